This is an optimization exercise on Yosys and OpenROAD, whose aim is small area and a short achievable clock period, not a production implementation.
At most, simulation tests tie the RTL to the original design; equivalence was not proved.
The runs stand in the order in which they began. Some may have run side by side, so a run need not build on the results above it, and the first need not be the original design.
Not every run is shown, and edits may drop behaviour that the tests do not exercise.
No functional check of the RTL was part of runs 3 to 6, 9 to 11, 14 and 16.
Power and IR drop assume default switching activity.

$ cat design/flow/constraint.sdc
create_clock -name core_clock -period 13.0 [get_ports {clk}]
set_input_delay 2.6000 -clock core_clock [delete_from_list [all_inputs] [get_ports {clk}]]
set_output_delay 2.6000 -clock core_clock [all_outputs]
set_load 0.01 [all_outputs]
$ cat design/flow/config.mk
export PLATFORM = sky130hd
export DESIGN_NAME = FPU
export DESIGN_NICKNAME = FPU
export VERILOG_FILES = /design/flow/design.v
export SDC_FILE = /design/flow/constraint.sdc
export NUM_CORES = 4
export LEC_CHECK = 0
export CAP_MARGIN = 20
export CORE_MARGIN = 2
export CORE_UTILIZATION = 40
export SLEW_MARGIN = 20
$ cat design/flow/design.v
`timescale 1ns / 1ps
module control(
    input clk,
    input [2:0] OPC,
    output clk1,output clk2,output clk3,output clk4,output clk5  
    );
assign clk1=(OPC==0); 
assign clk2=(OPC==1); 
assign clk3=(OPC==2); 
assign clk4=(OPC==3); 
assign clk5=(OPC==4); 
endmodule
`timescale 1ns / 1ps
module ieeesub(input opc,
    output reg [31:0] out,
    input clk,
    input en,
    input [31:0] A,
    input [31:0] B
    );
reg [7:0]e_sam,e_diff;
reg [23:0]m;
reg [24:0]m_add,m_sub;
reg [4:0]i_baf,i;
reg x;
reg [31:0]X1,X2,X3;
always @(posedge clk)
    if(en)
    begin
    if(opc==0)
    begin
        X1=(A[30:0]>B[30:0])?A:B;
        X2=(A[30:0]<B[30:0])?A:B;
        out[31]=X1[31];
        e_diff=X1[30:23]-X2[30:23];
        e_sam=X1[30:23];
        m={1'b1,X2[22:0]}>>e_diff;
        if(X1[31]==X2[31])
            begin
                m_add={1'b1,X1[22:0]}+m;
                out[22:0]=(m_add[24]==1)?m_add[23:1]:m_add[22:0];
                out[30:23]=(m_add[24]==1)?(e_sam+1):e_sam;      
            end
         else
            begin
                m_add={1'b1,X1[22:0]}-m;
                i_baf=23;i=23; x=0;
                for (i=23;i>0;i=i-1)
                      begin
                           if((m_add[i]==1) && (x==0))
                                  begin
                                     i_baf=i;
                                     x=1;
                                     end
                       end
                 m_sub[23:0]=m_add[23:0]<<(23-i_baf);
                 out[22:0]=m_sub[22:0];
                 out[30:23]=e_sam-(23-i_baf);       
            end
    end 
        else
        begin
        X3={~B[31],B[30:0]};
        X1=(A[30:0]>B[30:0])?A:X3;
        X2=(A[30:0]<B[30:0])?A:X3;
        out[31]=X1[31];
        e_diff=X1[30:23]-X2[30:23];
        e_sam=X1[30:23];
        m={1'b1,X2[22:0]}>>e_diff;
        if(X1[31]==X2[31])
            begin
                m_add={1'b1,X1[22:0]}+m;
                out[22:0]=(m_add[24]==1)?m_add[23:1]:m_add[22:0];
                out[30:23]=(m_add[24]==1)?(e_sam+1):e_sam;      
            end
         else
            begin
                m_add={1'b1,X1[22:0]}-m;
                i_baf=23;i=23; x=0;
                for (i=23;i>0;i=i-1)
                      begin
                           if((m_add[i]==1) && (x==0))
                                  begin
                                     i_baf=i;
                                     x=1;
                                     end
                       end
                 m_sub[23:0]=m_add[23:0]<<(23-i_baf);
                 out[22:0]=m_sub[22:0];
                 out[30:23]=e_sam-(23-i_baf);       
            end
    end      
    end
endmodule
`timescale 1ns / 1ps
module ieeemul(output reg [31:0] ans,
    input clk,
    input en,
    input [31:0] A,
    input [31:0] B
    );
reg [47:0]inter;
always @ (posedge clk)
if(en)
begin
if(A ==0 | B==0)
ans=0;
else
begin
    ans[31]=A[31]^B[31];
    inter[47:0]={1'b1,A[22:0]}*{1'b1,B[22:0]};
    if (inter[47]==1)
        begin
        ans[30:23]=(A[30:23]+B[30:23]-8'd126);
        ans[22:0]=inter[46:24];
        end
    else
    begin
        ans[30:23]=(A[30:23]+B[30:23]-8'd127);
        ans[22:0]=inter[45:23];
        end
    end
end
endmodule
`timescale 1ns / 1ps
module ieeedivision(
    output reg [31:0] out,
    input [31:0] A,
    input [31:0] B,
    input clk,
    input en
    );
reg [26:0]X,Y,Z,W,V;
reg [3:0]Q;
reg [26:0]M;
reg k;
always @ (posedge clk)
if(en)
begin
    out[31]=A[31]^B[31];
    X={1'b1,25'd0}-{3'b001,B[22:0]};
    Y={1'b1,25'd0}-(2*{3'b001,B[22:0]});
    Z={1'b1,25'd0}-(3*{3'b001,B[22:0]});
    W={1'b1,25'd0}-(4*{3'b001,B[22:0]});
    V={1'b1,25'd0}-(5*{3'b001,B[22:0]});
    if(X[26]==1)
        Q=3'd0;
    else if(Y[26]==1)
        Q=3'd1;
    else if(Z[26]==1)
        Q=3'd2;
    else if(W[26]==1)
        Q=3'd3;
    else if(V[26]==1)
        Q=3'd4;
    M={1'b1,A[22:0]}*Q;
          out[30:23]=(M[26]==1) ? (A[30:23]-B[30:23]+8'd126) :(A[30:23]-B[30:23]+8'd127);
          out[22:0]=(M[26]==1)  ? M[25:3] : M[24:2];
end    
endmodule
`timescale 1ns / 1ps
module ieecomp(output reg AEB,output reg AGB,output reg ALB,
    input clk,
    input en,
    input [31:0] A,
    input [31:0] B
    );
reg [31:0]D;
always @ (posedge clk)
if(en)
begin
AEB=0;ALB=0;AGB=0;
    if(A[31]^B[31]==0)
        begin
                D=A[30:0]-B[30:0];
                if(D==0)
                    AEB=1'b1;
                else if(D[31]==1)
                    if(A[31]==1)
                    ALB=1'b1;
                    else
                    AGB=1'b1;
                else
                    if(A[31]==1)
                    AGB=1'b1;
                    else
                    ALB=1'b1;       
        end
    else
        if(A[31]==1)
                ALB=1'b1;
        else
                AGB=1'b1;
end
endmodule
`timescale 1ns / 1ps
module finalmux(
    input [31:0] add1,
    input [31:0] sub1,
    input [31:0] mul1,
    input [31:0] div1,
    input ce,
    input cg,
    input cl,
    input [2:0] opc,
    output reg [31:0] OUT,
    output reg AEB,
    output reg AGB,
    output reg ALB
    );
always @ (opc,add1,sub1,mul1,div1,ce,cg,cl)
begin
    if(opc==0)
        begin
        OUT=add1;
        AEB=0;AGB=0;ALB=0;
        end
    else if(opc==1)
        begin
        OUT=sub1;
        AEB=0;AGB=0;ALB=0;
        end
    else if(opc==2)
        begin
        OUT=mul1;
        AEB=0;AGB=0;ALB=0;
        end
    else if(opc==3)
        begin
        OUT=div1;
        AEB=0;AGB=0;ALB=0;
        end
    else if (opc==4)
        begin
        OUT=0;
        AEB=ce;ALB=cl;AGB=cg;
        end
    else
    begin
    OUT=0;
     AEB=0;ALB=0;AGB=0;
     end
end
endmodule
`timescale 1ns / 1ps
module FPU(
    input clk,
    input [31:0] A,
    input [31:0] B,
    input [2:0] OPC,
    output [31:0] OUT,
    output AEB,
    output ALB,
    output AGB
    );
wire clk1,clk2,clk3,clk4,clk5;
wire [31:0]o1,o2,o3,o4;
wire aeb,alb,agb;
control X1(clk,OPC,clk1,clk2,clk3,clk4,clk5);
ieeesub X2(1'b0,o1,clk,clk1,A,B);
ieeesub X3(1'b1,o2,clk,clk2,A,B);
ieeemul x4(o3,clk,clk3,A,B);
ieeedivision x5(o4,A,B,clk,clk4);
ieecomp x6(aeb,agb,alb,clk,clk5,A,B);
finalmux x7(o1,o2,o3,o4,aeb,agb,alb,OPC,OUT,AEB,AGB,ALB);
endmodule
$ cat design/flow/run.sh
#!/bin/bash
# synth_recipe.tcl (not shown) runs the flow's synth.tcl, then flattens the netlist and writes it again
# the make line also repeats each setting of config.mk as NAME=value (left out here)
make -C /OpenROAD-flow-scripts/flow DESIGN_CONFIG=/design/flow/config.mk WORK_HOME=/design/flow/orfs CLKGATE_MAP_FILE= SYNTH_SCRIPT=/design/flow/synth_recipe.tcl finish
==> flow_metrics.env, run 1 <==
export IMPL_initial_utilization_pct=40.4
export IMPL_synth_avg_cell_area_um2=8.56
export IMPL_worst_setup_path_end_kind="flop"
export IMPL_fp_dieW_um=317
export IMPL_route_final_wire_length_um=134000
export IMPL_io_buffer_count=102
export IMPL_post_synth_top_area_fraction_pct=27.2
export IMPL_rrSetupSlack_ns=6.53
export IMPL_drt_iter0_markers=2809
export IMPL_gp_routability_congestion=0.994
export IMPL_seq_area_frac_synth_pct=10.4
export IMPL_gr_usage_all_layers_pct=27.2
export IMPL_num_fill_cells=9460
export IMPL_r2r_start="x5.Q[2]"
export IMPL_postLayoutCellArea_mm2=0.0439
export IMPL_slew_limit_headroom_pct=27.7
export IMPL_detail_route_antenna_nets=0
export IMPL_wire_length_of_the_first_global_routing_pass_um=208000
export IMPL_critical_path_slowest_cell="clkdlybuf4s50_1"
export IMPL_timing_hold_worst_start="x5.Q[1]"
export IMPL_run_status="timing/DRC/antenna clean"
export IMPL_dominantRegCellSynth="edfxtp_1"
export IMPL_grt_start_max_net_pins=54
export IMPL_remaining_drc_errors=0
export IMPL_drtPass1Iterations=5
export IMPL_timing_startpoint_of_the_critical_path="A[0]"
export IMPL_postSynthCellCount=4573
export IMPL_cp_data_required_time_ns=13.17
export IMPL_syn_cell_area_mm2=0.0392
export IMPL_standard_cell_area_after_detailed_placement_mm2=0.0432
export IMPL_tightestPinTransition_ns=1.08
export IMPL_cts_hold_buf=0
export IMPL_vias_per_cell=5.59
export IMPL_hpwl_um=106000
export IMPL_insertion_delay_ns=0.43
export IMPL_synth_edf_count=135
export IMPL_clkSlewWorstSetupHoldPaths_ns=0.07
export IMPL_report_final_setup_viol=0
export IMPL_cts_sinks=135
export IMPL_cpLargestDelayFamily="compound AO/OA/AOI/OAI gates"
export IMPL_syn_num_nets=5590
export IMPL_cts_made_buffers=17
export IMPL_die_height_um=317
export IMPL_synth_top_cells_by_area="fa_1, ha_1, edfxtp_1"
export IMPL_final_setup_skew_ns=0.0136
export IMPL_critical_path_buf_inv_count=5
export IMPL_grt_pass1_vias=34000
export IMPL_dieArea_mm2=0.100
export IMPL_final_max_slew_violation_count=0
export IMPL_yosys_warnings=5
export IMPL_hold_path_class="reg -> reg"
export IMPL_yosys_cell_types_count=104
export IMPL_vias=33800
export IMPL_final_net_count=5776
export IMPL_post_route_cells_drive_above_1_share_pct=10.3
export IMPL_post_route_period_util_pct=95.6
export IMPL_antenna_violations_before_repair=2
export IMPL_worstPathMaxFanout=9
export IMPL_final_period_minus_worst_setup_slack_ns=12.42
export IMPL_setup_repair_after_global_routing_missed_its_margin="false"
export IMPL_arrival_ns=12.59
export IMPL_setup_worst_path_class="in -> reg"
export IMPL_ys_async_sr_fraction_pct=0
export IMPL_detail_route_wl_per_cell_um=22.1
export IMPL_core_area_mm2=0.0969
export IMPL_boundaryPins=103
export IMPL_worst_setup_path_start_kind="primary input"
export IMPL_htreeDepth=4
export IMPL_max_cap_viol_count=0
export IMPL_critical_path_max_stage_delay_ns=0.56
export IMPL_synth_ff_latch_count=135
export IMPL_cts_root_buffer="clkbuf_16"
export IMPL_synthToLayoutAreaGrowth_pct=12.0
export IMPL_clock_tree_from_tritoncts="yes"
export IMPL_cts_path_max_buffers=2
export IMPL_max_clock_freq_mhz=80.5
export IMPL_gr_total_overflow=0
export IMPL_synth_area_leader_cell="fa_1"
export IMPL_rows=114
export IMPL_hold_viol_final=0
==> kinds of logic after synthesis <==
logic type / Yosys count / synth area share [%]
and+or+nand+nor: 1424 / 17.6
muxes: 195 / 6.22
DFF: 135 / 10.4
xor gates and xnor gates: 149 / 3.33
AOI/OAI and AO/OA: 738 / 12.3
buffers and inverters: 976 / 9.50
adders and majority gates: 956 / 40.7
==> per-layer routing <==
layer	track usage [%]	vias to the layer above	part of all wire, %
met2	44.7	1336	46
met5	0	-	0.0097
met1	36.8	16800	43
met3	3.78	262	7.2
met4	9.01	2	3.8
li1	-	15400	-
==> through the flow <==
step / hold slack, ns / cells / worst slack (ns) / util [%] / setup TNS, ns
2_1_floorplan: 0.875 / 4573 / 0.0287 / - / 0
3_3_place_gp: 0.713 / 6013 / -0.0187 / 44.6 / -0.0564
3_5_place_dp: 0.718 / 6013 / -0.00853 / 44.6 / -0.0141
4_1_cts: 0.745 / 6045 / 0.411 / 45.2 / 0
5_1_grt: 0.780 / 6049 / 0.00948 / 45.3 / 0
6_report: 0.764 / 6050 / 0.576 / 45.3 / 0
==> cell usage in the layout (no fill, tap or decap), types with 19 or more instances in the layout <==
cell	Yosys	layout
a211oi_1	28	27
a21oi_1	191	191
edfxtp_1	135	135
o21ai_0	164	163
xor2_1	44	43
mux2_2	38	38
fa_1	532	530
o21a_1	28	28
nand4_1	24	24
o21bai_1	23	23
mux2i_1	122	122
buf_4	2	303
o22ai_1	27	26
and2_1	221	221
inv_1	730	730
a21o_1	57	57
nand3_1	51	51
nor2b_1	67	67
o31ai_1	19	19
nor2_1	235	234
xnor2_1	105	104
ha_1	417	415
nor3_1	81	78
nand2b_1	35	34
mux4_2	35	35
nand2_1	580	580
clkdlybuf4s50_1	0	99
nor4_1	26	22
a31oi_1	19	19
==> cell type report <==
cell class,count,area [um^2],share of cell area [%]
diodes,2,5.00,0.0114
clock buffers,19,433,0.987
clock inverters,13,170,0.388
inverters,735,2760,6.30
multi-input cells,3462,31500,71.8
flip-flops and latches,135,4050,9.24
well taps,1276,1600,3.64
repair buffers,408,3330,7.59
==> worst paths after layout <==
kind	to	cells after the start
worst max-delay path	X3.out[30]	49
worst min-delay path	x5.Q[1]	2
worst max register to register	x5.out[12]	23
worst min register to register	x5.Q[1]	2
==> worst min-delay path: stages (launching register included) <==
cell      delay [ns]
edfxtp_1        0.35
a21o_1          0.16
buf_4           0.14
==> flip-flops by register name (all words and copies together), names as in the netlist <==
name / cells
X3.out: 32
x6.AGB: 1
x5.out: 32
x5.Q: 4
x6.AEB: 1
x6.ALB: 1
x4.ans: 32
X2.out: 32
==> synth_stat cells, types with 35 or more instances <==
master	number
a21o_1	57
a21oi_1	191
and2_1	221
clkbuf_1	187
edfxtp_1	135
fa_1	532
ha_1	417
inv_1	730
mux2_2	38
mux2i_1	122
mux4_2	35
nand2_1	580
nand2b_1	35
nand3_1	51
nor2_1	235
nor2b_1	67
nor3_1	81
o21ai_0	164
xnor2_1	105
xor2_1	44
==> timing repair <==
item	in CTS	in global routing
gates resized for setup	0	8
setup buffers	0	2
endpoints found under the setup margin	0	25
Power of run 1 is not shown: the default activity estimate is doubtful for this run.
==> run 2, diff against run 1 <==
==> design/flow/design.v (replaced) <==
module control(
    input clk,
    input [31:0] d_out,
    input d_aeb,
    input d_alb,
    input d_agb,
    output reg [31:0] q_out,
    output reg q_aeb,
    output reg q_alb,
    output reg q_agb
    );
always @(posedge clk) begin
    q_out <= d_out;
    q_aeb <= d_aeb;
    q_alb <= d_alb;
    q_agb <= d_agb;
end
endmodule
module ieeesub(
    input sub,
    input [31:0] A,
    input [31:0] B,
    input gt,
    input eq,
    output [31:0] out
    );
wire bs = B[31] ^ sub;
wire [30:0] mx   = gt ? A[30:0] : B[30:0];
wire [30:0] mn = gt ? B[30:0] : A[30:0];
wire sign = gt ? A[31] : bs;
wire effsub = (A[31] ^ bs) & ~eq;
wire [7:0] ediff = mx[30:23] - mn[30:23];
wire [23:0] sm = {1'b1, mn[22:0]} >> ediff;
wire [24:0] mb = {2'b01, mx[22:0]};
wire [24:0] s = effsub ? (mb - {1'b0, sm}) : (mb + {1'b0, sm});
wire [22:0] am = s[24] ? s[23:1] : s[22:0];
wire [7:0]  ae = mx[30:23] + {7'd0, s[24]};
reg [4:0] lz;
integer i;
always @* begin
    lz = 5'd0;
    for (i = 1; i <= 23; i = i + 1)
        if (s[i]) lz = 5'd23 - i[4:0];
end
wire [23:0] sl = s[23:0] << lz;
wire [22:0] smn = sl[22:0];
wire [7:0]  se = mx[30:23] - {3'd0, lz};
assign out = effsub ? {sign, se, smn} : {sign, ae, am};
endmodule
module ieeemul(
    input [31:0] A,
    input [31:0] B,
    output [31:0] ans
    );
wire [47:0] p = {1'b1, A[22:0]} * {1'b1, B[22:0]};
wire zero = (A == 32'd0) | (B == 32'd0);
wire [7:0] e = A[30:23] + B[30:23] + 8'd129 + {7'd0, p[47]};
wire [22:0] m = p[47] ? p[46:24] : p[45:23];
assign ans = zero ? 32'd0 : {A[31] ^ B[31], e, m};
endmodule
module ieeedivision(
    input [31:0] A,
    input [31:0] B,
    output [31:0] out
    );
wire [23:0] a = {1'b1, A[22:0]};
wire [25:0] a3 = {2'b00, a} + {1'b0, a, 1'b0};
wire q2 = B[22:0] > 23'd2796202;    
wire q4 = B[22:0] == 23'd0;
wire [22:0] m = q2 ? a[23:1] : (q4 ? a[22:0] : a3[24:2]);
wire [7:0] e = A[30:23] - B[30:23] + 8'd127;
assign out = {A[31] ^ B[31], e, m};
endmodule
module ieecomp(
    input [31:0] A,
    input [31:0] B,
    output gt,
    output eq,
    output ceq,
    output clt,
    output cgt
    );
assign gt = A[30:0] > B[30:0];
assign eq = A[30:0] == B[30:0];
wire lt = ~gt & ~eq;
wire same = ~(A[31] ^ B[31]);
assign ceq = same & eq;
assign cgt = same ? (~eq & (lt ^ A[31])) : ~A[31];
assign clt = same ? (~eq & ~(lt ^ A[31])) : A[31];
endmodule
module finalmux(
    input [2:0] opc,
    input [31:0] as_r,
    input [31:0] mul_r,
    input [31:0] div_r,
    input ceq,
    input clt,
    input cgt,
    output reg [31:0] out,
    output aeb,
    output alb,
    output agb
    );
always @* begin
    case (opc)
        3'd0, 3'd1: out = as_r;
        3'd2:       out = mul_r;
        3'd3:       out = div_r;
        default:    out = 32'd0;
    endcase
end
wire is_cmp = (opc == 3'd4);
assign aeb = is_cmp & ceq;
assign alb = is_cmp & clt;
assign agb = is_cmp & cgt;
endmodule
module FPU(
    input clk,
    input [31:0] A,
    input [31:0] B,
    input [2:0] OPC,
    output [31:0] OUT,
    output AEB,
    output ALB,
    output AGB
    );
wire gt, eq;
wire [31:0] o_as, o_mul, o_div;
wire ceq, clt, cgt;
wire [31:0] nxt_out;
wire nxt_aeb, nxt_alb, nxt_agb;
ieecomp      x6(A, B, gt, eq, ceq, clt, cgt);
ieeesub      x2(OPC[0], A, B, gt, eq, o_as);
ieeemul      x4(A, B, o_mul);
ieeedivision x5(A, B, o_div);
finalmux     x7(OPC, o_as, o_mul, o_div, ceq, clt, cgt, nxt_out, nxt_aeb, nxt_alb, nxt_agb);
control      x1(clk, nxt_out, nxt_aeb, nxt_alb, nxt_agb, OUT, AEB, ALB, AGB);
endmodule
==> run 2 against run 1 <==
Compared with the run above: still clean; sequential share of layout area shrank 7.2 points; critical path depth down 10; final cell count decreased by 18%; fmax fell by 2.6%; area after synthesis down 25%; routed wire length down 13%; clock-buffer cell count is 12 lower; cell area fell by 21%; utilization up 2.1 points; critical endpoint is now x1.q_out[29]; largest cell class unchanged; highest routed layer unchanged.
==> flow_metrics.env, run 2 <==
export IMPL_run_status="timing/DRC/antenna clean"
export IMPL_synthToLayoutAreaGrowth_pct=17.6
export IMPL_drtPass1Iterations=5
export IMPL_boundaryPins=103
export IMPL_seq_area_frac_synth_pct=2.39
export IMPL_synth_area_leader_cell="fa_1"
export IMPL_max_clock_freq_mhz=78.4
export IMPL_cts_sinks=35
export IMPL_synth_avg_cell_area_um2=7.97
export IMPL_postSynthCellCount=3677
export IMPL_detail_route_antenna_nets=0
export IMPL_gr_total_overflow=0
export IMPL_critPathMostFrequentCell="fa_1"
export IMPL_cp_data_required_time_ns=13.13
export IMPL_setup_worst_path_class="in -> reg"
export IMPL_postLayoutCellArea_mm2=0.0345
export IMPL_dominantRegCellSynth="dfxtp_1"
export IMPL_ys_async_sr_fraction_pct=0
export IMPL_route_final_wire_length_um=117000
export IMPL_standard_cell_area_after_detailed_placement_mm2=0.0341
export IMPL_syn_cell_area_mm2=0.0293
export IMPL_rows=99
export IMPL_utilization_pct=47.4
export IMPL_yosys_cell_count_top_type="inv_1"
export IMPL_drt_iter0_markers=3110
export IMPL_remaining_drc_errors=0
export IMPL_clkSlewWorstSetupHoldPaths_ns=0.06
export IMPL_clock_tree_from_tritoncts="yes"
export IMPL_hpwl_um=95100
export IMPL_cts_path_max_buffers=2
export IMPL_hold_path_class="in -> reg"
export IMPL_netlist_top_cells_count="inv_1, fa_1, nand2_1, nor2_1, ha_1"
export IMPL_io_buffer_count=102
export IMPL_syn_num_nets=4541
export IMPL_detail_route_wl_per_cell_um=23.5
export IMPL_grt_start_max_net_pins=42
export IMPL_gp_routability_congestion=1.01
export IMPL_cts_hold_buf=0
export IMPL_worst_setup_path_end_kind="flop"
export IMPL_critical_path_slowest_cell="fa_1"
export IMPL_yosys_cell_types_count=112
export IMPL_fp_dieW_um=275
export IMPL_initial_utilization_pct=40.3
export IMPL_max_cap_viol_count=0
export IMPL_layout_cells_most_common="inv_1"
export IMPL_synth_ff_latch_count=35
export IMPL_final_max_slew_violation_count=0
export IMPL_cts_root_buffer="clkbuf_16"
export IMPL_core_area_mm2=0.0727
export IMPL_worstPathMaxFanout=21
export IMPL_worst_setup_path_start_kind="primary input"
export IMPL_hold_viol_final=0
export IMPL_dieArea_mm2=0.0754
export IMPL_layout_common_cells="inv_1, fa_1, nand2_1"
export IMPL_die_height_um=275
export IMPL_report_final_setup_viol=0
export IMPL_arrival_ns=12.89
export IMPL_tightestPinTransition_ns=1.11
export IMPL_final_net_count=4880
export IMPL_post_synth_top_area_fraction_pct=33.5
export IMPL_cpLargestDelayFamily="adder cells"
export IMPL_timing_hold_worst_start="OPC[2]"
export IMPL_largest_reg_flops=32
export IMPL_gr_usage_all_layers_pct=31.2
export IMPL_cts_made_buffers=5
export IMPL_critical_path_buf_inv_count=8
export IMPL_post_route_setup_tns_ns=0
export IMPL_critical_path_max_stage_delay_ns=0.55
export IMPL_post_route_period_util_pct=98.1
export IMPL_post_route_cells_drive_above_1_share_pct=14.4
export IMPL_vias=28600
export IMPL_synth_edf_count=0
export IMPL_synth_top_cells_by_area="fa_1, ha_1, inv_1"
export IMPL_largest_register="x1.q_out"
export IMPL_antenna_violations_before_repair=3
export IMPL_slew_limit_headroom_pct=26.3
export IMPL_htreeDepth=2
export IMPL_timing_startpoint_of_the_critical_path="A[4]"
export IMPL_vias_per_cell=5.74
export IMPL_wire_length_of_the_first_global_routing_pass_um=177000
export IMPL_yosys_warnings=3
export IMPL_grt_pass1_vias=28500
export IMPL_final_period_minus_worst_setup_slack_ns=12.76
-- run 2: changes by cell type after synthesis, sizes merged, moves of 77 or more --
cell	delta
nand2	-121
nor2	+95
edfxtp	-135
inv	-85
and2	-186
mux2i	-77
ha	-111
-- run 2: layer usage --
metal  global-route usage (%)  part of all wire (%)
met2                     48.7                    43
met5                        0                  0.10
met4                     13.5                   5.7
met3                     6.11                    10
met1                     42.2                    41
-- run 2: final timing paths --
check / end / slack, ns / depth (start not counted)
worst min-delay path: x1.q_out[28] / 3.05 / 2
worst max-delay path: x1.q_out[29] / 0.24 / 39
-- run 2: final cells by class --
class / instances / area, um^2
Fill cell: 7240 / 38300
Inverter: 648 / 2440
Clock inverter: 1 / 8.76
Multi-Input combinational cell: 2770 / 25400
Clock buffer: 7 / 143
Antenna cell: 1 / 2.50
Timing Repair Buffer: 556 / 4600
Tap cell: 959 / 1200
Sequential cell: 35 / 701
-- run 2: cell families (layout without fill, tap and decap cells) --
| group | after synthesis | in the layout | share of synthesized area, % |
|---|---|---|---|
| other | 0 | 1 | 0 |
| AO/OA/AOI/OAI | 717 | 717 | 16.8 |
| AND/OR/NAND/NOR | 1087 | 1087 | 16.6 |
| XOR/XNOR | 105 | 105 | 3.22 |
| buffers and inverters | 872 | 1212 | 11.5 |
| adder cells (fa/ha/maj) | 796 | 796 | 46.5 |
| flip-flops | 35 | 35 | 2.39 |
| multiplexers | 65 | 65 | 2.88 |
-- run 2: stage by stage --
step                worst slack [ns]  std cells  hold slack [ns]
floorplan                     0.0358       3677             2.67
global placement              -0.298       4960             3.34
detailed placement            -0.333       4960             3.34
CTS                           0.0224       4968             3.06
global route                 -0.0214       4976             3.09
finish                         0.242       4977             3.05
-- run 2: repair_timing --
action                     4_1_cts  5_1_grt
resized for setup                2       49
setup endpoints to repair        1        5
pin swaps                        0       16
setup buffers                    0        8
Power of run 2 is left out: the tool's default activity adds up to more than one toggle a clock period on the data nets, which glitch-free logic cannot reach.
==> run 3, diff against run 2 <==
==> design/flow/design.v (replaced) <==
module control(
    input clk,
    input [59:0] d_st,
    input [1:0] d_tag,
    input [2:0] d_flg,
    output reg [59:0] q_st,
    output reg [1:0] q_tag,
    output reg [2:0] q_flg
    );
always @(posedge clk) begin
    q_st <= d_st;
    q_tag <= d_tag;
    q_flg <= d_flg;
end
endmodule
module ieeesub_pre(
    input sub,
    input [31:0] A,
    input [31:0] B,
    input gt,
    input eq,
    output [34:0] st
    );
wire bs = B[31] ^ sub;
wire [22:0] mxm = gt ? A[22:0] : B[22:0];
wire [22:0] mnm = gt ? B[22:0] : A[22:0];
wire [7:0] mxe = gt ? A[30:23] : B[30:23];
wire sign = gt ? A[31] : bs;
wire effsub = (A[31] ^ bs) & ~eq;
wire [8:0] dab = {1'b0, A[30:23]} - {1'b0, B[30:23]};
wire [7:0] dba = B[30:23] - A[30:23];
wire [7:0] ediff = dab[8] ? dba : dab[7:0];
wire [23:0] sm = {1'b1, mnm} >> ediff;
wire [24:0] mb = {2'b01, mxm};
wire [24:0] s;
wire s_co;
as_add25 ad(mb, {1'b0, sm} ^ {25{effsub}}, effsub, s, s_co);
assign st = {effsub, sign, mxe, s};
endmodule
module ieeesub_post(
    input [34:0] st,
    output [31:0] out
    );
wire [24:0] s = st[24:0];
wire [7:0] e = st[32:25];
wire sign = st[33];
wire effsub = st[34];
wire [22:0] am = s[24] ? s[23:1] : s[22:0];
wire [7:0]  ae = e + {7'd0, s[24]};
reg [4:0] lz;
integer i;
always @* begin
    lz = 5'd0;
    for (i = 1; i <= 23; i = i + 1)
        if (s[i]) lz = 5'd23 - i[4:0];
end
wire [23:0] sl = s[23:0] << lz;
wire [7:0]  se = e - {3'd0, lz};
assign out = effsub ? {sign, se, sl[22:0]} : {sign, ae, am};
endmodule
module as_add25(input [24:0] x, input [24:0] y, input ci, output [24:0] s, output co);
wire a_g0_0 = x[0] & y[0];
wire a_p0_0 = x[0] ^ y[0];
wire a_g1_1 = x[1] & y[1];
wire a_p1_1 = x[1] ^ y[1];
wire a_g2_2 = x[2] & y[2];
wire a_p2_2 = x[2] ^ y[2];
wire a_g3_3 = x[3] & y[3];
wire a_p3_3 = x[3] ^ y[3];
wire a_g4_4 = x[4] & y[4];
wire a_p4_4 = x[4] ^ y[4];
wire a_g5_5 = x[5] & y[5];
wire a_p5_5 = x[5] ^ y[5];
wire a_g6_6 = x[6] & y[6];
wire a_p6_6 = x[6] ^ y[6];
wire a_g7_7 = x[7] & y[7];
wire a_p7_7 = x[7] ^ y[7];
wire a_g8_8 = x[8] & y[8];
wire a_p8_8 = x[8] ^ y[8];
wire a_g9_9 = x[9] & y[9];
wire a_p9_9 = x[9] ^ y[9];
wire a_g10_10 = x[10] & y[10];
wire a_p10_10 = x[10] ^ y[10];
wire a_g11_11 = x[11] & y[11];
wire a_p11_11 = x[11] ^ y[11];
wire a_g12_12 = x[12] & y[12];
wire a_p12_12 = x[12] ^ y[12];
wire a_g13_13 = x[13] & y[13];
wire a_p13_13 = x[13] ^ y[13];
wire a_g14_14 = x[14] & y[14];
wire a_p14_14 = x[14] ^ y[14];
wire a_g15_15 = x[15] & y[15];
wire a_p15_15 = x[15] ^ y[15];
wire a_g16_16 = x[16] & y[16];
wire a_p16_16 = x[16] ^ y[16];
wire a_g17_17 = x[17] & y[17];
wire a_p17_17 = x[17] ^ y[17];
wire a_g18_18 = x[18] & y[18];
wire a_p18_18 = x[18] ^ y[18];
wire a_g19_19 = x[19] & y[19];
wire a_p19_19 = x[19] ^ y[19];
wire a_g20_20 = x[20] & y[20];
wire a_p20_20 = x[20] ^ y[20];
wire a_g21_21 = x[21] & y[21];
wire a_p21_21 = x[21] ^ y[21];
wire a_g22_22 = x[22] & y[22];
wire a_p22_22 = x[22] ^ y[22];
wire a_g23_23 = x[23] & y[23];
wire a_p23_23 = x[23] ^ y[23];
wire a_g24_24 = x[24] & y[24];
wire a_p24_24 = x[24] ^ y[24];
wire a_g0c = a_g0_0 | (a_p0_0 & ci);
wire a_G1 = a_g1_1 | (a_p1_1 & a_g0c);
wire a_P1 = a_p1_1 & a_p0_0;
wire a_G2 = a_g3_3 | (a_p3_3 & a_g2_2);
wire a_P2 = a_p3_3 & a_p2_2;
wire a_G3 = a_g5_5 | (a_p5_5 & a_g4_4);
wire a_P3 = a_p5_5 & a_p4_4;
wire a_G4 = a_g7_7 | (a_p7_7 & a_g6_6);
wire a_P4 = a_p7_7 & a_p6_6;
wire a_G5 = a_g9_9 | (a_p9_9 & a_g8_8);
wire a_P5 = a_p9_9 & a_p8_8;
wire a_G6 = a_g11_11 | (a_p11_11 & a_g10_10);
wire a_P6 = a_p11_11 & a_p10_10;
wire a_G7 = a_g13_13 | (a_p13_13 & a_g12_12);
wire a_P7 = a_p13_13 & a_p12_12;
wire a_G8 = a_g15_15 | (a_p15_15 & a_g14_14);
wire a_P8 = a_p15_15 & a_p14_14;
wire a_G9 = a_g17_17 | (a_p17_17 & a_g16_16);
wire a_P9 = a_p17_17 & a_p16_16;
wire a_G10 = a_g19_19 | (a_p19_19 & a_g18_18);
wire a_P10 = a_p19_19 & a_p18_18;
wire a_G11 = a_g21_21 | (a_p21_21 & a_g20_20);
wire a_P11 = a_p21_21 & a_p20_20;
wire a_G12 = a_g23_23 | (a_p23_23 & a_g22_22);
wire a_P12 = a_p23_23 & a_p22_22;
wire a_G13 = a_g2_2 | (a_p2_2 & a_G1);
wire a_P13 = a_p2_2 & a_P1;
wire a_G14 = a_G2 | (a_P2 & a_G1);
wire a_P14 = a_P2 & a_P1;
wire a_G15 = a_g6_6 | (a_p6_6 & a_G3);
wire a_P15 = a_p6_6 & a_P3;
wire a_G16 = a_G4 | (a_P4 & a_G3);
wire a_P16 = a_P4 & a_P3;
wire a_G17 = a_g10_10 | (a_p10_10 & a_G5);
wire a_P17 = a_p10_10 & a_P5;
wire a_G18 = a_G6 | (a_P6 & a_G5);
wire a_P18 = a_P6 & a_P5;
wire a_G19 = a_g14_14 | (a_p14_14 & a_G7);
wire a_P19 = a_p14_14 & a_P7;
wire a_G20 = a_G8 | (a_P8 & a_G7);
wire a_P20 = a_P8 & a_P7;
wire a_G21 = a_g18_18 | (a_p18_18 & a_G9);
wire a_P21 = a_p18_18 & a_P9;
wire a_G22 = a_G10 | (a_P10 & a_G9);
wire a_P22 = a_P10 & a_P9;
wire a_G23 = a_g22_22 | (a_p22_22 & a_G11);
wire a_P23 = a_p22_22 & a_P11;
wire a_G24 = a_G12 | (a_P12 & a_G11);
wire a_P24 = a_P12 & a_P11;
wire a_G25 = a_g4_4 | (a_p4_4 & a_G14);
wire a_P25 = a_p4_4 & a_P14;
wire a_G26 = a_G3 | (a_P3 & a_G14);
wire a_P26 = a_P3 & a_P14;
wire a_G27 = a_G15 | (a_P15 & a_G14);
wire a_P27 = a_P15 & a_P14;
wire a_G28 = a_G16 | (a_P16 & a_G14);
wire a_P28 = a_P16 & a_P14;
wire a_G29 = a_g12_12 | (a_p12_12 & a_G18);
wire a_P29 = a_p12_12 & a_P18;
wire a_G30 = a_G7 | (a_P7 & a_G18);
wire a_P30 = a_P7 & a_P18;
wire a_G31 = a_G19 | (a_P19 & a_G18);
wire a_P31 = a_P19 & a_P18;
wire a_G32 = a_G20 | (a_P20 & a_G18);
wire a_P32 = a_P20 & a_P18;
wire a_G33 = a_g20_20 | (a_p20_20 & a_G22);
wire a_P33 = a_p20_20 & a_P22;
wire a_G34 = a_G11 | (a_P11 & a_G22);
wire a_P34 = a_P11 & a_P22;
wire a_G35 = a_G23 | (a_P23 & a_G22);
wire a_P35 = a_P23 & a_P22;
wire a_G36 = a_G24 | (a_P24 & a_G22);
wire a_P36 = a_P24 & a_P22;
wire a_G37 = a_g8_8 | (a_p8_8 & a_G28);
wire a_P37 = a_p8_8 & a_P28;
wire a_G38 = a_G5 | (a_P5 & a_G28);
wire a_P38 = a_P5 & a_P28;
wire a_G39 = a_G17 | (a_P17 & a_G28);
wire a_P39 = a_P17 & a_P28;
wire a_G40 = a_G18 | (a_P18 & a_G28);
wire a_P40 = a_P18 & a_P28;
wire a_G41 = a_G29 | (a_P29 & a_G28);
wire a_P41 = a_P29 & a_P28;
wire a_G42 = a_G30 | (a_P30 & a_G28);
wire a_P42 = a_P30 & a_P28;
wire a_G43 = a_G31 | (a_P31 & a_G28);
wire a_P43 = a_P31 & a_P28;
wire a_G44 = a_G32 | (a_P32 & a_G28);
wire a_P44 = a_P32 & a_P28;
wire a_G45 = a_g24_24 | (a_p24_24 & a_G36);
wire a_P45 = a_p24_24 & a_P36;
wire a_G46 = a_g16_16 | (a_p16_16 & a_G44);
wire a_P46 = a_p16_16 & a_P44;
wire a_G47 = a_G9 | (a_P9 & a_G44);
wire a_P47 = a_P9 & a_P44;
wire a_G48 = a_G21 | (a_P21 & a_G44);
wire a_P48 = a_P21 & a_P44;
wire a_G49 = a_G22 | (a_P22 & a_G44);
wire a_P49 = a_P22 & a_P44;
wire a_G50 = a_G33 | (a_P33 & a_G44);
wire a_P50 = a_P33 & a_P44;
wire a_G51 = a_G34 | (a_P34 & a_G44);
wire a_P51 = a_P34 & a_P44;
wire a_G52 = a_G35 | (a_P35 & a_G44);
wire a_P52 = a_P35 & a_P44;
wire a_G53 = a_G36 | (a_P36 & a_G44);
wire a_P53 = a_P36 & a_P44;
wire a_G54 = a_G45 | (a_P45 & a_G44);
wire a_P54 = a_P45 & a_P44;
wire a_s0 = a_p0_0 ^ ci;
wire a_s1 = a_p1_1 ^ a_g0c;
wire a_s2 = a_p2_2 ^ a_G1;
wire a_s3 = a_p3_3 ^ a_G13;
wire a_s4 = a_p4_4 ^ a_G14;
wire a_s5 = a_p5_5 ^ a_G25;
wire a_s6 = a_p6_6 ^ a_G26;
wire a_s7 = a_p7_7 ^ a_G27;
wire a_s8 = a_p8_8 ^ a_G28;
wire a_s9 = a_p9_9 ^ a_G37;
wire a_s10 = a_p10_10 ^ a_G38;
wire a_s11 = a_p11_11 ^ a_G39;
wire a_s12 = a_p12_12 ^ a_G40;
wire a_s13 = a_p13_13 ^ a_G41;
wire a_s14 = a_p14_14 ^ a_G42;
wire a_s15 = a_p15_15 ^ a_G43;
wire a_s16 = a_p16_16 ^ a_G44;
wire a_s17 = a_p17_17 ^ a_G46;
wire a_s18 = a_p18_18 ^ a_G47;
wire a_s19 = a_p19_19 ^ a_G48;
wire a_s20 = a_p20_20 ^ a_G49;
wire a_s21 = a_p21_21 ^ a_G50;
wire a_s22 = a_p22_22 ^ a_G51;
wire a_s23 = a_p23_23 ^ a_G52;
wire a_s24 = a_p24_24 ^ a_G53;
assign s = {a_s24, a_s23, a_s22, a_s21, a_s20, a_s19, a_s18, a_s17, a_s16, a_s15, a_s14, a_s13, a_s12, a_s11, a_s10, a_s9, a_s8, a_s7, a_s6, a_s5, a_s4, a_s3, a_s2, a_s1, a_s0};
assign co = a_G54;
endmodule
module mul_tree(input [23:0] a, input [23:0] b, output [47:0] r0, output [47:0] r1);
wire w1 = (b[1] & ~b[0]);
wire w2 = ((b[0] & a[0]) ^ b[1]);
wire w3 = (((b[0] & a[1]) | (w1 & a[0])) ^ b[1]);
wire w4 = (((b[0] & a[2]) | (w1 & a[1])) ^ b[1]);
wire w5 = (((b[0] & a[3]) | (w1 & a[2])) ^ b[1]);
wire w6 = (((b[0] & a[4]) | (w1 & a[3])) ^ b[1]);
wire w7 = (((b[0] & a[5]) | (w1 & a[4])) ^ b[1]);
wire w8 = (((b[0] & a[6]) | (w1 & a[5])) ^ b[1]);
wire w9 = (((b[0] & a[7]) | (w1 & a[6])) ^ b[1]);
wire w10 = (((b[0] & a[8]) | (w1 & a[7])) ^ b[1]);
wire w11 = (((b[0] & a[9]) | (w1 & a[8])) ^ b[1]);
wire w12 = (((b[0] & a[10]) | (w1 & a[9])) ^ b[1]);
wire w13 = (((b[0] & a[11]) | (w1 & a[10])) ^ b[1]);
wire w14 = (((b[0] & a[12]) | (w1 & a[11])) ^ b[1]);
wire w15 = (((b[0] & a[13]) | (w1 & a[12])) ^ b[1]);
wire w16 = (((b[0] & a[14]) | (w1 & a[13])) ^ b[1]);
wire w17 = (((b[0] & a[15]) | (w1 & a[14])) ^ b[1]);
wire w18 = (((b[0] & a[16]) | (w1 & a[15])) ^ b[1]);
wire w19 = (((b[0] & a[17]) | (w1 & a[16])) ^ b[1]);
wire w20 = (((b[0] & a[18]) | (w1 & a[17])) ^ b[1]);
wire w21 = (((b[0] & a[19]) | (w1 & a[18])) ^ b[1]);
wire w22 = (((b[0] & a[20]) | (w1 & a[19])) ^ b[1]);
wire w23 = (((b[0] & a[21]) | (w1 & a[20])) ^ b[1]);
wire w24 = (((b[0] & a[22]) | (w1 & a[21])) ^ b[1]);
wire w25 = ((b[0] | (w1 & a[22])) ^ b[1]);
wire w26 = (w1 ^ b[1]);
wire w27 = ~b[1];
wire w28 = (b[2] ^ b[1]);
wire w29 = (((b[3] & ~b[2]) & ~b[1]) | ((~b[3] & b[2]) & b[1]));
wire w30 = ((w28 & a[0]) ^ b[3]);
wire w31 = (((w28 & a[1]) | (w29 & a[0])) ^ b[3]);
wire w32 = (((w28 & a[2]) | (w29 & a[1])) ^ b[3]);
wire w33 = (((w28 & a[3]) | (w29 & a[2])) ^ b[3]);
wire w34 = (((w28 & a[4]) | (w29 & a[3])) ^ b[3]);
wire w35 = (((w28 & a[5]) | (w29 & a[4])) ^ b[3]);
wire w36 = (((w28 & a[6]) | (w29 & a[5])) ^ b[3]);
wire w37 = (((w28 & a[7]) | (w29 & a[6])) ^ b[3]);
wire w38 = (((w28 & a[8]) | (w29 & a[7])) ^ b[3]);
wire w39 = (((w28 & a[9]) | (w29 & a[8])) ^ b[3]);
wire w40 = (((w28 & a[10]) | (w29 & a[9])) ^ b[3]);
wire w41 = (((w28 & a[11]) | (w29 & a[10])) ^ b[3]);
wire w42 = (((w28 & a[12]) | (w29 & a[11])) ^ b[3]);
wire w43 = (((w28 & a[13]) | (w29 & a[12])) ^ b[3]);
wire w44 = (((w28 & a[14]) | (w29 & a[13])) ^ b[3]);
wire w45 = (((w28 & a[15]) | (w29 & a[14])) ^ b[3]);
wire w46 = (((w28 & a[16]) | (w29 & a[15])) ^ b[3]);
wire w47 = (((w28 & a[17]) | (w29 & a[16])) ^ b[3]);
wire w48 = (((w28 & a[18]) | (w29 & a[17])) ^ b[3]);
wire w49 = (((w28 & a[19]) | (w29 & a[18])) ^ b[3]);
wire w50 = (((w28 & a[20]) | (w29 & a[19])) ^ b[3]);
wire w51 = (((w28 & a[21]) | (w29 & a[20])) ^ b[3]);
wire w52 = (((w28 & a[22]) | (w29 & a[21])) ^ b[3]);
wire w53 = ((w28 | (w29 & a[22])) ^ b[3]);
wire w54 = (w29 ^ b[3]);
wire w55 = ~b[3];
wire w56 = (b[4] ^ b[3]);
wire w57 = (((b[5] & ~b[4]) & ~b[3]) | ((~b[5] & b[4]) & b[3]));
wire w58 = ((w56 & a[0]) ^ b[5]);
wire w59 = (((w56 & a[1]) | (w57 & a[0])) ^ b[5]);
wire w60 = (((w56 & a[2]) | (w57 & a[1])) ^ b[5]);
wire w61 = (((w56 & a[3]) | (w57 & a[2])) ^ b[5]);
wire w62 = (((w56 & a[4]) | (w57 & a[3])) ^ b[5]);
wire w63 = (((w56 & a[5]) | (w57 & a[4])) ^ b[5]);
wire w64 = (((w56 & a[6]) | (w57 & a[5])) ^ b[5]);
wire w65 = (((w56 & a[7]) | (w57 & a[6])) ^ b[5]);
wire w66 = (((w56 & a[8]) | (w57 & a[7])) ^ b[5]);
wire w67 = (((w56 & a[9]) | (w57 & a[8])) ^ b[5]);
wire w68 = (((w56 & a[10]) | (w57 & a[9])) ^ b[5]);
wire w69 = (((w56 & a[11]) | (w57 & a[10])) ^ b[5]);
wire w70 = (((w56 & a[12]) | (w57 & a[11])) ^ b[5]);
wire w71 = (((w56 & a[13]) | (w57 & a[12])) ^ b[5]);
wire w72 = (((w56 & a[14]) | (w57 & a[13])) ^ b[5]);
wire w73 = (((w56 & a[15]) | (w57 & a[14])) ^ b[5]);
wire w74 = (((w56 & a[16]) | (w57 & a[15])) ^ b[5]);
wire w75 = (((w56 & a[17]) | (w57 & a[16])) ^ b[5]);
wire w76 = (((w56 & a[18]) | (w57 & a[17])) ^ b[5]);
wire w77 = (((w56 & a[19]) | (w57 & a[18])) ^ b[5]);
wire w78 = (((w56 & a[20]) | (w57 & a[19])) ^ b[5]);
wire w79 = (((w56 & a[21]) | (w57 & a[20])) ^ b[5]);
wire w80 = (((w56 & a[22]) | (w57 & a[21])) ^ b[5]);
wire w81 = ((w56 | (w57 & a[22])) ^ b[5]);
wire w82 = (w57 ^ b[5]);
wire w83 = ~b[5];
wire w84 = (b[6] ^ b[5]);
wire w85 = (((b[7] & ~b[6]) & ~b[5]) | ((~b[7] & b[6]) & b[5]));
wire w86 = ((w84 & a[0]) ^ b[7]);
wire w87 = (((w84 & a[1]) | (w85 & a[0])) ^ b[7]);
wire w88 = (((w84 & a[2]) | (w85 & a[1])) ^ b[7]);
wire w89 = (((w84 & a[3]) | (w85 & a[2])) ^ b[7]);
wire w90 = (((w84 & a[4]) | (w85 & a[3])) ^ b[7]);
wire w91 = (((w84 & a[5]) | (w85 & a[4])) ^ b[7]);
wire w92 = (((w84 & a[6]) | (w85 & a[5])) ^ b[7]);
wire w93 = (((w84 & a[7]) | (w85 & a[6])) ^ b[7]);
wire w94 = (((w84 & a[8]) | (w85 & a[7])) ^ b[7]);
wire w95 = (((w84 & a[9]) | (w85 & a[8])) ^ b[7]);
wire w96 = (((w84 & a[10]) | (w85 & a[9])) ^ b[7]);
wire w97 = (((w84 & a[11]) | (w85 & a[10])) ^ b[7]);
wire w98 = (((w84 & a[12]) | (w85 & a[11])) ^ b[7]);
wire w99 = (((w84 & a[13]) | (w85 & a[12])) ^ b[7]);
wire w100 = (((w84 & a[14]) | (w85 & a[13])) ^ b[7]);
wire w101 = (((w84 & a[15]) | (w85 & a[14])) ^ b[7]);
wire w102 = (((w84 & a[16]) | (w85 & a[15])) ^ b[7]);
wire w103 = (((w84 & a[17]) | (w85 & a[16])) ^ b[7]);
wire w104 = (((w84 & a[18]) | (w85 & a[17])) ^ b[7]);
wire w105 = (((w84 & a[19]) | (w85 & a[18])) ^ b[7]);
wire w106 = (((w84 & a[20]) | (w85 & a[19])) ^ b[7]);
wire w107 = (((w84 & a[21]) | (w85 & a[20])) ^ b[7]);
wire w108 = (((w84 & a[22]) | (w85 & a[21])) ^ b[7]);
wire w109 = ((w84 | (w85 & a[22])) ^ b[7]);
wire w110 = (w85 ^ b[7]);
wire w111 = ~b[7];
wire w112 = (b[8] ^ b[7]);
wire w113 = (((b[9] & ~b[8]) & ~b[7]) | ((~b[9] & b[8]) & b[7]));
wire w114 = ((w112 & a[0]) ^ b[9]);
wire w115 = (((w112 & a[1]) | (w113 & a[0])) ^ b[9]);
wire w116 = (((w112 & a[2]) | (w113 & a[1])) ^ b[9]);
wire w117 = (((w112 & a[3]) | (w113 & a[2])) ^ b[9]);
wire w118 = (((w112 & a[4]) | (w113 & a[3])) ^ b[9]);
wire w119 = (((w112 & a[5]) | (w113 & a[4])) ^ b[9]);
wire w120 = (((w112 & a[6]) | (w113 & a[5])) ^ b[9]);
wire w121 = (((w112 & a[7]) | (w113 & a[6])) ^ b[9]);
wire w122 = (((w112 & a[8]) | (w113 & a[7])) ^ b[9]);
wire w123 = (((w112 & a[9]) | (w113 & a[8])) ^ b[9]);
wire w124 = (((w112 & a[10]) | (w113 & a[9])) ^ b[9]);
wire w125 = (((w112 & a[11]) | (w113 & a[10])) ^ b[9]);
wire w126 = (((w112 & a[12]) | (w113 & a[11])) ^ b[9]);
wire w127 = (((w112 & a[13]) | (w113 & a[12])) ^ b[9]);
wire w128 = (((w112 & a[14]) | (w113 & a[13])) ^ b[9]);
wire w129 = (((w112 & a[15]) | (w113 & a[14])) ^ b[9]);
wire w130 = (((w112 & a[16]) | (w113 & a[15])) ^ b[9]);
wire w131 = (((w112 & a[17]) | (w113 & a[16])) ^ b[9]);
wire w132 = (((w112 & a[18]) | (w113 & a[17])) ^ b[9]);
wire w133 = (((w112 & a[19]) | (w113 & a[18])) ^ b[9]);
wire w134 = (((w112 & a[20]) | (w113 & a[19])) ^ b[9]);
wire w135 = (((w112 & a[21]) | (w113 & a[20])) ^ b[9]);
wire w136 = (((w112 & a[22]) | (w113 & a[21])) ^ b[9]);
wire w137 = ((w112 | (w113 & a[22])) ^ b[9]);
wire w138 = (w113 ^ b[9]);
wire w139 = ~b[9];
wire w140 = (b[10] ^ b[9]);
wire w141 = (((b[11] & ~b[10]) & ~b[9]) | ((~b[11] & b[10]) & b[9]));
wire w142 = ((w140 & a[0]) ^ b[11]);
wire w143 = (((w140 & a[1]) | (w141 & a[0])) ^ b[11]);
wire w144 = (((w140 & a[2]) | (w141 & a[1])) ^ b[11]);
wire w145 = (((w140 & a[3]) | (w141 & a[2])) ^ b[11]);
wire w146 = (((w140 & a[4]) | (w141 & a[3])) ^ b[11]);
wire w147 = (((w140 & a[5]) | (w141 & a[4])) ^ b[11]);
wire w148 = (((w140 & a[6]) | (w141 & a[5])) ^ b[11]);
wire w149 = (((w140 & a[7]) | (w141 & a[6])) ^ b[11]);
wire w150 = (((w140 & a[8]) | (w141 & a[7])) ^ b[11]);
wire w151 = (((w140 & a[9]) | (w141 & a[8])) ^ b[11]);
wire w152 = (((w140 & a[10]) | (w141 & a[9])) ^ b[11]);
wire w153 = (((w140 & a[11]) | (w141 & a[10])) ^ b[11]);
wire w154 = (((w140 & a[12]) | (w141 & a[11])) ^ b[11]);
wire w155 = (((w140 & a[13]) | (w141 & a[12])) ^ b[11]);
wire w156 = (((w140 & a[14]) | (w141 & a[13])) ^ b[11]);
wire w157 = (((w140 & a[15]) | (w141 & a[14])) ^ b[11]);
wire w158 = (((w140 & a[16]) | (w141 & a[15])) ^ b[11]);
wire w159 = (((w140 & a[17]) | (w141 & a[16])) ^ b[11]);
wire w160 = (((w140 & a[18]) | (w141 & a[17])) ^ b[11]);
wire w161 = (((w140 & a[19]) | (w141 & a[18])) ^ b[11]);
wire w162 = (((w140 & a[20]) | (w141 & a[19])) ^ b[11]);
wire w163 = (((w140 & a[21]) | (w141 & a[20])) ^ b[11]);
wire w164 = (((w140 & a[22]) | (w141 & a[21])) ^ b[11]);
wire w165 = ((w140 | (w141 & a[22])) ^ b[11]);
wire w166 = (w141 ^ b[11]);
wire w167 = ~b[11];
wire w168 = (b[12] ^ b[11]);
wire w169 = (((b[13] & ~b[12]) & ~b[11]) | ((~b[13] & b[12]) & b[11]));
wire w170 = ((w168 & a[0]) ^ b[13]);
wire w171 = (((w168 & a[1]) | (w169 & a[0])) ^ b[13]);
wire w172 = (((w168 & a[2]) | (w169 & a[1])) ^ b[13]);
wire w173 = (((w168 & a[3]) | (w169 & a[2])) ^ b[13]);
wire w174 = (((w168 & a[4]) | (w169 & a[3])) ^ b[13]);
wire w175 = (((w168 & a[5]) | (w169 & a[4])) ^ b[13]);
wire w176 = (((w168 & a[6]) | (w169 & a[5])) ^ b[13]);
wire w177 = (((w168 & a[7]) | (w169 & a[6])) ^ b[13]);
wire w178 = (((w168 & a[8]) | (w169 & a[7])) ^ b[13]);
wire w179 = (((w168 & a[9]) | (w169 & a[8])) ^ b[13]);
wire w180 = (((w168 & a[10]) | (w169 & a[9])) ^ b[13]);
wire w181 = (((w168 & a[11]) | (w169 & a[10])) ^ b[13]);
wire w182 = (((w168 & a[12]) | (w169 & a[11])) ^ b[13]);
wire w183 = (((w168 & a[13]) | (w169 & a[12])) ^ b[13]);
wire w184 = (((w168 & a[14]) | (w169 & a[13])) ^ b[13]);
wire w185 = (((w168 & a[15]) | (w169 & a[14])) ^ b[13]);
wire w186 = (((w168 & a[16]) | (w169 & a[15])) ^ b[13]);
wire w187 = (((w168 & a[17]) | (w169 & a[16])) ^ b[13]);
wire w188 = (((w168 & a[18]) | (w169 & a[17])) ^ b[13]);
wire w189 = (((w168 & a[19]) | (w169 & a[18])) ^ b[13]);
wire w190 = (((w168 & a[20]) | (w169 & a[19])) ^ b[13]);
wire w191 = (((w168 & a[21]) | (w169 & a[20])) ^ b[13]);
wire w192 = (((w168 & a[22]) | (w169 & a[21])) ^ b[13]);
wire w193 = ((w168 | (w169 & a[22])) ^ b[13]);
wire w194 = (w169 ^ b[13]);
wire w195 = ~b[13];
wire w196 = (b[14] ^ b[13]);
wire w197 = (((b[15] & ~b[14]) & ~b[13]) | ((~b[15] & b[14]) & b[13]));
wire w198 = ((w196 & a[0]) ^ b[15]);
wire w199 = (((w196 & a[1]) | (w197 & a[0])) ^ b[15]);
wire w200 = (((w196 & a[2]) | (w197 & a[1])) ^ b[15]);
wire w201 = (((w196 & a[3]) | (w197 & a[2])) ^ b[15]);
wire w202 = (((w196 & a[4]) | (w197 & a[3])) ^ b[15]);
wire w203 = (((w196 & a[5]) | (w197 & a[4])) ^ b[15]);
wire w204 = (((w196 & a[6]) | (w197 & a[5])) ^ b[15]);
wire w205 = (((w196 & a[7]) | (w197 & a[6])) ^ b[15]);
wire w206 = (((w196 & a[8]) | (w197 & a[7])) ^ b[15]);
wire w207 = (((w196 & a[9]) | (w197 & a[8])) ^ b[15]);
wire w208 = (((w196 & a[10]) | (w197 & a[9])) ^ b[15]);
wire w209 = (((w196 & a[11]) | (w197 & a[10])) ^ b[15]);
wire w210 = (((w196 & a[12]) | (w197 & a[11])) ^ b[15]);
wire w211 = (((w196 & a[13]) | (w197 & a[12])) ^ b[15]);
wire w212 = (((w196 & a[14]) | (w197 & a[13])) ^ b[15]);
wire w213 = (((w196 & a[15]) | (w197 & a[14])) ^ b[15]);
wire w214 = (((w196 & a[16]) | (w197 & a[15])) ^ b[15]);
wire w215 = (((w196 & a[17]) | (w197 & a[16])) ^ b[15]);
wire w216 = (((w196 & a[18]) | (w197 & a[17])) ^ b[15]);
wire w217 = (((w196 & a[19]) | (w197 & a[18])) ^ b[15]);
wire w218 = (((w196 & a[20]) | (w197 & a[19])) ^ b[15]);
wire w219 = (((w196 & a[21]) | (w197 & a[20])) ^ b[15]);
wire w220 = (((w196 & a[22]) | (w197 & a[21])) ^ b[15]);
wire w221 = ((w196 | (w197 & a[22])) ^ b[15]);
wire w222 = (w197 ^ b[15]);
wire w223 = ~b[15];
wire w224 = (b[16] ^ b[15]);
wire w225 = (((b[17] & ~b[16]) & ~b[15]) | ((~b[17] & b[16]) & b[15]));
wire w226 = ((w224 & a[0]) ^ b[17]);
wire w227 = (((w224 & a[1]) | (w225 & a[0])) ^ b[17]);
wire w228 = (((w224 & a[2]) | (w225 & a[1])) ^ b[17]);
wire w229 = (((w224 & a[3]) | (w225 & a[2])) ^ b[17]);
wire w230 = (((w224 & a[4]) | (w225 & a[3])) ^ b[17]);
wire w231 = (((w224 & a[5]) | (w225 & a[4])) ^ b[17]);
wire w232 = (((w224 & a[6]) | (w225 & a[5])) ^ b[17]);
wire w233 = (((w224 & a[7]) | (w225 & a[6])) ^ b[17]);
wire w234 = (((w224 & a[8]) | (w225 & a[7])) ^ b[17]);
wire w235 = (((w224 & a[9]) | (w225 & a[8])) ^ b[17]);
wire w236 = (((w224 & a[10]) | (w225 & a[9])) ^ b[17]);
wire w237 = (((w224 & a[11]) | (w225 & a[10])) ^ b[17]);
wire w238 = (((w224 & a[12]) | (w225 & a[11])) ^ b[17]);
wire w239 = (((w224 & a[13]) | (w225 & a[12])) ^ b[17]);
wire w240 = (((w224 & a[14]) | (w225 & a[13])) ^ b[17]);
wire w241 = (((w224 & a[15]) | (w225 & a[14])) ^ b[17]);
wire w242 = (((w224 & a[16]) | (w225 & a[15])) ^ b[17]);
wire w243 = (((w224 & a[17]) | (w225 & a[16])) ^ b[17]);
wire w244 = (((w224 & a[18]) | (w225 & a[17])) ^ b[17]);
wire w245 = (((w224 & a[19]) | (w225 & a[18])) ^ b[17]);
wire w246 = (((w224 & a[20]) | (w225 & a[19])) ^ b[17]);
wire w247 = (((w224 & a[21]) | (w225 & a[20])) ^ b[17]);
wire w248 = (((w224 & a[22]) | (w225 & a[21])) ^ b[17]);
wire w249 = ((w224 | (w225 & a[22])) ^ b[17]);
wire w250 = (w225 ^ b[17]);
wire w251 = ~b[17];
wire w252 = (b[18] ^ b[17]);
wire w253 = (((b[19] & ~b[18]) & ~b[17]) | ((~b[19] & b[18]) & b[17]));
wire w254 = ((w252 & a[0]) ^ b[19]);
wire w255 = (((w252 & a[1]) | (w253 & a[0])) ^ b[19]);
wire w256 = (((w252 & a[2]) | (w253 & a[1])) ^ b[19]);
wire w257 = (((w252 & a[3]) | (w253 & a[2])) ^ b[19]);
wire w258 = (((w252 & a[4]) | (w253 & a[3])) ^ b[19]);
wire w259 = (((w252 & a[5]) | (w253 & a[4])) ^ b[19]);
wire w260 = (((w252 & a[6]) | (w253 & a[5])) ^ b[19]);
wire w261 = (((w252 & a[7]) | (w253 & a[6])) ^ b[19]);
wire w262 = (((w252 & a[8]) | (w253 & a[7])) ^ b[19]);
wire w263 = (((w252 & a[9]) | (w253 & a[8])) ^ b[19]);
wire w264 = (((w252 & a[10]) | (w253 & a[9])) ^ b[19]);
wire w265 = (((w252 & a[11]) | (w253 & a[10])) ^ b[19]);
wire w266 = (((w252 & a[12]) | (w253 & a[11])) ^ b[19]);
wire w267 = (((w252 & a[13]) | (w253 & a[12])) ^ b[19]);
wire w268 = (((w252 & a[14]) | (w253 & a[13])) ^ b[19]);
wire w269 = (((w252 & a[15]) | (w253 & a[14])) ^ b[19]);
wire w270 = (((w252 & a[16]) | (w253 & a[15])) ^ b[19]);
wire w271 = (((w252 & a[17]) | (w253 & a[16])) ^ b[19]);
wire w272 = (((w252 & a[18]) | (w253 & a[17])) ^ b[19]);
wire w273 = (((w252 & a[19]) | (w253 & a[18])) ^ b[19]);
wire w274 = (((w252 & a[20]) | (w253 & a[19])) ^ b[19]);
wire w275 = (((w252 & a[21]) | (w253 & a[20])) ^ b[19]);
wire w276 = (((w252 & a[22]) | (w253 & a[21])) ^ b[19]);
wire w277 = ((w252 | (w253 & a[22])) ^ b[19]);
wire w278 = (w253 ^ b[19]);
wire w279 = ~b[19];
wire w280 = (b[20] ^ b[19]);
wire w281 = (((b[21] & ~b[20]) & ~b[19]) | ((~b[21] & b[20]) & b[19]));
wire w282 = ((w280 & a[0]) ^ b[21]);
wire w283 = (((w280 & a[1]) | (w281 & a[0])) ^ b[21]);
wire w284 = (((w280 & a[2]) | (w281 & a[1])) ^ b[21]);
wire w285 = (((w280 & a[3]) | (w281 & a[2])) ^ b[21]);
wire w286 = (((w280 & a[4]) | (w281 & a[3])) ^ b[21]);
wire w287 = (((w280 & a[5]) | (w281 & a[4])) ^ b[21]);
wire w288 = (((w280 & a[6]) | (w281 & a[5])) ^ b[21]);
wire w289 = (((w280 & a[7]) | (w281 & a[6])) ^ b[21]);
wire w290 = (((w280 & a[8]) | (w281 & a[7])) ^ b[21]);
wire w291 = (((w280 & a[9]) | (w281 & a[8])) ^ b[21]);
wire w292 = (((w280 & a[10]) | (w281 & a[9])) ^ b[21]);
wire w293 = (((w280 & a[11]) | (w281 & a[10])) ^ b[21]);
wire w294 = (((w280 & a[12]) | (w281 & a[11])) ^ b[21]);
wire w295 = (((w280 & a[13]) | (w281 & a[12])) ^ b[21]);
wire w296 = (((w280 & a[14]) | (w281 & a[13])) ^ b[21]);
wire w297 = (((w280 & a[15]) | (w281 & a[14])) ^ b[21]);
wire w298 = (((w280 & a[16]) | (w281 & a[15])) ^ b[21]);
wire w299 = (((w280 & a[17]) | (w281 & a[16])) ^ b[21]);
wire w300 = (((w280 & a[18]) | (w281 & a[17])) ^ b[21]);
wire w301 = (((w280 & a[19]) | (w281 & a[18])) ^ b[21]);
wire w302 = (((w280 & a[20]) | (w281 & a[19])) ^ b[21]);
wire w303 = (((w280 & a[21]) | (w281 & a[20])) ^ b[21]);
wire w304 = (((w280 & a[22]) | (w281 & a[21])) ^ b[21]);
wire w305 = ((w280 | (w281 & a[22])) ^ b[21]);
wire w306 = (w281 ^ b[21]);
wire w307 = ~b[21];
wire w308 = (b[22] ^ b[21]);
wire w309 = (~b[22] & ~b[21]);
wire w310 = ~(w308 & a[0]);
wire w311 = ~((w308 & a[1]) | (w309 & a[0]));
wire w312 = ~((w308 & a[2]) | (w309 & a[1]));
wire w313 = ~((w308 & a[3]) | (w309 & a[2]));
wire w314 = ~((w308 & a[4]) | (w309 & a[3]));
wire w315 = ~((w308 & a[5]) | (w309 & a[4]));
wire w316 = ~((w308 & a[6]) | (w309 & a[5]));
wire w317 = ~((w308 & a[7]) | (w309 & a[6]));
wire w318 = ~((w308 & a[8]) | (w309 & a[7]));
wire w319 = ~((w308 & a[9]) | (w309 & a[8]));
wire w320 = ~((w308 & a[10]) | (w309 & a[9]));
wire w321 = ~((w308 & a[11]) | (w309 & a[10]));
wire w322 = ~((w308 & a[12]) | (w309 & a[11]));
wire w323 = ~((w308 & a[13]) | (w309 & a[12]));
wire w324 = ~((w308 & a[14]) | (w309 & a[13]));
wire w325 = ~((w308 & a[15]) | (w309 & a[14]));
wire w326 = ~((w308 & a[16]) | (w309 & a[15]));
wire w327 = ~((w308 & a[17]) | (w309 & a[16]));
wire w328 = ~((w308 & a[18]) | (w309 & a[17]));
wire w329 = ~((w308 & a[19]) | (w309 & a[18]));
wire w330 = ~((w308 & a[20]) | (w309 & a[19]));
wire w331 = ~((w308 & a[21]) | (w309 & a[20]));
wire w332 = ~((w308 & a[22]) | (w309 & a[21]));
wire w333 = ~(w308 | (w309 & a[22]));
wire w334 = ~w309;
wire hs0 = w18 ^ w44;
wire hc0 = w18 & w44;
wire hs1 = w19 ^ w45;
wire hc1 = w19 & w45;
wire fs0 = w20 ^ w46 ^ w72;
wire fc0 = (w20 & w46) | (w20 & w72) | (w46 & w72);
wire hs2 = w98 ^ w124;
wire hc2 = w98 & w124;
wire fs1 = w21 ^ w47 ^ w73;
wire fc1 = (w21 & w47) | (w21 & w73) | (w47 & w73);
wire hs3 = w99 ^ w125;
wire hc3 = w99 & w125;
wire fs2 = w22 ^ w48 ^ w74;
wire fc2 = (w22 & w48) | (w22 & w74) | (w48 & w74);
wire fs3 = w100 ^ w126 ^ w152;
wire fc3 = (w100 & w126) | (w100 & w152) | (w126 & w152);
wire hs4 = w178 ^ w204;
wire hc4 = w178 & w204;
wire fs4 = w23 ^ w49 ^ w75;
wire fc4 = (w23 & w49) | (w23 & w75) | (w49 & w75);
wire fs5 = w101 ^ w127 ^ w153;
wire fc5 = (w101 & w127) | (w101 & w153) | (w127 & w153);
wire hs5 = w179 ^ w205;
wire hc5 = w179 & w205;
wire fs6 = w24 ^ w50 ^ w76;
wire fc6 = (w24 & w50) | (w24 & w76) | (w50 & w76);
wire fs7 = w102 ^ w128 ^ w154;
wire fc7 = (w102 & w128) | (w102 & w154) | (w128 & w154);
wire fs8 = w180 ^ w206 ^ w232;
wire fc8 = (w180 & w206) | (w180 & w232) | (w206 & w232);
wire fs9 = w25 ^ w51 ^ w77;
wire fc9 = (w25 & w51) | (w25 & w77) | (w51 & w77);
wire fs10 = w103 ^ w129 ^ w155;
wire fc10 = (w103 & w129) | (w103 & w155) | (w129 & w155);
wire fs11 = w181 ^ w207 ^ w233;
wire fc11 = (w181 & w207) | (w181 & w233) | (w207 & w233);
wire hs6 = w259 ^ w285;
wire hc6 = w259 & w285;
wire fs12 = w26 ^ w52 ^ w78;
wire fc12 = (w26 & w52) | (w26 & w78) | (w52 & w78);
wire fs13 = w104 ^ w130 ^ w156;
wire fc13 = (w104 & w130) | (w104 & w156) | (w130 & w156);
wire fs14 = w182 ^ w208 ^ w234;
wire fc14 = (w182 & w208) | (w182 & w234) | (w208 & w234);
wire fs15 = w260 ^ w286 ^ w312;
wire fc15 = (w260 & w286) | (w260 & w312) | (w286 & w312);
wire fs16 = w53 ^ w79 ^ w105;
wire fc16 = (w53 & w79) | (w53 & w105) | (w79 & w105);
wire fs17 = w131 ^ w157 ^ w183;
wire fc17 = (w131 & w157) | (w131 & w183) | (w157 & w183);
wire fs18 = w209 ^ w235 ^ w261;
wire fc18 = (w209 & w235) | (w209 & w261) | (w235 & w261);
wire fs19 = w287 ^ w313 ^ a[1];
wire fc19 = (w287 & w313) | (w287 & a[1]) | (w313 & a[1]);
wire fs20 = w54 ^ w80 ^ w106;
wire fc20 = (w54 & w80) | (w54 & w106) | (w80 & w106);
wire fs21 = w132 ^ w158 ^ w184;
wire fc21 = (w132 & w158) | (w132 & w184) | (w158 & w184);
wire fs22 = w210 ^ w236 ^ w262;
wire fc22 = (w210 & w236) | (w210 & w262) | (w236 & w262);
wire fs23 = w288 ^ a[2] ^ w27;
wire fc23 = (w288 & a[2]) | (w288 & w27) | (a[2] & w27);
wire fs24 = w55 ^ w81 ^ w107;
wire fc24 = (w55 & w81) | (w55 & w107) | (w81 & w107);
wire fs25 = w133 ^ w159 ^ w185;
wire fc25 = (w133 & w159) | (w133 & w185) | (w159 & w185);
wire fs26 = w211 ^ w237 ^ w263;
wire fc26 = (w211 & w237) | (w211 & w263) | (w237 & w263);
wire fs27 = w289 ^ w315 ^ a[3];
wire fc27 = (w289 & w315) | (w289 & a[3]) | (w315 & a[3]);
wire fs28 = w82 ^ w108 ^ w134;
wire fc28 = (w82 & w108) | (w82 & w134) | (w108 & w134);
wire fs29 = w160 ^ w186 ^ w212;
wire fc29 = (w160 & w186) | (w160 & w212) | (w186 & w212);
wire fs30 = w238 ^ w264 ^ w290;
wire fc30 = (w238 & w264) | (w238 & w290) | (w264 & w290);
wire hs7 = w316 ^ a[4];
wire hc7 = w316 & a[4];
wire fs31 = w83 ^ w109 ^ w135;
wire fc31 = (w83 & w109) | (w83 & w135) | (w109 & w135);
wire fs32 = w161 ^ w187 ^ w213;
wire fc32 = (w161 & w187) | (w161 & w213) | (w187 & w213);
wire fs33 = w239 ^ w265 ^ w291;
wire fc33 = (w239 & w265) | (w239 & w291) | (w265 & w291);
wire fs34 = w110 ^ w136 ^ w162;
wire fc34 = (w110 & w136) | (w110 & w162) | (w136 & w162);
wire fs35 = w188 ^ w214 ^ w240;
wire fc35 = (w188 & w214) | (w188 & w240) | (w214 & w240);
wire hs8 = w266 ^ w292;
wire hc8 = w266 & w292;
wire fs36 = w111 ^ w137 ^ w163;
wire fc36 = (w111 & w137) | (w111 & w163) | (w137 & w163);
wire fs37 = w189 ^ w215 ^ w241;
wire fc37 = (w189 & w215) | (w189 & w241) | (w215 & w241);
wire fs38 = w138 ^ w164 ^ w190;
wire fc38 = (w138 & w164) | (w138 & w190) | (w164 & w190);
wire hs9 = w216 ^ w242;
wire hc9 = w216 & w242;
wire fs39 = w139 ^ w165 ^ w191;
wire fc39 = (w139 & w165) | (w139 & w191) | (w165 & w191);
wire hs10 = w166 ^ w192;
wire hc10 = w166 & w192;
wire hs11 = w12 ^ w38;
wire hc11 = w12 & w38;
wire hs12 = w13 ^ w39;
wire hc12 = w13 & w39;
wire fs40 = w14 ^ w40 ^ w66;
wire fc40 = (w14 & w40) | (w14 & w66) | (w40 & w66);
wire hs13 = w92 ^ w118;
wire hc13 = w92 & w118;
wire fs41 = w15 ^ w41 ^ w67;
wire fc41 = (w15 & w41) | (w15 & w67) | (w41 & w67);
wire hs14 = w93 ^ w119;
wire hc14 = w93 & w119;
wire fs42 = w16 ^ w42 ^ w68;
wire fc42 = (w16 & w42) | (w16 & w68) | (w42 & w68);
wire fs43 = w94 ^ w120 ^ w146;
wire fc43 = (w94 & w120) | (w94 & w146) | (w120 & w146);
wire hs15 = w172 ^ w198;
wire hc15 = w172 & w198;
wire fs44 = w17 ^ w43 ^ w69;
wire fc44 = (w17 & w43) | (w17 & w69) | (w43 & w69);
wire fs45 = w95 ^ w121 ^ w147;
wire fc45 = (w95 & w121) | (w95 & w147) | (w121 & w147);
wire hs16 = w173 ^ w199;
wire hc16 = w173 & w199;
wire fs46 = hs0 ^ w70 ^ w96;
wire fc46 = (hs0 & w70) | (hs0 & w96) | (w70 & w96);
wire fs47 = w122 ^ w148 ^ w174;
wire fc47 = (w122 & w148) | (w122 & w174) | (w148 & w174);
wire fs48 = w200 ^ w226 ^ b[17];
wire fc48 = (w200 & w226) | (w200 & b[17]) | (w226 & b[17]);
wire fs49 = hc0 ^ hs1 ^ w71;
wire fc49 = (hc0 & hs1) | (hc0 & w71) | (hs1 & w71);
wire fs50 = w97 ^ w123 ^ w149;
wire fc50 = (w97 & w123) | (w97 & w149) | (w123 & w149);
wire fs51 = w175 ^ w201 ^ w227;
wire fc51 = (w175 & w201) | (w175 & w227) | (w201 & w227);
wire fs52 = hc1 ^ fs0 ^ hs2;
wire fc52 = (hc1 & fs0) | (hc1 & hs2) | (fs0 & hs2);
wire fs53 = w150 ^ w176 ^ w202;
wire fc53 = (w150 & w176) | (w150 & w202) | (w176 & w202);
wire fs54 = w228 ^ w254 ^ b[19];
wire fc54 = (w228 & w254) | (w228 & b[19]) | (w254 & b[19]);
wire fs55 = fc0 ^ hc2 ^ fs1;
wire fc55 = (fc0 & hc2) | (fc0 & fs1) | (hc2 & fs1);
wire fs56 = hs3 ^ w151 ^ w177;
wire fc56 = (hs3 & w151) | (hs3 & w177) | (w151 & w177);
wire fs57 = w203 ^ w229 ^ w255;
wire fc57 = (w203 & w229) | (w203 & w255) | (w229 & w255);
wire fs58 = fc1 ^ hc3 ^ fs2;
wire fc58 = (fc1 & hc3) | (fc1 & fs2) | (hc3 & fs2);
wire fs59 = fs3 ^ hs4 ^ w230;
wire fc59 = (fs3 & hs4) | (fs3 & w230) | (hs4 & w230);
wire fs60 = w256 ^ w282 ^ b[21];
wire fc60 = (w256 & w282) | (w256 & b[21]) | (w282 & b[21]);
wire fs61 = fc2 ^ fc3 ^ hc4;
wire fc61 = (fc2 & fc3) | (fc2 & hc4) | (fc3 & hc4);
wire fs62 = fs4 ^ fs5 ^ hs5;
wire fc62 = (fs4 & fs5) | (fs4 & hs5) | (fs5 & hs5);
wire fs63 = w231 ^ w257 ^ w283;
wire fc63 = (w231 & w257) | (w231 & w283) | (w257 & w283);
wire fs64 = fc4 ^ fc5 ^ hc5;
wire fc64 = (fc4 & fc5) | (fc4 & hc5) | (fc5 & hc5);
wire fs65 = fs6 ^ fs7 ^ fs8;
wire fc65 = (fs6 & fs7) | (fs6 & fs8) | (fs7 & fs8);
wire fs66 = w258 ^ w284 ^ (w308 & a[0]);
wire fc66 = (w258 & w284) | (w258 & (w308 & a[0])) | (w284 & (w308 & a[0]));
wire fs67 = fc6 ^ fc7 ^ fc8;
wire fc67 = (fc6 & fc7) | (fc6 & fc8) | (fc7 & fc8);
wire fs68 = fs9 ^ fs10 ^ fs11;
wire fc68 = (fs9 & fs10) | (fs9 & fs11) | (fs10 & fs11);
wire fs69 = hs6 ^ w311 ^ w310;
wire fc69 = (hs6 & w311) | (hs6 & w310) | (w311 & w310);
wire fs70 = fc9 ^ fc10 ^ fc11;
wire fc70 = (fc9 & fc10) | (fc9 & fc11) | (fc10 & fc11);
wire fs71 = hc6 ^ fs12 ^ fs13;
wire fc71 = (hc6 & fs12) | (hc6 & fs13) | (fs12 & fs13);
wire fs72 = fs14 ^ fs15 ^ a[0];
wire fc72 = (fs14 & fs15) | (fs14 & a[0]) | (fs15 & a[0]);
wire fs73 = fc12 ^ fc13 ^ fc14;
wire fc73 = (fc12 & fc13) | (fc12 & fc14) | (fc13 & fc14);
wire fs74 = fc15 ^ fs16 ^ fs17;
wire fc74 = (fc15 & fs16) | (fc15 & fs17) | (fs16 & fs17);
wire fs75 = fs18 ^ fs19 ^ b[1];
wire fc75 = (fs18 & fs19) | (fs18 & b[1]) | (fs19 & b[1]);
wire fs76 = fc16 ^ fc17 ^ fc18;
wire fc76 = (fc16 & fc17) | (fc16 & fc18) | (fc17 & fc18);
wire fs77 = fc19 ^ fs20 ^ fs21;
wire fc77 = (fc19 & fs20) | (fc19 & fs21) | (fs20 & fs21);
wire fs78 = fs22 ^ fs23 ^ ((w308 & a[4]) | (w309 & a[3]));
wire fc78 = (fs22 & fs23) | (fs22 & ((w308 & a[4]) | (w309 & a[3]))) | (fs23 & ((w308 & a[4]) | (w309 & a[3])));
wire fs79 = fc20 ^ fc21 ^ fc22;
wire fc79 = (fc20 & fc21) | (fc20 & fc22) | (fc21 & fc22);
wire fs80 = fc23 ^ fs24 ^ fs25;
wire fc80 = (fc23 & fs24) | (fc23 & fs25) | (fs24 & fs25);
wire fs81 = fs26 ^ fs27 ^ w314;
wire fc81 = (fs26 & fs27) | (fs26 & w314) | (fs27 & w314);
wire fs82 = fc24 ^ fc25 ^ fc26;
wire fc82 = (fc24 & fc25) | (fc24 & fc26) | (fc25 & fc26);
wire fs83 = fc27 ^ fs28 ^ fs29;
wire fc83 = (fc27 & fs28) | (fc27 & fs29) | (fs28 & fs29);
wire fs84 = fs30 ^ hs7 ^ 1'b1;
wire fc84 = (fs30 & hs7) | (fs30 & 1'b1) | (hs7 & 1'b1);
wire fs85 = fc28 ^ fc29 ^ fc30;
wire fc85 = (fc28 & fc29) | (fc28 & fc30) | (fc29 & fc30);
wire fs86 = hc7 ^ fs31 ^ fs32;
wire fc86 = (hc7 & fs31) | (hc7 & fs32) | (fs31 & fs32);
wire fs87 = fs33 ^ w317 ^ a[5];
wire fc87 = (fs33 & w317) | (fs33 & a[5]) | (w317 & a[5]);
wire fs88 = fc31 ^ fc32 ^ fc33;
wire fc88 = (fc31 & fc32) | (fc31 & fc33) | (fc32 & fc33);
wire fs89 = fs34 ^ fs35 ^ hs8;
wire fc89 = (fs34 & fs35) | (fs34 & hs8) | (fs35 & hs8);
wire fs90 = w318 ^ a[6] ^ 1'b1;
wire fc90 = (w318 & a[6]) | (w318 & 1'b1) | (a[6] & 1'b1);
wire fs91 = fc34 ^ fc35 ^ hc8;
wire fc91 = (fc34 & fc35) | (fc34 & hc8) | (fc35 & hc8);
wire fs92 = fs36 ^ fs37 ^ w267;
wire fc92 = (fs36 & fs37) | (fs36 & w267) | (fs37 & w267);
wire fs93 = w293 ^ w319 ^ a[7];
wire fc93 = (w293 & w319) | (w293 & a[7]) | (w319 & a[7]);
wire fs94 = fc36 ^ fc37 ^ fs38;
wire fc94 = (fc36 & fc37) | (fc36 & fs38) | (fc37 & fs38);
wire fs95 = hs9 ^ w268 ^ w294;
wire fc95 = (hs9 & w268) | (hs9 & w294) | (w268 & w294);
wire fs96 = w320 ^ a[8] ^ 1'b1;
wire fc96 = (w320 & a[8]) | (w320 & 1'b1) | (a[8] & 1'b1);
wire fs97 = fc38 ^ hc9 ^ fs39;
wire fc97 = (fc38 & hc9) | (fc38 & fs39) | (hc9 & fs39);
wire fs98 = w217 ^ w243 ^ w269;
wire fc98 = (w217 & w243) | (w217 & w269) | (w243 & w269);
wire fs99 = w295 ^ w321 ^ a[9];
wire fc99 = (w295 & w321) | (w295 & a[9]) | (w321 & a[9]);
wire fs100 = fc39 ^ hs10 ^ w218;
wire fc100 = (fc39 & hs10) | (fc39 & w218) | (hs10 & w218);
wire fs101 = w244 ^ w270 ^ w296;
wire fc101 = (w244 & w270) | (w244 & w296) | (w270 & w296);
wire fs102 = w322 ^ a[10] ^ 1'b1;
wire fc102 = (w322 & a[10]) | (w322 & 1'b1) | (a[10] & 1'b1);
wire fs103 = hc10 ^ w167 ^ w193;
wire fc103 = (hc10 & w167) | (hc10 & w193) | (w167 & w193);
wire fs104 = w219 ^ w245 ^ w271;
wire fc104 = (w219 & w245) | (w219 & w271) | (w245 & w271);
wire fs105 = w297 ^ w323 ^ a[11];
wire fc105 = (w297 & w323) | (w297 & a[11]) | (w323 & a[11]);
wire fs106 = w194 ^ w220 ^ w246;
wire fc106 = (w194 & w220) | (w194 & w246) | (w220 & w246);
wire fs107 = w272 ^ w298 ^ w324;
wire fc107 = (w272 & w298) | (w272 & w324) | (w298 & w324);
wire hs17 = a[12] ^ 1'b1;
wire hc17 = a[12] & 1'b1;
wire fs108 = w195 ^ w221 ^ w247;
wire fc108 = (w195 & w221) | (w195 & w247) | (w221 & w247);
wire fs109 = w273 ^ w299 ^ w325;
wire fc109 = (w273 & w299) | (w273 & w325) | (w299 & w325);
wire fs110 = w222 ^ w248 ^ w274;
wire fc110 = (w222 & w248) | (w222 & w274) | (w248 & w274);
wire hs18 = w300 ^ w326;
wire hc18 = w300 & w326;
wire fs111 = w223 ^ w249 ^ w275;
wire fc111 = (w223 & w249) | (w223 & w275) | (w249 & w275);
wire hs19 = w250 ^ w276;
wire hc19 = w250 & w276;
wire hs20 = w8 ^ w34;
wire hc20 = w8 & w34;
wire hs21 = w9 ^ w35;
wire hc21 = w9 & w35;
wire fs112 = w10 ^ w36 ^ w62;
wire fc112 = (w10 & w36) | (w10 & w62) | (w36 & w62);
wire hs22 = w88 ^ w114;
wire hc22 = w88 & w114;
wire fs113 = w11 ^ w37 ^ w63;
wire fc113 = (w11 & w37) | (w11 & w63) | (w37 & w63);
wire hs23 = w89 ^ w115;
wire hc23 = w89 & w115;
wire fs114 = hs11 ^ w64 ^ w90;
wire fc114 = (hs11 & w64) | (hs11 & w90) | (w64 & w90);
wire fs115 = w116 ^ w142 ^ b[11];
wire fc115 = (w116 & w142) | (w116 & b[11]) | (w142 & b[11]);
wire fs116 = hc11 ^ hs12 ^ w65;
wire fc116 = (hc11 & hs12) | (hc11 & w65) | (hs12 & w65);
wire fs117 = w91 ^ w117 ^ w143;
wire fc117 = (w91 & w117) | (w91 & w143) | (w117 & w143);
wire fs118 = hc12 ^ fs40 ^ hs13;
wire fc118 = (hc12 & fs40) | (hc12 & hs13) | (fs40 & hs13);
wire fs119 = w144 ^ w170 ^ b[13];
wire fc119 = (w144 & w170) | (w144 & b[13]) | (w170 & b[13]);
wire fs120 = fc40 ^ hc13 ^ fs41;
wire fc120 = (fc40 & hc13) | (fc40 & fs41) | (hc13 & fs41);
wire fs121 = hs14 ^ w145 ^ w171;
wire fc121 = (hs14 & w145) | (hs14 & w171) | (w145 & w171);
wire fs122 = fc41 ^ hc14 ^ fs42;
wire fc122 = (fc41 & hc14) | (fc41 & fs42) | (hc14 & fs42);
wire fs123 = fs43 ^ hs15 ^ b[15];
wire fc123 = (fs43 & hs15) | (fs43 & b[15]) | (hs15 & b[15]);
wire fs124 = fc42 ^ fc43 ^ hc15;
wire fc124 = (fc42 & fc43) | (fc42 & hc15) | (fc43 & hc15);
wire fs125 = fs44 ^ fs45 ^ hs16;
wire fc125 = (fs44 & fs45) | (fs44 & hs16) | (fs45 & hs16);
wire fs126 = fc44 ^ fc45 ^ hc16;
wire fc126 = (fc44 & fc45) | (fc44 & hc16) | (fc45 & hc16);
wire fs127 = fs46 ^ fs47 ^ fs48;
wire fc127 = (fs46 & fs47) | (fs46 & fs48) | (fs47 & fs48);
wire fs128 = fc46 ^ fc47 ^ fc48;
wire fc128 = (fc46 & fc47) | (fc46 & fc48) | (fc47 & fc48);
wire fs129 = fs49 ^ fs50 ^ fs51;
wire fc129 = (fs49 & fs50) | (fs49 & fs51) | (fs50 & fs51);
wire fs130 = fc49 ^ fc50 ^ fc51;
wire fc130 = (fc49 & fc50) | (fc49 & fc51) | (fc50 & fc51);
wire fs131 = fs52 ^ fs53 ^ fs54;
wire fc131 = (fs52 & fs53) | (fs52 & fs54) | (fs53 & fs54);
wire fs132 = fc52 ^ fc53 ^ fc54;
wire fc132 = (fc52 & fc53) | (fc52 & fc54) | (fc53 & fc54);
wire fs133 = fs55 ^ fs56 ^ fs57;
wire fc133 = (fs55 & fs56) | (fs55 & fs57) | (fs56 & fs57);
wire fs134 = fc55 ^ fc56 ^ fc57;
wire fc134 = (fc55 & fc56) | (fc55 & fc57) | (fc56 & fc57);
wire fs135 = fs58 ^ fs59 ^ fs60;
wire fc135 = (fs58 & fs59) | (fs58 & fs60) | (fs59 & fs60);
wire fs136 = fc58 ^ fc59 ^ fc60;
wire fc136 = (fc58 & fc59) | (fc58 & fc60) | (fc59 & fc60);
wire fs137 = fs61 ^ fs62 ^ fs63;
wire fc137 = (fs61 & fs62) | (fs61 & fs63) | (fs62 & fs63);
wire fs138 = fc61 ^ fc62 ^ fc63;
wire fc138 = (fc61 & fc62) | (fc61 & fc63) | (fc62 & fc63);
wire fs139 = fs64 ^ fs65 ^ fs66;
wire fc139 = (fs64 & fs65) | (fs64 & fs66) | (fs65 & fs66);
wire fs140 = fc64 ^ fc65 ^ fc66;
wire fc140 = (fc64 & fc65) | (fc64 & fc66) | (fc65 & fc66);
wire fs141 = fs67 ^ fs68 ^ fs69;
wire fc141 = (fs67 & fs68) | (fs67 & fs69) | (fs68 & fs69);
wire fs142 = fc67 ^ fc68 ^ fc69;
wire fc142 = (fc67 & fc68) | (fc67 & fc69) | (fc68 & fc69);
wire fs143 = fs70 ^ fs71 ^ fs72;
wire fc143 = (fs70 & fs71) | (fs70 & fs72) | (fs71 & fs72);
wire fs144 = fc70 ^ fc71 ^ fc72;
wire fc144 = (fc70 & fc71) | (fc70 & fc72) | (fc71 & fc72);
wire fs145 = fs73 ^ fs74 ^ fs75;
wire fc145 = (fs73 & fs74) | (fs73 & fs75) | (fs74 & fs75);
wire fs146 = fc73 ^ fc74 ^ fc75;
wire fc146 = (fc73 & fc74) | (fc73 & fc75) | (fc74 & fc75);
wire fs147 = fs76 ^ fs77 ^ fs78;
wire fc147 = (fs76 & fs77) | (fs76 & fs78) | (fs77 & fs78);
wire fs148 = fc76 ^ fc77 ^ fc78;
wire fc148 = (fc76 & fc77) | (fc76 & fc78) | (fc77 & fc78);
wire fs149 = fs79 ^ fs80 ^ fs81;
wire fc149 = (fs79 & fs80) | (fs79 & fs81) | (fs80 & fs81);
wire fs150 = fc79 ^ fc80 ^ fc81;
wire fc150 = (fc79 & fc80) | (fc79 & fc81) | (fc80 & fc81);
wire fs151 = fs82 ^ fs83 ^ fs84;
wire fc151 = (fs82 & fs83) | (fs82 & fs84) | (fs83 & fs84);
wire fs152 = fc82 ^ fc83 ^ fc84;
wire fc152 = (fc82 & fc83) | (fc82 & fc84) | (fc83 & fc84);
wire fs153 = fs85 ^ fs86 ^ fs87;
wire fc153 = (fs85 & fs86) | (fs85 & fs87) | (fs86 & fs87);
wire fs154 = fc85 ^ fc86 ^ fc87;
wire fc154 = (fc85 & fc86) | (fc85 & fc87) | (fc86 & fc87);
wire fs155 = fs88 ^ fs89 ^ fs90;
wire fc155 = (fs88 & fs89) | (fs88 & fs90) | (fs89 & fs90);
wire fs156 = fc88 ^ fc89 ^ fc90;
wire fc156 = (fc88 & fc89) | (fc88 & fc90) | (fc89 & fc90);
wire fs157 = fs91 ^ fs92 ^ fs93;
wire fc157 = (fs91 & fs92) | (fs91 & fs93) | (fs92 & fs93);
wire fs158 = fc91 ^ fc92 ^ fc93;
wire fc158 = (fc91 & fc92) | (fc91 & fc93) | (fc92 & fc93);
wire fs159 = fs94 ^ fs95 ^ fs96;
wire fc159 = (fs94 & fs95) | (fs94 & fs96) | (fs95 & fs96);
wire fs160 = fc94 ^ fc95 ^ fc96;
wire fc160 = (fc94 & fc95) | (fc94 & fc96) | (fc95 & fc96);
wire fs161 = fs97 ^ fs98 ^ fs99;
wire fc161 = (fs97 & fs98) | (fs97 & fs99) | (fs98 & fs99);
wire fs162 = fc97 ^ fc98 ^ fc99;
wire fc162 = (fc97 & fc98) | (fc97 & fc99) | (fc98 & fc99);
wire fs163 = fs100 ^ fs101 ^ fs102;
wire fc163 = (fs100 & fs101) | (fs100 & fs102) | (fs101 & fs102);
wire fs164 = fc100 ^ fc101 ^ fc102;
wire fc164 = (fc100 & fc101) | (fc100 & fc102) | (fc101 & fc102);
wire fs165 = fs103 ^ fs104 ^ fs105;
wire fc165 = (fs103 & fs104) | (fs103 & fs105) | (fs104 & fs105);
wire fs166 = fc103 ^ fc104 ^ fc105;
wire fc166 = (fc103 & fc104) | (fc103 & fc105) | (fc104 & fc105);
wire fs167 = fs106 ^ fs107 ^ hs17;
wire fc167 = (fs106 & fs107) | (fs106 & hs17) | (fs107 & hs17);
wire fs168 = fc106 ^ fc107 ^ hc17;
wire fc168 = (fc106 & fc107) | (fc106 & hc17) | (fc107 & hc17);
wire fs169 = fs108 ^ fs109 ^ a[13];
wire fc169 = (fs108 & fs109) | (fs108 & a[13]) | (fs109 & a[13]);
wire fs170 = fc108 ^ fc109 ^ fs110;
wire fc170 = (fc108 & fc109) | (fc108 & fs110) | (fc109 & fs110);
wire fs171 = hs18 ^ a[14] ^ 1'b1;
wire fc171 = (hs18 & a[14]) | (hs18 & 1'b1) | (a[14] & 1'b1);
wire fs172 = fc110 ^ hc18 ^ fs111;
wire fc172 = (fc110 & hc18) | (fc110 & fs111) | (hc18 & fs111);
wire fs173 = w301 ^ w327 ^ a[15];
wire fc173 = (w301 & w327) | (w301 & a[15]) | (w327 & a[15]);
wire fs174 = fc111 ^ hs19 ^ w302;
wire fc174 = (fc111 & hs19) | (fc111 & w302) | (hs19 & w302);
wire fs175 = w328 ^ a[16] ^ 1'b1;
wire fc175 = (w328 & a[16]) | (w328 & 1'b1) | (a[16] & 1'b1);
wire fs176 = hc19 ^ w251 ^ w277;
wire fc176 = (hc19 & w251) | (hc19 & w277) | (w251 & w277);
wire fs177 = w303 ^ w329 ^ a[17];
wire fc177 = (w303 & w329) | (w303 & a[17]) | (w329 & a[17]);
wire fs178 = w278 ^ w304 ^ w330;
wire fc178 = (w278 & w304) | (w278 & w330) | (w304 & w330);
wire hs24 = a[18] ^ 1'b1;
wire hc24 = a[18] & 1'b1;
wire fs179 = w279 ^ w305 ^ w331;
wire fc179 = (w279 & w305) | (w279 & w331) | (w305 & w331);
wire hs25 = w306 ^ w332;
wire hc25 = w306 & w332;
wire hs26 = w6 ^ w32;
wire hc26 = w6 & w32;
wire hs27 = w7 ^ w33;
wire hc27 = w7 & w33;
wire fs180 = hs20 ^ w60 ^ w86;
wire fc180 = (hs20 & w60) | (hs20 & w86) | (w60 & w86);
wire fs181 = hc20 ^ hs21 ^ w61;
wire fc181 = (hc20 & hs21) | (hc20 & w61) | (hs21 & w61);
wire fs182 = hc21 ^ fs112 ^ hs22;
wire fc182 = (hc21 & fs112) | (hc21 & hs22) | (fs112 & hs22);
wire fs183 = fc112 ^ hc22 ^ fs113;
wire fc183 = (fc112 & hc22) | (fc112 & fs113) | (hc22 & fs113);
wire fs184 = fc113 ^ hc23 ^ fs114;
wire fc184 = (fc113 & hc23) | (fc113 & fs114) | (hc23 & fs114);
wire fs185 = fc114 ^ fc115 ^ fs116;
wire fc185 = (fc114 & fc115) | (fc114 & fs116) | (fc115 & fs116);
wire fs186 = fc116 ^ fc117 ^ fs118;
wire fc186 = (fc116 & fc117) | (fc116 & fs118) | (fc117 & fs118);
wire fs187 = fc118 ^ fc119 ^ fs120;
wire fc187 = (fc118 & fc119) | (fc118 & fs120) | (fc119 & fs120);
wire fs188 = fc120 ^ fc121 ^ fs122;
wire fc188 = (fc120 & fc121) | (fc120 & fs122) | (fc121 & fs122);
wire fs189 = fc122 ^ fc123 ^ fs124;
wire fc189 = (fc122 & fc123) | (fc122 & fs124) | (fc123 & fs124);
wire fs190 = fc124 ^ fc125 ^ fs126;
wire fc190 = (fc124 & fc125) | (fc124 & fs126) | (fc125 & fs126);
wire fs191 = fc126 ^ fc127 ^ fs128;
wire fc191 = (fc126 & fc127) | (fc126 & fs128) | (fc127 & fs128);
wire fs192 = fc128 ^ fc129 ^ fs130;
wire fc192 = (fc128 & fc129) | (fc128 & fs130) | (fc129 & fs130);
wire fs193 = fc130 ^ fc131 ^ fs132;
wire fc193 = (fc130 & fc131) | (fc130 & fs132) | (fc131 & fs132);
wire fs194 = fc132 ^ fc133 ^ fs134;
wire fc194 = (fc132 & fc133) | (fc132 & fs134) | (fc133 & fs134);
wire fs195 = fc134 ^ fc135 ^ fs136;
wire fc195 = (fc134 & fc135) | (fc134 & fs136) | (fc135 & fs136);
wire fs196 = fc136 ^ fc137 ^ fs138;
wire fc196 = (fc136 & fc137) | (fc136 & fs138) | (fc137 & fs138);
wire fs197 = fc138 ^ fc139 ^ fs140;
wire fc197 = (fc138 & fc139) | (fc138 & fs140) | (fc139 & fs140);
wire fs198 = fc140 ^ fc141 ^ fs142;
wire fc198 = (fc140 & fc141) | (fc140 & fs142) | (fc141 & fs142);
wire fs199 = fc142 ^ fc143 ^ fs144;
wire fc199 = (fc142 & fc143) | (fc142 & fs144) | (fc143 & fs144);
wire fs200 = fc144 ^ fc145 ^ fs146;
wire fc200 = (fc144 & fc145) | (fc144 & fs146) | (fc145 & fs146);
wire fs201 = fc146 ^ fc147 ^ fs148;
wire fc201 = (fc146 & fc147) | (fc146 & fs148) | (fc147 & fs148);
wire fs202 = fc148 ^ fc149 ^ fs150;
wire fc202 = (fc148 & fc149) | (fc148 & fs150) | (fc149 & fs150);
wire fs203 = fc150 ^ fc151 ^ fs152;
wire fc203 = (fc150 & fc151) | (fc150 & fs152) | (fc151 & fs152);
wire fs204 = fc152 ^ fc153 ^ fs154;
wire fc204 = (fc152 & fc153) | (fc152 & fs154) | (fc153 & fs154);
wire fs205 = fc154 ^ fc155 ^ fs156;
wire fc205 = (fc154 & fc155) | (fc154 & fs156) | (fc155 & fs156);
wire fs206 = fc156 ^ fc157 ^ fs158;
wire fc206 = (fc156 & fc157) | (fc156 & fs158) | (fc157 & fs158);
wire fs207 = fc158 ^ fc159 ^ fs160;
wire fc207 = (fc158 & fc159) | (fc158 & fs160) | (fc159 & fs160);
wire fs208 = fc160 ^ fc161 ^ fs162;
wire fc208 = (fc160 & fc161) | (fc160 & fs162) | (fc161 & fs162);
wire fs209 = fc162 ^ fc163 ^ fs164;
wire fc209 = (fc162 & fc163) | (fc162 & fs164) | (fc163 & fs164);
wire fs210 = fc164 ^ fc165 ^ fs166;
wire fc210 = (fc164 & fc165) | (fc164 & fs166) | (fc165 & fs166);
wire fs211 = fc166 ^ fc167 ^ fs168;
wire fc211 = (fc166 & fc167) | (fc166 & fs168) | (fc167 & fs168);
wire fs212 = fc168 ^ fc169 ^ fs170;
wire fc212 = (fc168 & fc169) | (fc168 & fs170) | (fc169 & fs170);
wire fs213 = fc170 ^ fc171 ^ fs172;
wire fc213 = (fc170 & fc171) | (fc170 & fs172) | (fc171 & fs172);
wire fs214 = fc172 ^ fc173 ^ fs174;
wire fc214 = (fc172 & fc173) | (fc172 & fs174) | (fc173 & fs174);
wire fs215 = fc174 ^ fc175 ^ fs176;
wire fc215 = (fc174 & fc175) | (fc174 & fs176) | (fc175 & fs176);
wire fs216 = fc176 ^ fc177 ^ fs178;
wire fc216 = (fc176 & fc177) | (fc176 & fs178) | (fc177 & fs178);
wire fs217 = fc178 ^ hc24 ^ fs179;
wire fc217 = (fc178 & hc24) | (fc178 & fs179) | (hc24 & fs179);
wire fs218 = fc179 ^ hs25 ^ a[20];
wire fc218 = (fc179 & hs25) | (fc179 & a[20]) | (hs25 & a[20]);
wire fs219 = hc25 ^ w307 ^ w333;
wire fc219 = (hc25 & w307) | (hc25 & w333) | (w307 & w333);
wire hs28 = w334 ^ a[22];
wire hc28 = w334 & a[22];
wire hs29 = w4 ^ w30;
wire hc29 = w4 & w30;
wire hs30 = w5 ^ w31;
wire hc30 = w5 & w31;
wire fs220 = hs26 ^ w58 ^ b[5];
wire fc220 = (hs26 & w58) | (hs26 & b[5]) | (w58 & b[5]);
wire fs221 = hc26 ^ hs27 ^ w59;
wire fc221 = (hc26 & hs27) | (hc26 & w59) | (hs27 & w59);
wire fs222 = hc27 ^ fs180 ^ b[7];
wire fc222 = (hc27 & fs180) | (hc27 & b[7]) | (fs180 & b[7]);
wire fs223 = fc180 ^ fs181 ^ w87;
wire fc223 = (fc180 & fs181) | (fc180 & w87) | (fs181 & w87);
wire fs224 = fc181 ^ fs182 ^ b[9];
wire fc224 = (fc181 & fs182) | (fc181 & b[9]) | (fs182 & b[9]);
wire fs225 = fc182 ^ fs183 ^ hs23;
wire fc225 = (fc182 & fs183) | (fc182 & hs23) | (fs183 & hs23);
wire fs226 = fc183 ^ fs184 ^ fs115;
wire fc226 = (fc183 & fs184) | (fc183 & fs115) | (fs184 & fs115);
wire fs227 = fc184 ^ fs185 ^ fs117;
wire fc227 = (fc184 & fs185) | (fc184 & fs117) | (fs185 & fs117);
wire fs228 = fc185 ^ fs186 ^ fs119;
wire fc228 = (fc185 & fs186) | (fc185 & fs119) | (fs186 & fs119);
wire fs229 = fc186 ^ fs187 ^ fs121;
wire fc229 = (fc186 & fs187) | (fc186 & fs121) | (fs187 & fs121);
wire fs230 = fc187 ^ fs188 ^ fs123;
wire fc230 = (fc187 & fs188) | (fc187 & fs123) | (fs188 & fs123);
wire fs231 = fc188 ^ fs189 ^ fs125;
wire fc231 = (fc188 & fs189) | (fc188 & fs125) | (fs189 & fs125);
wire fs232 = fc189 ^ fs190 ^ fs127;
wire fc232 = (fc189 & fs190) | (fc189 & fs127) | (fs190 & fs127);
wire fs233 = fc190 ^ fs191 ^ fs129;
wire fc233 = (fc190 & fs191) | (fc190 & fs129) | (fs191 & fs129);
wire fs234 = fc191 ^ fs192 ^ fs131;
wire fc234 = (fc191 & fs192) | (fc191 & fs131) | (fs192 & fs131);
wire fs235 = fc192 ^ fs193 ^ fs133;
wire fc235 = (fc192 & fs193) | (fc192 & fs133) | (fs193 & fs133);
wire fs236 = fc193 ^ fs194 ^ fs135;
wire fc236 = (fc193 & fs194) | (fc193 & fs135) | (fs194 & fs135);
wire fs237 = fc194 ^ fs195 ^ fs137;
wire fc237 = (fc194 & fs195) | (fc194 & fs137) | (fs195 & fs137);
wire fs238 = fc195 ^ fs196 ^ fs139;
wire fc238 = (fc195 & fs196) | (fc195 & fs139) | (fs196 & fs139);
wire fs239 = fc196 ^ fs197 ^ fs141;
wire fc239 = (fc196 & fs197) | (fc196 & fs141) | (fs197 & fs141);
wire fs240 = fc197 ^ fs198 ^ fs143;
wire fc240 = (fc197 & fs198) | (fc197 & fs143) | (fs198 & fs143);
wire fs241 = fc198 ^ fs199 ^ fs145;
wire fc241 = (fc198 & fs199) | (fc198 & fs145) | (fs199 & fs145);
wire fs242 = fc199 ^ fs200 ^ fs147;
wire fc242 = (fc199 & fs200) | (fc199 & fs147) | (fs200 & fs147);
wire fs243 = fc200 ^ fs201 ^ fs149;
wire fc243 = (fc200 & fs201) | (fc200 & fs149) | (fs201 & fs149);
wire fs244 = fc201 ^ fs202 ^ fs151;
wire fc244 = (fc201 & fs202) | (fc201 & fs151) | (fs202 & fs151);
wire fs245 = fc202 ^ fs203 ^ fs153;
wire fc245 = (fc202 & fs203) | (fc202 & fs153) | (fs203 & fs153);
wire fs246 = fc203 ^ fs204 ^ fs155;
wire fc246 = (fc203 & fs204) | (fc203 & fs155) | (fs204 & fs155);
wire fs247 = fc204 ^ fs205 ^ fs157;
wire fc247 = (fc204 & fs205) | (fc204 & fs157) | (fs205 & fs157);
wire fs248 = fc205 ^ fs206 ^ fs159;
wire fc248 = (fc205 & fs206) | (fc205 & fs159) | (fs206 & fs159);
wire fs249 = fc206 ^ fs207 ^ fs161;
wire fc249 = (fc206 & fs207) | (fc206 & fs161) | (fs207 & fs161);
wire fs250 = fc207 ^ fs208 ^ fs163;
wire fc250 = (fc207 & fs208) | (fc207 & fs163) | (fs208 & fs163);
wire fs251 = fc208 ^ fs209 ^ fs165;
wire fc251 = (fc208 & fs209) | (fc208 & fs165) | (fs209 & fs165);
wire fs252 = fc209 ^ fs210 ^ fs167;
wire fc252 = (fc209 & fs210) | (fc209 & fs167) | (fs210 & fs167);
wire fs253 = fc210 ^ fs211 ^ fs169;
wire fc253 = (fc210 & fs211) | (fc210 & fs169) | (fs211 & fs169);
wire fs254 = fc211 ^ fs212 ^ fs171;
wire fc254 = (fc211 & fs212) | (fc211 & fs171) | (fs212 & fs171);
wire fs255 = fc212 ^ fs213 ^ fs173;
wire fc255 = (fc212 & fs213) | (fc212 & fs173) | (fs213 & fs173);
wire fs256 = fc213 ^ fs214 ^ fs175;
wire fc256 = (fc213 & fs214) | (fc213 & fs175) | (fs214 & fs175);
wire fs257 = fc214 ^ fs215 ^ fs177;
wire fc257 = (fc214 & fs215) | (fc214 & fs177) | (fs215 & fs177);
wire fs258 = fc215 ^ fs216 ^ hs24;
wire fc258 = (fc215 & fs216) | (fc215 & hs24) | (fs216 & hs24);
wire fs259 = fc216 ^ fs217 ^ a[19];
wire fc259 = (fc216 & fs217) | (fc216 & a[19]) | (fs217 & a[19]);
wire fs260 = fc217 ^ fs218 ^ 1'b1;
wire fc260 = (fc217 & fs218) | (fc217 & 1'b1) | (fs218 & 1'b1);
wire fs261 = fc218 ^ fs219 ^ a[21];
wire fc261 = (fc218 & fs219) | (fc218 & a[21]) | (fs219 & a[21]);
wire fs262 = fc219 ^ hs28 ^ 1'b1;
wire fc262 = (fc219 & hs28) | (fc219 & 1'b1) | (hs28 & 1'b1);
wire hs31 = hc28 ^ 1'b1;
wire hc31 = hc28 & 1'b1;
assign r0 = {fc262, fc261, fc260, fc259, fc258, fc257, fc256, fc255, fc254, fc253, fc252, fc251, fc250, fc249, fc248, fc247, fc246, fc245, fc244, fc243, fc242, fc241, fc240, fc239, fc238, fc237, fc236, fc235, fc234, fc233, fc232, fc231, fc230, fc229, fc228, fc227, fc226, fc225, fc224, fc223, fc222, fc221, fc220, hc30, hc29, hs29, w3, w2};
assign r1 = {hs31, fs262, fs261, fs260, fs259, fs258, fs257, fs256, fs255, fs254, fs253, fs252, fs251, fs250, fs249, fs248, fs247, fs246, fs245, fs244, fs243, fs242, fs241, fs240, fs239, fs238, fs237, fs236, fs235, fs234, fs233, fs232, fs231, fs230, fs229, fs228, fs227, fs226, fs225, fs224, fs223, fs222, fs221, fs220, hs30, b[3], 1'b0, b[1]};
endmodule
module ieeemul_pre(
    input [31:0] A,
    input [31:0] B,
    output [59:0] st,
    output zero
    );
wire [47:0] r0, r1;
mul_tree t({1'b1, A[22:0]}, {1'b1, B[22:0]}, r0, r1);
wire [23:0] lo = {1'b0, r0[22:0]} + {1'b0, r1[22:0]};
wire cin = lo[23];
wire [7:0] eb = A[30:23] + B[30:23] + 8'd129;
assign zero = (A == 32'd0) | (B == 32'd0);
assign st = {A[31] ^ B[31], eb, cin, r1[47:23], r0[47:23]};
endmodule
module ieeemul_post(
    input [59:0] st,
    output [31:0] ans
    );
wire [24:0] p = st[24:0] + st[49:25] + {24'd0, st[50]};   
wire [7:0] eb = st[58:51];
wire [7:0] e = eb + {7'd0, p[24]};
wire [22:0] m = p[24] ? p[23:1] : p[22:0];
assign ans = {st[59], e, m};
endmodule
module ieeedivision(
    input [31:0] A,
    input [31:0] B,
    output [31:0] out
    );
wire [23:0] a = {1'b1, A[22:0]};
wire [25:0] a3 = {2'b00, a} + {1'b0, a, 1'b0};
wire q2 = B[22:0] > 23'd2796202;    
wire q4 = B[22:0] == 23'd0;
wire [22:0] m = q2 ? a[23:1] : (q4 ? a[22:0] : a3[24:2]);
wire [7:0] e = A[30:23] - B[30:23] + 8'd127;
assign out = {A[31] ^ B[31], e, m};
endmodule
module ieecomp(
    input [31:0] A,
    input [31:0] B,
    output gt,
    output eq,
    output ceq,
    output clt,
    output cgt
    );
assign gt = A[30:0] > B[30:0];
assign eq = A[30:0] == B[30:0];
wire lt = ~gt & ~eq;
wire same = ~(A[31] ^ B[31]);
assign ceq = same & eq;
assign cgt = same ? (~eq & (lt ^ A[31])) : ~A[31];
assign clt = same ? (~eq & ~(lt ^ A[31])) : A[31];
endmodule
module finalmux_pre(
    input [2:0] opc,
    input [34:0] st_as,
    input [59:0] st_mul,
    input mul_zero,
    input [31:0] div_r,
    input ceq,
    input clt,
    input cgt,
    output reg [59:0] st,
    output reg [1:0] tag,
    output [2:0] flg
    );
always @* begin
    st = 60'd0;
    tag = 2'd0;
    case (opc)
        3'd0, 3'd1: begin st = {25'd0, st_as}; tag = 2'd2; end
        3'd2: if (!mul_zero) begin st = st_mul; tag = 2'd1; end
        3'd3: st = {28'd0, div_r};
        default: ;
    endcase
end
wire is_cmp = (opc == 3'd4);
assign flg = {is_cmp & ceq, is_cmp & clt, is_cmp & cgt};
endmodule
module finalmux_post(
    input [1:0] tag,
    input [31:0] st_lo,
    input [31:0] p_mul,
    input [31:0] p_as,
    input [2:0] flg,
    output [31:0] out,
    output aeb,
    output alb,
    output agb
    );
assign out = tag[0] ? p_mul : (tag[1] ? p_as : st_lo);
assign {aeb, alb, agb} = flg;
endmodule
module FPU(
    input clk,
    input [31:0] A,
    input [31:0] B,
    input [2:0] OPC,
    output [31:0] OUT,
    output AEB,
    output ALB,
    output AGB
    );
wire gt, eq;
wire ceq, clt, cgt;
wire [59:0] st_mul;
wire [34:0] st_as;
wire [31:0] o_div;
wire mul_zero;
wire [59:0] d_st, q_st;
wire [1:0] d_tag, q_tag;
wire [2:0] d_flg, q_flg;
wire [31:0] p_mul, p_as;
ieecomp      x6(A, B, gt, eq, ceq, clt, cgt);
ieeesub_pre  x2(OPC[0], A, B, gt, eq, st_as);
ieeemul_pre  x4(A, B, st_mul, mul_zero);
ieeedivision x5(A, B, o_div);
finalmux_pre x7(OPC, st_as, st_mul, mul_zero, o_div, ceq, clt, cgt, d_st, d_tag, d_flg);
control      x1(clk, d_st, d_tag, d_flg, q_st, q_tag, q_flg);
ieeemul_post x8(q_st, p_mul);
ieeesub_post x9(q_st[34:0], p_as);
finalmux_post x10(q_tag, q_st[31:0], p_mul, p_as, q_flg, OUT, AEB, ALB, AGB);
endmodule
==> run 3 against run 2 <==
Compared with the run above: global-route usage rose by 0.60 points; largest cell class unchanged; fmax is 18% higher; critical path depth decreased by 13; final cell count shrank 16%; sequential share of layout area rose by 2.6 points; critical path type unchanged.
==> flow_metrics.env, run 3 <==
export IMPL_fp_dieW_um=258
export IMPL_layout_common_cells="nand2_1, inv_1, xnor2_1"
export IMPL_power_frac_seq_pct=6.6
export IMPL_setup_worst_path_class="in -> reg"
export IMPL_post_route_setup_tns_ns=0
export IMPL_grt_start_max_net_pins=63
export IMPL_yosys_warnings=3
export IMPL_final_period_minus_worst_setup_slack_ns=10.84
export IMPL_detail_route_antenna_nets=0
export IMPL_netlist_top_cells_count="nand2_1, inv_1, xnor2_1, o21ai_0, fa_1"
export IMPL_layout_cells_most_common="nand2_1"
export IMPL_synth_ff_latch_count=65
export IMPL_dominantRegCellSynth="dfxtp_1"
export IMPL_antenna_violations_before_repair=6
export IMPL_dieArea_mm2=0.0667
export IMPL_report_final_setup_viol=0
export IMPL_largest_registers="x1.q_st x60, x1.q_flg x3, x1.q_tag x2"
export IMPL_hold_viol_final=0
export IMPL_synth_edf_count=0
export IMPL_cts_sinks=65
export IMPL_drtPass1Iterations=5
export IMPL_netSwitchingPower_mw=3.24
export IMPL_clkSlewWorstSetupHoldPaths_ns=0.06
export IMPL_synthToLayoutAreaGrowth_pct=8.24
export IMPL_clock_tree_from_tritoncts="yes"
export IMPL_max_clock_freq_mhz=92.2
export IMPL_htreeDepth=3
export IMPL_worstPathMaxFanout=62
export IMPL_cts_post_setup_buffers_inserted=0
export IMPL_vias=25500
export IMPL_route_final_wire_length_um=107000
export IMPL_core_area_mm2=0.0642
export IMPL_largest_register="x1.q_st"
export IMPL_post_synth_top_area_fraction_pct=20.6
export IMPL_yosys_cell_types_count=86
export IMPL_irDropWorstVdd_v=0.000358
export IMPL_worst_setup_path_end_kind="flop"
export IMPL_final_critical_path_setup_slack_ns=2.16
export IMPL_cp_data_required_time_ns=13.18
export IMPL_cts_hold_buf=0
export IMPL_synth_top_cells_by_area="fa_1, xnor2_1, ha_1"
export IMPL_num_fill_cells=6544
export IMPL_hold_slack_ns=3.09
export IMPL_syn_num_nets=3929
export IMPL_setup_repair_after_global_routing_missed_its_margin="false"
export IMPL_boundaryPins=103
export IMPL_initial_utilization_pct=40.3
export IMPL_p_int_mw=2.39
export IMPL_number_of_gates_resized_after_cts=0
export IMPL_post_synth_and_or_nand_nor_area_fraction_pct=14.2
export IMPL_synth_avg_cell_area_um2=7.65
export IMPL_postSynthCellCount=3380
export IMPL_arrival_ns=11.02
export IMPL_static_leakage_power_nw=11.7
export IMPL_comb_power_share_pct=88.9
export IMPL_slew_limit_headroom_pct=27.7
export IMPL_rows=93
export IMPL_gr_usage_all_layers_pct=31.8
export IMPL_detail_route_wl_per_cell_um=25.4
export IMPL_io_buffer_count=102
export IMPL_xor_xnor_share_of_the_synthesized_area_pct=12.5
export IMPL_dp_cells=4173
export IMPL_power_per_cell_area_mw_per_mm2=201
export IMPL_cts_made_buffers=9
export IMPL_post_layout_nonfiller_instances=4194
export IMPL_synth_adder_area_share_pct=31.2
export IMPL_final_max_slew_violation_count=0
export IMPL_synth_mux_area_fraction_pct=6.45
export IMPL_synth_compound_area_share_pct=21.2
export IMPL_wire_length_of_the_first_global_routing_pass_um=162000
export IMPL_grt_pass1_vias=25200
export IMPL_yosys_cell_count_top_type="nand2_1"
export IMPL_max_cap_viol_count=0
export IMPL_final_net_count=3879
export IMPL_tightestPinTransition_ns=1.08
export IMPL_seq_area_frac_synth_pct=5.03
export IMPL_placement_setup_worst_slack_ns=2.06
export IMPL_post_route_period_util_pct=83.4
export IMPL_vias_per_cell=6.09
export IMPL_syn_cell_area_mm2=0.0259
export IMPL_utilization_pct=43.6
export IMPL_gr_total_overflow=0
export IMPL_synth_top_family_by_area="adder cells"
export IMPL_cts_path_max_buffers=2
export IMPL_largest_reg_flops=60
export IMPL_power_switching_share_pct=57.5
export IMPL_hold_path_class="in -> reg"
export IMPL_ys_async_sr_fraction_pct=0
export IMPL_drt_iter0_markers=2921
export IMPL_post_route_cells_drive_above_1_share_pct=5.43
export IMPL_remaining_drc_errors=0
export IMPL_p_clk_share_pct=4.5
export IMPL_run_status="timing/DRC/antenna clean"
export IMPL_die_height_um=258
export IMPL_worst_setup_path_start_kind="primary input"
export IMPL_cts_root_buffer="clkbuf_16"
export IMPL_synth_area_leader_cell="fa_1"
export IMPL_hpwl_um=76700
export IMPL_gp_routability_congestion=0.992
==> run 3: cell count changes after synthesis, sizes merged, moves of 21 or more <==
cell	delta
fa	-224
nand2	-61
clkbuf	+29
inv	-265
and2	-21
dfxtp	+30
o21ai	+199
a22oi	+31
nor2	-190
mux2i	+50
ha	-91
xnor2	+259
==> run 3: path summary, 6_finish.rpt <==
| path | startpoint | endpoint | slack [ns] | cells after the start |
|---|---|---|---|---|
| worst max-delay path | B[21] | x1.q_st[17] | 2.16 | 26 |
| worst min-delay path | OPC[2] | x1.q_st[21] | 3.09 | 2 |
==> run 3: area by class of cell <==
class / count / area [um^2] / share of cell area [%]
diodes: 4 / 10.0 / 0.0358
clock buffers: 9 / 225 / 0.805
clock inverters: 7 / 85.1 / 0.304
inverters: 387 / 1450 / 5.19
multi-input cells: 2675 / 22200 / 79.2
flip-flops and latches: 65 / 1300 / 4.65
well taps: 855 / 1070 / 3.82
repair buffers: 192 / 1690 / 6.03
==> run 3: logic make-up after synthesis <==
group	after synthesis
buffers and inverters	640
multiplexers	132
XOR/XNOR	369
AND/OR/NAND/NOR	813
adder cells (fa/ha/maj)	485
flip-flops	65
AO/OA/AOI/OAI	876
==> run 3: power groups by stage <==
| stage | registers [mW] | logic, mW | clock network [mW] |
|---|---|---|---|
| floorplan | 0.295 | 3.05 | 0 |
| global placement | 0.374 | 4.83 | 0 |
| detailed placement | 0.373 | 4.86 | 0 |
| CTS | 0.369 | 4.90 | 0.256 |
| global route | 0.377 | 5.48 | 0.265 |
| finish | 0.372 | 5.01 | 0.253 |
==> run 3: per-stage QoR <==
step,instance area (um^2),total power [mW]
2_1_floorplan,25900,3.35
3_3_place_gp,27600,5.21
3_5_place_dp,27600,5.23
4_1_cts,27900,5.52
5_1_grt,28000,6.12
6_report,28000,5.63
==> run 3: layer usage <==
layer  part of all wire (%)  GRT usage (%)  vias up  wire, um
met1                     39           42.0    12300     41700
li1                       -              -    11400         -
met2                     44           49.9     1549     46800
met5                      0              0        -         0
met4                    6.1           16.5        0      6490
met3                     11           5.51      338     11600
==> run 3: critical path, cell delays in order <==
cell,delay (ns)
clkdlybuf4s50_1,0.46
buf_4,0.44
inv_1,0.54
ha_1,0.47
nand4_1,0.14
or4_4,0.47
or4_4,0.60
a21boi_4,0.20
nor2_8,0.77
mux4_1,0.70
and3_1,0.24
o31ai_1,0.39
nand3_1,0.14
mux2_2,0.29
fa_1,0.43
nor2b_1,0.14
o21a_1,0.17
o21a_1,0.12
o21ai_0,0.09
a21oi_1,0.28
inv_1,0.14
a211o_1,0.35
and2_1,0.18
fa_1,0.37
xor2_1,0.14
o221ai_1,0.11
==> run 4, diff against run 3 <==
--- a/design/flow/design.v
+++ b/design/flow/design.v
@@ -21,3 +21,4 @@
     input eq,
-    output [34:0] st
+    output [56:0] st,
+    output near
     );
@@ -32,19 +33,44 @@
 wire [7:0] ediff = dab[8] ? dba : dab[7:0];
-wire [23:0] sm = {1'b1, mnm} >> ediff;
-wire [24:0] mb = {2'b01, mxm};
+assign near = effsub & (ediff[7:1] == 7'd0);
+wire far = ({1'b0, A[30:23]} >= {1'b0, B[30:23]} + 9'd24) |
+           ({1'b0, B[30:23]} >= {1'b0, A[30:23]} + 9'd24);
+wire [23:0] t0 = ediff[0] ? {1'b0, 1'b1, mnm[22:1]} : {1'b1, mnm};
+wire [23:0] t1 = ediff[1] ? {2'b0, t0[23:2]} : t0;
+wire [23:0] t2 = ediff[2] ? {4'b0, t1[23:4]} : t1;
+wire [23:0] t3 = ediff[3] ? {8'b0, t2[23:8]} : t2;
+wire [23:0] t4 = ediff[4] ? {16'b0, t3[23:16]} : t3;
+wire [23:0] sm = far ? 24'd0 : t4;
+wire [23:0] nm = (A[23] ^ B[23]) ? {1'b0, 1'b1, mnm[22:1]} : {1'b1, mnm};
+wire [23:0] ns;
+wire ns_co;
+as_sub24 nsub({1'b1, mxm}, ~nm, 1'b1, ns, ns_co);
+assign st = near ? {sign, mxe, 24'd0, ns}
+                 : {sign, mxe, effsub, sm ^ {24{effsub}}, mxm};
+endmodule
+module ieeesub_post_far(
+    input [56:0] st,
+    output [31:0] out
+    );
+wire [22:0] x = st[22:0];
+wire [23:0] y = st[46:23];
+wire effsub = st[47];
+wire [7:0] e = st[55:48];
+wire sign = st[56];
 wire [24:0] s;
 wire s_co;
-as_add25 ad(mb, {1'b0, sm} ^ {25{effsub}}, effsub, s, s_co);
-assign st = {effsub, sign, mxe, s};
+as_add25 ad({2'b01, x}, {effsub, y}, effsub, s, s_co);
+wire [22:0] m = effsub ? (s[23] ? s[22:0] : {s[21:0], 1'b0})
+                       : (s[24] ? s[23:1] : s[22:0]);
+wire [7:0] ep = e + 8'd1;
+wire [7:0] em = e - 8'd1;
+wire [7:0] eo = effsub ? (s[23] ? e : em) : (s[24] ? ep : e);
+assign out = {sign, eo, m};
 endmodule
-module ieeesub_post(
-    input [34:0] st,
+module ieeesub_post_near(
+    input [56:0] st,
     output [31:0] out
     );
-wire [24:0] s = st[24:0];
-wire [7:0] e = st[32:25];
-wire sign = st[33];
-wire effsub = st[34];
-wire [22:0] am = s[24] ? s[23:1] : s[22:0];
-wire [7:0]  ae = e + {7'd0, s[24]};
+wire [23:0] s = st[23:0];
+wire [7:0] e = st[55:48];
+wire sign = st[56];
 reg [4:0] lz;
@@ -56,5 +82,5 @@
 end
-wire [23:0] sl = s[23:0] << lz;
+wire [23:0] sl = s << lz;
 wire [7:0]  se = e - {3'd0, lz};
-assign out = effsub ? {sign, se, sl[22:0]} : {sign, ae, am};
+assign out = {sign, se, sl[22:0]};
 endmodule
@@ -248,2 +274,183 @@
 endmodule
+module as_sub24(input [23:0] x, input [23:0] y, input ci, output [23:0] s, output co);
+wire a_g0_0 = x[0] & y[0];
+wire a_p0_0 = x[0] ^ y[0];
+wire a_g1_1 = x[1] & y[1];
+wire a_p1_1 = x[1] ^ y[1];
+wire a_g2_2 = x[2] & y[2];
+wire a_p2_2 = x[2] ^ y[2];
+wire a_g3_3 = x[3] & y[3];
+wire a_p3_3 = x[3] ^ y[3];
+wire a_g4_4 = x[4] & y[4];
+wire a_p4_4 = x[4] ^ y[4];
+wire a_g5_5 = x[5] & y[5];
+wire a_p5_5 = x[5] ^ y[5];
+wire a_g6_6 = x[6] & y[6];
+wire a_p6_6 = x[6] ^ y[6];
+wire a_g7_7 = x[7] & y[7];
+wire a_p7_7 = x[7] ^ y[7];
+wire a_g8_8 = x[8] & y[8];
+wire a_p8_8 = x[8] ^ y[8];
+wire a_g9_9 = x[9] & y[9];
+wire a_p9_9 = x[9] ^ y[9];
+wire a_g10_10 = x[10] & y[10];
+wire a_p10_10 = x[10] ^ y[10];
+wire a_g11_11 = x[11] & y[11];
+wire a_p11_11 = x[11] ^ y[11];
+wire a_g12_12 = x[12] & y[12];
+wire a_p12_12 = x[12] ^ y[12];
+wire a_g13_13 = x[13] & y[13];
+wire a_p13_13 = x[13] ^ y[13];
+wire a_g14_14 = x[14] & y[14];
+wire a_p14_14 = x[14] ^ y[14];
+wire a_g15_15 = x[15] & y[15];
+wire a_p15_15 = x[15] ^ y[15];
+wire a_g16_16 = x[16] & y[16];
+wire a_p16_16 = x[16] ^ y[16];
+wire a_g17_17 = x[17] & y[17];
+wire a_p17_17 = x[17] ^ y[17];
+wire a_g18_18 = x[18] & y[18];
+wire a_p18_18 = x[18] ^ y[18];
+wire a_g19_19 = x[19] & y[19];
+wire a_p19_19 = x[19] ^ y[19];
+wire a_g20_20 = x[20] & y[20];
+wire a_p20_20 = x[20] ^ y[20];
+wire a_g21_21 = x[21] & y[21];
+wire a_p21_21 = x[21] ^ y[21];
+wire a_g22_22 = x[22] & y[22];
+wire a_p22_22 = x[22] ^ y[22];
+wire a_g23_23 = x[23] & y[23];
+wire a_p23_23 = x[23] ^ y[23];
+wire a_g0c = a_g0_0 | (a_p0_0 & ci);
+wire a_G1 = a_g1_1 | (a_p1_1 & a_g0c);
+wire a_P1 = a_p1_1 & a_p0_0;
+wire a_G2 = a_g3_3 | (a_p3_3 & a_g2_2);
+wire a_P2 = a_p3_3 & a_p2_2;
+wire a_G3 = a_g5_5 | (a_p5_5 & a_g4_4);
+wire a_P3 = a_p5_5 & a_p4_4;
+wire a_G4 = a_g7_7 | (a_p7_7 & a_g6_6);
+wire a_P4 = a_p7_7 & a_p6_6;
+wire a_G5 = a_g9_9 | (a_p9_9 & a_g8_8);
+wire a_P5 = a_p9_9 & a_p8_8;
+wire a_G6 = a_g11_11 | (a_p11_11 & a_g10_10);
+wire a_P6 = a_p11_11 & a_p10_10;
+wire a_G7 = a_g13_13 | (a_p13_13 & a_g12_12);
+wire a_P7 = a_p13_13 & a_p12_12;
+wire a_G8 = a_g15_15 | (a_p15_15 & a_g14_14);
+wire a_P8 = a_p15_15 & a_p14_14;
+wire a_G9 = a_g17_17 | (a_p17_17 & a_g16_16);
+wire a_P9 = a_p17_17 & a_p16_16;
+wire a_G10 = a_g19_19 | (a_p19_19 & a_g18_18);
+wire a_P10 = a_p19_19 & a_p18_18;
+wire a_G11 = a_g21_21 | (a_p21_21 & a_g20_20);
+wire a_P11 = a_p21_21 & a_p20_20;
+wire a_G12 = a_g23_23 | (a_p23_23 & a_g22_22);
+wire a_P12 = a_p23_23 & a_p22_22;
+wire a_G13 = a_g2_2 | (a_p2_2 & a_G1);
+wire a_P13 = a_p2_2 & a_P1;
+wire a_G14 = a_G2 | (a_P2 & a_G1);
+wire a_P14 = a_P2 & a_P1;
+wire a_G15 = a_g6_6 | (a_p6_6 & a_G3);
+wire a_P15 = a_p6_6 & a_P3;
+wire a_G16 = a_G4 | (a_P4 & a_G3);
+wire a_P16 = a_P4 & a_P3;
+wire a_G17 = a_g10_10 | (a_p10_10 & a_G5);
+wire a_P17 = a_p10_10 & a_P5;
+wire a_G18 = a_G6 | (a_P6 & a_G5);
+wire a_P18 = a_P6 & a_P5;
+wire a_G19 = a_g14_14 | (a_p14_14 & a_G7);
+wire a_P19 = a_p14_14 & a_P7;
+wire a_G20 = a_G8 | (a_P8 & a_G7);
+wire a_P20 = a_P8 & a_P7;
+wire a_G21 = a_g18_18 | (a_p18_18 & a_G9);
+wire a_P21 = a_p18_18 & a_P9;
+wire a_G22 = a_G10 | (a_P10 & a_G9);
+wire a_P22 = a_P10 & a_P9;
+wire a_G23 = a_g22_22 | (a_p22_22 & a_G11);
+wire a_P23 = a_p22_22 & a_P11;
+wire a_G24 = a_G12 | (a_P12 & a_G11);
+wire a_P24 = a_P12 & a_P11;
+wire a_G25 = a_g4_4 | (a_p4_4 & a_G14);
+wire a_P25 = a_p4_4 & a_P14;
+wire a_G26 = a_G3 | (a_P3 & a_G14);
+wire a_P26 = a_P3 & a_P14;
+wire a_G27 = a_G15 | (a_P15 & a_G14);
+wire a_P27 = a_P15 & a_P14;
+wire a_G28 = a_G16 | (a_P16 & a_G14);
+wire a_P28 = a_P16 & a_P14;
+wire a_G29 = a_g12_12 | (a_p12_12 & a_G18);
+wire a_P29 = a_p12_12 & a_P18;
+wire a_G30 = a_G7 | (a_P7 & a_G18);
+wire a_P30 = a_P7 & a_P18;
+wire a_G31 = a_G19 | (a_P19 & a_G18);
+wire a_P31 = a_P19 & a_P18;
+wire a_G32 = a_G20 | (a_P20 & a_G18);
+wire a_P32 = a_P20 & a_P18;
+wire a_G33 = a_g20_20 | (a_p20_20 & a_G22);
+wire a_P33 = a_p20_20 & a_P22;
+wire a_G34 = a_G11 | (a_P11 & a_G22);
+wire a_P34 = a_P11 & a_P22;
+wire a_G35 = a_G23 | (a_P23 & a_G22);
+wire a_P35 = a_P23 & a_P22;
+wire a_G36 = a_G24 | (a_P24 & a_G22);
+wire a_P36 = a_P24 & a_P22;
+wire a_G37 = a_g8_8 | (a_p8_8 & a_G28);
+wire a_P37 = a_p8_8 & a_P28;
+wire a_G38 = a_G5 | (a_P5 & a_G28);
+wire a_P38 = a_P5 & a_P28;
+wire a_G39 = a_G17 | (a_P17 & a_G28);
+wire a_P39 = a_P17 & a_P28;
+wire a_G40 = a_G18 | (a_P18 & a_G28);
+wire a_P40 = a_P18 & a_P28;
+wire a_G41 = a_G29 | (a_P29 & a_G28);
+wire a_P41 = a_P29 & a_P28;
+wire a_G42 = a_G30 | (a_P30 & a_G28);
+wire a_P42 = a_P30 & a_P28;
+wire a_G43 = a_G31 | (a_P31 & a_G28);
+wire a_P43 = a_P31 & a_P28;
+wire a_G44 = a_G32 | (a_P32 & a_G28);
+wire a_P44 = a_P32 & a_P28;
+wire a_G45 = a_g16_16 | (a_p16_16 & a_G44);
+wire a_P45 = a_p16_16 & a_P44;
+wire a_G46 = a_G9 | (a_P9 & a_G44);
+wire a_P46 = a_P9 & a_P44;
+wire a_G47 = a_G21 | (a_P21 & a_G44);
+wire a_P47 = a_P21 & a_P44;
+wire a_G48 = a_G22 | (a_P22 & a_G44);
+wire a_P48 = a_P22 & a_P44;
+wire a_G49 = a_G33 | (a_P33 & a_G44);
+wire a_P49 = a_P33 & a_P44;
+wire a_G50 = a_G34 | (a_P34 & a_G44);
+wire a_P50 = a_P34 & a_P44;
+wire a_G51 = a_G35 | (a_P35 & a_G44);
+wire a_P51 = a_P35 & a_P44;
+wire a_G52 = a_G36 | (a_P36 & a_G44);
+wire a_P52 = a_P36 & a_P44;
+wire a_s0 = a_p0_0 ^ ci;
+wire a_s1 = a_p1_1 ^ a_g0c;
+wire a_s2 = a_p2_2 ^ a_G1;
+wire a_s3 = a_p3_3 ^ a_G13;
+wire a_s4 = a_p4_4 ^ a_G14;
+wire a_s5 = a_p5_5 ^ a_G25;
+wire a_s6 = a_p6_6 ^ a_G26;
+wire a_s7 = a_p7_7 ^ a_G27;
+wire a_s8 = a_p8_8 ^ a_G28;
+wire a_s9 = a_p9_9 ^ a_G37;
+wire a_s10 = a_p10_10 ^ a_G38;
+wire a_s11 = a_p11_11 ^ a_G39;
+wire a_s12 = a_p12_12 ^ a_G40;
+wire a_s13 = a_p13_13 ^ a_G41;
+wire a_s14 = a_p14_14 ^ a_G42;
+wire a_s15 = a_p15_15 ^ a_G43;
+wire a_s16 = a_p16_16 ^ a_G44;
+wire a_s17 = a_p17_17 ^ a_G45;
+wire a_s18 = a_p18_18 ^ a_G46;
+wire a_s19 = a_p19_19 ^ a_G47;
+wire a_s20 = a_p20_20 ^ a_G48;
+wire a_s21 = a_p21_21 ^ a_G49;
+wire a_s22 = a_p22_22 ^ a_G50;
+wire a_s23 = a_p23_23 ^ a_G51;
+assign s = {a_s23, a_s22, a_s21, a_s20, a_s19, a_s18, a_s17, a_s16, a_s15, a_s14, a_s13, a_s12, a_s11, a_s10, a_s9, a_s8, a_s7, a_s6, a_s5, a_s4, a_s3, a_s2, a_s1, a_s0};
+assign co = a_G52;
+endmodule
 module mul_tree(input [23:0] a, input [23:0] b, output [47:0] r0, output [47:0] r1);
@@ -1184,4 +1391,5 @@
 mul_tree t({1'b1, A[22:0]}, {1'b1, B[22:0]}, r0, r1);
-wire [23:0] lo = {1'b0, r0[22:0]} + {1'b0, r1[22:0]};
-wire cin = lo[23];
+wire [22:0] lo;
+wire cin;
+mul_lo23 lc(r0[22:0], r1[22:0], 1'b0, lo, cin);
 wire [7:0] eb = A[30:23] + B[30:23] + 8'd129;
@@ -1194,3 +1402,5 @@
     );
-wire [24:0] p = st[24:0] + st[49:25] + {24'd0, st[50]};   
+wire [24:0] p;   
+wire p_co;
+mul_hi25 hc(st[24:0], st[49:25], st[50], p, p_co);
 wire [7:0] eb = st[58:51];
@@ -1200,2 +1410,360 @@
 endmodule
+module mul_lo23(input [22:0] x, input [22:0] y, input ci, output [22:0] s, output co);
+wire a_g0_0 = x[0] & y[0];
+wire a_p0_0 = x[0] ^ y[0];
+wire a_g1_1 = x[1] & y[1];
+wire a_p1_1 = x[1] ^ y[1];
+wire a_g2_2 = x[2] & y[2];
+wire a_p2_2 = x[2] ^ y[2];
+wire a_g3_3 = x[3] & y[3];
+wire a_p3_3 = x[3] ^ y[3];
+wire a_g4_4 = x[4] & y[4];
+wire a_p4_4 = x[4] ^ y[4];
+wire a_g5_5 = x[5] & y[5];
+wire a_p5_5 = x[5] ^ y[5];
+wire a_g6_6 = x[6] & y[6];
+wire a_p6_6 = x[6] ^ y[6];
+wire a_g7_7 = x[7] & y[7];
+wire a_p7_7 = x[7] ^ y[7];
+wire a_g8_8 = x[8] & y[8];
+wire a_p8_8 = x[8] ^ y[8];
+wire a_g9_9 = x[9] & y[9];
+wire a_p9_9 = x[9] ^ y[9];
+wire a_g10_10 = x[10] & y[10];
+wire a_p10_10 = x[10] ^ y[10];
+wire a_g11_11 = x[11] & y[11];
+wire a_p11_11 = x[11] ^ y[11];
+wire a_g12_12 = x[12] & y[12];
+wire a_p12_12 = x[12] ^ y[12];
+wire a_g13_13 = x[13] & y[13];
+wire a_p13_13 = x[13] ^ y[13];
+wire a_g14_14 = x[14] & y[14];
+wire a_p14_14 = x[14] ^ y[14];
+wire a_g15_15 = x[15] & y[15];
+wire a_p15_15 = x[15] ^ y[15];
+wire a_g16_16 = x[16] & y[16];
+wire a_p16_16 = x[16] ^ y[16];
+wire a_g17_17 = x[17] & y[17];
+wire a_p17_17 = x[17] ^ y[17];
+wire a_g18_18 = x[18] & y[18];
+wire a_p18_18 = x[18] ^ y[18];
+wire a_g19_19 = x[19] & y[19];
+wire a_p19_19 = x[19] ^ y[19];
+wire a_g20_20 = x[20] & y[20];
+wire a_p20_20 = x[20] ^ y[20];
+wire a_g21_21 = x[21] & y[21];
+wire a_p21_21 = x[21] ^ y[21];
+wire a_g22_22 = x[22] & y[22];
+wire a_p22_22 = x[22] ^ y[22];
+wire a_g0c = a_g0_0 | (a_p0_0 & ci);
+wire a_G1 = a_g1_1 | (a_p1_1 & a_g0c);
+wire a_P1 = a_p1_1 & a_p0_0;
+wire a_G2 = a_g3_3 | (a_p3_3 & a_g2_2);
+wire a_P2 = a_p3_3 & a_p2_2;
+wire a_G3 = a_g5_5 | (a_p5_5 & a_g4_4);
+wire a_P3 = a_p5_5 & a_p4_4;
+wire a_G4 = a_g7_7 | (a_p7_7 & a_g6_6);
+wire a_P4 = a_p7_7 & a_p6_6;
+wire a_G5 = a_g9_9 | (a_p9_9 & a_g8_8);
+wire a_P5 = a_p9_9 & a_p8_8;
+wire a_G6 = a_g11_11 | (a_p11_11 & a_g10_10);
+wire a_P6 = a_p11_11 & a_p10_10;
+wire a_G7 = a_g13_13 | (a_p13_13 & a_g12_12);
+wire a_P7 = a_p13_13 & a_p12_12;
+wire a_G8 = a_g15_15 | (a_p15_15 & a_g14_14);
+wire a_P8 = a_p15_15 & a_p14_14;
+wire a_G9 = a_g17_17 | (a_p17_17 & a_g16_16);
+wire a_P9 = a_p17_17 & a_p16_16;
+wire a_G10 = a_g19_19 | (a_p19_19 & a_g18_18);
+wire a_P10 = a_p19_19 & a_p18_18;
+wire a_G11 = a_g21_21 | (a_p21_21 & a_g20_20);
+wire a_P11 = a_p21_21 & a_p20_20;
+wire a_G12 = a_g2_2 | (a_p2_2 & a_G1);
+wire a_P12 = a_p2_2 & a_P1;
+wire a_G13 = a_G2 | (a_P2 & a_G1);
+wire a_P13 = a_P2 & a_P1;
+wire a_G14 = a_g6_6 | (a_p6_6 & a_G3);
+wire a_P14 = a_p6_6 & a_P3;
+wire a_G15 = a_G4 | (a_P4 & a_G3);
+wire a_P15 = a_P4 & a_P3;
+wire a_G16 = a_g10_10 | (a_p10_10 & a_G5);
+wire a_P16 = a_p10_10 & a_P5;
+wire a_G17 = a_G6 | (a_P6 & a_G5);
+wire a_P17 = a_P6 & a_P5;
+wire a_G18 = a_g14_14 | (a_p14_14 & a_G7);
+wire a_P18 = a_p14_14 & a_P7;
+wire a_G19 = a_G8 | (a_P8 & a_G7);
+wire a_P19 = a_P8 & a_P7;
+wire a_G20 = a_g18_18 | (a_p18_18 & a_G9);
+wire a_P20 = a_p18_18 & a_P9;
+wire a_G21 = a_G10 | (a_P10 & a_G9);
+wire a_P21 = a_P10 & a_P9;
+wire a_G22 = a_g22_22 | (a_p22_22 & a_G11);
+wire a_P22 = a_p22_22 & a_P11;
+wire a_G23 = a_g4_4 | (a_p4_4 & a_G13);
+wire a_P23 = a_p4_4 & a_P13;
+wire a_G24 = a_G3 | (a_P3 & a_G13);
+wire a_P24 = a_P3 & a_P13;
+wire a_G25 = a_G14 | (a_P14 & a_G13);
+wire a_P25 = a_P14 & a_P13;
+wire a_G26 = a_G15 | (a_P15 & a_G13);
+wire a_P26 = a_P15 & a_P13;
+wire a_G27 = a_g12_12 | (a_p12_12 & a_G17);
+wire a_P27 = a_p12_12 & a_P17;
+wire a_G28 = a_G7 | (a_P7 & a_G17);
+wire a_P28 = a_P7 & a_P17;
+wire a_G29 = a_G18 | (a_P18 & a_G17);
+wire a_P29 = a_P18 & a_P17;
+wire a_G30 = a_G19 | (a_P19 & a_G17);
+wire a_P30 = a_P19 & a_P17;
+wire a_G31 = a_g20_20 | (a_p20_20 & a_G21);
+wire a_P31 = a_p20_20 & a_P21;
+wire a_G32 = a_G11 | (a_P11 & a_G21);
+wire a_P32 = a_P11 & a_P21;
+wire a_G33 = a_G22 | (a_P22 & a_G21);
+wire a_P33 = a_P22 & a_P21;
+wire a_G34 = a_g8_8 | (a_p8_8 & a_G26);
+wire a_P34 = a_p8_8 & a_P26;
+wire a_G35 = a_G5 | (a_P5 & a_G26);
+wire a_P35 = a_P5 & a_P26;
+wire a_G36 = a_G16 | (a_P16 & a_G26);
+wire a_P36 = a_P16 & a_P26;
+wire a_G37 = a_G17 | (a_P17 & a_G26);
+wire a_P37 = a_P17 & a_P26;
+wire a_G38 = a_G27 | (a_P27 & a_G26);
+wire a_P38 = a_P27 & a_P26;
+wire a_G39 = a_G28 | (a_P28 & a_G26);
+wire a_P39 = a_P28 & a_P26;
+wire a_G40 = a_G29 | (a_P29 & a_G26);
+wire a_P40 = a_P29 & a_P26;
+wire a_G41 = a_G30 | (a_P30 & a_G26);
+wire a_P41 = a_P30 & a_P26;
+wire a_G42 = a_g16_16 | (a_p16_16 & a_G41);
+wire a_P42 = a_p16_16 & a_P41;
+wire a_G43 = a_G9 | (a_P9 & a_G41);
+wire a_P43 = a_P9 & a_P41;
+wire a_G44 = a_G20 | (a_P20 & a_G41);
+wire a_P44 = a_P20 & a_P41;
+wire a_G45 = a_G21 | (a_P21 & a_G41);
+wire a_P45 = a_P21 & a_P41;
+wire a_G46 = a_G31 | (a_P31 & a_G41);
+wire a_P46 = a_P31 & a_P41;
+wire a_G47 = a_G32 | (a_P32 & a_G41);
+wire a_P47 = a_P32 & a_P41;
+wire a_G48 = a_G33 | (a_P33 & a_G41);
+wire a_P48 = a_P33 & a_P41;
+wire a_s0 = a_p0_0 ^ ci;
+wire a_s1 = a_p1_1 ^ a_g0c;
+wire a_s2 = a_p2_2 ^ a_G1;
+wire a_s3 = a_p3_3 ^ a_G12;
+wire a_s4 = a_p4_4 ^ a_G13;
+wire a_s5 = a_p5_5 ^ a_G23;
+wire a_s6 = a_p6_6 ^ a_G24;
+wire a_s7 = a_p7_7 ^ a_G25;
+wire a_s8 = a_p8_8 ^ a_G26;
+wire a_s9 = a_p9_9 ^ a_G34;
+wire a_s10 = a_p10_10 ^ a_G35;
+wire a_s11 = a_p11_11 ^ a_G36;
+wire a_s12 = a_p12_12 ^ a_G37;
+wire a_s13 = a_p13_13 ^ a_G38;
+wire a_s14 = a_p14_14 ^ a_G39;
+wire a_s15 = a_p15_15 ^ a_G40;
+wire a_s16 = a_p16_16 ^ a_G41;
+wire a_s17 = a_p17_17 ^ a_G42;
+wire a_s18 = a_p18_18 ^ a_G43;
+wire a_s19 = a_p19_19 ^ a_G44;
+wire a_s20 = a_p20_20 ^ a_G45;
+wire a_s21 = a_p21_21 ^ a_G46;
+wire a_s22 = a_p22_22 ^ a_G47;
+assign s = {a_s22, a_s21, a_s20, a_s19, a_s18, a_s17, a_s16, a_s15, a_s14, a_s13, a_s12, a_s11, a_s10, a_s9, a_s8, a_s7, a_s6, a_s5, a_s4, a_s3, a_s2, a_s1, a_s0};
+assign co = a_G48;
+endmodule
+module mul_hi25(input [24:0] x, input [24:0] y, input ci, output [24:0] s, output co);
+wire a_g0_0 = x[0] & y[0];
+wire a_p0_0 = x[0] ^ y[0];
+wire a_g1_1 = x[1] & y[1];
+wire a_p1_1 = x[1] ^ y[1];
+wire a_g2_2 = x[2] & y[2];
+wire a_p2_2 = x[2] ^ y[2];
+wire a_g3_3 = x[3] & y[3];
+wire a_p3_3 = x[3] ^ y[3];
+wire a_g4_4 = x[4] & y[4];
+wire a_p4_4 = x[4] ^ y[4];
+wire a_g5_5 = x[5] & y[5];
+wire a_p5_5 = x[5] ^ y[5];
+wire a_g6_6 = x[6] & y[6];
+wire a_p6_6 = x[6] ^ y[6];
+wire a_g7_7 = x[7] & y[7];
+wire a_p7_7 = x[7] ^ y[7];
+wire a_g8_8 = x[8] & y[8];
+wire a_p8_8 = x[8] ^ y[8];
+wire a_g9_9 = x[9] & y[9];
+wire a_p9_9 = x[9] ^ y[9];
+wire a_g10_10 = x[10] & y[10];
+wire a_p10_10 = x[10] ^ y[10];
+wire a_g11_11 = x[11] & y[11];
+wire a_p11_11 = x[11] ^ y[11];
+wire a_g12_12 = x[12] & y[12];
+wire a_p12_12 = x[12] ^ y[12];
+wire a_g13_13 = x[13] & y[13];
+wire a_p13_13 = x[13] ^ y[13];
+wire a_g14_14 = x[14] & y[14];
+wire a_p14_14 = x[14] ^ y[14];
+wire a_g15_15 = x[15] & y[15];
+wire a_p15_15 = x[15] ^ y[15];
+wire a_g16_16 = x[16] & y[16];
+wire a_p16_16 = x[16] ^ y[16];
+wire a_g17_17 = x[17] & y[17];
+wire a_p17_17 = x[17] ^ y[17];
+wire a_g18_18 = x[18] & y[18];
+wire a_p18_18 = x[18] ^ y[18];
+wire a_g19_19 = x[19] & y[19];
+wire a_p19_19 = x[19] ^ y[19];
+wire a_g20_20 = x[20] & y[20];
+wire a_p20_20 = x[20] ^ y[20];
+wire a_g21_21 = x[21] & y[21];
+wire a_p21_21 = x[21] ^ y[21];
+wire a_g22_22 = x[22] & y[22];
+wire a_p22_22 = x[22] ^ y[22];
+wire a_g23_23 = x[23] & y[23];
+wire a_p23_23 = x[23] ^ y[23];
+wire a_g24_24 = x[24] & y[24];
+wire a_p24_24 = x[24] ^ y[24];
+wire a_g0c = a_g0_0 | (a_p0_0 & ci);
+wire a_G1 = a_g1_1 | (a_p1_1 & a_g0c);
+wire a_P1 = a_p1_1 & a_p0_0;
+wire a_G2 = a_g3_3 | (a_p3_3 & a_g2_2);
+wire a_P2 = a_p3_3 & a_p2_2;
+wire a_G3 = a_g5_5 | (a_p5_5 & a_g4_4);
+wire a_P3 = a_p5_5 & a_p4_4;
+wire a_G4 = a_g7_7 | (a_p7_7 & a_g6_6);
+wire a_P4 = a_p7_7 & a_p6_6;
+wire a_G5 = a_g9_9 | (a_p9_9 & a_g8_8);
+wire a_P5 = a_p9_9 & a_p8_8;
+wire a_G6 = a_g11_11 | (a_p11_11 & a_g10_10);
+wire a_P6 = a_p11_11 & a_p10_10;
+wire a_G7 = a_g13_13 | (a_p13_13 & a_g12_12);
+wire a_P7 = a_p13_13 & a_p12_12;
+wire a_G8 = a_g15_15 | (a_p15_15 & a_g14_14);
+wire a_P8 = a_p15_15 & a_p14_14;
+wire a_G9 = a_g17_17 | (a_p17_17 & a_g16_16);
+wire a_P9 = a_p17_17 & a_p16_16;
+wire a_G10 = a_g19_19 | (a_p19_19 & a_g18_18);
+wire a_P10 = a_p19_19 & a_p18_18;
+wire a_G11 = a_g21_21 | (a_p21_21 & a_g20_20);
+wire a_P11 = a_p21_21 & a_p20_20;
+wire a_G12 = a_g23_23 | (a_p23_23 & a_g22_22);
+wire a_P12 = a_p23_23 & a_p22_22;
+wire a_G13 = a_g2_2 | (a_p2_2 & a_G1);
+wire a_P13 = a_p2_2 & a_P1;
+wire a_G14 = a_G2 | (a_P2 & a_G1);
+wire a_P14 = a_P2 & a_P1;
+wire a_G15 = a_g6_6 | (a_p6_6 & a_G3);
+wire a_P15 = a_p6_6 & a_P3;
+wire a_G16 = a_G4 | (a_P4 & a_G3);
+wire a_P16 = a_P4 & a_P3;
+wire a_G17 = a_g10_10 | (a_p10_10 & a_G5);
+wire a_P17 = a_p10_10 & a_P5;
+wire a_G18 = a_G6 | (a_P6 & a_G5);
+wire a_P18 = a_P6 & a_P5;
+wire a_G19 = a_g14_14 | (a_p14_14 & a_G7);
+wire a_P19 = a_p14_14 & a_P7;
+wire a_G20 = a_G8 | (a_P8 & a_G7);
+wire a_P20 = a_P8 & a_P7;
+wire a_G21 = a_g18_18 | (a_p18_18 & a_G9);
+wire a_P21 = a_p18_18 & a_P9;
+wire a_G22 = a_G10 | (a_P10 & a_G9);
+wire a_P22 = a_P10 & a_P9;
+wire a_G23 = a_g22_22 | (a_p22_22 & a_G11);
+wire a_P23 = a_p22_22 & a_P11;
+wire a_G24 = a_G12 | (a_P12 & a_G11);
+wire a_P24 = a_P12 & a_P11;
+wire a_G25 = a_g4_4 | (a_p4_4 & a_G14);
+wire a_P25 = a_p4_4 & a_P14;
+wire a_G26 = a_G3 | (a_P3 & a_G14);
+wire a_P26 = a_P3 & a_P14;
+wire a_G27 = a_G15 | (a_P15 & a_G14);
+wire a_P27 = a_P15 & a_P14;
+wire a_G28 = a_G16 | (a_P16 & a_G14);
+wire a_P28 = a_P16 & a_P14;
+wire a_G29 = a_g12_12 | (a_p12_12 & a_G18);
+wire a_P29 = a_p12_12 & a_P18;
+wire a_G30 = a_G7 | (a_P7 & a_G18);
+wire a_P30 = a_P7 & a_P18;
+wire a_G31 = a_G19 | (a_P19 & a_G18);
+wire a_P31 = a_P19 & a_P18;
+wire a_G32 = a_G20 | (a_P20 & a_G18);
+wire a_P32 = a_P20 & a_P18;
+wire a_G33 = a_g20_20 | (a_p20_20 & a_G22);
+wire a_P33 = a_p20_20 & a_P22;
+wire a_G34 = a_G11 | (a_P11 & a_G22);
+wire a_P34 = a_P11 & a_P22;
+wire a_G35 = a_G23 | (a_P23 & a_G22);
+wire a_P35 = a_P23 & a_P22;
+wire a_G36 = a_G24 | (a_P24 & a_G22);
+wire a_P36 = a_P24 & a_P22;
+wire a_G37 = a_g8_8 | (a_p8_8 & a_G28);
+wire a_P37 = a_p8_8 & a_P28;
+wire a_G38 = a_G5 | (a_P5 & a_G28);
+wire a_P38 = a_P5 & a_P28;
+wire a_G39 = a_G17 | (a_P17 & a_G28);
+wire a_P39 = a_P17 & a_P28;
+wire a_G40 = a_G18 | (a_P18 & a_G28);
+wire a_P40 = a_P18 & a_P28;
+wire a_G41 = a_G29 | (a_P29 & a_G28);
+wire a_P41 = a_P29 & a_P28;
+wire a_G42 = a_G30 | (a_P30 & a_G28);
+wire a_P42 = a_P30 & a_P28;
+wire a_G43 = a_G31 | (a_P31 & a_G28);
+wire a_P43 = a_P31 & a_P28;
+wire a_G44 = a_G32 | (a_P32 & a_G28);
+wire a_P44 = a_P32 & a_P28;
+wire a_G45 = a_g24_24 | (a_p24_24 & a_G36);
+wire a_P45 = a_p24_24 & a_P36;
+wire a_G46 = a_g16_16 | (a_p16_16 & a_G44);
+wire a_P46 = a_p16_16 & a_P44;
+wire a_G47 = a_G9 | (a_P9 & a_G44);
+wire a_P47 = a_P9 & a_P44;
+wire a_G48 = a_G21 | (a_P21 & a_G44);
+wire a_P48 = a_P21 & a_P44;
+wire a_G49 = a_G22 | (a_P22 & a_G44);
+wire a_P49 = a_P22 & a_P44;
+wire a_G50 = a_G33 | (a_P33 & a_G44);
+wire a_P50 = a_P33 & a_P44;
+wire a_G51 = a_G34 | (a_P34 & a_G44);
+wire a_P51 = a_P34 & a_P44;
+wire a_G52 = a_G35 | (a_P35 & a_G44);
+wire a_P52 = a_P35 & a_P44;
+wire a_G53 = a_G36 | (a_P36 & a_G44);
+wire a_P53 = a_P36 & a_P44;
+wire a_G54 = a_G45 | (a_P45 & a_G44);
+wire a_P54 = a_P45 & a_P44;
+wire a_s0 = a_p0_0 ^ ci;
+wire a_s1 = a_p1_1 ^ a_g0c;
+wire a_s2 = a_p2_2 ^ a_G1;
+wire a_s3 = a_p3_3 ^ a_G13;
+wire a_s4 = a_p4_4 ^ a_G14;
+wire a_s5 = a_p5_5 ^ a_G25;
+wire a_s6 = a_p6_6 ^ a_G26;
+wire a_s7 = a_p7_7 ^ a_G27;
+wire a_s8 = a_p8_8 ^ a_G28;
+wire a_s9 = a_p9_9 ^ a_G37;
+wire a_s10 = a_p10_10 ^ a_G38;
+wire a_s11 = a_p11_11 ^ a_G39;
+wire a_s12 = a_p12_12 ^ a_G40;
+wire a_s13 = a_p13_13 ^ a_G41;
+wire a_s14 = a_p14_14 ^ a_G42;
+wire a_s15 = a_p15_15 ^ a_G43;
+wire a_s16 = a_p16_16 ^ a_G44;
+wire a_s17 = a_p17_17 ^ a_G46;
+wire a_s18 = a_p18_18 ^ a_G47;
+wire a_s19 = a_p19_19 ^ a_G48;
+wire a_s20 = a_p20_20 ^ a_G49;
+wire a_s21 = a_p21_21 ^ a_G50;
+wire a_s22 = a_p22_22 ^ a_G51;
+wire a_s23 = a_p23_23 ^ a_G52;
+wire a_s24 = a_p24_24 ^ a_G53;
+assign s = {a_s24, a_s23, a_s22, a_s21, a_s20, a_s19, a_s18, a_s17, a_s16, a_s15, a_s14, a_s13, a_s12, a_s11, a_s10, a_s9, a_s8, a_s7, a_s6, a_s5, a_s4, a_s3, a_s2, a_s1, a_s0};
+assign co = a_G54;
+endmodule
 module ieeedivision(
@@ -1232,3 +1800,4 @@
     input [2:0] opc,
-    input [34:0] st_as,
+    input [56:0] st_as,
+    input as_near,
     input [59:0] st_mul,
@@ -1247,3 +1816,3 @@
     case (opc)
-        3'd0, 3'd1: begin st = {25'd0, st_as}; tag = 2'd2; end
+        3'd0, 3'd1: begin st = {3'd0, st_as}; tag = as_near ? 2'd3 : 2'd2; end
         3'd2: if (!mul_zero) begin st = st_mul; tag = 2'd1; end
@@ -1260,5 +1829,6 @@
     input [31:0] p_mul,
-    input [31:0] p_as,
+    input [31:0] p_far,
+    input [31:0] p_near,
     input [2:0] flg,
-    output [31:0] out,
+    output reg [31:0] out,
     output aeb,
@@ -1267,3 +1837,10 @@
     );
-assign out = tag[0] ? p_mul : (tag[1] ? p_as : st_lo);
+always @* begin
+    case (tag)
+        2'd0: out = st_lo;
+        2'd1: out = p_mul;
+        2'd2: out = p_far;
+        default: out = p_near;
+    endcase
+end
 assign {aeb, alb, agb} = flg;
@@ -1283,3 +1860,4 @@
 wire [59:0] st_mul;
-wire [34:0] st_as;
+wire [56:0] st_as;
+wire as_near;
 wire [31:0] o_div;
@@ -1289,12 +1867,13 @@
 wire [2:0] d_flg, q_flg;
-wire [31:0] p_mul, p_as;
+wire [31:0] p_mul, p_far, p_near;
 ieecomp      x6(A, B, gt, eq, ceq, clt, cgt);
-ieeesub_pre  x2(OPC[0], A, B, gt, eq, st_as);
+ieeesub_pre  x2(OPC[0], A, B, gt, eq, st_as, as_near);
 ieeemul_pre  x4(A, B, st_mul, mul_zero);
 ieeedivision x5(A, B, o_div);
-finalmux_pre x7(OPC, st_as, st_mul, mul_zero, o_div, ceq, clt, cgt, d_st, d_tag, d_flg);
+finalmux_pre x7(OPC, st_as, as_near, st_mul, mul_zero, o_div, ceq, clt, cgt, d_st, d_tag, d_flg);
 control      x1(clk, d_st, d_tag, d_flg, q_st, q_tag, q_flg);
 ieeemul_post x8(q_st, p_mul);
-ieeesub_post x9(q_st[34:0], p_as);
-finalmux_post x10(q_tag, q_st[31:0], p_mul, p_as, q_flg, OUT, AEB, ALB, AGB);
+ieeesub_post_far  x9(q_st[56:0], p_far);
+ieeesub_post_near x11(q_st[56:0], p_near);
+finalmux_post x10(q_tag, q_st[31:0], p_mul, p_far, p_near, q_flg, OUT, AEB, ALB, AGB);
 endmodule
--- a/design/flow/config.mk
+++ b/design/flow/config.mk
@@ -10,2 +10,3 @@
 export CORE_UTILIZATION = 40
+export SETUP_SLACK_MARGIN = 4
 export SLEW_MARGIN = 20
==> run 4 against run 3 <==
Compared with the run above: routed wire length is 14% higher; clock power hardly changed; first-iteration DRC count is 26% higher; sequential power is 6.5% higher; flip-flop and latch count stayed put; area after synthesis is 9.0% higher; synthesized cell count is 12% higher; via count is 14% higher; cell area is 9.2% higher; fmax is 22% higher; clock-buffer cell count stayed put; critical path type unchanged; largest power group unchanged.
==> flow_metrics.env, run 4 <==
export IMPL_cts_path_max_buffers=2
export IMPL_critPathMostFrequentCell="o21ai_0"
export IMPL_setup_repair_after_global_routing_missed_its_margin="true"
export IMPL_post_synth_top_area_fraction_pct=19.6
export IMPL_initial_utilization_pct=40.3
export IMPL_cts_root_buffer="clkbuf_16"
export IMPL_worst_setup_path_start_kind="primary input"
export IMPL_clock_tree_from_tritoncts="yes"
export IMPL_final_period_minus_worst_setup_slack_ns=8.89
export IMPL_final_net_count=4305
export IMPL_synth_area_leader_cell="fa_1"
export IMPL_worstPathMaxFanout=27
export IMPL_ys_async_sr_fraction_pct=0
export IMPL_yosys_warnings=4
export IMPL_largest_register="x1.q_st"
export IMPL_syn_cell_area_mm2=0.0282
export IMPL_max_clock_freq_mhz=113
export IMPL_dieArea_mm2=0.0726
export IMPL_drt_iter0_markers=3676
export IMPL_tightestPinTransition_ns=1.09
export IMPL_grt_start_max_net_pins=51
export IMPL_synth_edf_count=0
export IMPL_dominantRegCellSynth="dfxtp_1"
export IMPL_static_leakage_power_nw=12.8
export IMPL_vias=29100
export IMPL_synthToLayoutAreaGrowth_pct=8.40
export IMPL_critical_path_max_stage_delay_ns=0.56
export IMPL_drtPass1Iterations=8
export IMPL_layout_common_cells="nand2_1, inv_1, o21ai_0"
export IMPL_postLayoutCellArea_mm2=0.0305
export IMPL_cts_hold_buf=0
export IMPL_max_cap_viol_count=0
export IMPL_hpwl_um=89400
export IMPL_hold_path_class="in -> reg"
export IMPL_core_area_mm2=0.0699
export IMPL_slew_limit_headroom_pct=26.6
export IMPL_die_height_um=269
export IMPL_route_final_wire_length_um=122000
export IMPL_post_route_cells_drive_above_1_share_pct=6.11
export IMPL_seq_area_frac_synth_pct=4.62
export IMPL_run_status="timing/DRC/antenna clean"
export IMPL_cp_data_required_time_ns=13.26
export IMPL_clkSlewWorstSetupHoldPaths_ns=0.06
export IMPL_standard_cell_area_after_detailed_placement_mm2=0.0300
export IMPL_power_per_cell_area_mw_per_mm2=207
export IMPL_yosys_cell_types_count=99
export IMPL_final_max_slew_violation_count=0
export IMPL_critical_path_slowest_cell="a311oi_1"
export IMPL_synth_avg_cell_area_um2=7.47
export IMPL_largest_reg_flops=60
export IMPL_synth_ff_latch_count=65
export IMPL_htreeDepth=3
export IMPL_layout_cells_most_common="nand2_1"
export IMPL_detail_route_antenna_nets=0
export IMPL_setup_worst_path_class="in -> reg"
export IMPL_remaining_drc_errors=0
export IMPL_worst_setup_path_end_kind="flop"
export IMPL_netlist_top_cells_count="nand2_1, inv_1, o21ai_0, xnor2_1, fa_1"
export IMPL_cts_made_buffers=9
export IMPL_largest_registers="x1.q_st x60, x1.q_flg x3, x1.q_tag x2"
export IMPL_grt_pass1_vias=27900
export IMPL_arrival_ns=9.15
export IMPL_antenna_violations_before_repair=4
export IMPL_postSynthCellCount=3771
export IMPL_hold_viol_final=0
export IMPL_rows=97
export IMPL_io_buffer_count=102
export IMPL_post_route_period_util_pct=68.4
export IMPL_post_route_setup_tns_ns=0
export IMPL_gp_routability_congestion=1.00
export IMPL_irDropWorstVdd_v=0.000431
export IMPL_detail_route_wl_per_cell_um=26.2
export IMPL_gr_total_overflow=0
export IMPL_gr_usage_all_layers_pct=32.6
export IMPL_cts_sinks=65
export IMPL_yosys_cell_count_top_type="nand2_1"
export IMPL_report_final_setup_viol=0
export IMPL_synth_top_cells_by_area="fa_1, ha_1, xnor2_1"
export IMPL_fp_dieW_um=269
export IMPL_syn_num_nets=4363
export IMPL_vias_per_cell=6.24
export IMPL_boundaryPins=103
export IMPL_wire_length_of_the_first_global_routing_pass_um=181000
[run 4: cell count changes after synthesis, moves of 15 or more]
cell | previous run | this run
xnor2_1 | 328 | 310
a21o_1 | 30 | 45
clkbuf_1 | 201 | 217
a211oi_1 | 28 | 51
nor2_1 | 142 | 185
inv_1 | 377 | 399
a21oi_1 | 167 | 211
nand2_1 | 398 | 416
o21ai_0 | 324 | 352
nor3_1 | 48 | 91
ha_1 | 215 | 248
[run 4: final timing paths]
path	from	to	slack, ns	cells after the start
worst min-delay path	A[31]	x1.q_flg[1]	3.07	3
worst max-delay path	B[17]	x1.q_st[23]	4.11	25
[run 4: layout make-up]
class,instances,area (um^2)
Clock inverter,7,86.3
Clock buffer,9,225
Timing Repair Buffer,202,1780
Fill cell,7247,39400
Inverter,409,1550
Sequential cell,65,1300
Antenna cell,1,2.50
Multi-Input combinational cell,3026,24400
Tap cell,940,1180
[run 4: logic make-up after synthesis]
family	count (synthesis)	synth area share (%)
muxes	122	4.75
adders and majority gates	529	30.8
AOI/OAI and AO/OA	1040	23.5
xor gates and xnor gates	354	11.0
DFF	65	4.62
and+or+nand+nor	978	16.0
buffers and inverters	683	9.30
[run 4: per-layer routing]
| metal | GRT usage, % | routed length [um] | vias up |
|---|---|---|---|
| li1 | - | - | 12800 |
| met5 | 0 | 11 | - |
| met4 | 18.3 | 8330 | 2 |
| met1 | 42.3 | 47200 | 13800 |
| met3 | 7.03 | 14400 | 457 |
| met2 | 50.2 | 52000 | 1965 |
[run 4: critical path: cells and delay by family]
kind,cells,cell delay [ns]
XOR/XNOR,1,0.15
adder cells (fa/ha/maj),2,0.66
AND/OR/NAND/NOR,7,1.46
AO/OA/AOI/OAI,10,2.78
buffers and inverters,5,1.44
[run 4: power breakdown]
| part | internal [mW] | switching, mW | total, mW | leakage [nW] |
|---|---|---|---|---|
| Combinational | 2.17 | 3.50 | 5.67 | 12.1 |
| Clock | 0.152 | 0.104 | 0.256 | 0.150 |
| Sequential | 0.255 | 0.141 | 0.396 | 0.538 |
| Total | 2.58 | 3.74 | 6.32 | 12.8 |
[run 4: stage by stage]
step | setup WS [ns] | hold slack, ns | utilization (%) | std cells | total power, mW
2_1_floorplan | 4.54 | 2.74 | - | 3771 | 3.67
3_3_place_gp | 3.08 | 3.35 | 42.9 | 4629 | 5.79
3_5_place_dp | 2.99 | 3.35 | 43.0 | 4629 | 5.82
4_1_cts | 4.02 | 3.06 | 43.5 | 4648 | 6.13
5_1_grt | 3.92 | 3.09 | 43.7 | 4658 | 6.85
6_report | 4.11 | 3.07 | 43.7 | 4659 | 6.32
[run 4: repair_timing]
action,CTS,global route
endpoints found under the setup margin,8,9
buffers inserted,1,9
cloned,2,1
pin swaps,1,4
resized for setup,9,22
==> run 5, diff against run 4 <==
--- a/design/flow/config.mk
+++ b/design/flow/config.mk
@@ -10,3 +10,2 @@
 export CORE_UTILIZATION = 40
-export SETUP_SLACK_MARGIN = 4
 export SLEW_MARGIN = 20
==> run 5 against run 4 <==
Compared with the run above: clock-buffer cell count stayed put; power fell by 0.51%; via count grew 0.17%; cell area shrank 0.67%; sequential share of layout area barely moved; clock power about the same; critical path type unchanged; largest cell class unchanged; largest power group unchanged.
==> flow_metrics.env, run 5 <==
export IMPL_route_final_wire_length_um=121000
export IMPL_die_height_um=269
export IMPL_dominantRegCellSynth="dfxtp_1"
export IMPL_max_clock_freq_mhz=101
export IMPL_slew_limit_headroom_pct=24.4
export IMPL_core_area_mm2=0.0699
export IMPL_netlist_top_cells_count="nand2_1, inv_1, o21ai_0, xnor2_1, fa_1"
export IMPL_clkSlewWorstSetupHoldPaths_ns=0.06
export IMPL_timing_hold_worst_start="A[31]"
export IMPL_cp_data_required_time_ns=13.26
export IMPL_cts_post_setup_buffers_inserted=0
export IMPL_timing_startpoint_of_the_critical_path="B[17]"
export IMPL_initial_utilization_pct=40.3
export IMPL_hold_slack_ns=3.06
export IMPL_power_switching_share_pct=59.2
export IMPL_largest_registers="x1.q_st x60, x1.q_flg x3, x1.q_tag x2"
export IMPL_cpLargestDelayFamily="compound AO/OA/AOI/OAI gates"
export IMPL_p_int_mw=2.57
export IMPL_p_clk_share_pct=4.1
export IMPL_power_per_cell_area_mw_per_mm2=207
export IMPL_critical_path_buf_inv_count=4
export IMPL_drt_iter0_markers=3897
export IMPL_power_frac_seq_pct=6.3
export IMPL_worstPathMaxFanout=41
export IMPL_seq_area_frac_synth_pct=4.62
export IMPL_final_period_minus_worst_setup_slack_ns=9.92
export IMPL_cts_made_buffers=9
export IMPL_cts_path_max_buffers=2
export IMPL_hold_path_class="in -> reg"
export IMPL_yosys_cell_count_top_type="nand2_1"
export IMPL_comb_power_share_pct=89.6
export IMPL_cts_hold_buf=0
export IMPL_synth_area_leader_cell="fa_1"
export IMPL_static_leakage_power_nw=12.7
export IMPL_post_route_cells_drive_above_1_share_pct=5.51
export IMPL_setup_repair_after_global_routing_missed_its_margin="false"
export IMPL_clock_tree_from_tritoncts="yes"
export IMPL_synth_top_cells_by_area="fa_1, ha_1, xnor2_1"
export IMPL_largest_register="x1.q_st"
export IMPL_vias_per_cell=6.27
export IMPL_critical_path_max_stage_delay_ns=0.48
export IMPL_worst_setup_path_start_kind="primary input"
export IMPL_run_status="timing/DRC/antenna clean"
export IMPL_htreeDepth=3
export IMPL_arrival_ns=10.18
export IMPL_setup_worst_path_class="in -> reg"
export IMPL_synth_ff_latch_count=65
export IMPL_fp_dieW_um=269
export IMPL_synthToLayoutAreaGrowth_pct=7.67
export IMPL_post_route_period_util_pct=76.3
export IMPL_hpwl_um=89400
export IMPL_layout_common_cells="nand2_1, inv_1, o21ai_0"
export IMPL_dieArea_mm2=0.0726
export IMPL_syn_num_nets=4363
export IMPL_drtPass1Iterations=7
export IMPL_grt_pass1_vias=27800
export IMPL_largest_reg_flops=60
export IMPL_antenna_violations_before_repair=5
export IMPL_netSwitchingPower_mw=3.72
export IMPL_post_route_setup_tns_ns=0
export IMPL_tightestPinTransition_ns=1.12
export IMPL_yosys_warnings=4
export IMPL_gr_usage_all_layers_pct=32.5
export IMPL_hold_viol_final=0
export IMPL_vias=29100
export IMPL_syn_cell_area_mm2=0.0282
export IMPL_post_synth_top_area_fraction_pct=19.6
export IMPL_yosys_cell_types_count=99
export IMPL_cts_root_buffer="clkbuf_16"
export IMPL_final_net_count=4292
export IMPL_wire_length_of_the_first_global_routing_pass_um=180000
export IMPL_synth_edf_count=0
export IMPL_worst_setup_path_end_kind="flop"
export IMPL_boundaryPins=103
export IMPL_report_final_setup_viol=0
export IMPL_detail_route_antenna_nets=0
export IMPL_io_buffer_count=102
export IMPL_postSynthCellCount=3771
export IMPL_critical_path_slowest_cell="o311ai_0"
export IMPL_gp_routability_congestion=1.00
export IMPL_grt_start_max_net_pins=51
export IMPL_remaining_drc_errors=0
export IMPL_irDropWorstVdd_v=0.000414
export IMPL_max_cap_viol_count=0
export IMPL_layout_cells_most_common="nand2_1"
export IMPL_cts_sinks=65
export IMPL_detail_route_wl_per_cell_um=26.0
export IMPL_final_max_slew_violation_count=0
export IMPL_number_of_gates_resized_after_cts=0
export IMPL_synth_avg_cell_area_um2=7.47
export IMPL_rows=97
export IMPL_ys_async_sr_fraction_pct=0
export IMPL_gr_total_overflow=0
## run 5: cell types whose count changed in the layout (fill, tap and decap cells not counted), moves of 2 or more
| cell | previous run | this run |
|---|---|---|
| buf_6 | 6 | 0 |
| buf_4 | 94 | 90 |
| inv_2 | 4 | 8 |
| inv_4 | 4 | 0 |
| diode_2 | 1 | 3 |
| nand3_1 | 74 | 76 |
| nor2_2 | 3 | 1 |
## run 5: layout make-up
class	instances	area, um^2
Clock inverter	7	86.3
Tap cell	940	1180
Antenna cell	3	7.51
Clock buffer	9	225
Multi-Input combinational cell	3023	24300
Sequential cell	65	1300
Fill cell	7263	39600
Timing Repair Buffer	192	1690
Inverter	409	1540
## run 5: per-layer routing
layer  vias to the layer above  GRT usage, %  part of all wire, %
met5                         -             0                0.011
met4                         2          18.3                  6.9
met3                       471          6.58                   11
met2                      1967          50.0                   43
met1                     13900          42.5                   39
li1                      12800             -                    -
## run 5: kinds of logic after synthesis
| family | share of synthesized area, % |
|---|---|
| flops | 4.62 |
| compound gates | 23.5 |
| xor+xnor | 11.0 |
| mux | 4.75 |
| buf+inv | 9.30 |
| fa+ha+maj | 30.8 |
| simple gates | 16.0 |
## run 5: path summary, 6_finish.rpt
kind           to  slack (ns)  depth (start not counted)
max   x1.q_st[23]        3.08                         25
min   x1.q_flg[1]        3.06                          3
## run 5: through the flow
stage / cells / cell area (um^2) / power [mW] / setup WS, ns / utilization (%)
2_1_floorplan: 3771 / 28200 / 3.67 / 4.54 / -
3_3_place_gp: 4629 / 30000 / 5.79 / 3.08 / 42.9
3_5_place_dp: 4629 / 30000 / 5.82 / 2.99 / 43.0
4_1_cts: 4645 / 30300 / 6.12 / 3.34 / 43.4
5_1_grt: 4645 / 30300 / 6.81 / 2.56 / 43.4
6_report: 4648 / 30300 / 6.29 / 3.08 / 43.4
## run 5: power groups by stage
stage	Clock [mW]	Combinational, mW	Sequential (mW)
floorplan	0	3.35	0.316
global placement	0	5.39	0.395
detailed placement	0	5.43	0.393
CTS	0.259	5.47	0.389
global route	0.266	6.15	0.399
finish	0.257	5.64	0.395
## run 5: tightest hold or removal path, cell delays in order
cell,delay (ns)
clkdlybuf4s50_1,0.52
a21oi_1,0.18
nor2_1,0.06
==> run 6, diff against run 5 <==
--- a/design/flow/config.mk
+++ b/design/flow/config.mk
@@ -10,2 +10,3 @@
 export CORE_UTILIZATION = 40
+export SETUP_SLACK_MARGIN = 5
 export SLEW_MARGIN = 20
==> run 6 against run 5 <==
Compared with the run above: still clean; cell area grew 5.4%; non-clock buffer count grew 80; clock-buffer cell count is 1 higher; critical path depth fell by 4; hold slack got worse by 0.26 ns; area after synthesis stayed put; setup slack improved by 2.0 ns; combinational power grew 6.6%; routed wire length grew 4.8%; final cell count grew 1.9%; sequential power is 2% lower; largest power group unchanged.
==> flow_metrics.env, run 6 <==
export IMPL_combined_area_of_the_multi_input_logic_cells_mm2=0.0248
export IMPL_rows=97
export IMPL_post_route_cells_drive_above_1_share_pct=9.94
export IMPL_critical_path_max_stage_delay_ns=0.62
export IMPL_largest_registers="x1.q_st x60, x1.q_flg x3, x1.q_tag x2"
export IMPL_synthToLayoutAreaGrowth_pct=13.5
export IMPL_worstPathMaxFanout=13
export IMPL_cts_root_buffer="clkbuf_16"
export IMPL_critical_path_buf_inv_count=4
export IMPL_arrival_ns=8.10
export IMPL_largest_reg_flops=60
export IMPL_core_area_mm2=0.0699
export IMPL_cts_sinks=65
export IMPL_run_status="timing/DRC/antenna clean"
export IMPL_max_cap_viol_count=0
export IMPL_dominantRegCellSynth="dfxtp_1"
export IMPL_gr_usage_all_layers_pct=33.7
export IMPL_syn_num_nets=4363
export IMPL_final_net_count=4378
export IMPL_yosys_cell_types_count=99
export IMPL_num_fill_cells=7095
export IMPL_cts_path_max_buffers=2
export IMPL_initial_utilization_pct=40.3
export IMPL_vias=29800
export IMPL_seq_area_frac_synth_pct=4.62
export IMPL_setup_repair_after_global_routing_missed_its_margin="true"
export IMPL_cp_data_required_time_ns=13.19
export IMPL_clkSlewWorstSetupHoldPaths_ns=0.06
export IMPL_fp_dieW_um=269
export IMPL_post_route_setup_tns_ns=0
export IMPL_critical_path_slowest_cell="inv_1"
export IMPL_detail_route_wl_per_cell_um=26.8
export IMPL_post_synth_top_area_fraction_pct=19.6
export IMPL_hold_viol_final=0
export IMPL_postSynthCellCount=3771
export IMPL_report_final_setup_viol=0
export IMPL_synth_ff_latch_count=65
export IMPL_synth_edf_count=0
export IMPL_yosys_cell_count_top_type="nand2_1"
export IMPL_worst_setup_path_start_kind="primary input"
export IMPL_timing_startpoint_of_the_critical_path="B[1]"
export IMPL_power_per_cell_area_mw_per_mm2=208
export IMPL_total_power_mw=6.67
export IMPL_drtPass1Iterations=7
export IMPL_route_final_wire_length_um=127000
export IMPL_vias_per_cell=6.30
export IMPL_cpLargestDelayFamily="adder cells"
export IMPL_ys_async_sr_fraction_pct=0
export IMPL_slew_limit_headroom_pct=21.0
export IMPL_timing_hold_worst_start="B[25]"
export IMPL_static_leakage_power_nw=13.4
export IMPL_post_route_period_util_pct=60.8
export IMPL_clock_tree_from_tritoncts="yes"
export IMPL_yosys_warnings=4
export IMPL_layout_common_cells="nand2_1, inv_1, o21ai_0"
export IMPL_critPathMostFrequentCell="fa_1"
export IMPL_synth_top_cells_by_area="fa_1, ha_1, xnor2_1"
export IMPL_grt_pass1_vias=28700
export IMPL_ff_latch_area_mm2=0.00131
export IMPL_grt_start_max_net_pins=52
export IMPL_boundaryPins=103
export IMPL_netlist_top_cells_count="nand2_1, inv_1, o21ai_0, xnor2_1, fa_1"
export IMPL_gr_total_overflow=0
export IMPL_final_period_minus_worst_setup_slack_ns=7.91
export IMPL_final_max_slew_violation_count=0
export IMPL_irDropWorstVdd_v=0.000280
export IMPL_worst_setup_path_end_kind="flop"
export IMPL_largest_register="x1.q_st"
export IMPL_synth_area_leader_cell="fa_1"
export IMPL_setup_worst_path_class="in -> reg"
export IMPL_hpwl_um=90300
export IMPL_htreeDepth=3
export IMPL_max_clock_freq_mhz=126
export IMPL_dieArea_mm2=0.0726
export IMPL_cts_made_buffers=9
export IMPL_cts_hold_buf=0
export IMPL_sequence_of_cells_on_the_critical_path="buf_2, inv_1, ha_4, a22oi_1, xnor2_1, ha_1, fa_1, inv_1, fa_1, fa_1, fa_1, inv_1, ha_1, a21oi_1, nor2b_1, o21ai_0, nand2b_1, a221oi_2, o21ai_4, a31oi_4, o22ai_1"
export IMPL_synth_avg_cell_area_um2=7.47
export IMPL_wire_length_of_the_first_global_routing_pass_um=187000
export IMPL_die_height_um=269
export IMPL_detail_route_antenna_nets=0
export IMPL_io_buffer_count=102
export IMPL_drt_iter0_markers=3684
export IMPL_syn_cell_area_mm2=0.0282
export IMPL_tightestPinTransition_ns=1.18
export IMPL_remaining_drc_errors=0
export IMPL_gp_routability_congestion=1.01
export IMPL_hold_path_class="in -> reg"
export IMPL_layout_cells_most_common="nand2_1"
export IMPL_antenna_violations_before_repair=9
run 6: cell counts after synthesis:
No cell type changed its count.
run 6: power breakdown:
group | switching, mW | internal [mW] | total, mW
logic | 3.67 | 2.33 | 6.01
clock network | 0.0999 | 0.174 | 0.274
registers | 0.130 | 0.256 | 0.386
run 6: per-stage QoR:
step / setup slack, ns / instances / hold slack, ns / cell area, um^2 / util, %
finish: 5.09 / 4736 / 2.80 / 32000 / 45.8
floorplan: 5.07 / 3771 / 2.74 / 28200 / -
global route: 4.95 / 4731 / 2.81 / 32000 / 45.8
global placement: 3.26 / 4627 / 3.34 / 30000 / 42.9
detailed placement: 3.12 / 4627 / 3.34 / 30000 / 42.9
CTS: 4.98 / 4689 / 2.93 / 31100 / 44.6
run 6: repair_timing:
item                                    CTS  global route
pin swaps                                15            12
resized for setup                       129           125
endpoints found under the setup margin   57            21
setup buffers                            37            36
gates cloned                              9             5
run 6: per-layer routing:
layer	vias to the layer above	share of wire, %	global-route usage, %
met1	14200	38	44.1
met4	8	6.7	18.3
li1	13000	-	-
met3	475	13	7.95
met2	2134	42	51.3
met5	-	0.035	0
run 6: path summary, 6_finish.rpt:
check / end / slack (ns) / cells after the start
setup / recovery: x1.q_st[50] / 5.09 / 21
hold / removal: x1.q_st[50] / 2.80 / 3
run 6: tightest hold or removal path, delay by kind of cell:
kind,cells,cell delay [ns]
compound gates,2,0.28
buf+inv,1,0.22
run 6: logic make-up after synthesis:
logic type      share of synthesized area [%]
compound gates                           23.5
xor+xnor                                 11.0
fa+ha+maj                                30.8
buf+inv                                  9.30
flops                                    4.62
mux                                      4.75
simple gates                             16.0
run 6: cell type report:
type | instances | area share [%]
Multi-Input combinational cell | 3029 | 77.6
Clock buffer | 10 | 0.747
Sequential cell | 65 | 4.09
Inverter | 409 | 5.00
Tap cell | 940 | 3.68
Antenna cell | 5 | 0.0391
Clock inverter | 6 | 0.285
Timing Repair Buffer | 272 | 8.51
==> run 7, diff against run 6 <==
--- a/design/flow/design.v
+++ b/design/flow/design.v
@@ -1480,76 +1480,54 @@
 wire a_P11 = a_p21_21 & a_p20_20;
-wire a_G12 = a_g2_2 | (a_p2_2 & a_G1);
-wire a_P12 = a_p2_2 & a_P1;
-wire a_G13 = a_G2 | (a_P2 & a_G1);
-wire a_P13 = a_P2 & a_P1;
-wire a_G14 = a_g6_6 | (a_p6_6 & a_G3);
-wire a_P14 = a_p6_6 & a_P3;
-wire a_G15 = a_G4 | (a_P4 & a_G3);
-wire a_P15 = a_P4 & a_P3;
-wire a_G16 = a_g10_10 | (a_p10_10 & a_G5);
-wire a_P16 = a_p10_10 & a_P5;
-wire a_G17 = a_G6 | (a_P6 & a_G5);
-wire a_P17 = a_P6 & a_P5;
-wire a_G18 = a_g14_14 | (a_p14_14 & a_G7);
-wire a_P18 = a_p14_14 & a_P7;
-wire a_G19 = a_G8 | (a_P8 & a_G7);
-wire a_P19 = a_P8 & a_P7;
-wire a_G20 = a_g18_18 | (a_p18_18 & a_G9);
-wire a_P20 = a_p18_18 & a_P9;
-wire a_G21 = a_G10 | (a_P10 & a_G9);
-wire a_P21 = a_P10 & a_P9;
-wire a_G22 = a_g22_22 | (a_p22_22 & a_G11);
-wire a_P22 = a_p22_22 & a_P11;
-wire a_G23 = a_g4_4 | (a_p4_4 & a_G13);
-wire a_P23 = a_p4_4 & a_P13;
-wire a_G24 = a_G3 | (a_P3 & a_G13);
-wire a_P24 = a_P3 & a_P13;
-wire a_G25 = a_G14 | (a_P14 & a_G13);
-wire a_P25 = a_P14 & a_P13;
-wire a_G26 = a_G15 | (a_P15 & a_G13);
-wire a_P26 = a_P15 & a_P13;
-wire a_G27 = a_g12_12 | (a_p12_12 & a_G17);
-wire a_P27 = a_p12_12 & a_P17;
-wire a_G28 = a_G7 | (a_P7 & a_G17);
-wire a_P28 = a_P7 & a_P17;
-wire a_G29 = a_G18 | (a_P18 & a_G17);
-wire a_P29 = a_P18 & a_P17;
-wire a_G30 = a_G19 | (a_P19 & a_G17);
-wire a_P30 = a_P19 & a_P17;
-wire a_G31 = a_g20_20 | (a_p20_20 & a_G21);
-wire a_P31 = a_p20_20 & a_P21;
-wire a_G32 = a_G11 | (a_P11 & a_G21);
-wire a_P32 = a_P11 & a_P21;
-wire a_G33 = a_G22 | (a_P22 & a_G21);
-wire a_P33 = a_P22 & a_P21;
-wire a_G34 = a_g8_8 | (a_p8_8 & a_G26);
-wire a_P34 = a_p8_8 & a_P26;
-wire a_G35 = a_G5 | (a_P5 & a_G26);
-wire a_P35 = a_P5 & a_P26;
-wire a_G36 = a_G16 | (a_P16 & a_G26);
-wire a_P36 = a_P16 & a_P26;
-wire a_G37 = a_G17 | (a_P17 & a_G26);
-wire a_P37 = a_P17 & a_P26;
-wire a_G38 = a_G27 | (a_P27 & a_G26);
-wire a_P38 = a_P27 & a_P26;
-wire a_G39 = a_G28 | (a_P28 & a_G26);
-wire a_P39 = a_P28 & a_P26;
-wire a_G40 = a_G29 | (a_P29 & a_G26);
-wire a_P40 = a_P29 & a_P26;
-wire a_G41 = a_G30 | (a_P30 & a_G26);
-wire a_P41 = a_P30 & a_P26;
-wire a_G42 = a_g16_16 | (a_p16_16 & a_G41);
-wire a_P42 = a_p16_16 & a_P41;
-wire a_G43 = a_G9 | (a_P9 & a_G41);
-wire a_P43 = a_P9 & a_P41;
-wire a_G44 = a_G20 | (a_P20 & a_G41);
-wire a_P44 = a_P20 & a_P41;
-wire a_G45 = a_G21 | (a_P21 & a_G41);
-wire a_P45 = a_P21 & a_P41;
-wire a_G46 = a_G31 | (a_P31 & a_G41);
-wire a_P46 = a_P31 & a_P41;
-wire a_G47 = a_G32 | (a_P32 & a_G41);
-wire a_P47 = a_P32 & a_P41;
-wire a_G48 = a_G33 | (a_P33 & a_G41);
-wire a_P48 = a_P33 & a_P41;
+wire a_G12 = a_G2 | (a_P2 & a_G1);
+wire a_P12 = a_P2 & a_P1;
+wire a_G13 = a_G4 | (a_P4 & a_G3);
+wire a_P13 = a_P4 & a_P3;
+wire a_G14 = a_G6 | (a_P6 & a_G5);
+wire a_P14 = a_P6 & a_P5;
+wire a_G15 = a_G8 | (a_P8 & a_G7);
+wire a_P15 = a_P8 & a_P7;
+wire a_G16 = a_G10 | (a_P10 & a_G9);
+wire a_P16 = a_P10 & a_P9;
+wire a_G17 = a_G13 | (a_P13 & a_G12);
+wire a_P17 = a_P13 & a_P12;
+wire a_G18 = a_G15 | (a_P15 & a_G14);
+wire a_P18 = a_P15 & a_P14;
+wire a_G19 = a_G18 | (a_P18 & a_G17);
+wire a_P19 = a_P18 & a_P17;
+wire a_G20 = a_G14 | (a_P14 & a_G17);
+wire a_P20 = a_P14 & a_P17;
+wire a_G21 = a_G16 | (a_P16 & a_G19);
+wire a_P21 = a_P16 & a_P19;
+wire a_G22 = a_G3 | (a_P3 & a_G12);
+wire a_P22 = a_P3 & a_P12;
+wire a_G23 = a_G5 | (a_P5 & a_G17);
+wire a_P23 = a_P5 & a_P17;
+wire a_G24 = a_G7 | (a_P7 & a_G20);
+wire a_P24 = a_P7 & a_P20;
+wire a_G25 = a_G9 | (a_P9 & a_G19);
+wire a_P25 = a_P9 & a_P19;
+wire a_G26 = a_G11 | (a_P11 & a_G21);
+wire a_P26 = a_P11 & a_P21;
+wire a_G27 = a_g2_2 | (a_p2_2 & a_G1);
+wire a_P27 = a_p2_2 & a_P1;
+wire a_G28 = a_g4_4 | (a_p4_4 & a_G12);
+wire a_P28 = a_p4_4 & a_P12;
+wire a_G29 = a_g6_6 | (a_p6_6 & a_G22);
+wire a_P29 = a_p6_6 & a_P22;
+wire a_G30 = a_g8_8 | (a_p8_8 & a_G17);
+wire a_P30 = a_p8_8 & a_P17;
+wire a_G31 = a_g10_10 | (a_p10_10 & a_G23);
+wire a_P31 = a_p10_10 & a_P23;
+wire a_G32 = a_g12_12 | (a_p12_12 & a_G20);
+wire a_P32 = a_p12_12 & a_P20;
+wire a_G33 = a_g14_14 | (a_p14_14 & a_G24);
+wire a_P33 = a_p14_14 & a_P24;
+wire a_G34 = a_g16_16 | (a_p16_16 & a_G19);
+wire a_P34 = a_p16_16 & a_P19;
+wire a_G35 = a_g18_18 | (a_p18_18 & a_G25);
+wire a_P35 = a_p18_18 & a_P25;
+wire a_G36 = a_g20_20 | (a_p20_20 & a_G21);
+wire a_P36 = a_p20_20 & a_P21;
+wire a_G37 = a_g22_22 | (a_p22_22 & a_G26);
+wire a_P37 = a_p22_22 & a_P26;
 wire a_s0 = a_p0_0 ^ ci;
@@ -1557,24 +1535,24 @@
 wire a_s2 = a_p2_2 ^ a_G1;
-wire a_s3 = a_p3_3 ^ a_G12;
-wire a_s4 = a_p4_4 ^ a_G13;
-wire a_s5 = a_p5_5 ^ a_G23;
-wire a_s6 = a_p6_6 ^ a_G24;
-wire a_s7 = a_p7_7 ^ a_G25;
-wire a_s8 = a_p8_8 ^ a_G26;
-wire a_s9 = a_p9_9 ^ a_G34;
-wire a_s10 = a_p10_10 ^ a_G35;
-wire a_s11 = a_p11_11 ^ a_G36;
-wire a_s12 = a_p12_12 ^ a_G37;
-wire a_s13 = a_p13_13 ^ a_G38;
-wire a_s14 = a_p14_14 ^ a_G39;
-wire a_s15 = a_p15_15 ^ a_G40;
-wire a_s16 = a_p16_16 ^ a_G41;
-wire a_s17 = a_p17_17 ^ a_G42;
-wire a_s18 = a_p18_18 ^ a_G43;
-wire a_s19 = a_p19_19 ^ a_G44;
-wire a_s20 = a_p20_20 ^ a_G45;
-wire a_s21 = a_p21_21 ^ a_G46;
-wire a_s22 = a_p22_22 ^ a_G47;
+wire a_s3 = a_p3_3 ^ a_G27;
+wire a_s4 = a_p4_4 ^ a_G12;
+wire a_s5 = a_p5_5 ^ a_G28;
+wire a_s6 = a_p6_6 ^ a_G22;
+wire a_s7 = a_p7_7 ^ a_G29;
+wire a_s8 = a_p8_8 ^ a_G17;
+wire a_s9 = a_p9_9 ^ a_G30;
+wire a_s10 = a_p10_10 ^ a_G23;
+wire a_s11 = a_p11_11 ^ a_G31;
+wire a_s12 = a_p12_12 ^ a_G20;
+wire a_s13 = a_p13_13 ^ a_G32;
+wire a_s14 = a_p14_14 ^ a_G24;
+wire a_s15 = a_p15_15 ^ a_G33;
+wire a_s16 = a_p16_16 ^ a_G19;
+wire a_s17 = a_p17_17 ^ a_G34;
+wire a_s18 = a_p18_18 ^ a_G25;
+wire a_s19 = a_p19_19 ^ a_G35;
+wire a_s20 = a_p20_20 ^ a_G21;
+wire a_s21 = a_p21_21 ^ a_G36;
+wire a_s22 = a_p22_22 ^ a_G26;
 assign s = {a_s22, a_s21, a_s20, a_s19, a_s18, a_s17, a_s16, a_s15, a_s14, a_s13, a_s12, a_s11, a_s10, a_s9, a_s8, a_s7, a_s6, a_s5, a_s4, a_s3, a_s2, a_s1, a_s0};
-assign co = a_G48;
+assign co = a_G37;
 endmodule
@@ -1774,3 +1752,5 @@
 wire [23:0] a = {1'b1, A[22:0]};
-wire [25:0] a3 = {2'b00, a} + {1'b0, a, 1'b0};
+wire [24:0] a3;
+wire a3_co;
+div_add25 ad({1'b0, a}, {a, 1'b0}, 1'b0, a3, a3_co);
 wire q2 = B[22:0] > 23'd2796202;    
@@ -1781,2 +1761,166 @@
 endmodule
+module div_add25(input [24:0] x, input [24:0] y, input ci, output [24:0] s, output co);
+wire a_g0_0 = x[0] & y[0];
+wire a_p0_0 = x[0] ^ y[0];
+wire a_g1_1 = x[1] & y[1];
+wire a_p1_1 = x[1] ^ y[1];
+wire a_g2_2 = x[2] & y[2];
+wire a_p2_2 = x[2] ^ y[2];
+wire a_g3_3 = x[3] & y[3];
+wire a_p3_3 = x[3] ^ y[3];
+wire a_g4_4 = x[4] & y[4];
+wire a_p4_4 = x[4] ^ y[4];
+wire a_g5_5 = x[5] & y[5];
+wire a_p5_5 = x[5] ^ y[5];
+wire a_g6_6 = x[6] & y[6];
+wire a_p6_6 = x[6] ^ y[6];
+wire a_g7_7 = x[7] & y[7];
+wire a_p7_7 = x[7] ^ y[7];
+wire a_g8_8 = x[8] & y[8];
+wire a_p8_8 = x[8] ^ y[8];
+wire a_g9_9 = x[9] & y[9];
+wire a_p9_9 = x[9] ^ y[9];
+wire a_g10_10 = x[10] & y[10];
+wire a_p10_10 = x[10] ^ y[10];
+wire a_g11_11 = x[11] & y[11];
+wire a_p11_11 = x[11] ^ y[11];
+wire a_g12_12 = x[12] & y[12];
+wire a_p12_12 = x[12] ^ y[12];
+wire a_g13_13 = x[13] & y[13];
+wire a_p13_13 = x[13] ^ y[13];
+wire a_g14_14 = x[14] & y[14];
+wire a_p14_14 = x[14] ^ y[14];
+wire a_g15_15 = x[15] & y[15];
+wire a_p15_15 = x[15] ^ y[15];
+wire a_g16_16 = x[16] & y[16];
+wire a_p16_16 = x[16] ^ y[16];
+wire a_g17_17 = x[17] & y[17];
+wire a_p17_17 = x[17] ^ y[17];
+wire a_g18_18 = x[18] & y[18];
+wire a_p18_18 = x[18] ^ y[18];
+wire a_g19_19 = x[19] & y[19];
+wire a_p19_19 = x[19] ^ y[19];
+wire a_g20_20 = x[20] & y[20];
+wire a_p20_20 = x[20] ^ y[20];
+wire a_g21_21 = x[21] & y[21];
+wire a_p21_21 = x[21] ^ y[21];
+wire a_g22_22 = x[22] & y[22];
+wire a_p22_22 = x[22] ^ y[22];
+wire a_g23_23 = x[23] & y[23];
+wire a_p23_23 = x[23] ^ y[23];
+wire a_g24_24 = x[24] & y[24];
+wire a_p24_24 = x[24] ^ y[24];
+wire a_g0c = a_g0_0 | (a_p0_0 & ci);
+wire a_G1 = a_g1_1 | (a_p1_1 & a_g0c);
+wire a_P1 = a_p1_1 & a_p0_0;
+wire a_G2 = a_g3_3 | (a_p3_3 & a_g2_2);
+wire a_P2 = a_p3_3 & a_p2_2;
+wire a_G3 = a_g5_5 | (a_p5_5 & a_g4_4);
+wire a_P3 = a_p5_5 & a_p4_4;
+wire a_G4 = a_g7_7 | (a_p7_7 & a_g6_6);
+wire a_P4 = a_p7_7 & a_p6_6;
+wire a_G5 = a_g9_9 | (a_p9_9 & a_g8_8);
+wire a_P5 = a_p9_9 & a_p8_8;
+wire a_G6 = a_g11_11 | (a_p11_11 & a_g10_10);
+wire a_P6 = a_p11_11 & a_p10_10;
+wire a_G7 = a_g13_13 | (a_p13_13 & a_g12_12);
+wire a_P7 = a_p13_13 & a_p12_12;
+wire a_G8 = a_g15_15 | (a_p15_15 & a_g14_14);
+wire a_P8 = a_p15_15 & a_p14_14;
+wire a_G9 = a_g17_17 | (a_p17_17 & a_g16_16);
+wire a_P9 = a_p17_17 & a_p16_16;
+wire a_G10 = a_g19_19 | (a_p19_19 & a_g18_18);
+wire a_P10 = a_p19_19 & a_p18_18;
+wire a_G11 = a_g21_21 | (a_p21_21 & a_g20_20);
+wire a_P11 = a_p21_21 & a_p20_20;
+wire a_G12 = a_g23_23 | (a_p23_23 & a_g22_22);
+wire a_P12 = a_p23_23 & a_p22_22;
+wire a_G13 = a_G2 | (a_P2 & a_G1);
+wire a_P13 = a_P2 & a_P1;
+wire a_G14 = a_G4 | (a_P4 & a_G3);
+wire a_P14 = a_P4 & a_P3;
+wire a_G15 = a_G6 | (a_P6 & a_G5);
+wire a_P15 = a_P6 & a_P5;
+wire a_G16 = a_G8 | (a_P8 & a_G7);
+wire a_P16 = a_P8 & a_P7;
+wire a_G17 = a_G10 | (a_P10 & a_G9);
+wire a_P17 = a_P10 & a_P9;
+wire a_G18 = a_G12 | (a_P12 & a_G11);
+wire a_P18 = a_P12 & a_P11;
+wire a_G19 = a_G14 | (a_P14 & a_G13);
+wire a_P19 = a_P14 & a_P13;
+wire a_G20 = a_G16 | (a_P16 & a_G15);
+wire a_P20 = a_P16 & a_P15;
+wire a_G21 = a_G18 | (a_P18 & a_G17);
+wire a_P21 = a_P18 & a_P17;
+wire a_G22 = a_G20 | (a_P20 & a_G19);
+wire a_P22 = a_P20 & a_P19;
+wire a_G23 = a_G21 | (a_P21 & a_G22);
+wire a_P23 = a_P21 & a_P22;
+wire a_G24 = a_G15 | (a_P15 & a_G19);
+wire a_P24 = a_P15 & a_P19;
+wire a_G25 = a_G17 | (a_P17 & a_G22);
+wire a_P25 = a_P17 & a_P22;
+wire a_G26 = a_G3 | (a_P3 & a_G13);
+wire a_P26 = a_P3 & a_P13;
+wire a_G27 = a_G5 | (a_P5 & a_G19);
+wire a_P27 = a_P5 & a_P19;
+wire a_G28 = a_G7 | (a_P7 & a_G24);
+wire a_P28 = a_P7 & a_P24;
+wire a_G29 = a_G9 | (a_P9 & a_G22);
+wire a_P29 = a_P9 & a_P22;
+wire a_G30 = a_G11 | (a_P11 & a_G25);
+wire a_P30 = a_P11 & a_P25;
+wire a_G31 = a_g2_2 | (a_p2_2 & a_G1);
+wire a_P31 = a_p2_2 & a_P1;
+wire a_G32 = a_g4_4 | (a_p4_4 & a_G13);
+wire a_P32 = a_p4_4 & a_P13;
+wire a_G33 = a_g6_6 | (a_p6_6 & a_G26);
+wire a_P33 = a_p6_6 & a_P26;
+wire a_G34 = a_g8_8 | (a_p8_8 & a_G19);
+wire a_P34 = a_p8_8 & a_P19;
+wire a_G35 = a_g10_10 | (a_p10_10 & a_G27);
+wire a_P35 = a_p10_10 & a_P27;
+wire a_G36 = a_g12_12 | (a_p12_12 & a_G24);
+wire a_P36 = a_p12_12 & a_P24;
+wire a_G37 = a_g14_14 | (a_p14_14 & a_G28);
+wire a_P37 = a_p14_14 & a_P28;
+wire a_G38 = a_g16_16 | (a_p16_16 & a_G22);
+wire a_P38 = a_p16_16 & a_P22;
+wire a_G39 = a_g18_18 | (a_p18_18 & a_G29);
+wire a_P39 = a_p18_18 & a_P29;
+wire a_G40 = a_g20_20 | (a_p20_20 & a_G25);
+wire a_P40 = a_p20_20 & a_P25;
+wire a_G41 = a_g22_22 | (a_p22_22 & a_G30);
+wire a_P41 = a_p22_22 & a_P30;
+wire a_G42 = a_g24_24 | (a_p24_24 & a_G23);
+wire a_P42 = a_p24_24 & a_P23;
+wire a_s0 = a_p0_0 ^ ci;
+wire a_s1 = a_p1_1 ^ a_g0c;
+wire a_s2 = a_p2_2 ^ a_G1;
+wire a_s3 = a_p3_3 ^ a_G31;
+wire a_s4 = a_p4_4 ^ a_G13;
+wire a_s5 = a_p5_5 ^ a_G32;
+wire a_s6 = a_p6_6 ^ a_G26;
+wire a_s7 = a_p7_7 ^ a_G33;
+wire a_s8 = a_p8_8 ^ a_G19;
+wire a_s9 = a_p9_9 ^ a_G34;
+wire a_s10 = a_p10_10 ^ a_G27;
+wire a_s11 = a_p11_11 ^ a_G35;
+wire a_s12 = a_p12_12 ^ a_G24;
+wire a_s13 = a_p13_13 ^ a_G36;
+wire a_s14 = a_p14_14 ^ a_G28;
+wire a_s15 = a_p15_15 ^ a_G37;
+wire a_s16 = a_p16_16 ^ a_G22;
+wire a_s17 = a_p17_17 ^ a_G38;
+wire a_s18 = a_p18_18 ^ a_G29;
+wire a_s19 = a_p19_19 ^ a_G39;
+wire a_s20 = a_p20_20 ^ a_G25;
+wire a_s21 = a_p21_21 ^ a_G40;
+wire a_s22 = a_p22_22 ^ a_G30;
+wire a_s23 = a_p23_23 ^ a_G41;
+wire a_s24 = a_p24_24 ^ a_G23;
+assign s = {a_s24, a_s23, a_s22, a_s21, a_s20, a_s19, a_s18, a_s17, a_s16, a_s15, a_s14, a_s13, a_s12, a_s11, a_s10, a_s9, a_s8, a_s7, a_s6, a_s5, a_s4, a_s3, a_s2, a_s1, a_s0};
+assign co = a_G42;
+endmodule
 module ieecomp(
==> run 7 against run 6 <==
Compared with the run above: still clean; final cell count fell by 5.9%; setup slack worse by 0.30 ns; global-route usage shrank 0.36 points; utilization shrank 0.24 points; fmax shrank 3.7%; synthesized cell count fell by 5.6%.
==> flow_metrics.env, run 7 <==
export IMPL_run_status="timing/DRC/antenna clean"
export IMPL_max_clock_freq_mhz=122
export IMPL_yosys_cell_types_count=90
export IMPL_vias=27300
export IMPL_max_cap_viol_count=0
export IMPL_netlist_top_cells_count="inv_1, nand2_1, o21ai_0, xnor2_1, fa_1"
export IMPL_grt_start_max_net_pins=51
export IMPL_gr_usage_all_layers_pct=33.3
export IMPL_worst_setup_path_end_kind="flop"
export IMPL_critical_path_slowest_cell="dlygate4sd2_1"
export IMPL_critical_path_buf_inv_count=3
export IMPL_power_per_cell_area_mw_per_mm2=207
export IMPL_final_net_count=4178
export IMPL_die_height_um=265
export IMPL_clock_tree_from_tritoncts="yes"
export IMPL_setup_repair_after_global_routing_missed_its_margin="true"
export IMPL_arrival_ns=8.44
export IMPL_ff_latch_area_mm2=0.00131
export IMPL_layout_cells_most_common="inv_1"
export IMPL_gp_routability_congestion=1.01
export IMPL_grt_use_met3_pct=7.11
export IMPL_globalRouteMet1Util_pct=43.1
export IMPL_tightestPinTransition_ns=1.04
export IMPL_cts_made_buffers=9
export IMPL_detail_route_antenna_nets=0
export IMPL_core_area_mm2=0.0672
export IMPL_dieArea_mm2=0.0700
export IMPL_post_synth_top_area_fraction_pct=21.1
export IMPL_gr_total_overflow=0
export IMPL_grt_met2_usage_pct=51.1
export IMPL_synth_edf_count=0
export IMPL_hold_path_class="in -> reg"
export IMPL_antenna_violations_before_repair=4
export IMPL_route_final_wire_length_um=119000
export IMPL_vias_per_cell=6.13
export IMPL_cp_data_required_time_ns=13.23
export IMPL_total_power_mw=6.33
export IMPL_worstPathMaxFanout=7
export IMPL_drtPass1Iterations=6
export IMPL_yosys_warnings=4
export IMPL_slew_limit_headroom_pct=29.0
export IMPL_combined_area_of_the_multi_input_logic_cells_mm2=0.0236
export IMPL_ys_async_sr_fraction_pct=0
export IMPL_post_route_cells_drive_above_1_share_pct=8.82
export IMPL_hpwl_um=84600
export IMPL_sequence_of_cells_on_the_critical_path="dlygate4sd2_1, inv_1, ha_1, a21oi_1, o21ai_0, a221oi_1, o211ai_1, nand3_4, buf_4, mux2_2, fa_2, a211oi_2, o21ai_2, a2111oi_4, o311ai_2, a31oi_1, nor2b_1, o21ai_1, a21boi_1, o21a_1, or4_1, nand3_1, o21ai_2"
export IMPL_layout_common_cells="inv_1, nand2_1, o21ai_0"
export IMPL_seq_area_frac_synth_pct=4.79
export IMPL_largest_reg_flops=60
export IMPL_dominantRegCellSynth="dfxtp_1"
export IMPL_boundaryPins=103
export IMPL_cpLargestDelayFamily="compound AO/OA/AOI/OAI gates"
export IMPL_synth_area_leader_cell="fa_1"
export IMPL_final_max_slew_violation_count=0
export IMPL_initial_utilization_pct=40.4
export IMPL_hold_viol_final=0
export IMPL_post_route_period_util_pct=63.2
export IMPL_grt_pass1_vias=26800
export IMPL_top_usage_layer="met2"
export IMPL_postSynthCellCount=3558
export IMPL_remaining_drc_errors=0
export IMPL_static_leakage_power_nw=13.5
export IMPL_num_fill_cells=6726
export IMPL_synth_top_cells_by_area="fa_1, ha_1, xnor2_1"
export IMPL_htreeDepth=3
export IMPL_synth_ff_latch_count=65
export IMPL_largest_registers="x1.q_st x60, x1.q_flg x3, x1.q_tag x2"
export IMPL_dp_cells=4384
export IMPL_setup_worst_path_class="in -> reg"
export IMPL_largest_register="x1.q_st"
export IMPL_report_final_setup_viol=0
export IMPL_cts_sinks=65
export IMPL_wire_length_of_the_first_global_routing_pass_um=176000
export IMPL_irDropWorstVdd_v=0.000283
export IMPL_detail_route_wl_per_cell_um=26.7
export IMPL_critPathMostFrequentCell="o21ai_2"
export IMPL_cts_path_max_buffers=2
export IMPL_syn_num_nets=4160
export IMPL_syn_cell_area_mm2=0.0272
export IMPL_final_period_minus_worst_setup_slack_ns=8.21
export IMPL_critical_path_max_stage_delay_ns=0.52
export IMPL_drt_iter0_markers=3659
export IMPL_yosys_cell_count_top_type="inv_1"
export IMPL_post_route_setup_tns_ns=0
export IMPL_io_buffer_count=102
export IMPL_post_layout_nonfiller_instances=4457
export IMPL_worst_setup_path_start_kind="primary input"
export IMPL_synthToLayoutAreaGrowth_pct=12.6
export IMPL_clkSlewWorstSetupHoldPaths_ns=0.06
export IMPL_fp_dieW_um=265
export IMPL_cts_root_buffer="clkbuf_16"
export IMPL_synth_avg_cell_area_um2=7.63
export IMPL_rows=95
## run 7: cells by family (layout without fill, tap and decap cells)
group | count (synthesis) | in the layout | synth area share (%)
AO/OA/AOI/OAI | 901 | 901 | 20.4
other | 0 | 3 | 0
adder cells (fa/ha/maj) | 541 | 541 | 32.8
XOR/XNOR | 359 | 359 | 11.6
multiplexers | 161 | 161 | 7.10
flip-flops | 65 | 65 | 4.79
AND/OR/NAND/NOR | 849 | 851 | 13.8
buffers and inverters | 682 | 703 | 9.61
## run 7: routing by layer
layer / wire length [um] / up-vias
li1: - / 12000
met1: 46000 / 13000
met2: 50700 / 1805
met3: 13600 / 447
met4: 8700 / 6
met5: 38 / -
## run 7: area by class of cell
| class | count | area share (%) |
|---|---|---|
| sequential | 65 | 4.29 |
| clock inverter | 7 | 0.254 |
| inverter | 439 | 5.57 |
| tap | 873 | 3.57 |
| timing repair buffer | 248 | 8.27 |
| clock buffer | 9 | 0.737 |
| antenna | 3 | 0.0246 |
| multi-input combinational | 2813 | 77.3 |
## run 7: report_power, final
group | switching [mW] | internal [mW]
clock | 0.101 | 0.150
combinational | 3.48 | 2.20
sequential | 0.141 | 0.260
total | 3.72 | 2.61
## run 7: worst min-delay path: cells and delay by family
kind                   cells  cell delay (ns)
buffers and inverters      1             0.18
AO/OA/AOI/OAI              2             0.29
## run 7: worst paths after layout
path  start     endpoint  slack [ns]  cells after the start
max    B[8]  x1.q_st[23]        4.79                     23
min   B[29]  x1.q_st[54]        2.79                      3
## run 7: timing repair
action	in CTS	in global routing
gates resized for setup	109	92
setup buffers	21	20
endpoints found under the setup margin	59	27
pin swaps	9	13
hold buffers	0	0
gates cloned	9	4
## run 7: per-stage QoR
step,worst slack (ns),hold WS [ns],utilization (%),area [um^2]
floorplan,5.01,2.71,-,27200
global placement,3.16,3.36,43.3,29000
detailed placement,3.08,3.36,43.3,29000
CTS,4.88,2.96,44.8,30100
global route,4.65,2.80,45.5,30600
finish,4.79,2.79,45.5,30600
==> run 8, diff against run 7 <==
==> design/flow/flow/run.sh (new file) <==
#!/bin/bash
set -euo pipefail
bash standard.sh SETUP_SLACK_MARGIN=7 finish > layout.log 2>&1
==> design/flow/standard.sh (new file) <==
#!/bin/bash
# synth_recipe.tcl (not shown) runs the flow's synth.tcl, then flattens the netlist and writes it again
# the make line also repeats each setting of config.mk as NAME=value (left out here)
make -C /OpenROAD-flow-scripts/flow DESIGN_CONFIG=/design/flow/config.mk WORK_HOME=/design/flow/orfs CLKGATE_MAP_FILE= SYNTH_SCRIPT=/design/flow/synth_recipe.tcl "${@:-finish}"
removed: design/flow/run.sh
==> run 8 against run 7 <==
Compared with the run above: setup slack improved by 0.72 ns; clock-buffer cell count grew 1; sequential power about the same; routed wire length is 9.6% higher; fmax increased by 9.6%; utilization grew 6.8 points; critical path type unchanged; critical endpoint unchanged; largest power group unchanged.
==> flow_metrics.env, run 8 <==
export IMPL_largest_register="x1.q_st"
export IMPL_clkSlewWorstSetupHoldPaths_ns=0.06
export IMPL_antenna_violations_before_repair=5
export IMPL_grt_pass1_vias=28800
export IMPL_largest_registers="x1.q_st x60, x1.q_flg x3, x1.q_tag x2"
export IMPL_final_critical_path_setup_slack_ns=5.51
export IMPL_dieArea_mm2=0.0700
export IMPL_final_period_minus_worst_setup_slack_ns=7.49
export IMPL_report_final_setup_viol=0
export IMPL_final_net_count=4390
export IMPL_placement_setup_worst_slack_ns=3.69
export IMPL_setup_worst_path_class="in -> reg"
export IMPL_synth_edf_count=0
export IMPL_max_cap_viol_count=0
export IMPL_gp_routability_congestion=1.00
export IMPL_route_final_wire_length_um=130000
export IMPL_irDropWorstVdd_v=0.000412
export IMPL_post_route_setup_tns_ns=0
export IMPL_remaining_drc_errors=0
export IMPL_postSynthCellCount=3558
export IMPL_post_synth_top_area_fraction_pct=21.1
export IMPL_worst_setup_path_start_kind="primary input"
export IMPL_synth_top_cells_by_area="fa_1, ha_1, xnor2_1"
export IMPL_gr_usage_all_layers_pct=36.5
export IMPL_core_area_mm2=0.0672
export IMPL_run_status="timing/DRC/antenna clean"
export IMPL_power_per_cell_area_mw_per_mm2=200
export IMPL_cts_sinks=65
export IMPL_hold_viol_final=0
export IMPL_cts_root_buffer="clkbuf_16"
export IMPL_synthToLayoutAreaGrowth_pct=29.5
export IMPL_largest_reg_flops=60
export IMPL_yosys_cell_types_count=90
export IMPL_layout_cells_most_common="nand2_1"
export IMPL_detail_route_wl_per_cell_um=27.9
export IMPL_syn_cell_area_mm2=0.0272
export IMPL_cts_made_buffers=9
export IMPL_detail_route_antenna_nets=0
export IMPL_seq_area_frac_synth_pct=4.79
export IMPL_gr_total_overflow=0
export IMPL_syn_num_nets=4160
export IMPL_drtPass1Iterations=7
export IMPL_yosys_cell_count_top_type="inv_1"
export IMPL_layout_common_cells="nand2_1, inv_1, xnor2_1"
export IMPL_post_route_period_util_pct=57.6
export IMPL_wire_length_of_the_first_global_routing_pass_um=190000
export IMPL_htreeDepth=3
export IMPL_cts_hold_buf=0
export IMPL_die_height_um=265
export IMPL_fp_dieW_um=265
export IMPL_initial_utilization_pct=40.4
export IMPL_drt_iter0_markers=3579
export IMPL_ys_async_sr_fraction_pct=0
export IMPL_netlist_top_cells_count="inv_1, nand2_1, o21ai_0, xnor2_1, fa_1"
export IMPL_vias=29200
export IMPL_slew_limit_headroom_pct=20.2
export IMPL_total_power_mw=7.02
export IMPL_yosys_warnings=4
export IMPL_synth_ff_latch_count=65
export IMPL_final_max_slew_violation_count=0
export IMPL_cp_data_required_time_ns=13.22
export IMPL_io_buffer_count=102
export IMPL_worstPathMaxFanout=7
export IMPL_static_leakage_power_nw=15.3
export IMPL_setup_repair_after_global_routing_missed_its_margin="true"
export IMPL_post_route_cells_drive_above_1_share_pct=24.3
export IMPL_vias_per_cell=6.26
export IMPL_cts_path_max_buffers=2
export IMPL_utilization_pct=52.4
export IMPL_dp_cells=4377
export IMPL_grt_start_max_net_pins=51
export IMPL_worst_setup_path_end_kind="flop"
export IMPL_synth_avg_cell_area_um2=7.63
export IMPL_dominantRegCellSynth="dfxtp_1"
export IMPL_boundaryPins=103
export IMPL_synth_area_leader_cell="fa_1"
export IMPL_post_layout_nonfiller_instances=4672
export IMPL_clock_tree_from_tritoncts="yes"
export IMPL_rows=95
export IMPL_tightestPinTransition_ns=1.20
export IMPL_arrival_ns=7.70
export IMPL_hpwl_um=82100
export IMPL_max_clock_freq_mhz=134
export IMPL_hold_path_class="in -> reg"
## run 8: path summary, 6_finish.rpt
path | cells past startpoint | endpoint | start
worst max-delay path | 27 | x1.q_st[23] | B[18]
worst min-delay path | 3 | x1.q_st[54] | B[29]
## run 8: layout make-up
| cell class | count | area, um^2 |
|---|---|---|
| Antenna cell | 6 | 15.0 |
| Clock buffer | 10 | 239 |
| Clock inverter | 6 | 90.1 |
| Fill cell | 6306 | 32000 |
| Inverter | 439 | 1860 |
| Multi-Input combinational cell | 2816 | 25200 |
| Sequential cell | 65 | 1340 |
| Tap cell | 873 | 1090 |
| Timing Repair Buffer | 456 | 5290 |
| Timing Repair inverter | 1 | 11.3 |
## run 8: logic make-up after synthesis
kind of cell / Yosys count / synth area share [%]
AO/OA/AOI/OAI: 901 / 20.4
AND/OR/NAND/NOR: 849 / 13.8
buffers and inverters: 682 / 9.61
adder cells (fa/ha/maj): 541 / 32.8
XOR/XNOR: 359 / 11.6
multiplexers: 161 / 7.10
flip-flops: 65 / 4.79
## run 8: power by group
part	internal [mW]	leakage, nW	switching (mW)
Combinational	2.62	14.6	3.73
Sequential	0.264	0.544	0.138
Clock	0.174	0.159	0.0904
Total	3.06	15.3	3.96
## run 8: worst max-delay path, stage by stage
cell and delay, ns:
buf_4 0.16, inv_4 0.07, ha_4 0.27, buf_4 0.10, nand2_1 0.04, o21ai_0 0.51, nor4_2 0.07, o211ai_1 0.24
buf_4 0.21, nand3_4 0.08, buf_6 0.14, a21oi_4 0.18, ha_4 0.15, inv_2 0.03, fa_2 0.38, a211oi_4 0.33
o21ai_4 0.11, a2111oi_4 0.49, o311ai_2 0.14, a31oi_1 0.20, nor2b_1 0.10, o21ai_2 0.18, a21boi_2 0.09, o21a_1 0.19
or4_4 0.48, nand3_2 0.09, o21ai_2 0.05
## run 8: layer usage
metal / GRT usage (%) / up-vias / share of wire, %
li1: - / 12500 / -
met1: 43.4 / 13900 / 35
met2: 56.9 / 2121 / 44
met3: 8.37 / 712 / 11
met4: 28.8 / 2 / 9.8
met5: 0 / - / 0.0084
## run 8: per-stage QoR
step           cell area [um^2]  hold WS, ns
6_report                  35200         2.71
5_1_grt                   35200         2.70
4_1_cts                   34200         2.69
3_5_place_dp              29500         3.35
3_3_place_gp              29500         3.34
2_1_floorplan             28300         2.70
## run 8: what timing repair did
action,4_1_cts,5_1_grt
gates cloned,43,1
buffers inserted,178,50
setup endpoints to repair,90,81
pin swaps,127,118
resized for setup,850,180
==> run 9, diff against run 8 <==
--- a/design/flow/design.v
+++ b/design/flow/design.v
@@ -21,4 +21,3 @@
     input eq,
-    output [56:0] st,
-    output near
+    output [34:0] st
     );
@@ -33,3 +32,2 @@
 wire [7:0] ediff = dab[8] ? dba : dab[7:0];
-assign near = effsub & (ediff[7:1] == 7'd0);
 wire far = ({1'b0, A[30:23]} >= {1'b0, B[30:23]} + 9'd24) |
@@ -42,35 +40,18 @@
 wire [23:0] sm = far ? 24'd0 : t4;
-wire [23:0] nm = (A[23] ^ B[23]) ? {1'b0, 1'b1, mnm[22:1]} : {1'b1, mnm};
-wire [23:0] ns;
-wire ns_co;
-as_sub24 nsub({1'b1, mxm}, ~nm, 1'b1, ns, ns_co);
-assign st = near ? {sign, mxe, 24'd0, ns}
-                 : {sign, mxe, effsub, sm ^ {24{effsub}}, mxm};
-endmodule
-module ieeesub_post_far(
-    input [56:0] st,
-    output [31:0] out
-    );
-wire [22:0] x = st[22:0];
-wire [23:0] y = st[46:23];
-wire effsub = st[47];
-wire [7:0] e = st[55:48];
-wire sign = st[56];
+wire [24:0] mb = {2'b01, mxm};
 wire [24:0] s;
 wire s_co;
-as_add25 ad({2'b01, x}, {effsub, y}, effsub, s, s_co);
-wire [22:0] m = effsub ? (s[23] ? s[22:0] : {s[21:0], 1'b0})
-                       : (s[24] ? s[23:1] : s[22:0]);
-wire [7:0] ep = e + 8'd1;
-wire [7:0] em = e - 8'd1;
-wire [7:0] eo = effsub ? (s[23] ? e : em) : (s[24] ? ep : e);
-assign out = {sign, eo, m};
+as_add25 ad(mb, {1'b0, sm} ^ {25{effsub}}, effsub, s, s_co);
+assign st = {effsub, sign, mxe, s};
 endmodule
-module ieeesub_post_near(
-    input [56:0] st,
+module ieeesub_post(
+    input [34:0] st,
     output [31:0] out
     );
-wire [23:0] s = st[23:0];
-wire [7:0] e = st[55:48];
-wire sign = st[56];
+wire [24:0] s = st[24:0];
+wire [7:0] e = st[32:25];
+wire sign = st[33];
+wire effsub = st[34];
+wire [22:0] am = s[24] ? s[23:1] : s[22:0];
+wire [7:0]  ae = e + {7'd0, s[24]};
 reg [4:0] lz;
@@ -82,5 +63,5 @@
 end
-wire [23:0] sl = s << lz;
+wire [23:0] sl = s[23:0] << lz;
 wire [7:0]  se = e - {3'd0, lz};
-assign out = {sign, se, sl[22:0]};
+assign out = effsub ? {sign, se, sl[22:0]} : {sign, ae, am};
 endmodule
@@ -274,183 +255,2 @@
 endmodule
-module as_sub24(input [23:0] x, input [23:0] y, input ci, output [23:0] s, output co);
-wire a_g0_0 = x[0] & y[0];
-wire a_p0_0 = x[0] ^ y[0];
-wire a_g1_1 = x[1] & y[1];
-wire a_p1_1 = x[1] ^ y[1];
-wire a_g2_2 = x[2] & y[2];
-wire a_p2_2 = x[2] ^ y[2];
-wire a_g3_3 = x[3] & y[3];
-wire a_p3_3 = x[3] ^ y[3];
-wire a_g4_4 = x[4] & y[4];
-wire a_p4_4 = x[4] ^ y[4];
-wire a_g5_5 = x[5] & y[5];
-wire a_p5_5 = x[5] ^ y[5];
-wire a_g6_6 = x[6] & y[6];
-wire a_p6_6 = x[6] ^ y[6];
-wire a_g7_7 = x[7] & y[7];
-wire a_p7_7 = x[7] ^ y[7];
-wire a_g8_8 = x[8] & y[8];
-wire a_p8_8 = x[8] ^ y[8];
-wire a_g9_9 = x[9] & y[9];
-wire a_p9_9 = x[9] ^ y[9];
-wire a_g10_10 = x[10] & y[10];
-wire a_p10_10 = x[10] ^ y[10];
-wire a_g11_11 = x[11] & y[11];
-wire a_p11_11 = x[11] ^ y[11];
-wire a_g12_12 = x[12] & y[12];
-wire a_p12_12 = x[12] ^ y[12];
-wire a_g13_13 = x[13] & y[13];
-wire a_p13_13 = x[13] ^ y[13];
-wire a_g14_14 = x[14] & y[14];
-wire a_p14_14 = x[14] ^ y[14];
-wire a_g15_15 = x[15] & y[15];
-wire a_p15_15 = x[15] ^ y[15];
-wire a_g16_16 = x[16] & y[16];
-wire a_p16_16 = x[16] ^ y[16];
-wire a_g17_17 = x[17] & y[17];
-wire a_p17_17 = x[17] ^ y[17];
-wire a_g18_18 = x[18] & y[18];
-wire a_p18_18 = x[18] ^ y[18];
-wire a_g19_19 = x[19] & y[19];
-wire a_p19_19 = x[19] ^ y[19];
-wire a_g20_20 = x[20] & y[20];
-wire a_p20_20 = x[20] ^ y[20];
-wire a_g21_21 = x[21] & y[21];
-wire a_p21_21 = x[21] ^ y[21];
-wire a_g22_22 = x[22] & y[22];
-wire a_p22_22 = x[22] ^ y[22];
-wire a_g23_23 = x[23] & y[23];
-wire a_p23_23 = x[23] ^ y[23];
-wire a_g0c = a_g0_0 | (a_p0_0 & ci);
-wire a_G1 = a_g1_1 | (a_p1_1 & a_g0c);
-wire a_P1 = a_p1_1 & a_p0_0;
-wire a_G2 = a_g3_3 | (a_p3_3 & a_g2_2);
-wire a_P2 = a_p3_3 & a_p2_2;
-wire a_G3 = a_g5_5 | (a_p5_5 & a_g4_4);
-wire a_P3 = a_p5_5 & a_p4_4;
-wire a_G4 = a_g7_7 | (a_p7_7 & a_g6_6);
-wire a_P4 = a_p7_7 & a_p6_6;
-wire a_G5 = a_g9_9 | (a_p9_9 & a_g8_8);
-wire a_P5 = a_p9_9 & a_p8_8;
-wire a_G6 = a_g11_11 | (a_p11_11 & a_g10_10);
-wire a_P6 = a_p11_11 & a_p10_10;
-wire a_G7 = a_g13_13 | (a_p13_13 & a_g12_12);
-wire a_P7 = a_p13_13 & a_p12_12;
-wire a_G8 = a_g15_15 | (a_p15_15 & a_g14_14);
-wire a_P8 = a_p15_15 & a_p14_14;
-wire a_G9 = a_g17_17 | (a_p17_17 & a_g16_16);
-wire a_P9 = a_p17_17 & a_p16_16;
-wire a_G10 = a_g19_19 | (a_p19_19 & a_g18_18);
-wire a_P10 = a_p19_19 & a_p18_18;
-wire a_G11 = a_g21_21 | (a_p21_21 & a_g20_20);
-wire a_P11 = a_p21_21 & a_p20_20;
-wire a_G12 = a_g23_23 | (a_p23_23 & a_g22_22);
-wire a_P12 = a_p23_23 & a_p22_22;
-wire a_G13 = a_g2_2 | (a_p2_2 & a_G1);
-wire a_P13 = a_p2_2 & a_P1;
-wire a_G14 = a_G2 | (a_P2 & a_G1);
-wire a_P14 = a_P2 & a_P1;
-wire a_G15 = a_g6_6 | (a_p6_6 & a_G3);
-wire a_P15 = a_p6_6 & a_P3;
-wire a_G16 = a_G4 | (a_P4 & a_G3);
-wire a_P16 = a_P4 & a_P3;
-wire a_G17 = a_g10_10 | (a_p10_10 & a_G5);
-wire a_P17 = a_p10_10 & a_P5;
-wire a_G18 = a_G6 | (a_P6 & a_G5);
-wire a_P18 = a_P6 & a_P5;
-wire a_G19 = a_g14_14 | (a_p14_14 & a_G7);
-wire a_P19 = a_p14_14 & a_P7;
-wire a_G20 = a_G8 | (a_P8 & a_G7);
-wire a_P20 = a_P8 & a_P7;
-wire a_G21 = a_g18_18 | (a_p18_18 & a_G9);
-wire a_P21 = a_p18_18 & a_P9;
-wire a_G22 = a_G10 | (a_P10 & a_G9);
-wire a_P22 = a_P10 & a_P9;
-wire a_G23 = a_g22_22 | (a_p22_22 & a_G11);
-wire a_P23 = a_p22_22 & a_P11;
-wire a_G24 = a_G12 | (a_P12 & a_G11);
-wire a_P24 = a_P12 & a_P11;
-wire a_G25 = a_g4_4 | (a_p4_4 & a_G14);
-wire a_P25 = a_p4_4 & a_P14;
-wire a_G26 = a_G3 | (a_P3 & a_G14);
-wire a_P26 = a_P3 & a_P14;
-wire a_G27 = a_G15 | (a_P15 & a_G14);
-wire a_P27 = a_P15 & a_P14;
-wire a_G28 = a_G16 | (a_P16 & a_G14);
-wire a_P28 = a_P16 & a_P14;
-wire a_G29 = a_g12_12 | (a_p12_12 & a_G18);
-wire a_P29 = a_p12_12 & a_P18;
-wire a_G30 = a_G7 | (a_P7 & a_G18);
-wire a_P30 = a_P7 & a_P18;
-wire a_G31 = a_G19 | (a_P19 & a_G18);
-wire a_P31 = a_P19 & a_P18;
-wire a_G32 = a_G20 | (a_P20 & a_G18);
-wire a_P32 = a_P20 & a_P18;
-wire a_G33 = a_g20_20 | (a_p20_20 & a_G22);
-wire a_P33 = a_p20_20 & a_P22;
-wire a_G34 = a_G11 | (a_P11 & a_G22);
-wire a_P34 = a_P11 & a_P22;
-wire a_G35 = a_G23 | (a_P23 & a_G22);
-wire a_P35 = a_P23 & a_P22;
-wire a_G36 = a_G24 | (a_P24 & a_G22);
-wire a_P36 = a_P24 & a_P22;
-wire a_G37 = a_g8_8 | (a_p8_8 & a_G28);
-wire a_P37 = a_p8_8 & a_P28;
-wire a_G38 = a_G5 | (a_P5 & a_G28);
-wire a_P38 = a_P5 & a_P28;
-wire a_G39 = a_G17 | (a_P17 & a_G28);
-wire a_P39 = a_P17 & a_P28;
-wire a_G40 = a_G18 | (a_P18 & a_G28);
-wire a_P40 = a_P18 & a_P28;
-wire a_G41 = a_G29 | (a_P29 & a_G28);
-wire a_P41 = a_P29 & a_P28;
-wire a_G42 = a_G30 | (a_P30 & a_G28);
-wire a_P42 = a_P30 & a_P28;
-wire a_G43 = a_G31 | (a_P31 & a_G28);
-wire a_P43 = a_P31 & a_P28;
-wire a_G44 = a_G32 | (a_P32 & a_G28);
-wire a_P44 = a_P32 & a_P28;
-wire a_G45 = a_g16_16 | (a_p16_16 & a_G44);
-wire a_P45 = a_p16_16 & a_P44;
-wire a_G46 = a_G9 | (a_P9 & a_G44);
-wire a_P46 = a_P9 & a_P44;
-wire a_G47 = a_G21 | (a_P21 & a_G44);
-wire a_P47 = a_P21 & a_P44;
-wire a_G48 = a_G22 | (a_P22 & a_G44);
-wire a_P48 = a_P22 & a_P44;
-wire a_G49 = a_G33 | (a_P33 & a_G44);
-wire a_P49 = a_P33 & a_P44;
-wire a_G50 = a_G34 | (a_P34 & a_G44);
-wire a_P50 = a_P34 & a_P44;
-wire a_G51 = a_G35 | (a_P35 & a_G44);
-wire a_P51 = a_P35 & a_P44;
-wire a_G52 = a_G36 | (a_P36 & a_G44);
-wire a_P52 = a_P36 & a_P44;
-wire a_s0 = a_p0_0 ^ ci;
-wire a_s1 = a_p1_1 ^ a_g0c;
-wire a_s2 = a_p2_2 ^ a_G1;
-wire a_s3 = a_p3_3 ^ a_G13;
-wire a_s4 = a_p4_4 ^ a_G14;
-wire a_s5 = a_p5_5 ^ a_G25;
-wire a_s6 = a_p6_6 ^ a_G26;
-wire a_s7 = a_p7_7 ^ a_G27;
-wire a_s8 = a_p8_8 ^ a_G28;
-wire a_s9 = a_p9_9 ^ a_G37;
-wire a_s10 = a_p10_10 ^ a_G38;
-wire a_s11 = a_p11_11 ^ a_G39;
-wire a_s12 = a_p12_12 ^ a_G40;
-wire a_s13 = a_p13_13 ^ a_G41;
-wire a_s14 = a_p14_14 ^ a_G42;
-wire a_s15 = a_p15_15 ^ a_G43;
-wire a_s16 = a_p16_16 ^ a_G44;
-wire a_s17 = a_p17_17 ^ a_G45;
-wire a_s18 = a_p18_18 ^ a_G46;
-wire a_s19 = a_p19_19 ^ a_G47;
-wire a_s20 = a_p20_20 ^ a_G48;
-wire a_s21 = a_p21_21 ^ a_G49;
-wire a_s22 = a_p22_22 ^ a_G50;
-wire a_s23 = a_p23_23 ^ a_G51;
-assign s = {a_s23, a_s22, a_s21, a_s20, a_s19, a_s18, a_s17, a_s16, a_s15, a_s14, a_s13, a_s12, a_s11, a_s10, a_s9, a_s8, a_s7, a_s6, a_s5, a_s4, a_s3, a_s2, a_s1, a_s0};
-assign co = a_G52;
-endmodule
 module mul_tree(input [23:0] a, input [23:0] b, output [47:0] r0, output [47:0] r1);
@@ -1944,4 +1744,3 @@
     input [2:0] opc,
-    input [56:0] st_as,
-    input as_near,
+    input [34:0] st_as,
     input [59:0] st_mul,
@@ -1960,3 +1759,3 @@
     case (opc)
-        3'd0, 3'd1: begin st = {3'd0, st_as}; tag = as_near ? 2'd3 : 2'd2; end
+        3'd0, 3'd1: begin st = {25'd0, st_as}; tag = 2'd2; end
         3'd2: if (!mul_zero) begin st = st_mul; tag = 2'd1; end
@@ -1973,6 +1772,5 @@
     input [31:0] p_mul,
-    input [31:0] p_far,
-    input [31:0] p_near,
+    input [31:0] p_as,
     input [2:0] flg,
-    output reg [31:0] out,
+    output [31:0] out,
     output aeb,
@@ -1981,10 +1779,3 @@
     );
-always @* begin
-    case (tag)
-        2'd0: out = st_lo;
-        2'd1: out = p_mul;
-        2'd2: out = p_far;
-        default: out = p_near;
-    endcase
-end
+assign out = tag[0] ? p_mul : (tag[1] ? p_as : st_lo);
 assign {aeb, alb, agb} = flg;
@@ -2004,4 +1795,3 @@
 wire [59:0] st_mul;
-wire [56:0] st_as;
-wire as_near;
+wire [34:0] st_as;
 wire [31:0] o_div;
@@ -2011,13 +1801,12 @@
 wire [2:0] d_flg, q_flg;
-wire [31:0] p_mul, p_far, p_near;
+wire [31:0] p_mul, p_as;
 ieecomp      x6(A, B, gt, eq, ceq, clt, cgt);
-ieeesub_pre  x2(OPC[0], A, B, gt, eq, st_as, as_near);
+ieeesub_pre  x2(OPC[0], A, B, gt, eq, st_as);
 ieeemul_pre  x4(A, B, st_mul, mul_zero);
 ieeedivision x5(A, B, o_div);
-finalmux_pre x7(OPC, st_as, as_near, st_mul, mul_zero, o_div, ceq, clt, cgt, d_st, d_tag, d_flg);
+finalmux_pre x7(OPC, st_as, st_mul, mul_zero, o_div, ceq, clt, cgt, d_st, d_tag, d_flg);
 control      x1(clk, d_st, d_tag, d_flg, q_st, q_tag, q_flg);
 ieeemul_post x8(q_st, p_mul);
-ieeesub_post_far  x9(q_st[56:0], p_far);
-ieeesub_post_near x11(q_st[56:0], p_near);
-finalmux_post x10(q_tag, q_st[31:0], p_mul, p_far, p_near, q_flg, OUT, AEB, ALB, AGB);
+ieeesub_post x9(q_st[34:0], p_as);
+finalmux_post x10(q_tag, q_st[31:0], p_mul, p_as, q_flg, OUT, AEB, ALB, AGB);
 endmodule
==> design/flow/flow/run.sh (replaced) <==
#!/bin/bash
set -euo pipefail
bash standard.sh SETUP_SLACK_MARGIN=7 \
  "BUFFER_PORTS_ARGS=-buffer_cell sky130_fd_sc_hd__buf_2" finish > layout.log 2>&1
==> run 9 against run 8 <==
Compared with the run above: fmax down 6.1%; still clean; highest routed layer is now met4; cell area is 8.7% lower; first-iteration DRC count down 10%.
==> flow_metrics.env, run 9 <==
export IMPL_run_status="timing/DRC/antenna clean"
export IMPL_synth_top_cells_by_area="fa_1, ha_1, xnor2_1"
export IMPL_rows=92
export IMPL_min_to="x1.q_st[26]"
export IMPL_worst_setup_path_end_kind="flop"
export IMPL_num_fill_cells=5959
export IMPL_grt_start_max_net_pins=73
export IMPL_critical_path_max_stage_delay_ns=0.38
export IMPL_static_leakage_power_nw=13.4
export IMPL_hpwl_um=74600
export IMPL_largest_registers="x1.q_st x60, x1.q_flg x3, x1.q_tag x2"
export IMPL_postSynthCellCount=3324
export IMPL_globalRouteMet1Util_pct=44.5
export IMPL_gr_total_overflow=0
export IMPL_final_critical_path_setup_slack_ns=5.03
export IMPL_worst_setup_path_start_kind="primary input"
export IMPL_die_height_um=256
export IMPL_syn_cell_area_mm2=0.0255
export IMPL_gp_routability_congestion=0.971
export IMPL_clkSlewWorstSetupHoldPaths_ns=0.06
export IMPL_worstPathMaxFanout=13
export IMPL_layout_cells_most_common="nand2_1"
export IMPL_tightestPinTransition_ns=1.06
export IMPL_initial_utilization_pct=40.4
export IMPL_htreeDepth=3
export IMPL_route_final_wire_length_um=115000
export IMPL_post_route_period_util_pct=61.3
export IMPL_num_antenna_cells=0
export IMPL_placement_setup_worst_slack_ns=3.77
export IMPL_cts_root_buffer="clkbuf_16"
export IMPL_final_max_slew_violation_count=0
export IMPL_power_per_cell_area_mw_per_mm2=202
export IMPL_dominantRegCellSynth="dfxtp_1"
export IMPL_yosys_cell_types_count=93
export IMPL_report_final_setup_viol=0
export IMPL_synth_avg_cell_area_um2=7.66
export IMPL_slew_limit_headroom_pct=29.1
export IMPL_syn_num_nets=3893
export IMPL_seq_area_frac_synth_pct=5.11
export IMPL_final_net_count=4037
export IMPL_irDropWorstVdd_v=0.000192
export IMPL_vias=26600
export IMPL_dieArea_mm2=0.0657
export IMPL_antenna_violations_before_repair=1
export IMPL_drtPass1Iterations=6
export IMPL_final_period_minus_worst_setup_slack_ns=7.97
export IMPL_synth_compound_area_share_pct=20.8
export IMPL_critical_path_slowest_cell="o41ai_4"
export IMPL_arrival_ns=8.20
export IMPL_combined_area_of_the_multi_input_logic_cells_mm2=0.0239
export IMPL_fp_dieW_um=256
export IMPL_ys_async_sr_fraction_pct=0
export IMPL_grt_use_met3_pct=8.22
export IMPL_cts_made_buffers=9
export IMPL_yosys_cell_count_top_type="nand2_1"
export IMPL_post_route_cells_drive_above_1_share_pct=23.7
export IMPL_postLayoutCellArea_mm2=0.0321
export IMPL_xor_xnor_share_of_the_synthesized_area_pct=12.8
export IMPL_wire_length_of_the_first_global_routing_pass_um=166000
export IMPL_boundaryPins=103
export IMPL_cts_path_max_buffers=2
export IMPL_synth_edf_count=0
export IMPL_post_synth_top_area_fraction_pct=21.9
export IMPL_synth_mux_area_fraction_pct=5.10
export IMPL_cts_sinks=65
export IMPL_io_buffer_count=102
export IMPL_cp_data_required_time_ns=13.23
export IMPL_vias_per_cell=6.15
export IMPL_detail_route_wl_per_cell_um=26.6
export IMPL_yosys_warnings=3
export IMPL_setup_worst_path_class="in -> reg"
export IMPL_drt_iter0_markers=3205
export IMPL_grt_pass1_vias=25500
export IMPL_dp_cells=4091
export IMPL_remaining_drc_errors=0
export IMPL_setup_repair_after_global_routing_missed_its_margin="true"
export IMPL_gr_usage_all_layers_pct=33.4
export IMPL_post_layout_nonfiller_instances=4319
export IMPL_post_route_setup_tns_ns=0
export IMPL_synth_ff_latch_count=65
export IMPL_post_synth_and_or_nand_nor_area_fraction_pct=13.8
export IMPL_max_clock_freq_mhz=125
export IMPL_hold_viol_final=0
export IMPL_timing_hold_worst_start="OPC[2]"
export IMPL_hold_path_class="in -> reg"
export IMPL_synthToLayoutAreaGrowth_pct=26.1
export IMPL_worst_hold_path_depth=2
export IMPL_largest_register="x1.q_st"
export IMPL_synth_area_leader_cell="fa_1"
export IMPL_hold_slack_ns=2.54
export IMPL_netlist_top_cells_count="nand2_1, inv_1, xnor2_1, o21ai_0, fa_1"
export IMPL_largest_reg_flops=60
export IMPL_grt_met2_usage_pct=48.9
export IMPL_max_cap_viol_count=0
export IMPL_layout_common_cells="nand2_1, inv_1, xnor2_1"
export IMPL_clock_tree_from_tritoncts="yes"
export IMPL_standard_cell_area_after_detailed_placement_mm2=0.0271
export IMPL_synth_top_family_by_area="adder cells"
export IMPL_core_area_mm2=0.0630
export IMPL_top_usage_layer="met2"
export IMPL_ff_latch_area_mm2=0.00132
export IMPL_detail_route_antenna_nets=0
export IMPL_synth_adder_area_share_pct=33.0
## run 9: what timing repair did
item / CTS / global route
setup buffers: 110 / 77
setup endpoints to repair: 76 / 77
hold endpoints to repair: 0 / 0
gates resized for setup: 356 / 285
pin swaps: 107 / 123
gates cloned: 19 / 5
hold buffers: 0 / 0
## run 9: routing by layer
metal / wire [um] / up-vias
met5: 0 / -
met4: 8710 / 0
met3: 14400 / 514
met2: 47100 / 1864
met1: 44600 / 12700
li1: - / 11500
## run 9: cells by family after synthesis
logic type               after synthesis
adder cells (fa/ha/maj)              507
AO/OA/AOI/OAI                        851
multiplexers                         108
flip-flops                            65
buffers and inverters                626
AND/OR/NAND/NOR                      796
XOR/XNOR                             371
## run 9: through the flow
step                      utilization, %  total power, mW
after global placement              43.1             5.39
after detailed placement            43.1             5.41
final                               51.0             6.49
after global routing                51.0             6.95
after CTS                           48.0             6.01
after floorplan                        -             3.60
## run 9: where the power goes
part           internal [mW]  leakage, nW  switching, mW  total (mW)
sequential             0.259        0.538          0.143       0.402
combinational           2.43         12.7           3.39        5.82
clock                  0.176        0.165         0.0923       0.268
total                   2.86         13.4           3.62        6.49
## run 9: area by class of cell
cell class                      instances  share of cell area, %
Clock buffer                           10                  0.744
Clock inverter                          6                  0.304
Inverter                              375                   4.91
Multi-Input combinational cell       2637                   74.5
Sequential cell                        65                   4.10
Tap cell                              846                   3.30
Timing Repair Buffer                  378                   12.1
Timing Repair inverter                  2                 0.0468
## run 9: worst max path at each step
| stage | endpoint | from | depth (start not counted) | slack (ns) |
|---|---|---|---|---|
| after global routing | x1.q_st[24] | A[18] | 29 | 4.84 |
| after detailed placement | x1.q_st[24] | B[5] | 26 | 3.77 |
| after floorplan | x1.q_st[24] | B[15] | 28 | 5.15 |
| final | x1.q_st[22] | A[0] | 29 | 5.03 |
| after global placement | x1.q_st[24] | B[3] | 27 | 3.85 |
| after CTS | x1.q_st[24] | B[17] | 28 | 5.16 |
## run 9: critical path, delay by kind of cell
| family | cells | cell delay (ns) |
|---|---|---|
| compound gates | 13 | 2.59 |
| buf+inv | 6 | 0.86 |
| simple gates | 4 | 0.69 |
| fa+ha+maj | 2 | 0.58 |
| mux | 2 | 0.56 |
| xor+xnor | 2 | 0.31 |
==> run 10, diff against run 9 <==
==> design/flow/flow/run.sh (replaced) <==
#!/bin/bash
# Standard layout (standard.sh: standard synthesis, floorplan, place,
# CTS, route, finish) with two changes to how timing is repaired:
#  - port buffers are buf_2 cells instead of the slow delay-buffer cell the
#    resizer picks by default (every input and output still gets a buffer);
#  - timing repair aims at 5 ns of setup slack.
# The design is still laid out and signed off at the design's clock period.
# make's full output goes to layout.log; each ORFS step logs under orfs/logs.
set -euo pipefail
bash standard.sh SETUP_SLACK_MARGIN=5 \
  "BUFFER_PORTS_ARGS=-buffer_cell sky130_fd_sc_hd__buf_2" finish > layout.log 2>&1
==> run 10 against run 9 <==
Compared with the run above: still clean; power fell by 9.3%; final cell count shrank 2.5%; utilization is 4.9 points lower; via count shrank 4.3%; setup slack lost 0.022 ns; synthesized cell count unchanged; fmax fell by 0.28%; die area is the same; critical path type unchanged.
==> flow_metrics.env, run 10 <==
export IMPL_post_layout_nonfiller_instances=4213
export IMPL_utilization_pct=46.1
export IMPL_hold_path_class="in -> reg"
export IMPL_vias=25400
export IMPL_total_power_mw=5.89
export IMPL_cts_sinks=65
export IMPL_largest_register="x1.q_st"
export IMPL_htreeDepth=3
export IMPL_power_switching_share_pct=57.6
export IMPL_worst_setup_path_end_kind="flop"
export IMPL_layout_common_cells="nand2_1, inv_1, xnor2_1"
export IMPL_gp_routability_congestion=0.957
export IMPL_clkSlewWorstSetupHoldPaths_ns=0.06
export IMPL_yosys_warnings=3
export IMPL_largest_reg_flops=60
export IMPL_cts_root_buffer="clkbuf_16"
export IMPL_setup_repair_after_global_routing_missed_its_margin="true"
export IMPL_grt_pass1_vias=24300
export IMPL_arrival_ns=8.27
export IMPL_ys_async_sr_fraction_pct=0
export IMPL_antenna_violations_before_repair=2
export IMPL_netlist_top_cells_count="nand2_1, inv_1, xnor2_1, o21ai_0, fa_1"
export IMPL_hold_viol_final=0
export IMPL_slew_limit_headroom_pct=19.8
export IMPL_critPathMostFrequentCell="buf_4"
export IMPL_dp_cells=4100
export IMPL_syn_cell_area_mm2=0.0255
export IMPL_p_clk_share_pct=4.2
export IMPL_synth_edf_count=0
export IMPL_cp_data_required_time_ns=13.28
export IMPL_dominantRegCellSynth="dfxtp_1"
export IMPL_detail_route_wl_per_cell_um=25.2
export IMPL_clock_tree_from_tritoncts="yes"
export IMPL_power_frac_seq_pct=6.6
export IMPL_max_clock_freq_mhz=125
export IMPL_dieArea_mm2=0.0657
export IMPL_grt_start_max_net_pins=73
export IMPL_die_height_um=256
export IMPL_gr_total_overflow=0
export IMPL_cpLargestDelayFamily="compound AO/OA/AOI/OAI gates"
export IMPL_rows=92
export IMPL_standard_cell_area_after_detailed_placement_mm2=0.0268
export IMPL_detail_route_antenna_nets=0
export IMPL_seq_area_frac_synth_pct=5.11
export IMPL_static_leakage_power_nw=12.4
export IMPL_remaining_drc_errors=0
export IMPL_worst_setup_path_start_kind="primary input"
export IMPL_drt_iter0_markers=3311
export IMPL_max_cap_viol_count=0
export IMPL_synth_top_cells_by_area="fa_1, ha_1, xnor2_1"
export IMPL_layout_cells_most_common="nand2_1"
export IMPL_synth_area_leader_cell="fa_1"
export IMPL_syn_num_nets=3893
export IMPL_synth_ff_latch_count=65
export IMPL_power_per_cell_area_mw_per_mm2=203
export IMPL_cts_path_max_buffers=2
export IMPL_setup_worst_path_class="in -> reg"
export IMPL_yosys_cell_types_count=93
export IMPL_gr_usage_all_layers_pct=31.4
export IMPL_postSynthCellCount=3324
export IMPL_vias_per_cell=6.03
export IMPL_cts_made_buffers=9
export IMPL_cts_hold_buf=0
export IMPL_hold_slack_ns=2.55
export IMPL_placement_setup_worst_slack_ns=2.93
export IMPL_critical_path_slowest_cell="mux4_2"
export IMPL_post_route_setup_tns_ns=0
export IMPL_critical_path_max_stage_delay_ns=0.51
export IMPL_final_period_minus_worst_setup_slack_ns=7.99
export IMPL_comb_power_share_pct=89.2
export IMPL_tightestPinTransition_ns=1.19
export IMPL_worstPathMaxFanout=16
export IMPL_report_final_setup_viol=0
export IMPL_io_buffer_count=102
export IMPL_post_route_cells_drive_above_1_share_pct=13.8
export IMPL_final_critical_path_setup_slack_ns=5.01
export IMPL_hpwl_um=74000
export IMPL_p_int_mw=2.50
export IMPL_netSwitchingPower_mw=3.39
export IMPL_synthToLayoutAreaGrowth_pct=14.0
export IMPL_boundaryPins=103
export IMPL_core_area_mm2=0.0630
export IMPL_run_status="timing/DRC/antenna clean"
export IMPL_final_max_slew_violation_count=0
export IMPL_initial_utilization_pct=40.4
export IMPL_post_synth_top_area_fraction_pct=21.9
export IMPL_synth_avg_cell_area_um2=7.66
export IMPL_final_net_count=3930
export IMPL_fp_dieW_um=256
export IMPL_irDropWorstVdd_v=0.000192
export IMPL_largest_registers="x1.q_st x60, x1.q_flg x3, x1.q_tag x2"
export IMPL_wire_length_of_the_first_global_routing_pass_um=158000
export IMPL_route_final_wire_length_um=106000
export IMPL_critical_path_buf_inv_count=5
export IMPL_post_route_period_util_pct=61.5
export IMPL_yosys_cell_count_top_type="nand2_1"
export IMPL_drtPass1Iterations=6
export IMPL_postLayoutCellArea_mm2=0.0290
run 10: cell counts after synthesis:
No cell type changed its count.
run 10: final timing paths:
path                from     endpoint  cells past startpoint  slack [ns]
setup / recovery   B[20]  x1.q_st[24]                     29        5.01
hold / removal    OPC[2]  x1.q_st[26]                      2        2.55
run 10: cell families after synthesis:
logic type | count (synthesis) | share of synthesized area [%]
multiplexers | 108 | 5.10
adder cells (fa/ha/maj) | 507 | 33.1
flip-flops | 65 | 5.11
buffers and inverters | 626 | 9.36
XOR/XNOR | 371 | 12.8
AND/OR/NAND/NOR | 796 | 13.8
AO/OA/AOI/OAI | 851 | 20.8
run 10: timing repair:
| item | in CTS | in global routing |
|---|---|---|
| gates cloned | 10 | 2 |
| gates resized for setup | 138 | 98 |
| pin swaps | 31 | 36 |
| endpoints found under the setup margin | 34 | 23 |
| buffers inserted | 47 | 37 |
| endpoints found under the hold margin | 0 | 0 |
run 10: layer usage:
layer / wire (um) / up-vias / share of wire, % / GRT usage (%)
met3: 12400 / 331 / 12 / 5.54
met1: 42600 / 12100 / 40 / 43.0
met5: 0 / - / 0 / 0
li1: - / 11300 / - / -
met2: 45000 / 1725 / 42 / 47.9
met4: 6120 / 0 / 5.8 / 15.3
run 10: power by group through the flow:
stage | Combinational [mW] | Sequential [mW] | Clock (mW)
3_5_place_dp | 4.96 | 0.385 | 0
5_1_grt | 5.72 | 0.393 | 0.261
3_3_place_gp | 4.96 | 0.386 | 0
6_report | 5.25 | 0.390 | 0.247
4_1_cts | 5.08 | 0.380 | 0.250
2_1_floorplan | 3.21 | 0.295 | 0
run 10: area by class of cell:
| cell class | count | area [um^2] |
|---|---|---|
| Sequential cell | 65 | 1300 |
| Timing Repair Buffer | 273 | 2240 |
| Inverter | 375 | 1530 |
| Clock buffer | 9 | 225 |
| Clock inverter | 7 | 83.8 |
| Tap cell | 846 | 1060 |
| Fill cell | 6306 | 33900 |
| Antenna cell | 1 | 2.50 |
| Multi-Input combinational cell | 2636 | 22600 |
| Timing Repair inverter | 1 | 5.00 |
==> run 11, diff against run 10 <==
--- a/design/flow/design.v
+++ b/design/flow/design.v
@@ -21,3 +21,3 @@
     input eq,
-    output [34:0] st
+    output [48:0] st
     );
@@ -25,3 +25,2 @@
 wire [22:0] mxm = gt ? A[22:0] : B[22:0];
-wire [22:0] mnm = gt ? B[22:0] : A[22:0];
 wire [7:0] mxe = gt ? A[30:23] : B[30:23];
@@ -29,27 +28,25 @@
 wire effsub = (A[31] ^ bs) & ~eq;
-wire [8:0] dab = {1'b0, A[30:23]} - {1'b0, B[30:23]};
+wire [7:0] dab = A[30:23] - B[30:23];
 wire [7:0] dba = B[30:23] - A[30:23];
-wire [7:0] ediff = dab[8] ? dba : dab[7:0];
-wire far = ({1'b0, A[30:23]} >= {1'b0, B[30:23]} + 9'd24) |
-           ({1'b0, B[30:23]} >= {1'b0, A[30:23]} + 9'd24);
-wire [23:0] t0 = ediff[0] ? {1'b0, 1'b1, mnm[22:1]} : {1'b1, mnm};
-wire [23:0] t1 = ediff[1] ? {2'b0, t0[23:2]} : t0;
-wire [23:0] t2 = ediff[2] ? {4'b0, t1[23:4]} : t1;
-wire [23:0] t3 = ediff[3] ? {8'b0, t2[23:8]} : t2;
-wire [23:0] t4 = ediff[4] ? {16'b0, t3[23:16]} : t3;
-wire [23:0] sm = far ? 24'd0 : t4;
+wire [23:0] sb, sa;
+align al_b({1'b1, B[22:0]}, dab, effsub, sb);
+align al_a({1'b1, A[22:0]}, dba, effsub, sa);
+wire [23:0] smx = gt ? sb : sa;
 wire [24:0] mb = {2'b01, mxm};
-wire [24:0] s;
-wire s_co;
-as_add25 ad(mb, {1'b0, sm} ^ {25{effsub}}, effsub, s, s_co);
-assign st = {effsub, sign, mxe, s};
+wire [24:0] yv = {effsub, smx};
+wire [11:0] sl;
+wire c12;
+as_lo12 lo(mb[11:0], yv[11:0], effsub, sl, c12);
+wire [12:0] h0, h1;
+as_hi13 hi(mb[24:12], yv[24:12], h0, h1);
+assign st = {effsub, sign, mxe, c12, h1, h0, sl};
 endmodule
 module ieeesub_post(
-    input [34:0] st,
+    input [48:0] st,
     output [31:0] out
     );
-wire [24:0] s = st[24:0];
-wire [7:0] e = st[32:25];
-wire sign = st[33];
-wire effsub = st[34];
+wire [24:0] s = {st[38] ? st[37:25] : st[24:12], st[11:0]};
+wire [7:0] e = st[46:39];
+wire sign = st[47];
+wire effsub = st[48];
 wire [22:0] am = s[24] ? s[23:1] : s[22:0];
@@ -67,3 +64,3 @@
 endmodule
-module as_add25(input [24:0] x, input [24:0] y, input ci, output [24:0] s, output co);
+module as_lo12(input [11:0] x, input [11:0] y, input ci, output [11:0] s, output co);
 wire a_g0_0 = x[0] & y[0];
@@ -92,28 +89,2 @@
 wire a_p11_11 = x[11] ^ y[11];
-wire a_g12_12 = x[12] & y[12];
-wire a_p12_12 = x[12] ^ y[12];
-wire a_g13_13 = x[13] & y[13];
-wire a_p13_13 = x[13] ^ y[13];
-wire a_g14_14 = x[14] & y[14];
-wire a_p14_14 = x[14] ^ y[14];
-wire a_g15_15 = x[15] & y[15];
-wire a_p15_15 = x[15] ^ y[15];
-wire a_g16_16 = x[16] & y[16];
-wire a_p16_16 = x[16] ^ y[16];
-wire a_g17_17 = x[17] & y[17];
-wire a_p17_17 = x[17] ^ y[17];
-wire a_g18_18 = x[18] & y[18];
-wire a_p18_18 = x[18] ^ y[18];
-wire a_g19_19 = x[19] & y[19];
-wire a_p19_19 = x[19] ^ y[19];
-wire a_g20_20 = x[20] & y[20];
-wire a_p20_20 = x[20] ^ y[20];
-wire a_g21_21 = x[21] & y[21];
-wire a_p21_21 = x[21] ^ y[21];
-wire a_g22_22 = x[22] & y[22];
-wire a_p22_22 = x[22] ^ y[22];
-wire a_g23_23 = x[23] & y[23];
-wire a_p23_23 = x[23] ^ y[23];
-wire a_g24_24 = x[24] & y[24];
-wire a_p24_24 = x[24] ^ y[24];
 wire a_g0c = a_g0_0 | (a_p0_0 & ci);
@@ -131,98 +102,30 @@
 wire a_P6 = a_p11_11 & a_p10_10;
-wire a_G7 = a_g13_13 | (a_p13_13 & a_g12_12);
-wire a_P7 = a_p13_13 & a_p12_12;
-wire a_G8 = a_g15_15 | (a_p15_15 & a_g14_14);
-wire a_P8 = a_p15_15 & a_p14_14;
-wire a_G9 = a_g17_17 | (a_p17_17 & a_g16_16);
-wire a_P9 = a_p17_17 & a_p16_16;
-wire a_G10 = a_g19_19 | (a_p19_19 & a_g18_18);
-wire a_P10 = a_p19_19 & a_p18_18;
-wire a_G11 = a_g21_21 | (a_p21_21 & a_g20_20);
-wire a_P11 = a_p21_21 & a_p20_20;
-wire a_G12 = a_g23_23 | (a_p23_23 & a_g22_22);
-wire a_P12 = a_p23_23 & a_p22_22;
-wire a_G13 = a_g2_2 | (a_p2_2 & a_G1);
-wire a_P13 = a_p2_2 & a_P1;
-wire a_G14 = a_G2 | (a_P2 & a_G1);
-wire a_P14 = a_P2 & a_P1;
-wire a_G15 = a_g6_6 | (a_p6_6 & a_G3);
-wire a_P15 = a_p6_6 & a_P3;
-wire a_G16 = a_G4 | (a_P4 & a_G3);
-wire a_P16 = a_P4 & a_P3;
-wire a_G17 = a_g10_10 | (a_p10_10 & a_G5);
-wire a_P17 = a_p10_10 & a_P5;
-wire a_G18 = a_G6 | (a_P6 & a_G5);
-wire a_P18 = a_P6 & a_P5;
-wire a_G19 = a_g14_14 | (a_p14_14 & a_G7);
-wire a_P19 = a_p14_14 & a_P7;
-wire a_G20 = a_G8 | (a_P8 & a_G7);
-wire a_P20 = a_P8 & a_P7;
-wire a_G21 = a_g18_18 | (a_p18_18 & a_G9);
-wire a_P21 = a_p18_18 & a_P9;
-wire a_G22 = a_G10 | (a_P10 & a_G9);
-wire a_P22 = a_P10 & a_P9;
-wire a_G23 = a_g22_22 | (a_p22_22 & a_G11);
-wire a_P23 = a_p22_22 & a_P11;
-wire a_G24 = a_G12 | (a_P12 & a_G11);
-wire a_P24 = a_P12 & a_P11;
-wire a_G25 = a_g4_4 | (a_p4_4 & a_G14);
-wire a_P25 = a_p4_4 & a_P14;
-wire a_G26 = a_G3 | (a_P3 & a_G14);
-wire a_P26 = a_P3 & a_P14;
-wire a_G27 = a_G15 | (a_P15 & a_G14);
-wire a_P27 = a_P15 & a_P14;
-wire a_G28 = a_G16 | (a_P16 & a_G14);
-wire a_P28 = a_P16 & a_P14;
-wire a_G29 = a_g12_12 | (a_p12_12 & a_G18);
-wire a_P29 = a_p12_12 & a_P18;
-wire a_G30 = a_G7 | (a_P7 & a_G18);
-wire a_P30 = a_P7 & a_P18;
-wire a_G31 = a_G19 | (a_P19 & a_G18);
-wire a_P31 = a_P19 & a_P18;
-wire a_G32 = a_G20 | (a_P20 & a_G18);
-wire a_P32 = a_P20 & a_P18;
-wire a_G33 = a_g20_20 | (a_p20_20 & a_G22);
-wire a_P33 = a_p20_20 & a_P22;
-wire a_G34 = a_G11 | (a_P11 & a_G22);
-wire a_P34 = a_P11 & a_P22;
-wire a_G35 = a_G23 | (a_P23 & a_G22);
-wire a_P35 = a_P23 & a_P22;
-wire a_G36 = a_G24 | (a_P24 & a_G22);
-wire a_P36 = a_P24 & a_P22;
-wire a_G37 = a_g8_8 | (a_p8_8 & a_G28);
-wire a_P37 = a_p8_8 & a_P28;
-wire a_G38 = a_G5 | (a_P5 & a_G28);
-wire a_P38 = a_P5 & a_P28;
-wire a_G39 = a_G17 | (a_P17 & a_G28);
-wire a_P39 = a_P17 & a_P28;
-wire a_G40 = a_G18 | (a_P18 & a_G28);
-wire a_P40 = a_P18 & a_P28;
-wire a_G41 = a_G29 | (a_P29 & a_G28);
-wire a_P41 = a_P29 & a_P28;
-wire a_G42 = a_G30 | (a_P30 & a_G28);
-wire a_P42 = a_P30 & a_P28;
-wire a_G43 = a_G31 | (a_P31 & a_G28);
-wire a_P43 = a_P31 & a_P28;
-wire a_G44 = a_G32 | (a_P32 & a_G28);
-wire a_P44 = a_P32 & a_P28;
-wire a_G45 = a_g24_24 | (a_p24_24 & a_G36);
-wire a_P45 = a_p24_24 & a_P36;
-wire a_G46 = a_g16_16 | (a_p16_16 & a_G44);
-wire a_P46 = a_p16_16 & a_P44;
-wire a_G47 = a_G9 | (a_P9 & a_G44);
-wire a_P47 = a_P9 & a_P44;
-wire a_G48 = a_G21 | (a_P21 & a_G44);
-wire a_P48 = a_P21 & a_P44;
-wire a_G49 = a_G22 | (a_P22 & a_G44);
-wire a_P49 = a_P22 & a_P44;
-wire a_G50 = a_G33 | (a_P33 & a_G44);
-wire a_P50 = a_P33 & a_P44;
-wire a_G51 = a_G34 | (a_P34 & a_G44);
-wire a_P51 = a_P34 & a_P44;
-wire a_G52 = a_G35 | (a_P35 & a_G44);
-wire a_P52 = a_P35 & a_P44;
-wire a_G53 = a_G36 | (a_P36 & a_G44);
-wire a_P53 = a_P36 & a_P44;
-wire a_G54 = a_G45 | (a_P45 & a_G44);
-wire a_P54 = a_P45 & a_P44;
+wire a_G7 = a_g2_2 | (a_p2_2 & a_G1);
+wire a_P7 = a_p2_2 & a_P1;
+wire a_G8 = a_G2 | (a_P2 & a_G1);
+wire a_P8 = a_P2 & a_P1;
+wire a_G9 = a_g6_6 | (a_p6_6 & a_G3);
+wire a_P9 = a_p6_6 & a_P3;
+wire a_G10 = a_G4 | (a_P4 & a_G3);
+wire a_P10 = a_P4 & a_P3;
+wire a_G11 = a_g10_10 | (a_p10_10 & a_G5);
+wire a_P11 = a_p10_10 & a_P5;
+wire a_G12 = a_G6 | (a_P6 & a_G5);
+wire a_P12 = a_P6 & a_P5;
+wire a_G13 = a_g4_4 | (a_p4_4 & a_G8);
+wire a_P13 = a_p4_4 & a_P8;
+wire a_G14 = a_G3 | (a_P3 & a_G8);
+wire a_P14 = a_P3 & a_P8;
+wire a_G15 = a_G9 | (a_P9 & a_G8);
+wire a_P15 = a_P9 & a_P8;
+wire a_G16 = a_G10 | (a_P10 & a_G8);
+wire a_P16 = a_P10 & a_P8;
+wire a_G17 = a_g8_8 | (a_p8_8 & a_G16);
+wire a_P17 = a_p8_8 & a_P16;
+wire a_G18 = a_G5 | (a_P5 & a_G16);
+wire a_P18 = a_P5 & a_P16;
+wire a_G19 = a_G11 | (a_P11 & a_G16);
+wire a_P19 = a_P11 & a_P16;
+wire a_G20 = a_G12 | (a_P12 & a_G16);
+wire a_P20 = a_P12 & a_P16;
 wire a_s0 = a_p0_0 ^ ci;
@@ -230,26 +133,128 @@
 wire a_s2 = a_p2_2 ^ a_G1;
-wire a_s3 = a_p3_3 ^ a_G13;
-wire a_s4 = a_p4_4 ^ a_G14;
-wire a_s5 = a_p5_5 ^ a_G25;
-wire a_s6 = a_p6_6 ^ a_G26;
-wire a_s7 = a_p7_7 ^ a_G27;
-wire a_s8 = a_p8_8 ^ a_G28;
-wire a_s9 = a_p9_9 ^ a_G37;
-wire a_s10 = a_p10_10 ^ a_G38;
-wire a_s11 = a_p11_11 ^ a_G39;
-wire a_s12 = a_p12_12 ^ a_G40;
-wire a_s13 = a_p13_13 ^ a_G41;
-wire a_s14 = a_p14_14 ^ a_G42;
-wire a_s15 = a_p15_15 ^ a_G43;
-wire a_s16 = a_p16_16 ^ a_G44;
-wire a_s17 = a_p17_17 ^ a_G46;
-wire a_s18 = a_p18_18 ^ a_G47;
-wire a_s19 = a_p19_19 ^ a_G48;
-wire a_s20 = a_p20_20 ^ a_G49;
-wire a_s21 = a_p21_21 ^ a_G50;
-wire a_s22 = a_p22_22 ^ a_G51;
-wire a_s23 = a_p23_23 ^ a_G52;
-wire a_s24 = a_p24_24 ^ a_G53;
-assign s = {a_s24, a_s23, a_s22, a_s21, a_s20, a_s19, a_s18, a_s17, a_s16, a_s15, a_s14, a_s13, a_s12, a_s11, a_s10, a_s9, a_s8, a_s7, a_s6, a_s5, a_s4, a_s3, a_s2, a_s1, a_s0};
-assign co = a_G54;
+wire a_s3 = a_p3_3 ^ a_G7;
+wire a_s4 = a_p4_4 ^ a_G8;
+wire a_s5 = a_p5_5 ^ a_G13;
+wire a_s6 = a_p6_6 ^ a_G14;
+wire a_s7 = a_p7_7 ^ a_G15;
+wire a_s8 = a_p8_8 ^ a_G16;
+wire a_s9 = a_p9_9 ^ a_G17;
+wire a_s10 = a_p10_10 ^ a_G18;
+wire a_s11 = a_p11_11 ^ a_G19;
+assign s = {a_s11, a_s10, a_s9, a_s8, a_s7, a_s6, a_s5, a_s4, a_s3, a_s2, a_s1, a_s0};
+assign co = a_G20;
+endmodule
+module as_hi13(input [12:0] x, input [12:0] y, output [12:0] s0, output [12:0] s1);
+wire c_g0 = x[0] & y[0];
+wire c_p0 = x[0] ^ y[0];
+wire c_g1 = x[1] & y[1];
+wire c_p1 = x[1] ^ y[1];
+wire c_g2 = x[2] & y[2];
+wire c_p2 = x[2] ^ y[2];
+wire c_g3 = x[3] & y[3];
+wire c_p3 = x[3] ^ y[3];
+wire c_g4 = x[4] & y[4];
+wire c_p4 = x[4] ^ y[4];
+wire c_g5 = x[5] & y[5];
+wire c_p5 = x[5] ^ y[5];
+wire c_g6 = x[6] & y[6];
+wire c_p6 = x[6] ^ y[6];
+wire c_g7 = x[7] & y[7];
+wire c_p7 = x[7] ^ y[7];
+wire c_g8 = x[8] & y[8];
+wire c_p8 = x[8] ^ y[8];
+wire c_g9 = x[9] & y[9];
+wire c_p9 = x[9] ^ y[9];
+wire c_g10 = x[10] & y[10];
+wire c_p10 = x[10] ^ y[10];
+wire c_g11 = x[11] & y[11];
+wire c_p11 = x[11] ^ y[11];
+wire c_g12 = x[12] & y[12];
+wire c_p12 = x[12] ^ y[12];
+wire c_G1 = c_g1 | (c_p1 & c_g0);
+wire c_P1 = c_p1 & c_p0;
+wire c_G2 = c_g3 | (c_p3 & c_g2);
+wire c_P2 = c_p3 & c_p2;
+wire c_G3 = c_g5 | (c_p5 & c_g4);
+wire c_P3 = c_p5 & c_p4;
+wire c_G4 = c_g7 | (c_p7 & c_g6);
+wire c_P4 = c_p7 & c_p6;
+wire c_G5 = c_g9 | (c_p9 & c_g8);
+wire c_P5 = c_p9 & c_p8;
+wire c_G6 = c_g11 | (c_p11 & c_g10);
+wire c_P6 = c_p11 & c_p10;
+wire c_G7 = c_g2 | (c_p2 & c_G1);
+wire c_P7 = c_p2 & c_P1;
+wire c_G8 = c_G2 | (c_P2 & c_G1);
+wire c_P8 = c_P2 & c_P1;
+wire c_G9 = c_g6 | (c_p6 & c_G3);
+wire c_P9 = c_p6 & c_P3;
+wire c_G10 = c_G4 | (c_P4 & c_G3);
+wire c_P10 = c_P4 & c_P3;
+wire c_G11 = c_g10 | (c_p10 & c_G5);
+wire c_P11 = c_p10 & c_P5;
+wire c_G12 = c_G6 | (c_P6 & c_G5);
+wire c_P12 = c_P6 & c_P5;
+wire c_G13 = c_g4 | (c_p4 & c_G8);
+wire c_P13 = c_p4 & c_P8;
+wire c_G14 = c_G3 | (c_P3 & c_G8);
+wire c_P14 = c_P3 & c_P8;
+wire c_G15 = c_G9 | (c_P9 & c_G8);
+wire c_P15 = c_P9 & c_P8;
+wire c_G16 = c_G10 | (c_P10 & c_G8);
+wire c_P16 = c_P10 & c_P8;
+wire c_G17 = c_g12 | (c_p12 & c_G12);
+wire c_P17 = c_p12 & c_P12;
+wire c_G18 = c_g8 | (c_p8 & c_G16);
+wire c_P18 = c_p8 & c_P16;
+wire c_G19 = c_G5 | (c_P5 & c_G16);
+wire c_P19 = c_P5 & c_P16;
+wire c_G20 = c_G11 | (c_P11 & c_G16);
+wire c_P20 = c_P11 & c_P16;
+wire c_G21 = c_G12 | (c_P12 & c_G16);
+wire c_P21 = c_P12 & c_P16;
+wire c_G22 = c_G17 | (c_P17 & c_G16);
+wire c_P22 = c_P17 & c_P16;
+wire c_t0 = ~c_p0;
+wire c_s0_1 = c_p1 ^ c_g0;
+wire c_s1_1 = c_p1 ^ (c_g0 | c_p0);
+wire c_s0_2 = c_p2 ^ c_G1;
+wire c_s1_2 = c_p2 ^ (c_G1 | c_P1);
+wire c_s0_3 = c_p3 ^ c_G7;
+wire c_s1_3 = c_p3 ^ (c_G7 | c_P7);
+wire c_s0_4 = c_p4 ^ c_G8;
+wire c_s1_4 = c_p4 ^ (c_G8 | c_P8);
+wire c_s0_5 = c_p5 ^ c_G13;
+wire c_s1_5 = c_p5 ^ (c_G13 | c_P13);
+wire c_s0_6 = c_p6 ^ c_G14;
+wire c_s1_6 = c_p6 ^ (c_G14 | c_P14);
+wire c_s0_7 = c_p7 ^ c_G15;
+wire c_s1_7 = c_p7 ^ (c_G15 | c_P15);
+wire c_s0_8 = c_p8 ^ c_G16;
+wire c_s1_8 = c_p8 ^ (c_G16 | c_P16);
+wire c_s0_9 = c_p9 ^ c_G18;
+wire c_s1_9 = c_p9 ^ (c_G18 | c_P18);
+wire c_s0_10 = c_p10 ^ c_G19;
+wire c_s1_10 = c_p10 ^ (c_G19 | c_P19);
+wire c_s0_11 = c_p11 ^ c_G20;
+wire c_s1_11 = c_p11 ^ (c_G20 | c_P20);
+wire c_s0_12 = c_p12 ^ c_G21;
+wire c_s1_12 = c_p12 ^ (c_G21 | c_P21);
+assign s0 = {c_s0_12, c_s0_11, c_s0_10, c_s0_9, c_s0_8, c_s0_7, c_s0_6, c_s0_5, c_s0_4, c_s0_3, c_s0_2, c_s0_1, c_p0};
+assign s1 = {c_s1_12, c_s1_11, c_s1_10, c_s1_9, c_s1_8, c_s1_7, c_s1_6, c_s1_5, c_s1_4, c_s1_3, c_s1_2, c_s1_1, c_t0};
+endmodule
+module align(
+    input [23:0] x,
+    input [7:0] d,
+    input inv,
+    output [23:0] y
+    );
+wire [23:0] xi = x ^ {24{inv}};
+wire [23:0] f = {24{inv}};
+wire [23:0] t0 = d[0] ? {f[0],    xi[23:1]}  : xi;
+wire [23:0] t1 = d[1] ? {f[1:0],  t0[23:2]}  : t0;
+wire [23:0] t2 = d[2] ? {f[3:0],  t1[23:4]}  : t1;
+wire [23:0] t3 = d[3] ? {f[7:0],  t2[23:8]}  : t2;
+wire [23:0] t4 = d[4] ? {f[15:0], t3[23:16]} : t3;
+wire out_all = (d[7:5] != 3'd0) | (d[4] & d[3]);
+assign y = out_all ? f : t4;
 endmodule
@@ -1744,3 +1749,3 @@
     input [2:0] opc,
-    input [34:0] st_as,
+    input [48:0] st_as,
     input [59:0] st_mul,
@@ -1759,3 +1764,3 @@
     case (opc)
-        3'd0, 3'd1: begin st = {25'd0, st_as}; tag = 2'd2; end
+        3'd0, 3'd1: begin st = {11'd0, st_as}; tag = 2'd2; end
         3'd2: if (!mul_zero) begin st = st_mul; tag = 2'd1; end
@@ -1795,3 +1800,3 @@
 wire [59:0] st_mul;
-wire [34:0] st_as;
+wire [48:0] st_as;
 wire [31:0] o_div;
@@ -1809,3 +1814,3 @@
 ieeemul_post x8(q_st, p_mul);
-ieeesub_post x9(q_st[34:0], p_as);
+ieeesub_post x9(q_st[48:0], p_as);
 finalmux_post x10(q_tag, q_st[31:0], p_mul, p_as, q_flg, OUT, AEB, ALB, AGB);
==> run 11 against run 10 <==
Compared with the run above: still clean on timing, DRC and antenna; final cell count rose by 3.6%; first-iteration DRC count rose by 13%; critical path depth fell by 3; clock-buffer cell count rose by 1; combinational power rose by 13%; cell area rose by 0.75%; die area rose by 7.0%.
==> flow_metrics.env, run 11 <==
export IMPL_remaining_drc_errors=0
export IMPL_critPathMostFrequentCell="inv_1"
export IMPL_post_route_setup_tns_ns=0
export IMPL_io_buffer_count=102
export IMPL_route_final_wire_length_um=114000
export IMPL_synth_area_leader_cell="fa_1"
export IMPL_clkSlewWorstSetupHoldPaths_ns=0.06
export IMPL_boundaryPins=103
export IMPL_netlist_top_cells_count="inv_1, nand2_1, xnor2_1, o21ai_0, fa_1"
export IMPL_slew_limit_headroom_pct=26.7
export IMPL_htreeDepth=3
export IMPL_syn_num_nets=4105
export IMPL_critical_path_max_stage_delay_ns=0.50
export IMPL_clock_tree_from_tritoncts="yes"
export IMPL_synth_ff_latch_count=65
export IMPL_cts_made_buffers=9
export IMPL_rows=95
export IMPL_core_area_mm2=0.0673
export IMPL_yosys_warnings=3
export IMPL_hold_viol_final=0
export IMPL_worstPathMaxFanout=24
export IMPL_synth_top_cells_by_area="fa_1, xnor2_1, ha_1"
export IMPL_gr_total_overflow=0
export IMPL_drt_iter0_markers=3734
export IMPL_static_leakage_power_nw=12.5
export IMPL_largest_registers="x1.q_st x60, x1.q_flg x3, x1.q_tag x2"
export IMPL_syn_cell_area_mm2=0.0273
export IMPL_xor_xnor_share_of_the_synthesized_area_pct=12.3
export IMPL_post_route_period_util_pct=60.3
export IMPL_hold_path_class="in -> reg"
export IMPL_synth_edf_count=0
export IMPL_yosys_cell_count_top_type="inv_1"
export IMPL_num_antenna_cells=0
export IMPL_grt_start_max_net_pins=51
export IMPL_synth_mux_area_fraction_pct=7.00
export IMPL_critical_path_slowest_cell="a2111o_1"
export IMPL_grt_pass1_vias=25800
export IMPL_cpLargestDelayFamily="compound AO/OA/AOI/OAI gates"
export IMPL_synthToLayoutAreaGrowth_pct=7.28
export IMPL_power_per_cell_area_mw_per_mm2=227
export IMPL_irDropWorstVdd_v=0.000206
export IMPL_synth_compound_area_share_pct=22.4
export IMPL_antenna_violations_before_repair=0
export IMPL_placement_setup_worst_slack_ns=3.44
export IMPL_hold_slack_ns=2.55
export IMPL_gp_routability_congestion=0.974
export IMPL_cts_hold_buf=0
export IMPL_yosys_cell_types_count=91
export IMPL_max_clock_freq_mhz=128
export IMPL_worst_setup_path_start_kind="primary input"
export IMPL_tightestPinTransition_ns=1.10
export IMPL_detail_route_antenna_nets=0
export IMPL_ys_async_sr_fraction_pct=0
export IMPL_seq_area_frac_synth_pct=4.77
export IMPL_detail_route_wl_per_cell_um=26.0
export IMPL_layout_common_cells="inv_1, nand2_1, xnor2_1"
export IMPL_worst_setup_path_end_kind="flop"
export IMPL_critical_path_cell_count=26
export IMPL_final_net_count=4040
export IMPL_timing_startpoint_of_the_critical_path="A[23]"
export IMPL_gr_usage_all_layers_pct=31.5
export IMPL_cts_root_buffer="clkbuf_16"
export IMPL_cts_path_max_buffers=2
export IMPL_vias_per_cell=6.21
export IMPL_largest_register="x1.q_st"
export IMPL_final_max_slew_violation_count=0
export IMPL_setup_worst_path_class="in -> reg"
export IMPL_arrival_ns=8.04
export IMPL_layout_cells_most_common="inv_1"
export IMPL_fp_dieW_um=265
export IMPL_num_fill_cells=6888
export IMPL_synth_adder_area_share_pct=30.0
export IMPL_synth_top_family_by_area="adder cells"
export IMPL_postSynthCellCount=3553
export IMPL_die_height_um=265
export IMPL_setup_repair_after_global_routing_missed_its_margin="true"
export IMPL_report_final_setup_viol=0
export IMPL_post_synth_top_area_fraction_pct=20.3
export IMPL_synth_avg_cell_area_um2=7.68
export IMPL_post_synth_and_or_nand_nor_area_fraction_pct=13.9
export IMPL_vias=27100
export IMPL_dieArea_mm2=0.0703
export IMPL_drtPass1Iterations=9
export IMPL_cts_sinks=65
export IMPL_critical_path_buf_inv_count=7
export IMPL_timing_critical_path_to="x1.q_st[21]"
export IMPL_final_period_minus_worst_setup_slack_ns=7.84
export IMPL_cp_data_required_time_ns=13.21
export IMPL_max_cap_viol_count=0
export IMPL_total_power_mw=6.65
export IMPL_final_critical_path_setup_slack_ns=5.16
export IMPL_largest_reg_flops=60
export IMPL_post_route_cells_drive_above_1_share_pct=9.68
export IMPL_hpwl_um=82300
export IMPL_run_status="timing/DRC/antenna clean"
export IMPL_initial_utilization_pct=40.5
export IMPL_wire_length_of_the_first_global_routing_pass_um=169000
export IMPL_dominantRegCellSynth="dfxtp_1"
## run 11: how the worst min path moves through the flow
stage	from	end	slack [ns]	cells after the start
after detailed placement	OPC[2]	x1.q_st[31]	2.91	2
after global routing	OPC[2]	x1.q_st[31]	2.58	2
after global placement	OPC[2]	x1.q_st[31]	2.90	2
after CTS	OPC[2]	x1.q_st[31]	2.54	2
final	OPC[2]	x1.q_st[31]	2.55	2
after floorplan	A[31]	x1.q_flg[1]	2.75	2
## run 11: what timing repair did
action                     in CTS  in global routing
resized for setup              29                 56
pin swaps                       3                  5
buffers inserted               10                 10
gates cloned                    1                  3
setup endpoints to repair      38                 19
## run 11: where the power goes
part	internal, mW	switching (mW)	leakage, nW	total (mW)
Clock	0.174	0.102	0.159	0.276
Sequential	0.257	0.165	0.537	0.422
Combinational	2.25	3.70	11.8	5.95
Total	2.68	3.97	12.5	6.65
## run 11: per-stage QoR
| stage | util (%) | area (um^2) | cells |
|---|---|---|---|
| 2_1_floorplan | - | 27300 | 3553 |
| 3_3_place_gp | 42.2 | 28400 | 4326 |
| 3_5_place_dp | 42.2 | 28400 | 4326 |
| 4_1_cts | 42.9 | 28900 | 4353 |
| 5_1_grt | 43.5 | 29300 | 4366 |
| 6_report | 43.5 | 29300 | 4366 |
## run 11: layout make-up
type	count	area, um^2	area share, %
Clock inverter	6	90.1	0.308
Multi-Input combinational cell	2807	23600	80.6
Tap cell	873	1090	3.73
Sequential cell	65	1300	4.45
Timing Repair Buffer	202	1410	4.81
Inverter	403	1550	5.30
Clock buffer	10	239	0.817
## run 11: cells by family (layout without fill, tap and decap cells)
kind of cell,Yosys count,after routing
AO/OA/AOI/OAI,944,945
AND/OR/NAND/NOR,833,833
buffers and inverters,682,621
adder cells (fa/ha/maj),489,489
XOR/XNOR,381,381
multiplexers,159,159
flip-flops,65,65
## run 11: routing by layer
metal | track usage [%] | routed length, um | vias up
met3 | 5.42 | 12700 | 335
li1 | - | - | 12000
met2 | 47.6 | 48100 | 1838
met4 | 14.5 | 6290 | 0
met1 | 43.9 | 46500 | 13000
met5 | 0 | 0 | -
==> run 12, diff against run 11 <==
--- a/design/flow/design.v
+++ b/design/flow/design.v
@@ -21,3 +21,3 @@
     input eq,
-    output [48:0] st
+    output [34:0] st
     );
@@ -35,18 +35,15 @@
 wire [24:0] mb = {2'b01, mxm};
-wire [24:0] yv = {effsub, smx};
-wire [11:0] sl;
-wire c12;
-as_lo12 lo(mb[11:0], yv[11:0], effsub, sl, c12);
-wire [12:0] h0, h1;
-as_hi13 hi(mb[24:12], yv[24:12], h0, h1);
-assign st = {effsub, sign, mxe, c12, h1, h0, sl};
+wire [24:0] s;
+wire s_co;
+as_add25 ad(mb, {effsub, smx}, effsub, s, s_co);
+assign st = {effsub, sign, mxe, s};
 endmodule
 module ieeesub_post(
-    input [48:0] st,
+    input [34:0] st,
     output [31:0] out
     );
-wire [24:0] s = {st[38] ? st[37:25] : st[24:12], st[11:0]};
-wire [7:0] e = st[46:39];
-wire sign = st[47];
-wire effsub = st[48];
+wire [24:0] s = st[24:0];
+wire [7:0] e = st[32:25];
+wire sign = st[33];
+wire effsub = st[34];
 wire [22:0] am = s[24] ? s[23:1] : s[22:0];
@@ -64,3 +61,3 @@
 endmodule
-module as_lo12(input [11:0] x, input [11:0] y, input ci, output [11:0] s, output co);
+module as_add25(input [24:0] x, input [24:0] y, input ci, output [24:0] s, output co);
 wire a_g0_0 = x[0] & y[0];
@@ -89,2 +86,28 @@
 wire a_p11_11 = x[11] ^ y[11];
+wire a_g12_12 = x[12] & y[12];
+wire a_p12_12 = x[12] ^ y[12];
+wire a_g13_13 = x[13] & y[13];
+wire a_p13_13 = x[13] ^ y[13];
+wire a_g14_14 = x[14] & y[14];
+wire a_p14_14 = x[14] ^ y[14];
+wire a_g15_15 = x[15] & y[15];
+wire a_p15_15 = x[15] ^ y[15];
+wire a_g16_16 = x[16] & y[16];
+wire a_p16_16 = x[16] ^ y[16];
+wire a_g17_17 = x[17] & y[17];
+wire a_p17_17 = x[17] ^ y[17];
+wire a_g18_18 = x[18] & y[18];
+wire a_p18_18 = x[18] ^ y[18];
+wire a_g19_19 = x[19] & y[19];
+wire a_p19_19 = x[19] ^ y[19];
+wire a_g20_20 = x[20] & y[20];
+wire a_p20_20 = x[20] ^ y[20];
+wire a_g21_21 = x[21] & y[21];
+wire a_p21_21 = x[21] ^ y[21];
+wire a_g22_22 = x[22] & y[22];
+wire a_p22_22 = x[22] ^ y[22];
+wire a_g23_23 = x[23] & y[23];
+wire a_p23_23 = x[23] ^ y[23];
+wire a_g24_24 = x[24] & y[24];
+wire a_p24_24 = x[24] ^ y[24];
 wire a_g0c = a_g0_0 | (a_p0_0 & ci);
@@ -102,30 +125,98 @@
 wire a_P6 = a_p11_11 & a_p10_10;
-wire a_G7 = a_g2_2 | (a_p2_2 & a_G1);
-wire a_P7 = a_p2_2 & a_P1;
-wire a_G8 = a_G2 | (a_P2 & a_G1);
-wire a_P8 = a_P2 & a_P1;
-wire a_G9 = a_g6_6 | (a_p6_6 & a_G3);
-wire a_P9 = a_p6_6 & a_P3;
-wire a_G10 = a_G4 | (a_P4 & a_G3);
-wire a_P10 = a_P4 & a_P3;
-wire a_G11 = a_g10_10 | (a_p10_10 & a_G5);
-wire a_P11 = a_p10_10 & a_P5;
-wire a_G12 = a_G6 | (a_P6 & a_G5);
-wire a_P12 = a_P6 & a_P5;
-wire a_G13 = a_g4_4 | (a_p4_4 & a_G8);
-wire a_P13 = a_p4_4 & a_P8;
-wire a_G14 = a_G3 | (a_P3 & a_G8);
-wire a_P14 = a_P3 & a_P8;
-wire a_G15 = a_G9 | (a_P9 & a_G8);
-wire a_P15 = a_P9 & a_P8;
-wire a_G16 = a_G10 | (a_P10 & a_G8);
-wire a_P16 = a_P10 & a_P8;
-wire a_G17 = a_g8_8 | (a_p8_8 & a_G16);
-wire a_P17 = a_p8_8 & a_P16;
-wire a_G18 = a_G5 | (a_P5 & a_G16);
-wire a_P18 = a_P5 & a_P16;
-wire a_G19 = a_G11 | (a_P11 & a_G16);
-wire a_P19 = a_P11 & a_P16;
-wire a_G20 = a_G12 | (a_P12 & a_G16);
-wire a_P20 = a_P12 & a_P16;
+wire a_G7 = a_g13_13 | (a_p13_13 & a_g12_12);
+wire a_P7 = a_p13_13 & a_p12_12;
+wire a_G8 = a_g15_15 | (a_p15_15 & a_g14_14);
+wire a_P8 = a_p15_15 & a_p14_14;
+wire a_G9 = a_g17_17 | (a_p17_17 & a_g16_16);
+wire a_P9 = a_p17_17 & a_p16_16;
+wire a_G10 = a_g19_19 | (a_p19_19 & a_g18_18);
+wire a_P10 = a_p19_19 & a_p18_18;
+wire a_G11 = a_g21_21 | (a_p21_21 & a_g20_20);
+wire a_P11 = a_p21_21 & a_p20_20;
+wire a_G12 = a_g23_23 | (a_p23_23 & a_g22_22);
+wire a_P12 = a_p23_23 & a_p22_22;
+wire a_G13 = a_g2_2 | (a_p2_2 & a_G1);
+wire a_P13 = a_p2_2 & a_P1;
+wire a_G14 = a_G2 | (a_P2 & a_G1);
+wire a_P14 = a_P2 & a_P1;
+wire a_G15 = a_g6_6 | (a_p6_6 & a_G3);
+wire a_P15 = a_p6_6 & a_P3;
+wire a_G16 = a_G4 | (a_P4 & a_G3);
+wire a_P16 = a_P4 & a_P3;
+wire a_G17 = a_g10_10 | (a_p10_10 & a_G5);
+wire a_P17 = a_p10_10 & a_P5;
+wire a_G18 = a_G6 | (a_P6 & a_G5);
+wire a_P18 = a_P6 & a_P5;
+wire a_G19 = a_g14_14 | (a_p14_14 & a_G7);
+wire a_P19 = a_p14_14 & a_P7;
+wire a_G20 = a_G8 | (a_P8 & a_G7);
+wire a_P20 = a_P8 & a_P7;
+wire a_G21 = a_g18_18 | (a_p18_18 & a_G9);
+wire a_P21 = a_p18_18 & a_P9;
+wire a_G22 = a_G10 | (a_P10 & a_G9);
+wire a_P22 = a_P10 & a_P9;
+wire a_G23 = a_g22_22 | (a_p22_22 & a_G11);
+wire a_P23 = a_p22_22 & a_P11;
+wire a_G24 = a_G12 | (a_P12 & a_G11);
+wire a_P24 = a_P12 & a_P11;
+wire a_G25 = a_g4_4 | (a_p4_4 & a_G14);
+wire a_P25 = a_p4_4 & a_P14;
+wire a_G26 = a_G3 | (a_P3 & a_G14);
+wire a_P26 = a_P3 & a_P14;
+wire a_G27 = a_G15 | (a_P15 & a_G14);
+wire a_P27 = a_P15 & a_P14;
+wire a_G28 = a_G16 | (a_P16 & a_G14);
+wire a_P28 = a_P16 & a_P14;
+wire a_G29 = a_g12_12 | (a_p12_12 & a_G18);
+wire a_P29 = a_p12_12 & a_P18;
+wire a_G30 = a_G7 | (a_P7 & a_G18);
+wire a_P30 = a_P7 & a_P18;
+wire a_G31 = a_G19 | (a_P19 & a_G18);
+wire a_P31 = a_P19 & a_P18;
+wire a_G32 = a_G20 | (a_P20 & a_G18);
+wire a_P32 = a_P20 & a_P18;
+wire a_G33 = a_g20_20 | (a_p20_20 & a_G22);
+wire a_P33 = a_p20_20 & a_P22;
+wire a_G34 = a_G11 | (a_P11 & a_G22);
+wire a_P34 = a_P11 & a_P22;
+wire a_G35 = a_G23 | (a_P23 & a_G22);
+wire a_P35 = a_P23 & a_P22;
+wire a_G36 = a_G24 | (a_P24 & a_G22);
+wire a_P36 = a_P24 & a_P22;
+wire a_G37 = a_g8_8 | (a_p8_8 & a_G28);
+wire a_P37 = a_p8_8 & a_P28;
+wire a_G38 = a_G5 | (a_P5 & a_G28);
+wire a_P38 = a_P5 & a_P28;
+wire a_G39 = a_G17 | (a_P17 & a_G28);
+wire a_P39 = a_P17 & a_P28;
+wire a_G40 = a_G18 | (a_P18 & a_G28);
+wire a_P40 = a_P18 & a_P28;
+wire a_G41 = a_G29 | (a_P29 & a_G28);
+wire a_P41 = a_P29 & a_P28;
+wire a_G42 = a_G30 | (a_P30 & a_G28);
+wire a_P42 = a_P30 & a_P28;
+wire a_G43 = a_G31 | (a_P31 & a_G28);
+wire a_P43 = a_P31 & a_P28;
+wire a_G44 = a_G32 | (a_P32 & a_G28);
+wire a_P44 = a_P32 & a_P28;
+wire a_G45 = a_g24_24 | (a_p24_24 & a_G36);
+wire a_P45 = a_p24_24 & a_P36;
+wire a_G46 = a_g16_16 | (a_p16_16 & a_G44);
+wire a_P46 = a_p16_16 & a_P44;
+wire a_G47 = a_G9 | (a_P9 & a_G44);
+wire a_P47 = a_P9 & a_P44;
+wire a_G48 = a_G21 | (a_P21 & a_G44);
+wire a_P48 = a_P21 & a_P44;
+wire a_G49 = a_G22 | (a_P22 & a_G44);
+wire a_P49 = a_P22 & a_P44;
+wire a_G50 = a_G33 | (a_P33 & a_G44);
+wire a_P50 = a_P33 & a_P44;
+wire a_G51 = a_G34 | (a_P34 & a_G44);
+wire a_P51 = a_P34 & a_P44;
+wire a_G52 = a_G35 | (a_P35 & a_G44);
+wire a_P52 = a_P35 & a_P44;
+wire a_G53 = a_G36 | (a_P36 & a_G44);
+wire a_P53 = a_P36 & a_P44;
+wire a_G54 = a_G45 | (a_P45 & a_G44);
+wire a_P54 = a_P45 & a_P44;
 wire a_s0 = a_p0_0 ^ ci;
@@ -133,112 +224,26 @@
 wire a_s2 = a_p2_2 ^ a_G1;
-wire a_s3 = a_p3_3 ^ a_G7;
-wire a_s4 = a_p4_4 ^ a_G8;
-wire a_s5 = a_p5_5 ^ a_G13;
-wire a_s6 = a_p6_6 ^ a_G14;
-wire a_s7 = a_p7_7 ^ a_G15;
-wire a_s8 = a_p8_8 ^ a_G16;
-wire a_s9 = a_p9_9 ^ a_G17;
-wire a_s10 = a_p10_10 ^ a_G18;
-wire a_s11 = a_p11_11 ^ a_G19;
-assign s = {a_s11, a_s10, a_s9, a_s8, a_s7, a_s6, a_s5, a_s4, a_s3, a_s2, a_s1, a_s0};
-assign co = a_G20;
-endmodule
-module as_hi13(input [12:0] x, input [12:0] y, output [12:0] s0, output [12:0] s1);
-wire c_g0 = x[0] & y[0];
-wire c_p0 = x[0] ^ y[0];
-wire c_g1 = x[1] & y[1];
-wire c_p1 = x[1] ^ y[1];
-wire c_g2 = x[2] & y[2];
-wire c_p2 = x[2] ^ y[2];
-wire c_g3 = x[3] & y[3];
-wire c_p3 = x[3] ^ y[3];
-wire c_g4 = x[4] & y[4];
-wire c_p4 = x[4] ^ y[4];
-wire c_g5 = x[5] & y[5];
-wire c_p5 = x[5] ^ y[5];
-wire c_g6 = x[6] & y[6];
-wire c_p6 = x[6] ^ y[6];
-wire c_g7 = x[7] & y[7];
-wire c_p7 = x[7] ^ y[7];
-wire c_g8 = x[8] & y[8];
-wire c_p8 = x[8] ^ y[8];
-wire c_g9 = x[9] & y[9];
-wire c_p9 = x[9] ^ y[9];
-wire c_g10 = x[10] & y[10];
-wire c_p10 = x[10] ^ y[10];
-wire c_g11 = x[11] & y[11];
-wire c_p11 = x[11] ^ y[11];
-wire c_g12 = x[12] & y[12];
-wire c_p12 = x[12] ^ y[12];
-wire c_G1 = c_g1 | (c_p1 & c_g0);
-wire c_P1 = c_p1 & c_p0;
-wire c_G2 = c_g3 | (c_p3 & c_g2);
-wire c_P2 = c_p3 & c_p2;
-wire c_G3 = c_g5 | (c_p5 & c_g4);
-wire c_P3 = c_p5 & c_p4;
-wire c_G4 = c_g7 | (c_p7 & c_g6);
-wire c_P4 = c_p7 & c_p6;
-wire c_G5 = c_g9 | (c_p9 & c_g8);
-wire c_P5 = c_p9 & c_p8;
-wire c_G6 = c_g11 | (c_p11 & c_g10);
-wire c_P6 = c_p11 & c_p10;
-wire c_G7 = c_g2 | (c_p2 & c_G1);
-wire c_P7 = c_p2 & c_P1;
-wire c_G8 = c_G2 | (c_P2 & c_G1);
-wire c_P8 = c_P2 & c_P1;
-wire c_G9 = c_g6 | (c_p6 & c_G3);
-wire c_P9 = c_p6 & c_P3;
-wire c_G10 = c_G4 | (c_P4 & c_G3);
-wire c_P10 = c_P4 & c_P3;
-wire c_G11 = c_g10 | (c_p10 & c_G5);
-wire c_P11 = c_p10 & c_P5;
-wire c_G12 = c_G6 | (c_P6 & c_G5);
-wire c_P12 = c_P6 & c_P5;
-wire c_G13 = c_g4 | (c_p4 & c_G8);
-wire c_P13 = c_p4 & c_P8;
-wire c_G14 = c_G3 | (c_P3 & c_G8);
-wire c_P14 = c_P3 & c_P8;
-wire c_G15 = c_G9 | (c_P9 & c_G8);
-wire c_P15 = c_P9 & c_P8;
-wire c_G16 = c_G10 | (c_P10 & c_G8);
-wire c_P16 = c_P10 & c_P8;
-wire c_G17 = c_g12 | (c_p12 & c_G12);
-wire c_P17 = c_p12 & c_P12;
-wire c_G18 = c_g8 | (c_p8 & c_G16);
-wire c_P18 = c_p8 & c_P16;
-wire c_G19 = c_G5 | (c_P5 & c_G16);
-wire c_P19 = c_P5 & c_P16;
-wire c_G20 = c_G11 | (c_P11 & c_G16);
-wire c_P20 = c_P11 & c_P16;
-wire c_G21 = c_G12 | (c_P12 & c_G16);
-wire c_P21 = c_P12 & c_P16;
-wire c_G22 = c_G17 | (c_P17 & c_G16);
-wire c_P22 = c_P17 & c_P16;
-wire c_t0 = ~c_p0;
-wire c_s0_1 = c_p1 ^ c_g0;
-wire c_s1_1 = c_p1 ^ (c_g0 | c_p0);
-wire c_s0_2 = c_p2 ^ c_G1;
-wire c_s1_2 = c_p2 ^ (c_G1 | c_P1);
-wire c_s0_3 = c_p3 ^ c_G7;
-wire c_s1_3 = c_p3 ^ (c_G7 | c_P7);
-wire c_s0_4 = c_p4 ^ c_G8;
-wire c_s1_4 = c_p4 ^ (c_G8 | c_P8);
-wire c_s0_5 = c_p5 ^ c_G13;
-wire c_s1_5 = c_p5 ^ (c_G13 | c_P13);
-wire c_s0_6 = c_p6 ^ c_G14;
-wire c_s1_6 = c_p6 ^ (c_G14 | c_P14);
-wire c_s0_7 = c_p7 ^ c_G15;
-wire c_s1_7 = c_p7 ^ (c_G15 | c_P15);
-wire c_s0_8 = c_p8 ^ c_G16;
-wire c_s1_8 = c_p8 ^ (c_G16 | c_P16);
-wire c_s0_9 = c_p9 ^ c_G18;
-wire c_s1_9 = c_p9 ^ (c_G18 | c_P18);
-wire c_s0_10 = c_p10 ^ c_G19;
-wire c_s1_10 = c_p10 ^ (c_G19 | c_P19);
-wire c_s0_11 = c_p11 ^ c_G20;
-wire c_s1_11 = c_p11 ^ (c_G20 | c_P20);
-wire c_s0_12 = c_p12 ^ c_G21;
-wire c_s1_12 = c_p12 ^ (c_G21 | c_P21);
-assign s0 = {c_s0_12, c_s0_11, c_s0_10, c_s0_9, c_s0_8, c_s0_7, c_s0_6, c_s0_5, c_s0_4, c_s0_3, c_s0_2, c_s0_1, c_p0};
-assign s1 = {c_s1_12, c_s1_11, c_s1_10, c_s1_9, c_s1_8, c_s1_7, c_s1_6, c_s1_5, c_s1_4, c_s1_3, c_s1_2, c_s1_1, c_t0};
+wire a_s3 = a_p3_3 ^ a_G13;
+wire a_s4 = a_p4_4 ^ a_G14;
+wire a_s5 = a_p5_5 ^ a_G25;
+wire a_s6 = a_p6_6 ^ a_G26;
+wire a_s7 = a_p7_7 ^ a_G27;
+wire a_s8 = a_p8_8 ^ a_G28;
+wire a_s9 = a_p9_9 ^ a_G37;
+wire a_s10 = a_p10_10 ^ a_G38;
+wire a_s11 = a_p11_11 ^ a_G39;
+wire a_s12 = a_p12_12 ^ a_G40;
+wire a_s13 = a_p13_13 ^ a_G41;
+wire a_s14 = a_p14_14 ^ a_G42;
+wire a_s15 = a_p15_15 ^ a_G43;
+wire a_s16 = a_p16_16 ^ a_G44;
+wire a_s17 = a_p17_17 ^ a_G46;
+wire a_s18 = a_p18_18 ^ a_G47;
+wire a_s19 = a_p19_19 ^ a_G48;
+wire a_s20 = a_p20_20 ^ a_G49;
+wire a_s21 = a_p21_21 ^ a_G50;
+wire a_s22 = a_p22_22 ^ a_G51;
+wire a_s23 = a_p23_23 ^ a_G52;
+wire a_s24 = a_p24_24 ^ a_G53;
+assign s = {a_s24, a_s23, a_s22, a_s21, a_s20, a_s19, a_s18, a_s17, a_s16, a_s15, a_s14, a_s13, a_s12, a_s11, a_s10, a_s9, a_s8, a_s7, a_s6, a_s5, a_s4, a_s3, a_s2, a_s1, a_s0};
+assign co = a_G54;
 endmodule
@@ -1749,3 +1754,3 @@
     input [2:0] opc,
-    input [48:0] st_as,
+    input [34:0] st_as,
     input [59:0] st_mul,
@@ -1764,3 +1769,3 @@
     case (opc)
-        3'd0, 3'd1: begin st = {11'd0, st_as}; tag = 2'd2; end
+        3'd0, 3'd1: begin st = {25'd0, st_as}; tag = 2'd2; end
         3'd2: if (!mul_zero) begin st = st_mul; tag = 2'd1; end
@@ -1800,3 +1805,3 @@
 wire [59:0] st_mul;
-wire [48:0] st_as;
+wire [34:0] st_as;
 wire [31:0] o_div;
@@ -1814,3 +1819,3 @@
 ieeemul_post x8(q_st, p_mul);
-ieeesub_post x9(q_st[48:0], p_as);
+ieeesub_post x9(q_st[34:0], p_as);
 finalmux_post x10(q_tag, q_st[31:0], p_mul, p_as, q_flg, OUT, AEB, ALB, AGB);
--- a/design/flow/config.mk
+++ b/design/flow/config.mk
@@ -9,3 +9,3 @@
 export CORE_MARGIN = 2
-export CORE_UTILIZATION = 40
+export CORE_UTILIZATION = 60
 export SETUP_SLACK_MARGIN = 5
==> run 12 against run 11 <==
Compared with the run above: still clean on timing, DRC and antenna; sequential share of layout area up 0.19 points; cell area down 4.2%; critical path depth down 3; clock power down 5%; non-clock buffer count up 4; final cell count down 9.8%; hold slack worse by 0.066 ns; routed wire length down 0.85%; synthesized cell count down 4.0%; power down 7.3%; via count up 1.5%; largest power group unchanged; highest routed layer is now met5.
==> flow_metrics.env, run 12 <==
export IMPL_postSynthCellCount=3410
export IMPL_yosys_cell_count_top_type="inv_1"
export IMPL_netlist_top_cells_count="inv_1, xnor2_1, nand2_1, fa_1, o21ai_0"
export IMPL_rows=76
export IMPL_htreeDepth=3
export IMPL_dominantRegCellSynth="dfxtp_1"
export IMPL_remaining_drc_errors=0
export IMPL_detail_route_wl_per_cell_um=28.6
export IMPL_vias_per_cell=6.99
export IMPL_core_area_mm2=0.0433
export IMPL_final_max_slew_violation_count=0
export IMPL_grt_pass1_vias=27300
export IMPL_num_fill_cells=3779
export IMPL_final_net_count=3895
export IMPL_hpwl_um=80200
export IMPL_wire_length_of_the_first_global_routing_pass_um=167000
export IMPL_run_status="timing/DRC/antenna clean"
export IMPL_sequence_of_cells_on_the_critical_path="buf_2, inv_1, ha_1, inv_1, fa_1, nand3_1, and3_1, nor2_1, buf_4, nor4_2, o21ai_4, o21ai_0, xnor2_1, ha_1, a21o_1, or3b_2, o21ai_2, o21bai_2, a21o_1, fa_1, xor2_1, nand2_1, o221ai_1"
export IMPL_cts_path_max_buffers=2
export IMPL_drt_iter0_markers=3778
export IMPL_antenna_violations_before_repair=7
export IMPL_setup_repair_after_global_routing_missed_its_margin="true"
export IMPL_synth_avg_cell_area_um2=7.76
export IMPL_boundaryPins=103
export IMPL_max_cap_viol_count=0
export IMPL_fp_dieW_um=214
export IMPL_setup_worst_path_class="in -> reg"
export IMPL_cts_made_buffers=9
export IMPL_clkSlewWorstSetupHoldPaths_ns=0.06
export IMPL_layout_cells_most_common="inv_1"
export IMPL_cpLargestDelayFamily="simple AND/OR/NAND/NOR gates"
export IMPL_worst_setup_path_start_kind="primary input"
export IMPL_arrival_ns=8.07
export IMPL_post_synth_top_area_fraction_pct=20.7
export IMPL_standard_cell_area_after_detailed_placement_mm2=0.0272
export IMPL_die_height_um=214
export IMPL_hold_viol_final=0
export IMPL_gr_usage_all_layers_pct=47.8
export IMPL_largest_registers="x1.q_st x60, x1.q_flg x3, x1.q_tag x2"
export IMPL_static_leakage_power_nw=12.2
export IMPL_report_final_setup_viol=0
export IMPL_synth_ff_latch_count=65
export IMPL_cp_data_required_time_ns=13.21
export IMPL_route_final_wire_length_um=113000
export IMPL_worstPathMaxFanout=15
export IMPL_dieArea_mm2=0.0458
export IMPL_worst_hold_path_depth=2
export IMPL_synthToLayoutAreaGrowth_pct=5.97
export IMPL_drtPass1Iterations=11
export IMPL_synth_area_leader_cell="fa_1"
export IMPL_tightestPinTransition_ns=1.22
export IMPL_synth_edf_count=0
export IMPL_critical_path_buf_inv_count=4
export IMPL_gp_routability_congestion=1.05
export IMPL_post_route_period_util_pct=60.5
export IMPL_slew_limit_headroom_pct=18.7
export IMPL_ys_async_sr_fraction_pct=0
export IMPL_critical_path_slowest_cell="nor4_2"
export IMPL_largest_reg_flops=60
export IMPL_gr_total_overflow=0
export IMPL_irDropWorstVdd_v=0.000849
export IMPL_syn_num_nets=3958
export IMPL_yosys_cell_types_count=93
export IMPL_hold_path_class="in -> reg"
export IMPL_min_to="x1.q_st[34]"
export IMPL_timing_startpoint_of_the_critical_path="B[23]"
export IMPL_initial_utilization_pct=61.1
export IMPL_io_buffer_count=102
export IMPL_cts_sinks=65
export IMPL_postLayoutCellArea_mm2=0.0280
export IMPL_largest_register="x1.q_st"
export IMPL_yosys_warnings=3
export IMPL_vias=27500
export IMPL_detail_route_antenna_nets=0
export IMPL_seq_area_frac_synth_pct=4.92
export IMPL_power_per_cell_area_mw_per_mm2=220
export IMPL_cts_root_buffer="clkbuf_16"
export IMPL_max_clock_freq_mhz=127
export IMPL_clock_tree_from_tritoncts="yes"
export IMPL_worst_setup_path_end_kind="flop"
export IMPL_grt_start_max_net_pins=78
export IMPL_syn_cell_area_mm2=0.0265
export IMPL_critical_path_max_stage_delay_ns=0.82
export IMPL_post_route_setup_tns_ns=0
export IMPL_synth_top_cells_by_area="fa_1, xnor2_1, ha_1"
export IMPL_layout_common_cells="inv_1, xnor2_1, nand2_1"
export IMPL_post_route_cells_drive_above_1_share_pct=9.99
export IMPL_timing_hold_worst_start="OPC[2]"
export IMPL_final_period_minus_worst_setup_slack_ns=7.86
[run 12: changes by cell type after synthesis, sizes merged, moves of 12 or more]
| cell | before | now |
|---|---|---|
| nand2 | 380 | 324 |
| mux2i | 113 | 101 |
| o211ai | 36 | 24 |
| nand3 | 62 | 46 |
| o21ai | 301 | 261 |
| nor2 | 179 | 194 |
| nand4 | 32 | 17 |
| a211oi | 30 | 55 |
| mux2 | 25 | 13 |
| o22ai | 38 | 26 |
| a2bb2oi | 65 | 83 |
[run 12: cells by family after synthesis]
group                      share of synthesized area [%]
AOI/OAI and AO/OA                                   23.0
and+or+nand+nor                                     12.8
buffers and inverters                               10.1
adders and majority gates                           30.6
xor gates and xnor gates                            12.3
muxes                                               6.33
DFF                                                 4.92
[run 12: area by class of cell]
cell class,instances,area (um^2),area share (%)
Inverter,399,1540,5.49
Sequential cell,65,1300,4.64
Clock buffer,9,225,0.803
Timing Repair Buffer,206,1450,5.17
Antenna cell,2,5.00,0.0179
Multi-Input combinational cell,2666,22700,81.0
Clock inverter,7,77.6,0.277
Tap cell,585,732,2.61
[run 12: worst max path at each step]
stage | slack, ns | endpoint | cells after the start
6_report | 5.14 | x1.q_st[17] | 23
5_1_grt | 4.96 | x1.q_st[24] | 24
4_1_cts | 5.00 | x1.q_st[24] | 22
3_5_place_dp | 3.50 | x1.q_st[24] | 24
3_3_place_gp | 3.68 | x1.q_st[24] | 24
2_1_floorplan | 5.10 | x1.q_st[16] | 25
[run 12: timing repair]
item	4_1_cts	5_1_grt
buffers inserted	5	16
resized for setup	39	45
pin swaps	2	7
setup endpoints to repair	23	13
hold endpoints to repair	0	0
cloned	0	2
hold buffers	0	0
[run 12: report_power, final]
group / switching [mW] / leakage [nW] / internal, mW
sequential: 0.130 / 0.535 / 0.254
clock: 0.110 / 0.146 / 0.150
combinational: 3.43 / 11.5 / 2.08
total: 3.67 / 12.2 / 2.49
[run 12: routing by layer]
layer | GRT usage [%] | vias up | share of wire [%]
met3 | 12.8 | 770 | 14
met5 | 0 | - | 0.056
met1 | 57.9 | 13000 | 34
met2 | 71.8 | 2291 | 42
li1 | - | 11500 | -
met4 | 38.0 | 10 | 9.9
[run 12: through the flow]
step	setup WS (ns)	hold WS [ns]	std cells	utilization, %	total power [mW]
after floorplan	5.10	2.67	3410	-	3.64
after global placement	3.68	2.86	3898	62.8	5.46
after detailed placement	3.50	2.85	3898	62.8	5.59
after CTS	5.00	2.48	3919	63.9	5.90
after global routing	4.96	2.48	3937	64.8	6.59
final	5.14	2.49	3939	64.8	6.16
==> run 13, diff against run 12 <==
--- a/design/flow/config.mk
+++ b/design/flow/config.mk
@@ -9,3 +9,3 @@
 export CORE_MARGIN = 2
-export CORE_UTILIZATION = 60
+export CORE_UTILIZATION = 40
 export SETUP_SLACK_MARGIN = 5
==> run 13 against run 12 <==
Compared with the run above: routed wire length shrank 4.0%; utilization shrank 22 points; die area grew 49%; power shrank 5.2%; global-route usage shrank 17 points; non-clock buffer count shrank 9; largest cell class unchanged; largest power group unchanged.
==> flow_metrics.env, run 13 <==
export IMPL_run_status="timing/DRC/antenna clean"
export IMPL_syn_cell_area_mm2=0.0265
export IMPL_ys_async_sr_fraction_pct=0
export IMPL_hpwl_um=76300
export IMPL_cts_made_buffers=9
export IMPL_hold_slack_ns=2.49
export IMPL_seq_area_frac_synth_pct=4.92
export IMPL_boundaryPins=103
export IMPL_synth_edf_count=0
export IMPL_detail_route_wl_per_cell_um=25.7
export IMPL_tightestPinTransition_ns=1.07
export IMPL_gr_usage_all_layers_pct=31.1
export IMPL_synth_top_cells_by_area="fa_1, xnor2_1, ha_1"
export IMPL_cts_sinks=65
export IMPL_final_period_minus_worst_setup_slack_ns=7.79
export IMPL_antenna_violations_before_repair=4
export IMPL_rows=94
export IMPL_grt_pass1_vias=24300
export IMPL_standard_cell_area_after_detailed_placement_mm2=0.0276
export IMPL_drt_iter0_markers=3099
export IMPL_layout_cells_most_common="inv_1"
export IMPL_core_area_mm2=0.0656
export IMPL_yosys_warnings=3
export IMPL_gp_routability_congestion=0.967
export IMPL_worstPathMaxFanout=14
export IMPL_cts_root_buffer="clkbuf_16"
export IMPL_drtPass1Iterations=6
export IMPL_static_leakage_power_nw=12.2
export IMPL_post_route_cells_drive_above_1_share_pct=9.84
export IMPL_route_final_wire_length_um=108000
export IMPL_grt_start_max_net_pins=57
export IMPL_io_buffer_count=102
export IMPL_clock_tree_from_tritoncts="yes"
export IMPL_post_synth_top_area_fraction_pct=20.7
export IMPL_post_layout_nonfiller_instances=4210
export IMPL_power_per_cell_area_mw_per_mm2=206
export IMPL_gr_total_overflow=0
export IMPL_slew_limit_headroom_pct=28.7
export IMPL_dieArea_mm2=0.0682
export IMPL_postSynthCellCount=3410
export IMPL_arrival_ns=7.98
export IMPL_htreeDepth=3
export IMPL_synth_area_leader_cell="fa_1"
export IMPL_remaining_drc_errors=0
export IMPL_vias=25800
export IMPL_total_power_mw=5.83
export IMPL_setup_worst_path_class="in -> reg"
export IMPL_worst_setup_path_end_kind="flop"
export IMPL_synthToLayoutAreaGrowth_pct=6.93
export IMPL_postLayoutCellArea_mm2=0.0283
export IMPL_report_final_setup_viol=0
export IMPL_max_clock_freq_mhz=128
export IMPL_irDropWorstVdd_v=0.000249
export IMPL_final_critical_path_setup_slack_ns=5.21
export IMPL_hold_viol_final=0
export IMPL_final_max_slew_violation_count=0
export IMPL_vias_per_cell=6.12
export IMPL_yosys_cell_count_top_type="inv_1"
export IMPL_setup_repair_after_global_routing_missed_its_margin="true"
export IMPL_synth_ff_latch_count=65
export IMPL_netlist_top_cells_count="inv_1, xnor2_1, nand2_1, fa_1, o21ai_0"
export IMPL_syn_num_nets=3958
export IMPL_post_route_setup_tns_ns=0
export IMPL_fp_dieW_um=261
export IMPL_layout_common_cells="inv_1, xnor2_1, nand2_1"
export IMPL_cts_hold_buf=0
export IMPL_dominantRegCellSynth="dfxtp_1"
export IMPL_final_net_count=3888
export IMPL_placement_setup_worst_slack_ns=3.13
export IMPL_largest_reg_flops=60
export IMPL_dp_cells=4178
export IMPL_post_route_period_util_pct=59.9
export IMPL_cp_data_required_time_ns=13.18
export IMPL_die_height_um=261
export IMPL_max_cap_viol_count=0
export IMPL_initial_utilization_pct=40.3
export IMPL_wire_length_of_the_first_global_routing_pass_um=159000
export IMPL_utilization_pct=43.1
export IMPL_synth_avg_cell_area_um2=7.76
export IMPL_clkSlewWorstSetupHoldPaths_ns=0.06
export IMPL_largest_register="x1.q_st"
export IMPL_hold_path_class="in -> reg"
export IMPL_cts_path_max_buffers=2
export IMPL_detail_route_antenna_nets=0
export IMPL_worst_setup_path_start_kind="primary input"
export IMPL_yosys_cell_types_count=93
export IMPL_largest_registers="x1.q_st x60, x1.q_flg x3, x1.q_tag x2"
run 13: kinds of logic after synthesis:
family,Yosys count,share of synthesized area [%]
muxes,137,6.33
AOI/OAI and AO/OA,922,23.0
adders and majority gates,485,30.6
buffers and inverters,679,10.1
and+or+nand+nor,751,12.8
DFF,65,4.92
xor gates and xnor gates,371,12.3
run 13: repair_timing:
item                                    in CTS  in global routing
gates resized for setup                     43                 41
pin swaps                                    6                  4
endpoints found under the setup margin      25                 10
setup buffers                                8                  4
gates cloned                                 2                  1
run 13: routing by layer:
layer	part of all wire, %	track usage, %	wire length (um)	vias to the layer above
li1	-	-	-	11500
met2	42	46.3	45500	1695
met5	0.016	0	17	-
met3	12	6.04	12800	280
met4	4.7	12.7	5060	2
met1	41	43.9	44700	12300
run 13: report_power, final:
part | internal, mW | switching [mW]
registers | 0.254 | 0.128
logic | 2.05 | 3.13
clock network | 0.170 | 0.101
total | 2.48 | 3.36
run 13: layout make-up:
type	count	area, um^2
diodes	1	2.50
clock buffers	9	225
clock inverters	7	100
fillers	6729	37300
inverters	399	1540
multi-input cells	2668	22700
flip-flops and latches	65	1300
well taps	864	1080
repair buffers	197	1350
run 13: worst paths after layout:
check | startpoint | end | slack (ns) | cells past startpoint
hold / removal | OPC[2] | x1.q_st[34] | 2.49 | 2
setup / recovery | A[23] | x1.q_st[16] | 5.21 | 24
run 13: worst max-delay path: stages:
cell and delay (ns):
buf_2 0.13, inv_1 0.09, ha_1 0.20, inv_1 0.07, fa_2 0.58, buf_12 0.17
mux4_2 0.56, mux2i_2 0.21, mux2i_2 0.14, xnor2_1 0.15, a22oi_1 0.19, o21ai_0 0.09
mux2_2 0.29, fa_1 0.40, fa_2 0.38, nor2b_2 0.15, o31a_1 0.19, o221a_4 0.23
o21ai_2 0.11, o21bai_1 0.18, a21o_1 0.16, fa_1 0.41, a22oi_1 0.17, o21ai_1 0.09
==> run 14, diff against run 13 <==
--- a/design/flow/design.v
+++ b/design/flow/design.v
@@ -1196,2 +1196,4 @@
     input [31:0] B,
+    input div3,
+    input [7:0] ediv,
     output [59:0] st,
@@ -1199,4 +1201,5 @@
     );
+wire [22:0] bm = div3 ? {1'b1, 22'd0} : B[22:0];
 wire [47:0] r0, r1;
-mul_tree t({1'b1, A[22:0]}, {1'b1, B[22:0]}, r0, r1);
+mul_tree t({1'b1, A[22:0]}, {1'b1, bm}, r0, r1);
 wire [22:0] lo;
@@ -1204,3 +1207,3 @@
 mul_lo23 lc(r0[22:0], r1[22:0], 1'b0, lo, cin);
-wire [7:0] eb = A[30:23] + B[30:23] + 8'd129;
+wire [7:0] eb = div3 ? ediv : A[30:23] + B[30:23] + 8'd129;
 assign zero = (A == 32'd0) | (B == 32'd0);
@@ -1210,2 +1213,3 @@
     input [59:0] st,
+    input fix,       
     output [31:0] ans
@@ -1216,4 +1220,5 @@
 wire [7:0] eb = st[58:51];
-wire [7:0] e = eb + {7'd0, p[24]};
-wire [22:0] m = p[24] ? p[23:1] : p[22:0];
+wire top = p[24] | fix;
+wire [7:0] e = eb + {7'd0, top};
+wire [22:0] m = top ? p[23:1] : p[22:0];
 assign ans = {st[59], e, m};
@@ -1559,178 +1564,15 @@
     input [31:0] B,
-    output [31:0] out
+    output [31:0] out,
+    output q3,
+    output [7:0] ediv
     );
 wire [23:0] a = {1'b1, A[22:0]};
-wire [24:0] a3;
-wire a3_co;
-div_add25 ad({1'b0, a}, {a, 1'b0}, 1'b0, a3, a3_co);
 wire q2 = B[22:0] > 23'd2796202;    
 wire q4 = B[22:0] == 23'd0;
-wire [22:0] m = q2 ? a[23:1] : (q4 ? a[22:0] : a3[24:2]);
+assign q3 = ~q2 & ~q4;
+wire [22:0] m = q2 ? a[23:1] : a[22:0];
 wire [7:0] e = A[30:23] - B[30:23] + 8'd127;
+assign ediv = A[30:23] - B[30:23] + 8'd126;
 assign out = {A[31] ^ B[31], e, m};
 endmodule
-module div_add25(input [24:0] x, input [24:0] y, input ci, output [24:0] s, output co);
-wire a_g0_0 = x[0] & y[0];
-wire a_p0_0 = x[0] ^ y[0];
-wire a_g1_1 = x[1] & y[1];
-wire a_p1_1 = x[1] ^ y[1];
-wire a_g2_2 = x[2] & y[2];
-wire a_p2_2 = x[2] ^ y[2];
-wire a_g3_3 = x[3] & y[3];
-wire a_p3_3 = x[3] ^ y[3];
-wire a_g4_4 = x[4] & y[4];
-wire a_p4_4 = x[4] ^ y[4];
-wire a_g5_5 = x[5] & y[5];
-wire a_p5_5 = x[5] ^ y[5];
-wire a_g6_6 = x[6] & y[6];
-wire a_p6_6 = x[6] ^ y[6];
-wire a_g7_7 = x[7] & y[7];
-wire a_p7_7 = x[7] ^ y[7];
-wire a_g8_8 = x[8] & y[8];
-wire a_p8_8 = x[8] ^ y[8];
-wire a_g9_9 = x[9] & y[9];
-wire a_p9_9 = x[9] ^ y[9];
-wire a_g10_10 = x[10] & y[10];
-wire a_p10_10 = x[10] ^ y[10];
-wire a_g11_11 = x[11] & y[11];
-wire a_p11_11 = x[11] ^ y[11];
-wire a_g12_12 = x[12] & y[12];
-wire a_p12_12 = x[12] ^ y[12];
-wire a_g13_13 = x[13] & y[13];
-wire a_p13_13 = x[13] ^ y[13];
-wire a_g14_14 = x[14] & y[14];
-wire a_p14_14 = x[14] ^ y[14];
-wire a_g15_15 = x[15] & y[15];
-wire a_p15_15 = x[15] ^ y[15];
-wire a_g16_16 = x[16] & y[16];
-wire a_p16_16 = x[16] ^ y[16];
-wire a_g17_17 = x[17] & y[17];
-wire a_p17_17 = x[17] ^ y[17];
-wire a_g18_18 = x[18] & y[18];
-wire a_p18_18 = x[18] ^ y[18];
-wire a_g19_19 = x[19] & y[19];
-wire a_p19_19 = x[19] ^ y[19];
-wire a_g20_20 = x[20] & y[20];
-wire a_p20_20 = x[20] ^ y[20];
-wire a_g21_21 = x[21] & y[21];
-wire a_p21_21 = x[21] ^ y[21];
-wire a_g22_22 = x[22] & y[22];
-wire a_p22_22 = x[22] ^ y[22];
-wire a_g23_23 = x[23] & y[23];
-wire a_p23_23 = x[23] ^ y[23];
-wire a_g24_24 = x[24] & y[24];
-wire a_p24_24 = x[24] ^ y[24];
-wire a_g0c = a_g0_0 | (a_p0_0 & ci);
-wire a_G1 = a_g1_1 | (a_p1_1 & a_g0c);
-wire a_P1 = a_p1_1 & a_p0_0;
-wire a_G2 = a_g3_3 | (a_p3_3 & a_g2_2);
-wire a_P2 = a_p3_3 & a_p2_2;
-wire a_G3 = a_g5_5 | (a_p5_5 & a_g4_4);
-wire a_P3 = a_p5_5 & a_p4_4;
-wire a_G4 = a_g7_7 | (a_p7_7 & a_g6_6);
-wire a_P4 = a_p7_7 & a_p6_6;
-wire a_G5 = a_g9_9 | (a_p9_9 & a_g8_8);
-wire a_P5 = a_p9_9 & a_p8_8;
-wire a_G6 = a_g11_11 | (a_p11_11 & a_g10_10);
-wire a_P6 = a_p11_11 & a_p10_10;
-wire a_G7 = a_g13_13 | (a_p13_13 & a_g12_12);
-wire a_P7 = a_p13_13 & a_p12_12;
-wire a_G8 = a_g15_15 | (a_p15_15 & a_g14_14);
-wire a_P8 = a_p15_15 & a_p14_14;
-wire a_G9 = a_g17_17 | (a_p17_17 & a_g16_16);
-wire a_P9 = a_p17_17 & a_p16_16;
-wire a_G10 = a_g19_19 | (a_p19_19 & a_g18_18);
-wire a_P10 = a_p19_19 & a_p18_18;
-wire a_G11 = a_g21_21 | (a_p21_21 & a_g20_20);
-wire a_P11 = a_p21_21 & a_p20_20;
-wire a_G12 = a_g23_23 | (a_p23_23 & a_g22_22);
-wire a_P12 = a_p23_23 & a_p22_22;
-wire a_G13 = a_G2 | (a_P2 & a_G1);
-wire a_P13 = a_P2 & a_P1;
-wire a_G14 = a_G4 | (a_P4 & a_G3);
-wire a_P14 = a_P4 & a_P3;
-wire a_G15 = a_G6 | (a_P6 & a_G5);
-wire a_P15 = a_P6 & a_P5;
-wire a_G16 = a_G8 | (a_P8 & a_G7);
-wire a_P16 = a_P8 & a_P7;
-wire a_G17 = a_G10 | (a_P10 & a_G9);
-wire a_P17 = a_P10 & a_P9;
-wire a_G18 = a_G12 | (a_P12 & a_G11);
-wire a_P18 = a_P12 & a_P11;
-wire a_G19 = a_G14 | (a_P14 & a_G13);
-wire a_P19 = a_P14 & a_P13;
-wire a_G20 = a_G16 | (a_P16 & a_G15);
-wire a_P20 = a_P16 & a_P15;
-wire a_G21 = a_G18 | (a_P18 & a_G17);
-wire a_P21 = a_P18 & a_P17;
-wire a_G22 = a_G20 | (a_P20 & a_G19);
-wire a_P22 = a_P20 & a_P19;
-wire a_G23 = a_G21 | (a_P21 & a_G22);
-wire a_P23 = a_P21 & a_P22;
-wire a_G24 = a_G15 | (a_P15 & a_G19);
-wire a_P24 = a_P15 & a_P19;
-wire a_G25 = a_G17 | (a_P17 & a_G22);
-wire a_P25 = a_P17 & a_P22;
-wire a_G26 = a_G3 | (a_P3 & a_G13);
-wire a_P26 = a_P3 & a_P13;
-wire a_G27 = a_G5 | (a_P5 & a_G19);
-wire a_P27 = a_P5 & a_P19;
-wire a_G28 = a_G7 | (a_P7 & a_G24);
-wire a_P28 = a_P7 & a_P24;
-wire a_G29 = a_G9 | (a_P9 & a_G22);
-wire a_P29 = a_P9 & a_P22;
-wire a_G30 = a_G11 | (a_P11 & a_G25);
-wire a_P30 = a_P11 & a_P25;
-wire a_G31 = a_g2_2 | (a_p2_2 & a_G1);
-wire a_P31 = a_p2_2 & a_P1;
-wire a_G32 = a_g4_4 | (a_p4_4 & a_G13);
-wire a_P32 = a_p4_4 & a_P13;
-wire a_G33 = a_g6_6 | (a_p6_6 & a_G26);
-wire a_P33 = a_p6_6 & a_P26;
-wire a_G34 = a_g8_8 | (a_p8_8 & a_G19);
-wire a_P34 = a_p8_8 & a_P19;
-wire a_G35 = a_g10_10 | (a_p10_10 & a_G27);
-wire a_P35 = a_p10_10 & a_P27;
-wire a_G36 = a_g12_12 | (a_p12_12 & a_G24);
-wire a_P36 = a_p12_12 & a_P24;
-wire a_G37 = a_g14_14 | (a_p14_14 & a_G28);
-wire a_P37 = a_p14_14 & a_P28;
-wire a_G38 = a_g16_16 | (a_p16_16 & a_G22);
-wire a_P38 = a_p16_16 & a_P22;
-wire a_G39 = a_g18_18 | (a_p18_18 & a_G29);
-wire a_P39 = a_p18_18 & a_P29;
-wire a_G40 = a_g20_20 | (a_p20_20 & a_G25);
-wire a_P40 = a_p20_20 & a_P25;
-wire a_G41 = a_g22_22 | (a_p22_22 & a_G30);
-wire a_P41 = a_p22_22 & a_P30;
-wire a_G42 = a_g24_24 | (a_p24_24 & a_G23);
-wire a_P42 = a_p24_24 & a_P23;
-wire a_s0 = a_p0_0 ^ ci;
-wire a_s1 = a_p1_1 ^ a_g0c;
-wire a_s2 = a_p2_2 ^ a_G1;
-wire a_s3 = a_p3_3 ^ a_G31;
-wire a_s4 = a_p4_4 ^ a_G13;
-wire a_s5 = a_p5_5 ^ a_G32;
-wire a_s6 = a_p6_6 ^ a_G26;
-wire a_s7 = a_p7_7 ^ a_G33;
-wire a_s8 = a_p8_8 ^ a_G19;
-wire a_s9 = a_p9_9 ^ a_G34;
-wire a_s10 = a_p10_10 ^ a_G27;
-wire a_s11 = a_p11_11 ^ a_G35;
-wire a_s12 = a_p12_12 ^ a_G24;
-wire a_s13 = a_p13_13 ^ a_G36;
-wire a_s14 = a_p14_14 ^ a_G28;
-wire a_s15 = a_p15_15 ^ a_G37;
-wire a_s16 = a_p16_16 ^ a_G22;
-wire a_s17 = a_p17_17 ^ a_G38;
-wire a_s18 = a_p18_18 ^ a_G29;
-wire a_s19 = a_p19_19 ^ a_G39;
-wire a_s20 = a_p20_20 ^ a_G25;
-wire a_s21 = a_p21_21 ^ a_G40;
-wire a_s22 = a_p22_22 ^ a_G30;
-wire a_s23 = a_p23_23 ^ a_G41;
-wire a_s24 = a_p24_24 ^ a_G23;
-assign s = {a_s24, a_s23, a_s22, a_s21, a_s20, a_s19, a_s18, a_s17, a_s16, a_s15, a_s14, a_s13, a_s12, a_s11, a_s10, a_s9, a_s8, a_s7, a_s6, a_s5, a_s4, a_s3, a_s2, a_s1, a_s0};
-assign co = a_G42;
-endmodule
 module ieecomp(
@@ -1758,2 +1600,3 @@
     input [31:0] div_r,
+    input div_q3,
     input ceq,
@@ -1771,3 +1614,4 @@
         3'd2: if (!mul_zero) begin st = st_mul; tag = 2'd1; end
-        3'd3: st = {28'd0, div_r};
+        3'd3: if (div_q3) begin st = st_mul; tag = 2'd3; end
+              else st = {28'd0, div_r};
         default: ;
@@ -1808,2 +1652,4 @@
 wire mul_zero;
+wire div_q3;
+wire [7:0] div_e;
 wire [59:0] d_st, q_st;
@@ -1814,7 +1660,7 @@
 ieeesub_pre  x2(OPC[0], A, B, gt, eq, st_as);
-ieeemul_pre  x4(A, B, st_mul, mul_zero);
-ieeedivision x5(A, B, o_div);
-finalmux_pre x7(OPC, st_as, st_mul, mul_zero, o_div, ceq, clt, cgt, d_st, d_tag, d_flg);
+ieeemul_pre  x4(A, B, OPC == 3'd3, div_e, st_mul, mul_zero);
+ieeedivision x5(A, B, o_div, div_q3, div_e);
+finalmux_pre x7(OPC, st_as, st_mul, mul_zero, o_div, div_q3, ceq, clt, cgt, d_st, d_tag, d_flg);
 control      x1(clk, d_st, d_tag, d_flg, q_st, q_tag, q_flg);
-ieeemul_post x8(q_st, p_mul);
+ieeemul_post x8(q_st, q_tag[1], p_mul);
 ieeesub_post x9(q_st[34:0], p_as);
==> run 14 against run 13 <==
Compared with the run above: sequential power rose by 1%; flip-flop and latch count unchanged; utilization is 1.1 points higher; combinational power is 7.3% lower; critical endpoint is now x1.q_st[12]; critical path depth down 7; sequential share of layout area fell by 0.57 points; clock-buffer cell count is the same; routed wire length up 25%; die area up 12%; area after synthesis up 12%.
==> flow_metrics.env, run 14 <==
export IMPL_run_status="timing/DRC/antenna clean"
export IMPL_hpwl_um=94200
export IMPL_rows=99
export IMPL_hold_slack_ns=2.57
export IMPL_power_per_cell_area_mw_per_mm2=167
export IMPL_arrival_ns=8.25
export IMPL_drtPass1Iterations=10
export IMPL_synth_avg_cell_area_um2=6.89
export IMPL_vias=33800
export IMPL_setup_repair_after_global_routing_missed_its_margin="false"
export IMPL_max_clock_freq_mhz=125
export IMPL_drt_iter0_markers=5017
export IMPL_dominantRegCellSynth="dfxtp_1"
export IMPL_post_route_cells_drive_above_1_share_pct=11.8
export IMPL_io_buffer_count=102
export IMPL_layout_cells_most_common="o21ai_0"
export IMPL_clock_tree_from_tritoncts="yes"
export IMPL_yosys_cell_types_count=99
export IMPL_postLayoutCellArea_mm2=0.0323
export IMPL_max_cap_viol_count=0
export IMPL_wire_length_of_the_first_global_routing_pass_um=197000
export IMPL_syn_cell_area_mm2=0.0297
export IMPL_worst_setup_path_end_kind="flop"
export IMPL_seq_area_frac_synth_pct=4.39
export IMPL_netlist_top_cells_count="o21ai_0, nand2_1, nor2_1, inv_1, clkbuf_1"
export IMPL_largest_register="x1.q_st"
export IMPL_boundaryPins=103
export IMPL_grt_start_max_net_pins=60
export IMPL_final_net_count=4672
export IMPL_yosys_cell_count_top_type="o21ai_0"
export IMPL_clkSlewWorstSetupHoldPaths_ns=0.06
export IMPL_report_final_setup_viol=0
export IMPL_worstPathMaxFanout=33
export IMPL_synth_edf_count=0
export IMPL_grt_pass1_vias=30600
export IMPL_initial_utilization_pct=40.5
export IMPL_postSynthCellCount=4308
export IMPL_synth_area_leader_cell="fa_1"
export IMPL_cts_made_buffers=9
export IMPL_post_layout_nonfiller_instances=5141
export IMPL_worst_setup_path_start_kind="primary input"
export IMPL_irDropWorstVdd_v=0.000259
export IMPL_htreeDepth=3
export IMPL_detail_route_wl_per_cell_um=26.3
export IMPL_syn_num_nets=4804
export IMPL_cts_root_buffer="clkbuf_16"
export IMPL_cts_hold_buf=0
export IMPL_hold_viol_final=0
export IMPL_cts_path_max_buffers=2
export IMPL_final_period_minus_worst_setup_slack_ns=7.99
export IMPL_dp_cells=5035
export IMPL_core_area_mm2=0.0732
export IMPL_cp_data_required_time_ns=13.26
export IMPL_cts_sinks=65
export IMPL_timing_hold_worst_start="A[31]"
export IMPL_detail_route_antenna_nets=0
export IMPL_route_final_wire_length_um=135000
export IMPL_final_max_slew_violation_count=0
export IMPL_synth_top_cells_by_area="fa_1, o21ai_0, ha_1"
export IMPL_largest_registers="x1.q_st x60, x1.q_flg x3, x1.q_tag x2"
export IMPL_gr_total_overflow=0
export IMPL_layout_common_cells="o21ai_0, nand2_1, nor2_1"
export IMPL_dieArea_mm2=0.0764
export IMPL_vias_per_cell=6.57
export IMPL_ys_async_sr_fraction_pct=0
export IMPL_min_to="x1.q_flg[1]"
export IMPL_worst_hold_path_depth=3
export IMPL_hold_path_class="in -> reg"
export IMPL_largest_reg_flops=60
export IMPL_standard_cell_area_after_detailed_placement_mm2=0.0306
export IMPL_antenna_violations_before_repair=4
export IMPL_yosys_warnings=3
export IMPL_die_height_um=276
export IMPL_post_synth_top_area_fraction_pct=17.6
export IMPL_static_leakage_power_nw=14.0
export IMPL_gp_routability_congestion=1.00
export IMPL_synth_ff_latch_count=65
export IMPL_remaining_drc_errors=0
export IMPL_post_route_setup_tns_ns=0
export IMPL_tightestPinTransition_ns=1.17
export IMPL_fp_dieW_um=276
export IMPL_slew_limit_headroom_pct=21.3
export IMPL_post_route_period_util_pct=61.5
export IMPL_gr_usage_all_layers_pct=33.1
export IMPL_synthToLayoutAreaGrowth_pct=9.02
export IMPL_setup_worst_path_class="in -> reg"
==> run 14: cell types whose count changed after synthesis, sizes merged, moves of 119 or more <==
cell,delta
nand2,+119
nor2,+221
a22oi,+165
xnor2,-231
clkbuf,+167
o21ai,+293
==> run 14: critical path, cell delays in order <==
cell	delay, ns
buf_2	0.50
buf_4	0.53
inv_1	0.08
buf_4	0.23
nand2_1	0.11
nor2_1	0.05
o311ai_1	0.87
buf_4	0.25
fa_1	0.43
fa_1	0.47
fa_1	0.56
inv_1	0.05
fa_1	0.47
inv_1	0.05
fa_1	0.49
a221o_1	0.37
o221ai_1	0.07
==> run 14: layer usage <==
layer,global-route usage (%),part of all wire [%],up-vias
met3,4.99,11,513
li1,-,-,14900
met4,17.8,7.4,2
met2,51.6,43,2362
met5,0,0.012,-
met1,44.2,39,16000
==> run 14: layout make-up <==
| type | count | area, um^2 |
|---|---|---|
| Antenna cell | 1 | 2.50 |
| Clock buffer | 9 | 225 |
| Clock inverter | 7 | 47.5 |
| Fill cell | 7653 | 40900 |
| Inverter | 414 | 1610 |
| Multi-Input combinational cell | 3380 | 25400 |
| Sequential cell | 65 | 1300 |
| Tap cell | 959 | 1200 |
| Timing Repair Buffer | 303 | 2540 |
| Timing Repair inverter | 3 | 17.5 |
==> run 14: worst max path at each step <==
stage	startpoint	end	slack, ns	cells after the start
final	A[22]	x1.q_st[12]	5.01	17
after CTS	B[17]	x1.q_st[23]	4.93	24
after global placement	A[23]	x1.q_st[23]	3.31	26
after detailed placement	B[15]	x1.q_st[23]	3.16	23
after global routing	B[18]	x1.q_st[23]	4.94	27
after floorplan	B[13]	x1.q_st[23]	5.01	27
==> run 14: what timing repair did <==
| action | CTS | global route |
|---|---|---|
| setup buffers | 14 | 58 |
| gates cloned | 4 | 13 |
| setup endpoints to repair | 24 | 15 |
| resized for setup | 50 | 125 |
| pin swaps | 3 | 22 |
==> run 14: power by group <==
| group | internal (mW) | total [mW] | switching (mW) |
|---|---|---|---|
| Combinational | 1.86 | 4.80 | 2.94 |
| Clock | 0.128 | 0.225 | 0.0971 |
| Sequential | 0.257 | 0.386 | 0.129 |
==> run 14: metrics by stage <==
| step | power, mW | worst slack (ns) | utilization [%] |
|---|---|---|---|
| detailed placement | 4.94 | 3.16 | 41.7 |
| global placement | 4.93 | 3.31 | 41.7 |
| finish | 5.41 | 5.01 | 44.2 |
| CTS | 5.23 | 4.93 | 42.6 |
| global route | 5.85 | 4.94 | 44.2 |
| floorplan | 3.28 | 5.01 | - |
==> run 14: logic make-up (layout without fill, tap and decap cells) <==
logic type | after synthesis | count (layout) | share of synthesized area, %
buffers and inverters | 864 | 736 | 11.2
and+or+nand+nor | 1157 | 1158 | 17.1
AOI/OAI and AO/OA | 1500 | 1500 | 32.0
xor gates and xnor gates | 126 | 126 | 3.74
DFF | 65 | 65 | 4.39
other | 0 | 1 | 0
adders and majority gates | 456 | 456 | 25.6
muxes | 140 | 140 | 6.03
==> run 15, diff against run 14 <==
==> design/flow/design.v: back to that of run 12 <==
==> design/flow/flow/run.sh (replaced) <==
#!/bin/bash
set -euo pipefail
bash standard.sh SETUP_SLACK_MARGIN=6 \
  "BUFFER_PORTS_ARGS=-buffer_cell sky130_fd_sc_hd__buf_2" finish > layout.log 2>&1
==> run 15 against run 14 <==
Compared with the run above: still clean; clock-buffer cell count up 1; synthesized cell count down 21%; utilization up 3.0 points; area after synthesis down 11%; clock power up about 10%; combinational power up 16%; routed wire length down 14%; flip-flop and latch count unchanged; fmax up 8.3%; first-iteration DRC count down 31%; critical endpoint is now x1.q_st[16]; largest cell class unchanged.
==> flow_metrics.env, run 15 <==
export IMPL_cts_hold_buf=0
export IMPL_synth_edf_count=0
export IMPL_standard_cell_area_after_detailed_placement_mm2=0.0276
export IMPL_boundaryPins=103
export IMPL_post_synth_top_area_fraction_pct=20.7
export IMPL_detail_route_antenna_nets=0
export IMPL_synth_compound_area_share_pct=23.0
export IMPL_critical_path_max_stage_delay_ns=0.56
export IMPL_syn_cell_area_mm2=0.0265
export IMPL_worst_setup_path_start_kind="primary input"
export IMPL_worst_setup_path_end_kind="flop"
export IMPL_cts_path_max_buffers=2
export IMPL_io_buffer_count=102
export IMPL_largest_reg_flops=60
export IMPL_route_final_wire_length_um=116000
export IMPL_final_max_slew_violation_count=0
export IMPL_cp_data_required_time_ns=13.19
export IMPL_synth_ff_latch_count=65
export IMPL_irDropWorstVdd_v=0.000227
export IMPL_static_leakage_power_nw=13.2
export IMPL_layout_common_cells="inv_1, xnor2_1, nand2_1"
export IMPL_worstPathMaxFanout=6
export IMPL_synth_top_family_by_area="adder cells"
export IMPL_critPathMostFrequentCell="fa_2"
export IMPL_yosys_warnings=3
export IMPL_layout_cells_most_common="inv_1"
export IMPL_yosys_cell_types_count=93
export IMPL_post_route_cells_drive_above_1_share_pct=17.7
export IMPL_netlist_top_cells_count="inv_1, xnor2_1, nand2_1, fa_1, o21ai_0"
export IMPL_postSynthCellCount=3410
export IMPL_timing_startpoint_of_the_critical_path="A[23]"
export IMPL_combined_area_of_the_multi_input_logic_cells_mm2=0.0234
export IMPL_hold_path_class="in -> reg"
export IMPL_wire_length_of_the_first_global_routing_pass_um=167000
export IMPL_ys_async_sr_fraction_pct=0
export IMPL_power_per_cell_area_mw_per_mm2=201
export IMPL_post_layout_nonfiller_instances=4348
export IMPL_cts_root_buffer="clkbuf_16"
export IMPL_grt_start_max_net_pins=61
export IMPL_gr_usage_all_layers_pct=32.8
export IMPL_cts_made_buffers=9
export IMPL_report_final_setup_viol=0
export IMPL_slew_limit_headroom_pct=26.5
export IMPL_post_synth_and_or_nand_nor_area_fraction_pct=12.8
export IMPL_hold_viol_final=0
export IMPL_clkSlewWorstSetupHoldPaths_ns=0.06
export IMPL_grt_pass1_vias=25400
export IMPL_largest_registers="x1.q_st x60, x1.q_flg x3, x1.q_tag x2"
export IMPL_synthToLayoutAreaGrowth_pct=17.0
export IMPL_min_to="x1.q_st[34]"
export IMPL_synth_adder_area_share_pct=30.6
export IMPL_setup_worst_path_class="in -> reg"
export IMPL_post_route_period_util_pct=56.8
export IMPL_initial_utilization_pct=40.3
export IMPL_antenna_violations_before_repair=3
export IMPL_vias_per_cell=6.21
export IMPL_gr_total_overflow=0
export IMPL_final_net_count=4026
export IMPL_num_fill_cells=6477
export IMPL_critical_path_slowest_cell="fa_2"
export IMPL_total_power_mw=6.23
export IMPL_run_status="timing/DRC/antenna clean"
export IMPL_cts_sinks=65
export IMPL_worst_hold_path_depth=2
export IMPL_drtPass1Iterations=11
export IMPL_arrival_ns=7.58
export IMPL_dieArea_mm2=0.0682
export IMPL_synth_top_cells_by_area="fa_1, xnor2_1, ha_1"
export IMPL_drt_iter0_markers=3480
export IMPL_max_clock_freq_mhz=135
export IMPL_postLayoutCellArea_mm2=0.0309
export IMPL_hpwl_um=77300
export IMPL_seq_area_frac_synth_pct=4.92
export IMPL_final_period_minus_worst_setup_slack_ns=7.38
export IMPL_die_height_um=261
export IMPL_detail_route_wl_per_cell_um=26.8
export IMPL_clock_tree_from_tritoncts="yes"
export IMPL_rows=94
export IMPL_core_area_mm2=0.0656
export IMPL_tightestPinTransition_ns=1.10
export IMPL_gp_routability_congestion=0.974
export IMPL_yosys_cell_count_top_type="inv_1"
export IMPL_dominantRegCellSynth="dfxtp_1"
export IMPL_htreeDepth=3
export IMPL_timing_hold_worst_start="OPC[2]"
export IMPL_syn_num_nets=3958
export IMPL_remaining_drc_errors=0
export IMPL_ff_latch_area_mm2=0.00131
export IMPL_synth_area_leader_cell="fa_1"
export IMPL_vias=27000
export IMPL_setup_repair_after_global_routing_missed_its_margin="true"
export IMPL_fp_dieW_um=261
export IMPL_utilization_pct=47.1
export IMPL_post_route_setup_tns_ns=0
export IMPL_synth_avg_cell_area_um2=7.76
export IMPL_max_cap_viol_count=0
export IMPL_xor_xnor_share_of_the_synthesized_area_pct=12.3
export IMPL_dp_cells=4167
export IMPL_largest_register="x1.q_st"
export IMPL_synth_mux_area_fraction_pct=6.33
==> run 15: cell count changes after synthesis, moves of 26 or more <==
cell	change
a2bb2oi_1	+82
o21ai_0	-298
xnor2_1	+231
a221oi_1	-31
a21oi_1	-72
clkbuf_1	-169
ha_1	+40
o22ai_1	-35
a22oi_1	-165
nor2_1	-220
or2_2	-26
nand2_1	-118
==> run 15: logic make-up (layout without fill, tap and decap cells) <==
kind of cell               count (synthesis)  in the layout
adders and majority gates                485            485
xor gates and xnor gates                 371            371
muxes                                    137            137
other                                      0              1
and+or+nand+nor                          751            751
DFF                                       65             65
AOI/OAI and AO/OA                        922            922
buffers and inverters                    679            752
==> run 15: worst max-delay path: cells and delay by family <==
kind / cells / cell delay [ns]
and+or+nand+nor: 1 / 0.13
adders and majority gates: 5 / 1.85
AOI/OAI and AO/OA: 9 / 1.32
buffers and inverters: 6 / 0.59
muxes: 4 / 0.91
xor gates and xnor gates: 1 / 0.15
==> run 15: final cells by class <==
class                      count  share of cell area [%]
clock buffer                  10                   0.740
tap                          864                    3.49
antenna                        1                 0.00809
timing repair buffer         337                    10.2
multi-input combinational   2666                    75.7
clock inverter                 6                   0.218
sequential                    65                    4.25
inverter                     399                    5.35
==> run 15: how the worst max path moves through the flow <==
stage	endpoint	slack [ns]	depth (start not counted)
finish	x1.q_st[16]	5.62	26
CTS	x1.q_st[16]	5.68	24
global route	x1.q_st[17]	5.51	24
global placement	x1.q_st[16]	4.23	23
detailed placement	x1.q_st[16]	4.04	23
floorplan	x1.q_st[16]	5.75	23
==> run 15: what timing repair did <==
action                                  in CTS  in global routing
gates cloned                                10                  6
pin swaps                                   60                 95
endpoints found under the setup margin      49                 37
gates resized for setup                    196                189
buffers inserted                            91                 57
==> run 15: where the power goes <==
group          switching (mW)  internal [mW]  leakage [nW]
Clock                  0.0990          0.149         0.139
Combinational            3.32           2.28          12.5
Sequential              0.131          0.257         0.538
==> run 15: per-layer routing <==
metal	track usage [%]	routed length, um	up-vias
met1	44.5	46200	12900
met3	7.86	14100	441
met4	17.0	7610	2
met2	48.5	48500	1849
li1	-	-	11800
met5	0	13	-
==> run 15: per-stage QoR <==
stage	setup slack [ns]	hold WS [ns]
2_1_floorplan	5.75	2.67
3_3_place_gp	4.23	2.82
3_5_place_dp	4.04	2.82
4_1_cts	5.68	2.45
5_1_grt	5.51	2.48
6_report	5.62	2.46
==> run 16, diff against run 15 <==
--- a/design/flow/design.v
+++ b/design/flow/design.v
@@ -49,3 +49,4 @@
 wire [22:0] am = s[24] ? s[23:1] : s[22:0];
-wire [7:0]  ae = e + {7'd0, s[24]};
+wire [7:0]  e1 = e + 8'd1;
+wire [7:0]  ae = s[24] ? e1 : e;
 reg [4:0] lz;
@@ -1216,3 +1217,4 @@
 wire [7:0] eb = st[58:51];
-wire [7:0] e = eb + {7'd0, p[24]};
+wire [7:0] eb1 = eb + 8'd1;    
+wire [7:0] e = p[24] ? eb1 : eb;
 wire [22:0] m = p[24] ? p[23:1] : p[22:0];
==> design/flow/flow/run.sh (replaced) <==
#!/bin/bash
# Standard layout (standard.sh: standard synthesis, floorplan, place,
# CTS, route, finish) with two changes to how timing is repaired:
#  - port buffers are buf_2 cells instead of the slow delay-buffer cell the
#    resizer picks by default (every input and output still gets a buffer);
#  - timing repair aims at 5 ns of setup slack.
# The design is still laid out and signed off at the design's clock period.
# make's full output goes to layout.log; each ORFS step logs under orfs/logs.
set -euo pipefail
bash standard.sh SETUP_SLACK_MARGIN=5 \
  "BUFFER_PORTS_ARGS=-buffer_cell sky130_fd_sc_hd__buf_2" finish > layout.log 2>&1
==> run 16 against run 15 <==
Compared with the run above: die area grew 0.59%; critical endpoint is now x1.q_st[24]; via count shrank 3.0%; final cell count shrank 1.9%; area after synthesis grew 0.60%; clock power grew 15%; routed wire length shrank 7.1%; hold slack gained 0.063 ns; utilization shrank 3.7 points; flip-flop and latch count is the same; critical path depth shrank 1; fmax shrank 5.1%.
==> flow_metrics.env, run 16 <==
export IMPL_tightestPinTransition_ns=0.998
export IMPL_antenna_violations_before_repair=4
export IMPL_run_status="timing/DRC/antenna clean"
export IMPL_gp_routability_congestion=0.965
export IMPL_initial_utilization_pct=40.4
export IMPL_power_per_cell_area_mw_per_mm2=200
export IMPL_synthToLayoutAreaGrowth_pct=7.58
export IMPL_postSynthCellCount=3459
export IMPL_die_height_um=262
export IMPL_post_synth_top_area_fraction_pct=20.5
export IMPL_fp_dieW_um=262
export IMPL_synth_ff_latch_count=65
export IMPL_synth_edf_count=0
export IMPL_cts_sinks=65
export IMPL_core_area_mm2=0.0659
export IMPL_cts_made_buffers=9
export IMPL_slew_limit_headroom_pct=33.5
export IMPL_min_to="x1.q_st[34]"
export IMPL_gr_usage_all_layers_pct=31.2
export IMPL_synth_top_family_by_area="adder cells"
export IMPL_syn_cell_area_mm2=0.0266
export IMPL_hpwl_um=76300
export IMPL_post_route_setup_tns_ns=0
export IMPL_num_fill_cells=6716
export IMPL_hold_viol_final=0
export IMPL_post_synth_and_or_nand_nor_area_fraction_pct=13.6
export IMPL_synth_compound_area_share_pct=22.7
export IMPL_grt_pass1_vias=25200
export IMPL_drtPass1Iterations=8
export IMPL_synth_top_cells_by_area="fa_1, xnor2_1, ha_1"
export IMPL_cts_root_buffer="clkbuf_16"
export IMPL_final_period_minus_worst_setup_slack_ns=7.78
export IMPL_synth_adder_area_share_pct=30.3
export IMPL_timing_hold_worst_start="OPC[2]"
export IMPL_combined_area_of_the_multi_input_logic_cells_mm2=0.0230
export IMPL_final_max_slew_violation_count=0
export IMPL_cts_hold_buf=0
export IMPL_syn_num_nets=4005
export IMPL_ff_latch_area_mm2=0.00130
export IMPL_synth_area_leader_cell="fa_1"
export IMPL_report_final_setup_viol=0
export IMPL_hold_slack_ns=2.52
export IMPL_largest_register="x1.q_st"
export IMPL_htreeDepth=3
export IMPL_cts_path_max_buffers=2
export IMPL_rows=94
export IMPL_detail_route_antenna_nets=0
export IMPL_detail_route_wl_per_cell_um=25.3
export IMPL_wire_length_of_the_first_global_routing_pass_um=161000
export IMPL_largest_reg_flops=60
export IMPL_static_leakage_power_nw=12.4
export IMPL_clock_tree_from_tritoncts="yes"
export IMPL_post_route_cells_drive_above_1_share_pct=10.1
export IMPL_dieArea_mm2=0.0686
export IMPL_layout_cells_most_common="inv_1"
export IMPL_route_final_wire_length_um=108000
export IMPL_setup_worst_path_class="in -> reg"
export IMPL_worst_hold_path_depth=2
export IMPL_arrival_ns=8.03
export IMPL_worst_setup_path_start_kind="primary input"
export IMPL_vias=26200
export IMPL_layout_common_cells="inv_1, nand2_1, xnor2_1"
export IMPL_final_net_count=3943
export IMPL_drt_iter0_markers=3095
export IMPL_xor_xnor_share_of_the_synthesized_area_pct=12.7
export IMPL_yosys_cell_types_count=91
export IMPL_cp_data_required_time_ns=13.25
export IMPL_seq_area_frac_synth_pct=4.89
export IMPL_worst_setup_path_end_kind="flop"
export IMPL_dominantRegCellSynth="dfxtp_1"
export IMPL_io_buffer_count=102
export IMPL_clkSlewWorstSetupHoldPaths_ns=0.10
export IMPL_largest_registers="x1.q_st x60, x1.q_flg x3, x1.q_tag x2"
export IMPL_gr_total_overflow=0
export IMPL_setup_repair_after_global_routing_missed_its_margin="true"
export IMPL_synth_avg_cell_area_um2=7.69
export IMPL_critical_path_slowest_cell="o311a_4"
export IMPL_boundaryPins=103
export IMPL_irDropWorstVdd_v=0.000241
export IMPL_total_power_mw=5.74
export IMPL_netlist_top_cells_count="inv_1, nand2_1, xnor2_1, fa_1, o21ai_0"
export IMPL_yosys_warnings=3
export IMPL_max_clock_freq_mhz=129
export IMPL_remaining_drc_errors=0
export IMPL_worstPathMaxFanout=25
export IMPL_grt_start_max_net_pins=81
export IMPL_ys_async_sr_fraction_pct=0
export IMPL_max_cap_viol_count=0
export IMPL_hold_path_class="in -> reg"
export IMPL_post_route_period_util_pct=59.9
export IMPL_critical_path_max_stage_delay_ns=0.47
export IMPL_yosys_cell_count_top_type="inv_1"
export IMPL_synth_mux_area_fraction_pct=5.90
export IMPL_vias_per_cell=6.13
run 16: cell count changes in the layout (fill, tap and decap cells not counted), sizes merged, moves of 12 or more:
cell,before,now
nand3,46,26
clkinvlp,21,1
nand2,324,350
xor2,40,79
nor3,37,49
buf,319,208
xnor2,331,303
run 16: repair_timing:
action | in CTS | in global routing
cloned | 0 | 1
endpoints found under the setup margin | 22 | 15
pin swaps | 1 | 6
gates resized for setup | 22 | 61
endpoints found under the hold margin | 0 | 0
buffers inserted | 2 | 6
run 16: metrics by stage:
stage | instance area (um^2) | setup slack, ns | utilization, % | instances
after detailed placement | 27800 | 3.47 | 42.3 | 4240
after floorplan | 26600 | 4.94 | - | 3459
after global placement | 27800 | 3.60 | 42.3 | 4240
after CTS | 28300 | 4.99 | 42.9 | 4258
final | 28600 | 5.22 | 43.5 | 4267
after global routing | 28600 | 4.98 | 43.5 | 4266
run 16: area by class of cell:
class | instances | share of cell area, %
flip-flops and latches | 65 | 4.55
repair buffers | 211 | 5.09
multi-input cells | 2723 | 80.3
inverters | 387 | 5.14
diodes | 1 | 0.00874
clock inverters | 7 | 0.358
clock buffers | 9 | 0.787
well taps | 864 | 3.78
run 16: report_power, final:
group | internal (mW) | switching [mW] | leakage, nW
clock network | 0.171 | 0.116 | 0.162
registers | 0.254 | 0.151 | 0.536
logic | 2.01 | 3.04 | 11.7
total | 2.43 | 3.30 | 12.4
run 16: worst max-delay path by stage:
stage               slack, ns  start           to  cells past startpoint
floorplan                4.94  B[21]  x1.q_st[24]                     25
global placement         3.60   B[5]  x1.q_st[24]                     22
detailed placement       3.47   B[5]  x1.q_st[24]                     22
CTS                      4.99  A[23]  x1.q_st[24]                     25
global route             4.98  A[23]  x1.q_st[24]                     25
finish                   5.22   A[0]  x1.q_st[24]                     25
run 16: cell families after synthesis:
| logic type | Yosys count |
|---|---|
| buf+inv | 671 |
| mux | 128 |
| xor+xnor | 382 |
| flops | 65 |
| simple gates | 807 |
| fa+ha+maj | 482 |
| compound gates | 924 |
run 16: critical path, delay by kind of cell:
family                     cells  cell delay [ns]
AOI/OAI and AO/OA             13             2.58
xor gates and xnor gates       1             0.17
adders and majority gates      3             1.07
buffers and inverters          3             0.82
and+or+nand+nor                5             0.78
run 16: per-layer routing:
metal	vias to the layer above	GRT usage, %	wire length, um
li1	11600	-	-
met1	12600	40.9	43400
met2	1595	48.9	47100
met3	357	7.34	11800
met4	8	13.6	5730
met5	-	0	50
==> run 17, diff against run 16 <==
--- a/design/flow/design.v
+++ b/design/flow/design.v
@@ -49,4 +49,3 @@
 wire [22:0] am = s[24] ? s[23:1] : s[22:0];
-wire [7:0]  e1 = e + 8'd1;
-wire [7:0]  ae = s[24] ? e1 : e;
+wire [7:0]  ae = e + {7'd0, s[24]};
 reg [4:0] lz;
@@ -1217,4 +1216,3 @@
 wire [7:0] eb = st[58:51];
-wire [7:0] eb1 = eb + 8'd1;    
-wire [7:0] e = p[24] ? eb1 : eb;
+wire [7:0] e = eb + {7'd0, p[24]};
 wire [22:0] m = p[24] ? p[23:1] : p[22:0];
--- a/design/flow/config.mk
+++ b/design/flow/config.mk
@@ -10,2 +10,3 @@
 export CORE_UTILIZATION = 40
+export PLACE_DENSITY = 0.72
 export SETUP_SLACK_MARGIN = 5
==> run 17 against run 16 <==
Compared with the run above: still clean on timing, DRC and antenna; setup slack worse by 0.065 ns; clock-buffer cell count stayed put; critical path depth is 7 lower; sequential power is 6.4% lower; hold slack worse by 0.042 ns; cell area is 1.7% lower; utilization is 0.56 points lower; fmax is 0.83% lower; final cell count is 1.5% lower; sequential share of layout area is 0.072 points higher; routed wire length is 4.1% lower; critical endpoint is now x1.q_st[50].
==> flow_metrics.env, run 17 <==
export IMPL_run_status="timing/DRC/antenna clean"
export IMPL_timing_startpoint_of_the_critical_path="A[2]"
export IMPL_clkSlewWorstSetupHoldPaths_ns=0.08
export IMPL_detail_route_wl_per_cell_um=24.7
export IMPL_post_synth_top_area_fraction_pct=20.7
export IMPL_boundaryPins=103
export IMPL_timing_critical_path_to="x1.q_st[50]"
export IMPL_cts_root_buffer="clkbuf_16"
export IMPL_max_cap_viol_count=0
export IMPL_die_height_um=261
export IMPL_slew_limit_headroom_pct=22.8
export IMPL_dieArea_mm2=0.0682
export IMPL_ys_async_sr_fraction_pct=0
export IMPL_grt_start_max_net_pins=60
export IMPL_largest_register="x1.q_st"
export IMPL_route_final_wire_length_um=104000
export IMPL_detail_route_antenna_nets=0
export IMPL_syn_cell_area_mm2=0.0265
export IMPL_netlist_top_cells_count="inv_1, xnor2_1, nand2_1, fa_1, o21ai_0"
export IMPL_fp_dieW_um=261
export IMPL_remaining_drc_errors=0
export IMPL_gr_total_overflow=0
export IMPL_static_leakage_power_nw=12.1
export IMPL_postLayoutCellArea_mm2=0.0282
export IMPL_layout_common_cells="inv_1, xnor2_1, nand2_1"
export IMPL_hold_slack_ns=2.48
export IMPL_initial_utilization_pct=40.3
export IMPL_core_area_mm2=0.0656
export IMPL_final_max_slew_violation_count=0
export IMPL_dominantRegCellSynth="dfxtp_1"
export IMPL_synth_ff_latch_count=65
export IMPL_critPathMostFrequentCell="fa_1"
export IMPL_power_per_cell_area_mw_per_mm2=206
export IMPL_standard_cell_area_after_detailed_placement_mm2=0.0275
export IMPL_critical_path_slowest_cell="clkinvlp_4"
export IMPL_placement_setup_worst_slack_ns=3.83
export IMPL_sequence_of_cells_on_the_critical_path="buf_2, clkinvlp_4, o21ai_0, xnor2_1, mux2i_1, fa_1, fa_1, fa_1, inv_1, ha_1, a21o_1, a21oi_1, nor2b_1, o21ai_0, nand2b_1, a211o_1, a21oi_1, nor3_1"
export IMPL_yosys_warnings=3
export IMPL_total_power_mw=5.80
export IMPL_synth_edf_count=0
export IMPL_htreeDepth=3
export IMPL_clock_tree_from_tritoncts="yes"
export IMPL_cts_path_max_buffers=2
export IMPL_arrival_ns=8.06
export IMPL_yosys_cell_count_top_type="inv_1"
export IMPL_final_critical_path_setup_slack_ns=5.15
export IMPL_grt_pass1_vias=24600
export IMPL_worst_setup_path_end_kind="flop"
export IMPL_num_fill_cells=6590
export IMPL_layout_cells_most_common="inv_1"
export IMPL_postSynthCellCount=3410
export IMPL_cts_made_buffers=9
export IMPL_num_antenna_cells=0
export IMPL_synthToLayoutAreaGrowth_pct=6.43
export IMPL_max_clock_freq_mhz=127
export IMPL_drt_iter0_markers=3451
export IMPL_setup_repair_after_global_routing_missed_its_margin="false"
export IMPL_synth_top_cells_by_area="fa_1, xnor2_1, ha_1"
export IMPL_cp_data_required_time_ns=13.22
export IMPL_largest_reg_flops=60
export IMPL_post_route_cells_drive_above_1_share_pct=9.46
export IMPL_final_period_minus_worst_setup_slack_ns=7.85
export IMPL_critical_path_max_stage_delay_ns=0.77
export IMPL_yosys_cell_types_count=93
export IMPL_tightestPinTransition_ns=1.16
export IMPL_irDropWorstVdd_v=0.000198
export IMPL_final_net_count=3882
export IMPL_post_route_setup_tns_ns=0
export IMPL_report_final_setup_viol=0
export IMPL_worstPathMaxFanout=27
export IMPL_wire_length_of_the_first_global_routing_pass_um=154000
export IMPL_seq_area_frac_synth_pct=4.92
export IMPL_vias=26300
export IMPL_largest_registers="x1.q_st x60, x1.q_flg x3, x1.q_tag x2"
export IMPL_timing_hold_worst_start="OPC[2]"
export IMPL_rows=94
export IMPL_combined_area_of_the_multi_input_logic_cells_mm2=0.0227
export IMPL_hold_viol_final=0
export IMPL_worst_setup_path_start_kind="primary input"
export IMPL_vias_per_cell=6.25
export IMPL_cts_sinks=65
export IMPL_gp_routability_congestion=1.02
export IMPL_hold_path_class="in -> reg"
export IMPL_setup_worst_path_class="in -> reg"
export IMPL_ff_latch_area_mm2=0.00130
export IMPL_drtPass1Iterations=8
export IMPL_syn_num_nets=3958
export IMPL_hpwl_um=72700
export IMPL_cts_hold_buf=0
export IMPL_antenna_violations_before_repair=2
export IMPL_post_route_period_util_pct=60.4
export IMPL_gr_usage_all_layers_pct=29.5
export IMPL_synth_area_leader_cell="fa_1"
export IMPL_io_buffer_count=102
export IMPL_synth_avg_cell_area_um2=7.76
==> run 17: cell types whose count changed in the layout (fill, tap and decap cells not counted), moves of 10 or more <==
| cell | previous run | this run |
|---|---|---|
| xor2_1 | 78 | 40 |
| xnor2_1 | 299 | 329 |
| nand2_1 | 349 | 323 |
| nand3_1 | 25 | 46 |
| buf_4 | 100 | 86 |
| a21oi_1 | 181 | 193 |
| a31oi_1 | 17 | 29 |
| nor3_1 | 49 | 37 |
| nor2_1 | 202 | 191 |
| o211ai_1 | 35 | 24 |
| inv_1 | 374 | 384 |
==> run 17: worst max-delay path: cells and delay by family <==
kind / cells / cell delay, ns
adders and majority gates: 4 / 1.76
buffers and inverters: 3 / 1.55
AOI/OAI and AO/OA: 6 / 1.46
muxes: 1 / 0.30
and+or+nand+nor: 3 / 0.22
xor gates and xnor gates: 1 / 0.17
==> run 17: routing by layer <==
| layer | part of all wire (%) | GRT usage [%] | vias up |
|---|---|---|---|
| li1 | - | - | 11500 |
| met5 | 0.021 | 0 | - |
| met2 | 41 | 43.2 | 1993 |
| met4 | 6.1 | 14.9 | 4 |
| met3 | 14 | 7.21 | 426 |
| met1 | 38 | 40.4 | 12400 |
==> run 17: repair_timing <==
action                                  4_1_cts  5_1_grt
gates cloned                                  1        1
endpoints found under the setup margin       21       13
resized for setup                            30       31
buffers inserted                              8        1
pin swaps                                     3        4
==> run 17: how the worst min path moves through the flow <==
| stage | endpoint | slack, ns | cells after the start |
|---|---|---|---|
| floorplan | x1.q_st[34] | 2.67 | 1 |
| global placement | x1.q_st[34] | 2.84 | 2 |
| detailed placement | x1.q_st[34] | 2.83 | 2 |
| CTS | x1.q_st[34] | 2.48 | 2 |
| global route | x1.q_st[34] | 2.49 | 2 |
| finish | x1.q_st[34] | 2.48 | 2 |
==> run 17: kinds of logic (layout without fill, tap and decap cells) <==
| kind of cell | after synthesis | count (layout) | synth area share [%] |
|---|---|---|---|
| buf+inv | 679 | 607 | 10.1 |
| flops | 65 | 65 | 4.92 |
| fa+ha+maj | 485 | 485 | 30.6 |
| mux | 137 | 137 | 6.33 |
| simple gates | 751 | 752 | 12.8 |
| compound gates | 922 | 922 | 23.0 |
| xor+xnor | 371 | 371 | 12.3 |
==> run 17: through the flow <==
stage          instances  utilization (%)
6_report            4203             42.9
5_1_grt             4203             42.9
4_1_cts             4201             42.7
3_5_place_dp        4176             41.9
3_3_place_gp        4176             41.9
2_1_floorplan       3410                -
==> run 17: cell type report <==
class	instances	share of cell area (%)
Timing Repair Buffer	192	4.51
Clock inverter	7	0.356
Clock buffer	9	0.800
Tap cell	864	3.84
Inverter	399	5.42
Multi-Input combinational cell	2667	80.5
Sequential cell	65	4.62
==> run 17: where the power goes <==
part           internal [mW]  switching (mW)  total, mW
logic                   2.03            3.11       5.14
registers              0.254           0.124      0.379
clock network          0.170           0.105      0.275
==> run 18, diff against run 17 <==
--- a/design/flow/config.mk
+++ b/design/flow/config.mk
@@ -7,7 +7,6 @@
 export LEC_CHECK = 0
-export CAP_MARGIN = 20
+export CAP_MARGIN = 0
 export CORE_MARGIN = 2
 export CORE_UTILIZATION = 40
-export PLACE_DENSITY = 0.72
 export SETUP_SLACK_MARGIN = 5
-export SLEW_MARGIN = 20
+export SLEW_MARGIN = 0
==> run 18 against run 17 <==
Compared with the run above: still clean; via count shrank 1.9%; area after synthesis is the same; clock power shrank 1%; cell area grew 0.47%; clock-buffer cell count is the same; hold slack gained 0.011 ns; first-iteration DRC count shrank 10%; global-route usage grew 1.5 points.
==> flow_metrics.env, run 18 <==
export IMPL_report_final_setup_viol=0
export IMPL_ff_latch_area_mm2=0.00130
export IMPL_wire_length_of_the_first_global_routing_pass_um=159000
export IMPL_tightestPinTransition_ns=1.07
export IMPL_syn_cell_area_mm2=0.0265
export IMPL_num_fill_cells=6729
export IMPL_route_final_wire_length_um=108000
export IMPL_arrival_ns=7.98
export IMPL_cts_sinks=65
export IMPL_vias=25800
export IMPL_critical_path_slowest_cell="fa_2"
export IMPL_layout_common_cells="inv_1, xnor2_1, nand2_1"
export IMPL_netSwitchingPower_mw=3.36
export IMPL_hpwl_um=76300
export IMPL_initial_utilization_pct=40.3
export IMPL_power_switching_share_pct=57.5
export IMPL_synth_area_leader_cell="fa_1"
export IMPL_final_period_minus_worst_setup_slack_ns=7.79
export IMPL_cp_data_required_time_ns=13.18
export IMPL_combined_area_of_the_multi_input_logic_cells_mm2=0.0227
export IMPL_drtPass1Iterations=6
export IMPL_synth_mux_area_fraction_pct=6.33
export IMPL_antenna_violations_before_repair=4
export IMPL_vias_per_cell=6.12
export IMPL_irDropWorstVdd_v=0.000249
export IMPL_cts_made_buffers=9
export IMPL_largest_register="x1.q_st"
export IMPL_clkSlewWorstSetupHoldPaths_ns=0.06
export IMPL_dominantRegCellSynth="dfxtp_1"
export IMPL_max_clock_freq_mhz=128
export IMPL_max_cap_viol_count=0
export IMPL_gr_total_overflow=0
export IMPL_largest_registers="x1.q_st x60, x1.q_flg x3, x1.q_tag x2"
export IMPL_io_buffer_count=102
export IMPL_power_per_cell_area_mw_per_mm2=206
export IMPL_synth_compound_area_share_pct=23.0
export IMPL_yosys_cell_count_top_type="inv_1"
export IMPL_clock_tree_from_tritoncts="yes"
export IMPL_cts_hold_buf=0
export IMPL_grt_start_max_net_pins=57
export IMPL_critical_path_buf_inv_count=4
export IMPL_run_status="timing/DRC/antenna clean"
export IMPL_synth_adder_area_share_pct=30.6
export IMPL_p_clk_share_pct=4.6
export IMPL_worst_setup_path_start_kind="primary input"
export IMPL_synth_avg_cell_area_um2=7.76
export IMPL_postSynthCellCount=3410
export IMPL_slew_limit_headroom_pct=28.7
export IMPL_core_area_mm2=0.0656
export IMPL_setup_repair_after_global_routing_missed_its_margin="true"
export IMPL_netlist_top_cells_count="inv_1, xnor2_1, nand2_1, fa_1, o21ai_0"
export IMPL_static_leakage_power_nw=12.2
export IMPL_final_max_slew_violation_count=0
export IMPL_cpLargestDelayFamily="adder cells"
export IMPL_seq_area_frac_synth_pct=4.92
export IMPL_worst_setup_path_end_kind="flop"
export IMPL_cts_path_max_buffers=2
export IMPL_boundaryPins=103
export IMPL_critical_path_max_stage_delay_ns=0.58
export IMPL_utilization_pct=43.1
export IMPL_detail_route_wl_per_cell_um=25.7
export IMPL_fp_dieW_um=261
export IMPL_largest_reg_flops=60
export IMPL_final_net_count=3888
export IMPL_layout_cells_most_common="inv_1"
export IMPL_sequence_of_cells_on_the_critical_path="buf_2, inv_1, ha_1, inv_1, fa_2, buf_12, mux4_2, mux2i_2, mux2i_2, xnor2_1, a22oi_1, o21ai_0, mux2_2, fa_1, fa_2, nor2b_2, o31a_1, o221a_4, o21ai_2, o21bai_1, a21o_1, fa_1, a22oi_1, o21ai_1"
export IMPL_synth_edf_count=0
export IMPL_yosys_warnings=3
export IMPL_post_route_setup_tns_ns=0
export IMPL_synth_top_family_by_area="adder cells"
export IMPL_post_route_cells_drive_above_1_share_pct=9.84
export IMPL_post_route_period_util_pct=59.9
export IMPL_ys_async_sr_fraction_pct=0
export IMPL_cts_root_buffer="clkbuf_16"
export IMPL_gr_usage_all_layers_pct=31.1
export IMPL_synthToLayoutAreaGrowth_pct=6.93
export IMPL_worstPathMaxFanout=14
export IMPL_post_synth_top_area_fraction_pct=20.7
export IMPL_rows=94
export IMPL_remaining_drc_errors=0
export IMPL_synth_ff_latch_count=65
export IMPL_yosys_cell_types_count=93
export IMPL_detail_route_antenna_nets=0
export IMPL_die_height_um=261
export IMPL_syn_num_nets=3958
export IMPL_p_int_mw=2.48
export IMPL_power_frac_seq_pct=6.5
export IMPL_grt_pass1_vias=24300
export IMPL_xor_xnor_share_of_the_synthesized_area_pct=12.3
export IMPL_setup_worst_path_class="in -> reg"
export IMPL_htreeDepth=3
export IMPL_hold_path_class="in -> reg"
export IMPL_post_synth_and_or_nand_nor_area_fraction_pct=12.8
export IMPL_gp_routability_congestion=0.967
export IMPL_comb_power_share_pct=88.8
export IMPL_drt_iter0_markers=3099
export IMPL_dieArea_mm2=0.0682
export IMPL_synth_top_cells_by_area="fa_1, xnor2_1, ha_1"
export IMPL_hold_viol_final=0
-- run 18: cell types whose count changed in the layout (fill, tap and decap cells not counted), moves of 3 or more --
cell / previous run / this run
buf_6: 2 / 6
inv_4: 4 / 7
o21ai_0: 242 / 239
o21ai_2: 5 / 9
-- run 18: cell families (layout without fill, tap and decap cells) --
group,count (synthesis),count (layout)
mux,137,137
other cells,0,1
fa+ha+maj,485,485
simple gates,751,753
buf+inv,679,612
xor+xnor,371,371
flops,65,65
compound gates,922,922
-- run 18: repair_timing --
action | CTS | global route
buffers inserted | 8 | 4
pin swaps | 6 | 4
setup endpoints to repair | 25 | 10
cloned | 2 | 1
resized for setup | 43 | 41
-- run 18: per-stage QoR --
step	worst slack (ns)	std cells	power, mW	area, um^2	hold slack, ns
floorplan	5.10	3410	3.64	26500	2.67
global placement	3.34	4178	5.41	27600	2.85
CTS	5.01	4204	5.78	28100	2.47
detailed placement	3.13	4178	5.44	27600	2.83
finish	5.21	4210	5.83	28300	2.49
global route	4.98	4209	6.37	28300	2.50
-- run 18: routing by layer --
layer	global-route usage, %	vias up	share of wire, %
met5	0	-	0.016
met4	12.7	2	4.7
met2	46.3	1695	42
met1	43.9	12300	41
met3	6.04	280	12
li1	-	11500	-
-- run 18: worst paths after layout --
path | to | depth (start not counted) | startpoint | slack [ns]
setup / recovery | x1.q_st[16] | 24 | A[23] | 5.21
hold / removal | x1.q_st[34] | 2 | OPC[2] | 2.49
-- run 18: power groups by stage --
| stage | Sequential [mW] | Clock (mW) | Combinational [mW] |
|---|---|---|---|
| 3_5_place_dp | 0.380 | 0 | 5.06 |
| 6_report | 0.382 | 0.271 | 5.18 |
| 4_1_cts | 0.375 | 0.276 | 5.13 |
| 3_3_place_gp | 0.381 | 0 | 5.03 |
| 2_1_floorplan | 0.295 | 0 | 3.34 |
| 5_1_grt | 0.388 | 0.281 | 5.70 |
-- run 18: area by class of cell --
| class | count | share of cell area (%) |
|---|---|---|
| antenna | 1 | 0.00885 |
| clock buffer | 9 | 0.796 |
| clock inverter | 7 | 0.354 |
| inverter | 399 | 5.43 |
| multi-input combinational | 2668 | 80.2 |
| sequential | 65 | 4.60 |
| tap | 864 | 3.82 |
| timing repair buffer | 197 | 4.77 |

## static timing again, ports no longer ideal
The flow's constraints put no driver on any port. The routed layouts listed below were extracted and timed again, unchanged, in two steps.
Step 1, drivers: a clkbuf_16 drives clk and a buf_2 each remaining input, both assumed.
Step 2 also shifts input and output timing later by t, the mid clock arrival at the registers, as if the neighbouring blocks saw the same clock.
Three values: ideal, step 1, step 2; two values: the first two.
run	t, ns	setup slack, ns	worst data-port slew with drivers (ns)	cell pins on the clock port's net
run 1	0.481	0.576 / 0.587 / 0.105	0.06	1
run 2	0.325	0.242 / 0.255 / -0.070	0.05	1
run 3	0.379	2.160 / 2.178 / 1.800	0.10	1
run 4	0.394	4.112 / 4.129 / 3.736	0.05	1
run 5	0.388	3.080 / 3.096 / 2.708	0.05	1
run 6	0.385	5.093 / 5.123 / 4.738	0.04	1
run 7	0.389	4.790 / 4.797 / 4.409	0.05	1
run 8	0.369	5.513 / 5.407 / 5.038	0.15	1
run 9	0.380	5.028 / 5.036 / 4.657	0.06	1
run 10	0.379	5.006 / 5.001 / 4.622	0.08	1
run 11	0.397	5.164 / 5.180 / 4.784	0.04	1
run 12	0.412	5.140 / 5.169 / 4.757	0.08	1
run 13	0.391	5.208 / 5.227 / 4.836	0.09	1
run 14	0.391	5.007 / 5.028 / 4.637	0.07	1
run 15	0.399	5.616 / 5.614 / 5.214	0.16	1
run 16	0.423	5.219 / 5.245 / 4.822	0.07	1
run 17	0.385	5.154 / 5.175 / 4.790	0.11	1
run 18	0.391	5.208 / 5.227 / 4.836	0.09	1
Met with ideal ports but missed after step 2: setup timing in run 2. The setup slack of run 8, which loses most, moves by -0.106 ns with the drivers and by -0.475 ns with both steps.
